This is an optimization exercise on Yosys and OpenROAD, whose aim is small area, not a production implementation. Where RTL was checked, it was by simulation tests only, not by an equivalence proof against the original. The runs stand in the order in which they began. Some may have run side by side, so a run need not build on the results above it, and the first need not be the original design. Some runs may be left out. An edit can pass the tests and still lose a function that they never use. Function not checked in runs 1, 4 to 15, 17, 21, 31 and 34: the RTL went through the layout flow alone. No activity file was given, so power comes from the tool's default toggle rates.

**design/flow/design.v**
```verilog
module blinking #(   
)(
    input  logic clk,
    input  logic reset,
    input  logic [31:0] rate_ms,    
    output logic led
);
    localparam CLK_FREQ = 100_000_000;
    logic [31:0] counter;
    logic [31:0] toggle_count;
    always_comb begin
        if (rate_ms != 0)
            toggle_count = (CLK_FREQ / 1000) * rate_ms;
        else
            toggle_count = 32'd0;
    end
    always_ff @(posedge clk or posedge reset) begin
        if (reset) begin
            counter <= 0;
            led <= 0;
        end else begin
            if (counter >= toggle_count) begin
                counter <= 0;
                led <= ~led;
            end else begin
                counter <= counter + 1;
            end
        end
    end
endmodule
module blinking_led
   #(parameter W = 4)
   (
    input  logic clk,
    input  logic reset,
    input  logic cs,
    input  logic read,
    input  logic write,
    input  logic [4:0] addr,
    input  logic [31:0] wr_data,
    output logic [31:0] rd_data,
    output logic [W-1:0] led_out
   );
    logic [31:0] led_rate [3:0];   
   always_ff @(posedge clk or posedge reset) begin
      if (reset) begin
            led_rate[0] <= 32'd0;
            led_rate[1] <= 32'd0;
            led_rate[2] <= 32'd0;
            led_rate[3] <= 32'd0;
      end 
      else if (cs && write) begin
         case (addr)
            5'd0: led_rate[0] <= wr_data;
            5'd1: led_rate[1] <= wr_data;
            5'd2: led_rate[2] <= wr_data;
            5'd3: led_rate[3] <= wr_data;
            default: ;  
         endcase
      end
   end
   assign rd_data = 32'd0;
   blinking led0(.clk(clk), .reset(reset), .rate_ms(led_rate[0]), .led(led_out[0]));
   blinking led1(.clk(clk), .reset(reset), .rate_ms(led_rate[1]), .led(led_out[1]));
   blinking led2(.clk(clk), .reset(reset), .rate_ms(led_rate[2]), .led(led_out[2]));
   blinking led3(.clk(clk), .reset(reset), .rate_ms(led_rate[3]), .led(led_out[3]));
endmodule
```
**design/flow/run.sh**
```bash
#!/bin/bash
# synth_recipe.tcl (not shown) runs the flow's synth.tcl, then flattens the netlist and writes it again
# the make line also repeats each setting of config.mk as NAME=value (left out here)
make -C /OpenROAD-flow-scripts/flow DESIGN_CONFIG=/design/flow/config.mk WORK_HOME=/design/flow/orfs CLKGATE_MAP_FILE= SYNTH_SCRIPT=/design/flow/synth_recipe.tcl finish
```
**design/flow/config.mk**
```make
export PLATFORM = sky130hd
export DESIGN_NAME = blinking_led
export DESIGN_NICKNAME = blinking_led
export VERILOG_FILES = /design/flow/design.v
export SDC_FILE = /design/flow/constraint.sdc
export NUM_CORES = 4
export LEC_CHECK = 0
export CAP_MARGIN = 20
export CORE_MARGIN = 2
export CORE_UTILIZATION = 40
export SLEW_MARGIN = 20
```
**design/flow/constraint.sdc**
```tcl
create_clock -name core_clock -period 10.0 [get_ports {clk}]
set_input_delay 2.0000 -clock core_clock [delete_from_list [all_inputs] [get_ports {clk}]]
set_output_delay 2.0000 -clock core_clock [all_outputs]
set_load 0.01 [all_outputs]
```
==> results.sh, run 1 <==
export IMPL_status="no timing/DRC/antenna violations"
export IMPL_path_buf_inv=6
export IMPL_antenna_found_initial=1
export IMPL_synth_ff_latch_count=260
export IMPL_cp_slowest_stage_delay_ns=0.56
export IMPL_cts_setup_buffers=0
export IMPL_numCtsBuffers=35
export IMPL_yosysUniqueCellTypes=77
export IMPL_ys_async_sr_fraction=1.00
export IMPL_syn_area_per_cell_sq_um=9.33
export IMPL_worstSkewPairLatency_ns=0.56
export IMPL_grt_use_total=0.170
export IMPL_crit_cells=27
export IMPL_yosys_area_top_type="ha_1"
export IMPL_clockRootBuffer="clkbuf_16"
export IMPL_clk_pin_slew_ns=0.06
export IMPL_worstRegToRegCells=27
export IMPL_cts_sinks=260
export IMPL_critPathMostFrequentCell="inv_1"
export IMPL_die_w_microns=286
export IMPL_synth_flop_cell="dfrtp_1"
export IMPL_htreeDepth=2
export IMPL_seq_area_frac_synth=0.204
export IMPL_fin_nets=4339
export IMPL_io_buffers=44
export IMPL_setup_viol=0
export IMPL_critPathLaunchType="flip-flop"
export IMPL_cp_slowest_cell="fa_1"
export IMPL_drt_total_wl_mm=66.5
export IMPL_synthCells=3410
export IMPL_holdBufCountCts=0
export IMPL_cts_resized=0
export IMPL_fin_crit_ns=7.05
export IMPL_tritoncts="built"
export IMPL_netlist_top_cells_count="inv_1, ha_1, dfrtp_1, fa_1, nand2_1"
export IMPL_drv_slew=0
export IMPL_synthesis_area_sq_um=31800
export IMPL_rsz0062_at_grt="false"
export IMPL_grt_pass1_wl_mm=114
export IMPL_antenna_left=0
export IMPL_crit_required_ns=10.43
export IMPL_hold_path_cell_count=1
export IMPL_maxCapViolCount=0
export IMPL_synth_most_common_cell="inv_1"
export IMPL_die_y_microns=286
export IMPL_firstDrtPassIters=5
export IMPL_start_util=0.403
export IMPL_slew_headroom=0.451
export IMPL_rows=103
export IMPL_drive_above_1_share=0.0707
export IMPL_worstSetupPathType="reg -> reg"
export IMPL_drc_errors=0
export IMPL_tightest_slew_ns=0.823
export IMPL_dieArea_sq_um=81800
export IMPL_finalCritPeriodShare=0.705
export IMPL_hpwlAfterDp_mm=54.5
export IMPL_yosys_top_cells_area="ha_1, dfrtp_1, fa_1"
export IMPL_worst_clock_skew_ns=0.0207
export IMPL_syn2layout_area_growth_pct=8.75
export IMPL_vias_per_cell=4.72
export IMPL_core_sq_um=78900
export IMPL_hold_path_class="reg -> reg"
export IMPL_critPathArrivalTime_ns=7.47
export IMPL_fmax_mhz=142
export IMPL_grt_max_degree=97
export IMPL_pin_count=78
export IMPL_path_delay_family="adder cells"
export IMPL_num_vias=21400
export IMPL_synth_edff_count=0
export IMPL_drtIter0Drc=757
export IMPL_yosysTopAreaCellShare=0.229
export IMPL_crit_fanout=35
export IMPL_wl_per_cell_microns=14.7
export IMPL_endpoint_kind="flip-flop"
export IMPL_place_gp_congestion=0.872
export IMPL_grt_overflow=0
export IMPL_yosysWarnings=4
export IMPL_grt_pass1_vias=22100
export IMPL_tns_ns=0
export IMPL_hold_viol_final=0
export IMPL_cts_buffer_depth=3
[layer usage]
layer / up-vias / routed length (microns) / track usage
met5: - / 0 / 0
met3: 87 / 1530 / 0.0197
met4: 0 / 1750 / 0.0463
met2: 166 / 31200 / 0.286
li1: 11000 / - / -
met1: 10100 / 32000 / 0.232
[cells by family (layout without fill, tap and decap cells)]
family                     after synthesis  after routing  share of synthesized area
DFF                                    260            260                      0.204
and+or+nand+nor                        716            716                      0.113
other                                    1             33                   0.000118
muxes                                  114            114                     0.0403
AOI/OAI and AO/OA                      359            359                     0.0744
adders and majority gates              842            842                      0.392
buffers and inverters                  876            915                      0.108
xor gates and xnor gates               242            242                     0.0666
[final timing paths]
path                       slack [ns]             from               end
min in group asynchronous        1.94            reset   led2.counter[6]
hold reg to reg                  0.46         led1.led          led1.led
setup reg to reg                 2.95  led_rate[0][10]          led0.led
hold / removal                   0.46         led1.led          led1.led
max in group asynchronous        6.82            reset  led1.counter[27]
setup / recovery                 2.95  led_rate[0][10]          led0.led
[sequential cells by signal (all words and copies together), names as in the netlist]
register and cells:
led_rate 128, led0.counter 32, led1.counter 32, led2.counter 32
led3.counter 32, led0.led 1, led1.led 1, led2.led 1
led3.led 1
[area by class of cell]
type | instances | area [sq um]
diodes | 1 | 2.50
inverters | 796 | 3000
repair buffers | 57 | 538
flip-flops and latches | 260 | 6510
clock inverters | 18 | 274
fillers | 7739 | 44300
clock buffers | 44 | 971
multi-input cells | 2305 | 22000
well taps | 1050 | 1310
[worst reg2reg max path: cells and delay by family, from the launching register on]
kind | cells | cell delay, ns
compound gates | 8 | 1.30
fa+ha+maj | 7 | 2.93
buf+inv | 6 | 0.62
flops | 1 | 0.44
simple gates | 6 | 1.64
[per-stage QoR]
stage / hold slack [ns] / std cells / area (sq um) / setup WS [ns] / util
after global placement: 0.457 / 4468 / 33400 / 2.97 / 0.423
after floorplan: 0.443 / 3441 / 31900 / 0.845 / -
final: 0.463 / 4531 / 34600 / 2.95 / 0.439
after global routing: 0.477 / 4530 / 34600 / 2.49 / 0.439
after CTS: 0.469 / 4530 / 34600 / 2.89 / 0.439
after detailed placement: 0.460 / 4468 / 33400 / 2.94 / 0.423
[cells in the final DEF, fill, tap and decap left out, drive strengths merged, types with 14 or more instances in the layout]
cell type	netlist	final
a211oi	18	18
a21o	46	46
a21oi	95	95
and3	29	29
and4	16	16
clkbuf	35	44
clkdlybuf4s50	0	44
conb	1	32
dfrtp	260	260
fa	260	260
ha	582	582
inv	796	798
mux2	112	112
nand2	222	222
nand2b	14	14
nand3	60	60
nand4	53	53
nor2	186	186
nor2b	15	15
nor3	43	43
o211ai	17	17
o21ai	78	78
xnor2	135	135
xor2	107	107
Power of run 1 is left out: the tool's default activity adds up to more than one toggle a clock period on the data nets, which glitch-free logic cannot reach.
==> inputs of run 2 (changes only) <==
==> design/flow/design.v (replaced) <==
module blinking (
    input  logic        clk,
    input  logic        reset,
    input  logic        we,           
    input  logic [26:0] tnew,         
    output logic        led
);
    logic        valid;               
    logic [26:0] tq;
    logic [31:0] counter;
    logic        ge;
    assign ge = !valid || (counter[31:5] >= tq);
    always_ff @(posedge clk or posedge reset) begin
        if (reset) valid <= 1'b0;
        else if (we) valid <= 1'b1;
    end
    always_ff @(posedge clk) begin
        if (we) tq <= tnew;
    end
    always_ff @(posedge clk) begin
        if (ge) counter <= 32'd0;
        else    counter <= counter + 32'd1;
    end
    always_ff @(posedge clk or posedge reset) begin
        if (reset)   led <= 1'b0;
        else if (ge) led <= ~led;
    end
endmodule
module blinking_led
   #(parameter W = 4)
   (
    input  logic clk,
    input  logic reset,
    input  logic cs,
    input  logic read,
    input  logic write,
    input  logic [4:0] addr,
    input  logic [31:0] wr_data,
    output logic [31:0] rd_data,
    output logic [W-1:0] led_out
   );
   logic        we;
   logic [26:0] tnew;
   assign we   = cs && write && (addr[4:2] == 3'd0);
   assign tnew = wr_data[26:0] * 27'd3125;
   assign rd_data = 32'd0;
   genvar i;
   generate
      for (i = 0; i < W; i++) begin : g_led
         blinking led_i (.clk(clk), .reset(reset), .we(we && addr[1:0] == i),
                         .tnew(tnew), .led(led_out[i]));
      end
   endgenerate
endmodule
==> results.sh, run 2 <==
export IMPL_status="no timing/DRC/antenna violations"
export IMPL_cp_cell_sequence="clkdlybuf4s50_1, ha_1, ha_1, xor2_1, ha_1, a31oi_1, fa_1, fa_1, inv_1, ha_1, nand2_1, o21ai_0, a21oi_1, o22ai_1, nand3_1, a311o_1, xnor2_1"
export IMPL_hold_path_class="reg -> reg"
export IMPL_utilization=0.444
export IMPL_synthCells=1625
export IMPL_vdd_drop_max_mv=0.213
export IMPL_antenna_left=0
export IMPL_yosys_area_top_type="edfxtp_1"
export IMPL_cts_resized=0
export IMPL_synth_ff_latch_count=244
export IMPL_ys_async_sr_fraction=0.0328
export IMPL_clk_pin_slew_ns=0.06
export IMPL_wl_per_cell_microns=14.3
export IMPL_yosysUniqueCellTypes=62
export IMPL_finalCritPeriodShare=0.729
export IMPL_power_density_nw_per_um2=240
export IMPL_crit_fanout=7
export IMPL_diodes=0
export IMPL_setup_viol=0
export IMPL_tightest_slew_ns=1.03
export IMPL_tritoncts="built"
export IMPL_cts_sinks=244
export IMPL_synth_flop_cell="dfxtp_1"
export IMPL_synth_edff_count=108
export IMPL_seq_area_frac_synth=0.376
export IMPL_drive_above_1_share=0.0401
export IMPL_maxCapViolCount=0
export IMPL_worstSetupPathType="in -> reg"
export IMPL_start_util=0.403
export IMPL_place_gp_congestion=0.818
export IMPL_cts_buffer_depth=3
export IMPL_core_sq_um=39600
export IMPL_yosys_top_cells_area="edfxtp_1, ha_1, dfxtp_1"
export IMPL_grt_max_degree=34
export IMPL_numCtsBuffers=27
export IMPL_die_w_microns=204
export IMPL_drt_total_wl_mm=31.9
export IMPL_rows=73
export IMPL_cts_setup_buffers=0
export IMPL_grt_pass1_wl_mm=53.4
export IMPL_endpoint_kind="flip-flop"
export IMPL_dieArea_sq_um=41600
export IMPL_antenna_found_initial=0
export IMPL_grt_use_total=0.159
export IMPL_rsz0062_at_grt="false"
export IMPL_syn2layout_area_growth_pct=10.1
export IMPL_firstDrtPassIters=5
export IMPL_drtIter0Drc=529
export IMPL_critPathMostFrequentCell="ha_1"
export IMPL_hpwlAfterDp_mm=24.6
export IMPL_drv_slew=0
export IMPL_worstSkewPairLatency_ns=0.54
export IMPL_finalNonFillerCells=2222
export IMPL_holdBufCountCts=0
export IMPL_syn_area_per_cell_sq_um=9.84
export IMPL_yosysTopAreaCellShare=0.203
export IMPL_largest_register="g_led.led_i.counter"
export IMPL_cp_slowest_stage_delay_ns=0.81
export IMPL_clockRootBuffer="clkbuf_16"
export IMPL_htreeDepth=1
export IMPL_critPathArrivalTime_ns=7.47
export IMPL_cp_slowest_cell="xnor2_1"
export IMPL_io_buffers=39
export IMPL_die_y_microns=204
export IMPL_vias_per_cell=4.72
export IMPL_grt_pass1_vias=10600
export IMPL_pin_count=78
export IMPL_synth_most_common_cell="inv_1"
export IMPL_fmax_mhz=137
export IMPL_worst_clock_skew_ns=0.0158
export IMPL_dp_cells=2172
export IMPL_fin_crit_ns=7.29
export IMPL_reg_top3="g_led.led_i.counter (128), g_led.led_i.tq (108)"
export IMPL_critPathLaunchType="input port"
export IMPL_fin_nets=2002
export IMPL_grt_overflow=0
export IMPL_power_mw=4.23
export IMPL_largest_reg_flops=128
export IMPL_num_vias=10500
export IMPL_crit_required_ns=10.18
export IMPL_hold_viol_final=0
export IMPL_synthesis_area_sq_um=16000
export IMPL_leakagePower_nw=7.91
export IMPL_netlist_top_cells_count="inv_1, ha_1, nor2_1"
export IMPL_final_cell_mix="inv_1, ha_1, nor2_1"
export IMPL_yosysWarnings=1
export IMPL_tns_ns=0
export IMPL_drc_errors=0
export IMPL_slew_headroom=0.308
export IMPL_layout_commonest_cell="inv_1"
[run 2: per-stage QoR]
step	area [sq um]	hold WS [ns]	setup slack [ns]
after floorplan	16100	0.418	3.94
after global placement	16800	0.427	2.30
final	17600	0.451	2.71
after detailed placement	16800	0.440	2.22
after global routing	17600	0.484	2.51
after CTS	17600	0.452	2.77
[run 2: report_power, final]
part / switching, mW / internal (mW) / total, mW
registers: 0.0197 / 1.38 / 1.40
logic: 1.38 / 0.575 / 1.95
clock network: 0.388 / 0.497 / 0.885
[run 2: layout make-up]
class,instances,area [sq um]
inverter,284,1070
clock inverter,16,85.1
tap,525,657
fill,3848,22000
sequential,244,6010
timing repair buffer,42,413
clock buffer,34,702
multi-input combinational,1077,8680
[run 2: worst paths after layout]
path | start | to | slack [ns] | cells past startpoint
max | wr_data[1] | g_led[0].led_i.tq[25] | 2.71 | 17
min | g_led[1].led_i.counter[0] | g_led[1].led_i.counter[0] | 0.45 | 1
max reg2reg | g_led[0].led_i.tq[14] | g_led[0].led_i.led | 7.19 | 9
min reg2reg | g_led[1].led_i.counter[0] | g_led[1].led_i.counter[0] | 0.45 | 1
max in group asynchronous | reset | g_led[0].led_i.valid | 7.69 | 2
min in group asynchronous | reset | g_led[3].led_i.led | 1.86 | 2
[run 2: metal layers]
metal	vias to the layer above	track usage	routed length [microns]
li1	5421	-	-
met5	-	0	0
met3	35	0.0136	871
met2	130	0.272	14900
met1	4911	0.222	15600
met4	0	0.0287	453
[run 2: cell families (layout without fill, tap and decap cells)]
| family | Yosys count | count (layout) | synth area share |
|---|---|---|---|
| fa+ha+maj | 284 | 284 | 0.252 |
| buf+inv | 335 | 376 | 0.0895 |
| flops | 244 | 244 | 0.376 |
| compound gates | 141 | 141 | 0.0559 |
| other cells | 1 | 32 | 0.000234 |
| xor+xnor | 159 | 159 | 0.0871 |
| simple gates | 461 | 461 | 0.140 |
[run 2: worst max-delay path, delay by kind of cell]
kind            cells  cell delay, ns
buf+inv             2            0.74
fa+ha+maj           6            2.31
compound gates      5            1.16
xor+xnor            2            0.98
simple gates        2            0.26
==> inputs of run 3 (changes only) <==
--- a/design/flow/design.v
+++ b/design/flow/design.v
@@ -8,6 +8,21 @@
     logic        valid;               
-    logic [26:0] tq;
+    logic [26:0] tqn;                 
     logic [31:0] counter;
+    logic [31:0] cnext;
+    logic [27:0] cy;                  
+    logic [32:0] k;                   
     logic        ge;
-    assign ge = !valid || (counter[31:5] >= tq);
+    always_comb begin
+        cy[0] = 1'b1;
+        for (int i = 0; i < 27; i++)
+            cy[i+1] = (counter[i+5] & tqn[i]) | (counter[i+5] & cy[i]) | (tqn[i] & cy[i]);
+    end
+    assign ge = !valid || cy[27];
+    always_comb begin
+        k[0] = 1'b1;
+        for (int i = 0; i < 32; i++) begin
+            cnext[i] = (counter[i] ^ k[i]) & !ge;
+            k[i+1]   = k[i] & counter[i];
+        end
+    end
     always_ff @(posedge clk or posedge reset) begin
@@ -17,7 +32,6 @@
     always_ff @(posedge clk) begin
-        if (we) tq <= tnew;
+        if (we) tqn <= ~tnew;
     end
     always_ff @(posedge clk) begin
-        if (ge) counter <= 32'd0;
-        else    counter <= counter + 32'd1;
+        counter <= cnext;
     end
@@ -44,3 +58,17 @@
    assign we   = cs && write && (addr[4:2] == 3'd0);
-   assign tnew = wr_data[26:0] * 27'd3125;
+   function automatic logic [26:0] radd(input logic [26:0] a, input logic [26:0] b);
+      logic        c;
+      logic [26:0] s;
+      c = 1'b0;
+      for (int i = 0; i < 27; i++) begin
+         s[i] = a[i] ^ b[i] ^ c;
+         c    = (a[i] & b[i]) | (a[i] & c) | (b[i] & c);
+      end
+      radd = s;
+   endfunction
+   logic [26:0] x5, x3, x195;
+   assign x5   = radd(wr_data[26:0], {wr_data[24:0], 2'b0});
+   assign x3   = radd(wr_data[26:0], {wr_data[25:0], 1'b0});
+   assign x195 = radd(x3, {x3[20:0], 6'b0});
+   assign tnew = radd(x5, {x195[22:0], 4'b0});
    assign rd_data = 32'd0;
==> results.sh, run 3 <==
export IMPL_start_util=0.406
export IMPL_synth_edff_count=108
export IMPL_dp_slack_ns=-1.84
export IMPL_yosys_top_cells_area="edfxtp_1, dfxtp_1, ha_1"
export IMPL_synth_fa_ha_area_frac=0.260
export IMPL_tightest_slew_ns=0.601
export IMPL_drv_slew=0
export IMPL_hold_viol_final=0
export IMPL_io_buffers=39
export IMPL_violations="setup timing"
export IMPL_wl_per_cell_microns=14.7
export IMPL_clockPowerShare=0.327
export IMPL_vdd_drop_max_mv=0.202
export IMPL_layout_commonest_cell="dfxtp_1"
export IMPL_hpwlAfterDp_mm=16.5
export IMPL_setup_viol=12
export IMPL_vias_per_cell=4.93
export IMPL_drtIter0Drc=402
export IMPL_numCtsBuffers=27
export IMPL_grt_pass1_wl_mm=35.6
export IMPL_rsz0062_at_grt="true"
export IMPL_rows=64
export IMPL_antenna_found_initial=0
export IMPL_pin_count=78
export IMPL_worst_clock_skew_ns=0.0203
export IMPL_yosysUniqueCellTypes=61
export IMPL_crit_required_ns=10.24
export IMPL_switching_share=0.296
export IMPL_fin_crit_ns=10.68
export IMPL_endpoint_kind="flip-flop"
export IMPL_hold_worst_slack_ns=0.420
export IMPL_critPathArrivalTime_ns=10.92
export IMPL_slew_headroom=0.599
export IMPL_antenna_left=0
export IMPL_drive_above_1_share=0.180
export IMPL_final_cell_mix="dfxtp_1, ha_1, edfxtp_1"
export IMPL_drt_total_wl_mm=21.7
export IMPL_largest_reg_flops=128
export IMPL_fin_nets=1299
export IMPL_fin_ws_ns=-0.676
export IMPL_num_vias=7251
export IMPL_critPathMostFrequentCell="fa_2"
export IMPL_seq_area_frac_synth=0.482
export IMPL_yosys_area_share_simple=0.109
export IMPL_power_frac_comb=0.262
export IMPL_leakagePower_nw=6.18
export IMPL_muxShareOfSynthArea=0.000904
export IMPL_grt_use_total=0.134
export IMPL_clk_pin_slew_ns=0.06
export IMPL_netlist_top_cells_count="dfxtp_1, ha_1, edfxtp_1"
export IMPL_crit_fanout=4
export IMPL_cp_slowest_stage_delay_ns=0.42
export IMPL_status="finished with violations"
export IMPL_cts_buffer_depth=3
export IMPL_yosysWarnings=2
export IMPL_grt_max_degree=34
export IMPL_place_gp_congestion=0.795
export IMPL_grt_overflow=0
export IMPL_synth_top_family_by_area="adder cells"
export IMPL_cts_sinks=244
export IMPL_synthCells=968
export IMPL_tns_ns=-4.90
export IMPL_dieArea_sq_um=32600
export IMPL_multi_input_comb_area_sq_um=6160
export IMPL_hold_path_class="reg -> reg"
export IMPL_worstSetupPathType="in -> reg"
export IMPL_synth_flop_cell="dfxtp_1"
export IMPL_nFillCells=2689
export IMPL_synth_ff_latch_count=244
export IMPL_worstSkewPairLatency_ns=0.53
export IMPL_drc_errors=0
export IMPL_seqCellArea_sq_um=6010
export IMPL_core_sq_um=30700
export IMPL_syn2layout_area_growth_pct=16.6
export IMPL_tritoncts="built"
export IMPL_cp_slowest_cell="fa_1"
export IMPL_die_w_microns=180
export IMPL_synth_compound_area_frac=0.0899
export IMPL_reg_top3="g_led.led_i.counter (128), g_led.led_i.tqn (108)"
export IMPL_p_int_mw=2.17
export IMPL_synthXorXnorAreaFrac=0.0104
export IMPL_synth_most_common_cell="dfxtp_1"
export IMPL_yosysTopAreaCellShare=0.260
export IMPL_firstDrtPassIters=5
export IMPL_yosys_area_top_type="edfxtp_1"
export IMPL_ys_async_sr_fraction=0.0328
export IMPL_synthesis_area_sq_um=12500
export IMPL_p_switching_mw=0.913
export IMPL_pwr_share_seq=0.411
export IMPL_maxCapViolCount=0
export IMPL_critPathLaunchType="input port"
export IMPL_diodes=0
export IMPL_htreeDepth=1
export IMPL_grt_pass1_vias=7291
export IMPL_clockRootBuffer="clkbuf_16"
export IMPL_fmax_mhz=93.7
export IMPL_largest_register="g_led.led_i.counter"
export IMPL_die_y_microns=180
export IMPL_syn_area_per_cell_sq_um=12.9
export IMPL_power_density_nw_per_um2=212
export IMPL_finalCritPeriodShare=1.07
## run 3: changes by cell type after synthesis, moves of 38 or more
cell and delta:
inv_1 -218, nor2b_1 +56, and2_1 +38, nor2_1 -157, nand3_1 -50, xor2_1 -78, xnor2_1 -68, nand2_1 -63
ha_1 -96
## run 3: what timing repair did
action / in CTS / in global routing
hold buffers: 0 / 0
pin swaps: 4 / 0
setup buffers: 3 / 0
hold endpoints to repair: 0 / 0
gates resized for setup: 20 / 8
endpoints found under the setup margin: 20 / 16
## run 3: cells by family (layout without fill, tap and decap cells)
kind of cell,after synthesis,after routing
adders and majority gates,214,214
and+or+nand+nor,220,220
DFF,244,244
AOI/OAI and AO/OA,160,160
other,1,32
xor gates and xnor gates,14,14
muxes,1,1
buffers and inverters,114,190
## run 3: critical path, delay by kind of cell
| kind | cells | cell delay [ns] |
|---|---|---|
| xor+xnor | 4 | 0.60 |
| fa+ha+maj | 25 | 8.04 |
| buf+inv | 4 | 0.25 |
## run 3: power groups by stage
stage          logic (mW)  registers [mW]  clock network, mW
6_report            0.807            1.27               1.01
3_3_place_gp        0.803            1.29                  0
4_1_cts             0.832            1.27               1.04
3_5_place_dp        0.825            1.29                  0
2_1_floorplan       0.500            1.28                  0
5_1_grt             0.932            1.27               1.09
## run 3: layout make-up
class,instances,area share
repair buffers,74,0.0462
multi-input cells,641,0.424
clock inverters,7,0.00293
clock buffers,43,0.0624
inverters,66,0.0172
flip-flops and latches,244,0.413
well taps,396,0.0341
## run 3: routing by layer
| metal | wire length (microns) | vias up | GRT usage |
|---|---|---|---|
| met5 | 0 | - | 0 |
| met4 | 269 | 0 | 0.0290 |
| met3 | 880 | 20 | 0.0212 |
| met2 | 10000 | 137 | 0.222 |
| met1 | 10500 | 3526 | 0.187 |
| li1 | - | 3568 | - |
## run 3: worst paths after layout
path                                      startpoint                         end  slack [ns]  cells after the start
min in group asynchronous                      reset          g_led[1].led_i.led        1.83                      2
max                                       wr_data[0]      g_led[1].led_i.tqn[26]       -0.68                     33
max reg2reg                g_led[2].led_i.counter[0]  g_led[2].led_i.counter[31]        2.76                     34
min                        g_led[0].led_i.counter[0]   g_led[0].led_i.counter[0]        0.42                      1
max in group asynchronous                      reset        g_led[1].led_i.valid        7.76                      2
min reg2reg                g_led[0].led_i.counter[0]   g_led[0].led_i.counter[0]        0.42                      1
## run 3: stage by stage
stage / util / power (mW) / cell area (sq um) / instances
after floorplan: - / 1.78 / 12700 / 999
after global placement: 0.441 / 2.09 / 13500 / 1419
after detailed placement: 0.441 / 2.11 / 13500 / 1419
after CTS: 0.474 / 3.13 / 14500 / 1472
after global routing: 0.474 / 3.29 / 14500 / 1471
final: 0.474 / 3.08 / 14500 / 1471
==> inputs of run 4 (changes only) <==
--- a/design/flow/design.v
+++ b/design/flow/design.v
@@ -58,17 +58,444 @@
    assign we   = cs && write && (addr[4:2] == 3'd0);
-   function automatic logic [26:0] radd(input logic [26:0] a, input logic [26:0] b);
-      logic        c;
-      logic [26:0] s;
-      c = 1'b0;
-      for (int i = 0; i < 27; i++) begin
-         s[i] = a[i] ^ b[i] ^ c;
-         c    = (a[i] & b[i]) | (a[i] & c) | (b[i] & c);
-      end
-      radd = s;
-   endfunction
-   logic [26:0] x5, x3, x195;
-   assign x5   = radd(wr_data[26:0], {wr_data[24:0], 2'b0});
-   assign x3   = radd(wr_data[26:0], {wr_data[25:0], 1'b0});
-   assign x195 = radd(x3, {x3[20:0], 6'b0});
-   assign tnew = radd(x5, {x195[22:0], 4'b0});
+   logic [26:0] x, y;
+   assign x    = wr_data[26:0];
+   assign tnew = y;
+   logic s1;
+   logic c2;
+   logic s3;
+   logic c4;
+   logic s5;
+   logic c6;
+   logic s7;
+   logic c8;
+   logic s9;
+   logic c10;
+   logic s11;
+   logic c12;
+   logic s13;
+   logic c14;
+   logic s15;
+   logic c16;
+   logic s17;
+   logic c18;
+   logic s19;
+   logic c20;
+   logic s21;
+   logic c22;
+   logic s23;
+   logic c24;
+   logic s25;
+   logic c26;
+   logic s27;
+   logic c28;
+   logic s29;
+   logic c30;
+   logic s31;
+   logic c32;
+   logic s33;
+   logic c34;
+   logic s35;
+   logic c36;
+   logic s37;
+   logic c38;
+   logic s39;
+   logic c40;
+   logic s41;
+   logic c42;
+   logic s43;
+   logic c44;
+   logic s45;
+   logic c46;
+   logic s47;
+   logic c48;
+   logic s49;
+   logic c50;
+   logic s51;
+   logic c52;
+   logic s53;
+   logic c54;
+   logic s55;
+   logic c56;
+   logic s57;
+   logic c58;
+   logic s59;
+   logic c60;
+   logic s61;
+   logic c62;
+   logic s63;
+   logic c64;
+   logic s65;
+   logic c66;
+   logic s67;
+   logic c68;
+   logic s69;
+   logic c70;
+   logic s71;
+   logic c72;
+   logic s73;
+   logic c74;
+   logic s75;
+   logic c76;
+   logic s77;
+   logic c78;
+   logic s79;
+   logic c80;
+   logic s81;
+   logic c82;
+   logic s83;
+   logic c84;
+   logic s85;
+   logic c86;
+   logic s87;
+   logic c88;
+   logic s89;
+   logic c90;
+   logic s91;
+   logic c92;
+   logic s93;
+   logic c94;
+   logic s95;
+   logic c96;
+   logic s97;
+   logic c98;
+   logic s99;
+   logic c100;
+   logic s101;
+   logic c102;
+   logic s103;
+   logic c104;
+   logic s105;
+   logic c106;
+   logic s107;
+   logic c108;
+   logic s109;
+   logic c110;
+   logic s111;
+   logic c112;
+   logic s113;
+   logic c114;
+   logic s115;
+   logic c116;
+   logic s117;
+   logic c118;
+   logic s119;
+   logic c120;
+   logic s121;
+   logic c122;
+   logic s123;
+   logic c124;
+   logic s125;
+   logic c126;
+   logic s127;
+   logic c128;
+   logic s129;
+   logic c130;
+   logic s131;
+   logic c132;
+   logic s133;
+   logic c134;
+   logic s135;
+   logic c136;
+   logic s137;
+   logic c138;
+   logic s139;
+   logic c140;
+   logic s141;
+   logic c142;
+   logic s143;
+   logic c144;
+   logic s145;
+   logic c146;
+   logic s147;
+   logic c148;
+   logic s149;
+   logic c150;
+   logic s151;
+   logic c152;
+   logic s153;
+   logic c154;
+   logic s155;
+   logic c156;
+   logic s157;
+   logic c158;
+   logic s159;
+   logic c160;
+   logic s161;
+   logic c162;
+   logic s163;
+   logic c164;
+   logic s165;
+   logic c166;
+   logic s167;
+   logic c168;
+   logic s169;
+   logic c170;
+   logic s171;
+   logic c172;
+   logic s173;
+   logic c174;
+   logic s175;
+   logic c176;
+   logic s177;
+   logic c178;
+   logic s179;
+   logic c180;
+   logic s181;
+   logic c182;
+   logic s183;
+   logic c184;
+   logic s185;
+   logic c186;
+   logic s187;
+   logic c188;
+   logic s189;
+   logic c190;
+   logic s191;
+   logic c192;
+   logic s193;
+   logic c194;
+   logic s195;
+   logic c196;
+   logic s197;
+   logic c198;
+   logic s199;
+   logic c200;
+   logic s201;
+   logic c202;
+   logic s203;
+   logic c204;
+   logic s205;
+   logic c206;
+   assign s1 = x[10] ^ x[8];
+   assign c2 = x[10] & x[8];
+   assign s3 = x[11] ^ x[9] ^ x[7];
+   assign c4 = (x[11] & x[9]) | (x[11] & x[7]) | (x[9] & x[7]);
+   assign s5 = x[6] ^ x[1];
+   assign c6 = x[6] & x[1];
+   assign s7 = x[12] ^ x[10] ^ x[8];
+   assign c8 = (x[12] & x[10]) | (x[12] & x[8]) | (x[10] & x[8]);
+   assign s9 = x[7] ^ x[2] ^ x[1];
+   assign c10 = (x[7] & x[2]) | (x[7] & x[1]) | (x[2] & x[1]);
+   assign s11 = x[13] ^ x[11] ^ x[9];
+   assign c12 = (x[13] & x[11]) | (x[13] & x[9]) | (x[11] & x[9]);
+   assign s13 = x[8] ^ x[3] ^ x[2];
+   assign c14 = (x[8] & x[3]) | (x[8] & x[2]) | (x[3] & x[2]);
+   assign s15 = x[14] ^ x[12] ^ x[10];
+   assign c16 = (x[14] & x[12]) | (x[14] & x[10]) | (x[12] & x[10]);
+   assign s17 = x[9] ^ x[4] ^ x[3];
+   assign c18 = (x[9] & x[4]) | (x[9] & x[3]) | (x[4] & x[3]);
+   assign s19 = x[15] ^ x[13] ^ x[11];
+   assign c20 = (x[15] & x[13]) | (x[15] & x[11]) | (x[13] & x[11]);
+   assign s21 = x[10] ^ x[5] ^ x[4];
+   assign c22 = (x[10] & x[5]) | (x[10] & x[4]) | (x[5] & x[4]);
+   assign s23 = x[16] ^ x[14] ^ x[12];
+   assign c24 = (x[16] & x[14]) | (x[16] & x[12]) | (x[14] & x[12]);
+   assign s25 = x[11] ^ x[6] ^ x[5];
+   assign c26 = (x[11] & x[6]) | (x[11] & x[5]) | (x[6] & x[5]);
+   assign s27 = x[17] ^ x[15] ^ x[13];
+   assign c28 = (x[17] & x[15]) | (x[17] & x[13]) | (x[15] & x[13]);
+   assign s29 = x[12] ^ x[7] ^ x[6];
+   assign c30 = (x[12] & x[7]) | (x[12] & x[6]) | (x[7] & x[6]);
+   assign s31 = x[18] ^ x[16] ^ x[14];
+   assign c32 = (x[18] & x[16]) | (x[18] & x[14]) | (x[16] & x[14]);
+   assign s33 = x[13] ^ x[8] ^ x[7];
+   assign c34 = (x[13] & x[8]) | (x[13] & x[7]) | (x[8] & x[7]);
+   assign s35 = x[19] ^ x[17] ^ x[15];
+   assign c36 = (x[19] & x[17]) | (x[19] & x[15]) | (x[17] & x[15]);
+   assign s37 = x[14] ^ x[9] ^ x[8];
+   assign c38 = (x[14] & x[9]) | (x[14] & x[8]) | (x[9] & x[8]);
+   assign s39 = x[20] ^ x[18] ^ x[16];
+   assign c40 = (x[20] & x[18]) | (x[20] & x[16]) | (x[18] & x[16]);
+   assign s41 = x[15] ^ x[10] ^ x[9];
+   assign c42 = (x[15] & x[10]) | (x[15] & x[9]) | (x[10] & x[9]);
+   assign s43 = x[21] ^ x[19] ^ x[17];
+   assign c44 = (x[21] & x[19]) | (x[21] & x[17]) | (x[19] & x[17]);
+   assign s45 = x[16] ^ x[11] ^ x[10];
+   assign c46 = (x[16] & x[11]) | (x[16] & x[10]) | (x[11] & x[10]);
+   assign s47 = x[22] ^ x[20] ^ x[18];
+   assign c48 = (x[22] & x[20]) | (x[22] & x[18]) | (x[20] & x[18]);
+   assign s49 = x[17] ^ x[12] ^ x[11];
+   assign c50 = (x[17] & x[12]) | (x[17] & x[11]) | (x[12] & x[11]);
+   assign s51 = x[23] ^ x[21] ^ x[19];
+   assign c52 = (x[23] & x[21]) | (x[23] & x[19]) | (x[21] & x[19]);
+   assign s53 = x[18] ^ x[13] ^ x[12];
+   assign c54 = (x[18] & x[13]) | (x[18] & x[12]) | (x[13] & x[12]);
+   assign s55 = x[24] ^ x[22] ^ x[20];
+   assign c56 = (x[24] & x[22]) | (x[24] & x[20]) | (x[22] & x[20]);
+   assign s57 = x[19] ^ x[14] ^ x[13];
+   assign c58 = (x[19] & x[14]) | (x[19] & x[13]) | (x[14] & x[13]);
+   assign s59 = x[25] ^ x[23] ^ x[21];
+   assign c60 = (x[25] & x[23]) | (x[25] & x[21]) | (x[23] & x[21]);
+   assign s61 = x[20] ^ x[15] ^ x[14];
+   assign c62 = (x[20] & x[15]) | (x[20] & x[14]) | (x[15] & x[14]);
+   assign s63 = x[26] ^ x[24] ^ x[22];
+   assign c64 = (x[26] & x[24]) | (x[26] & x[22]) | (x[24] & x[22]);
+   assign s65 = x[21] ^ x[16] ^ x[15];
+   assign c66 = (x[21] & x[16]) | (x[21] & x[15]) | (x[16] & x[15]);
+   assign s67 = x[5] ^ x[3];
+   assign c68 = x[5] & x[3];
+   assign s69 = x[6] ^ x[4] ^ x[2];
+   assign c70 = (x[6] & x[4]) | (x[6] & x[2]) | (x[4] & x[2]);
+   assign s71 = x[7] ^ x[5] ^ x[3];
+   assign c72 = (x[7] & x[5]) | (x[7] & x[3]) | (x[5] & x[3]);
+   assign s73 = x[8] ^ x[6] ^ x[4];
+   assign c74 = (x[8] & x[6]) | (x[8] & x[4]) | (x[6] & x[4]);
+   assign s75 = x[9] ^ x[7] ^ x[5];
+   assign c76 = (x[9] & x[7]) | (x[9] & x[5]) | (x[7] & x[5]);
+   assign s77 = s1 ^ x[6] ^ x[5];
+   assign c78 = (s1 & x[6]) | (s1 & x[5]) | (x[6] & x[5]);
+   assign s79 = s3 ^ s5 ^ x[0];
+   assign c80 = (s3 & s5) | (s3 & x[0]) | (s5 & x[0]);
+   assign s81 = s7 ^ s9 ^ c4;
+   assign c82 = (s7 & s9) | (s7 & c4) | (s9 & c4);
+   assign s83 = s11 ^ s13 ^ c8;
+   assign c84 = (s11 & s13) | (s11 & c8) | (s13 & c8);
+   assign s85 = s15 ^ s17 ^ c12;
+   assign c86 = (s15 & s17) | (s15 & c12) | (s17 & c12);
+   assign s87 = s19 ^ s21 ^ c16;
+   assign c88 = (s19 & s21) | (s19 & c16) | (s21 & c16);
+   assign s89 = s23 ^ s25 ^ c20;
+   assign c90 = (s23 & s25) | (s23 & c20) | (s25 & c20);
+   assign s91 = s27 ^ s29 ^ c24;
+   assign c92 = (s27 & s29) | (s27 & c24) | (s29 & c24);
+   assign s93 = s31 ^ s33 ^ c28;
+   assign c94 = (s31 & s33) | (s31 & c28) | (s33 & c28);
+   assign s95 = s35 ^ s37 ^ c32;
+   assign c96 = (s35 & s37) | (s35 & c32) | (s37 & c32);
+   assign s97 = s39 ^ s41 ^ c36;
+   assign c98 = (s39 & s41) | (s39 & c36) | (s41 & c36);
+   assign s99 = s43 ^ s45 ^ c40;
+   assign c100 = (s43 & s45) | (s43 & c40) | (s45 & c40);
+   assign s101 = s47 ^ s49 ^ c44;
+   assign c102 = (s47 & s49) | (s47 & c44) | (s49 & c44);
+   assign s103 = s51 ^ s53 ^ c48;
+   assign c104 = (s51 & s53) | (s51 & c48) | (s53 & c48);
+   assign s105 = s55 ^ s57 ^ c52;
+   assign c106 = (s55 & s57) | (s55 & c52) | (s57 & c52);
+   assign s107 = s59 ^ s61 ^ c56;
+   assign c108 = (s59 & s61) | (s59 & c56) | (s61 & c56);
+   assign s109 = s63 ^ s65 ^ c60;
+   assign c110 = (s63 & s65) | (s63 & c60) | (s65 & c60);
+   assign s111 = x[4] ^ x[2];
+   assign c112 = x[4] & x[2];
+   assign s113 = s67 ^ x[1] ^ x[0];
+   assign c114 = (s67 & x[1]) | (s67 & x[0]) | (x[1] & x[0]);
+   assign s115 = s69 ^ x[1] ^ c68;
+   assign c116 = (s69 & x[1]) | (s69 & c68) | (x[1] & c68);
+   assign s117 = s71 ^ x[2] ^ c70;
+   assign c118 = (s71 & x[2]) | (s71 & c70) | (x[2] & c70);
+   assign s119 = s73 ^ x[3] ^ c72;
+   assign c120 = (s73 & x[3]) | (s73 & c72) | (x[3] & c72);
+   assign s121 = s75 ^ x[4] ^ c74;
+   assign c122 = (s75 & x[4]) | (s75 & c74) | (x[4] & c74);
+   assign s123 = s77 ^ x[0] ^ c76;
+   assign c124 = (s77 & x[0]) | (s77 & c76) | (x[0] & c76);
+   assign s125 = s79 ^ c2 ^ c78;
+   assign c126 = (s79 & c2) | (s79 & c78) | (c2 & c78);
+   assign s127 = s81 ^ c6 ^ c80;
+   assign c128 = (s81 & c6) | (s81 & c80) | (c6 & c80);
+   assign s129 = s83 ^ c10 ^ c82;
+   assign c130 = (s83 & c10) | (s83 & c82) | (c10 & c82);
+   assign s131 = s85 ^ c14 ^ c84;
+   assign c132 = (s85 & c14) | (s85 & c84) | (c14 & c84);
+   assign s133 = s87 ^ c18 ^ c86;
+   assign c134 = (s87 & c18) | (s87 & c86) | (c18 & c86);
+   assign s135 = s89 ^ c22 ^ c88;
+   assign c136 = (s89 & c22) | (s89 & c88) | (c22 & c88);
+   assign s137 = s91 ^ c26 ^ c90;
+   assign c138 = (s91 & c26) | (s91 & c90) | (c26 & c90);
+   assign s139 = s93 ^ c30 ^ c92;
+   assign c140 = (s93 & c30) | (s93 & c92) | (c30 & c92);
+   assign s141 = s95 ^ c34 ^ c94;
+   assign c142 = (s95 & c34) | (s95 & c94) | (c34 & c94);
+   assign s143 = s97 ^ c38 ^ c96;
+   assign c144 = (s97 & c38) | (s97 & c96) | (c38 & c96);
+   assign s145 = s99 ^ c42 ^ c98;
+   assign c146 = (s99 & c42) | (s99 & c98) | (c42 & c98);
+   assign s147 = s101 ^ c46 ^ c100;
+   assign c148 = (s101 & c46) | (s101 & c100) | (c46 & c100);
+   assign s149 = s103 ^ c50 ^ c102;
+   assign c150 = (s103 & c50) | (s103 & c102) | (c50 & c102);
+   assign s151 = s105 ^ c54 ^ c104;
+   assign c152 = (s105 & c54) | (s105 & c104) | (c54 & c104);
+   assign s153 = s107 ^ c58 ^ c106;
+   assign c154 = (s107 & c58) | (s107 & c106) | (c58 & c106);
+   assign s155 = s109 ^ c62 ^ c108;
+   assign c156 = (s109 & c62) | (s109 & c108) | (c62 & c108);
+   assign s157 = x[2] ^ x[0];
+   assign c158 = x[2] & x[0];
+   assign s159 = x[3] ^ x[1] ^ c158;
+   assign c160 = (x[3] & x[1]) | (x[3] & c158) | (x[1] & c158);
+   assign s161 = s111 ^ x[0] ^ c160;
+   assign c162 = (s111 & x[0]) | (s111 & c160) | (x[0] & c160);
+   assign s163 = s113 ^ c112 ^ c162;
+   assign c164 = (s113 & c112) | (s113 & c162) | (c112 & c162);
+   assign s165 = s115 ^ c114 ^ c164;
+   assign c166 = (s115 & c114) | (s115 & c164) | (c114 & c164);
+   assign s167 = s117 ^ c116 ^ c166;
+   assign c168 = (s117 & c116) | (s117 & c166) | (c116 & c166);
+   assign s169 = s119 ^ c118 ^ c168;
+   assign c170 = (s119 & c118) | (s119 & c168) | (c118 & c168);
+   assign s171 = s121 ^ c120 ^ c170;
+   assign c172 = (s121 & c120) | (s121 & c170) | (c120 & c170);
+   assign s173 = s123 ^ c122 ^ c172;
+   assign c174 = (s123 & c122) | (s123 & c172) | (c122 & c172);
+   assign s175 = s125 ^ c124 ^ c174;
+   assign c176 = (s125 & c124) | (s125 & c174) | (c124 & c174);
+   assign s177 = s127 ^ c126 ^ c176;
+   assign c178 = (s127 & c126) | (s127 & c176) | (c126 & c176);
+   assign s179 = s129 ^ c128 ^ c178;
+   assign c180 = (s129 & c128) | (s129 & c178) | (c128 & c178);
+   assign s181 = s131 ^ c130 ^ c180;
+   assign c182 = (s131 & c130) | (s131 & c180) | (c130 & c180);
+   assign s183 = s133 ^ c132 ^ c182;
+   assign c184 = (s133 & c132) | (s133 & c182) | (c132 & c182);
+   assign s185 = s135 ^ c134 ^ c184;
+   assign c186 = (s135 & c134) | (s135 & c184) | (c134 & c184);
+   assign s187 = s137 ^ c136 ^ c186;
+   assign c188 = (s137 & c136) | (s137 & c186) | (c136 & c186);
+   assign s189 = s139 ^ c138 ^ c188;
+   assign c190 = (s139 & c138) | (s139 & c188) | (c138 & c188);
+   assign s191 = s141 ^ c140 ^ c190;
+   assign c192 = (s141 & c140) | (s141 & c190) | (c140 & c190);
+   assign s193 = s143 ^ c142 ^ c192;
+   assign c194 = (s143 & c142) | (s143 & c192) | (c142 & c192);
+   assign s195 = s145 ^ c144 ^ c194;
+   assign c196 = (s145 & c144) | (s145 & c194) | (c144 & c194);
+   assign s197 = s147 ^ c146 ^ c196;
+   assign c198 = (s147 & c146) | (s147 & c196) | (c146 & c196);
+   assign s199 = s149 ^ c148 ^ c198;
+   assign c200 = (s149 & c148) | (s149 & c198) | (c148 & c198);
+   assign s201 = s151 ^ c150 ^ c200;
+   assign c202 = (s151 & c150) | (s151 & c200) | (c150 & c200);
+   assign s203 = s153 ^ c152 ^ c202;
+   assign c204 = (s153 & c152) | (s153 & c202) | (c152 & c202);
+   assign s205 = s155 ^ c154 ^ c204;
+   assign c206 = (s155 & c154) | (s155 & c204) | (c154 & c204);
+   assign y[0] = x[0];
+   assign y[1] = x[1];
+   assign y[2] = s157;
+   assign y[3] = s159;
+   assign y[4] = s161;
+   assign y[5] = s163;
+   assign y[6] = s165;
+   assign y[7] = s167;
+   assign y[8] = s169;
+   assign y[9] = s171;
+   assign y[10] = s173;
+   assign y[11] = s175;
+   assign y[12] = s177;
+   assign y[13] = s179;
+   assign y[14] = s181;
+   assign y[15] = s183;
+   assign y[16] = s185;
+   assign y[17] = s187;
+   assign y[18] = s189;
+   assign y[19] = s191;
+   assign y[20] = s193;
+   assign y[21] = s195;
+   assign y[22] = s197;
+   assign y[23] = s199;
+   assign y[24] = s201;
+   assign y[25] = s203;
+   assign y[26] = s205;
    assign rd_data = 32'd0;
==> results.sh, run 4 <==
export IMPL_maxCapViolCount=0
export IMPL_power_density_nw_per_um2=210
export IMPL_htreeDepth=1
export IMPL_fmax_mhz=99.6
export IMPL_antenna_left=0
export IMPL_netlist_top_cells_count="dfxtp_1, ha_1, inv_1"
export IMPL_finalCritPeriodShare=1.00
export IMPL_tightest_slew_ns=0.768
export IMPL_numCtsBuffers=27
export IMPL_drc_errors=0
export IMPL_hold_path_class="reg -> reg"
export IMPL_finalInstanceArea_sq_um=14700
export IMPL_pin_count=78
export IMPL_num_vias=7475
export IMPL_yosys_top_cells_area="edfxtp_1, dfxtp_1, fa_1"
export IMPL_cts_sinks=244
export IMPL_path_buf_inv=4
export IMPL_vias_per_cell=4.88
export IMPL_drtIter0Drc=412
export IMPL_drt_total_wl_mm=24.4
export IMPL_grt_max_degree=34
export IMPL_die_y_microns=184
export IMPL_rows=65
export IMPL_drv_slew=0
export IMPL_layout_commonest_cell="dfxtp_1"
export IMPL_syn_area_per_cell_sq_um=12.5
export IMPL_grt_pass1_vias=7692
export IMPL_reg_top3="g_led.led_i.counter (128), g_led.led_i.tqn (108)"
export IMPL_final_cell_mix="dfxtp_1, ha_1, inv_1"
export IMPL_diodes=0
export IMPL_worst_clock_skew_ns=0.0332
export IMPL_leakagePower_nw=6.71
export IMPL_yosys_area_top_type="edfxtp_1"
export IMPL_fin_crit_ns=10.04
export IMPL_wl_per_cell_microns=15.9
export IMPL_core_sq_um=31700
export IMPL_drive_above_1_share=0.117
export IMPL_clk_pin_slew_ns=0.06
export IMPL_regToRegStartpoint="g_led[2].led_i.counter[0]"
export IMPL_critPathMostFrequentCell="fa_2"
export IMPL_cp_slowest_cell="fa_2"
export IMPL_fin_nets=1368
export IMPL_crit_start="wr_data[2]"
export IMPL_yosysUniqueCellTypes=66
export IMPL_hpwlAfterDp_mm=18.0
export IMPL_worstSkewPairLatency_ns=0.55
export IMPL_status="finished with violations"
export IMPL_placed_cell_area_sq_um=13800
export IMPL_hp_start="g_led[2].led_i.counter[0]"
export IMPL_cp_slowest_stage_delay_ns=0.40
export IMPL_ys_async_sr_fraction=0.0328
export IMPL_critPathLaunchType="input port"
export IMPL_grt_overflow=0
export IMPL_clockRootBuffer="clkbuf_16"
export IMPL_die_w_microns=184
export IMPL_place_gp_congestion=0.813
export IMPL_violations="setup timing"
export IMPL_setup_viol=4
export IMPL_syn2layout_area_growth_pct=14.0
export IMPL_synthesis_area_sq_um=12900
export IMPL_endpoint_kind="flip-flop"
export IMPL_synth_most_common_cell="dfxtp_1"
export IMPL_synth_flop_cell="dfxtp_1"
export IMPL_crit_fanout=4
export IMPL_hold_viol_final=0
export IMPL_io_buffers=39
export IMPL_cts_buffer_depth=3
export IMPL_vdd_drop_max_mv=0.121
export IMPL_cts_setup_buffers=0
export IMPL_critPathArrivalTime_ns=10.32
export IMPL_grt_use_total=0.152
export IMPL_grt_pass1_wl_mm=40.0
export IMPL_power_mw=3.10
export IMPL_start_util=0.407
export IMPL_tritoncts="built"
export IMPL_synth_ff_latch_count=244
export IMPL_yosysWarnings=1
export IMPL_synth_edff_count=108
export IMPL_fin_ws_ns=-0.0449
export IMPL_rsz0062_at_grt="true"
export IMPL_antenna_found_initial=0
export IMPL_yosysTopAreaCellShare=0.251
export IMPL_firstDrtPassIters=5
export IMPL_slew_headroom=0.488
export IMPL_dieArea_sq_um=33700
export IMPL_holdBufCountCts=0
export IMPL_seq_area_frac_synth=0.465
export IMPL_crit_required_ns=10.27
export IMPL_largest_register="g_led.led_i.counter"
export IMPL_synthCells=1037
export IMPL_path_delay_family="adder cells"
export IMPL_worstSetupPathType="in -> reg"
export IMPL_largest_reg_flops=128
## run 4: cell count changes in the layout (fill, tap and decap cells not counted), sizes merged, moves of 10 or more
cell	before	now
buf	38	28
and3	1	31
o21ai	33	19
inv	67	126
fa	78	93
and2	70	100
nor2b	64	6
## run 4: worst paths after layout
path                                               to  slack, ns  cells after the start
min reg2reg                 g_led[2].led_i.counter[0]       0.42                      1
max in group asynchronous          g_led[0].led_i.led       7.83                      2
max reg2reg                g_led[2].led_i.counter[31]       3.21                     34
max                            g_led[1].led_i.tqn[26]      -0.04                     31
min                         g_led[2].led_i.counter[0]       0.42                      1
min in group asynchronous          g_led[2].led_i.led       1.79                      2
## run 4: cell type report
type,instances,area [sq um]
Clock inverter,9,72.6
Timing Repair Buffer,62,571
Inverter,123,462
Tap cell,402,503
Sequential cell,244,6010
Fill cell,2866,17000
Clock buffer,41,830
Multi-Input combinational cell,650,6290
## run 4: where the power goes
group / switching, mW / leakage, nW / internal (mW) / total [mW]
sequential: 0.0219 / 2.10 / 1.25 / 1.27
combinational: 0.591 / 4.16 / 0.265 / 0.856
clock: 0.399 / 0.447 / 0.577 / 0.975
total: 1.01 / 6.71 / 2.09 / 3.10
## run 4: logic make-up (layout without fill, tap and decap cells)
group	after synthesis	after routing	synth area share
AO/OA/AOI/OAI	155	155	0.0884
other	1	32	0.000290
XOR/XNOR	16	16	0.0108
multiplexers	1	1	0.000872
AND/OR/NAND/NOR	220	220	0.0964
adder cells (fa/ha/maj)	226	226	0.272
flip-flops	244	244	0.465
buffers and inverters	174	235	0.0665
## run 4: timing repair
item | CTS | global route
gates resized for setup | 32 | 7
endpoints found under the hold margin | 0 | 0
pin swaps | 4 | 4
endpoints found under the setup margin | 12 | 8
## run 4: worst register-to-register path, delay by kind of cell (launching register included)
family                     cells  cell delay, ns
AOI/OAI and AO/OA              2            0.18
adders and majority gates     30            6.00
DFF                            1            0.31
and+or+nand+nor                2            0.26
## run 4: metrics by stage
step	worst slack [ns]	hold slack, ns	util	TNS (ns)	cells
after global placement	-0.974	0.410	0.435	-10.71	1481
final	-0.0449	0.420	0.464	-0.176	1531
after CTS	-0.0302	0.421	0.463	-0.116	1531
after floorplan	-0.203	0.395	-	-0.952	1068
after detailed placement	-1.08	0.411	0.435	-11.82	1481
after global routing	-0.268	0.444	0.464	-1.07	1531
## run 4: routing by layer
| metal | track usage | up-vias | share of wire |
|---|---|---|---|
| met1 | 0.212 | 3581 | 0.48 |
| met4 | 0.0454 | 0 | 0.028 |
| li1 | - | 3701 | - |
| met3 | 0.0186 | 37 | 0.039 |
| met2 | 0.249 | 156 | 0.46 |
| met5 | 0 | - | 0 |
==> inputs of run 5 (changes only) <==
--- a/design/flow/design.v
+++ b/design/flow/design.v
@@ -267,2 +267,27 @@
    logic c206;
+   logic q207;
+   logic p208;
+   logic q209;
+   logic p210;
+   logic q211;
+   logic p212;
+   logic q213;
+   logic p214;
+   logic q215;
+   logic p216;
+   logic q217;
+   logic p218;
+   logic q219;
+   logic p220;
+   logic q221;
+   logic p222;
+   logic q223;
+   logic p224;
+   logic q225;
+   logic p226;
+   logic q227;
+   logic p228;
+   logic q229;
+   logic p230;
+   logic q231;
    assign s1 = x[10] ^ x[8];
@@ -445,4 +470,4 @@
    assign c178 = (s127 & c126) | (s127 & c176) | (c126 & c176);
-   assign s179 = s129 ^ c128 ^ c178;
-   assign c180 = (s129 & c128) | (s129 & c178) | (c128 & c178);
+   assign s179 = s129 ^ c128;
+   assign c180 = s129 & c128;
    assign s181 = s131 ^ c130 ^ c180;
@@ -473,2 +498,41 @@
    assign c206 = (s155 & c154) | (s155 & c204) | (c154 & c204);
+   assign y[13] = s179 ^ c178;
+   assign q207 = c178 & s179;
+   assign y[14] = s181 ^ q207;
+   assign p208 = s179 & s181;
+   assign q209 = c178 & p208;
+   assign y[15] = s183 ^ q209;
+   assign p210 = p208 & s183;
+   assign q211 = c178 & p210;
+   assign y[16] = s185 ^ q211;
+   assign p212 = p210 & s185;
+   assign q213 = c178 & p212;
+   assign y[17] = s187 ^ q213;
+   assign p214 = p212 & s187;
+   assign q215 = c178 & p214;
+   assign y[18] = s189 ^ q215;
+   assign p216 = p214 & s189;
+   assign q217 = c178 & p216;
+   assign y[19] = s191 ^ q217;
+   assign p218 = p216 & s191;
+   assign q219 = c178 & p218;
+   assign y[20] = s193 ^ q219;
+   assign p220 = p218 & s193;
+   assign q221 = c178 & p220;
+   assign y[21] = s195 ^ q221;
+   assign p222 = p220 & s195;
+   assign q223 = c178 & p222;
+   assign y[22] = s197 ^ q223;
+   assign p224 = p222 & s197;
+   assign q225 = c178 & p224;
+   assign y[23] = s199 ^ q225;
+   assign p226 = p224 & s199;
+   assign q227 = c178 & p226;
+   assign y[24] = s201 ^ q227;
+   assign p228 = p226 & s201;
+   assign q229 = c178 & p228;
+   assign y[25] = s203 ^ q229;
+   assign p230 = p228 & s203;
+   assign q231 = c178 & p230;
+   assign y[26] = s205 ^ q231;
    assign y[0] = x[0];
@@ -486,16 +550,2 @@
    assign y[12] = s177;
-   assign y[13] = s179;
-   assign y[14] = s181;
-   assign y[15] = s183;
-   assign y[16] = s185;
-   assign y[17] = s187;
-   assign y[18] = s189;
-   assign y[19] = s191;
-   assign y[20] = s193;
-   assign y[21] = s195;
-   assign y[22] = s197;
-   assign y[23] = s199;
-   assign y[24] = s201;
-   assign y[25] = s203;
-   assign y[26] = s205;
    assign rd_data = 32'd0;
==> results.sh, run 5 <==
export IMPL_largest_register="g_led.led_i.counter"
export IMPL_start_util=0.404
export IMPL_seq_area_frac_synth=0.459
export IMPL_critPathLaunchType="input port"
export IMPL_ff2ff_setup_slack_ns=3.19
export IMPL_diodes=0
export IMPL_pin_count=78
export IMPL_io_buffers=39
export IMPL_finalInstanceArea_sq_um=14800
export IMPL_multi_input_comb_area_sq_um=6370
export IMPL_finalCritPeriodShare=0.962
export IMPL_yosysTopAreaCellShare=0.248
export IMPL_power_density_nw_per_um2=223
export IMPL_drive_above_1_share=0.0812
export IMPL_hold_path_class="reg -> reg"
export IMPL_synth_most_common_cell="dfxtp_1"
export IMPL_min_to="g_led[3].led_i.counter[0]"
export IMPL_vdd_drop_max_mv=0.169
export IMPL_drc_errors=0
export IMPL_wl_per_cell_microns=15.6
export IMPL_cts_resized=0
export IMPL_worstSkewPairLatency_ns=0.52
export IMPL_syn_area_per_cell_sq_um=12.4
export IMPL_final_cell_mix="dfxtp_1, ha_1, inv_1"
export IMPL_antenna_found_initial=0
export IMPL_rows=66
export IMPL_netlist_top_cells_count="dfxtp_1, ha_1, inv_1"
export IMPL_tritoncts="built"
export IMPL_rsz0062_at_grt="false"
export IMPL_yosys_area_top_type="edfxtp_1"
export IMPL_grt_overflow=0
export IMPL_grt_pass1_vias=7600
export IMPL_synthesis_area_sq_um=13100
export IMPL_num_vias=7627
export IMPL_yosysUniqueCellTypes=67
export IMPL_ys_async_sr_fraction=0.0328
export IMPL_r2r_end="g_led[2].led_i.counter[31]"
export IMPL_synth_edff_count=108
export IMPL_cts_buffer_depth=3
export IMPL_fin_crit_ns=9.62
export IMPL_clockRootBuffer="clkbuf_16"
export IMPL_die_y_microns=185
export IMPL_largest_reg_flops=128
export IMPL_fmax_mhz=104
export IMPL_yosysWarnings=1
export IMPL_synthCells=1055
export IMPL_yosys_top_cells_area="edfxtp_1, dfxtp_1, fa_1"
export IMPL_layout_commonest_cell="dfxtp_1"
export IMPL_reg_top3="g_led.led_i.counter (128), g_led.led_i.tqn (108)"
export IMPL_seqCellArea_sq_um=6010
export IMPL_slew_headroom=0.253
export IMPL_crit_fanout=4
export IMPL_drv_slew=0
export IMPL_die_w_microns=185
export IMPL_hold_viol_final=0
export IMPL_critPathArrivalTime_ns=9.89
export IMPL_htreeDepth=1
export IMPL_endpoint_kind="flip-flop"
export IMPL_grt_use_total=0.149
export IMPL_synth_ff_latch_count=244
export IMPL_crit_required_ns=10.26
export IMPL_hpwlAfterDp_mm=18.1
export IMPL_worstSetupPathType="in -> reg"
export IMPL_clk_pin_slew_ns=0.06
export IMPL_synth_flop_cell="dfxtp_1"
export IMPL_place_gp_congestion=0.809
export IMPL_numCtsBuffers=26
export IMPL_power_mw=3.31
export IMPL_placed_cell_area_sq_um=13900
export IMPL_vias_per_cell=4.81
export IMPL_cts_setup_buffers=0
export IMPL_firstDrtPassIters=6
export IMPL_holdBufCountCts=0
export IMPL_drtIter0Drc=385
export IMPL_antenna_left=0
export IMPL_setup_viol=0
export IMPL_tightest_slew_ns=1.11
export IMPL_nFillCells=3008
export IMPL_leakagePower_nw=6.71
export IMPL_regToRegStartpoint="g_led[2].led_i.counter[0]"
export IMPL_worstRegToRegCells=34
export IMPL_syn2layout_area_growth_pct=13.3
export IMPL_maxCapViolCount=0
export IMPL_hp_start="g_led[3].led_i.counter[0]"
export IMPL_status="no timing/DRC/antenna violations"
export IMPL_grt_pass1_wl_mm=39.5
export IMPL_cts_sinks=244
export IMPL_worst_clock_skew_ns=0.00994
export IMPL_drt_total_wl_mm=24.7
export IMPL_core_sq_um=32400
export IMPL_hold_path_cell_count=1
export IMPL_grt_max_degree=34
export IMPL_dieArea_sq_um=34200
export IMPL_fin_nets=1386
## run 5: cells by family after synthesis
| kind of cell | count (synthesis) | share of synthesized area |
|---|---|---|
| compound gates | 155 | 0.0874 |
| xor+xnor | 29 | 0.0194 |
| fa+ha+maj | 227 | 0.269 |
| buf+inv | 166 | 0.0634 |
| flops | 244 | 0.459 |
| mux | 1 | 0.000861 |
| other cells | 1 | 0.000287 |
| simple gates | 232 | 0.100 |
## run 5: layout make-up
cell class | count | share of cell area
multi-input cells | 676 | 0.430
inverters | 115 | 0.0291
clock inverters | 12 | 0.00659
well taps | 442 | 0.0373
flip-flops and latches | 244 | 0.405
clock buffers | 36 | 0.0535
repair buffers | 62 | 0.0380
## run 5: critical path, cell delays in order
cell             delay (ns)
clkdlybuf4s50_1        0.49
fa_1                   0.57
inv_1                  0.06
fa_1                   0.46
fa_1                   0.49
inv_1                  0.04
ha_1                   0.17
inv_1                  0.07
fa_1                   0.17
inv_1                  0.05
fa_1                   0.45
fa_1                   0.46
fa_1                   0.46
fa_1                   0.46
fa_1                   0.47
fa_1                   0.46
fa_1                   0.46
fa_1                   0.46
fa_1                   0.43
inv_1                  0.09
fa_1                   0.20
fa_1                   0.41
nor3_1                 0.23
xnor2_1                0.27
## run 5: worst max-delay path by stage
stage,cells after the start,startpoint,end,slack [ns]
floorplan,23,wr_data[1],g_led[0].led_i.tqn[26],0.68
global placement,24,wr_data[2],g_led[0].led_i.tqn[25],-0.16
detailed placement,24,wr_data[2],g_led[3].led_i.tqn[26],-0.22
CTS,24,wr_data[2],g_led[0].led_i.tqn[25],0.33
global route,24,wr_data[2],g_led[0].led_i.tqn[26],0.0002
finish,24,wr_data[2],g_led[3].led_i.tqn[26],0.38
## run 5: layer usage
metal / GRT usage / up-vias / share of wire
met5: 0 / - / 0
met4: 0.0400 / 0 / 0.025
met3: 0.0234 / 38 / 0.048
met2: 0.250 / 167 / 0.47
met1: 0.200 / 3647 / 0.46
li1: - / 3775 / -
## run 5: stage by stage
step           worst slack [ns]  TNS [ns]  std cells  hold slack, ns  utilization
2_1_floorplan             0.681         0       1086           0.395            -
3_3_place_gp             -0.164     -1.38       1539           0.410        0.430
3_5_place_dp             -0.222     -2.12       1539           0.412        0.430
4_1_cts                   0.326         0       1587           0.425        0.458
5_1_grt                0.000236         0       1587           0.438        0.458
6_report                  0.377         0       1587           0.421        0.458
## run 5: power by group
| part | leakage, nW | internal, mW | switching [mW] |
|---|---|---|---|
| Clock | 0.430 | 0.581 | 0.393 |
| Sequential | 2.10 | 1.26 | 0.0218 |
| Combinational | 4.18 | 0.340 | 0.711 |
==> inputs of run 6 (changes only) <==
--- a/design/flow/config.mk
+++ b/design/flow/config.mk
@@ -10,2 +10,3 @@
 export CORE_UTILIZATION = 40
+export CTS_BUF_LIST = sky130_fd_sc_hd__clkbuf_4
 export SLEW_MARGIN = 20
==> results.sh, run 6 <==
export IMPL_vdd_drop_max_mv=0.104
export IMPL_endpoint="g_led[3].led_i.tqn[26]"
export IMPL_cts_resized=0
export IMPL_vias_per_cell=4.75
export IMPL_cts_buffer_depth=3
export IMPL_final_cell_mix="dfxtp_1, ha_1, inv_1"
export IMPL_io_buffers=39
export IMPL_clockRootBuffer="clkbuf_4"
export IMPL_syn_area_per_cell_sq_um=12.4
export IMPL_dieArea_sq_um=34200
export IMPL_cts_setup_buffers=0
export IMPL_fmax_mhz=105
export IMPL_synthesis_area_sq_um=13100
export IMPL_cp_slowest_stage_delay_ns=0.57
export IMPL_synthCells=1055
export IMPL_worstSkewPairLatency_ns=0.66
export IMPL_utilization=0.458
export IMPL_finalNonFillerCells=1661
export IMPL_fin_crit_ns=9.52
export IMPL_cp_slowest_cell="fa_1"
export IMPL_num_vias=7884
export IMPL_ff2ff_setup_slack_ns=3.20
export IMPL_fin_nets=1426
export IMPL_antenna_left=0
export IMPL_grt_pass1_wl_mm=40.5
export IMPL_synth_ff_latch_count=244
export IMPL_firstDrtPassIters=6
export IMPL_clk_pin_slew_ns=0.06
export IMPL_pin_count=78
export IMPL_antenna_found_initial=1
export IMPL_power_density_nw_per_um2=220
export IMPL_worstRegToRegCells=34
export IMPL_drc_errors=0
export IMPL_endpoint_kind="flip-flop"
export IMPL_hold_worst_slack_ns=0.420
export IMPL_cp_cell_sequence="clkdlybuf4s50_1, fa_1, inv_1, fa_1, fa_1, inv_1, ha_1, inv_1, fa_1, inv_1, fa_1, fa_1, fa_1, fa_1, fa_1, fa_1, fa_1, fa_1, fa_1, inv_1, fa_1, fa_1, nor3_1, xnor2_1"
export IMPL_drv_slew=0
export IMPL_path_delay_family="adder cells"
export IMPL_grt_pass1_vias=8021
export IMPL_synth_edff_count=108
export IMPL_place_gp_congestion=0.809
export IMPL_wl_per_cell_microns=15.2
export IMPL_setup_viol=0
export IMPL_holdBufCountCts=0
export IMPL_path_buf_inv=6
export IMPL_synth_flop_cell="dfxtp_1"
export IMPL_regToRegStartpoint="g_led[2].led_i.counter[0]"
export IMPL_tightest_slew_ns=0.995
export IMPL_critPathLaunchType="input port"
export IMPL_finalInstanceArea_sq_um=14800
export IMPL_reg_top3="g_led.led_i.counter (128), g_led.led_i.tqn (108)"
export IMPL_yosys_top_cells_area="edfxtp_1, dfxtp_1, fa_1"
export IMPL_maxCapViolCount=0
export IMPL_synth_most_common_cell="dfxtp_1"
export IMPL_critPathArrivalTime_ns=9.89
export IMPL_htreeDepth=3
export IMPL_die_w_microns=185
export IMPL_yosysTopAreaCellShare=0.248
export IMPL_crit_required_ns=10.37
export IMPL_dp_cells=1539
export IMPL_start_util=0.404
export IMPL_rsz0062_at_grt="false"
export IMPL_largest_register="g_led.led_i.counter"
export IMPL_finalCritPeriodShare=0.952
export IMPL_crit_start="wr_data[2]"
export IMPL_numCtsBuffers=66
export IMPL_yosys_area_top_type="edfxtp_1"
export IMPL_drt_total_wl_mm=25.3
export IMPL_leakagePower_nw=6.81
export IMPL_ys_async_sr_fraction=0.0328
export IMPL_yosysWarnings=1
export IMPL_yosysUniqueCellTypes=67
export IMPL_r2r_end="g_led[2].led_i.counter[31]"
export IMPL_drive_above_1_share=0.124
export IMPL_core_sq_um=32400
export IMPL_grt_overflow=0
export IMPL_status="no timing/DRC/antenna violations"
export IMPL_critPathMostFrequentCell="fa_1"
export IMPL_cts_sinks=244
export IMPL_tns_ns=0
export IMPL_netlist_top_cells_count="dfxtp_1, ha_1, inv_1"
export IMPL_tritoncts="built"
export IMPL_seq_area_frac_synth=0.459
export IMPL_crit_fanout=4
export IMPL_largest_reg_flops=128
export IMPL_slew_headroom=0.332
export IMPL_worst_clock_skew_ns=0.0366
export IMPL_hold_viol_final=0
export IMPL_rows=66
export IMPL_hold_path_class="reg -> reg"
export IMPL_grt_use_total=0.155
export IMPL_layout_commonest_cell="dfxtp_1"
export IMPL_placed_cell_area_sq_um=13900
export IMPL_syn2layout_area_growth_pct=13.3
export IMPL_die_y_microns=185
export IMPL_grt_max_degree=34
export IMPL_hpwlAfterDp_mm=18.1
export IMPL_worstSetupPathType="in -> reg"
export IMPL_crit_cells=24
export IMPL_drtIter0Drc=444
## run 6: cell counts after synthesis
No cell type changed its count.
## run 6: worst min path at each step
stage	start	endpoint	slack, ns	cells after the start
floorplan	g_led[1].led_i.counter[0]	g_led[1].led_i.counter[0]	0.40	1
global placement	g_led[0].led_i.counter[0]	g_led[0].led_i.counter[0]	0.41	1
detailed placement	g_led[2].led_i.counter[0]	g_led[2].led_i.counter[0]	0.41	1
CTS	g_led[2].led_i.counter[0]	g_led[2].led_i.counter[0]	0.42	1
global route	g_led[0].led_i.counter[0]	g_led[0].led_i.counter[0]	0.44	1
finish	g_led[3].led_i.counter[0]	g_led[3].led_i.counter[0]	0.42	1
## run 6: metrics by stage
stage / worst slack, ns / power, mW
floorplan: 0.681 / 1.88
global placement: -0.164 / 2.36
detailed placement: -0.222 / 2.38
CTS: 0.469 / 3.32
global route: 0.136 / 3.46
finish: 0.482 / 3.25
## run 6: layer usage
| metal | part of all wire | vias up | routed length, microns | global-route usage |
|---|---|---|---|---|
| li1 | - | 3890 | - | - |
| met1 | 0.45 | 3772 | 11500 | 0.198 |
| met2 | 0.47 | 177 | 12000 | 0.257 |
| met3 | 0.048 | 45 | 1210 | 0.0334 |
| met4 | 0.024 | 0 | 613 | 0.0587 |
| met5 | 0 | - | 0 | 0 |
## run 6: area by class of cell
type / instances / area (sq um)
fillers: 3054 / 17600
clock inverters: 27 / 184
multi-input cells: 676 / 6370
flip-flops and latches: 244 / 6010
inverters: 115 / 432
well taps: 442 / 553
diodes: 1 / 2.50
clock buffers: 94 / 706
repair buffers: 62 / 563
## run 6: worst register-to-register path, delay by kind of cell, from the launching register on
kind | cells | cell delay (ns)
adders and majority gates | 30 | 6.02
DFF | 1 | 0.31
AOI/OAI and AO/OA | 2 | 0.17
and+or+nand+nor | 2 | 0.26
## run 6: where the power goes
part	switching (mW)	internal [mW]
registers	0.0219	1.26
logic	0.702	0.339
clock network	0.416	0.514
total	1.14	2.11
## run 6: cells by family after synthesis
kind of cell,count (synthesis),synth area share
xor+xnor,29,0.0194
compound gates,155,0.0874
other cells,1,0.000287
mux,1,0.000861
simple gates,232,0.100
buf+inv,166,0.0634
flops,244,0.459
fa+ha+maj,227,0.269
==> inputs of run 7 (changes only) <==
--- a/design/flow/config.mk
+++ b/design/flow/config.mk
@@ -10,3 +10,4 @@
 export CORE_UTILIZATION = 40
-export CTS_BUF_LIST = sky130_fd_sc_hd__clkbuf_4
+export CTS_BUF_LIST = sky130_fd_sc_hd__clkbuf_2 sky130_fd_sc_hd__clkbuf_4 sky130_fd_sc_hd__clkbuf_8
+export CTS_CLUSTER_SIZE = 20
 export SLEW_MARGIN = 20
==> results.sh, run 7 <==
export IMPL_fin_nets=1402
export IMPL_critPathMostFrequentCell="fa_1"
export IMPL_largest_reg_flops=128
export IMPL_grt_use_met3=0.0281
export IMPL_worstSkewPairLatency_ns=0.53
export IMPL_placed_cell_area_sq_um=13900
export IMPL_dieArea_sq_um=34200
export IMPL_cts_resized=0
export IMPL_dp_cells=1539
export IMPL_critPathLaunchType="input port"
export IMPL_hold_path_cell_count=1
export IMPL_finalNonFillerCells=1616
export IMPL_wl_per_cell_microns=15.4
export IMPL_fmax_mhz=104
export IMPL_rows=66
export IMPL_leakagePower_nw=6.75
export IMPL_seq_area_frac_synth=0.459
export IMPL_syn_area_per_cell_sq_um=12.4
export IMPL_yosys_top_cells_area="edfxtp_1, dfxtp_1, fa_1"
export IMPL_synth_flop_cell="dfxtp_1"
export IMPL_synth_ff_latch_count=244
export IMPL_synthesis_area_sq_um=13100
export IMPL_reg_top3="g_led.led_i.counter (128), g_led.led_i.tqn (108)"
export IMPL_yosysUniqueCellTypes=67
export IMPL_worst_clock_skew_ns=0.0175
export IMPL_syn2layout_area_growth_pct=13.4
export IMPL_drive_above_1_share=0.104
export IMPL_clk_pin_slew_ns=0.06
export IMPL_drv_slew=0
export IMPL_path_delay_family="adder cells"
export IMPL_die_w_microns=185
export IMPL_drt_total_wl_mm=25.0
export IMPL_drtIter0Drc=436
export IMPL_cts_setup_buffers=0
export IMPL_synthCells=1055
export IMPL_tightest_slew_ns=1.09
export IMPL_netlist_top_cells_count="dfxtp_1, ha_1, inv_1"
export IMPL_setup_viol=0
export IMPL_diodes=0
export IMPL_hold_path_class="reg -> reg"
export IMPL_hp_start="g_led[3].led_i.counter[0]"
export IMPL_io_buffers=39
export IMPL_grt_pass1_wl_mm=40.0
export IMPL_min_to="g_led[3].led_i.counter[0]"
export IMPL_place_gp_congestion=0.809
export IMPL_nFillCells=3013
export IMPL_crit_fanout=4
export IMPL_fin_crit_ns=9.60
export IMPL_num_vias=7708
export IMPL_busiest_layer="met2"
export IMPL_core_sq_um=32400
export IMPL_grt_pass1_vias=7762
export IMPL_r2r_end="g_led[2].led_i.counter[31]"
export IMPL_cts_buffer_depth=3
export IMPL_maxCapViolCount=0
export IMPL_largest_register="g_led.led_i.counter"
export IMPL_cp_slowest_stage_delay_ns=0.57
export IMPL_multi_input_comb_area_sq_um=6370
export IMPL_seqCellArea_sq_um=6010
export IMPL_crit_required_ns=10.28
export IMPL_power_density_nw_per_um2=221
export IMPL_utilization=0.458
export IMPL_status="no timing/DRC/antenna violations"
export IMPL_layout_commonest_cell="dfxtp_1"
export IMPL_cp_slowest_cell="fa_1"
export IMPL_firstDrtPassIters=5
export IMPL_finalInstanceArea_sq_um=14800
export IMPL_grt_use_total=0.152
export IMPL_yosysWarnings=1
export IMPL_final_cell_mix="dfxtp_1, ha_1, inv_1"
export IMPL_yosysTopAreaCellShare=0.248
export IMPL_numCtsBuffers=42
export IMPL_synth_edff_count=108
export IMPL_critPathArrivalTime_ns=9.88
export IMPL_slew_headroom=0.269
export IMPL_worstSetupPathType="in -> reg"
export IMPL_antenna_found_initial=0
export IMPL_vdd_drop_max_mv=0.112
export IMPL_hpwlAfterDp_mm=18.1
export IMPL_cp_cell_sequence="clkdlybuf4s50_1, fa_1, inv_1, fa_1, fa_1, inv_1, ha_1, inv_1, fa_1, inv_1, fa_1, fa_1, fa_1, fa_1, fa_1, fa_1, fa_1, fa_1, fa_1, inv_1, fa_1, fa_1, nor3_1, xnor2_1"
export IMPL_hold_worst_slack_ns=0.420
export IMPL_antenna_left=0
export IMPL_finalCritPeriodShare=0.960
export IMPL_tritoncts="built"
export IMPL_vias_per_cell=4.77
export IMPL_ff2ff_setup_slack_ns=3.19
export IMPL_rsz0062_at_grt="false"
export IMPL_htreeDepth=2
export IMPL_clockRootBuffer="clkbuf_8"
export IMPL_met2_usage=0.251
export IMPL_cts_sinks=244
export IMPL_grt_overflow=0
export IMPL_path_buf_inv=6
export IMPL_start_util=0.404
export IMPL_ys_async_sr_fraction=0.0328
export IMPL_grt_max_degree=34
export IMPL_groute_layer_met1_usage=0.200
export IMPL_endpoint_kind="flip-flop"
export IMPL_worstRegToRegCells=34
export IMPL_die_y_microns=185
export IMPL_hold_viol_final=0
export IMPL_drc_errors=0
export IMPL_yosys_area_top_type="edfxtp_1"
export IMPL_holdBufCountCts=0
export IMPL_regToRegStartpoint="g_led[2].led_i.counter[0]"
export IMPL_pin_count=78
export IMPL_synth_most_common_cell="dfxtp_1"
[run 7: cell counts after synthesis]
Identical to the previous run, type by type.
[run 7: layout make-up]
type                       instances  share of cell area
multi-input combinational        676               0.430
sequential                       244               0.405
clock buffer                      61              0.0516
timing repair buffer              62              0.0380
tap                              442              0.0373
inverter                         115              0.0291
clock inverter                    16             0.00920
[run 7: routing by layer]
metal / part of all wire / up-vias / wire length, microns
met1: 0.45 / 3678 / 11300
met4: 0.030 / 0 / 758
met5: 0 / - / 0
li1: - / 3807 / -
met3: 0.050 / 49 / 1250
met2: 0.47 / 174 / 11600
[run 7: power by group]
group,internal [mW],leakage (nW),switching [mW]
sequential,1.26,2.10,0.0220
combinational,0.340,4.18,0.706
clock,0.546,0.470,0.400
[run 7: kinds of logic (layout without fill, tap and decap cells)]
kind of cell,Yosys count,after routing,synth area share
multiplexers,1,1,0.000861
flip-flops,244,244,0.459
adder cells (fa/ha/maj),227,227,0.269
other,1,32,0.000287
buffers and inverters,166,254,0.0634
XOR/XNOR,29,29,0.0194
AND/OR/NAND/NOR,232,232,0.100
AO/OA/AOI/OAI,155,155,0.0874
[run 7: per-stage QoR]
step	TNS (ns)	total power [mW]	worst slack (ns)
floorplan	0	1.88	0.681
global placement	-1.38	2.36	-0.164
detailed placement	-2.12	2.38	-0.222
CTS	0	3.34	0.352
global route	0	3.46	0.0242
finish	0	3.27	0.398
[run 7: worst max-delay path by stage]
| stage | startpoint | endpoint | slack [ns] | depth (start not counted) |
|---|---|---|---|---|
| detailed placement | wr_data[2] | g_led[3].led_i.tqn[26] | -0.22 | 24 |
| global route | wr_data[2] | g_led[1].led_i.tqn[26] | 0.02 | 24 |
| CTS | wr_data[2] | g_led[1].led_i.tqn[25] | 0.35 | 24 |
| floorplan | wr_data[1] | g_led[0].led_i.tqn[26] | 0.68 | 23 |
| global placement | wr_data[2] | g_led[0].led_i.tqn[25] | -0.16 | 24 |
| finish | wr_data[2] | g_led[0].led_i.tqn[26] | 0.40 | 24 |
==> inputs of run 8 (changes only) <==
--- a/design/flow/config.mk
+++ b/design/flow/config.mk
@@ -10,4 +10,5 @@
 export CORE_UTILIZATION = 40
-export CTS_BUF_LIST = sky130_fd_sc_hd__clkbuf_2 sky130_fd_sc_hd__clkbuf_4 sky130_fd_sc_hd__clkbuf_8
-export CTS_CLUSTER_SIZE = 20
+export CTS_BUF_LIST = sky130_fd_sc_hd__clkbuf_8
+export CTS_CLUSTER_DIAMETER = 80
+export CTS_CLUSTER_SIZE = 18
 export SLEW_MARGIN = 20
==> results.sh, run 8 <==
export IMPL_fin_nets=1378
export IMPL_holdBufCountCts=0
export IMPL_reg_top3="g_led.led_i.counter (128), g_led.led_i.tqn (108)"
export IMPL_regToRegStartpoint="g_led[2].led_i.counter[0]"
export IMPL_leakagePower_nw=6.50
export IMPL_crit_fanout=4
export IMPL_grt_pass1_wl_mm=39.2
export IMPL_grt_pass1_vias=7514
export IMPL_synth_most_common_cell="dfxtp_1"
export IMPL_cts_sinks=244
export IMPL_hold_path_class="reg -> reg"
export IMPL_syn_area_per_cell_sq_um=12.4
export IMPL_worst_clock_skew_ns=0.0400
export IMPL_yosysWarnings=1
export IMPL_netlist_top_cells_count="dfxtp_1, ha_1, inv_1"
export IMPL_cp_slowest_stage_delay_ns=0.57
export IMPL_core_sq_um=32400
export IMPL_grt_overflow=0
export IMPL_endpoint_kind="flip-flop"
export IMPL_tns_ns=0
export IMPL_critPathMostFrequentCell="fa_1"
export IMPL_yosys_top_cells_area="edfxtp_1, dfxtp_1, fa_1"
export IMPL_pin_count=78
export IMPL_cp_slowest_cell="fa_1"
export IMPL_r2r_end="g_led[2].led_i.counter[31]"
export IMPL_synthXorXnorAreaFrac=0.0194
export IMPL_clk_pin_slew_ns=0.11
export IMPL_maxCapViolCount=0
export IMPL_yosysUniqueCellTypes=67
export IMPL_cts_setup_buffers=0
export IMPL_numCtsBuffers=18
export IMPL_synthesis_area_sq_um=13100
export IMPL_rsz0062_at_grt="false"
export IMPL_slew_headroom=0.286
export IMPL_synth_flop_cell="dfxtp_1"
export IMPL_io_buffers=39
export IMPL_syn2layout_area_growth_pct=9.26
export IMPL_yosys_area_top_type="edfxtp_1"
export IMPL_vdd_drop_max_mv=0.106
export IMPL_crit_start="wr_data[2]"
export IMPL_critPathArrivalTime_ns=9.88
export IMPL_hold_path_cell_count=1
export IMPL_rows=66
export IMPL_drc_errors=0
export IMPL_drive_above_1_share=0.0638
export IMPL_worstSkewPairLatency_ns=0.54
export IMPL_muxShareOfSynthArea=0.000861
export IMPL_synth_fa_ha_area_frac=0.269
export IMPL_finalNonFillerCells=1571
export IMPL_largest_register="g_led.led_i.counter"
export IMPL_tightest_slew_ns=1.06
export IMPL_drtIter0Drc=388
export IMPL_fmax_mhz=104
export IMPL_setup_viol=0
export IMPL_min_to="g_led[3].led_i.counter[0]"
export IMPL_grt_max_degree=34
export IMPL_cp_cell_sequence="clkdlybuf4s50_1, fa_1, inv_1, fa_1, fa_1, inv_1, ha_1, inv_1, fa_1, inv_1, fa_1, fa_1, fa_1, fa_1, fa_1, fa_1, fa_1, fa_1, fa_1, inv_1, fa_1, fa_1, nor3_1, xnor2_1"
export IMPL_hold_viol_final=0
export IMPL_antenna_left=0
export IMPL_tritoncts="built"
export IMPL_synth_top_family_by_area="adder cells"
export IMPL_wl_per_cell_microns=15.6
export IMPL_vias_per_cell=4.79
export IMPL_yosys_area_share_simple=0.100
export IMPL_htreeDepth=1
export IMPL_die_w_microns=185
export IMPL_ff2ff_setup_slack_ns=3.17
export IMPL_die_y_microns=185
export IMPL_layout_commonest_cell="dfxtp_1"
export IMPL_ys_async_sr_fraction=0.0328
export IMPL_cts_buffer_depth=3
export IMPL_synth_ff_latch_count=244
export IMPL_cts_resized=0
export IMPL_final_cell_mix="dfxtp_1, ha_1, inv_1"
export IMPL_clockRootBuffer="clkbuf_8"
export IMPL_seq_area_frac_synth=0.459
export IMPL_drt_total_wl_mm=24.5
export IMPL_critPathLaunchType="input port"
export IMPL_grt_use_total=0.148
export IMPL_num_vias=7531
export IMPL_crit_required_ns=10.29
export IMPL_worstSetupPathType="in -> reg"
export IMPL_dieArea_sq_um=34200
export IMPL_hpwlAfterDp_mm=18.1
export IMPL_power_mw=2.87
export IMPL_worstRegToRegCells=34
export IMPL_synth_compound_area_frac=0.0874
export IMPL_finalInstanceArea_sq_um=14300
export IMPL_yosysTopAreaCellShare=0.248
export IMPL_dp_cells=1539
export IMPL_largest_reg_flops=128
export IMPL_utilization=0.441
export IMPL_placed_cell_area_sq_um=13900
export IMPL_power_density_nw_per_um2=201
export IMPL_fin_crit_ns=9.59
export IMPL_synthCells=1055
export IMPL_antenna_found_initial=0
export IMPL_synth_edff_count=108
export IMPL_firstDrtPassIters=5
export IMPL_drv_slew=0
export IMPL_start_util=0.404
export IMPL_diodes=0
export IMPL_finalCritPeriodShare=0.959
export IMPL_place_gp_congestion=0.809
export IMPL_hp_start="g_led[3].led_i.counter[0]"
export IMPL_status="no timing/DRC/antenna violations"
run 8: cell counts after synthesis:
No cell type changed its count.
run 8: cells by family after synthesis:
| family | count (synthesis) |
|---|---|
| XOR/XNOR | 29 |
| AND/OR/NAND/NOR | 232 |
| flip-flops | 244 |
| other | 1 |
| AO/OA/AOI/OAI | 155 |
| buffers and inverters | 166 |
| adder cells (fa/ha/maj) | 227 |
| multiplexers | 1 |
run 8: per-stage QoR:
step / worst slack, ns / hold WS, ns
after detailed placement: -0.222 / 0.412
final: 0.409 / 0.428
after CTS: 0.370 / 0.431
after floorplan: 0.681 / 0.395
after global routing: 0.0297 / 0.446
after global placement: -0.164 / 0.410
run 8: critical path, delay by kind of cell:
kind | cells | cell delay [ns]
fa+ha+maj | 16 | 6.58
xor+xnor | 1 | 0.27
simple gates | 1 | 0.23
buf+inv | 6 | 0.80
run 8: cell type report:
type / count / area (sq um)
well taps: 442 / 553
clock inverters: 12 / 88.8
fillers: 3066 / 18100
clock buffers: 20 / 275
multi-input cells: 676 / 6370
flip-flops and latches: 244 / 6010
inverters: 115 / 432
repair buffers: 62 / 563
run 8: worst max path at each step:
stage	slack, ns	end
floorplan	0.68	g_led[0].led_i.tqn[26]
global placement	-0.16	g_led[0].led_i.tqn[25]
detailed placement	-0.22	g_led[3].led_i.tqn[26]
CTS	0.37	g_led[0].led_i.tqn[25]
global route	0.03	g_led[1].led_i.tqn[26]
finish	0.41	g_led[1].led_i.tqn[26]
run 8: power breakdown:
part	internal [mW]	switching [mW]	leakage, nW	total (mW)
Combinational	0.339	0.704	4.18	1.04
Clock	0.216	0.326	0.217	0.542
Sequential	1.26	0.0218	2.10	1.28
Total	1.81	1.05	6.50	2.87
run 8: layer usage:
metal  wire length, microns  share of wire  track usage  vias up
met1                  11400           0.46        0.201     3633
met4                    552          0.022       0.0390        0
met3                   1070          0.044       0.0189       30
li1                       -              -            -     3732
met2                  11500           0.47        0.251      136
met5                      0              0            0        -
==> inputs of run 9 (changes only) <==
--- a/design/flow/config.mk
+++ b/design/flow/config.mk
@@ -10,5 +10,5 @@
 export CORE_UTILIZATION = 40
-export CTS_BUF_LIST = sky130_fd_sc_hd__clkbuf_8
-export CTS_CLUSTER_DIAMETER = 80
-export CTS_CLUSTER_SIZE = 18
+export CTS_BUF_LIST = sky130_fd_sc_hd__clkbuf_16
+export CTS_CLUSTER_DIAMETER = 100
+export CTS_CLUSTER_SIZE = 25
 export SLEW_MARGIN = 20
==> results.sh, run 9 <==
export IMPL_largest_register="g_led.led_i.counter"
export IMPL_firstDrtPassIters=4
export IMPL_maxCapViolCount=0
export IMPL_fin_nets=1373
export IMPL_dp_slack_ns=-0.222
export IMPL_yosys_top_cells_area="edfxtp_1, dfxtp_1, fa_1"
export IMPL_utilization=0.442
export IMPL_num_vias=7497
export IMPL_leakagePower_nw=6.49
export IMPL_hold_path_class="reg -> reg"
export IMPL_grt_pass1_wl_mm=39.0
export IMPL_grt_overflow=0
export IMPL_drv_slew=0
export IMPL_clockRootBuffer="clkbuf_16"
export IMPL_antenna_found_initial=0
export IMPL_vias_per_cell=4.80
export IMPL_layout_commonest_cell="dfxtp_1"
export IMPL_rows=66
export IMPL_diodes=0
export IMPL_setup_viol=0
export IMPL_dieArea_sq_um=34200
export IMPL_synthesis_area_sq_um=13100
export IMPL_seq_area_frac_synth=0.459
export IMPL_grt_use_total=0.147
export IMPL_vdd_drop_max_mv=0.106
export IMPL_htreeDepth=1
export IMPL_critPathArrivalTime_ns=9.90
export IMPL_die_w_microns=185
export IMPL_crit_fanout=4
export IMPL_synth_most_common_cell="dfxtp_1"
export IMPL_pin_count=78
export IMPL_seqCellArea_sq_um=6010
export IMPL_hpwlAfterDp_mm=18.1
export IMPL_syn2layout_area_growth_pct=9.39
export IMPL_tns_ns=0
export IMPL_synth_edff_count=108
export IMPL_yosysWarnings=1
export IMPL_power_mw=2.90
export IMPL_yosysTopAreaCellShare=0.248
export IMPL_grt_max_degree=34
export IMPL_grt_pass1_vias=7479
export IMPL_placed_cell_area_sq_um=13900
export IMPL_hold_viol_final=0
export IMPL_rsz0062_at_grt="false"
export IMPL_synthCells=1055
export IMPL_dp_cells=1539
export IMPL_tritoncts="built"
export IMPL_cts_sinks=244
export IMPL_worst_clock_skew_ns=0.0167
export IMPL_fin_ws_ns=0.351
export IMPL_wl_per_cell_microns=15.6
export IMPL_reg_top3="g_led.led_i.counter (128), g_led.led_i.tqn (108)"
export IMPL_synth_flop_cell="dfxtp_1"
export IMPL_numCtsBuffers=13
export IMPL_synth_ff_latch_count=244
export IMPL_drc_errors=0
export IMPL_antenna_left=0
export IMPL_worstSkewPairLatency_ns=0.49
export IMPL_multi_input_comb_area_sq_um=6380
export IMPL_nFillCells=3065
export IMPL_yosys_area_top_type="edfxtp_1"
export IMPL_start_util=0.404
export IMPL_endpoint_kind="flip-flop"
export IMPL_slew_headroom=0.247
export IMPL_final_cell_mix="dfxtp_1, ha_1, inv_1"
export IMPL_hold_worst_slack_ns=0.426
export IMPL_crit_required_ns=10.25
export IMPL_drtIter0Drc=392
export IMPL_finalNonFillerCells=1561
export IMPL_critPathLaunchType="input port"
export IMPL_status="no timing/DRC/antenna violations"
export IMPL_io_buffers=39
export IMPL_syn_area_per_cell_sq_um=12.4
export IMPL_power_density_nw_per_um2=202
export IMPL_ys_async_sr_fraction=0.0328
export IMPL_die_y_microns=185
export IMPL_finalCritPeriodShare=0.965
export IMPL_worstSetupPathType="in -> reg"
export IMPL_drive_above_1_share=0.0590
export IMPL_fin_crit_ns=9.65
export IMPL_core_sq_um=32400
export IMPL_finalInstanceArea_sq_um=14300
export IMPL_clk_pin_slew_ns=0.10
export IMPL_cts_setup_buffers=0
export IMPL_tightest_slew_ns=1.12
export IMPL_drt_total_wl_mm=24.3
export IMPL_place_gp_congestion=0.809
export IMPL_largest_reg_flops=128
export IMPL_netlist_top_cells_count="dfxtp_1, ha_1, inv_1"
export IMPL_fmax_mhz=104
export IMPL_yosysUniqueCellTypes=67
export IMPL_cts_buffer_depth=3
-- run 9: changes by cell type in the layout (fill, tap and decap cells not counted), sizes merged --
cell      change
clkbuf        -7
clkinvlp      +1
bufinv        -1
inv           -2
clkinv        -1
-- run 9: final timing paths --
check | startpoint | endpoint | slack, ns | cells after the start
max | wr_data[2] | g_led[3].led_i.tqn[25] | 0.35 | 24
min | g_led[3].led_i.counter[0] | g_led[3].led_i.counter[0] | 0.43 | 1
max reg2reg | g_led[2].led_i.counter[0] | g_led[2].led_i.counter[31] | 3.17 | 34
min reg2reg | g_led[3].led_i.counter[0] | g_led[3].led_i.counter[0] | 0.43 | 1
max in group asynchronous | reset | g_led[1].led_i.led | 7.78 | 2
min in group asynchronous | reset | g_led[2].led_i.led | 1.85 | 2
-- run 9: area by class of cell --
class                   count  area share
inverters                 115      0.0302
repair buffers             62      0.0394
well taps                 442      0.0387
clock buffers              13      0.0227
multi-input cells         676       0.446
flip-flops and latches    244       0.420
clock inverters             9     0.00297
-- run 9: cell families after synthesis --
logic type | share of synthesized area
mux | 0.000861
simple gates | 0.100
flops | 0.459
other cells | 0.000287
compound gates | 0.0874
buf+inv | 0.0634
fa+ha+maj | 0.269
xor+xnor | 0.0194
-- run 9: per-layer routing --
metal | global-route usage | up-vias | share of wire
met4 | 0.0444 | 0 | 0.028
met3 | 0.0193 | 31 | 0.043
li1 | - | 3731 | -
met2 | 0.248 | 137 | 0.47
met5 | 0 | - | 0
met1 | 0.198 | 3598 | 0.46
-- run 9: report_power, final --
| part | internal [mW] | switching (mW) | leakage, nW |
|---|---|---|---|
| clock | 0.242 | 0.314 | 0.202 |
| sequential | 1.26 | 0.0217 | 2.10 |
| combinational | 0.346 | 0.714 | 4.19 |
| total | 1.85 | 1.05 | 6.49 |
-- run 9: critical path, cell delays in order --
cell	delay (ns)
clkdlybuf4s50_1	0.49
fa_1	0.57
inv_1	0.06
fa_1	0.46
fa_1	0.49
inv_1	0.04
ha_1	0.17
inv_1	0.07
fa_1	0.17
inv_1	0.05
fa_1	0.45
fa_1	0.46
fa_1	0.46
fa_1	0.46
fa_1	0.47
fa_1	0.46
fa_1	0.46
fa_1	0.46
fa_1	0.43
inv_1	0.09
fa_1	0.20
fa_1	0.42
buf_4	0.15
xor2_1	0.35
-- run 9: what timing repair did --
action	in CTS	in global routing
hold buffers	0	0
endpoints found under the setup margin	0	4
resized for setup	0	2
==> inputs of run 10 (changes only) <==
--- a/design/flow/design.v
+++ b/design/flow/design.v
@@ -17,3 +17,3 @@
         for (int i = 0; i < 27; i++)
-            cy[i+1] = (counter[i+5] & tqn[i]) | (counter[i+5] & cy[i]) | (tqn[i] & cy[i]);
+            cy[i+1] = tqn[i] ? (counter[i+5] | cy[i]) : (counter[i+5] & cy[i]);
     end
==> design/flow/flow/run.sh (new file) <==
#!/bin/bash
# Own layout flow: the standard flow (standard synthesis unchanged), with
#  - the port buffers made of the smallest buffer cell (buf_1) instead of the flow's pick;
#  - no dummy loads in the clock tree.
set -euo pipefail
bash standard.sh \
  "BUFFER_PORTS_ARGS=-buffer_cell sky130_fd_sc_hd__buf_1" \
  finish > flow_make.log 2>&1
==> design/flow/standard.sh (new file) <==
#!/bin/bash
# synth_recipe.tcl (not shown) runs the flow's synth.tcl, then flattens the netlist and writes it again
# the make line also repeats each setting of config.mk as NAME=value (left out here)
make -C /OpenROAD-flow-scripts/flow DESIGN_CONFIG=/design/flow/config.mk WORK_HOME=/design/flow/orfs CLKGATE_MAP_FILE= SYNTH_SCRIPT=/design/flow/synth_recipe.tcl "${@:-finish}"
removed: design/flow/run.sh
==> results.sh, run 10 <==
export IMPL_start_util=0.407
export IMPL_power_density_nw_per_um2=204
export IMPL_tns_ns=0
export IMPL_drt_total_wl_mm=23.6
export IMPL_p_int_mw=1.80
export IMPL_antenna_left=0
export IMPL_grt_overflow=0
export IMPL_place_gp_congestion=0.810
export IMPL_multi_input_comb_area_sq_um=6210
export IMPL_maxCapViolCount=0
export IMPL_synth_ff_latch_count=244
export IMPL_hold_worst_slack_ns=0.426
export IMPL_cts_sinks=244
export IMPL_yosysTopAreaCellShare=0.253
export IMPL_synthesis_area_sq_um=12800
export IMPL_vias_per_cell=4.94
export IMPL_core_sq_um=31600
export IMPL_reg_top3="g_led.led_i.counter (128), g_led.led_i.tqn (108)"
export IMPL_largest_register="g_led.led_i.counter"
export IMPL_layout_commonest_cell="dfxtp_1"
export IMPL_numCtsBuffers=13
export IMPL_hold_viol_final=0
export IMPL_critPathLaunchType="input port"
export IMPL_grt_pass1_wl_mm=38.1
export IMPL_io_buffers=39
export IMPL_die_w_microns=183
export IMPL_drive_above_1_share=0.0431
export IMPL_antenna_found_initial=1
export IMPL_min_to="g_led[3].led_i.counter[0]"
export IMPL_grt_pass1_vias=7388
export IMPL_ff2ff_setup_slack_ns=3.30
export IMPL_yosysUniqueCellTypes=55
export IMPL_clockPowerShare=0.194
export IMPL_leakagePower_nw=6.18
export IMPL_cts_setup_buffers=0
export IMPL_syn_area_per_cell_sq_um=12.3
export IMPL_yosys_top_cells_area="edfxtp_1, dfxtp_1, fa_1"
export IMPL_die_y_microns=183
export IMPL_worstSetupPathType="in -> reg"
export IMPL_worstRegToRegCells=32
export IMPL_power_mw=2.82
export IMPL_rsz0062_at_grt="false"
export IMPL_r2r_end="g_led[2].led_i.counter[31]"
export IMPL_pwr_share_seq=0.452
export IMPL_largest_reg_flops=128
export IMPL_vdd_drop_max_mv=0.188
export IMPL_dieArea_sq_um=33600
export IMPL_htreeDepth=1
export IMPL_clk_pin_slew_ns=0.10
export IMPL_diodes=0
export IMPL_firstDrtPassIters=5
export IMPL_regToRegStartpoint="g_led[2].led_i.counter[0]"
export IMPL_power_frac_comb=0.354
export IMPL_switching_share=0.361
export IMPL_slew_headroom=0.316
export IMPL_drtIter0Drc=450
export IMPL_fmax_mhz=107
export IMPL_crit_fanout=5
export IMPL_rows=65
export IMPL_seq_area_frac_synth=0.468
export IMPL_synth_flop_cell="dfxtp_1"
export IMPL_dp_cells=1494
export IMPL_fin_nets=1368
export IMPL_synth_edff_count=108
export IMPL_utilization=0.438
export IMPL_hpwlAfterDp_mm=17.8
export IMPL_netlist_top_cells_count="dfxtp_1, ha_1, inv_1"
export IMPL_wl_per_cell_microns=15.6
export IMPL_endpoint_kind="flip-flop"
export IMPL_status="no timing/DRC/antenna violations"
export IMPL_seqCellArea_sq_um=6010
export IMPL_hp_start="g_led[3].led_i.counter[0]"
export IMPL_finalCritPeriodShare=0.931
export IMPL_drc_errors=0
export IMPL_setup_viol=0
export IMPL_yosys_area_top_type="edfxtp_1"
export IMPL_synth_most_common_cell="dfxtp_1"
export IMPL_critPathArrivalTime_ns=9.52
export IMPL_hold_path_cell_count=1
export IMPL_cts_buffer_depth=3
export IMPL_finalNonFillerCells=1515
export IMPL_grt_max_degree=34
export IMPL_fin_crit_ns=9.31
export IMPL_drv_slew=0
export IMPL_clockRootBuffer="clkbuf_16"
export IMPL_nFillCells=2901
export IMPL_p_switching_mw=1.02
export IMPL_syn2layout_area_growth_pct=7.69
export IMPL_synthCells=1048
export IMPL_tightest_slew_ns=1.02
export IMPL_grt_use_total=0.145
export IMPL_num_vias=7489
export IMPL_tritoncts="built"
export IMPL_crit_required_ns=10.21
export IMPL_pin_count=78
export IMPL_yosysWarnings=1
export IMPL_hold_path_class="reg -> reg"
export IMPL_final_cell_mix="dfxtp_1, ha_1, inv_1"
export IMPL_cts_resized=0
export IMPL_worst_clock_skew_ns=0.0124
export IMPL_worstSkewPairLatency_ns=0.47
export IMPL_holdBufCountCts=0
export IMPL_ys_async_sr_fraction=0.0328
run 10: metrics by stage:
stage / setup WS [ns] / instance area (sq um)
final: 0.694 / 13800
after global routing: 0.387 / 13800
after CTS: 0.627 / 13800
after detailed placement: 0.117 / 13500
after global placement: 0.203 / 13500
after floorplan: 0.681 / 13000
run 10: power groups by stage:
stage	logic (mW)	registers, mW	clock network (mW)
2_1_floorplan	0.590	1.29	0
3_3_place_gp	1.01	1.30	0
3_5_place_dp	1.04	1.30	0
4_1_cts	1.04	1.27	0.569
5_1_grt	1.11	1.28	0.601
6_report	0.997	1.27	0.547
run 10: cell type report:
cell class | instances | share of cell area
flip-flops and latches | 244 | 0.434
repair buffers | 61 | 0.0225
clock buffers | 13 | 0.0235
well taps | 402 | 0.0364
inverters | 116 | 0.0315
clock inverters | 8 | 0.00253
multi-input cells | 671 | 0.449
run 10: worst max-delay path by stage:
stage	startpoint	end	depth (start not counted)
global placement	wr_data[7]	g_led[1].led_i.tqn[26]	24
global route	wr_data[8]	g_led[3].led_i.tqn[26]	24
CTS	wr_data[7]	g_led[0].led_i.tqn[26]	24
finish	wr_data[7]	g_led[0].led_i.tqn[26]	24
detailed placement	wr_data[7]	g_led[0].led_i.tqn[26]	24
floorplan	wr_data[1]	g_led[0].led_i.tqn[26]	23
run 10: cell families after synthesis:
logic type      after synthesis  share of synthesized area
simple gates                231                     0.0964
compound gates              157                     0.0864
xor+xnor                     30                     0.0205
buf+inv                     164                     0.0600
flops                       244                      0.468
fa+ha+maj                   221                      0.269
other cells                   1                   0.000292
run 10: layer usage:
| layer | track usage | vias up | share of wire | wire length, microns |
|---|---|---|---|---|
| met1 | 0.206 | 3635 | 0.49 | 11500 |
| met5 | 0 | - | 0 | 0 |
| met3 | 0.0163 | 30 | 0.040 | 946 |
| li1 | - | 3666 | - | - |
| met2 | 0.233 | 158 | 0.45 | 10600 |
| met4 | 0.0448 | 0 | 0.026 | 604 |
run 10: worst max-delay path: stages:
cell     delay (ns)
buf_1          0.21
fa_1           0.54
inv_1          0.05
fa_1           0.41
fa_1           0.54
inv_1          0.04
ha_1           0.16
inv_1          0.07
fa_1           0.16
inv_1          0.05
fa_1           0.45
fa_1           0.48
fa_1           0.46
fa_1           0.46
fa_1           0.46
fa_1           0.47
fa_1           0.47
fa_1           0.47
fa_1           0.43
inv_1          0.09
fa_1           0.21
fa_1           0.43
nor3_1         0.23
xnor2_1        0.15
==> inputs of run 11 (changes only) <==
==> design/flow/run.sh (new file) <==
#!/bin/bash
# synth_recipe.tcl (not shown) runs the flow's synth.tcl, then flattens the netlist and writes it again
# the make line also repeats each setting of config.mk as NAME=value (left out here)
make -C /OpenROAD-flow-scripts/flow DESIGN_CONFIG=/design/flow/config.mk WORK_HOME=/design/flow/orfs CLKGATE_MAP_FILE= SYNTH_SCRIPT=/design/flow/synth_recipe.tcl finish
--- a/design/flow/config.mk
+++ b/design/flow/config.mk
@@ -9,6 +9,6 @@
 export CORE_MARGIN = 2
-export CORE_UTILIZATION = 40
+export CORE_UTILIZATION = 60
 export CTS_BUF_LIST = sky130_fd_sc_hd__clkbuf_16
 export CTS_CLUSTER_DIAMETER = 100
-export CTS_CLUSTER_SIZE = 25
+export CTS_CLUSTER_SIZE = 30
 export SLEW_MARGIN = 20
removed: design/flow/flow/run.sh
removed: design/flow/standard.sh
==> results.sh, run 11 <==
export IMPL_status="no timing/DRC/antenna violations"
export IMPL_hold_viol_final=0
export IMPL_grt_pass1_vias=7180
export IMPL_yosysUniqueCellTypes=55
export IMPL_synth_compound_area_frac=0.0864
export IMPL_netlist_top_cells_count="dfxtp_1, ha_1, inv_1"
export IMPL_dieArea_sq_um=22600
export IMPL_place_gp_congestion=0.833
export IMPL_worstSkewPairLatency_ns=0.48
export IMPL_hold_path_class="reg -> reg"
export IMPL_power_frac_comb=0.363
export IMPL_numCtsBuffers=12
export IMPL_syn2layout_area_growth_pct=8.60
export IMPL_synth_edff_count=108
export IMPL_p_int_mw=1.84
export IMPL_synthXorXnorAreaFrac=0.0205
export IMPL_maxCapViolCount=0
export IMPL_die_y_microns=150
export IMPL_clockRootBuffer="clkbuf_16"
export IMPL_ff2ff_setup_slack_ns=3.27
export IMPL_yosys_top_cells_area="edfxtp_1, dfxtp_1, fa_1"
export IMPL_pin_count=78
export IMPL_synth_most_common_cell="dfxtp_1"
export IMPL_hpwlAfterDp_mm=17.3
export IMPL_crit_fanout=4
export IMPL_layout_commonest_cell="dfxtp_1"
export IMPL_yosysTopAreaCellShare=0.253
export IMPL_synth_ff_latch_count=244
export IMPL_yosys_area_share_simple=0.0964
export IMPL_io_buffers=39
export IMPL_largest_reg_flops=128
export IMPL_drc_errors=0
export IMPL_yosysWarnings=1
export IMPL_drive_above_1_share=0.0467
export IMPL_synthCells=1048
export IMPL_holdBufCountCts=0
export IMPL_rsz0062_at_grt="false"
export IMPL_largest_register="g_led.led_i.counter"
export IMPL_grt_pass1_wl_mm=36.7
export IMPL_muxShareOfSynthArea=0
export IMPL_finalCritPeriodShare=0.959
export IMPL_endpoint_kind="flip-flop"
export IMPL_switching_share=0.359
export IMPL_finalInstanceArea_sq_um=13900
export IMPL_p_switching_mw=1.03
export IMPL_fin_nets=1368
export IMPL_yosys_area_top_type="edfxtp_1"
export IMPL_critPathLaunchType="input port"
export IMPL_pwr_share_seq=0.445
export IMPL_drv_slew=0
export IMPL_cts_buffer_depth=3
export IMPL_grt_overflow=0
export IMPL_power_density_nw_per_um2=205
export IMPL_synthesis_area_sq_um=12800
export IMPL_final_cell_mix="dfxtp_1, ha_1, inv_1"
export IMPL_leakagePower_nw=6.30
export IMPL_critPathArrivalTime_ns=9.79
export IMPL_drt_total_wl_mm=23.4
export IMPL_fmax_mhz=104
export IMPL_syn_area_per_cell_sq_um=12.3
export IMPL_htreeDepth=1
export IMPL_seq_area_frac_synth=0.468
export IMPL_cts_sinks=244
export IMPL_clockPowerShare=0.193
export IMPL_crit_required_ns=10.20
export IMPL_vdd_drop_max_mv=0.126
export IMPL_num_vias=7388
export IMPL_synth_flop_cell="dfxtp_1"
export IMPL_diodes=0
export IMPL_ys_async_sr_fraction=0.0328
export IMPL_antenna_found_initial=0
export IMPL_start_util=0.611
export IMPL_slew_headroom=0.403
export IMPL_rows=53
export IMPL_synth_fa_ha_area_frac=0.269
export IMPL_hold_worst_slack_ns=0.425
export IMPL_synth_top_family_by_area="adder cells"
export IMPL_reg_top3="g_led.led_i.counter (128), g_led.led_i.tqn (108)"
export IMPL_grt_max_degree=34
export IMPL_utilization=0.663
export IMPL_firstDrtPassIters=7
export IMPL_clk_pin_slew_ns=0.11
export IMPL_setup_viol=0
export IMPL_tns_ns=0
export IMPL_tightest_slew_ns=0.889
export IMPL_antenna_left=0
export IMPL_grt_use_total=0.213
export IMPL_fin_crit_ns=9.59
export IMPL_tritoncts="built"
export IMPL_vias_per_cell=5.32
export IMPL_placed_cell_area_sq_um=13600
export IMPL_cts_setup_buffers=0
export IMPL_core_sq_um=21000
export IMPL_worst_clock_skew_ns=0.0292
export IMPL_die_w_microns=150
export IMPL_drtIter0Drc=372
export IMPL_wl_per_cell_microns=16.9
export IMPL_worstSetupPathType="in -> reg"
run 11: power by group through the flow:
stage	clock (mW)	combinational [mW]	sequential [mW]
after floorplan	0	0.590	1.29
after global placement	0	1.02	1.29
after detailed placement	0	1.04	1.30
after CTS	0.571	1.05	1.27
after global routing	0.599	1.15	1.28
final	0.551	1.04	1.27
run 11: per-stage QoR:
stage / total power, mW / setup WS [ns] / cells
5_1_grt: 3.02 / 0.0429 / 1388
3_5_place_dp: 2.34 / -0.175 / 1368
3_3_place_gp: 2.31 / -0.0764 / 1368
6_report: 2.86 / 0.405 / 1388
4_1_cts: 2.89 / 0.324 / 1388
2_1_floorplan: 1.88 / 0.681 / 1079
run 11: what timing repair did:
item | CTS | global route
setup endpoints to repair | 0 | 4
resized for setup | 0 | 2
hold endpoints to repair | 0 | 0
run 11: cells by family after synthesis:
logic type                 count (synthesis)
and+or+nand+nor                          231
xor gates and xnor gates                  30
buffers and inverters                    164
AOI/OAI and AO/OA                        157
adders and majority gates                221
DFF                                      244
other                                      1
run 11: worst max-delay path, cell delays in order:
cell	delay, ns
clkdlybuf4s50_1	0.49
fa_1	0.56
inv_1	0.05
fa_1	0.46
fa_1	0.49
inv_1	0.04
ha_1	0.16
inv_1	0.07
fa_1	0.16
inv_1	0.05
fa_1	0.45
fa_1	0.47
fa_1	0.46
fa_1	0.47
fa_1	0.48
fa_1	0.46
fa_1	0.46
fa_1	0.47
fa_1	0.42
inv_1	0.09
fa_1	0.20
fa_1	0.43
nor3_2	0.23
xnor2_2	0.14
run 11: metal layers:
metal / vias up / share of wire / global-route usage
li1: 3658 / - / -
met1: 3539 / 0.48 / 0.306
met2: 152 / 0.45 / 0.343
met3: 39 / 0.033 / 0.0194
met4: 0 / 0.033 / 0.0741
met5: - / 0 / 0
run 11: cell type report:
| cell class | instances | area [sq um] |
|---|---|---|
| well taps | 275 | 344 |
| inverters | 116 | 435 |
| repair buffers | 62 | 563 |
| clock buffers | 13 | 325 |
| fillers | 1633 | 7070 |
| flip-flops and latches | 244 | 6010 |
| multi-input cells | 671 | 6230 |
| clock inverters | 7 | 47.5 |
run 11: worst paths after layout:
check,from,endpoint,cells after the start
hold reg to reg,g_led[1].led_i.counter[0],g_led[1].led_i.counter[0],1
hold / removal,g_led[1].led_i.counter[0],g_led[1].led_i.counter[0],1
min in group asynchronous,reset,g_led[0].led_i.valid,2
max in group asynchronous,reset,g_led[0].led_i.led,2
setup / recovery,wr_data[2],g_led[0].led_i.tqn[26],24
setup reg to reg,g_led[3].led_i.counter[0],g_led[3].led_i.counter[31],32
==> inputs of run 12 (changes only) <==
==> design/flow/flow/run.sh (new file) <==
#!/bin/bash
# Own layout flow: the standard flow with the standard synthesis unchanged, plus
#  - polopt.py: after synthesis, the full adders' polarities are chosen so that fewer
#    inverters sit between them (same logic function, same registers);
#  - the port buffers made of the smallest buffer cell (buf_1) instead of the flow's pick;
#  - the clock tree built from clkbuf_16 in clusters of up to 25 sinks, without dummy loads.
# Each tool's output goes to a log file of its own in this folder.
set -euo pipefail
R="$PWD/orfs/results/$FLOW_PLATFORM/blinking_led/base"
bash standard.sh "$R/1_2_yosys.v" > make_synth.log 2>&1
cp "$R/1_2_yosys.v" "$R/1_2_yosys_standard.v"
python3 flow/polopt.py "$R/1_2_yosys_standard.v" "$R/1_2_yosys.v" > polopt.log 2>&1
bash standard.sh \
  "BUFFER_PORTS_ARGS=-buffer_cell sky130_fd_sc_hd__buf_1" \
  "CTS_ARGS=-sink_clustering_enable -repair_clock_nets -sink_clustering_size 25 -sink_clustering_max_diameter 100 -buf_list sky130_fd_sc_hd__clkbuf_16 -dont_use_dummy_load" \
  finish > make_finish.log 2>&1
==> design/flow/flow/polopt.py (new file) <==
#!/usr/bin/env python3
"""Inverter clean-up for a Yosys netlist of sky130 cells.

A full adder is self-dual: fa(~a, ~b, ~c) = (~sum, ~cout). Synthesis leaves inverters between
full adders wherever it picked the other polarity. This script chooses, for each full adder,
whether it computes its signals true or inverted so that as few inverters as possible are needed,
then rebuilds the inverters: every net keeps its logic function at every non-full-adder pin.
Registers, ports and all other cells are left as they are.

usage: polopt.py IN.v OUT.v
"""
import re
import sys
import collections

src = open(sys.argv[1]).read()
m = re.search(r"^module\s.*?;\n", src, re.S | re.M)
head_end = m.end()
body_start = re.search(r"^\s*sky130_fd_sc_hd__", src[head_end:], re.M).start() + head_end
endm = src.rindex("endmodule")
decls = src[head_end:body_start]
inst_text = src[body_start:endm]

inst_re = re.compile(r"\s*(sky130_fd_sc_hd__\w+)\s+(\\\S+ |\S+)\s*\((.*?)\);\n", re.S)
pin_re = re.compile(r"\.(\w+)\(([^()]*)\)")
insts = []
pos = 0
while pos < len(inst_text):
    mm = inst_re.match(inst_text, pos)
    if not mm:
        rest = inst_text[pos:].strip()
        assert rest == "", "unparsed: " + inst_text[pos:pos + 200]
        break
    typ, name, body = mm.groups()
    pins = [(p, n.strip()) for p, n in pin_re.findall(body)]
    insts.append([typ, name, pins])
    pos = mm.end()

OUT_PINS = {"X", "Y", "Q", "Q_N", "SUM", "COUT", "HI", "LO"}
ports_out = set()
for line in decls.splitlines():
    mo = re.match(r"\s*output\s+(\[(\d+):(\d+)\]\s+)?(\S+);", line)
    if mo:
        if mo.group(1):
            hi, lo = int(mo.group(2)), int(mo.group(3))
            for i in range(min(hi, lo), max(hi, lo) + 1):
                ports_out.add(f"{mo.group(4)}[{i}]")
        else:
            ports_out.add(mo.group(4))

def is_inv(t):
    return re.match(r"sky130_fd_sc_hd__(inv|clkinv)_\d+$", t) is not None

def is_fa(t):
    return re.match(r"sky130_fd_sc_hd__fa_\d+$", t) is not None

# inverters that may be removed: output not a port
inv_of = {}  # out net -> in net
removable = set()
for i, (t, n, pins) in enumerate(insts):
    if is_inv(t):
        d = dict(pins)
        if d["Y"] not in ports_out:
            inv_of[d["Y"]] = d["A"]
            removable.add(i)

def lit(net):
    ph = 0
    while net in inv_of:
        net = inv_of[net]
        ph ^= 1
    return net, ph

driver = {}
for i, (t, n, pins) in enumerate(insts):
    if i in removable:
        continue
    for p, net in pins:
        if p in OUT_PINS:
            driver[net] = (i, p)

# consumers: (inst, pin index, base, phase)
cons = []
for i, (t, n, pins) in enumerate(insts):
    if i in removable:
        continue
    for k, (p, net) in enumerate(pins):
        if p in OUT_PINS or net == "" or net.startswith("1'b"):
            continue
        b, ph = lit(net)
        cons.append((i, k, b, ph))

fa_ids = [i for i, (t, n, p) in enumerate(insts) if is_fa(t)]
flip = collections.defaultdict(int)
by_base = collections.defaultdict(list)
for c in cons:
    by_base[c[2]].append(c)
fa_bases = collections.defaultdict(set)  # fa -> bases it touches
for c in cons:
    if is_fa(insts[c[0]][0]):
        fa_bases[c[0]].add(c[2])
for b, (i, p) in driver.items():
    if is_fa(insts[i][0]):
        fa_bases[i].add(b)

def provided(b):
    d = driver.get(b)
    if d and is_fa(insts[d[0]][0]):
        return flip[d[0]]
    return 0

def cost(b):
    pv = provided(b)
    for (i, k, bb, ph) in by_base[b]:
        req = ph ^ (flip[i] if is_fa(insts[i][0]) else 0)
        if req != pv:
            return 1
    return 0

def total():
    return sum(cost(b) for b in by_base)

before = total()
improved = True
while improved:
    improved = False
    for f in fa_ids:
        bs = fa_bases[f]
        c0 = sum(cost(b) for b in bs)
        flip[f] ^= 1
        c1 = sum(cost(b) for b in bs)
        if c1 < c0:
            improved = True
        else:
            flip[f] ^= 1
after = total()

# rebuild
new_inv = {}
extra_decl = []
def inv_net(b):
    if b not in new_inv:
        nm = f"_pol{len(new_inv)}_"
        new_inv[b] = nm
        extra_decl.append(f"  wire {nm};\n")
    return new_inv[b]

for (i, k, b, ph) in cons:
    req = ph ^ (flip[i] if is_fa(insts[i][0]) else 0)
    p, _ = insts[i][2][k]
    insts[i][2][k] = (p, b if req == provided(b) else inv_net(b))

def esc(net):
    return net + " " if net.startswith("\\") else net

out = [src[:head_end], decls] + extra_decl
for i, (t, n, pins) in enumerate(insts):
    if i in removable:
        continue
    out.append(f"  {t} {n}(\n" + ",\n".join(f"    .{p}({esc(net)})" for p, net in pins) + "\n  );\n")
for k, (b, nm) in enumerate(new_inv.items()):
    out.append(f"  sky130_fd_sc_hd__inv_1 _polinv{k}_ (\n    .A({esc(b)}),\n    .Y({nm})\n  );\n")
out.append(src[endm:])
open(sys.argv[2], "w").write("".join(out))
print(f"polopt: {len(removable)} inverters before, {len(new_inv)} after "
      f"(bases needing one: {before} -> {after}); {sum(flip[f] for f in fa_ids)} of {len(fa_ids)} full adders flipped")
==> design/flow/standard.sh (new file) <==
#!/bin/bash
# synth_recipe.tcl (not shown) runs the flow's synth.tcl, then flattens the netlist and writes it again
# the make line also repeats each setting of config.mk as NAME=value (left out here)
make -C /OpenROAD-flow-scripts/flow DESIGN_CONFIG=/design/flow/config.mk WORK_HOME=/design/flow/orfs CLKGATE_MAP_FILE= SYNTH_SCRIPT=/design/flow/synth_recipe.tcl "${@:-finish}"
--- a/design/flow/config.mk
+++ b/design/flow/config.mk
@@ -9,6 +9,3 @@
 export CORE_MARGIN = 2
-export CORE_UTILIZATION = 60
-export CTS_BUF_LIST = sky130_fd_sc_hd__clkbuf_16
-export CTS_CLUSTER_DIAMETER = 100
-export CTS_CLUSTER_SIZE = 30
+export CORE_UTILIZATION = 40
 export SLEW_MARGIN = 20
removed: design/flow/run.sh
==> results.sh, run 12 <==
export IMPL_io_buffers=39
export IMPL_rsz0062_at_grt="false"
export IMPL_numCtsBuffers=13
export IMPL_grt_max_degree=34
export IMPL_crit_start="wr_data[9]"
export IMPL_finalInstanceArea_sq_um=13600
export IMPL_drc_errors=0
export IMPL_power_mw=2.65
export IMPL_clk_pin_slew_ns=0.09
export IMPL_maxCapViolCount=0
export IMPL_vdd_drop_max_mv=0.155
export IMPL_final_cell_mix="dfxtp_1, ha_1, edfxtp_1"
export IMPL_grt_overflow=0
export IMPL_cts_setup_buffers=0
export IMPL_dp_slack_ns=-0.305
export IMPL_die_y_microns=181
export IMPL_hp_start="g_led[2].led_i.counter[0]"
export IMPL_finalNonFillerCells=1423
export IMPL_fin_nets=1290
export IMPL_critPathMostFrequentCell="fa_1"
export IMPL_drive_above_1_share=0.0633
export IMPL_cp_slowest_stage_delay_ns=0.55
export IMPL_antenna_found_initial=0
export IMPL_drt_total_wl_mm=21.6
export IMPL_path_delay_family="adder cells"
export IMPL_cp_slowest_cell="fa_1"
export IMPL_pwr_share_seq=0.479
export IMPL_antenna_left=0
export IMPL_syn_area_per_cell_sq_um=13.0
export IMPL_synthesis_area_sq_um=12500
export IMPL_cts_sinks=244
export IMPL_hold_viol_final=0
export IMPL_num_vias=7046
export IMPL_clockPowerShare=0.198
export IMPL_htreeDepth=1
export IMPL_start_util=0.408
export IMPL_diodes=0
export IMPL_dieArea_sq_um=32700
export IMPL_yosysWarnings=1
export IMPL_leakagePower_nw=5.75
export IMPL_pin_count=78
export IMPL_crit_required_ns=10.21
export IMPL_worstSkewPairLatency_ns=0.47
export IMPL_placed_cell_area_sq_um=13200
export IMPL_synthCells=960
export IMPL_syn2layout_area_growth_pct=8.59
export IMPL_critPathArrivalTime_ns=9.86
export IMPL_drtIter0Drc=355
export IMPL_power_density_nw_per_um2=195
export IMPL_largest_reg_flops=128
export IMPL_rows=64
export IMPL_dp_cells=1410
export IMPL_switching_share=0.319
export IMPL_critPathLaunchType="input port"
export IMPL_cp_cell_sequence="buf_1, buf_12, fa_1, fa_1, fa_1, ha_1, fa_1, fa_1, fa_1, fa_1, fa_1, fa_1, fa_1, fa_1, fa_1, fa_2, fa_1, fa_1, inv_1, nor3_2, xnor2_2"
export IMPL_endpoint_kind="flip-flop"
export IMPL_die_w_microns=181
export IMPL_grt_pass1_vias=7096
export IMPL_tns_ns=0
export IMPL_cts_buffer_depth=3
export IMPL_grt_use_total=0.136
export IMPL_hpwlAfterDp_mm=17.2
export IMPL_finalCritPeriodShare=0.965
export IMPL_reg_top3="g_led.led_i.counter (128), g_led.led_i.tqn (108)"
export IMPL_largest_register="g_led.led_i.counter"
export IMPL_vias_per_cell=4.95
export IMPL_place_gp_congestion=0.805
export IMPL_fmax_mhz=104
export IMPL_hold_path_class="reg -> reg"
export IMPL_slew_headroom=0.615
export IMPL_drv_slew=0
export IMPL_grt_pass1_wl_mm=36.2
export IMPL_worstSetupPathType="in -> reg"
export IMPL_worst_clock_skew_ns=0.0191
export IMPL_core_sq_um=30700
export IMPL_clockRootBuffer="clkbuf_16"
export IMPL_path_buf_inv=3
export IMPL_power_frac_comb=0.323
export IMPL_crit_fanout=5
export IMPL_cts_resized=0
export IMPL_firstDrtPassIters=5
export IMPL_tightest_slew_ns=0.576
export IMPL_p_switching_mw=0.846
export IMPL_fin_ws_ns=0.347
export IMPL_wl_per_cell_microns=15.2
export IMPL_layout_commonest_cell="dfxtp_1"
export IMPL_fin_crit_ns=9.65
export IMPL_tritoncts="built"
export IMPL_status="no timing/DRC/antenna violations"
export IMPL_p_int_mw=1.81
export IMPL_regToRegStartpoint="g_led[2].led_i.counter[0]"
export IMPL_holdBufCountCts=0
export IMPL_setup_viol=0
==> run 12: stage by stage <==
| step | hold WS, ns | util |
|---|---|---|
| 2_1_floorplan | 0.398 | - |
| 4_1_cts | 0.433 | 0.442 |
| 3_3_place_gp | 0.408 | 0.431 |
| 6_report | 0.423 | 0.443 |
| 5_1_grt | 0.453 | 0.443 |
| 3_5_place_dp | 0.417 | 0.431 |
==> run 12: area by class of cell <==
class                   instances  area [sq um]
repair buffers                 71           432
clock buffers                  13           325
multi-input cells             671          6220
flip-flops and latches        244          6010
fillers                      2819         17100
well taps                     396           495
inverters                      28           105
==> run 12: worst paths after layout <==
kind / end / slack [ns] / depth (start not counted)
setup reg to reg: g_led[2].led_i.counter[31] / 3.33 / 32
setup / recovery: g_led[0].led_i.tqn[26] / 0.35 / 21
hold / removal: g_led[2].led_i.counter[0] / 0.42 / 1
max in group asynchronous: g_led[1].led_i.valid / 8.08 / 2
min in group asynchronous: g_led[0].led_i.valid / 1.54 / 2
hold reg to reg: g_led[2].led_i.counter[0] / 0.42 / 1
==> run 12: metal layers <==
metal | up-vias | GRT usage | share of wire
met2 | 116 | 0.225 | 0.48
li1 | 3494 | - | -
met1 | 3414 | 0.189 | 0.47
met3 | 22 | 0.0216 | 0.037
met5 | - | 0 | 0
met4 | 0 | 0.0274 | 0.017
==> run 12: power by group through the flow <==
stage               Combinational, mW  Sequential, mW  Clock, mW
floorplan                       0.581            1.29          0
global placement                0.860            1.29          0
detailed placement              0.887            1.29          0
CTS                             0.888            1.27      0.548
global route                    0.984            1.27      0.579
finish                          0.858            1.27      0.526
==> inputs of run 13 (changes only) <==
--- a/design/flow/flow/run.sh
+++ b/design/flow/flow/run.sh
@@ -14,3 +14,3 @@
   "BUFFER_PORTS_ARGS=-buffer_cell sky130_fd_sc_hd__buf_1" \
-  "CTS_ARGS=-sink_clustering_enable -repair_clock_nets -sink_clustering_size 25 -sink_clustering_max_diameter 100 -buf_list sky130_fd_sc_hd__clkbuf_16 -dont_use_dummy_load" \
+  "CTS_ARGS=-sink_clustering_enable -repair_clock_nets -sink_clustering_size 30 -sink_clustering_max_diameter 80 -buf_list sky130_fd_sc_hd__clkbuf_16 -dont_use_dummy_load" \
   finish > make_finish.log 2>&1
--- a/design/flow/config.mk
+++ b/design/flow/config.mk
@@ -9,3 +9,3 @@
 export CORE_MARGIN = 2
-export CORE_UTILIZATION = 40
+export CORE_UTILIZATION = 60
 export SLEW_MARGIN = 20
==> results.sh, run 13 <==
export IMPL_status="no timing/DRC/antenna violations"
export IMPL_grt_max_degree=34
export IMPL_maxCapViolCount=0
export IMPL_vdd_drop_max_mv=0.232
export IMPL_grt_use_total=0.223
export IMPL_tightest_slew_ns=0.713
export IMPL_synthesis_area_sq_um=12500
export IMPL_critPathLaunchType="input port"
export IMPL_multi_input_comb_area_sq_um=6250
export IMPL_drtIter0Drc=380
export IMPL_critPathArrivalTime_ns=9.84
export IMPL_grt_overflow=0
export IMPL_setup_viol=0
export IMPL_power_density_nw_per_um2=204
export IMPL_reg_top3="g_led.led_i.counter (128), g_led.led_i.tqn (108)"
export IMPL_cts_buffer_depth=3
export IMPL_fin_ws_ns=0.315
export IMPL_hold_worst_slack_ns=0.418
export IMPL_grt_pass1_vias=7528
export IMPL_hpwlAfterDp_mm=18.5
export IMPL_holdBufCountCts=0
export IMPL_path_delay_family="adder cells"
export IMPL_drv_slew=0
export IMPL_worstSetupPathType="in -> reg"
export IMPL_cts_sinks=244
export IMPL_cts_setup_buffers=0
export IMPL_leakagePower_nw=5.74
export IMPL_tritoncts="built"
export IMPL_vias_per_cell=5.62
export IMPL_power_mw=2.73
export IMPL_hold_path_class="reg -> reg"
export IMPL_critPathMostFrequentCell="fa_1"
export IMPL_finalInstanceArea_sq_um=13400
export IMPL_fin_nets=1287
export IMPL_nFillCells=1561
export IMPL_syn2layout_area_growth_pct=7.04
export IMPL_worstSkewPairLatency_ns=0.48
export IMPL_crit_required_ns=10.16
export IMPL_firstDrtPassIters=5
export IMPL_num_vias=7267
export IMPL_numCtsBuffers=13
export IMPL_cp_cell_sequence="clkbuf_2, fa_1, fa_1, fa_1, ha_1, fa_1, fa_1, fa_1, fa_1, fa_2, fa_1, fa_1, fa_1, fa_1, fa_1, fa_1, fa_1, inv_1, xnor2_1, xnor2_1, xnor2_2"
export IMPL_largest_register="g_led.led_i.counter"
export IMPL_pin_count=78
export IMPL_crit_fanout=4
export IMPL_io_buffers=39
export IMPL_fin_crit_ns=9.69
export IMPL_layout_commonest_cell="dfxtp_1"
export IMPL_htreeDepth=1
export IMPL_finalCritPeriodShare=0.969
export IMPL_rows=52
export IMPL_dp_slack_ns=-0.479
export IMPL_grt_pass1_wl_mm=38.4
export IMPL_start_util=0.614
export IMPL_antenna_found_initial=0
export IMPL_core_sq_um=20400
export IMPL_syn_area_per_cell_sq_um=13.0
export IMPL_yosysWarnings=1
export IMPL_drive_above_1_share=0.0645
export IMPL_slew_headroom=0.524
export IMPL_endpoint_kind="flip-flop"
export IMPL_antenna_left=0
export IMPL_path_buf_inv=2
export IMPL_fmax_mhz=103
export IMPL_die_y_microns=148
export IMPL_drt_total_wl_mm=23.3
export IMPL_place_gp_congestion=0.908
export IMPL_synthCells=960
export IMPL_utilization=0.658
export IMPL_cp_slowest_stage_delay_ns=0.59
export IMPL_dieArea_sq_um=22000
export IMPL_rsz0062_at_grt="false"
export IMPL_worst_clock_skew_ns=0.0521
export IMPL_die_w_microns=148
export IMPL_largest_reg_flops=128
export IMPL_hold_viol_final=0
export IMPL_clockRootBuffer="clkbuf_16"
export IMPL_cp_slowest_cell="fa_1"
export IMPL_clk_pin_slew_ns=0.08
export IMPL_drc_errors=0
export IMPL_diodes=0
export IMPL_placed_cell_area_sq_um=13000
export IMPL_seqCellArea_sq_um=6010
export IMPL_wl_per_cell_microns=18.0
export IMPL_final_cell_mix="dfxtp_1, ha_1, edfxtp_1"
## run 13: cell count changes in the layout (fill, tap and decap cells not counted), moves of 2 or more
| cell | delta |
|---|---|
| a21oi_2 | -2 |
| a21oi_4 | +2 |
| buf_1 | -4 |
| buf_12 | -3 |
| clkbuf_2 | +4 |
## run 13: worst paths after layout
kind / startpoint / endpoint / slack, ns / cells past startpoint
max reg2reg: g_led[2].led_i.counter[0] / g_led[2].led_i.counter[31] / 3.22 / 32
min in group asynchronous: reset / g_led[1].led_i.led / 1.58 / 2
max: wr_data[9] / g_led[3].led_i.tqn[26] / 0.31 / 21
min reg2reg: g_led[2].led_i.counter[0] / g_led[2].led_i.counter[0] / 0.42 / 1
min: g_led[2].led_i.counter[0] / g_led[2].led_i.counter[0] / 0.42 / 1
max in group asynchronous: reset / g_led[3].led_i.valid / 7.92 / 2
## run 13: what timing repair did
action,CTS,global route
resized for setup,1,11
pin swaps,0,4
setup endpoints to repair,1,8
endpoints found under the hold margin,0,0
## run 13: layout make-up
type / instances / area share
Clock buffer: 13 / 0.0243
Multi-Input combinational cell: 671 / 0.466
Timing Repair Buffer: 68 / 0.0278
Tap cell: 270 / 0.0252
Sequential cell: 244 / 0.448
Inverter: 28 / 0.00785
## run 13: worst reg2reg max path: cells and delay by family, from the launching register on
family / cells / cell delay, ns
xor gates and xnor gates: 1 / 0.14
DFF: 1 / 0.32
and+or+nand+nor: 1 / 0.15
adders and majority gates: 30 / 6.10
## run 13: metrics by stage
step	cells	setup TNS, ns
after floorplan	991	0
after global placement	1281	-2.26
after detailed placement	1281	-3.49
after CTS	1294	0
after global routing	1294	0
final	1294	0
## run 13: where the power goes
part | switching [mW] | leakage, nW | internal (mW)
combinational | 0.588 | 3.48 | 0.336
sequential | 0.0164 | 2.10 | 1.26
clock | 0.296 | 0.160 | 0.235
## run 13: layer usage
layer | part of all wire | vias up | GRT usage
met5 | 0 | - | 0
met4 | 0.020 | 0 | 0.0443
met3 | 0.048 | 29 | 0.0393
met2 | 0.49 | 171 | 0.381
met1 | 0.44 | 3576 | 0.304
li1 | - | 3491 | -
==> inputs of run 14 (changes only) <==
--- a/design/flow/design.v
+++ b/design/flow/design.v
@@ -267,27 +267,2 @@
    logic c206;
-   logic q207;
-   logic p208;
-   logic q209;
-   logic p210;
-   logic q211;
-   logic p212;
-   logic q213;
-   logic p214;
-   logic q215;
-   logic p216;
-   logic q217;
-   logic p218;
-   logic q219;
-   logic p220;
-   logic q221;
-   logic p222;
-   logic q223;
-   logic p224;
-   logic q225;
-   logic p226;
-   logic q227;
-   logic p228;
-   logic q229;
-   logic p230;
-   logic q231;
    assign s1 = x[10] ^ x[8];
@@ -470,4 +445,4 @@
    assign c178 = (s127 & c126) | (s127 & c176) | (c126 & c176);
-   assign s179 = s129 ^ c128;
-   assign c180 = s129 & c128;
+   assign s179 = s129 ^ c128 ^ c178;
+   assign c180 = (s129 & c128) | (s129 & c178) | (c128 & c178);
    assign s181 = s131 ^ c130 ^ c180;
@@ -498,41 +473,2 @@
    assign c206 = (s155 & c154) | (s155 & c204) | (c154 & c204);
-   assign y[13] = s179 ^ c178;
-   assign q207 = c178 & s179;
-   assign y[14] = s181 ^ q207;
-   assign p208 = s179 & s181;
-   assign q209 = c178 & p208;
-   assign y[15] = s183 ^ q209;
-   assign p210 = p208 & s183;
-   assign q211 = c178 & p210;
-   assign y[16] = s185 ^ q211;
-   assign p212 = p210 & s185;
-   assign q213 = c178 & p212;
-   assign y[17] = s187 ^ q213;
-   assign p214 = p212 & s187;
-   assign q215 = c178 & p214;
-   assign y[18] = s189 ^ q215;
-   assign p216 = p214 & s189;
-   assign q217 = c178 & p216;
-   assign y[19] = s191 ^ q217;
-   assign p218 = p216 & s191;
-   assign q219 = c178 & p218;
-   assign y[20] = s193 ^ q219;
-   assign p220 = p218 & s193;
-   assign q221 = c178 & p220;
-   assign y[21] = s195 ^ q221;
-   assign p222 = p220 & s195;
-   assign q223 = c178 & p222;
-   assign y[22] = s197 ^ q223;
-   assign p224 = p222 & s197;
-   assign q225 = c178 & p224;
-   assign y[23] = s199 ^ q225;
-   assign p226 = p224 & s199;
-   assign q227 = c178 & p226;
-   assign y[24] = s201 ^ q227;
-   assign p228 = p226 & s201;
-   assign q229 = c178 & p228;
-   assign y[25] = s203 ^ q229;
-   assign p230 = p228 & s203;
-   assign q231 = c178 & p230;
-   assign y[26] = s205 ^ q231;
    assign y[0] = x[0];
@@ -550,2 +486,16 @@
    assign y[12] = s177;
+   assign y[13] = s179;
+   assign y[14] = s181;
+   assign y[15] = s183;
+   assign y[16] = s185;
+   assign y[17] = s187;
+   assign y[18] = s189;
+   assign y[19] = s191;
+   assign y[20] = s193;
+   assign y[21] = s195;
+   assign y[22] = s197;
+   assign y[23] = s199;
+   assign y[24] = s201;
+   assign y[25] = s203;
+   assign y[26] = s205;
    assign rd_data = 32'd0;
--- a/design/flow/flow/run.sh
+++ b/design/flow/flow/run.sh
@@ -14,3 +14,3 @@
   "BUFFER_PORTS_ARGS=-buffer_cell sky130_fd_sc_hd__buf_1" \
-  "CTS_ARGS=-sink_clustering_enable -repair_clock_nets -sink_clustering_size 30 -sink_clustering_max_diameter 80 -buf_list sky130_fd_sc_hd__clkbuf_16 -dont_use_dummy_load" \
+  "CTS_ARGS=-sink_clustering_enable -repair_clock_nets -sink_clustering_size 25 -sink_clustering_max_diameter 100 -buf_list sky130_fd_sc_hd__clkbuf_16 -dont_use_dummy_load" \
   finish > make_finish.log 2>&1
--- a/design/flow/config.mk
+++ b/design/flow/config.mk
@@ -9,3 +9,3 @@
 export CORE_MARGIN = 2
-export CORE_UTILIZATION = 60
+export CORE_UTILIZATION = 40
 export SLEW_MARGIN = 20
==> results.sh, run 14 <==
export IMPL_maxCapViolCount=0
export IMPL_num_vias=6601
export IMPL_final_cell_mix="dfxtp_1, ha_1, and2_1"
export IMPL_tns_ns=-0.465
export IMPL_grt_pass1_vias=6707
export IMPL_leakagePower_nw=5.67
export IMPL_largest_register="g_led.led_i.counter"
export IMPL_rsz0062_at_grt="true"
export IMPL_endpoint_kind="flip-flop"
export IMPL_syn_area_per_cell_sq_um=13.6
export IMPL_grt_pass1_wl_mm=35.4
export IMPL_fin_crit_ns=10.12
export IMPL_grt_use_total=0.142
export IMPL_fmax_mhz=98.8
export IMPL_hold_worst_slack_ns=0.427
export IMPL_worstSkewPairLatency_ns=0.48
export IMPL_die_w_microns=179
export IMPL_power_mw=2.55
export IMPL_hpwlAfterDp_mm=17.0
export IMPL_antenna_left=0
export IMPL_worst_clock_skew_ns=0.0255
export IMPL_fin_nets=1226
export IMPL_crit_required_ns=10.21
export IMPL_start_util=0.403
export IMPL_nFillCells=2799
export IMPL_hold_viol_final=0
export IMPL_vdd_drop_max_mv=0.0932
export IMPL_largest_reg_flops=128
export IMPL_grt_max_degree=34
export IMPL_dieArea_sq_um=32100
export IMPL_tritoncts="built"
export IMPL_antenna_found_initial=0
export IMPL_wl_per_cell_microns=15.9
export IMPL_synthesis_area_sq_um=12300
export IMPL_place_gp_congestion=0.848
export IMPL_violations="setup timing"
export IMPL_hold_path_class="reg -> reg"
export IMPL_core_sq_um=30400
export IMPL_drt_total_wl_mm=21.6
export IMPL_crit_start="wr_data[5]"
export IMPL_reg_top3="g_led.led_i.counter (128), g_led.led_i.tqn (108)"
export IMPL_pin_count=78
export IMPL_layout_commonest_cell="dfxtp_1"
export IMPL_fin_ws_ns=-0.118
export IMPL_dp_slack_ns=-0.889
export IMPL_cts_sinks=244
export IMPL_tightest_slew_ns=0.934
export IMPL_htreeDepth=1
export IMPL_synthCells=904
export IMPL_rows=64
export IMPL_syn2layout_area_growth_pct=8.50
export IMPL_cts_setup_buffers=0
export IMPL_setup_viol=4
export IMPL_drtIter0Drc=363
export IMPL_critPathLaunchType="input port"
export IMPL_clk_pin_slew_ns=0.09
export IMPL_status="finished with violations"
export IMPL_die_y_microns=179
export IMPL_cts_buffer_depth=3
export IMPL_yosysWarnings=1
export IMPL_regToRegStartpoint="g_led[2].led_i.counter[0]"
export IMPL_drc_errors=0
export IMPL_cp_slowest_cell="fa_1"
export IMPL_hp_start="g_led[0].led_i.counter[0]"
export IMPL_drive_above_1_share=0.0944
export IMPL_diodes=0
export IMPL_crit_fanout=4
export IMPL_vias_per_cell=4.85
export IMPL_grt_overflow=0
export IMPL_drv_slew=0
export IMPL_critPathMostFrequentCell="fa_2"
export IMPL_slew_headroom=0.376
export IMPL_io_buffers=39
export IMPL_worstSetupPathType="in -> reg"
export IMPL_critPathArrivalTime_ns=10.33
export IMPL_firstDrtPassIters=4
export IMPL_power_density_nw_per_um2=191
export IMPL_clockRootBuffer="clkbuf_16"
export IMPL_finalCritPeriodShare=1.01
export IMPL_numCtsBuffers=13
export IMPL_ff2ff_setup_slack_ns=3.26
export IMPL_cp_slowest_stage_delay_ns=0.57
[run 14: cell types whose count changed in the layout (fill, tap and decap cells not counted), sizes merged, moves of 11 or more]
cell	change
and2	+29
nor2	-25
nor2b	-32
o21ai	-17
o22ai	+15
o31ai	-11
[run 14: through the flow]
step           instances  area, sq um   util
2_1_floorplan        935        12400      -
3_3_place_gp        1346        12900  0.424
3_5_place_dp        1346        12900  0.424
4_1_cts             1359        13200  0.435
5_1_grt             1360        13300  0.437
6_report            1360        13300  0.437
[run 14: path summary, 6_finish.rpt]
path	to	cells after the start
max	g_led[0].led_i.tqn[26]	30
min	g_led[0].led_i.counter[0]	1
max reg2reg	g_led[2].led_i.counter[30]	31
min reg2reg	g_led[0].led_i.counter[0]	1
max in group asynchronous	g_led[1].led_i.valid	2
min in group asynchronous	g_led[1].led_i.led	2
[run 14: metal layers]
layer / vias to the layer above / GRT usage / routed length, microns
li1: 3293 / - / -
met1: 3158 / 0.206 / 10600
met2: 129 / 0.225 / 9700
met3: 21 / 0.0208 / 958
met4: 0 / 0.0306 / 400
met5: - / 0 / 0
[run 14: area by class of cell]
class,instances,area (sq um),share of cell area
inverters,38,143,0.0107
repair buffers,64,373,0.0280
clock buffers,13,325,0.0244
multi-input cells,605,5970,0.448
well taps,396,495,0.0372
flip-flops and latches,244,6010,0.451
[run 14: what timing repair did]
item	CTS	global route
setup endpoints to repair	4	8
pin swaps	2	2
resized for setup	9	16
hold buffers	0	0
[run 14: report_power, final]
group          internal (mW)  switching (mW)  total, mW
combinational          0.259           0.477      0.736
sequential              1.26          0.0238       1.28
clock                  0.235           0.297      0.531
[run 14: worst max-delay path, delay by kind of cell]
kind                       cells  cell delay, ns
adders and majority gates     23            7.65
xor gates and xnor gates       3            0.43
buffers and inverters          4            0.26
==> inputs of run 15 (changes only) <==
--- a/design/flow/config.mk
+++ b/design/flow/config.mk
@@ -10,2 +10,3 @@
 export CORE_UTILIZATION = 40
+export SETUP_SLACK_MARGIN = 0.3
 export SLEW_MARGIN = 20
==> results.sh, run 15 <==
export IMPL_numCtsBuffers=13
export IMPL_worstRegToRegCells=32
export IMPL_leakagePower_nw=5.66
export IMPL_dieArea_sq_um=32100
export IMPL_antenna_found_initial=0
export IMPL_diodes=0
export IMPL_utilization=0.437
export IMPL_grt_pass1_wl_mm=34.3
export IMPL_critPathMostFrequentCell="fa_2"
export IMPL_tightest_slew_ns=0.870
export IMPL_reg_top3="g_led.led_i.counter (128), g_led.led_i.tqn (108)"
export IMPL_finalCritPeriodShare=1.01
export IMPL_die_y_microns=179
export IMPL_power_mw=2.53
export IMPL_grt_use_total=0.137
export IMPL_final_cell_mix="dfxtp_1, ha_1, and2_1"
export IMPL_largest_reg_flops=128
export IMPL_syn_area_per_cell_sq_um=13.6
export IMPL_fmax_mhz=98.9
export IMPL_cts_setup_buffers=0
export IMPL_status="finished with violations"
export IMPL_grt_overflow=0
export IMPL_crit_required_ns=10.21
export IMPL_rows=64
export IMPL_htreeDepth=1
export IMPL_synthesis_area_sq_um=12300
export IMPL_drive_above_1_share=0.0923
export IMPL_tritoncts="built"
export IMPL_seqCellArea_sq_um=6010
export IMPL_yosysWarnings=1
export IMPL_synthCells=904
export IMPL_slew_headroom=0.419
export IMPL_die_w_microns=179
export IMPL_firstDrtPassIters=5
export IMPL_drtIter0Drc=374
export IMPL_vdd_drop_max_mv=0.0956
export IMPL_critPathLaunchType="input port"
export IMPL_grt_pass1_vias=6650
export IMPL_setup_viol=4
export IMPL_endpoint_kind="flip-flop"
export IMPL_maxCapViolCount=0
export IMPL_power_density_nw_per_um2=190
export IMPL_antenna_left=0
export IMPL_hold_path_cell_count=1
export IMPL_clk_pin_slew_ns=0.09
export IMPL_pin_count=78
export IMPL_crit_fanout=4
export IMPL_hold_viol_final=0
export IMPL_violations="setup timing"
export IMPL_critPathArrivalTime_ns=10.32
export IMPL_start_util=0.403
export IMPL_hpwlAfterDp_mm=16.8
export IMPL_fin_crit_ns=10.11
export IMPL_worst_clock_skew_ns=0.0104
export IMPL_layout_commonest_cell="dfxtp_1"
export IMPL_drc_errors=0
export IMPL_dp_slack_ns=-0.834
export IMPL_nFillCells=2809
export IMPL_drv_slew=0
export IMPL_vias_per_cell=4.85
export IMPL_tns_ns=-0.447
export IMPL_fin_nets=1226
export IMPL_clockRootBuffer="clkbuf_16"
export IMPL_holdBufCountCts=0
export IMPL_cp_slowest_stage_delay_ns=0.52
export IMPL_grt_max_degree=34
export IMPL_place_gp_congestion=0.857
export IMPL_drt_total_wl_mm=21.2
export IMPL_num_vias=6595
export IMPL_core_sq_um=30400
export IMPL_fin_ws_ns=-0.115
export IMPL_syn2layout_area_growth_pct=8.29
export IMPL_cts_sinks=244
export IMPL_largest_register="g_led.led_i.counter"
export IMPL_io_buffers=39
export IMPL_multi_input_comb_area_sq_um=5950
export IMPL_hold_worst_slack_ns=0.438
export IMPL_worstSkewPairLatency_ns=0.47
export IMPL_cp_slowest_cell="fa_1"
export IMPL_cts_buffer_depth=3
export IMPL_worstSetupPathType="in -> reg"
export IMPL_hold_path_class="reg -> reg"
export IMPL_wl_per_cell_microns=15.6
export IMPL_rsz0062_at_grt="true"
[run 15: final timing paths]
check / slack [ns] / start / to
worst min register to register: 0.44 / g_led[0].led_i.counter[0] / g_led[0].led_i.counter[0]
worst max-delay path: -0.11 / wr_data[2] / g_led[3].led_i.tqn[26]
max in group asynchronous: 7.99 / reset / g_led[3].led_i.valid
min in group asynchronous: 1.57 / reset / g_led[3].led_i.led
worst max register to register: 3.30 / g_led[2].led_i.counter[0] / g_led[2].led_i.counter[31]
worst min-delay path: 0.44 / g_led[0].led_i.counter[0] / g_led[0].led_i.counter[0]
[run 15: report_power, final]
| group | leakage (nW) | internal (mW) | total (mW) | switching, mW |
|---|---|---|---|---|
| Clock | 0.160 | 0.234 | 0.526 | 0.292 |
| Combinational | 3.39 | 0.254 | 0.719 | 0.465 |
| Sequential | 2.10 | 1.26 | 1.28 | 0.0241 |
| Total | 5.66 | 1.74 | 2.53 | 0.782 |
[run 15: metal layers]
layer  global-route usage  vias to the layer above  part of all wire
met1                0.194                     3155              0.48
met5                    0                        -                 0
li1                     -                     3290                 -
met4               0.0272                        0             0.011
met3               0.0269                       16             0.057
met2                0.221                      134              0.45
[run 15: what timing repair did]
| action | 4_1_cts | 5_1_grt |
|---|---|---|
| pin swaps | 4 | 2 |
| gates resized for setup | 11 | 6 |
| endpoints found under the setup margin | 8 | 8 |
[run 15: layout make-up]
class	count	area share
Inverter	38	0.0107
Clock buffer	13	0.0245
Multi-Input combinational cell	605	0.448
Timing Repair Buffer	64	0.0273
Sequential cell	244	0.452
Tap cell	396	0.0373
[run 15: critical path, delay by kind of cell]
family,cells,cell delay [ns]
fa+ha+maj,22,7.64
xor+xnor,3,0.46
buf+inv,4,0.25
[run 15: per-stage QoR]
stage / cell area, sq um / instances
2_1_floorplan: 12400 / 935
3_3_place_gp: 12900 / 1346
3_5_place_dp: 12900 / 1346
4_1_cts: 13200 / 1359
5_1_grt: 13300 / 1360
6_report: 13300 / 1360
==> inputs of run 16 (changes only) <==
--- a/design/flow/design.v
+++ b/design/flow/design.v
@@ -267,2 +267,15 @@
    logic c206;
+   logic q207;
+   logic p208;
+   logic q209;
+   logic p210;
+   logic q211;
+   logic p212;
+   logic q213;
+   logic p214;
+   logic q215;
+   logic p216;
+   logic q217;
+   logic p218;
+   logic q219;
    assign s1 = x[10] ^ x[8];
@@ -457,4 +470,4 @@
    assign c190 = (s139 & c138) | (s139 & c188) | (c138 & c188);
-   assign s191 = s141 ^ c140 ^ c190;
-   assign c192 = (s141 & c140) | (s141 & c190) | (c140 & c190);
+   assign s191 = s141 ^ c140;
+   assign c192 = s141 & c140;
    assign s193 = s143 ^ c142 ^ c192;
@@ -473,2 +486,23 @@
    assign c206 = (s155 & c154) | (s155 & c204) | (c154 & c204);
+   assign y[19] = s191 ^ c190;
+   assign q207 = c190 & s191;
+   assign y[20] = s193 ^ q207;
+   assign p208 = s191 & s193;
+   assign q209 = c190 & p208;
+   assign y[21] = s195 ^ q209;
+   assign p210 = p208 & s195;
+   assign q211 = c190 & p210;
+   assign y[22] = s197 ^ q211;
+   assign p212 = p210 & s197;
+   assign q213 = c190 & p212;
+   assign y[23] = s199 ^ q213;
+   assign p214 = p212 & s199;
+   assign q215 = c190 & p214;
+   assign y[24] = s201 ^ q215;
+   assign p216 = p214 & s201;
+   assign q217 = c190 & p216;
+   assign y[25] = s203 ^ q217;
+   assign p218 = p216 & s203;
+   assign q219 = c190 & p218;
+   assign y[26] = s205 ^ q219;
    assign y[0] = x[0];
@@ -492,10 +526,2 @@
    assign y[18] = s189;
-   assign y[19] = s191;
-   assign y[20] = s193;
-   assign y[21] = s195;
-   assign y[22] = s197;
-   assign y[23] = s199;
-   assign y[24] = s201;
-   assign y[25] = s203;
-   assign y[26] = s205;
    assign rd_data = 32'd0;
--- a/design/flow/config.mk
+++ b/design/flow/config.mk
@@ -10,3 +10,2 @@
 export CORE_UTILIZATION = 40
-export SETUP_SLACK_MARGIN = 0.3
 export SLEW_MARGIN = 20
==> results.sh, run 16 <==
export IMPL_status="no timing/DRC/antenna violations"
export IMPL_num_vias=7027
export IMPL_finalCritPeriodShare=0.965
export IMPL_crit_required_ns=10.20
export IMPL_nFillCells=2807
export IMPL_hpwlAfterDp_mm=17.7
export IMPL_critPathArrivalTime_ns=9.86
export IMPL_drv_slew=0
export IMPL_fin_ws_ns=0.348
export IMPL_hold_path_class="reg -> reg"
export IMPL_worstSkewPairLatency_ns=0.47
export IMPL_critPathLaunchType="input port"
export IMPL_grt_pass1_vias=6954
export IMPL_drc_errors=0
export IMPL_hold_viol_final=0
export IMPL_drt_total_wl_mm=23.0
export IMPL_grt_overflow=0
export IMPL_slew_headroom=0.379
export IMPL_fin_crit_ns=9.65
export IMPL_vias_per_cell=5.01
export IMPL_path_delay_family="adder cells"
export IMPL_reg_top3="g_led.led_i.counter (128), g_led.led_i.tqn (108)"
export IMPL_die_w_microns=181
export IMPL_worst_clock_skew_ns=0.0114
export IMPL_maxCapViolCount=0
export IMPL_diodes=0
export IMPL_path_buf_inv=4
export IMPL_antenna_found_initial=0
export IMPL_vdd_drop_max_mv=0.144
export IMPL_largest_register="g_led.led_i.counter"
export IMPL_firstDrtPassIters=7
export IMPL_worstRegToRegCells=32
export IMPL_cts_setup_buffers=0
export IMPL_cp_slowest_stage_delay_ns=0.48
export IMPL_wl_per_cell_microns=16.4
export IMPL_grt_use_total=0.144
export IMPL_start_util=0.407
export IMPL_ff2ff_setup_slack_ns=3.23
export IMPL_syn2layout_area_growth_pct=7.29
export IMPL_clockRootBuffer="clkbuf_16"
export IMPL_drive_above_1_share=0.0507
export IMPL_hold_path_cell_count=1
export IMPL_layout_commonest_cell="dfxtp_1"
export IMPL_grt_max_degree=33
export IMPL_numCtsBuffers=13
export IMPL_cts_sinks=244
export IMPL_cp_slowest_cell="fa_1"
export IMPL_largest_reg_flops=128
export IMPL_fmax_mhz=104
export IMPL_core_sq_um=30700
export IMPL_critPathMostFrequentCell="fa_1"
export IMPL_min_to="g_led[0].led_i.counter[0]"
export IMPL_tns_ns=0
export IMPL_tritoncts="built"
export IMPL_endpoint_kind="flip-flop"
export IMPL_crit_start="wr_data[0]"
export IMPL_synthesis_area_sq_um=12500
export IMPL_final_cell_mix="dfxtp_1, ha_1, edfxtp_1"
export IMPL_yosysWarnings=1
export IMPL_setup_viol=0
export IMPL_fin_nets=1269
export IMPL_tightest_slew_ns=0.929
export IMPL_holdBufCountCts=0
export IMPL_worstSetupPathType="in -> reg"
export IMPL_io_buffers=39
export IMPL_hp_start="g_led[0].led_i.counter[0]"
export IMPL_cts_buffer_depth=3
export IMPL_regToRegStartpoint="g_led[3].led_i.counter[0]"
export IMPL_place_gp_congestion=0.805
export IMPL_rsz0062_at_grt="false"
export IMPL_power_density_nw_per_um2=197
export IMPL_grt_pass1_wl_mm=37.3
export IMPL_syn_area_per_cell_sq_um=13.1
export IMPL_synthCells=949
export IMPL_clk_pin_slew_ns=0.09
export IMPL_dieArea_sq_um=32600
export IMPL_antenna_left=0
export IMPL_htreeDepth=1
export IMPL_r2r_end="g_led[3].led_i.counter[31]"
export IMPL_rows=64
export IMPL_drtIter0Drc=506
export IMPL_pin_count=78
export IMPL_die_y_microns=181
export IMPL_crit_fanout=4
export IMPL_leakagePower_nw=5.71
export IMPL_dp_slack_ns=-0.476
==> run 16: cell type report <==
| class | instances | area, sq um | area share |
|---|---|---|---|
| inverters | 33 | 124 | 0.00926 |
| multi-input cells | 655 | 6120 | 0.457 |
| clock buffers | 13 | 325 | 0.0243 |
| repair buffers | 61 | 312 | 0.0233 |
| well taps | 396 | 495 | 0.0370 |
| flip-flops and latches | 244 | 6010 | 0.449 |
==> run 16: what timing repair did <==
item	in CTS	in global routing
endpoints found under the setup margin	4	16
pin swaps	0	1
gates resized for setup	1	3
==> run 16: report_power, final <==
part / total [mW] / switching [mW] / internal, mW
Sequential: 1.27 / 0.0172 / 1.26
Combinational: 0.826 / 0.560 / 0.266
Clock: 0.533 / 0.298 / 0.235
Total: 2.63 / 0.876 / 1.76
==> run 16: worst reg2reg max path, delay by kind of cell, from the launching register on <==
kind,cells,cell delay (ns)
xor+xnor,1,0.13
flops,1,0.33
fa+ha+maj,30,6.07
simple gates,1,0.15
==> run 16: metal layers <==
metal	part of all wire	GRT usage
met1	0.50	0.216
met2	0.46	0.229
met3	0.034	0.0131
met4	0.014	0.0277
met5	0	0
==> run 16: how the worst max path moves through the flow <==
stage | to | slack [ns] | depth (start not counted)
6_report | g_led[1].led_i.tqn[26] | 0.35 | 27
5_1_grt | g_led[1].led_i.tqn[26] | 0.05 | 27
4_1_cts | g_led[3].led_i.tqn[26] | 0.11 | 27
3_5_place_dp | g_led[1].led_i.tqn[26] | -0.48 | 27
3_3_place_gp | g_led[3].led_i.tqn[26] | -0.29 | 27
2_1_floorplan | g_led[0].led_i.tqn[26] | 0.17 | 26
==> run 16: per-stage QoR <==
step | area (sq um) | hold slack, ns | utilization | cells | power, mW
CTS | 13400 | 0.428 | 0.436 | 1402 | 2.67
global placement | 13000 | 0.409 | 0.425 | 1389 | 2.10
detailed placement | 13000 | 0.410 | 0.425 | 1389 | 2.13
global route | 13400 | 0.444 | 0.436 | 1402 | 2.81
floorplan | 12600 | 0.398 | - | 980 | 1.81
finish | 13400 | 0.423 | 0.436 | 1402 | 2.63
==> inputs of run 17 (changes only) <==
--- a/design/flow/design.v
+++ b/design/flow/design.v
@@ -274,8 +274,2 @@
    logic q213;
-   logic p214;
-   logic q215;
-   logic p216;
-   logic q217;
-   logic p218;
-   logic q219;
    assign s1 = x[10] ^ x[8];
@@ -470,4 +464,4 @@
    assign c190 = (s139 & c138) | (s139 & c188) | (c138 & c188);
-   assign s191 = s141 ^ c140;
-   assign c192 = s141 & c140;
+   assign s191 = s141 ^ c140 ^ c190;
+   assign c192 = (s141 & c140) | (s141 & c190) | (c140 & c190);
    assign s193 = s143 ^ c142 ^ c192;
@@ -476,4 +470,4 @@
    assign c196 = (s145 & c144) | (s145 & c194) | (c144 & c194);
-   assign s197 = s147 ^ c146 ^ c196;
-   assign c198 = (s147 & c146) | (s147 & c196) | (c146 & c196);
+   assign s197 = s147 ^ c146;
+   assign c198 = s147 & c146;
    assign s199 = s149 ^ c148 ^ c198;
@@ -486,23 +480,14 @@
    assign c206 = (s155 & c154) | (s155 & c204) | (c154 & c204);
-   assign y[19] = s191 ^ c190;
-   assign q207 = c190 & s191;
-   assign y[20] = s193 ^ q207;
-   assign p208 = s191 & s193;
-   assign q209 = c190 & p208;
-   assign y[21] = s195 ^ q209;
-   assign p210 = p208 & s195;
-   assign q211 = c190 & p210;
-   assign y[22] = s197 ^ q211;
-   assign p212 = p210 & s197;
-   assign q213 = c190 & p212;
-   assign y[23] = s199 ^ q213;
-   assign p214 = p212 & s199;
-   assign q215 = c190 & p214;
-   assign y[24] = s201 ^ q215;
-   assign p216 = p214 & s201;
-   assign q217 = c190 & p216;
-   assign y[25] = s203 ^ q217;
-   assign p218 = p216 & s203;
-   assign q219 = c190 & p218;
-   assign y[26] = s205 ^ q219;
+   assign y[22] = s197 ^ c196;
+   assign q207 = c196 & s197;
+   assign y[23] = s199 ^ q207;
+   assign p208 = s197 & s199;
+   assign q209 = c196 & p208;
+   assign y[24] = s201 ^ q209;
+   assign p210 = p208 & s201;
+   assign q211 = c196 & p210;
+   assign y[25] = s203 ^ q211;
+   assign p212 = p210 & s203;
+   assign q213 = c196 & p212;
+   assign y[26] = s205 ^ q213;
    assign y[0] = x[0];
@@ -526,2 +511,5 @@
    assign y[18] = s189;
+   assign y[19] = s191;
+   assign y[20] = s193;
+   assign y[21] = s195;
    assign rd_data = 32'd0;
==> design/flow/flow/run.sh (replaced) <==
#!/bin/bash
# Own layout flow: the standard flow with the standard synthesis unchanged, plus
#  - polopt.py: after synthesis, the full adders' polarities are chosen so that fewer
#    inverters sit between them (same logic function, same registers);
#  - the port buffers made of the smallest buffer cell (buf_1) instead of the flow's pick;
#  - tiemerge.tcl: after global placement, one tie cell drives all the constant-0 output
#    ports instead of one tie cell per port;
#  - the clock tree built from clkbuf_16 in clusters of up to 25 sinks, without dummy loads.
# Each tool's output goes to a log file of its own in this folder.
set -euo pipefail
R="$PWD/orfs/results/$FLOW_PLATFORM/blinking_led/base"
ARGS=(
  "BUFFER_PORTS_ARGS=-buffer_cell sky130_fd_sc_hd__buf_1"
  "CTS_ARGS=-sink_clustering_enable -repair_clock_nets -sink_clustering_size 25 -sink_clustering_max_diameter 100 -buf_list sky130_fd_sc_hd__clkbuf_16 -dont_use_dummy_load"
)
bash standard.sh "$R/1_2_yosys.v" > make_synth.log 2>&1
cp "$R/1_2_yosys.v" "$R/1_2_yosys_standard.v"
python3 flow/polopt.py "$R/1_2_yosys_standard.v" "$R/1_2_yosys.v" > polopt.log 2>&1
bash standard.sh "${ARGS[@]}" "$R/3_3_place_gp.odb" > make_place.log 2>&1
TIE_DB="$R/3_3_place_gp.odb" openroad -no_init -exit flow/tiemerge.tcl > tiemerge.log 2>&1
bash standard.sh "${ARGS[@]}" finish > make_finish.log 2>&1
==> design/flow/flow/tiemerge.tcl (new file) <==
# Merge the tie cells that drive only output ports: one conb_1 per constant value drives all
# the ports that need that value (the flow's repair_tie_fanout gives each port its own).
set db_file $::env(TIE_DB)
read_db $db_file
set block [ord::get_db_block]
array set keep {}
set removed 0
foreach inst [$block getInsts] {
  if {[[$inst getMaster] getName] ne "sky130_fd_sc_hd__conb_1"} { continue }
  set used {}
  foreach it [$inst getITerms] {
    set n [$it getNet]
    if {$n ne "NULL" && [[$it getMTerm] getName] in {HI LO}} { lappend used [list [[$it getMTerm] getName] $n] }
  }
  if {[llength $used] != 1} { continue }
  lassign [lindex $used 0] pin net
  # only nets whose sole loads are ports
  if {[llength [$net getITerms]] != 1 || [llength [$net getBTerms]] == 0} { continue }
  if {![info exists keep($pin)]} { set keep($pin) $net; continue }
  foreach bt [$net getBTerms] { $bt connect $keep($pin) }
  odb::dbInst_destroy $inst
  odb::dbNet_destroy $net
  incr removed
}
puts "tiemerge: removed $removed tie cells"
write_db $db_file
==> results.sh, run 17 <==
export IMPL_crit_required_ns=10.18
export IMPL_wl_per_cell_microns=17.3
export IMPL_hold_path_cell_count=1
export IMPL_syn_area_per_cell_sq_um=12.9
export IMPL_fin_ws_ns=0.341
export IMPL_leakagePower_nw=5.64
export IMPL_rsz0062_at_grt="false"
export IMPL_worstSkewPairLatency_ns=0.48
export IMPL_crit_fanout=4
export IMPL_grt_pass1_vias=7191
export IMPL_status="no timing/DRC/antenna violations"
export IMPL_die_y_microns=181
export IMPL_slew_headroom=0.341
export IMPL_hold_viol_final=0
export IMPL_setup_viol=0
export IMPL_vdd_drop_max_mv=0.115
export IMPL_grt_overflow=0
export IMPL_dp_cells=1387
export IMPL_path_buf_inv=4
export IMPL_die_w_microns=181
export IMPL_antenna_left=0
export IMPL_worst_clock_skew_ns=0.0293
export IMPL_power_mw=2.72
export IMPL_fin_nets=1269
export IMPL_cts_buffer_depth=3
export IMPL_drt_total_wl_mm=24.2
export IMPL_num_vias=7291
export IMPL_cp_slowest_stage_delay_ns=0.53
export IMPL_dp_slack_ns=-0.419
export IMPL_start_util=0.409
export IMPL_hold_worst_slack_ns=0.421
export IMPL_vias_per_cell=5.20
export IMPL_antenna_found_initial=0
export IMPL_fin_crit_ns=9.66
export IMPL_path_delay_family="adder cells"
export IMPL_drive_above_1_share=0.0646
export IMPL_pin_count=78
export IMPL_synthCells=978
export IMPL_drtIter0Drc=490
export IMPL_hp_start="g_led[2].led_i.counter[0]"
export IMPL_numCtsBuffers=14
export IMPL_holdBufCountCts=0
export IMPL_drv_slew=0
export IMPL_worstRegToRegCells=32
export IMPL_firstDrtPassIters=7
export IMPL_cts_setup_buffers=0
export IMPL_cts_resized=0
export IMPL_layout_commonest_cell="dfxtp_1"
export IMPL_hpwlAfterDp_mm=18.0
export IMPL_cp_slowest_cell="fa_1"
export IMPL_grt_pass1_wl_mm=38.7
export IMPL_drc_errors=0
export IMPL_worstSetupPathType="in -> reg"
export IMPL_fmax_mhz=104
export IMPL_dieArea_sq_um=32900
export IMPL_critPathLaunchType="input port"
export IMPL_synthesis_area_sq_um=12600
export IMPL_clk_pin_slew_ns=0.06
export IMPL_clockRootBuffer="clkbuf_16"
export IMPL_rows=64
export IMPL_critPathArrivalTime_ns=9.84
export IMPL_tritoncts="built"
export IMPL_finalCritPeriodShare=0.966
export IMPL_final_cell_mix="dfxtp_1, ha_1, edfxtp_1"
export IMPL_cts_sinks=244
export IMPL_largest_reg_flops=128
export IMPL_regToRegStartpoint="g_led[3].led_i.counter[0]"
export IMPL_reg_top3="g_led.led_i.counter (128), g_led.led_i.tqn (108)"
export IMPL_finalNonFillerCells=1402
export IMPL_place_gp_congestion=0.824
export IMPL_critPathMostFrequentCell="fa_2"
export IMPL_io_buffers=39
export IMPL_htreeDepth=1
export IMPL_power_density_nw_per_um2=201
export IMPL_largest_register="g_led.led_i.counter"
export IMPL_yosysWarnings=1
export IMPL_syn2layout_area_growth_pct=7.06
export IMPL_endpoint_kind="flip-flop"
export IMPL_crit_start="wr_data[2]"
export IMPL_grt_use_total=0.150
export IMPL_hold_path_class="reg -> reg"
export IMPL_diodes=0
export IMPL_tightest_slew_ns=0.979
export IMPL_grt_max_degree=34
export IMPL_core_sq_um=30800
export IMPL_crit_cells=27
export IMPL_maxCapViolCount=0
## run 17: path summary, 6_finish.rpt
check / endpoint / slack, ns
worst max register to register: g_led[3].led_i.counter[31] / 3.36
worst max-delay path: g_led[1].led_i.tqn[26] / 0.34
max in group asynchronous: g_led[3].led_i.led / 7.95
worst min register to register: g_led[2].led_i.counter[0] / 0.42
worst min-delay path: g_led[2].led_i.counter[0] / 0.42
min in group asynchronous: g_led[1].led_i.valid / 1.58
## run 17: where the power goes
group,internal (mW),switching [mW]
Sequential,1.26,0.0198
Combinational,0.276,0.611
Clock,0.251,0.298
Total,1.79,0.928
## run 17: layout make-up
type,instances,area (sq um)
fillers,2773,17300
multi-input cells,641,6130
flip-flops and latches,244,6010
well taps,396,495
clock buffers,14,350
repair buffers,65,345
inverters,42,158
## run 17: metrics by stage
step / cell area, sq um / utilization / TNS, ns
after floorplan: 12700 / - / 0
after global placement: 13200 / 0.429 / -4.60
after detailed placement: 13100 / 0.425 / -5.63
after CTS: 13500 / 0.437 / 0
after global routing: 13500 / 0.438 / 0
final: 13500 / 0.438 / 0
## run 17: routing by layer
layer,wire [microns],share of wire,global-route usage,vias to the layer above
li1,-,-,-,3526
met1,11600,0.48,0.215,3571
met2,11100,0.46,0.245,164
met3,934,0.039,0.0134,30
met4,539,0.022,0.0403,0
met5,0,0,0,-
==> inputs of run 18 (changes only) <==
--- a/design/flow/design.v
+++ b/design/flow/design.v
@@ -274,2 +274,8 @@
    logic q213;
+   logic p214;
+   logic q215;
+   logic p216;
+   logic q217;
+   logic p218;
+   logic q219;
    assign s1 = x[10] ^ x[8];
@@ -464,4 +470,4 @@
    assign c190 = (s139 & c138) | (s139 & c188) | (c138 & c188);
-   assign s191 = s141 ^ c140 ^ c190;
-   assign c192 = (s141 & c140) | (s141 & c190) | (c140 & c190);
+   assign s191 = s141 ^ c140;
+   assign c192 = s141 & c140;
    assign s193 = s143 ^ c142 ^ c192;
@@ -470,4 +476,4 @@
    assign c196 = (s145 & c144) | (s145 & c194) | (c144 & c194);
-   assign s197 = s147 ^ c146;
-   assign c198 = s147 & c146;
+   assign s197 = s147 ^ c146 ^ c196;
+   assign c198 = (s147 & c146) | (s147 & c196) | (c146 & c196);
    assign s199 = s149 ^ c148 ^ c198;
@@ -480,14 +486,23 @@
    assign c206 = (s155 & c154) | (s155 & c204) | (c154 & c204);
-   assign y[22] = s197 ^ c196;
-   assign q207 = c196 & s197;
-   assign y[23] = s199 ^ q207;
-   assign p208 = s197 & s199;
-   assign q209 = c196 & p208;
-   assign y[24] = s201 ^ q209;
-   assign p210 = p208 & s201;
-   assign q211 = c196 & p210;
-   assign y[25] = s203 ^ q211;
-   assign p212 = p210 & s203;
-   assign q213 = c196 & p212;
-   assign y[26] = s205 ^ q213;
+   assign y[19] = s191 ^ c190;
+   assign q207 = c190 & s191;
+   assign y[20] = s193 ^ q207;
+   assign p208 = s191 & s193;
+   assign q209 = c190 & p208;
+   assign y[21] = s195 ^ q209;
+   assign p210 = p208 & s195;
+   assign q211 = c190 & p210;
+   assign y[22] = s197 ^ q211;
+   assign p212 = p210 & s197;
+   assign q213 = c190 & p212;
+   assign y[23] = s199 ^ q213;
+   assign p214 = p212 & s199;
+   assign q215 = c190 & p214;
+   assign y[24] = s201 ^ q215;
+   assign p216 = p214 & s201;
+   assign q217 = c190 & p216;
+   assign y[25] = s203 ^ q217;
+   assign p218 = p216 & s203;
+   assign q219 = c190 & p218;
+   assign y[26] = s205 ^ q219;
    assign y[0] = x[0];
@@ -511,5 +526,2 @@
    assign y[18] = s189;
-   assign y[19] = s191;
-   assign y[20] = s193;
-   assign y[21] = s195;
    assign rd_data = 32'd0;
==> results.sh, run 18 <==
export IMPL_diodes=0
export IMPL_final_cell_mix="dfxtp_1, ha_1, edfxtp_1"
export IMPL_pwr_share_seq=0.487
export IMPL_power_mw=2.62
export IMPL_switching_share=0.329
export IMPL_crit_fanout=4
export IMPL_wl_per_cell_microns=16.7
export IMPL_drive_above_1_share=0.0513
export IMPL_leakagePower_nw=5.61
export IMPL_nFillCells=2816
export IMPL_cp_slowest_stage_delay_ns=0.48
export IMPL_num_vias=6948
export IMPL_die_w_microns=181
export IMPL_place_gp_congestion=0.805
export IMPL_path_buf_inv=5
export IMPL_largest_register="g_led.led_i.counter"
export IMPL_start_util=0.407
export IMPL_drt_total_wl_mm=22.9
export IMPL_tritoncts="built"
export IMPL_cts_sinks=244
export IMPL_worstSkewPairLatency_ns=0.47
export IMPL_pin_count=78
export IMPL_maxCapViolCount=0
export IMPL_syn2layout_area_growth_pct=6.34
export IMPL_hp_start="g_led[0].led_i.counter[0]"
export IMPL_numCtsBuffers=13
export IMPL_cts_setup_buffers=0
export IMPL_antenna_found_initial=1
export IMPL_endpoint_kind="flip-flop"
export IMPL_core_sq_um=30700
export IMPL_hold_path_class="reg -> reg"
export IMPL_seqCellArea_sq_um=6010
export IMPL_synthesis_area_sq_um=12500
export IMPL_r2r_end="g_led[3].led_i.counter[31]"
export IMPL_crit_cells=27
export IMPL_ff2ff_setup_slack_ns=3.24
export IMPL_hold_viol_final=0
export IMPL_critPathLaunchType="input port"
export IMPL_slew_headroom=0.397
export IMPL_path_delay_family="adder cells"
export IMPL_power_density_nw_per_um2=197
export IMPL_die_y_microns=181
export IMPL_synthCells=949
export IMPL_critPathArrivalTime_ns=9.96
export IMPL_rows=64
export IMPL_finalInstanceArea_sq_um=13300
export IMPL_clockPowerShare=0.200
export IMPL_dieArea_sq_um=32600
export IMPL_drv_slew=0
export IMPL_layout_commonest_cell="dfxtp_1"
export IMPL_multi_input_comb_area_sq_um=6000
export IMPL_clockRootBuffer="clkbuf_16"
export IMPL_worst_clock_skew_ns=0.0179
export IMPL_yosysWarnings=1
export IMPL_grt_pass1_vias=7022
export IMPL_largest_reg_flops=128
export IMPL_clk_pin_slew_ns=0.09
export IMPL_status="no timing/DRC/antenna violations"
export IMPL_power_frac_comb=0.314
export IMPL_hpwlAfterDp_mm=17.9
export IMPL_vias_per_cell=5.07
export IMPL_vdd_drop_max_mv=0.128
export IMPL_grt_pass1_wl_mm=37.3
export IMPL_reg_top3="g_led.led_i.counter (128), g_led.led_i.tqn (108)"
export IMPL_crit_required_ns=10.26
export IMPL_io_buffers=39
export IMPL_antenna_left=0
export IMPL_critPathMostFrequentCell="fa_1"
export IMPL_crit_start="wr_data[0]"
export IMPL_regToRegStartpoint="g_led[3].led_i.counter[0]"
export IMPL_cp_slowest_cell="fa_1"
export IMPL_rsz0062_at_grt="false"
export IMPL_holdBufCountCts=0
export IMPL_tightest_slew_ns=0.903
export IMPL_fin_crit_ns=9.70
export IMPL_worstRegToRegCells=32
export IMPL_firstDrtPassIters=4
export IMPL_cts_buffer_depth=3
export IMPL_p_int_mw=1.75
export IMPL_setup_viol=0
export IMPL_drc_errors=0
export IMPL_placed_cell_area_sq_um=12900
export IMPL_drtIter0Drc=539
export IMPL_htreeDepth=1
export IMPL_grt_use_total=0.144
export IMPL_hold_worst_slack_ns=0.423
export IMPL_finalCritPeriodShare=0.970
export IMPL_endpoint="g_led[1].led_i.tqn[25]"
export IMPL_worstSetupPathType="in -> reg"
export IMPL_fin_nets=1238
export IMPL_grt_overflow=0
export IMPL_p_switching_mw=0.862
export IMPL_grt_max_degree=33
export IMPL_fmax_mhz=103
export IMPL_syn_area_per_cell_sq_um=13.1
[run 18: worst min-delay path by stage]
stage                                endpoint  slack [ns]  cells past startpoint
floorplan           g_led[1].led_i.counter[0]        0.40                      1
global placement    g_led[1].led_i.counter[0]        0.41                      1
detailed placement  g_led[0].led_i.counter[0]        0.41                      1
CTS                 g_led[0].led_i.counter[0]        0.43                      1
global route        g_led[1].led_i.counter[0]        0.44                      1
finish              g_led[0].led_i.counter[0]        0.42                      1
[run 18: power by group through the flow]
stage               Sequential (mW)  Combinational (mW)  Clock (mW)
finish                         1.27               0.821       0.523
global placement               1.30               0.807           0
detailed placement             1.30               0.835           0
CTS                            1.27               0.837       0.551
floorplan                      1.29               0.520           0
global route                   1.28               0.935       0.580
[run 18: what timing repair did]
action / 4_1_cts / 5_1_grt
endpoints found under the hold margin: 0 / 0
gates resized for setup: 0 / 3
endpoints found under the setup margin: 0 / 16
[run 18: cell type report]
cell class,instances,share of cell area
clock buffer,13,0.0245
inverter,33,0.00934
multi-input combinational,624,0.452
sequential,244,0.453
tap,396,0.0374
timing repair buffer,61,0.0235
[run 18: per-layer routing]
metal,global-route usage,wire (microns),up-vias
met2,0.239,10600,121
met3,0.0154,911,18
met1,0.207,11000,3409
met4,0.0274,371,0
met5,0,0,-
li1,-,-,3400
[run 18: per-stage QoR]
step,setup slack (ns),TNS [ns],cells,util
2_1_floorplan,0.173,0,980,-
3_3_place_gp,-0.289,-3.28,1389,0.425
3_5_place_dp,-0.475,-7.43,1358,0.421
4_1_cts,0.0174,0,1371,0.432
5_1_grt,0.00168,0,1371,0.432
6_report,0.295,0,1371,0.432
==> inputs of run 19 (changes only) <==
--- a/design/flow/flow/run.sh
+++ b/design/flow/flow/run.sh
@@ -13,3 +13,3 @@
   "BUFFER_PORTS_ARGS=-buffer_cell sky130_fd_sc_hd__buf_1"
-  "CTS_ARGS=-sink_clustering_enable -repair_clock_nets -sink_clustering_size 25 -sink_clustering_max_diameter 100 -buf_list sky130_fd_sc_hd__clkbuf_16 -dont_use_dummy_load"
+  "CTS_ARGS=-sink_clustering_enable -repair_clock_nets -sink_clustering_size 20 -sink_clustering_max_diameter 60 -buf_list sky130_fd_sc_hd__clkbuf_8 -dont_use_dummy_load"
 )
==> results.sh, run 19 <==
export IMPL_antenna_left=0
export IMPL_die_w_microns=181
export IMPL_dp_cells=1358
export IMPL_numCtsBuffers=21
export IMPL_drv_slew=0
export IMPL_pin_count=78
export IMPL_utilization=0.431
export IMPL_finalNonFillerCells=1379
export IMPL_hold_path_cell_count=1
export IMPL_dieArea_sq_um=32600
export IMPL_largest_reg_flops=128
export IMPL_vdd_drop_max_mv=0.123
export IMPL_status="no timing/DRC/antenna violations"
export IMPL_ff2ff_setup_slack_ns=3.25
export IMPL_num_vias=6974
export IMPL_critPathArrivalTime_ns=9.90
export IMPL_cts_buffer_depth=3
export IMPL_core_sq_um=30700
export IMPL_antenna_found_initial=1
export IMPL_leakagePower_nw=5.60
export IMPL_grt_overflow=0
export IMPL_syn2layout_area_growth_pct=6.05
export IMPL_io_buffers=39
export IMPL_hp_start="g_led[0].led_i.counter[0]"
export IMPL_regToRegStartpoint="g_led[3].led_i.counter[0]"
export IMPL_hold_viol_final=0
export IMPL_drtIter0Drc=452
export IMPL_worstSkewPairLatency_ns=0.55
export IMPL_fin_ws_ns=0.339
export IMPL_drt_total_wl_mm=23.1
export IMPL_crit_fanout=4
export IMPL_drc_errors=0
export IMPL_htreeDepth=1
export IMPL_grt_pass1_wl_mm=37.7
export IMPL_crit_required_ns=10.24
export IMPL_fin_nets=1246
export IMPL_layout_commonest_cell="dfxtp_1"
export IMPL_r2r_end="g_led[3].led_i.counter[31]"
export IMPL_worst_clock_skew_ns=0.0576
export IMPL_min_to="g_led[0].led_i.counter[0]"
export IMPL_drive_above_1_share=0.0590
export IMPL_critPathLaunchType="input port"
export IMPL_hold_path_class="reg -> reg"
export IMPL_rsz0062_at_grt="false"
export IMPL_wl_per_cell_microns=16.8
export IMPL_nFillCells=2830
export IMPL_worstSetupPathType="in -> reg"
export IMPL_firstDrtPassIters=4
export IMPL_clockRootBuffer="clkbuf_8"
export IMPL_cts_sinks=244
export IMPL_syn_area_per_cell_sq_um=13.1
export IMPL_endpoint_kind="flip-flop"
export IMPL_tritoncts="built"
export IMPL_largest_register="g_led.led_i.counter"
export IMPL_synthCells=949
export IMPL_setup_viol=0
export IMPL_dp_slack_ns=-0.475
export IMPL_final_cell_mix="dfxtp_1, ha_1, edfxtp_1"
export IMPL_tns_ns=0
export IMPL_power_mw=2.58
export IMPL_synthesis_area_sq_um=12500
export IMPL_maxCapViolCount=0
export IMPL_fmax_mhz=104
export IMPL_power_density_nw_per_um2=195
export IMPL_diodes=0
export IMPL_grt_pass1_vias=7109
export IMPL_fin_crit_ns=9.66
export IMPL_vias_per_cell=5.06
export IMPL_reg_top3="g_led.led_i.counter (128), g_led.led_i.tqn (108)"
export IMPL_yosysWarnings=1
export IMPL_start_util=0.407
export IMPL_finalCritPeriodShare=0.966
export IMPL_place_gp_congestion=0.805
export IMPL_tightest_slew_ns=0.928
export IMPL_hpwlAfterDp_mm=17.9
export IMPL_grt_max_degree=33
export IMPL_die_y_microns=181
export IMPL_worstRegToRegCells=32
export IMPL_clk_pin_slew_ns=0.07
export IMPL_grt_use_total=0.146
export IMPL_slew_headroom=0.380
export IMPL_rows=64
==> run 19: metal layers <==
layer  GRT usage  part of all wire  wire length [microns]
met4      0.0342             0.017                    399
met2       0.239              0.46                  10700
met1       0.208              0.48                  11100
met5           0                 0                      0
met3      0.0168             0.041                    944
==> run 19: worst max-delay path by stage <==
stage,from,to,slack (ns),cells after the start
6_report,wr_data[0],g_led[3].led_i.tqn[26],0.34,27
5_1_grt,wr_data[0],g_led[3].led_i.tqn[26],0.05,27
4_1_cts,wr_data[0],g_led[3].led_i.tqn[26],0.07,27
3_5_place_dp,wr_data[0],g_led[1].led_i.tqn[26],-0.48,27
3_3_place_gp,wr_data[0],g_led[3].led_i.tqn[26],-0.29,27
2_1_floorplan,wr_data[0],g_led[0].led_i.tqn[26],0.17,26
==> run 19: layout make-up <==
| class | instances | area [sq um] | area share |
|---|---|---|---|
| Inverter | 33 | 124 | 0.00937 |
| Tap cell | 396 | 495 | 0.0375 |
| Multi-Input combinational cell | 624 | 6000 | 0.454 |
| Sequential cell | 244 | 6010 | 0.454 |
| Timing Repair Buffer | 61 | 312 | 0.0236 |
| Clock buffer | 21 | 289 | 0.0219 |
==> run 19: power breakdown <==
group / switching, mW / leakage, nW / internal [mW]
logic: 0.548 / 3.35 / 0.265
clock network: 0.302 / 0.151 / 0.188
registers: 0.0173 / 2.10 / 1.26
==> run 19: critical path, cell delays in order <==
cell and delay [ns]:
buf_1 0.09, ha_1 0.21, fa_1 0.40, fa_1 0.43, fa_1 0.44, inv_1 0.10, fa_1 0.21, fa_1 0.19
inv_1 0.06, fa_1 0.44, fa_1 0.48, fa_2 0.43, fa_2 0.40, fa_1 0.46, fa_1 0.47, fa_1 0.46
fa_1 0.48, fa_1 0.47, fa_1 0.47, fa_1 0.46, inv_1 0.07, nor2_1 0.04, and3_1 0.21, nand3_1 0.11
or2_2 0.12, nor2_1 0.05, xnor2_2 0.16
==> run 19: through the flow <==
stage / cell area (sq um) / hold WS [ns]
6_report: 13200 / 0.419
4_1_cts: 13200 / 0.425
3_3_place_gp: 13000 / 0.409
5_1_grt: 13200 / 0.443
3_5_place_dp: 12900 / 0.414
2_1_floorplan: 12600 / 0.398
==> run 19: repair_timing <==
item / CTS / global route
endpoints found under the setup margin: 0 / 9
setup buffers: 0 / 0
hold buffers: 0 / 0
gates resized for setup: 0 / 3
==> inputs of run 20 (changes only) <==
--- a/design/flow/flow/run.sh
+++ b/design/flow/flow/run.sh
@@ -13,3 +13,3 @@
   "BUFFER_PORTS_ARGS=-buffer_cell sky130_fd_sc_hd__buf_1"
-  "CTS_ARGS=-sink_clustering_enable -repair_clock_nets -sink_clustering_size 20 -sink_clustering_max_diameter 60 -buf_list sky130_fd_sc_hd__clkbuf_8 -dont_use_dummy_load"
+  "CTS_ARGS=-sink_clustering_enable -repair_clock_nets -sink_clustering_size 25 -sink_clustering_max_diameter 100 -buf_list sky130_fd_sc_hd__clkbuf_16 -root_buf sky130_fd_sc_hd__clkbuf_4 -tree_buf sky130_fd_sc_hd__clkbuf_4 -dont_use_dummy_load"
 )
==> results.sh, run 20 <==
export IMPL_status="no timing/DRC/antenna violations"
export IMPL_die_w_microns=181
export IMPL_grt_pass1_wl_mm=37.2
export IMPL_slew_headroom=0.395
export IMPL_worstSkewPairLatency_ns=0.62
export IMPL_tns_ns=0
export IMPL_hold_viol_final=0
export IMPL_io_buffers=39
export IMPL_htreeDepth=1
export IMPL_fin_ws_ns=0.313
export IMPL_antenna_left=0
export IMPL_power_mw=2.57
export IMPL_core_sq_um=30700
export IMPL_rows=64
export IMPL_r2r_end="g_led[3].led_i.counter[31]"
export IMPL_die_y_microns=181
export IMPL_finalCritPeriodShare=0.969
export IMPL_vdd_drop_max_mv=0.123
export IMPL_final_cell_mix="dfxtp_1, ha_1, edfxtp_1"
export IMPL_pin_count=78
export IMPL_drtIter0Drc=470
export IMPL_syn_area_per_cell_sq_um=13.1
export IMPL_hold_path_class="reg -> reg"
export IMPL_leakagePower_nw=5.59
export IMPL_num_vias=6951
export IMPL_clk_pin_slew_ns=0.09
export IMPL_hpwlAfterDp_mm=17.9
export IMPL_nFillCells=2819
export IMPL_grt_use_total=0.144
export IMPL_grt_pass1_vias=7023
export IMPL_dp_slack_ns=-0.475
export IMPL_place_gp_congestion=0.805
export IMPL_crit_required_ns=10.34
export IMPL_synthCells=949
export IMPL_synthesis_area_sq_um=12500
export IMPL_endpoint_kind="flip-flop"
export IMPL_tritoncts="built"
export IMPL_drc_errors=0
export IMPL_fin_nets=1238
export IMPL_worstSetupPathType="in -> reg"
export IMPL_grt_overflow=0
export IMPL_reg_top3="g_led.led_i.counter (128), g_led.led_i.tqn (108)"
export IMPL_vias_per_cell=5.07
export IMPL_wl_per_cell_microns=16.7
export IMPL_regToRegStartpoint="g_led[3].led_i.counter[0]"
export IMPL_crit_fanout=4
export IMPL_fmax_mhz=103
export IMPL_crit_start="wr_data[0]"
export IMPL_power_density_nw_per_um2=194
export IMPL_setup_viol=0
export IMPL_grt_max_degree=33
export IMPL_fin_crit_ns=9.69
export IMPL_dieArea_sq_um=32600
export IMPL_firstDrtPassIters=5
export IMPL_syn2layout_area_growth_pct=5.90
export IMPL_clockRootBuffer="clkbuf_4"
export IMPL_drive_above_1_share=0.0492
export IMPL_rsz0062_at_grt="false"
export IMPL_critPathLaunchType="input port"
export IMPL_largest_reg_flops=128
export IMPL_maxCapViolCount=0
export IMPL_numCtsBuffers=13
export IMPL_tightest_slew_ns=0.906
export IMPL_layout_commonest_cell="dfxtp_1"
export IMPL_holdBufCountCts=0
export IMPL_antenna_found_initial=2
export IMPL_largest_register="g_led.led_i.counter"
export IMPL_drv_slew=0
export IMPL_endpoint="g_led[0].led_i.tqn[26]"
export IMPL_worstRegToRegCells=32
export IMPL_worst_clock_skew_ns=0.0289
export IMPL_drt_total_wl_mm=22.9
export IMPL_yosysWarnings=1
export IMPL_ff2ff_setup_slack_ns=3.24
export IMPL_critPathArrivalTime_ns=10.03
export IMPL_cts_sinks=244
export IMPL_cts_buffer_depth=3
export IMPL_start_util=0.407
-- run 20: critical path, cell delays in order --
cell and delay, ns:
buf_1 0.09, ha_1 0.21, fa_1 0.40, fa_1 0.43, fa_1 0.44, inv_1 0.10
fa_1 0.21, fa_1 0.19, inv_1 0.06, fa_1 0.44, fa_1 0.48, fa_1 0.48
fa_1 0.46, fa_1 0.46, fa_1 0.47, fa_1 0.46, fa_1 0.48, fa_1 0.47
fa_1 0.47, fa_1 0.46, inv_1 0.07, nor2_1 0.04, and3_1 0.21, nand3_1 0.11
or2_2 0.12, nor2_1 0.05, xnor2_2 0.16
-- run 20: worst min-delay path by stage --
stage / startpoint / endpoint / slack, ns / cells past startpoint
2_1_floorplan: g_led[1].led_i.counter[0] / g_led[1].led_i.counter[0] / 0.40 / 1
3_3_place_gp: g_led[1].led_i.counter[0] / g_led[1].led_i.counter[0] / 0.41 / 1
3_5_place_dp: g_led[0].led_i.counter[0] / g_led[0].led_i.counter[0] / 0.41 / 1
4_1_cts: g_led[0].led_i.counter[0] / g_led[0].led_i.counter[0] / 0.43 / 1
5_1_grt: g_led[1].led_i.counter[0] / g_led[1].led_i.counter[0] / 0.45 / 1
6_report: g_led[0].led_i.counter[0] / g_led[0].led_i.counter[0] / 0.42 / 1
-- run 20: cell type report --
cell class	count	area [sq um]	area share
clock buffer	13	273	0.0207
inverter	33	124	0.00938
antenna	1	2.50	0.000189
timing repair buffer	61	312	0.0236
sequential	244	6010	0.455
tap	396	495	0.0375
multi-input combinational	624	5990	0.454
-- run 20: routing by layer --
metal	wire, microns	share of wire	up-vias	global-route usage
li1	-	-	3399	-
met1	11100	0.48	3416	0.207
met2	10600	0.46	117	0.239
met3	783	0.034	19	0.0154
met4	362	0.016	0	0.0265
met5	0	0	-	0
-- run 20: repair_timing --
item | CTS | global route
gates resized for setup | 0 | 1
endpoints found under the hold margin | 0 | 0
endpoints found under the setup margin | 0 | 4
buffers inserted | 0 | 0
-- run 20: where the power goes --
group / switching, mW / leakage [nW] / internal [mW] / total, mW
Clock: 0.287 / 0.137 / 0.192 / 0.478
Sequential: 0.0173 / 2.10 / 1.26 / 1.27
Combinational: 0.551 / 3.35 / 0.263 / 0.815
Total: 0.855 / 5.59 / 1.71 / 2.57
-- run 20: metrics by stage --
step	std cells	utilization	instance area [sq um]	hold slack (ns)
6_report	1372	0.431	13200	0.423
5_1_grt	1372	0.431	13200	0.445
4_1_cts	1371	0.430	13200	0.428
3_5_place_dp	1358	0.421	12900	0.414
3_3_place_gp	1389	0.425	13000	0.409
2_1_floorplan	980	-	12600	0.398
==> inputs of run 21 (changes only) <==
--- a/design/flow/design.v
+++ b/design/flow/design.v
@@ -272,10 +272,2 @@
    logic q211;
-   logic p212;
-   logic q213;
-   logic p214;
-   logic q215;
-   logic p216;
-   logic q217;
-   logic p218;
-   logic q219;
    assign s1 = x[10] ^ x[8];
@@ -470,4 +462,4 @@
    assign c190 = (s139 & c138) | (s139 & c188) | (c138 & c188);
-   assign s191 = s141 ^ c140;
-   assign c192 = s141 & c140;
+   assign s191 = s141 ^ c140 ^ c190;
+   assign c192 = (s141 & c140) | (s141 & c190) | (c140 & c190);
    assign s193 = s143 ^ c142 ^ c192;
@@ -478,4 +470,4 @@
    assign c198 = (s147 & c146) | (s147 & c196) | (c146 & c196);
-   assign s199 = s149 ^ c148 ^ c198;
-   assign c200 = (s149 & c148) | (s149 & c198) | (c148 & c198);
+   assign s199 = s149 ^ c148;
+   assign c200 = s149 & c148;
    assign s201 = s151 ^ c150 ^ c200;
@@ -486,23 +478,11 @@
    assign c206 = (s155 & c154) | (s155 & c204) | (c154 & c204);
-   assign y[19] = s191 ^ c190;
-   assign q207 = c190 & s191;
-   assign y[20] = s193 ^ q207;
-   assign p208 = s191 & s193;
-   assign q209 = c190 & p208;
-   assign y[21] = s195 ^ q209;
-   assign p210 = p208 & s195;
-   assign q211 = c190 & p210;
-   assign y[22] = s197 ^ q211;
-   assign p212 = p210 & s197;
-   assign q213 = c190 & p212;
-   assign y[23] = s199 ^ q213;
-   assign p214 = p212 & s199;
-   assign q215 = c190 & p214;
-   assign y[24] = s201 ^ q215;
-   assign p216 = p214 & s201;
-   assign q217 = c190 & p216;
-   assign y[25] = s203 ^ q217;
-   assign p218 = p216 & s203;
-   assign q219 = c190 & p218;
-   assign y[26] = s205 ^ q219;
+   assign y[23] = s199 ^ c198;
+   assign q207 = c198 & s199;
+   assign y[24] = s201 ^ q207;
+   assign p208 = s199 & s201;
+   assign q209 = c198 & p208;
+   assign y[25] = s203 ^ q209;
+   assign p210 = p208 & s203;
+   assign q211 = c198 & p210;
+   assign y[26] = s205 ^ q211;
    assign y[0] = x[0];
@@ -526,2 +506,6 @@
    assign y[18] = s189;
+   assign y[19] = s191;
+   assign y[20] = s193;
+   assign y[21] = s195;
+   assign y[22] = s197;
    assign rd_data = 32'd0;
--- a/design/flow/flow/run.sh
+++ b/design/flow/flow/run.sh
@@ -13,3 +13,3 @@
   "BUFFER_PORTS_ARGS=-buffer_cell sky130_fd_sc_hd__buf_1"
-  "CTS_ARGS=-sink_clustering_enable -repair_clock_nets -sink_clustering_size 25 -sink_clustering_max_diameter 100 -buf_list sky130_fd_sc_hd__clkbuf_16 -root_buf sky130_fd_sc_hd__clkbuf_4 -tree_buf sky130_fd_sc_hd__clkbuf_4 -dont_use_dummy_load"
+  "CTS_ARGS=-sink_clustering_enable -repair_clock_nets -sink_clustering_size 25 -sink_clustering_max_diameter 100 -buf_list sky130_fd_sc_hd__clkbuf_16 -dont_use_dummy_load"
 )
==> results.sh, run 21 <==
export IMPL_routed_top_layer="met4"
export IMPL_vdd_drop_max_mv=0.120
export IMPL_diodes=0
export IMPL_die_y_microns=184
export IMPL_grt_overflow=0
export IMPL_slew_headroom=0.323
export IMPL_io_buffers=39
export IMPL_yosysWarnings=1
export IMPL_critPathArrivalTime_ns=9.96
export IMPL_hold_worst_slack_ns=0.425
export IMPL_htreeDepth=1
export IMPL_cp_slowest_stage_delay_ns=0.54
export IMPL_fin_nets=1279
export IMPL_numCtsBuffers=14
export IMPL_hold_viol_final=0
export IMPL_antenna_left=0
export IMPL_grt_max_degree=34
export IMPL_final_cell_mix="dfxtp_1, ha_1, edfxtp_1"
export IMPL_tightest_slew_ns=1.02
export IMPL_syn2layout_area_growth_pct=6.53
export IMPL_place_gp_congestion=0.801
export IMPL_drv_slew=0
export IMPL_grt_pass1_wl_mm=40.9
export IMPL_worstRegToRegCells=32
export IMPL_hp_start="g_led[0].led_i.counter[0]"
export IMPL_largest_register="g_led.led_i.counter"
export IMPL_worstSetupPathType="in -> reg"
export IMPL_core_sq_um=31700
export IMPL_start_util=0.409
export IMPL_largest_reg_flops=128
export IMPL_rows=65
export IMPL_cts_sinks=244
export IMPL_cts_buffer_depth=3
export IMPL_fin_crit_ns=9.75
export IMPL_pin_count=78
export IMPL_syn_area_per_cell_sq_um=13.1
export IMPL_drt_total_wl_mm=24.7
export IMPL_clk_pin_slew_ns=0.09
export IMPL_drc_errors=0
export IMPL_drtIter0Drc=472
export IMPL_num_vias=7282
export IMPL_dr_wl_met2_mm=11.9
export IMPL_critPathMostFrequentCell="fa_2"
export IMPL_hold_path_class="reg -> reg"
export IMPL_power_density_nw_per_um2=195
export IMPL_worst_clock_skew_ns=0.0344
export IMPL_holdBufCountCts=0
export IMPL_worstSkewPairLatency_ns=0.49
export IMPL_grt_use_total=0.156
export IMPL_status="no timing/DRC/antenna violations"
export IMPL_setup_viol=0
export IMPL_hpwlAfterDp_mm=18.8
export IMPL_die_w_microns=184
export IMPL_endpoint_kind="flip-flop"
export IMPL_regToRegStartpoint="g_led[3].led_i.counter[0]"
export IMPL_crit_required_ns=10.21
export IMPL_hold_path_cell_count=1
export IMPL_dieArea_sq_um=33900
export IMPL_drive_above_1_share=0.143
export IMPL_ff2ff_setup_slack_ns=3.30
export IMPL_synthCells=993
export IMPL_critPathLaunchType="input port"
export IMPL_r2r_end="g_led[3].led_i.counter[31]"
export IMPL_fmax_mhz=103
export IMPL_cp_slowest_cell="fa_1"
export IMPL_wl_per_cell_microns=17.4
export IMPL_finalCritPeriodShare=0.975
export IMPL_min_to="g_led[0].led_i.counter[0]"
export IMPL_reg_top3="g_led.led_i.counter (128), g_led.led_i.tqn (108)"
export IMPL_antenna_found_initial=0
export IMPL_synthesis_area_sq_um=13000
export IMPL_firstDrtPassIters=7
export IMPL_vias_per_cell=5.14
export IMPL_maxCapViolCount=0
export IMPL_met3_length_mm=1.02
export IMPL_rsz0062_at_grt="false"
export IMPL_nFillCells=2921
export IMPL_grt_pass1_vias=7634
export IMPL_tritoncts="built"
export IMPL_leakagePower_nw=5.89
export IMPL_crit_fanout=4
export IMPL_layout_commonest_cell="dfxtp_1"
export IMPL_clockRootBuffer="clkbuf_16"
export IMPL_finalNonFillerCells=1418
export IMPL_dp_cells=1404
export IMPL_wl_met1_mm=11.4
run 21: layer usage:
| metal | up-vias | GRT usage |
|---|---|---|
| met1 | 3553 | 0.213 |
| met4 | 0 | 0.0298 |
| li1 | 3563 | - |
| met3 | 23 | 0.0182 |
| met2 | 143 | 0.269 |
| met5 | - | 0 |
run 21: how the worst max path moves through the flow:
stage                           from                     end  cells after the start
after global placement    wr_data[2]  g_led[2].led_i.tqn[26]                     26
after CTS                 wr_data[2]  g_led[3].led_i.tqn[26]                     26
final                     wr_data[2]  g_led[3].led_i.tqn[26]                     26
after detailed placement  wr_data[2]  g_led[2].led_i.tqn[26]                     26
after global routing      wr_data[2]  g_led[3].led_i.tqn[26]                     26
after floorplan           wr_data[2]  g_led[0].led_i.tqn[26]                     25
run 21: stage by stage:
step / instance area [sq um] / setup slack [ns] / util / power (mW) / TNS [ns]
final: 13800 / 0.247 / 0.435 / 2.69 / 0
after global routing: 13800 / 0.0120 / 0.435 / 2.87 / 0
after CTS: 13800 / 0.0470 / 0.435 / 2.73 / 0
after detailed placement: 13400 / -0.527 / 0.424 / 2.16 / -6.78
after global placement: 13500 / -0.415 / 0.427 / 2.14 / -4.78
after floorplan: 13100 / 0.0171 / - / 1.79 / 0
run 21: repair_timing:
item	in CTS	in global routing
endpoints found under the setup margin	4	12
resized for setup	1	4
pin swaps	0	2
buffers inserted	0	0
run 21: cell type report:
type	count	area, sq um	share of cell area
Multi-Input combinational cell	658	6490	0.470
Sequential cell	244	6010	0.435
Tap cell	402	503	0.0364
Clock buffer	14	350	0.0254
Timing Repair Buffer	63	327	0.0236
Inverter	37	139	0.0101
run 21: worst max-delay path, delay by kind of cell:
kind                     cells  cell delay (ns)
adder cells (fa/ha/maj)     19             7.26
buffers and inverters        3             0.22
AND/OR/NAND/NOR              2             0.15
XOR/XNOR                     2             0.33
run 21: report_power, final:
group / switching (mW) / internal (mW) / leakage (nW)
sequential: 0.0307 / 1.25 / 2.10
combinational: 0.581 / 0.276 / 3.62
clock: 0.301 / 0.252 / 0.173
==> inputs of run 22 (changes only) <==
--- a/design/flow/design.v
+++ b/design/flow/design.v
@@ -272,2 +272,6 @@
    logic q211;
+   logic p212;
+   logic q213;
+   logic p214;
+   logic q215;
    assign s1 = x[10] ^ x[8];
@@ -466,8 +470,8 @@
    assign c194 = (s143 & c142) | (s143 & c192) | (c142 & c192);
-   assign s195 = s145 ^ c144 ^ c194;
-   assign c196 = (s145 & c144) | (s145 & c194) | (c144 & c194);
+   assign s195 = s145 ^ c144;
+   assign c196 = s145 & c144;
    assign s197 = s147 ^ c146 ^ c196;
    assign c198 = (s147 & c146) | (s147 & c196) | (c146 & c196);
-   assign s199 = s149 ^ c148;
-   assign c200 = s149 & c148;
+   assign s199 = s149 ^ c148 ^ c198;
+   assign c200 = (s149 & c148) | (s149 & c198) | (c148 & c198);
    assign s201 = s151 ^ c150 ^ c200;
@@ -478,11 +482,17 @@
    assign c206 = (s155 & c154) | (s155 & c204) | (c154 & c204);
-   assign y[23] = s199 ^ c198;
-   assign q207 = c198 & s199;
-   assign y[24] = s201 ^ q207;
-   assign p208 = s199 & s201;
-   assign q209 = c198 & p208;
-   assign y[25] = s203 ^ q209;
-   assign p210 = p208 & s203;
-   assign q211 = c198 & p210;
-   assign y[26] = s205 ^ q211;
+   assign y[21] = s195 ^ c194;
+   assign q207 = c194 & s195;
+   assign y[22] = s197 ^ q207;
+   assign p208 = s195 & s197;
+   assign q209 = c194 & p208;
+   assign y[23] = s199 ^ q209;
+   assign p210 = p208 & s199;
+   assign q211 = c194 & p210;
+   assign y[24] = s201 ^ q211;
+   assign p212 = p210 & s201;
+   assign q213 = c194 & p212;
+   assign y[25] = s203 ^ q213;
+   assign p214 = p212 & s203;
+   assign q215 = c194 & p214;
+   assign y[26] = s205 ^ q215;
    assign y[0] = x[0];
@@ -508,4 +518,2 @@
    assign y[20] = s193;
-   assign y[21] = s195;
-   assign y[22] = s197;
    assign rd_data = 32'd0;
==> results.sh, run 22 <==
export IMPL_cts_buffer_depth=3
export IMPL_crit_required_ns=10.20
export IMPL_holdBufCountCts=0
export IMPL_rows=64
export IMPL_final_cell_mix="dfxtp_1, ha_1, edfxtp_1"
export IMPL_r2r_end="g_led[2].led_i.counter[31]"
export IMPL_start_util=0.405
export IMPL_status="no timing/DRC/antenna violations"
export IMPL_pin_count=78
export IMPL_endpoint_kind="flip-flop"
export IMPL_hold_path_class="reg -> reg"
export IMPL_syn_area_per_cell_sq_um=13.2
export IMPL_vias_per_cell=5.11
export IMPL_setup_viol=0
export IMPL_worstSkewPairLatency_ns=0.48
export IMPL_power_density_nw_per_um2=205
export IMPL_grt_max_degree=34
export IMPL_worstSetupPathType="in -> reg"
export IMPL_yosysWarnings=1
export IMPL_clk_pin_slew_ns=0.10
export IMPL_rsz0062_at_grt="false"
export IMPL_p_int_mw=1.80
export IMPL_largest_register="g_led.led_i.counter"
export IMPL_clockPowerShare=0.197
export IMPL_synthCells=940
export IMPL_multi_input_comb_area_sq_um=5960
export IMPL_worstRegToRegCells=32
export IMPL_p_switching_mw=0.917
export IMPL_clockRootBuffer="clkbuf_16"
export IMPL_grt_overflow=0
export IMPL_core_sq_um=30600
export IMPL_firstDrtPassIters=5
export IMPL_drt_total_wl_mm=23.9
export IMPL_die_w_microns=180
export IMPL_fin_nets=1229
export IMPL_layout_commonest_cell="dfxtp_1"
export IMPL_leakagePower_nw=5.62
export IMPL_seqCellArea_sq_um=6010
export IMPL_synthesis_area_sq_um=12400
export IMPL_maxCapViolCount=0
export IMPL_power_mw=2.72
export IMPL_vdd_drop_max_mv=0.120
export IMPL_num_vias=6959
export IMPL_pwr_share_seq=0.478
export IMPL_antenna_found_initial=1
export IMPL_antenna_left=0
export IMPL_grt_use_total=0.152
export IMPL_cts_sinks=244
export IMPL_tightest_slew_ns=0.846
export IMPL_fmax_mhz=103
export IMPL_finalCritPeriodShare=0.968
export IMPL_drc_errors=0
export IMPL_wl_per_cell_microns=17.6
export IMPL_fin_crit_ns=9.68
export IMPL_drive_above_1_share=0.0580
export IMPL_critPathArrivalTime_ns=9.88
export IMPL_hpwlAfterDp_mm=17.8
export IMPL_dp_slack_ns=-0.417
export IMPL_finalNonFillerCells=1362
export IMPL_slew_headroom=0.421
export IMPL_die_y_microns=180
export IMPL_tritoncts="built"
export IMPL_switching_share=0.337
export IMPL_dp_cells=1348
export IMPL_largest_reg_flops=128
export IMPL_grt_pass1_vias=7197
export IMPL_worst_clock_skew_ns=0.0384
export IMPL_crit_fanout=4
export IMPL_io_buffers=39
export IMPL_ff2ff_setup_slack_ns=3.37
export IMPL_hold_path_cell_count=1
export IMPL_endpoint="g_led[2].led_i.tqn[26]"
export IMPL_fin_ws_ns=0.323
export IMPL_diodes=0
export IMPL_place_gp_congestion=0.824
export IMPL_nFillCells=2792
export IMPL_numCtsBuffers=13
export IMPL_crit_start="wr_data[2]"
export IMPL_reg_top3="g_led.led_i.counter (128), g_led.led_i.tqn (108)"
export IMPL_grt_pass1_wl_mm=39.0
export IMPL_hold_viol_final=0
export IMPL_syn2layout_area_growth_pct=6.87
export IMPL_htreeDepth=1
export IMPL_critPathLaunchType="input port"
export IMPL_dieArea_sq_um=32400
export IMPL_power_frac_comb=0.325
export IMPL_drv_slew=0
export IMPL_drtIter0Drc=485
export IMPL_regToRegStartpoint="g_led[2].led_i.counter[0]"
run 22: cell types whose count changed in the layout (fill, tap and decap cells not counted), sizes merged, moves of 6 or more:
cell,previous run,this run
and3,34,1
nor2b,3,35
and2,65,96
nor2,58,29
nand2,54,32
o22ai,21,36
o21ai,26,14
or2,14,4
o22a,7,0
a211oi,6,0
o2111ai,3,9
run 22: how the worst min path moves through the flow:
stage	endpoint	start	slack, ns
2_1_floorplan	g_led[1].led_i.counter[0]	g_led[1].led_i.counter[0]	0.40
3_3_place_gp	g_led[2].led_i.counter[0]	g_led[2].led_i.counter[0]	0.41
6_report	g_led[3].led_i.counter[0]	g_led[3].led_i.counter[0]	0.42
4_1_cts	g_led[1].led_i.counter[0]	g_led[1].led_i.counter[0]	0.43
5_1_grt	g_led[1].led_i.counter[0]	g_led[1].led_i.counter[0]	0.45
3_5_place_dp	g_led[1].led_i.counter[0]	g_led[1].led_i.counter[0]	0.41
run 22: critical path: stages:
cell and delay, ns:
buf_1 0.10, fa_1 0.54, inv_1 0.06, fa_1 0.52
fa_1 0.20, fa_1 0.18, inv_1 0.06, fa_1 0.45
fa_2 0.43, fa_1 0.47, fa_1 0.47, fa_2 0.41
fa_1 0.45, fa_1 0.47, fa_2 0.41, fa_2 0.40
fa_2 0.41, fa_2 0.40, fa_2 0.40, fa_1 0.44
inv_1 0.07, nor3b_1 0.05, nand2_1 0.09, nor3_1 0.06
xnor2_1 0.22, xnor2_2 0.11
run 22: layout make-up:
| type | instances | share of cell area |
|---|---|---|
| well taps | 396 | 0.0374 |
| repair buffers | 61 | 0.0241 |
| multi-input cells | 611 | 0.450 |
| flip-flops and latches | 244 | 0.453 |
| inverters | 37 | 0.0105 |
| clock buffers | 13 | 0.0246 |
run 22: through the flow:
step | cell area [sq um] | hold WS [ns] | setup TNS (ns) | utilization
2_1_floorplan | 12500 | 0.398 | 0 | -
3_3_place_gp | 13000 | 0.408 | -6.25 | 0.425
3_5_place_dp | 12900 | 0.412 | -7.41 | 0.421
4_1_cts | 13200 | 0.427 | 0 | 0.432
5_1_grt | 13200 | 0.455 | 0 | 0.433
6_report | 13200 | 0.422 | 0 | 0.433
run 22: timing repair:
item	4_1_cts	5_1_grt
buffers inserted	0	0
resized for setup	0	6
endpoints found under the setup margin	0	24
run 22: metal layers:
metal | up-vias | share of wire | global-route usage
li1 | 3349 | - | -
met5 | - | 0 | 0
met1 | 3433 | 0.47 | 0.218
met2 | 154 | 0.47 | 0.250
met4 | 0 | 0.015 | 0.0268
met3 | 23 | 0.045 | 0.0222
run 22: power by group through the flow:
stage / clock [mW] / sequential [mW] / combinational [mW]
after floorplan: 0 / 1.32 / 0.531
after global placement: 0 / 1.32 / 0.884
after detailed placement: 0 / 1.32 / 0.900
after CTS: 0.560 / 1.30 / 0.905
after global routing: 0.593 / 1.31 / 1.02
final: 0.536 / 1.30 / 0.885
==> inputs of run 23 (changes only) <==
--- a/design/flow/design.v
+++ b/design/flow/design.v
@@ -276,2 +276,6 @@
    logic q215;
+   logic p216;
+   logic q217;
+   logic p218;
+   logic q219;
    assign s1 = x[10] ^ x[8];
@@ -466,8 +470,8 @@
    assign c190 = (s139 & c138) | (s139 & c188) | (c138 & c188);
-   assign s191 = s141 ^ c140 ^ c190;
-   assign c192 = (s141 & c140) | (s141 & c190) | (c140 & c190);
+   assign s191 = s141 ^ c140;
+   assign c192 = s141 & c140;
    assign s193 = s143 ^ c142 ^ c192;
    assign c194 = (s143 & c142) | (s143 & c192) | (c142 & c192);
-   assign s195 = s145 ^ c144;
-   assign c196 = s145 & c144;
+   assign s195 = s145 ^ c144 ^ c194;
+   assign c196 = (s145 & c144) | (s145 & c194) | (c144 & c194);
    assign s197 = s147 ^ c146 ^ c196;
@@ -482,17 +486,23 @@
    assign c206 = (s155 & c154) | (s155 & c204) | (c154 & c204);
-   assign y[21] = s195 ^ c194;
-   assign q207 = c194 & s195;
-   assign y[22] = s197 ^ q207;
-   assign p208 = s195 & s197;
-   assign q209 = c194 & p208;
-   assign y[23] = s199 ^ q209;
-   assign p210 = p208 & s199;
-   assign q211 = c194 & p210;
-   assign y[24] = s201 ^ q211;
-   assign p212 = p210 & s201;
-   assign q213 = c194 & p212;
-   assign y[25] = s203 ^ q213;
-   assign p214 = p212 & s203;
-   assign q215 = c194 & p214;
-   assign y[26] = s205 ^ q215;
+   assign y[19] = s191 ^ c190;
+   assign q207 = c190 & s191;
+   assign y[20] = s193 ^ q207;
+   assign p208 = s191 & s193;
+   assign q209 = c190 & p208;
+   assign y[21] = s195 ^ q209;
+   assign p210 = p208 & s195;
+   assign q211 = c190 & p210;
+   assign y[22] = s197 ^ q211;
+   assign p212 = p210 & s197;
+   assign q213 = c190 & p212;
+   assign y[23] = s199 ^ q213;
+   assign p214 = p212 & s199;
+   assign q215 = c190 & p214;
+   assign y[24] = s201 ^ q215;
+   assign p216 = p214 & s201;
+   assign q217 = c190 & p216;
+   assign y[25] = s203 ^ q217;
+   assign p218 = p216 & s203;
+   assign q219 = c190 & p218;
+   assign y[26] = s205 ^ q219;
    assign y[0] = x[0];
@@ -516,4 +526,2 @@
    assign y[18] = s189;
-   assign y[19] = s191;
-   assign y[20] = s193;
    assign rd_data = 32'd0;
--- a/design/flow/flow/run.sh
+++ b/design/flow/flow/run.sh
@@ -13,3 +13,3 @@
   "BUFFER_PORTS_ARGS=-buffer_cell sky130_fd_sc_hd__buf_1"
-  "CTS_ARGS=-sink_clustering_enable -repair_clock_nets -sink_clustering_size 25 -sink_clustering_max_diameter 100 -buf_list sky130_fd_sc_hd__clkbuf_16 -dont_use_dummy_load"
+  "CTS_ARGS=-sink_clustering_enable -repair_clock_nets -sink_clustering_size 31 -sink_clustering_max_diameter 120 -buf_list sky130_fd_sc_hd__clkbuf_16 -root_buf sky130_fd_sc_hd__clkbuf_2 -tree_buf sky130_fd_sc_hd__clkbuf_2 -dont_use_dummy_load"
 )
==> results.sh, run 23 <==
export IMPL_holdBufCountCts=0
export IMPL_dieArea_sq_um=32600
export IMPL_yosysWarnings=1
export IMPL_rows=64
export IMPL_grt_overflow=0
export IMPL_critPathArrivalTime_ns=10.02
export IMPL_htreeDepth=1
export IMPL_setup_viol=0
export IMPL_clk_pin_slew_ns=0.11
export IMPL_worstSkewPairLatency_ns=0.69
export IMPL_hold_path_cell_count=1
export IMPL_reg_top3="g_led.led_i.counter (128), g_led.led_i.tqn (108)"
export IMPL_syn2layout_area_growth_pct=5.44
export IMPL_maxCapViolCount=0
export IMPL_endpoint_kind="flip-flop"
export IMPL_final_cell_mix="dfxtp_1, ha_1, edfxtp_1"
export IMPL_critPathLaunchType="input port"
export IMPL_slew_headroom=0.397
export IMPL_synthesis_area_sq_um=12500
export IMPL_vdd_drop_max_mv=0.125
export IMPL_cts_resized=0
export IMPL_power_density_nw_per_um2=191
export IMPL_grt_use_total=0.144
export IMPL_power_mw=2.52
export IMPL_cts_sinks=244
export IMPL_start_util=0.407
export IMPL_die_w_microns=181
export IMPL_cts_buffer_depth=3
export IMPL_syn_area_per_cell_sq_um=13.1
export IMPL_drv_slew=0
export IMPL_drtIter0Drc=490
export IMPL_worstRegToRegCells=32
export IMPL_fin_crit_ns=9.59
export IMPL_place_gp_congestion=0.805
export IMPL_num_vias=6949
export IMPL_tritoncts="built"
export IMPL_grt_pass1_vias=7030
export IMPL_antenna_found_initial=2
export IMPL_fin_nets=1236
export IMPL_drt_total_wl_mm=22.8
export IMPL_die_y_microns=181
export IMPL_hold_worst_slack_ns=0.426
export IMPL_worstSetupPathType="in -> reg"
export IMPL_placed_cell_area_sq_um=12900
export IMPL_hp_start="g_led[1].led_i.counter[0]"
export IMPL_finalNonFillerCells=1370
export IMPL_largest_reg_flops=128
export IMPL_hold_viol_final=0
export IMPL_hpwlAfterDp_mm=17.9
export IMPL_crit_start="wr_data[0]"
export IMPL_grt_max_degree=33
export IMPL_tightest_slew_ns=0.903
export IMPL_vias_per_cell=5.07
export IMPL_min_to="g_led[1].led_i.counter[0]"
export IMPL_crit_fanout=4
export IMPL_finalInstanceArea_sq_um=13100
export IMPL_antenna_left=0
export IMPL_finalCritPeriodShare=0.959
export IMPL_pin_count=78
export IMPL_worst_clock_skew_ns=0.0158
export IMPL_hold_path_class="reg -> reg"
export IMPL_tns_ns=0
export IMPL_cts_setup_buffers=0
export IMPL_dp_cells=1358
export IMPL_firstDrtPassIters=5
export IMPL_clockRootBuffer="clkbuf_2"
export IMPL_drc_errors=0
export IMPL_grt_pass1_wl_mm=37.4
export IMPL_core_sq_um=30700
export IMPL_fmax_mhz=104
export IMPL_numCtsBuffers=11
export IMPL_drive_above_1_share=0.0473
export IMPL_crit_required_ns=10.44
export IMPL_status="no timing/DRC/antenna violations"
export IMPL_rsz0062_at_grt="false"
export IMPL_layout_commonest_cell="dfxtp_1"
export IMPL_regToRegStartpoint="g_led[3].led_i.counter[0]"
export IMPL_io_buffers=39
export IMPL_wl_per_cell_microns=16.7
export IMPL_ff2ff_setup_slack_ns=3.22
export IMPL_synthCells=949
export IMPL_r2r_end="g_led[3].led_i.counter[31]"
export IMPL_leakagePower_nw=5.56
export IMPL_largest_register="g_led.led_i.counter"
[run 23: where the power goes]
group | leakage, nW | total, mW | switching (mW) | internal (mW)
logic | 3.35 | 0.810 | 0.547 | 0.263
clock network | 0.111 | 0.434 | 0.283 | 0.150
registers | 2.10 | 1.27 | 0.0172 | 1.26
total | 5.56 | 2.52 | 0.848 | 1.67
[run 23: worst max path at each step]
stage / endpoint / slack (ns) / cells after the start
6_report: g_led[3].led_i.tqn[26] / 0.41 / 27
5_1_grt: g_led[3].led_i.tqn[26] / 0.12 / 27
4_1_cts: g_led[3].led_i.tqn[26] / 0.27 / 27
3_5_place_dp: g_led[1].led_i.tqn[26] / -0.48 / 27
3_3_place_gp: g_led[3].led_i.tqn[26] / -0.29 / 27
2_1_floorplan: g_led[0].led_i.tqn[26] / 0.17 / 26
[run 23: final cells by class]
type,instances,area (sq um)
fillers,2832,17500
inverters,33,124
well taps,396,495
diodes,1,2.50
flip-flops and latches,244,6010
repair buffers,61,312
multi-input cells,624,5990
clock buffers,11,215
[run 23: worst max-delay path: stages]
cell,delay [ns]
buf_1,0.09
ha_1,0.21
fa_1,0.40
fa_1,0.43
fa_1,0.44
inv_1,0.10
fa_1,0.21
fa_1,0.19
inv_1,0.06
fa_1,0.44
fa_1,0.48
fa_1,0.48
fa_1,0.46
fa_1,0.46
fa_1,0.47
fa_1,0.46
fa_1,0.48
fa_1,0.47
fa_1,0.47
fa_1,0.46
inv_1,0.07
nor2_1,0.04
and3_1,0.21
nand3_1,0.11
or2_2,0.12
nor2_1,0.05
xnor2_2,0.16
[run 23: metrics by stage]
| step | utilization | worst slack (ns) |
|---|---|---|
| final | 0.429 | 0.414 |
| after global routing | 0.429 | 0.121 |
| after CTS | 0.428 | 0.270 |
| after detailed placement | 0.421 | -0.475 |
| after global placement | 0.425 | -0.289 |
| after floorplan | - | 0.173 |
[run 23: per-layer routing]
| layer | wire length, microns | global-route usage | part of all wire |
|---|---|---|---|
| met1 | 11100 | 0.209 | 0.49 |
| met2 | 10600 | 0.238 | 0.47 |
| met3 | 830 | 0.0139 | 0.036 |
| met4 | 284 | 0.0261 | 0.012 |
| met5 | 0 | 0 | 0 |
==> inputs of run 24 (changes only) <==
--- a/design/flow/design.v
+++ b/design/flow/design.v
@@ -276,6 +276,2 @@
    logic q215;
-   logic p216;
-   logic q217;
-   logic p218;
-   logic q219;
    assign s1 = x[10] ^ x[8];
@@ -470,8 +466,8 @@
    assign c190 = (s139 & c138) | (s139 & c188) | (c138 & c188);
-   assign s191 = s141 ^ c140;
-   assign c192 = s141 & c140;
+   assign s191 = s141 ^ c140 ^ c190;
+   assign c192 = (s141 & c140) | (s141 & c190) | (c140 & c190);
    assign s193 = s143 ^ c142 ^ c192;
    assign c194 = (s143 & c142) | (s143 & c192) | (c142 & c192);
-   assign s195 = s145 ^ c144 ^ c194;
-   assign c196 = (s145 & c144) | (s145 & c194) | (c144 & c194);
+   assign s195 = s145 ^ c144;
+   assign c196 = s145 & c144;
    assign s197 = s147 ^ c146 ^ c196;
@@ -486,23 +482,17 @@
    assign c206 = (s155 & c154) | (s155 & c204) | (c154 & c204);
-   assign y[19] = s191 ^ c190;
-   assign q207 = c190 & s191;
-   assign y[20] = s193 ^ q207;
-   assign p208 = s191 & s193;
-   assign q209 = c190 & p208;
-   assign y[21] = s195 ^ q209;
-   assign p210 = p208 & s195;
-   assign q211 = c190 & p210;
-   assign y[22] = s197 ^ q211;
-   assign p212 = p210 & s197;
-   assign q213 = c190 & p212;
-   assign y[23] = s199 ^ q213;
-   assign p214 = p212 & s199;
-   assign q215 = c190 & p214;
-   assign y[24] = s201 ^ q215;
-   assign p216 = p214 & s201;
-   assign q217 = c190 & p216;
-   assign y[25] = s203 ^ q217;
-   assign p218 = p216 & s203;
-   assign q219 = c190 & p218;
-   assign y[26] = s205 ^ q219;
+   assign y[21] = s195 ^ c194;
+   assign q207 = c194 & s195;
+   assign y[22] = s197 ^ q207;
+   assign p208 = s195 & s197;
+   assign q209 = c194 & p208;
+   assign y[23] = s199 ^ q209;
+   assign p210 = p208 & s199;
+   assign q211 = c194 & p210;
+   assign y[24] = s201 ^ q211;
+   assign p212 = p210 & s201;
+   assign q213 = c194 & p212;
+   assign y[25] = s203 ^ q213;
+   assign p214 = p212 & s203;
+   assign q215 = c194 & p214;
+   assign y[26] = s205 ^ q215;
    assign y[0] = x[0];
@@ -526,2 +516,4 @@
    assign y[18] = s189;
+   assign y[19] = s191;
+   assign y[20] = s193;
    assign rd_data = 32'd0;
--- a/design/flow/flow/run.sh
+++ b/design/flow/flow/run.sh
@@ -13,3 +13,3 @@
   "BUFFER_PORTS_ARGS=-buffer_cell sky130_fd_sc_hd__buf_1"
-  "CTS_ARGS=-sink_clustering_enable -repair_clock_nets -sink_clustering_size 31 -sink_clustering_max_diameter 120 -buf_list sky130_fd_sc_hd__clkbuf_16 -root_buf sky130_fd_sc_hd__clkbuf_2 -tree_buf sky130_fd_sc_hd__clkbuf_2 -dont_use_dummy_load"
+  "CTS_ARGS=-sink_clustering_enable -repair_clock_nets -sink_clustering_size 25 -sink_clustering_max_diameter 100 -buf_list sky130_fd_sc_hd__clkbuf_16 -root_buf sky130_fd_sc_hd__clkbuf_4 -tree_buf sky130_fd_sc_hd__clkbuf_4 -dont_use_dummy_load"
 )
==> results.sh, run 24 <==
export IMPL_tritoncts="built"
export IMPL_die_w_microns=180
export IMPL_final_cell_mix="dfxtp_1, ha_1, edfxtp_1"
export IMPL_regToRegStartpoint="g_led[2].led_i.counter[0]"
export IMPL_hold_path_cell_count=1
export IMPL_hpwlAfterDp_mm=17.8
export IMPL_clockPowerShare=0.183
export IMPL_hold_viol_final=0
export IMPL_fin_nets=1229
export IMPL_antenna_left=0
export IMPL_holdBufCountCts=0
export IMPL_hp_start="g_led[3].led_i.counter[0]"
export IMPL_num_vias=6978
export IMPL_grt_pass1_wl_mm=39.1
export IMPL_cts_sinks=244
export IMPL_core_sq_um=30600
export IMPL_wl_per_cell_microns=17.6
export IMPL_numCtsBuffers=13
export IMPL_finalCritPeriodShare=0.967
export IMPL_grt_max_degree=34
export IMPL_multi_input_comb_area_sq_um=5950
export IMPL_tightest_slew_ns=0.846
export IMPL_endpoint_kind="flip-flop"
export IMPL_power_mw=2.68
export IMPL_pin_count=78
export IMPL_drt_total_wl_mm=24.0
export IMPL_grt_use_met3=0.0222
export IMPL_p_int_mw=1.76
export IMPL_switching_share=0.344
export IMPL_rows=64
export IMPL_drtIter0Drc=512
export IMPL_worstSetupPathType="in -> reg"
export IMPL_setup_viol=0
export IMPL_crit_start="wr_data[2]"
export IMPL_met2_usage=0.250
export IMPL_cp_slowest_stage_delay_ns=0.54
export IMPL_critPathArrivalTime_ns=10.00
export IMPL_leakagePower_nw=5.60
export IMPL_drv_slew=0
export IMPL_maxCapViolCount=0
export IMPL_rsz0062_at_grt="false"
export IMPL_power_frac_comb=0.331
export IMPL_drc_errors=0
export IMPL_place_gp_congestion=0.824
export IMPL_slew_headroom=0.422
export IMPL_nFillCells=2801
export IMPL_clockRootBuffer="clkbuf_4"
export IMPL_r2r_end="g_led[2].led_i.counter[31]"
export IMPL_critPathLaunchType="input port"
export IMPL_grt_pass1_vias=7194
export IMPL_worstRegToRegCells=32
export IMPL_cts_buffer_depth=3
export IMPL_groute_layer_met1_usage=0.218
export IMPL_fmax_mhz=103
export IMPL_tns_ns=0
export IMPL_ff2ff_setup_slack_ns=3.37
export IMPL_firstDrtPassIters=6
export IMPL_reg_top3="g_led.led_i.counter (128), g_led.led_i.tqn (108)"
export IMPL_clk_pin_slew_ns=0.10
export IMPL_worstSkewPairLatency_ns=0.67
export IMPL_pwr_share_seq=0.486
export IMPL_htreeDepth=1
export IMPL_grt_use_total=0.153
export IMPL_p_switching_mw=0.920
export IMPL_critPathMostFrequentCell="fa_1"
export IMPL_crit_required_ns=10.33
export IMPL_grt_overflow=0
export IMPL_worst_clock_skew_ns=0.105
export IMPL_fin_crit_ns=9.67
export IMPL_dieArea_sq_um=32400
export IMPL_antenna_found_initial=2
export IMPL_syn2layout_area_growth_pct=6.39
export IMPL_crit_fanout=4
export IMPL_vdd_drop_max_mv=0.119
export IMPL_layout_commonest_cell="dfxtp_1"
export IMPL_synthCells=940
export IMPL_seqCellArea_sq_um=6010
export IMPL_cp_slowest_cell="fa_1"
export IMPL_busiest_layer="met2"
export IMPL_vias_per_cell=5.12
export IMPL_hold_worst_slack_ns=0.422
export IMPL_status="no timing/DRC/antenna violations"
export IMPL_hold_path_class="reg -> reg"
export IMPL_yosysWarnings=1
export IMPL_io_buffers=39
export IMPL_start_util=0.405
export IMPL_syn_area_per_cell_sq_um=13.2
export IMPL_power_density_nw_per_um2=203
export IMPL_synthesis_area_sq_um=12400
export IMPL_largest_register="g_led.led_i.counter"
export IMPL_largest_reg_flops=128
export IMPL_drive_above_1_share=0.0538
export IMPL_min_to="g_led[3].led_i.counter[0]"
export IMPL_die_y_microns=180
## run 24: cell count changes in the layout (fill, tap and decap cells not counted), sizes merged, moves of 5 or more
cell,change
nand2,-11
a211oi,-6
o21ai,-5
o22ai,+11
a21oi,+12
nor2,-9
a222oi,-5
a22oi,-7
o2111ai,+6
o31ai,-7
a31oi,+9
maj3,+6
## run 24: per-stage QoR
| stage | setup slack (ns) | area, sq um | utilization | instances |
|---|---|---|---|---|
| finish | 0.333 | 13200 | 0.431 | 1363 |
| global route | 0.0601 | 13200 | 0.431 | 1363 |
| CTS | 0.214 | 13200 | 0.430 | 1361 |
| detailed placement | -0.417 | 12900 | 0.421 | 1348 |
| global placement | -0.344 | 13000 | 0.425 | 1379 |
| floorplan | 0.0172 | 12500 | - | 971 |
## run 24: how the worst max path moves through the flow
stage | endpoint | slack, ns | cells after the start
2_1_floorplan | g_led[0].led_i.tqn[26] | 0.02 | 25
6_report | g_led[2].led_i.tqn[26] | 0.33 | 26
3_3_place_gp | g_led[1].led_i.tqn[26] | -0.34 | 26
3_5_place_dp | g_led[1].led_i.tqn[26] | -0.42 | 26
5_1_grt | g_led[2].led_i.tqn[26] | 0.06 | 29
4_1_cts | g_led[2].led_i.tqn[26] | 0.21 | 26
## run 24: layout make-up
type	count	share of cell area
flip-flops and latches	244	0.455
multi-input cells	611	0.451
well taps	396	0.0376
repair buffers	61	0.0242
clock buffers	13	0.0207
inverters	37	0.0105
diodes	1	0.000190
## run 24: power by group through the flow
stage                     registers, mW  logic [mW]  clock network (mW)
after detailed placement           1.32       0.900                   0
after CTS                          1.30       0.905               0.512
after floorplan                    1.32       0.531                   0
after global placement             1.32       0.884                   0
final                              1.30       0.886               0.490
after global routing               1.31        1.02               0.546
## run 24: critical path, delay by kind of cell
family	cells	cell delay [ns]
buffers and inverters	4	0.29
xor gates and xnor gates	2	0.33
adders and majority gates	17	7.18
and+or+nand+nor	3	0.20
## run 24: what timing repair did
item | 4_1_cts | 5_1_grt
buffers inserted | 0 | 0
endpoints found under the setup margin | 0 | 4
resized for setup | 0 | 2
## run 24: layer usage
| metal | vias to the layer above | part of all wire |
|---|---|---|
| met3 | 17 | 0.049 |
| li1 | 3355 | - |
| met5 | - | 0 |
| met2 | 170 | 0.47 |
| met1 | 3436 | 0.47 |
| met4 | 0 | 0.015 |
==> inputs of run 25 (changes only) <==
--- a/design/flow/config.mk
+++ b/design/flow/config.mk
@@ -9,3 +9,3 @@
 export CORE_MARGIN = 2
-export CORE_UTILIZATION = 40
+export CORE_UTILIZATION = 55
 export SLEW_MARGIN = 20
==> results.sh, run 25 <==
export IMPL_cts_resized=0
export IMPL_setup_viol=0
export IMPL_grt_use_total=0.217
export IMPL_worst_clock_skew_ns=0.0132
export IMPL_cp_slowest_stage_delay_ns=0.54
export IMPL_finalInstanceArea_sq_um=13000
export IMPL_drt_total_wl_mm=24.7
export IMPL_final_cell_mix="dfxtp_1, ha_1, edfxtp_1"
export IMPL_clk_pin_slew_ns=0.10
export IMPL_crit_required_ns=10.34
export IMPL_slew_headroom=0.345
export IMPL_worstSkewPairLatency_ns=0.62
export IMPL_tritoncts="built"
export IMPL_nFillCells=1731
export IMPL_leakagePower_nw=5.60
export IMPL_critPathArrivalTime_ns=10.06
export IMPL_grt_overflow=0
export IMPL_grt_max_degree=34
export IMPL_maxCapViolCount=0
export IMPL_wl_per_cell_microns=19.8
export IMPL_num_vias=7035
export IMPL_fmax_mhz=103
export IMPL_rsz0062_at_grt="false"
export IMPL_finalCritPeriodShare=0.971
export IMPL_firstDrtPassIters=5
export IMPL_worstSetupPathType="in -> reg"
export IMPL_vias_per_cell=5.63
export IMPL_p_switching_mw=0.971
export IMPL_pwr_share_seq=0.476
export IMPL_yosysWarnings=1
export IMPL_power_density_nw_per_um2=210
export IMPL_vdd_drop_max_mv=0.131
export IMPL_antenna_left=0
export IMPL_hold_path_class="reg -> reg"
export IMPL_core_sq_um=22000
export IMPL_hold_viol_final=0
export IMPL_numCtsBuffers=13
export IMPL_utilization=0.594
export IMPL_layout_commonest_cell="dfxtp_1"
export IMPL_cp_slowest_cell="fa_1"
export IMPL_p_int_mw=1.77
export IMPL_power_frac_comb=0.347
export IMPL_cts_sinks=244
export IMPL_synthesis_area_sq_um=12400
export IMPL_cts_setup_buffers=0
export IMPL_status="no timing/DRC/antenna violations"
export IMPL_fin_crit_ns=9.71
export IMPL_reg_top3="g_led.led_i.counter (128), g_led.led_i.tqn (108)"
export IMPL_htreeDepth=1
export IMPL_syn_area_per_cell_sq_um=13.2
export IMPL_start_util=0.565
export IMPL_switching_share=0.355
export IMPL_tightest_slew_ns=0.977
export IMPL_cts_buffer_depth=3
export IMPL_antenna_found_initial=3
export IMPL_largest_reg_flops=128
export IMPL_hpwlAfterDp_mm=18.9
export IMPL_die_w_microns=154
export IMPL_crit_fanout=4
export IMPL_fin_nets=1230
export IMPL_drtIter0Drc=404
export IMPL_holdBufCountCts=0
export IMPL_largest_register="g_led.led_i.counter"
export IMPL_grt_pass1_wl_mm=39.6
export IMPL_synthCells=940
export IMPL_die_y_microns=154
export IMPL_dieArea_sq_um=23800
export IMPL_pin_count=78
export IMPL_grt_pass1_vias=7579
export IMPL_drive_above_1_share=0.0569
export IMPL_drc_errors=0
export IMPL_critPathLaunchType="input port"
export IMPL_syn2layout_area_growth_pct=5.25
export IMPL_clockRootBuffer="clkbuf_4"
export IMPL_endpoint_kind="flip-flop"
export IMPL_rows=54
export IMPL_place_gp_congestion=0.903
export IMPL_placed_cell_area_sq_um=12700
export IMPL_clockPowerShare=0.177
export IMPL_critPathMostFrequentCell="fa_1"
export IMPL_drv_slew=0
export IMPL_io_buffers=39
## run 25: cell count changes in the layout (fill, tap and decap cells not counted), sizes merged
cell   before  now
diode       1    2
buf        61   62
## run 25: path summary, 6_finish.rpt
check	start	endpoint	slack, ns	depth (start not counted)
max in group asynchronous	reset	g_led[3].led_i.valid	8.31	2
hold reg to reg	g_led[1].led_i.counter[0]	g_led[1].led_i.counter[0]	0.43	1
min in group asynchronous	reset	g_led[1].led_i.led	1.35	2
hold / removal	g_led[1].led_i.counter[0]	g_led[1].led_i.counter[0]	0.43	1
setup reg to reg	g_led[2].led_i.counter[0]	g_led[2].led_i.counter[31]	3.23	32
setup / recovery	wr_data[2]	g_led[0].led_i.tqn[26]	0.29	26
## run 25: stage by stage
stage                     std cells  hold WS (ns)  total power, mW  worst slack [ns]  TNS [ns]
after floorplan                 971         0.398             1.85            0.0172         0
after global placement         1265         0.407             2.24            -0.546     -8.08
after detailed placement       1234         0.417             2.28            -0.659    -11.79
after CTS                      1247         0.436             2.76           0.00779         0
after global routing           1249         0.456             2.91            0.0154         0
final                          1249         0.433             2.74             0.287         0
## run 25: final cells by class
cell class	count	area, sq um	area share
Sequential cell	244	6010	0.460
Multi-Input combinational cell	611	5960	0.456
Tap cell	280	350	0.0269
Timing Repair Buffer	62	319	0.0245
Clock buffer	13	273	0.0209
Inverter	37	139	0.0106
Antenna cell	2	5.00	0.000384
## run 25: power by group through the flow
stage	Clock (mW)	Sequential [mW]	Combinational [mW]
floorplan	0	1.32	0.531
global placement	0	1.32	0.921
detailed placement	0	1.33	0.957
CTS	0.500	1.30	0.958
global route	0.533	1.31	1.07
finish	0.485	1.30	0.951
## run 25: critical path, delay by kind of cell
family | cells | cell delay, ns
adders and majority gates | 17 | 7.15
and+or+nand+nor | 3 | 0.19
buffers and inverters | 4 | 0.30
xor gates and xnor gates | 2 | 0.39
## run 25: metal layers
layer / vias to the layer above / wire, microns / track usage
li1: 3373 / - / -
met1: 3507 / 11100 / 0.291
met2: 126 / 12200 / 0.383
met3: 29 / 840 / 0.0248
met4: 0 / 493 / 0.0472
met5: - / 0 / 0
==> inputs of run 26 (changes only) <==
==> design/flow/flow/run.sh (replaced) <==
#!/bin/bash
# Own layout flow: the standard flow with the standard synthesis unchanged, plus
#  - polopt.py: after synthesis, the full adders' polarities are chosen so that fewer
#    inverters sit between them (same logic function, same registers);
#  - cntopt.py: the counters' half adder + clear gate per bit rebuilt as xnor/xor + nor2 with
#    the carry chain in alternating polarity (same logic function, same registers);
#  - the port buffers made of the smallest buffer cell (buf_1) instead of the flow's pick;
#  - tiemerge.tcl: after global placement, one tie cell drives all the constant-0 output
#    ports instead of one tie cell per port;
#  - the clock tree built from clkbuf_16 in clusters of up to 25 sinks, with clkbuf_2 above
#    them, without dummy loads.
# Each tool's output goes to a log file of its own in this folder.
set -euo pipefail
R="$PWD/orfs/results/$FLOW_PLATFORM/blinking_led/base"
ARGS=(
  "BUFFER_PORTS_ARGS=-buffer_cell sky130_fd_sc_hd__buf_1"
  "CTS_ARGS=-sink_clustering_enable -repair_clock_nets -sink_clustering_size 25 -sink_clustering_max_diameter 100 -buf_list sky130_fd_sc_hd__clkbuf_16 -root_buf sky130_fd_sc_hd__clkbuf_2 -tree_buf sky130_fd_sc_hd__clkbuf_2 -dont_use_dummy_load"
)
bash standard.sh "$R/1_2_yosys.v" > make_synth.log 2>&1
cp "$R/1_2_yosys.v" "$R/1_2_yosys_standard.v"
python3 flow/polopt.py "$R/1_2_yosys_standard.v" "$R/1_2_yosys_polopt.v" > polopt.log 2>&1
python3 flow/cntopt.py "$R/1_2_yosys_polopt.v" "$R/1_2_yosys.v" > cntopt.log 2>&1
bash standard.sh "${ARGS[@]}" "$R/3_3_place_gp.odb" > make_place.log 2>&1
TIE_DB="$R/3_3_place_gp.odb" openroad -no_init -exit flow/tiemerge.tcl > tiemerge.log 2>&1
bash standard.sh "${ARGS[@]}" finish > make_finish.log 2>&1
==> design/flow/flow/cntopt.py (new file) <==
#!/usr/bin/env python3
"""Counter clean-up for a Yosys netlist of sky130 cells.

Synthesis builds each counter bit with a clear as a half adder (q ^ k, q & k) whose sum goes
through an and2 (or nor2b) with the clear into the flip-flop. This script rebuilds those bits
with the carry chain in alternating polarity:
    carry true  k : next = nor2(clr, xnor2(q, k)),  carry out kn = nand2(q, k)
    carry low  kn : next = nor2(clr, xor2(q, kn)),  carry out k  = nor2b(kn, q)
which computes the same functions with less area. Flip-flops, ports and all other cells are
left as they are.

usage: cntopt.py IN.v OUT.v
"""
import re
import sys
import collections

src = open(sys.argv[1]).read()
m = re.search(r"^module\s.*?;\n", src, re.S | re.M)
head_end = m.end()
body_start = re.search(r"^\s*sky130_fd_sc_hd__", src[head_end:], re.M).start() + head_end
endm = src.rindex("endmodule")
decls = src[head_end:body_start]
inst_text = src[body_start:endm]

inst_re = re.compile(r"\s*(sky130_fd_sc_hd__\w+)\s+(\\\S+ |\S+)\s*\((.*?)\);\n", re.S)
pin_re = re.compile(r"\.(\w+)\(([^()]*)\)")
insts = []
pos = 0
while pos < len(inst_text):
    mm = inst_re.match(inst_text, pos)
    if not mm:
        assert inst_text[pos:].strip() == "", "unparsed: " + inst_text[pos:pos + 200]
        break
    typ, name, body = mm.groups()
    insts.append([typ, name, [(p, n.strip()) for p, n in pin_re.findall(body)]])
    pos = mm.end()

OUT_PINS = {"X", "Y", "Q", "Q_N", "SUM", "COUT", "HI", "LO"}
driver = {}
loads = collections.defaultdict(list)
for i, (t, n, pins) in enumerate(insts):
    for p, net in pins:
        if p in OUT_PINS:
            driver[net] = (i, p)
        elif net:
            loads[net].append((i, p))

def typ(i):
    return insts[i][0].replace("sky130_fd_sc_hd__", "")

def pin(i, p):
    return dict(insts[i][2])[p]

new_cells = []
new_nets = []
removed = set()
cnt = [0]

def net():
    cnt[0] += 1
    nm = f"_cnt{cnt[0]}_"
    new_nets.append(nm)
    return nm

def cell(t, pins):
    cnt[0] += 1
    new_cells.append((f"sky130_fd_sc_hd__{t}", f"_cntc{cnt[0]}_", pins))

# the clear in true polarity, one net per clear-low net (an inverter where none exists)
clr_true = {}
def clear_of(gn):
    if gn in clr_true:
        return clr_true[gn]
    d = driver.get(gn)
    if d and re.match(r"(inv|clkinv)_\d+$", typ(d[0])):
        clr_true[gn] = pin(d[0], "A")
    else:
        c = net()
        cell("inv_1", [("A", gn), ("Y", c)])
        clr_true[gn] = c
    return clr_true[gn]

# candidate bits: ha -> (q, k, clear net (true) getter, gate index, flop D net)
cand = {}
for i, (t, n, pins) in enumerate(insts):
    if not re.match(r"ha_\d+$", typ(i)):
        continue
    s = pin(i, "SUM")
    if len(loads[s]) != 1:
        continue
    g, gp = loads[s][0]
    gt = typ(g)
    d_net = pin(g, "X") if gt.startswith("and2_") else pin(g, "Y") if gt.startswith("nor2b_") else None
    if d_net is None or len(loads[d_net]) != 1:
        continue
    f, fp = loads[d_net][0]
    if not re.match(r"dfxtp_\d+$", typ(f)) or fp != "D":
        continue
    q = pin(f, "Q")
    a, b = pin(i, "A"), pin(i, "B")
    if q == a:
        k = b
    elif q == b:
        k = a
    else:
        continue
    if gt.startswith("and2_"):
        other = pin(g, "B") if gp == "A" else pin(g, "A")
        clr = ("low", other)
    else:
        if gp != "B_N":
            continue
        clr = ("true", pin(g, "A"))
    cand[i] = dict(q=q, k=k, clr=clr, gate=g, d=d_net, cout=pin(i, "COUT"))

# chains: a candidate whose k is the COUT of another candidate follows it
cout_of = {c["cout"]: i for i, c in cand.items()}
starts = [i for i, c in cand.items() if c["k"] not in cout_of]
rewired = collections.defaultdict(dict)  # consumer inst -> {pin: new net}
done = 0
for st in starts:
    i = st
    k_net, k_low = cand[i]["k"], False
    while True:
        c = cand[i]
        clr = c["clr"][1] if c["clr"][0] == "true" else clear_of(c["clr"][1])
        x = net()
        cell("xor2_1" if k_low else "xnor2_1", [("A", c["q"]), ("B", k_net), ("X" if k_low else "Y", x)])
        cell("nor2_1", [("A", clr), ("B", x), ("Y", c["d"])])
        removed.add(i)
        removed.add(c["gate"])
        done += 1
        cout = c["cout"]
        users = [(u, p) for (u, p) in loads[cout]]
        nxt = [u for (u, p) in users if u in cand and cand[u]["k"] == cout]
        others = [(u, p) for (u, p) in users if not (u in cand and cand[u]["k"] == cout)]
        if not users:
            break
        nk = net()
        if k_low:
            cell("nor2b_1", [("A", k_net), ("B_N", c["q"]), ("Y", nk)])   # k = ~kn & q
        else:
            cell("nand2_1", [("A", c["q"]), ("B", k_net), ("Y", nk)])     # kn = ~(q & k)
        new_low = not k_low
        if others:
            if new_low:
                t = net()
                cell("inv_1", [("A", nk), ("Y", t)])
            else:
                t = nk
            for (u, p) in others:
                rewired[u][p] = t
        if not nxt:
            break
        i = nxt[0]
        k_net, k_low = nk, new_low

def esc(nm):
    return nm + " " if nm.startswith("\\") else nm

out = [src[:head_end], decls] + [f"  wire {nm};\n" for nm in new_nets]
for i, (t, n, pins) in enumerate(insts):
    if i in removed:
        continue
    pins = [(p, rewired[i].get(p, nt)) for p, nt in pins]
    out.append(f"  {t} {n}(\n" + ",\n".join(f"    .{p}({esc(nt)})" for p, nt in pins) + "\n  );\n")
for t, n, pins in new_cells:
    out.append(f"  {t} {n} (\n" + ",\n".join(f"    .{p}({esc(nt)})" for p, nt in pins) + "\n  );\n")
out.append(src[endm:])
open(sys.argv[2], "w").write("".join(out))
print(f"cntopt: rebuilt {done} counter bits in {len(starts)} chains")
--- a/design/flow/flow/polopt.py
+++ b/design/flow/flow/polopt.py
@@ -14,2 +14,4 @@
 import collections
+import math
+import random
 
@@ -123,2 +125,12 @@
 before = total()
+
+def delta_flip(f):
+    bs = fa_bases[f]
+    c0 = sum(cost(b) for b in bs)
+    flip[f] ^= 1
+    c1 = sum(cost(b) for b in bs)
+    flip[f] ^= 1
+    return c1 - c0
+
+# greedy descent, then simulated annealing from the best point found (fixed seed: repeatable)
 improved = True
@@ -127,10 +139,20 @@
     for f in fa_ids:
-        bs = fa_bases[f]
-        c0 = sum(cost(b) for b in bs)
+        if delta_flip(f) < 0:
+            flip[f] ^= 1
+            improved = True
+rng = random.Random(1)
+cur = total()
+best, best_flip = cur, dict(flip)
+steps = 200000
+for step in range(steps):
+    temp = 2.0 * (1 - step / steps) + 0.01
+    f = rng.choice(fa_ids)
+    d = delta_flip(f)
+    if d <= 0 or rng.random() < math.exp(-d / temp):
         flip[f] ^= 1
-        c1 = sum(cost(b) for b in bs)
-        if c1 < c0:
-            improved = True
-        else:
-            flip[f] ^= 1
+        cur += d
+        if cur < best:
+            best, best_flip = cur, dict(flip)
+flip.clear()
+flip.update(best_flip)
 after = total()
--- a/design/flow/config.mk
+++ b/design/flow/config.mk
@@ -7,5 +7,5 @@
 export LEC_CHECK = 0
-export CAP_MARGIN = 20
+export CAP_MARGIN = 5
 export CORE_MARGIN = 2
-export CORE_UTILIZATION = 55
-export SLEW_MARGIN = 20
+export CORE_UTILIZATION = 40
+export SLEW_MARGIN = 5
==> results.sh, run 26 <==
export IMPL_maxCapViolCount=0
export IMPL_dieArea_sq_um=32100
export IMPL_layout_commonest_cell="nor2_1"
export IMPL_holdBufCountCts=0
export IMPL_power_mw=2.58
export IMPL_fin_ws_ns=0.396
export IMPL_firstDrtPassIters=5
export IMPL_start_util=0.403
export IMPL_worstSetupPathType="in -> reg"
export IMPL_fmax_mhz=104
export IMPL_grt_max_degree=34
export IMPL_drc_errors=0
export IMPL_clockRootBuffer="clkbuf_2"
export IMPL_power_density_nw_per_um2=198
export IMPL_place_gp_congestion=0.870
export IMPL_crit_required_ns=10.44
export IMPL_largest_reg_flops=128
export IMPL_utilization=0.429
export IMPL_regToRegStartpoint="g_led[1].led_i.counter[0]"
export IMPL_hold_path_class="reg -> reg"
export IMPL_antenna_found_initial=4
export IMPL_numCtsBuffers=13
export IMPL_largest_register="g_led.led_i.counter"
export IMPL_pin_count=78
export IMPL_placed_cell_area_sq_um=12800
export IMPL_finalInstanceArea_sq_um=13000
export IMPL_status="no timing/DRC/antenna violations"
export IMPL_grt_use_total=0.156
export IMPL_clk_pin_slew_ns=0.10
export IMPL_yosysWarnings=1
export IMPL_worstSkewPairLatency_ns=0.73
export IMPL_reg_top3="g_led.led_i.counter (128), g_led.led_i.tqn (108)"
export IMPL_drive_above_1_share=0.0568
export IMPL_drv_slew=0
export IMPL_setup_viol=0
export IMPL_rows=64
export IMPL_syn2layout_area_growth_pct=6.28
export IMPL_worst_clock_skew_ns=0.0213
export IMPL_rsz0062_at_grt="false"
export IMPL_dp_slack_ns=-0.463
export IMPL_min_to="g_led[2].led_i.counter[0]"
export IMPL_synthesis_area_sq_um=12300
export IMPL_tightest_slew_ns=0.696
export IMPL_crit_fanout=4
export IMPL_finalCritPeriodShare=0.960
export IMPL_critPathArrivalTime_ns=10.05
export IMPL_fin_nets=1234
export IMPL_core_sq_um=30400
export IMPL_synthCells=1068
export IMPL_vdd_drop_max_mv=0.0973
export IMPL_cts_buffer_depth=3
export IMPL_hp_start="g_led[2].led_i.counter[0]"
export IMPL_fin_crit_ns=9.60
export IMPL_final_cell_mix="nor2_1, dfxtp_1, edfxtp_1"
export IMPL_slew_headroom=0.536
export IMPL_antenna_left=0
export IMPL_tritoncts="built"
export IMPL_grt_pass1_wl_mm=38.6
export IMPL_hpwlAfterDp_mm=18.4
export IMPL_ff2ff_setup_slack_ns=4.72
export IMPL_worstRegToRegCells=32
export IMPL_cts_sinks=244
export IMPL_drtIter0Drc=502
export IMPL_io_buffers=39
export IMPL_hold_viol_final=0
export IMPL_critPathLaunchType="input port"
export IMPL_num_vias=7466
export IMPL_cts_resized=0
export IMPL_die_y_microns=179
export IMPL_endpoint_kind="flip-flop"
export IMPL_vias_per_cell=5.01
export IMPL_leakagePower_nw=4.51
export IMPL_wl_per_cell_microns=16.1
export IMPL_htreeDepth=1
export IMPL_drt_total_wl_mm=24.0
export IMPL_cts_setup_buffers=0
export IMPL_hold_worst_slack_ns=0.463
export IMPL_r2r_end="g_led[1].led_i.counter[31]"
export IMPL_hold_path_cell_count=1
export IMPL_grt_overflow=0
export IMPL_syn_area_per_cell_sq_um=11.5
export IMPL_grt_pass1_vias=7439
export IMPL_die_w_microns=179
run 26: layout make-up:
| cell class | instances | area [sq um] |
|---|---|---|
| Clock buffer | 13 | 265 |
| Sequential cell | 244 | 6010 |
| Inverter | 45 | 169 |
| Multi-Input combinational cell | 731 | 5820 |
| Timing Repair Buffer | 58 | 289 |
| Fill cell | 2882 | 17400 |
| Antenna cell | 3 | 7.51 |
| Tap cell | 396 | 495 |
run 26: worst max path at each step:
stage / from / end / cells after the start
after floorplan: wr_data[0] / g_led[0].led_i.tqn[26] / 25
after global placement: wr_data[0] / g_led[1].led_i.tqn[26] / 26
after detailed placement: wr_data[0] / g_led[1].led_i.tqn[26] / 26
after CTS: wr_data[0] / g_led[3].led_i.tqn[26] / 26
after global routing: wr_data[0] / g_led[2].led_i.tqn[25] / 26
final: wr_data[0] / g_led[3].led_i.tqn[26] / 26
run 26: routing by layer:
metal  share of wire  vias up  GRT usage
li1                -     3618          -
met1            0.47     3666      0.219
met2            0.46      154      0.258
met3           0.041       28     0.0180
met4           0.024        0     0.0380
met5               0        -          0
run 26: metrics by stage:
stage	TNS, ns	instances
detailed placement	-6.64	1474
CTS	0	1487
floorplan	0	1099
global placement	-4.95	1505
finish	0	1490
global route	0	1489
run 26: worst max-delay path, cell delays in order:
cell     delay (ns)
buf_1          0.09
ha_1           0.21
fa_2           0.34
fa_2           0.38
fa_2           0.35
fa_2           0.35
fa_2           0.41
fa_2           0.40
fa_2           0.42
fa_2           0.41
fa_2           0.42
fa_2           0.41
fa_2           0.41
fa_2           0.40
fa_2           0.41
fa_2           0.40
fa_2           0.41
fa_2           0.40
fa_2           0.41
fa_2           0.39
inv_1          0.06
nor3b_1        0.05
nand2_1        0.08
nor3_1         0.06
xnor2_1        0.23
xnor2_2        0.15
run 26: power breakdown:
group / internal (mW) / switching, mW
clock network: 0.184 / 0.293
logic: 0.273 / 0.556
registers: 1.26 / 0.0205
==> inputs of run 27 (changes only) <==
--- a/design/flow/config.mk
+++ b/design/flow/config.mk
@@ -7,5 +7,5 @@
 export LEC_CHECK = 0
-export CAP_MARGIN = 5
+export CAP_MARGIN = 20
 export CORE_MARGIN = 2
 export CORE_UTILIZATION = 40
-export SLEW_MARGIN = 5
+export SLEW_MARGIN = 20
==> results.sh, run 27 <==
export IMPL_largest_register="g_led.led_i.counter"
export IMPL_vias_per_cell=5.01
export IMPL_hold_path_cell_count=1
export IMPL_dp_cells=1474
export IMPL_pin_count=78
export IMPL_worst_clock_skew_ns=0.0213
export IMPL_hold_path_class="reg -> reg"
export IMPL_antenna_found_initial=4
export IMPL_fin_ws_ns=0.396
export IMPL_final_cell_mix="nor2_1, dfxtp_1, edfxtp_1"
export IMPL_hold_worst_slack_ns=0.463
export IMPL_syn_area_per_cell_sq_um=11.5
export IMPL_rsz0062_at_grt="false"
export IMPL_path_delay_family="adder cells"
export IMPL_dieArea_sq_um=32100
export IMPL_worstSetupPathType="in -> reg"
export IMPL_io_buffers=39
export IMPL_cts_buffer_depth=3
export IMPL_critPathLaunchType="input port"
export IMPL_cp_slowest_stage_delay_ns=0.42
export IMPL_num_vias=7466
export IMPL_drc_errors=0
export IMPL_nFillCells=2882
export IMPL_start_util=0.403
export IMPL_layout_commonest_cell="nor2_1"
export IMPL_drive_above_1_share=0.0568
export IMPL_htreeDepth=1
export IMPL_holdBufCountCts=0
export IMPL_ff2ff_setup_slack_ns=4.72
export IMPL_yosysWarnings=1
export IMPL_die_y_microns=179
export IMPL_antenna_left=0
export IMPL_hold_viol_final=0
export IMPL_fin_nets=1234
export IMPL_power_mw=2.58
export IMPL_cts_sinks=244
export IMPL_power_density_nw_per_um2=198
export IMPL_worstRegToRegCells=32
export IMPL_multi_input_comb_area_sq_um=5820
export IMPL_drt_total_wl_mm=24.0
export IMPL_grt_pass1_vias=7439
export IMPL_placed_cell_area_sq_um=12800
export IMPL_fin_crit_ns=9.60
export IMPL_r2r_end="g_led[1].led_i.counter[31]"
export IMPL_path_buf_inv=2
export IMPL_syn2layout_area_growth_pct=6.28
export IMPL_grt_pass1_wl_mm=38.6
export IMPL_endpoint_kind="flip-flop"
export IMPL_synthCells=1068
export IMPL_utilization=0.429
export IMPL_hp_start="g_led[2].led_i.counter[0]"
export IMPL_crit_fanout=4
export IMPL_numCtsBuffers=13
export IMPL_clockRootBuffer="clkbuf_2"
export IMPL_rows=64
export IMPL_regToRegStartpoint="g_led[1].led_i.counter[0]"
export IMPL_grt_overflow=0
export IMPL_wl_per_cell_microns=16.1
export IMPL_status="no timing/DRC/antenna violations"
export IMPL_seqCellArea_sq_um=6010
export IMPL_finalNonFillerCells=1490
export IMPL_worstSkewPairLatency_ns=0.73
export IMPL_drv_slew=0
export IMPL_vdd_drop_max_mv=0.0973
export IMPL_grt_use_total=0.156
export IMPL_die_w_microns=179
export IMPL_crit_required_ns=10.44
export IMPL_critPathMostFrequentCell="fa_2"
export IMPL_clk_pin_slew_ns=0.10
export IMPL_finalCritPeriodShare=0.960
export IMPL_leakagePower_nw=4.51
export IMPL_slew_headroom=0.536
export IMPL_firstDrtPassIters=5
export IMPL_finalInstanceArea_sq_um=13000
export IMPL_setup_viol=0
export IMPL_hpwlAfterDp_mm=18.4
export IMPL_tritoncts="built"
export IMPL_core_sq_um=30400
export IMPL_min_to="g_led[2].led_i.counter[0]"
export IMPL_dp_slack_ns=-0.463
export IMPL_maxCapViolCount=0
export IMPL_tns_ns=0
export IMPL_largest_reg_flops=128
export IMPL_fmax_mhz=104
export IMPL_tightest_slew_ns=0.696
export IMPL_grt_max_degree=34
export IMPL_place_gp_congestion=0.870
export IMPL_drtIter0Drc=502
export IMPL_cp_slowest_cell="fa_2"
export IMPL_reg_top3="g_led.led_i.counter (128), g_led.led_i.tqn (108)"
export IMPL_synthesis_area_sq_um=12300
export IMPL_critPathArrivalTime_ns=10.05
[run 27: what timing repair did]
action / in CTS / in global routing
setup buffers: 0 / 0
endpoints found under the setup margin: 0 / 4
resized for setup: 0 / 1
[run 27: area by class of cell]
| cell class | count | share of cell area |
|---|---|---|
| sequential | 244 | 0.460 |
| multi-input combinational | 731 | 0.446 |
| tap | 396 | 0.0380 |
| timing repair buffer | 58 | 0.0222 |
| clock buffer | 13 | 0.0203 |
| inverter | 45 | 0.0129 |
| antenna | 3 | 0.000575 |
[run 27: worst reg2reg max path: cells and delay by family, from the launching register on]
family                    cells  cell delay, ns
DFF                           1            0.38
and+or+nand+nor              31            4.64
xor gates and xnor gates      1            0.14
[run 27: worst max-delay path by stage]
| stage | from | endpoint | cells past startpoint |
|---|---|---|---|
| 2_1_floorplan | wr_data[0] | g_led[0].led_i.tqn[26] | 25 |
| 3_3_place_gp | wr_data[0] | g_led[1].led_i.tqn[26] | 26 |
| 3_5_place_dp | wr_data[0] | g_led[1].led_i.tqn[26] | 26 |
| 4_1_cts | wr_data[0] | g_led[3].led_i.tqn[26] | 26 |
| 5_1_grt | wr_data[0] | g_led[2].led_i.tqn[25] | 26 |
| 6_report | wr_data[0] | g_led[3].led_i.tqn[26] | 26 |
[run 27: power breakdown]
part / internal [mW] / switching [mW] / total, mW / leakage, nW
combinational: 0.273 / 0.556 / 0.829 / 2.28
sequential: 1.26 / 0.0205 / 1.28 / 2.10
clock: 0.184 / 0.293 / 0.477 / 0.136
total: 1.71 / 0.870 / 2.58 / 4.51
[run 27: routing by layer]
layer / GRT usage / up-vias / share of wire
li1: - / 3618 / -
met1: 0.219 / 3666 / 0.47
met2: 0.258 / 154 / 0.46
met3: 0.0180 / 28 / 0.041
met4: 0.0380 / 0 / 0.024
met5: 0 / - / 0
==> inputs of run 28 (changes only) <==
--- a/design/flow/flow/run.sh
+++ b/design/flow/flow/run.sh
@@ -16,3 +16,3 @@
   "BUFFER_PORTS_ARGS=-buffer_cell sky130_fd_sc_hd__buf_1"
-  "CTS_ARGS=-sink_clustering_enable -repair_clock_nets -sink_clustering_size 25 -sink_clustering_max_diameter 100 -buf_list sky130_fd_sc_hd__clkbuf_16 -root_buf sky130_fd_sc_hd__clkbuf_2 -tree_buf sky130_fd_sc_hd__clkbuf_2 -dont_use_dummy_load"
+  "CTS_ARGS=-sink_clustering_enable -repair_clock_nets -sink_clustering_size 31 -sink_clustering_max_diameter 120 -buf_list sky130_fd_sc_hd__clkbuf_16 -root_buf sky130_fd_sc_hd__clkbuf_2 -tree_buf sky130_fd_sc_hd__clkbuf_2 -dont_use_dummy_load"
 )
==> results.sh, run 28 <==
export IMPL_status="no timing/DRC/antenna violations"
export IMPL_power_frac_comb=0.325
export IMPL_drv_slew=0
export IMPL_power_density_nw_per_um2=196
export IMPL_largest_reg_flops=128
export IMPL_wl_per_cell_microns=16.2
export IMPL_tritoncts="built"
export IMPL_grt_max_degree=34
export IMPL_synthCells=1068
export IMPL_fmax_mhz=104
export IMPL_grt_overflow=0
export IMPL_grt_use_total=0.156
export IMPL_drive_above_1_share=0.0551
export IMPL_die_y_microns=179
export IMPL_hold_worst_slack_ns=0.466
export IMPL_utilization=0.427
export IMPL_syn2layout_area_growth_pct=5.85
export IMPL_placed_cell_area_sq_um=12800
export IMPL_power_mw=2.54
export IMPL_synthesis_area_sq_um=12300
export IMPL_p_switching_mw=0.861
export IMPL_maxCapViolCount=0
export IMPL_fin_nets=1232
export IMPL_rsz0062_at_grt="false"
export IMPL_fin_crit_ns=9.62
export IMPL_layout_commonest_cell="nor2_1"
export IMPL_reg_top3="g_led.led_i.counter (128), g_led.led_i.tqn (108)"
export IMPL_slew_headroom=0.526
export IMPL_vdd_drop_max_mv=0.0970
export IMPL_switching_share=0.339
export IMPL_core_sq_um=30400
export IMPL_drc_errors=0
export IMPL_io_buffers=39
export IMPL_die_w_microns=179
export IMPL_critPathLaunchType="input port"
export IMPL_hpwlAfterDp_mm=18.4
export IMPL_cts_sinks=244
export IMPL_pwr_share_seq=0.503
export IMPL_pin_count=78
export IMPL_place_gp_congestion=0.870
export IMPL_final_cell_mix="nor2_1, dfxtp_1, edfxtp_1"
export IMPL_cts_buffer_depth=3
export IMPL_crit_required_ns=10.46
export IMPL_drtIter0Drc=453
export IMPL_endpoint_kind="flip-flop"
export IMPL_finalCritPeriodShare=0.962
export IMPL_ff2ff_setup_slack_ns=4.71
export IMPL_critPathArrivalTime_ns=10.08
export IMPL_drt_total_wl_mm=24.0
export IMPL_grt_pass1_wl_mm=38.6
export IMPL_rows=64
export IMPL_numCtsBuffers=11
export IMPL_dieArea_sq_um=32100
export IMPL_worstSetupPathType="in -> reg"
export IMPL_hold_viol_final=0
export IMPL_tightest_slew_ns=0.711
export IMPL_start_util=0.403
export IMPL_largest_register="g_led.led_i.counter"
export IMPL_antenna_found_initial=4
export IMPL_tns_ns=0
export IMPL_crit_fanout=4
export IMPL_clockRootBuffer="clkbuf_2"
export IMPL_vias_per_cell=5.03
export IMPL_num_vias=7474
export IMPL_grt_pass1_vias=7463
export IMPL_syn_area_per_cell_sq_um=11.5
export IMPL_worst_clock_skew_ns=0.0163
export IMPL_antenna_left=0
export IMPL_firstDrtPassIters=7
export IMPL_hold_path_class="reg -> reg"
export IMPL_finalInstanceArea_sq_um=13000
export IMPL_cts_setup_buffers=0
export IMPL_setup_viol=0
export IMPL_leakagePower_nw=4.48
export IMPL_clk_pin_slew_ns=0.12
export IMPL_yosysWarnings=1
export IMPL_htreeDepth=1
export IMPL_clockPowerShare=0.172
export IMPL_p_int_mw=1.68
export IMPL_worstSkewPairLatency_ns=0.69
==> run 28: power by group through the flow <==
stage                     sequential, mW  clock, mW  combinational [mW]
final                               1.28      0.438               0.826
after global routing                1.28      0.484               0.958
after CTS                           1.28      0.457               0.850
after detailed placement            1.30          0               0.847
after global placement              1.30          0               0.826
after floorplan                     1.30          0               0.527
==> run 28: area by class of cell <==
type | instances | area, sq um
diodes | 2 | 5.00
clock buffers | 11 | 215
fillers | 2887 | 17400
inverters | 45 | 169
multi-input cells | 731 | 5820
flip-flops and latches | 244 | 6010
well taps | 396 | 495
repair buffers | 58 | 289
==> run 28: repair_timing <==
| item | in CTS | in global routing |
|---|---|---|
| hold buffers | 0 | 0 |
| endpoints found under the setup margin | 0 | 4 |
| hold endpoints to repair | 0 | 0 |
| gates resized for setup | 0 | 1 |
==> run 28: worst paths after layout <==
kind | from | cells past startpoint | to
worst max-delay path | wr_data[0] | 26 | g_led[3].led_i.tqn[25]
worst min-delay path | g_led[2].led_i.counter[0] | 1 | g_led[2].led_i.counter[0]
worst max register to register | g_led[1].led_i.counter[0] | 32 | g_led[1].led_i.counter[31]
worst min register to register | g_led[2].led_i.counter[0] | 1 | g_led[2].led_i.counter[0]
max in group asynchronous | reset | 2 | g_led[1].led_i.valid
min in group asynchronous | reset | 2 | g_led[3].led_i.led
==> run 28: metrics by stage <==
step	cells	worst slack [ns]
4_1_cts	1485	0.238
6_report	1487	0.382
2_1_floorplan	1099	0.00675
3_5_place_dp	1474	-0.463
3_3_place_gp	1505	-0.377
5_1_grt	1487	0.0842
==> run 28: worst max-delay path, stage by stage <==
cell     delay (ns)
buf_1          0.09
ha_1           0.21
fa_2           0.34
fa_2           0.38
fa_2           0.35
fa_2           0.35
fa_2           0.41
fa_2           0.40
fa_2           0.42
fa_2           0.41
fa_2           0.42
fa_2           0.41
fa_2           0.41
fa_2           0.40
fa_2           0.41
fa_2           0.40
fa_2           0.41
fa_2           0.40
fa_2           0.41
fa_2           0.39
inv_1          0.06
nor3b_1        0.05
nand2_1        0.08
buf_4          0.12
nor2_1         0.04
xor2_1         0.32
==> run 28: per-layer routing <==
metal | part of all wire | vias to the layer above | track usage
met5 | 0 | - | 0
met4 | 0.025 | 0 | 0.0427
met3 | 0.042 | 26 | 0.0176
met2 | 0.46 | 177 | 0.256
met1 | 0.47 | 3669 | 0.219
li1 | - | 3602 | -
==> inputs of run 29 (changes only) <==
--- a/design/flow/flow/run.sh
+++ b/design/flow/flow/run.sh
@@ -16,3 +16,3 @@
   "BUFFER_PORTS_ARGS=-buffer_cell sky130_fd_sc_hd__buf_1"
-  "CTS_ARGS=-sink_clustering_enable -repair_clock_nets -sink_clustering_size 31 -sink_clustering_max_diameter 120 -buf_list sky130_fd_sc_hd__clkbuf_16 -root_buf sky130_fd_sc_hd__clkbuf_2 -tree_buf sky130_fd_sc_hd__clkbuf_2 -dont_use_dummy_load"
+  "CTS_ARGS=-sink_clustering_enable -repair_clock_nets -sink_clustering_size 28 -sink_clustering_max_diameter 110 -buf_list sky130_fd_sc_hd__clkbuf_16 -root_buf sky130_fd_sc_hd__clkbuf_2 -tree_buf sky130_fd_sc_hd__clkbuf_2 -dont_use_dummy_load"
 )
==> results.sh, run 29 <==
export IMPL_status="no timing/DRC/antenna violations"
export IMPL_multi_input_comb_area_sq_um=5820
export IMPL_largest_register="g_led.led_i.counter"
export IMPL_grt_overflow=0
export IMPL_antenna_found_initial=4
export IMPL_rows=64
export IMPL_vdd_drop_max_mv=0.109
export IMPL_cts_sinks=244
export IMPL_fin_ws_ns=0.355
export IMPL_synthesis_area_sq_um=12300
export IMPL_firstDrtPassIters=5
export IMPL_ff2ff_setup_slack_ns=4.69
export IMPL_r2r_end="g_led[2].led_i.counter[31]"
export IMPL_layout_commonest_cell="nor2_1"
export IMPL_crit_fanout=4
export IMPL_hold_viol_final=0
export IMPL_hold_path_class="reg -> reg"
export IMPL_fmax_mhz=104
export IMPL_busiest_layer="met2"
export IMPL_drc_errors=0
export IMPL_worstRegToRegCells=32
export IMPL_worstSetupPathType="in -> reg"
export IMPL_fin_nets=1233
export IMPL_final_cell_mix="nor2_1, dfxtp_1, edfxtp_1"
export IMPL_synthCells=1068
export IMPL_antenna_left=0
export IMPL_hold_worst_slack_ns=0.464
export IMPL_rsz0062_at_grt="false"
export IMPL_largest_reg_flops=128
export IMPL_wl_per_cell_microns=16.2
export IMPL_grt_use_total=0.156
export IMPL_drtIter0Drc=470
export IMPL_groute_layer_met1_usage=0.220
export IMPL_cts_buffer_depth=3
export IMPL_fin_crit_ns=9.64
export IMPL_reg_top3="g_led.led_i.counter (128), g_led.led_i.tqn (108)"
export IMPL_seqCellArea_sq_um=6010
export IMPL_finalCritPeriodShare=0.964
export IMPL_slew_headroom=0.531
export IMPL_hpwlAfterDp_mm=18.4
export IMPL_critPathLaunchType="input port"
export IMPL_vias_per_cell=4.99
export IMPL_worstSkewPairLatency_ns=0.75
export IMPL_worst_clock_skew_ns=0.0969
export IMPL_crit_required_ns=10.44
export IMPL_grt_pass1_wl_mm=38.8
export IMPL_leakagePower_nw=4.50
export IMPL_dieArea_sq_um=32100
export IMPL_setup_viol=0
export IMPL_numCtsBuffers=12
export IMPL_grt_use_met3=0.0153
export IMPL_regToRegStartpoint="g_led[2].led_i.counter[0]"
export IMPL_place_gp_congestion=0.870
export IMPL_htreeDepth=1
export IMPL_min_to="g_led[2].led_i.counter[0]"
export IMPL_tritoncts="built"
export IMPL_clk_pin_slew_ns=0.11
export IMPL_utilization=0.428
export IMPL_crit_start="wr_data[0]"
export IMPL_met2_usage=0.259
export IMPL_critPathArrivalTime_ns=10.08
export IMPL_nFillCells=2894
export IMPL_tightest_slew_ns=0.703
export IMPL_pin_count=78
export IMPL_num_vias=7437
export IMPL_start_util=0.403
export IMPL_hp_start="g_led[2].led_i.counter[0]"
export IMPL_core_sq_um=30400
export IMPL_die_w_microns=179
export IMPL_drive_above_1_share=0.0560
export IMPL_syn2layout_area_growth_pct=6.07
export IMPL_drv_slew=0
export IMPL_yosysWarnings=1
export IMPL_drt_total_wl_mm=24.1
export IMPL_io_buffers=39
export IMPL_power_density_nw_per_um2=197
export IMPL_holdBufCountCts=0
export IMPL_hold_path_cell_count=1
export IMPL_die_y_microns=179
export IMPL_grt_pass1_vias=7444
export IMPL_clockRootBuffer="clkbuf_2"
export IMPL_grt_max_degree=34
export IMPL_dp_slack_ns=-0.463
export IMPL_endpoint_kind="flip-flop"
export IMPL_maxCapViolCount=0
export IMPL_syn_area_per_cell_sq_um=11.5
## run 29: changes by cell type in the layout (fill, tap and decap cells not counted)
cell       previous run  this run
diode_2               2         3
clkbuf_16             8         9
## run 29: worst max path at each step
stage	slack [ns]	cells past startpoint	endpoint
after global routing	0.05	26	g_led[2].led_i.tqn[25]
after CTS	0.20	26	g_led[1].led_i.tqn[26]
final	0.36	26	g_led[2].led_i.tqn[25]
after floorplan	0.007	25	g_led[0].led_i.tqn[26]
after global placement	-0.38	26	g_led[1].led_i.tqn[26]
after detailed placement	-0.46	26	g_led[1].led_i.tqn[26]
## run 29: area by class of cell
type	count	share of cell area
tap	396	0.0380
clock buffer	12	0.0184
multi-input combinational	731	0.447
inverter	45	0.0130
antenna	3	0.000576
sequential	244	0.461
timing repair buffer	58	0.0222
## run 29: routing by layer
metal / part of all wire / up-vias
met5: 0 / -
li1: - / 3607
met2: 0.46 / 155
met4: 0.018 / 0
met3: 0.036 / 25
met1: 0.48 / 3650
## run 29: power breakdown
| group | switching (mW) | internal, mW | total, mW |
|---|---|---|---|
| registers | 0.0204 | 1.26 | 1.28 |
| logic | 0.557 | 0.273 | 0.829 |
| clock network | 0.291 | 0.167 | 0.458 |
| total | 0.868 | 1.70 | 2.57 |
## run 29: worst max-delay path, cell delays in order
cell and delay (ns):
buf_1 0.09, ha_1 0.21, fa_2 0.34, fa_2 0.38, fa_2 0.35, fa_2 0.35, fa_2 0.41, fa_2 0.40
fa_2 0.41, fa_2 0.41, fa_2 0.42, fa_2 0.41, fa_2 0.41, fa_2 0.40, fa_2 0.41, fa_2 0.40
fa_2 0.41, fa_2 0.40, fa_2 0.41, fa_2 0.39, inv_1 0.06, nor3b_1 0.05, nand2_1 0.08, buf_4 0.12
nor2_1 0.04, xor2_1 0.32
## run 29: repair_timing
| action | in CTS | in global routing |
|---|---|---|
| setup buffers | 0 | 0 |
| setup endpoints to repair | 0 | 4 |
| gates resized for setup | 0 | 1 |
## run 29: stage by stage
stage                     instances  cell area, sq um  total power, mW  setup TNS [ns]
final                          1489             13000             2.57               0
after CTS                      1486             13000             2.60               0
after global placement         1505             12900             2.13           -4.95
after global routing           1488             13000             2.75               0
after detailed placement       1474             12800             2.15           -6.64
after floorplan                1099             12400             1.82               0
==> inputs of run 30 (changes only) <==
--- a/design/flow/design.v
+++ b/design/flow/design.v
@@ -276,2 +276,6 @@
    logic q215;
+   logic p216;
+   logic q217;
+   logic p218;
+   logic q219;
    assign s1 = x[10] ^ x[8];
@@ -466,8 +470,8 @@
    assign c190 = (s139 & c138) | (s139 & c188) | (c138 & c188);
-   assign s191 = s141 ^ c140 ^ c190;
-   assign c192 = (s141 & c140) | (s141 & c190) | (c140 & c190);
+   assign s191 = s141 ^ c140;
+   assign c192 = s141 & c140;
    assign s193 = s143 ^ c142 ^ c192;
    assign c194 = (s143 & c142) | (s143 & c192) | (c142 & c192);
-   assign s195 = s145 ^ c144;
-   assign c196 = s145 & c144;
+   assign s195 = s145 ^ c144 ^ c194;
+   assign c196 = (s145 & c144) | (s145 & c194) | (c144 & c194);
    assign s197 = s147 ^ c146 ^ c196;
@@ -482,17 +486,23 @@
    assign c206 = (s155 & c154) | (s155 & c204) | (c154 & c204);
-   assign y[21] = s195 ^ c194;
-   assign q207 = c194 & s195;
-   assign y[22] = s197 ^ q207;
-   assign p208 = s195 & s197;
-   assign q209 = c194 & p208;
-   assign y[23] = s199 ^ q209;
-   assign p210 = p208 & s199;
-   assign q211 = c194 & p210;
-   assign y[24] = s201 ^ q211;
-   assign p212 = p210 & s201;
-   assign q213 = c194 & p212;
-   assign y[25] = s203 ^ q213;
-   assign p214 = p212 & s203;
-   assign q215 = c194 & p214;
-   assign y[26] = s205 ^ q215;
+   assign y[19] = s191 ^ c190;
+   assign q207 = c190 & s191;
+   assign y[20] = s193 ^ q207;
+   assign p208 = s191 & s193;
+   assign q209 = c190 & p208;
+   assign y[21] = s195 ^ q209;
+   assign p210 = p208 & s195;
+   assign q211 = c190 & p210;
+   assign y[22] = s197 ^ q211;
+   assign p212 = p210 & s197;
+   assign q213 = c190 & p212;
+   assign y[23] = s199 ^ q213;
+   assign p214 = p212 & s199;
+   assign q215 = c190 & p214;
+   assign y[24] = s201 ^ q215;
+   assign p216 = p214 & s201;
+   assign q217 = c190 & p216;
+   assign y[25] = s203 ^ q217;
+   assign p218 = p216 & s203;
+   assign q219 = c190 & p218;
+   assign y[26] = s205 ^ q219;
    assign y[0] = x[0];
@@ -516,4 +526,2 @@
    assign y[18] = s189;
-   assign y[19] = s191;
-   assign y[20] = s193;
    assign rd_data = 32'd0;
==> results.sh, run 30 <==
export IMPL_rows=64
export IMPL_drtIter0Drc=481
export IMPL_setup_viol=0
export IMPL_routed_top_layer="met4"
export IMPL_clockRootBuffer="clkbuf_2"
export IMPL_reg_top3="g_led.led_i.counter (128), g_led.led_i.tqn (108)"
export IMPL_hold_path_class="reg -> reg"
export IMPL_io_buffers=39
export IMPL_grt_pass1_wl_mm=38.6
export IMPL_yosysWarnings=1
export IMPL_r2r_end="g_led[3].led_i.counter[31]"
export IMPL_crit_required_ns=10.41
export IMPL_utilization=0.428
export IMPL_placed_cell_area_sq_um=12800
export IMPL_clockPowerShare=0.180
export IMPL_drive_above_1_share=0.0464
export IMPL_synthesis_area_sq_um=12400
export IMPL_fin_crit_ns=9.59
export IMPL_crit_fanout=4
export IMPL_maxCapViolCount=0
export IMPL_critPathLaunchType="input port"
export IMPL_clk_pin_slew_ns=0.11
export IMPL_critPathArrivalTime_ns=10.00
export IMPL_largest_register="g_led.led_i.counter"
export IMPL_worstSkewPairLatency_ns=0.76
export IMPL_start_util=0.405
export IMPL_antenna_found_initial=1
export IMPL_cts_buffer_depth=3
export IMPL_power_frac_comb=0.314
export IMPL_firstDrtPassIters=5
export IMPL_numCtsBuffers=12
export IMPL_power_density_nw_per_um2=193
export IMPL_vdd_drop_max_mv=0.144
export IMPL_pin_count=78
export IMPL_worstSetupPathType="in -> reg"
export IMPL_fin_nets=1243
export IMPL_drc_errors=0
export IMPL_worstRegToRegCells=32
export IMPL_grt_pass1_vias=7359
export IMPL_dr_wl_met2_mm=11.2
export IMPL_dp_slack_ns=-0.467
export IMPL_p_switching_mw=0.821
export IMPL_crit_start="wr_data[0]"
export IMPL_drv_slew=0
export IMPL_met3_length_microns=689
export IMPL_dieArea_sq_um=32300
export IMPL_core_sq_um=30500
export IMPL_finalNonFillerCells=1497
export IMPL_slew_headroom=0.549
export IMPL_place_gp_congestion=0.793
export IMPL_antenna_left=0
export IMPL_syn_area_per_cell_sq_um=11.5
export IMPL_wl_met1_mm=10.9
export IMPL_pwr_share_seq=0.505
export IMPL_tritoncts="built"
export IMPL_endpoint_kind="flip-flop"
export IMPL_wl_per_cell_microns=15.6
export IMPL_regToRegStartpoint="g_led[3].led_i.counter[0]"
export IMPL_drt_total_wl_mm=23.3
export IMPL_rsz0062_at_grt="false"
export IMPL_fmax_mhz=104
export IMPL_status="no timing/DRC/antenna violations"
export IMPL_fin_ws_ns=0.405
export IMPL_htreeDepth=1
export IMPL_finalCritPeriodShare=0.959
export IMPL_die_y_microns=180
export IMPL_syn2layout_area_growth_pct=5.69
export IMPL_final_cell_mix="nor2_1, dfxtp_1, edfxtp_1"
export IMPL_die_w_microns=180
export IMPL_p_int_mw=1.70
export IMPL_vias_per_cell=4.94
export IMPL_ff2ff_setup_slack_ns=4.60
export IMPL_grt_use_total=0.146
export IMPL_synthCells=1077
export IMPL_grt_max_degree=33
export IMPL_tightest_slew_ns=0.677
export IMPL_largest_reg_flops=128
export IMPL_dp_cells=1484
export IMPL_layout_commonest_cell="nor2_1"
export IMPL_leakagePower_nw=4.36
export IMPL_endpoint="g_led[0].led_i.tqn[26]"
export IMPL_worst_clock_skew_ns=0.111
export IMPL_num_vias=7393
export IMPL_switching_share=0.325
export IMPL_hold_viol_final=0
export IMPL_cts_sinks=244
export IMPL_hpwlAfterDp_mm=18.0
export IMPL_grt_overflow=0
export IMPL_finalInstanceArea_sq_um=13100
==> run 30: through the flow <==
step	setup TNS, ns	power, mW	hold slack, ns
after floorplan	0	1.83	0.426
after global placement	-5.86	2.08	0.435
after detailed placement	-7.12	2.11	0.445
after CTS	0	2.57	0.471
after global routing	0	2.69	0.476
final	0	2.52	0.465
==> run 30: how the worst min path moves through the flow <==
stage / from / endpoint / slack (ns) / cells past startpoint
6_report: g_led[2].led_i.counter[0] / g_led[2].led_i.counter[0] / 0.47 / 1
5_1_grt: g_led[2].led_i.counter[0] / g_led[2].led_i.counter[0] / 0.48 / 1
4_1_cts: g_led[2].led_i.counter[0] / g_led[2].led_i.counter[0] / 0.47 / 1
3_5_place_dp: g_led[0].led_i.counter[0] / g_led[0].led_i.counter[0] / 0.45 / 1
3_3_place_gp: g_led[0].led_i.counter[0] / g_led[0].led_i.counter[0] / 0.43 / 1
2_1_floorplan: g_led[0].led_i.counter[0] / g_led[0].led_i.counter[0] / 0.43 / 1
==> run 30: layout make-up <==
| class | instances | area (sq um) |
|---|---|---|
| clock buffer | 12 | 240 |
| tap | 396 | 495 |
| fill | 2838 | 17500 |
| multi-input combinational | 744 | 5860 |
| inverter | 41 | 154 |
| antenna | 1 | 2.50 |
| timing repair buffer | 59 | 297 |
| sequential | 244 | 6010 |
==> run 30: timing repair <==
action	in CTS	in global routing
endpoints found under the hold margin	0	0
hold buffers	0	0
endpoints found under the setup margin	0	2
gates resized for setup	0	1
setup buffers	0	0
==> run 30: power by group through the flow <==
stage / logic, mW / clock network (mW) / registers [mW]
floorplan: 0.537 / 0 / 1.29
global placement: 0.784 / 0 / 1.30
detailed placement: 0.815 / 0 / 1.30
CTS: 0.817 / 0.477 / 1.28
global route: 0.910 / 0.505 / 1.28
finish: 0.794 / 0.455 / 1.28
==> run 30: metal layers <==
layer | track usage | vias up
li1 | - | 3656
met1 | 0.205 | 3574
met2 | 0.248 | 137
met3 | 0.0154 | 26
met4 | 0.0319 | 0
met5 | 0 | -
==> run 30: critical path, cell delays in order <==
cell and delay [ns]:
buf_1 0.09, ha_1 0.20, fa_1 0.39, fa_2 0.38
fa_2 0.40, fa_2 0.40, fa_1 0.45, fa_1 0.46
fa_1 0.49, fa_1 0.47, fa_1 0.46, fa_1 0.46
fa_1 0.47, fa_1 0.46, fa_2 0.41, fa_2 0.41
fa_2 0.40, fa_1 0.44, inv_1 0.06, nor2_1 0.04
and3_1 0.20, nand3_1 0.10, or2_2 0.12, nor2_1 0.05
xnor2_2 0.17
==> inputs of run 31 (changes only) <==
--- a/design/flow/design.v
+++ b/design/flow/design.v
@@ -280,2 +280,6 @@
    logic q219;
+   logic p220;
+   logic q221;
+   logic p222;
+   logic q223;
    assign s1 = x[10] ^ x[8];
@@ -466,8 +470,8 @@
    assign c186 = (s135 & c134) | (s135 & c184) | (c134 & c184);
-   assign s187 = s137 ^ c136 ^ c186;
-   assign c188 = (s137 & c136) | (s137 & c186) | (c136 & c186);
+   assign s187 = s137 ^ c136;
+   assign c188 = s137 & c136;
    assign s189 = s139 ^ c138 ^ c188;
    assign c190 = (s139 & c138) | (s139 & c188) | (c138 & c188);
-   assign s191 = s141 ^ c140;
-   assign c192 = s141 & c140;
+   assign s191 = s141 ^ c140 ^ c190;
+   assign c192 = (s141 & c140) | (s141 & c190) | (c140 & c190);
    assign s193 = s143 ^ c142 ^ c192;
@@ -486,23 +490,29 @@
    assign c206 = (s155 & c154) | (s155 & c204) | (c154 & c204);
-   assign y[19] = s191 ^ c190;
-   assign q207 = c190 & s191;
-   assign y[20] = s193 ^ q207;
-   assign p208 = s191 & s193;
-   assign q209 = c190 & p208;
-   assign y[21] = s195 ^ q209;
-   assign p210 = p208 & s195;
-   assign q211 = c190 & p210;
-   assign y[22] = s197 ^ q211;
-   assign p212 = p210 & s197;
-   assign q213 = c190 & p212;
-   assign y[23] = s199 ^ q213;
-   assign p214 = p212 & s199;
-   assign q215 = c190 & p214;
-   assign y[24] = s201 ^ q215;
-   assign p216 = p214 & s201;
-   assign q217 = c190 & p216;
-   assign y[25] = s203 ^ q217;
-   assign p218 = p216 & s203;
-   assign q219 = c190 & p218;
-   assign y[26] = s205 ^ q219;
+   assign y[17] = s187 ^ c186;
+   assign q207 = c186 & s187;
+   assign y[18] = s189 ^ q207;
+   assign p208 = s187 & s189;
+   assign q209 = c186 & p208;
+   assign y[19] = s191 ^ q209;
+   assign p210 = p208 & s191;
+   assign q211 = c186 & p210;
+   assign y[20] = s193 ^ q211;
+   assign p212 = p210 & s193;
+   assign q213 = c186 & p212;
+   assign y[21] = s195 ^ q213;
+   assign p214 = p212 & s195;
+   assign q215 = c186 & p214;
+   assign y[22] = s197 ^ q215;
+   assign p216 = p214 & s197;
+   assign q217 = c186 & p216;
+   assign y[23] = s199 ^ q217;
+   assign p218 = p216 & s199;
+   assign q219 = c186 & p218;
+   assign y[24] = s201 ^ q219;
+   assign p220 = p218 & s201;
+   assign q221 = c186 & p220;
+   assign y[25] = s203 ^ q221;
+   assign p222 = p220 & s203;
+   assign q223 = c186 & p222;
+   assign y[26] = s205 ^ q223;
    assign y[0] = x[0];
@@ -524,4 +534,2 @@
    assign y[16] = s185;
-   assign y[17] = s187;
-   assign y[18] = s189;
    assign rd_data = 32'd0;
==> results.sh, run 31 <==
export IMPL_status="no timing/DRC/antenna violations"
export IMPL_antenna_found_initial=1
export IMPL_critPathArrivalTime_ns=9.54
export IMPL_largest_reg_flops=128
export IMPL_critPathLaunchType="input port"
export IMPL_hp_start="g_led[0].led_i.counter[0]"
export IMPL_cts_setup_buffers=0
export IMPL_num_vias=7323
export IMPL_finalInstanceArea_sq_um=13000
export IMPL_final_cell_mix="nor2_1, dfxtp_1, edfxtp_1"
export IMPL_grt_pass1_wl_mm=38.3
export IMPL_drtIter0Drc=349
export IMPL_pin_count=78
export IMPL_hold_path_cell_count=1
export IMPL_clockRootBuffer="clkbuf_2"
export IMPL_utilization=0.427
export IMPL_worstRegToRegCells=32
export IMPL_cts_resized=0
export IMPL_power_mw=2.51
export IMPL_start_util=0.406
export IMPL_crit_start="wr_data[0]"
export IMPL_syn2layout_area_growth_pct=5.31
export IMPL_fin_crit_ns=9.08
export IMPL_drv_slew=0
export IMPL_fmax_mhz=110
export IMPL_cts_sinks=244
export IMPL_fin_nets=1245
export IMPL_finalCritPeriodShare=0.908
export IMPL_dieArea_sq_um=32400
export IMPL_grt_max_degree=33
export IMPL_grt_overflow=0
export IMPL_crit_required_ns=10.46
export IMPL_worst_clock_skew_ns=0.0900
export IMPL_crit_fanout=4
export IMPL_cts_buffer_depth=3
export IMPL_synthCells=1085
export IMPL_r2r_end="g_led[2].led_i.counter[31]"
export IMPL_drc_errors=0
export IMPL_htreeDepth=1
export IMPL_grt_use_total=0.144
export IMPL_endpoint_kind="flip-flop"
export IMPL_slew_headroom=0.519
export IMPL_synthesis_area_sq_um=12400
export IMPL_place_gp_congestion=0.767
export IMPL_worstSetupPathType="in -> reg"
export IMPL_drt_total_wl_mm=22.5
export IMPL_power_density_nw_per_um2=193
export IMPL_rsz0062_at_grt="false"
export IMPL_die_w_microns=180
export IMPL_regToRegStartpoint="g_led[2].led_i.counter[0]"
export IMPL_drive_above_1_share=0.0345
export IMPL_vias_per_cell=4.89
export IMPL_layout_commonest_cell="nor2_1"
export IMPL_holdBufCountCts=0
export IMPL_ff2ff_setup_slack_ns=4.63
export IMPL_numCtsBuffers=12
export IMPL_tightest_slew_ns=0.721
export IMPL_die_y_microns=180
export IMPL_maxCapViolCount=0
export IMPL_leakagePower_nw=4.32
export IMPL_placed_cell_area_sq_um=12800
export IMPL_hpwlAfterDp_mm=17.4
export IMPL_wl_per_cell_microns=15.0
export IMPL_largest_register="g_led.led_i.counter"
export IMPL_reg_top3="g_led.led_i.counter (128), g_led.led_i.tqn (108)"
export IMPL_io_buffers=39
export IMPL_firstDrtPassIters=6
export IMPL_hold_viol_final=0
export IMPL_syn_area_per_cell_sq_um=11.4
export IMPL_rows=64
export IMPL_clk_pin_slew_ns=0.11
export IMPL_core_sq_um=30500
export IMPL_worstSkewPairLatency_ns=0.76
export IMPL_grt_pass1_vias=7427
export IMPL_yosysWarnings=1
export IMPL_nFillCells=2840
export IMPL_tns_ns=0
export IMPL_hold_path_class="reg -> reg"
export IMPL_tritoncts="built"
export IMPL_setup_viol=0
export IMPL_antenna_left=0
export IMPL_vdd_drop_max_mv=0.142
export IMPL_min_to="g_led[0].led_i.counter[0]"
==> run 31: area by class of cell <==
cell class                      instances  area, sq um  area share
Antenna cell                            1         2.50    0.000192
Clock buffer                           12          240      0.0184
Inverter                               41          154      0.0118
Multi-Input combinational cell        752         5890       0.452
Sequential cell                       244         6010       0.461
Tap cell                              396          495      0.0380
Timing Repair Buffer                   53          251      0.0193
==> run 31: how the worst max path moves through the flow <==
| stage | end | slack, ns | cells after the start |
|---|---|---|---|
| 2_1_floorplan | g_led[0].led_i.tqn[26] | 0.61 | 22 |
| 3_3_place_gp | g_led[3].led_i.tqn[26] | 0.27 | 23 |
| 3_5_place_dp | g_led[3].led_i.tqn[25] | 0.18 | 22 |
| 4_1_cts | g_led[3].led_i.tqn[25] | 0.92 | 22 |
| 5_1_grt | g_led[3].led_i.tqn[25] | 0.53 | 22 |
| 6_report | g_led[3].led_i.tqn[25] | 0.92 | 22 |
==> run 31: worst max-delay path: stages <==
cell     delay, ns
buf_1         0.09
ha_1          0.20
fa_1          0.38
fa_1          0.43
fa_1          0.47
fa_1          0.46
fa_1          0.46
fa_1          0.46
fa_1          0.46
fa_1          0.46
fa_1          0.46
fa_1          0.46
fa_1          0.46
fa_1          0.46
fa_1          0.46
fa_1          0.48
inv_1         0.07
nor2_1        0.05
and3_1        0.22
nand4_1       0.15
nor3_1        0.11
xor2_1        0.30
==> run 31: routing by layer <==
metal  vias up  GRT usage  share of wire
met2       108      0.245           0.48
met5         -          0              0
met1      3532      0.200           0.48
met3        20     0.0158          0.026
li1       3663          -              -
met4         0     0.0309          0.017
==> run 31: report_power, final <==
group	internal, mW	switching (mW)	leakage, nW	total, mW
Combinational	0.264	0.510	2.10	0.774
Sequential	1.26	0.0197	2.10	1.28
Clock	0.167	0.294	0.123	0.461
Total	1.69	0.824	4.32	2.51
==> run 31: per-stage QoR <==
stage / instances / hold slack [ns] / setup slack (ns)
floorplan: 1116 / 0.426 / 0.610
global placement: 1517 / 0.434 / 0.272
detailed placement: 1486 / 0.448 / 0.177
CTS: 1498 / 0.468 / 0.921
global route: 1499 / 0.477 / 0.534
finish: 1499 / 0.465 / 0.921
==> inputs of run 32 (changes only) <==
--- a/design/flow/design.v
+++ b/design/flow/design.v
@@ -276,10 +276,2 @@
    logic q215;
-   logic p216;
-   logic q217;
-   logic p218;
-   logic q219;
-   logic p220;
-   logic q221;
-   logic p222;
-   logic q223;
    assign s1 = x[10] ^ x[8];
@@ -470,4 +462,4 @@
    assign c186 = (s135 & c134) | (s135 & c184) | (c134 & c184);
-   assign s187 = s137 ^ c136;
-   assign c188 = s137 & c136;
+   assign s187 = s137 ^ c136 ^ c186;
+   assign c188 = (s137 & c136) | (s137 & c186) | (c136 & c186);
    assign s189 = s139 ^ c138 ^ c188;
@@ -478,4 +470,4 @@
    assign c194 = (s143 & c142) | (s143 & c192) | (c142 & c192);
-   assign s195 = s145 ^ c144 ^ c194;
-   assign c196 = (s145 & c144) | (s145 & c194) | (c144 & c194);
+   assign s195 = s145 ^ c144;
+   assign c196 = s145 & c144;
    assign s197 = s147 ^ c146 ^ c196;
@@ -490,29 +482,17 @@
    assign c206 = (s155 & c154) | (s155 & c204) | (c154 & c204);
-   assign y[17] = s187 ^ c186;
-   assign q207 = c186 & s187;
-   assign y[18] = s189 ^ q207;
-   assign p208 = s187 & s189;
-   assign q209 = c186 & p208;
-   assign y[19] = s191 ^ q209;
-   assign p210 = p208 & s191;
-   assign q211 = c186 & p210;
-   assign y[20] = s193 ^ q211;
-   assign p212 = p210 & s193;
-   assign q213 = c186 & p212;
-   assign y[21] = s195 ^ q213;
-   assign p214 = p212 & s195;
-   assign q215 = c186 & p214;
-   assign y[22] = s197 ^ q215;
-   assign p216 = p214 & s197;
-   assign q217 = c186 & p216;
-   assign y[23] = s199 ^ q217;
-   assign p218 = p216 & s199;
-   assign q219 = c186 & p218;
-   assign y[24] = s201 ^ q219;
-   assign p220 = p218 & s201;
-   assign q221 = c186 & p220;
-   assign y[25] = s203 ^ q221;
-   assign p222 = p220 & s203;
-   assign q223 = c186 & p222;
-   assign y[26] = s205 ^ q223;
+   assign y[21] = s195 ^ c194;
+   assign q207 = c194 & s195;
+   assign y[22] = s197 ^ q207;
+   assign p208 = s195 & s197;
+   assign q209 = c194 & p208;
+   assign y[23] = s199 ^ q209;
+   assign p210 = p208 & s199;
+   assign q211 = c194 & p210;
+   assign y[24] = s201 ^ q211;
+   assign p212 = p210 & s201;
+   assign q213 = c194 & p212;
+   assign y[25] = s203 ^ q213;
+   assign p214 = p212 & s203;
+   assign q215 = c194 & p214;
+   assign y[26] = s205 ^ q215;
    assign y[0] = x[0];
@@ -534,2 +514,6 @@
    assign y[16] = s185;
+   assign y[17] = s187;
+   assign y[18] = s189;
+   assign y[19] = s191;
+   assign y[20] = s193;
    assign rd_data = 32'd0;
--- a/design/flow/flow/run.sh
+++ b/design/flow/flow/run.sh
@@ -9,3 +9,3 @@
 #    ports instead of one tie cell per port;
-#  - the clock tree built from clkbuf_16 in clusters of up to 25 sinks, with clkbuf_2 above
+#  - the clock tree built from clkbuf_16 in clusters of up to 28 sinks, with clkbuf_2 above
 #    them, without dummy loads.
==> results.sh, run 32 <==
export IMPL_status="no timing/DRC/antenna violations"
export IMPL_dp_cells=1474
export IMPL_reg_top3="g_led.led_i.counter (128), g_led.led_i.tqn (108)"
export IMPL_p_switching_mw=0.868
export IMPL_hp_start="g_led[2].led_i.counter[0]"
export IMPL_layout_commonest_cell="nor2_1"
export IMPL_wl_per_cell_microns=16.2
export IMPL_grt_overflow=0
export IMPL_endpoint_kind="flip-flop"
export IMPL_start_util=0.403
export IMPL_hold_worst_slack_ns=0.464
export IMPL_pin_count=78
export IMPL_crit_required_ns=10.44
export IMPL_finalNonFillerCells=1489
export IMPL_nFillCells=2894
export IMPL_grt_pass1_vias=7444
export IMPL_largest_reg_flops=128
export IMPL_drt_total_wl_mm=24.1
export IMPL_synthesis_area_sq_um=12300
export IMPL_grt_pass1_wl_mm=38.8
export IMPL_grt_use_total=0.156
export IMPL_antenna_left=0
export IMPL_p_int_mw=1.70
export IMPL_leakagePower_nw=4.50
export IMPL_yosysWarnings=1
export IMPL_vias_per_cell=4.99
export IMPL_worst_clock_skew_ns=0.0969
export IMPL_cp_slowest_cell="fa_2"
export IMPL_core_sq_um=30400
export IMPL_crit_fanout=4
export IMPL_htreeDepth=1
export IMPL_maxCapViolCount=0
export IMPL_clockPowerShare=0.178
export IMPL_power_density_nw_per_um2=197
export IMPL_seqCellArea_sq_um=6010
export IMPL_switching_share=0.338
export IMPL_crit_start="wr_data[0]"
export IMPL_fmax_mhz=104
export IMPL_die_w_microns=179
export IMPL_critPathArrivalTime_ns=10.08
export IMPL_cp_slowest_stage_delay_ns=0.42
export IMPL_tritoncts="built"
export IMPL_clockRootBuffer="clkbuf_2"
export IMPL_setup_viol=0
export IMPL_fin_crit_ns=9.64
export IMPL_rows=64
export IMPL_finalCritPeriodShare=0.964
export IMPL_multi_input_comb_area_sq_um=5820
export IMPL_tightest_slew_ns=0.703
export IMPL_pwr_share_seq=0.498
export IMPL_slew_headroom=0.531
export IMPL_critPathMostFrequentCell="fa_2"
export IMPL_holdBufCountCts=0
export IMPL_num_vias=7437
export IMPL_drv_slew=0
export IMPL_rsz0062_at_grt="false"
export IMPL_firstDrtPassIters=5
export IMPL_largest_register="g_led.led_i.counter"
export IMPL_fin_nets=1233
export IMPL_place_gp_congestion=0.870
export IMPL_worstSkewPairLatency_ns=0.75
export IMPL_power_frac_comb=0.323
export IMPL_antenna_found_initial=4
export IMPL_final_cell_mix="nor2_1, dfxtp_1, edfxtp_1"
export IMPL_critPathLaunchType="input port"
export IMPL_dieArea_sq_um=32100
export IMPL_worstSetupPathType="in -> reg"
export IMPL_syn2layout_area_growth_pct=6.07
export IMPL_numCtsBuffers=12
export IMPL_die_y_microns=179
export IMPL_cts_sinks=244
export IMPL_drc_errors=0
export IMPL_cts_buffer_depth=3
export IMPL_vdd_drop_max_mv=0.109
export IMPL_hold_path_class="reg -> reg"
export IMPL_drive_above_1_share=0.0560
export IMPL_synthCells=1068
export IMPL_power_mw=2.57
export IMPL_hpwlAfterDp_mm=18.4
export IMPL_regToRegStartpoint="g_led[2].led_i.counter[0]"
export IMPL_cts_setup_buffers=0
export IMPL_drtIter0Drc=470
export IMPL_hold_viol_final=0
export IMPL_clk_pin_slew_ns=0.11
export IMPL_io_buffers=39
export IMPL_syn_area_per_cell_sq_um=11.5
export IMPL_grt_max_degree=34
==> run 32: metal layers <==
metal	global-route usage	part of all wire	up-vias
met5	0	0	-
met3	0.0153	0.036	25
li1	-	-	3607
met1	0.220	0.48	3650
met4	0.0383	0.018	0
met2	0.259	0.46	155
==> run 32: worst max-delay path, delay by kind of cell <==
family / cells / cell delay (ns)
adder cells (fa/ha/maj): 19 / 7.32
XOR/XNOR: 1 / 0.32
buffers and inverters: 3 / 0.27
AND/OR/NAND/NOR: 3 / 0.17
==> run 32: power by group through the flow <==
stage	clock, mW	combinational [mW]	sequential [mW]
after global placement	0	0.826	1.30
after floorplan	0	0.527	1.30
final	0.458	0.829	1.28
after CTS	0.473	0.851	1.28
after detailed placement	0	0.847	1.30
after global routing	0.506	0.959	1.28
==> run 32: final cells by class <==
| cell class | instances | area share |
|---|---|---|
| Antenna cell | 3 | 0.000576 |
| Inverter | 45 | 0.0130 |
| Sequential cell | 244 | 0.461 |
| Tap cell | 396 | 0.0380 |
| Timing Repair Buffer | 58 | 0.0222 |
| Multi-Input combinational cell | 731 | 0.447 |
| Clock buffer | 12 | 0.0184 |
==> run 32: what timing repair did <==
item / 4_1_cts / 5_1_grt
gates resized for setup: 0 / 1
endpoints found under the hold margin: 0 / 0
setup endpoints to repair: 0 / 4
==> run 32: metrics by stage <==
step / worst slack, ns / utilization / TNS [ns] / cell area, sq um
2_1_floorplan: 0.00675 / - / 0 / 12400
3_3_place_gp: -0.377 / 0.423 / -4.95 / 12900
3_5_place_dp: -0.463 / 0.420 / -6.64 / 12800
4_1_cts: 0.205 / 0.427 / 0 / 13000
5_1_grt: 0.0455 / 0.428 / 0 / 13000
6_report: 0.355 / 0.428 / 0 / 13000
==> run 32: worst paths after layout <==
kind	to	slack [ns]	depth (start not counted)
min	g_led[2].led_i.counter[0]	0.46	1
max	g_led[2].led_i.tqn[25]	0.36	26
min reg2reg	g_led[2].led_i.counter[0]	0.46	1
max reg2reg	g_led[2].led_i.counter[31]	4.69	32
max in group asynchronous	g_led[2].led_i.valid	8.18	2
min in group asynchronous	g_led[1].led_i.valid	1.31	2
==> inputs of run 33 (changes only) <==
--- a/design/flow/flow/cntopt.py
+++ b/design/flow/flow/cntopt.py
@@ -72,2 +72,9 @@
 def clear_of(gn):
+    # look through buffers (the flow removes synthesis buffers and rebuffers anyway)
+    while True:
+        d = driver.get(gn)
+        if d and re.match(r"(buf|clkbuf)_\d+$", typ(d[0])):
+            gn = pin(d[0], "A")
+        else:
+            break
     if gn in clr_true:
@@ -158,2 +165,29 @@
 
+# remove combinational cells left without loads (the buffers that fed the old clear gates)
+ports_out = set()
+for line in decls.splitlines():
+    mo = re.match(r"\s*output\s+(\[(\d+):(\d+)\]\s+)?(\S+);", line)
+    if mo:
+        if mo.group(1):
+            hi, lo = int(mo.group(2)), int(mo.group(3))
+            ports_out.update(f"{mo.group(4)}[{b}]" for b in range(min(hi, lo), max(hi, lo) + 1))
+        else:
+            ports_out.add(mo.group(4))
+final = [(t, n, [(p, rewired[i].get(p, nt)) for p, nt in pins])
+         for i, (t, n, pins) in enumerate(insts) if i not in removed] + new_cells
+swept = 0
+while True:
+    used = collections.Counter(nt for t, n, pins in final for p, nt in pins if p not in OUT_PINS)
+    keep = []
+    for t, n, pins in final:
+        outs = [nt for p, nt in pins if p in OUT_PINS]
+        comb = not re.search(r"__(df|edf|sdf|dl|conb)", t)
+        if comb and outs and all(used[o] == 0 and o not in ports_out for o in outs):
+            swept += 1
+            continue
+        keep.append((t, n, pins))
+    if len(keep) == len(final):
+        break
+    final = keep
+
 def esc(nm):
@@ -162,11 +196,6 @@
 out = [src[:head_end], decls] + [f"  wire {nm};\n" for nm in new_nets]
-for i, (t, n, pins) in enumerate(insts):
-    if i in removed:
-        continue
-    pins = [(p, rewired[i].get(p, nt)) for p, nt in pins]
+for t, n, pins in final:
     out.append(f"  {t} {n}(\n" + ",\n".join(f"    .{p}({esc(nt)})" for p, nt in pins) + "\n  );\n")
-for t, n, pins in new_cells:
-    out.append(f"  {t} {n} (\n" + ",\n".join(f"    .{p}({esc(nt)})" for p, nt in pins) + "\n  );\n")
 out.append(src[endm:])
 open(sys.argv[2], "w").write("".join(out))
-print(f"cntopt: rebuilt {done} counter bits in {len(starts)} chains")
+print(f"cntopt: rebuilt {done} counter bits in {len(starts)} chains; removed {swept} cells left without loads")
==> results.sh, run 33 <==
export IMPL_vias_per_cell=4.96
export IMPL_hold_path_cell_count=1
export IMPL_tns_ns=0
export IMPL_dieArea_sq_um=32000
export IMPL_endpoint_kind="flip-flop"
export IMPL_final_cell_mix="nor2_1, dfxtp_1, edfxtp_1"
export IMPL_crit_required_ns=10.50
export IMPL_drive_above_1_share=0.0546
export IMPL_crit_fanout=4
export IMPL_cts_sinks=244
export IMPL_die_y_microns=179
export IMPL_worstRegToRegCells=32
export IMPL_cts_setup_buffers=0
export IMPL_power_mw=2.61
export IMPL_fin_nets=1223
export IMPL_io_buffers=39
export IMPL_worst_clock_skew_ns=0.0983
export IMPL_rows=63
export IMPL_min_to="g_led[1].led_i.counter[0]"
export IMPL_critPathLaunchType="input port"
export IMPL_num_vias=7289
export IMPL_syn2layout_area_growth_pct=6.08
export IMPL_pin_count=78
export IMPL_fin_crit_ns=9.69
export IMPL_vdd_drop_max_mv=0.119
export IMPL_setup_viol=0
export IMPL_grt_max_degree=34
export IMPL_hp_start="g_led[1].led_i.counter[0]"
export IMPL_die_w_microns=179
export IMPL_htreeDepth=1
export IMPL_worstSkewPairLatency_ns=0.80
export IMPL_critPathArrivalTime_ns=10.18
export IMPL_firstDrtPassIters=5
export IMPL_path_buf_inv=2
export IMPL_holdBufCountCts=0
export IMPL_hpwlAfterDp_mm=18.2
export IMPL_syn_area_per_cell_sq_um=11.6
export IMPL_path_delay_family="adder cells"
export IMPL_regToRegStartpoint="g_led[3].led_i.counter[0]"
export IMPL_synthCells=1053
export IMPL_tritoncts="built"
export IMPL_wl_per_cell_microns=16.6
export IMPL_hold_viol_final=0
export IMPL_layout_commonest_cell="nor2_1"
export IMPL_status="no timing/DRC/antenna violations"
export IMPL_clockRootBuffer="clkbuf_2"
export IMPL_finalInstanceArea_sq_um=13000
export IMPL_rsz0062_at_grt="false"
export IMPL_largest_reg_flops=128
export IMPL_hold_path_class="reg -> reg"
export IMPL_finalNonFillerCells=1471
export IMPL_grt_overflow=0
export IMPL_grt_pass1_wl_mm=39.2
export IMPL_yosysWarnings=1
export IMPL_start_util=0.409
export IMPL_drv_slew=0
export IMPL_largest_register="g_led.led_i.counter"
export IMPL_leakagePower_nw=4.43
export IMPL_placed_cell_area_sq_um=12700
export IMPL_worstSetupPathType="in -> reg"
export IMPL_maxCapViolCount=0
export IMPL_finalCritPeriodShare=0.969
export IMPL_utilization=0.434
export IMPL_dp_slack_ns=-0.453
export IMPL_core_sq_um=29900
export IMPL_drtIter0Drc=443
export IMPL_dp_cells=1458
export IMPL_antenna_found_initial=2
export IMPL_cts_buffer_depth=3
export IMPL_cp_slowest_stage_delay_ns=0.41
export IMPL_tightest_slew_ns=1.00
export IMPL_cp_slowest_cell="fa_2"
export IMPL_cts_resized=0
export IMPL_numCtsBuffers=12
export IMPL_drt_total_wl_mm=24.4
export IMPL_fin_ws_ns=0.313
export IMPL_ff2ff_setup_slack_ns=4.69
export IMPL_power_density_nw_per_um2=201
export IMPL_drc_errors=0
export IMPL_synthesis_area_sq_um=12200
export IMPL_place_gp_congestion=0.836
export IMPL_grt_pass1_vias=7278
export IMPL_critPathMostFrequentCell="fa_2"
export IMPL_grt_use_total=0.160
export IMPL_hold_worst_slack_ns=0.466
export IMPL_antenna_left=0
export IMPL_fmax_mhz=103
export IMPL_r2r_end="g_led[3].led_i.counter[31]"
export IMPL_clk_pin_slew_ns=0.10
export IMPL_reg_top3="g_led.led_i.counter (128), g_led.led_i.tqn (108)"
export IMPL_slew_headroom=0.331
==> run 33: final cells by class <==
type,instances,area (sq um)
Fill cell,2735,16900
Multi-Input combinational cell,731,5810
Tap cell,390,488
Sequential cell,244,6010
Inverter,36,135
Timing Repair Buffer,57,282
Clock buffer,12,240
Antenna cell,1,2.50
==> run 33: worst max path at each step <==
stage / slack [ns] / start / cells past startpoint / end
3_5_place_dp: -0.45 / wr_data[2] / 26 / g_led[2].led_i.tqn[26]
3_3_place_gp: -0.32 / wr_data[2] / 26 / g_led[2].led_i.tqn[26]
5_1_grt: 0.01 / wr_data[2] / 26 / g_led[3].led_i.tqn[26]
2_1_floorplan: 0.007 / wr_data[0] / 25 / g_led[0].led_i.tqn[26]
4_1_cts: 0.32 / wr_data[2] / 26 / g_led[3].led_i.tqn[26]
6_report: 0.31 / wr_data[2] / 26 / g_led[3].led_i.tqn[26]
==> run 33: layer usage <==
| layer | wire [microns] | global-route usage | part of all wire |
|---|---|---|---|
| met1 | 11800 | 0.224 | 0.48 |
| met2 | 11300 | 0.264 | 0.46 |
| met3 | 903 | 0.0208 | 0.037 |
| met4 | 424 | 0.0373 | 0.017 |
| met5 | 0 | 0 | 0 |
==> run 33: worst reg2reg max path, delay by kind of cell (launching register included) <==
kind / cells / cell delay [ns]
and+or+nand+nor: 31 / 4.74
DFF: 1 / 0.39
xor gates and xnor gates: 1 / 0.15
==> run 33: power breakdown <==
part / switching, mW / internal [mW] / total [mW]
Clock: 0.301 / 0.167 / 0.468
Sequential: 0.0204 / 1.26 / 1.28
Combinational: 0.592 / 0.268 / 0.861
Total: 0.914 / 1.69 / 2.61
==> inputs of run 34 (changes only) <==
==> design/flow/design.v (replaced) <==
module blinking (
    input  logic        clk,
    input  logic        reset,
    input  logic        we,           
    input  logic [26:0] tnew,         
    output logic        led
);
    logic        valid;               
    logic [26:0] tqn;                 
    logic [31:0] counter;
    logic [31:0] cnext;
    logic [27:0] cy;                  
    logic [32:0] k;                   
    logic        ge;
    always_comb begin
        cy[0] = 1'b1;
        for (int i = 0; i < 27; i++)
            cy[i+1] = tqn[i] ? (counter[i+5] | cy[i]) : (counter[i+5] & cy[i]);
    end
    assign ge = !valid || cy[27];
    always_comb begin
        k[0] = 1'b1;
        for (int i = 0; i < 32; i++) begin
            cnext[i] = (counter[i] ^ k[i]) & !ge;
            k[i+1]   = k[i] & counter[i];
        end
    end
    always_ff @(posedge clk or posedge reset) begin
        if (reset) valid <= 1'b0;
        else if (we) valid <= 1'b1;
    end
    always_ff @(posedge clk) begin
        if (we) tqn <= ~tnew;
    end
    always_ff @(posedge clk) begin
        counter <= cnext;
    end
    always_ff @(posedge clk or posedge reset) begin
        if (reset)   led <= 1'b0;
        else if (ge) led <= ~led;
    end
endmodule
module blinking_led
   #(parameter W = 4)
   (
    input  logic clk,
    input  logic reset,
    input  logic cs,
    input  logic read,
    input  logic write,
    input  logic [4:0] addr,
    input  logic [31:0] wr_data,
    output logic [31:0] rd_data,
    output logic [W-1:0] led_out
   );
   logic        we;
   logic [26:0] tnew;
   assign we   = cs && write && (addr[4:2] == 3'd0);
   logic [26:0] x, y;
   assign x    = wr_data[26:0];
   assign tnew = y;
   logic s1;
   logic c2;
   logic s3;
   logic c4;
   logic s5;
   logic c6;
   logic s7;
   logic c8;
   logic s9;
   logic c10;
   logic s11;
   logic c12;
   logic s13;
   logic c14;
   logic s15;
   logic c16;
   logic s17;
   logic c18;
   logic s19;
   logic c20;
   logic s21;
   logic c22;
   logic s23;
   logic c24;
   logic s25;
   logic c26;
   logic s27;
   logic c28;
   logic s29;
   logic c30;
   logic s31;
   logic c32;
   logic s33;
   logic c34;
   logic s35;
   logic c36;
   logic s37;
   logic c38;
   logic s39;
   logic c40;
   logic s41;
   logic c42;
   logic s43;
   logic c44;
   logic s45;
   logic c46;
   logic s47;
   logic c48;
   logic s49;
   logic c50;
   logic s51;
   logic c52;
   logic s53;
   logic c54;
   logic s55;
   logic c56;
   logic s57;
   logic c58;
   logic s59;
   logic c60;
   logic s61;
   logic c62;
   logic s63;
   logic c64;
   logic s65;
   logic c66;
   logic s67;
   logic c68;
   logic s69;
   logic c70;
   logic s71;
   logic c72;
   logic s73;
   logic c74;
   logic s75;
   logic c76;
   logic s77;
   logic c78;
   logic s79;
   logic c80;
   logic s81;
   logic c82;
   logic s83;
   logic c84;
   logic s85;
   logic c86;
   logic s87;
   logic c88;
   logic s89;
   logic c90;
   logic s91;
   logic c92;
   logic s93;
   logic c94;
   logic s95;
   logic c96;
   logic s97;
   logic c98;
   logic s99;
   logic c100;
   logic s101;
   logic c102;
   logic s103;
   logic c104;
   logic s105;
   logic c106;
   logic s107;
   logic c108;
   logic s109;
   logic c110;
   logic s111;
   logic c112;
   logic s113;
   logic c114;
   logic s115;
   logic c116;
   logic s117;
   logic c118;
   logic s119;
   logic c120;
   logic s121;
   logic c122;
   logic s123;
   logic c124;
   logic s125;
   logic c126;
   logic s127;
   logic c128;
   logic s129;
   logic c130;
   logic s131;
   logic c132;
   logic s133;
   logic c134;
   logic s135;
   logic c136;
   logic s137;
   logic c138;
   logic s139;
   logic c140;
   logic s141;
   logic c142;
   logic s143;
   logic c144;
   logic s145;
   logic c146;
   logic s147;
   logic c148;
   logic s149;
   logic c150;
   logic s151;
   logic c152;
   logic s153;
   logic c154;
   logic s155;
   logic c156;
   logic s157;
   logic c158;
   logic s159;
   logic c160;
   logic s161;
   logic c162;
   logic s163;
   logic c164;
   logic s165;
   logic c166;
   logic s167;
   logic c168;
   logic s169;
   logic c170;
   logic s171;
   logic c172;
   logic s173;
   logic c174;
   logic q175;
   logic p176;
   logic q177;
   logic p178;
   logic q179;
   logic p180;
   logic q181;
   logic p182;
   logic q183;
   assign s1 = x[1] ^ x[0];
   assign c2 = x[1] & x[0];
   assign s3 = x[2] ^ x[1] ^ c2;
   assign c4 = (x[2] & x[1]) | (x[2] & c2) | (x[1] & c2);
   assign s5 = x[3] ^ x[2] ^ c4;
   assign c6 = (x[3] & x[2]) | (x[3] & c4) | (x[2] & c4);
   assign s7 = x[4] ^ x[3] ^ c6;
   assign c8 = (x[4] & x[3]) | (x[4] & c6) | (x[3] & c6);
   assign s9 = x[5] ^ x[4] ^ c8;
   assign c10 = (x[5] & x[4]) | (x[5] & c8) | (x[4] & c8);
   assign s11 = x[6] ^ x[5] ^ c10;
   assign c12 = (x[6] & x[5]) | (x[6] & c10) | (x[5] & c10);
   assign s13 = x[7] ^ x[6] ^ c12;
   assign c14 = (x[7] & x[6]) | (x[7] & c12) | (x[6] & c12);
   assign s15 = x[8] ^ x[7] ^ c14;
   assign c16 = (x[8] & x[7]) | (x[8] & c14) | (x[7] & c14);
   assign s17 = x[9] ^ x[8] ^ c16;
   assign c18 = (x[9] & x[8]) | (x[9] & c16) | (x[8] & c16);
   assign s19 = x[10] ^ x[9] ^ c18;
   assign c20 = (x[10] & x[9]) | (x[10] & c18) | (x[9] & c18);
   assign s21 = x[11] ^ x[10] ^ c20;
   assign c22 = (x[11] & x[10]) | (x[11] & c20) | (x[10] & c20);
   assign s23 = x[12] ^ x[11] ^ c22;
   assign c24 = (x[12] & x[11]) | (x[12] & c22) | (x[11] & c22);
   assign s25 = x[13] ^ x[12] ^ c24;
   assign c26 = (x[13] & x[12]) | (x[13] & c24) | (x[12] & c24);
   assign s27 = x[14] ^ x[13] ^ c26;
   assign c28 = (x[14] & x[13]) | (x[14] & c26) | (x[13] & c26);
   assign s29 = x[15] ^ x[14] ^ c28;
   assign c30 = (x[15] & x[14]) | (x[15] & c28) | (x[14] & c28);
   assign s31 = x[16] ^ x[15] ^ c30;
   assign c32 = (x[16] & x[15]) | (x[16] & c30) | (x[15] & c30);
   assign s33 = x[17] ^ x[16] ^ c32;
   assign c34 = (x[17] & x[16]) | (x[17] & c32) | (x[16] & c32);
   assign s35 = x[18] ^ x[17] ^ c34;
   assign c36 = (x[18] & x[17]) | (x[18] & c34) | (x[17] & c34);
   assign s37 = x[19] ^ x[18] ^ c36;
   assign c38 = (x[19] & x[18]) | (x[19] & c36) | (x[18] & c36);
   assign s39 = x[20] ^ x[19] ^ c38;
   assign c40 = (x[20] & x[19]) | (x[20] & c38) | (x[19] & c38);
   assign s41 = x[21] ^ x[20] ^ c40;
   assign c42 = (x[21] & x[20]) | (x[21] & c40) | (x[20] & c40);
   assign s43 = x[22] ^ x[21] ^ c42;
   assign c44 = (x[22] & x[21]) | (x[22] & c42) | (x[21] & c42);
   assign s45 = x[10] ^ x[8];
   assign c46 = x[10] & x[8];
   assign s47 = x[11] ^ x[9] ^ s13;
   assign c48 = (x[11] & x[9]) | (x[11] & s13) | (x[9] & s13);
   assign s49 = x[12] ^ x[10] ^ s15;
   assign c50 = (x[12] & x[10]) | (x[12] & s15) | (x[10] & s15);
   assign s51 = x[13] ^ x[11] ^ s17;
   assign c52 = (x[13] & x[11]) | (x[13] & s17) | (x[11] & s17);
   assign s53 = x[14] ^ x[12] ^ s19;
   assign c54 = (x[14] & x[12]) | (x[14] & s19) | (x[12] & s19);
   assign s55 = x[15] ^ x[13] ^ s21;
   assign c56 = (x[15] & x[13]) | (x[15] & s21) | (x[13] & s21);
   assign s57 = x[16] ^ x[14] ^ s23;
   assign c58 = (x[16] & x[14]) | (x[16] & s23) | (x[14] & s23);
   assign s59 = x[17] ^ x[15] ^ s25;
   assign c60 = (x[17] & x[15]) | (x[17] & s25) | (x[15] & s25);
   assign s61 = x[18] ^ x[16] ^ s27;
   assign c62 = (x[18] & x[16]) | (x[18] & s27) | (x[16] & s27);
   assign s63 = x[19] ^ x[17] ^ s29;
   assign c64 = (x[19] & x[17]) | (x[19] & s29) | (x[17] & s29);
   assign s65 = x[20] ^ x[18] ^ s31;
   assign c66 = (x[20] & x[18]) | (x[20] & s31) | (x[18] & s31);
   assign s67 = x[21] ^ x[19] ^ s33;
   assign c68 = (x[21] & x[19]) | (x[21] & s33) | (x[19] & s33);
   assign s69 = x[22] ^ x[20] ^ s35;
   assign c70 = (x[22] & x[20]) | (x[22] & s35) | (x[20] & s35);
   assign s71 = x[23] ^ x[21] ^ s37;
   assign c72 = (x[23] & x[21]) | (x[23] & s37) | (x[21] & s37);
   assign s73 = x[24] ^ x[22] ^ s39;
   assign c74 = (x[24] & x[22]) | (x[24] & s39) | (x[22] & s39);
   assign s75 = x[25] ^ x[23] ^ s41;
   assign c76 = (x[25] & x[23]) | (x[25] & s41) | (x[23] & s41);
   assign s77 = x[26] ^ x[24] ^ s43;
   assign c78 = (x[26] & x[24]) | (x[26] & s43) | (x[24] & s43);
   assign s79 = x[4] ^ x[2];
   assign c80 = x[4] & x[2];
   assign s81 = x[5] ^ x[3] ^ s1;
   assign c82 = (x[5] & x[3]) | (x[5] & s1) | (x[3] & s1);
   assign s83 = x[6] ^ x[4] ^ s3;
   assign c84 = (x[6] & x[4]) | (x[6] & s3) | (x[4] & s3);
   assign s85 = x[7] ^ x[5] ^ s5;
   assign c86 = (x[7] & x[5]) | (x[7] & s5) | (x[5] & s5);
   assign s87 = x[8] ^ x[6] ^ s7;
   assign c88 = (x[8] & x[6]) | (x[8] & s7) | (x[6] & s7);
   assign s89 = x[9] ^ x[7] ^ s9;
   assign c90 = (x[9] & x[7]) | (x[9] & s9) | (x[7] & s9);
   assign s91 = s45 ^ s11 ^ x[0];
   assign c92 = (s45 & s11) | (s45 & x[0]) | (s11 & x[0]);
   assign s93 = s47 ^ s1 ^ c46;
   assign c94 = (s47 & s1) | (s47 & c46) | (s1 & c46);
   assign s95 = s49 ^ s3 ^ c48;
   assign c96 = (s49 & s3) | (s49 & c48) | (s3 & c48);
   assign s97 = s51 ^ s5 ^ c50;
   assign c98 = (s51 & s5) | (s51 & c50) | (s5 & c50);
   assign s99 = s53 ^ s7 ^ c52;
   assign c100 = (s53 & s7) | (s53 & c52) | (s7 & c52);
   assign s101 = s55 ^ s9 ^ c54;
   assign c102 = (s55 & s9) | (s55 & c54) | (s9 & c54);
   assign s103 = s57 ^ s11 ^ c56;
   assign c104 = (s57 & s11) | (s57 & c56) | (s11 & c56);
   assign s105 = s59 ^ s13 ^ c58;
   assign c106 = (s59 & s13) | (s59 & c58) | (s13 & c58);
   assign s107 = s61 ^ s15 ^ c60;
   assign c108 = (s61 & s15) | (s61 & c60) | (s15 & c60);
   assign s109 = s63 ^ s17 ^ c62;
   assign c110 = (s63 & s17) | (s63 & c62) | (s17 & c62);
   assign s111 = s65 ^ s19 ^ c64;
   assign c112 = (s65 & s19) | (s65 & c64) | (s19 & c64);
   assign s113 = s67 ^ s21 ^ c66;
   assign c114 = (s67 & s21) | (s67 & c66) | (s21 & c66);
   assign s115 = s69 ^ s23 ^ c68;
   assign c116 = (s69 & s23) | (s69 & c68) | (s23 & c68);
   assign s117 = s71 ^ s25 ^ c70;
   assign c118 = (s71 & s25) | (s71 & c70) | (s25 & c70);
   assign s119 = s73 ^ s27 ^ c72;
   assign c120 = (s73 & s27) | (s73 & c72) | (s27 & c72);
   assign s121 = s75 ^ s29 ^ c74;
   assign c122 = (s75 & s29) | (s75 & c74) | (s29 & c74);
   assign s123 = s77 ^ s31 ^ c76;
   assign c124 = (s77 & s31) | (s77 & c76) | (s31 & c76);
   assign s125 = x[2] ^ x[0];
   assign c126 = x[2] & x[0];
   assign s127 = x[3] ^ x[1] ^ c126;
   assign c128 = (x[3] & x[1]) | (x[3] & c126) | (x[1] & c126);
   assign s129 = s79 ^ x[0] ^ c128;
   assign c130 = (s79 & x[0]) | (s79 & c128) | (x[0] & c128);
   assign s131 = s81 ^ c80 ^ c130;
   assign c132 = (s81 & c80) | (s81 & c130) | (c80 & c130);
   assign s133 = s83 ^ c82 ^ c132;
   assign c134 = (s83 & c82) | (s83 & c132) | (c82 & c132);
   assign s135 = s85 ^ c84 ^ c134;
   assign c136 = (s85 & c84) | (s85 & c134) | (c84 & c134);
   assign s137 = s87 ^ c86 ^ c136;
   assign c138 = (s87 & c86) | (s87 & c136) | (c86 & c136);
   assign s139 = s89 ^ c88 ^ c138;
   assign c140 = (s89 & c88) | (s89 & c138) | (c88 & c138);
   assign s141 = s91 ^ c90 ^ c140;
   assign c142 = (s91 & c90) | (s91 & c140) | (c90 & c140);
   assign s143 = s93 ^ c92 ^ c142;
   assign c144 = (s93 & c92) | (s93 & c142) | (c92 & c142);
   assign s145 = s95 ^ c94 ^ c144;
   assign c146 = (s95 & c94) | (s95 & c144) | (c94 & c144);
   assign s147 = s97 ^ c96 ^ c146;
   assign c148 = (s97 & c96) | (s97 & c146) | (c96 & c146);
   assign s149 = s99 ^ c98 ^ c148;
   assign c150 = (s99 & c98) | (s99 & c148) | (c98 & c148);
   assign s151 = s101 ^ c100 ^ c150;
   assign c152 = (s101 & c100) | (s101 & c150) | (c100 & c150);
   assign s153 = s103 ^ c102 ^ c152;
   assign c154 = (s103 & c102) | (s103 & c152) | (c102 & c152);
   assign s155 = s105 ^ c104 ^ c154;
   assign c156 = (s105 & c104) | (s105 & c154) | (c104 & c154);
   assign s157 = s107 ^ c106 ^ c156;
   assign c158 = (s107 & c106) | (s107 & c156) | (c106 & c156);
   assign s159 = s109 ^ c108 ^ c158;
   assign c160 = (s109 & c108) | (s109 & c158) | (c108 & c158);
   assign s161 = s111 ^ c110 ^ c160;
   assign c162 = (s111 & c110) | (s111 & c160) | (c110 & c160);
   assign s163 = s113 ^ c112;
   assign c164 = s113 & c112;
   assign s165 = s115 ^ c114 ^ c164;
   assign c166 = (s115 & c114) | (s115 & c164) | (c114 & c164);
   assign s167 = s117 ^ c116 ^ c166;
   assign c168 = (s117 & c116) | (s117 & c166) | (c116 & c166);
   assign s169 = s119 ^ c118 ^ c168;
   assign c170 = (s119 & c118) | (s119 & c168) | (c118 & c168);
   assign s171 = s121 ^ c120 ^ c170;
   assign c172 = (s121 & c120) | (s121 & c170) | (c120 & c170);
   assign s173 = s123 ^ c122 ^ c172;
   assign c174 = (s123 & c122) | (s123 & c172) | (c122 & c172);
   assign y[21] = s163 ^ c162;
   assign q175 = c162 & s163;
   assign y[22] = s165 ^ q175;
   assign p176 = s163 & s165;
   assign q177 = c162 & p176;
   assign y[23] = s167 ^ q177;
   assign p178 = p176 & s167;
   assign q179 = c162 & p178;
   assign y[24] = s169 ^ q179;
   assign p180 = p178 & s169;
   assign q181 = c162 & p180;
   assign y[25] = s171 ^ q181;
   assign p182 = p180 & s171;
   assign q183 = c162 & p182;
   assign y[26] = s173 ^ q183;
   assign y[0] = x[0];
   assign y[1] = x[1];
   assign y[2] = s125;
   assign y[3] = s127;
   assign y[4] = s129;
   assign y[5] = s131;
   assign y[6] = s133;
   assign y[7] = s135;
   assign y[8] = s137;
   assign y[9] = s139;
   assign y[10] = s141;
   assign y[11] = s143;
   assign y[12] = s145;
   assign y[13] = s147;
   assign y[14] = s149;
   assign y[15] = s151;
   assign y[16] = s153;
   assign y[17] = s155;
   assign y[18] = s157;
   assign y[19] = s159;
   assign y[20] = s161;
   assign rd_data = 32'd0;
   genvar i;
   generate
      for (i = 0; i < W; i++) begin : g_led
         blinking led_i (.clk(clk), .reset(reset), .we(we && addr[1:0] == i),
                         .tnew(tnew), .led(led_out[i]));
      end
   endgenerate
endmodule
--- a/design/flow/flow/cntopt.py
+++ b/design/flow/flow/cntopt.py
@@ -4,3 +4,3 @@
 Synthesis builds each counter bit with a clear as a half adder (q ^ k, q & k) whose sum goes
-through an and2 (or nor2b) with the clear into the flip-flop. This script rebuilds those bits
+through an and2 (or a nor2b, or an inverter and a nor2) with the clear into the flip-flop. This script rebuilds those bits
 with the carry chain in alternating polarity:
@@ -100,3 +100,12 @@
     gt = typ(g)
-    d_net = pin(g, "X") if gt.startswith("and2_") else pin(g, "Y") if gt.startswith("nor2b_") else None
+    extra = None
+    if re.match(r"(inv|clkinv)_\d+$", gt):
+        # sum -> inverter -> nor2 with the clear
+        sn = pin(g, "Y")
+        if len(loads[sn]) != 1 or not typ(loads[sn][0][0]).startswith("nor2_"):
+            continue
+        extra = g
+        g, gp = loads[sn][0]
+        gt = typ(g)
+    d_net = pin(g, "X") if gt.startswith("and2_") else pin(g, "Y") if gt.startswith(("nor2b_", "nor2_")) else None
     if d_net is None or len(loads[d_net]) != 1:
@@ -117,3 +126,9 @@
         clr = ("low", other)
+    elif gt.startswith("nor2_"):
+        if extra is None:
+            continue
+        clr = ("true", pin(g, "B") if gp == "A" else pin(g, "A"))
     else:
+        if extra is not None:
+            continue
         if gp != "B_N":
@@ -121,3 +136,3 @@
         clr = ("true", pin(g, "A"))
-    cand[i] = dict(q=q, k=k, clr=clr, gate=g, d=d_net, cout=pin(i, "COUT"))
+    cand[i] = dict(q=q, k=k, clr=clr, gate=g, extra=extra, d=d_net, cout=pin(i, "COUT"))
 
@@ -139,2 +154,4 @@
         removed.add(c["gate"])
+        if c["extra"] is not None:
+            removed.add(c["extra"])
         done += 1
==> results.sh, run 34 <==
export IMPL_tritoncts="built"
export IMPL_critPathLaunchType="input port"
export IMPL_synthesis_area_sq_um=12200
export IMPL_hold_viol_final=0
export IMPL_slew_headroom=0.398
export IMPL_r2r_end="g_led[2].led_i.counter[31]"
export IMPL_firstDrtPassIters=5
export IMPL_critPathArrivalTime_ns=11.50
export IMPL_largest_register="g_led.led_i.counter"
export IMPL_nFillCells=2816
export IMPL_final_cell_mix="nor2_1, dfxtp_1, edfxtp_1"
export IMPL_fin_ws_ns=-1.08
export IMPL_seqCellArea_sq_um=6010
export IMPL_power_mw=2.69
export IMPL_synthCells=1070
export IMPL_place_gp_congestion=0.808
export IMPL_pwr_share_seq=0.476
export IMPL_worstSetupPathType="in -> reg"
export IMPL_hold_path_cell_count=1
export IMPL_pin_count=78
export IMPL_yosysWarnings=1
export IMPL_clk_pin_slew_ns=0.10
export IMPL_layout_commonest_cell="nor2_1"
export IMPL_grt_overflow=0
export IMPL_drt_total_wl_mm=21.8
export IMPL_tns_ns=-8.27
export IMPL_tightest_slew_ns=0.902
export IMPL_maxCapViolCount=0
export IMPL_drive_above_1_share=0.116
export IMPL_syn2layout_area_growth_pct=9.04
export IMPL_fmax_mhz=90.2
export IMPL_start_util=0.408
export IMPL_grt_pass1_wl_mm=36.9
export IMPL_p_switching_mw=0.864
export IMPL_worstRegToRegCells=32
export IMPL_cts_buffer_depth=3
export IMPL_hp_start="g_led[2].led_i.counter[0]"
export IMPL_setup_viol=12
export IMPL_clockPowerShare=0.171
export IMPL_regToRegStartpoint="g_led[2].led_i.counter[0]"
export IMPL_min_to="g_led[2].led_i.counter[0]"
export IMPL_drc_errors=0
export IMPL_fin_nets=1242
export IMPL_power_density_nw_per_um2=202
export IMPL_drtIter0Drc=402
export IMPL_hpwlAfterDp_mm=16.6
export IMPL_antenna_found_initial=1
export IMPL_finalCritPeriodShare=1.11
export IMPL_io_buffers=39
export IMPL_violations="setup timing"
export IMPL_largest_reg_flops=128
export IMPL_status="finished with violations"
export IMPL_leakagePower_nw=4.48
export IMPL_num_vias=7439
export IMPL_drv_slew=0
export IMPL_switching_share=0.322
export IMPL_hold_path_class="reg -> reg"
export IMPL_core_sq_um=29800
export IMPL_power_frac_comb=0.353
export IMPL_crit_fanout=4
export IMPL_worstSkewPairLatency_ns=0.75
export IMPL_die_w_microns=178
export IMPL_cp_slowest_cell="fa_1"
export IMPL_ff2ff_setup_slack_ns=4.60
export IMPL_numCtsBuffers=12
export IMPL_cp_slowest_stage_delay_ns=0.56
export IMPL_vias_per_cell=4.95
export IMPL_rows=63
export IMPL_p_int_mw=1.82
export IMPL_reg_top3="g_led.led_i.counter (128), g_led.led_i.tqn (108)"
export IMPL_endpoint_kind="flip-flop"
export IMPL_htreeDepth=1
export IMPL_rsz0062_at_grt="true"
export IMPL_crit_required_ns=10.42
export IMPL_die_y_microns=178
export IMPL_fin_crit_ns=11.08
export IMPL_grt_use_total=0.143
export IMPL_multi_input_comb_area_sq_um=5940
export IMPL_dieArea_sq_um=31800
export IMPL_wl_per_cell_microns=14.5
export IMPL_syn_area_per_cell_sq_um=11.4
export IMPL_antenna_left=0
export IMPL_grt_max_degree=33
export IMPL_clockRootBuffer="clkbuf_2"
export IMPL_vdd_drop_max_mv=0.172
export IMPL_worst_clock_skew_ns=0.0882
export IMPL_cts_sinks=244
export IMPL_grt_pass1_vias=7595
export IMPL_holdBufCountCts=0
export IMPL_hold_worst_slack_ns=0.464
export IMPL_critPathMostFrequentCell="fa_2"
export IMPL_dp_slack_ns=-1.95
==> run 34: power by group through the flow <==
| stage | Sequential, mW | Clock (mW) | Combinational (mW) |
|---|---|---|---|
| after floorplan | 1.30 | 0 | 0.572 |
| after global placement | 1.30 | 0 | 0.848 |
| after detailed placement | 1.30 | 0 | 0.878 |
| after CTS | 1.28 | 0.484 | 0.934 |
| after global routing | 1.28 | 0.518 | 1.09 |
| final | 1.28 | 0.460 | 0.948 |
==> run 34: stage by stage <==
stage	cell area (sq um)	cells	util
finish	13300	1504	0.445
CTS	13200	1502	0.444
global placement	13000	1521	0.437
detailed placement	12900	1490	0.433
global route	13300	1504	0.445
floorplan	12400	1101	-
==> run 34: layer usage <==
layer	track usage	vias to the layer above	part of all wire
met5	0	-	0
met4	0.0305	0	0.014
met3	0.0139	17	0.025
met2	0.249	96	0.49
met1	0.195	3616	0.47
li1	-	3710	-
==> run 34: timing repair <==
action / CTS / global route
pin swaps: 15 / 7
gates resized for setup: 15 / 8
endpoints found under the setup margin: 20 / 24
hold endpoints to repair: 0 / 0
buffers inserted: 1 / 2
==> run 34: layout make-up <==
cell class | count | area share
Antenna cell | 1 | 0.000189
Clock buffer | 12 | 0.0181
Inverter | 34 | 0.00962
Multi-Input combinational cell | 746 | 0.448
Sequential cell | 244 | 0.453
Tap cell | 390 | 0.0368
Timing Repair Buffer | 77 | 0.0349
==> run 34: critical path, delay by kind of cell <==
| family | cells | cell delay, ns |
|---|---|---|
| XOR/XNOR | 5 | 0.71 |
| AO/OA/AOI/OAI | 1 | 0.20 |
| adder cells (fa/ha/maj) | 23 | 8.35 |
| buffers and inverters | 3 | 0.25 |
==> run 34: how the worst max path moves through the flow <==
stage / from / to / slack [ns] / cells past startpoint
4_1_cts: wr_data[1] / g_led[0].led_i.tqn[26] / -1.07 / 32
2_1_floorplan: wr_data[0] / g_led[0].led_i.tqn[26] / -1.46 / 31
6_report: wr_data[1] / g_led[0].led_i.tqn[26] / -1.08 / 32
3_3_place_gp: wr_data[0] / g_led[0].led_i.tqn[26] / -1.88 / 32
5_1_grt: wr_data[1] / g_led[0].led_i.tqn[26] / -1.40 / 32
3_5_place_dp: wr_data[0] / g_led[0].led_i.tqn[26] / -1.95 / 32
==> inputs of run 35 (changes only) <==
==> design/flow/design.v: back to that of run 22 <==
--- a/design/flow/flow/run.sh
+++ b/design/flow/flow/run.sh
@@ -9,3 +9,3 @@
 #    ports instead of one tie cell per port;
-#  - the clock tree built from clkbuf_16 in clusters of up to 28 sinks, with clkbuf_2 above
+#  - the clock tree built from clkbuf_16 in clusters of up to 30 sinks, with clkbuf_2 above
 #    them, without dummy loads.
@@ -16,3 +16,3 @@
   "BUFFER_PORTS_ARGS=-buffer_cell sky130_fd_sc_hd__buf_1"
-  "CTS_ARGS=-sink_clustering_enable -repair_clock_nets -sink_clustering_size 28 -sink_clustering_max_diameter 110 -buf_list sky130_fd_sc_hd__clkbuf_16 -root_buf sky130_fd_sc_hd__clkbuf_2 -tree_buf sky130_fd_sc_hd__clkbuf_2 -dont_use_dummy_load"
+  "CTS_ARGS=-sink_clustering_enable -repair_clock_nets -sink_clustering_size 30 -sink_clustering_max_diameter 110 -buf_list sky130_fd_sc_hd__clkbuf_16 -root_buf sky130_fd_sc_hd__clkbuf_2 -tree_buf sky130_fd_sc_hd__clkbuf_2 -dont_use_dummy_load"
 )
--- a/design/flow/flow/cntopt.py
+++ b/design/flow/flow/cntopt.py
@@ -4,3 +4,3 @@
 Synthesis builds each counter bit with a clear as a half adder (q ^ k, q & k) whose sum goes
-through an and2 (or a nor2b, or an inverter and a nor2) with the clear into the flip-flop. This script rebuilds those bits
+through an and2 (or nor2b) with the clear into the flip-flop. This script rebuilds those bits
 with the carry chain in alternating polarity:
@@ -100,12 +100,3 @@
     gt = typ(g)
-    extra = None
-    if re.match(r"(inv|clkinv)_\d+$", gt):
-        # sum -> inverter -> nor2 with the clear
-        sn = pin(g, "Y")
-        if len(loads[sn]) != 1 or not typ(loads[sn][0][0]).startswith("nor2_"):
-            continue
-        extra = g
-        g, gp = loads[sn][0]
-        gt = typ(g)
-    d_net = pin(g, "X") if gt.startswith("and2_") else pin(g, "Y") if gt.startswith(("nor2b_", "nor2_")) else None
+    d_net = pin(g, "X") if gt.startswith("and2_") else pin(g, "Y") if gt.startswith("nor2b_") else None
     if d_net is None or len(loads[d_net]) != 1:
@@ -126,9 +117,3 @@
         clr = ("low", other)
-    elif gt.startswith("nor2_"):
-        if extra is None:
-            continue
-        clr = ("true", pin(g, "B") if gp == "A" else pin(g, "A"))
     else:
-        if extra is not None:
-            continue
         if gp != "B_N":
@@ -136,3 +121,3 @@
         clr = ("true", pin(g, "A"))
-    cand[i] = dict(q=q, k=k, clr=clr, gate=g, extra=extra, d=d_net, cout=pin(i, "COUT"))
+    cand[i] = dict(q=q, k=k, clr=clr, gate=g, d=d_net, cout=pin(i, "COUT"))
 
@@ -154,4 +139,2 @@
         removed.add(c["gate"])
-        if c["extra"] is not None:
-            removed.add(c["extra"])
         done += 1
==> results.sh, run 35 <==
export IMPL_drtIter0Drc=447
export IMPL_maxCapViolCount=0
export IMPL_r2r_end="g_led[3].led_i.counter[31]"
export IMPL_synthesis_area_sq_um=12200
export IMPL_tritoncts="built"
export IMPL_start_util=0.409
export IMPL_ff2ff_setup_slack_ns=4.70
export IMPL_fmax_mhz=103
export IMPL_pin_count=78
export IMPL_vias_per_cell=4.96
export IMPL_io_buffers=39
export IMPL_drc_errors=0
export IMPL_yosysWarnings=1
export IMPL_place_gp_congestion=0.836
export IMPL_cp_slowest_stage_delay_ns=0.41
export IMPL_finalNonFillerCells=1471
export IMPL_status="no timing/DRC/antenna violations"
export IMPL_path_delay_family="adder cells"
export IMPL_leakagePower_nw=4.44
export IMPL_cp_slowest_cell="fa_2"
export IMPL_drt_total_wl_mm=24.5
export IMPL_syn2layout_area_growth_pct=6.14
export IMPL_worst_clock_skew_ns=0.114
export IMPL_critPathArrivalTime_ns=10.09
export IMPL_numCtsBuffers=12
export IMPL_fin_crit_ns=9.67
export IMPL_slew_headroom=0.329
export IMPL_rsz0062_at_grt="false"
export IMPL_finalInstanceArea_sq_um=13000
export IMPL_hpwlAfterDp_mm=18.2
export IMPL_setup_viol=0
export IMPL_fin_nets=1223
export IMPL_grt_overflow=0
export IMPL_worstRegToRegCells=32
export IMPL_layout_commonest_cell="nor2_1"
export IMPL_critPathLaunchType="input port"
export IMPL_firstDrtPassIters=5
export IMPL_holdBufCountCts=0
export IMPL_vdd_drop_max_mv=0.123
export IMPL_tightest_slew_ns=1.01
export IMPL_rows=63
export IMPL_syn_area_per_cell_sq_um=11.6
export IMPL_hp_start="g_led[1].led_i.counter[0]"
export IMPL_critPathMostFrequentCell="fa_2"
export IMPL_cts_sinks=244
export IMPL_power_mw=2.61
export IMPL_crit_required_ns=10.42
export IMPL_utilization=0.434
export IMPL_clockRootBuffer="clkbuf_2"
export IMPL_worstSetupPathType="in -> reg"
export IMPL_wl_per_cell_microns=16.6
export IMPL_antenna_found_initial=2
export IMPL_drv_slew=0
export IMPL_finalCritPeriodShare=0.967
export IMPL_synthCells=1053
export IMPL_dp_cells=1458
export IMPL_grt_max_degree=34
export IMPL_antenna_left=0
export IMPL_cts_buffer_depth=3
export IMPL_reg_top3="g_led.led_i.counter (128), g_led.led_i.tqn (108)"
export IMPL_die_w_microns=179
export IMPL_grt_use_total=0.159
export IMPL_final_cell_mix="nor2_1, dfxtp_1, edfxtp_1"
export IMPL_min_to="g_led[1].led_i.counter[0]"
export IMPL_path_buf_inv=2
export IMPL_hold_viol_final=0
export IMPL_grt_pass1_vias=7261
export IMPL_die_y_microns=179
export IMPL_endpoint_kind="flip-flop"
export IMPL_hold_path_class="reg -> reg"
export IMPL_core_sq_um=29900
export IMPL_grt_pass1_wl_mm=39.2
export IMPL_placed_cell_area_sq_um=12700
export IMPL_regToRegStartpoint="g_led[3].led_i.counter[0]"
export IMPL_num_vias=7298
export IMPL_hold_worst_slack_ns=0.465
export IMPL_dieArea_sq_um=32000
export IMPL_power_density_nw_per_um2=201
export IMPL_largest_register="g_led.led_i.counter"
export IMPL_largest_reg_flops=128
export IMPL_crit_fanout=4
export IMPL_hold_path_cell_count=1
export IMPL_worstSkewPairLatency_ns=0.78
export IMPL_clk_pin_slew_ns=0.11
export IMPL_htreeDepth=1
export IMPL_drive_above_1_share=0.0556
## run 35: how the worst max path moves through the flow
stage,from,to,slack [ns],depth (start not counted)
2_1_floorplan,wr_data[0],g_led[0].led_i.tqn[26],0.007,25
3_3_place_gp,wr_data[2],g_led[2].led_i.tqn[26],-0.32,26
3_5_place_dp,wr_data[2],g_led[2].led_i.tqn[26],-0.45,26
4_1_cts,wr_data[2],g_led[3].led_i.tqn[26],0.28,26
5_1_grt,wr_data[2],g_led[3].led_i.tqn[26],0.08,26
6_report,wr_data[2],g_led[3].led_i.tqn[26],0.33,26
## run 35: through the flow
stage,setup TNS (ns),setup slack [ns]
2_1_floorplan,0,0.00675
3_3_place_gp,-4.86,-0.318
3_5_place_dp,-7.47,-0.453
4_1_cts,0,0.284
5_1_grt,0,0.0836
6_report,0,0.331
## run 35: repair_timing
action,CTS,global route
endpoints found under the setup margin,0,3
gates resized for setup,0,1
buffers inserted,0,0
## run 35: final cells by class
type / instances / area (sq um)
Multi-Input combinational cell: 731 / 5820
Timing Repair Buffer: 57 / 282
Tap cell: 390 / 488
Clock buffer: 12 / 240
Fill cell: 2735 / 16900
Sequential cell: 244 / 6010
Inverter: 36 / 135
Antenna cell: 1 / 2.50
## run 35: metal layers
| metal | part of all wire | global-route usage |
|---|---|---|
| met5 | 0 | 0 |
| met4 | 0.019 | 0.0362 |
| met3 | 0.041 | 0.0244 |
| met2 | 0.46 | 0.261 |
| met1 | 0.48 | 0.222 |
## run 35: power by group
part	switching (mW)	total (mW)	internal, mW	leakage (nW)
Combinational	0.592	0.866	0.274	2.22
Sequential	0.0203	1.28	1.26	2.10
Clock	0.298	0.465	0.167	0.123
Total	0.910	2.61	1.70	4.44
==> inputs of run 36 (changes only) <==
--- a/design/flow/flow/run.sh
+++ b/design/flow/flow/run.sh
@@ -9,3 +9,3 @@
 #    ports instead of one tie cell per port;
-#  - the clock tree built from clkbuf_16 in clusters of up to 30 sinks, with clkbuf_2 above
+#  - the clock tree built from clkbuf_16 in clusters of up to 28 sinks, with clkbuf_2 above
 #    them, without dummy loads.
@@ -15,4 +15,4 @@
 ARGS=(
-  "BUFFER_PORTS_ARGS=-buffer_cell sky130_fd_sc_hd__buf_1"
-  "CTS_ARGS=-sink_clustering_enable -repair_clock_nets -sink_clustering_size 30 -sink_clustering_max_diameter 110 -buf_list sky130_fd_sc_hd__clkbuf_16 -root_buf sky130_fd_sc_hd__clkbuf_2 -tree_buf sky130_fd_sc_hd__clkbuf_2 -dont_use_dummy_load"
+  "BUFFER_PORTS_ARGS=-buffer_cell sky130_fd_sc_hd__buf_2"
+  "CTS_ARGS=-sink_clustering_enable -repair_clock_nets -sink_clustering_size 28 -sink_clustering_max_diameter 110 -buf_list sky130_fd_sc_hd__clkbuf_16 -root_buf sky130_fd_sc_hd__clkbuf_2 -tree_buf sky130_fd_sc_hd__clkbuf_2 -dont_use_dummy_load"
 )
==> results.sh, run 36 <==
export IMPL_holdBufCountCts=0
export IMPL_crit_fanout=4
export IMPL_cts_setup_buffers=0
export IMPL_worst_clock_skew_ns=0.107
export IMPL_drive_above_1_share=0.0891
export IMPL_worstSkewPairLatency_ns=0.76
export IMPL_endpoint="g_led[2].led_i.tqn[26]"
export IMPL_drc_errors=0
export IMPL_pin_count=78
export IMPL_grt_max_degree=34
export IMPL_power_density_nw_per_um2=199
export IMPL_crit_start="wr_data[0]"
export IMPL_vias_per_cell=5.00
export IMPL_cts_sinks=244
export IMPL_worstRegToRegCells=32
export IMPL_nFillCells=2787
export IMPL_utilization=0.435
export IMPL_hold_viol_final=0
export IMPL_drt_total_wl_mm=24.3
export IMPL_drv_slew=0
export IMPL_num_vias=7352
export IMPL_rsz0062_at_grt="false"
export IMPL_clockRootBuffer="clkbuf_2"
export IMPL_cts_buffer_depth=3
export IMPL_numCtsBuffers=12
export IMPL_r2r_end="g_led[0].led_i.counter[31]"
export IMPL_firstDrtPassIters=7
export IMPL_cts_resized=0
export IMPL_setup_viol=0
export IMPL_ff2ff_setup_slack_ns=4.65
export IMPL_final_cell_mix="nor2_1, dfxtp_1, edfxtp_1"
export IMPL_grt_pass1_vias=7407
export IMPL_synthesis_area_sq_um=12200
export IMPL_grt_pass1_wl_mm=39.5
export IMPL_largest_register="g_led.led_i.counter"
export IMPL_yosysWarnings=1
export IMPL_tightest_slew_ns=0.989
export IMPL_tritoncts="built"
export IMPL_reg_top3="g_led.led_i.counter (128), g_led.led_i.tqn (108)"
export IMPL_critPathArrivalTime_ns=10.15
export IMPL_endpoint_kind="flip-flop"
export IMPL_rows=63
export IMPL_syn_area_per_cell_sq_um=11.6
export IMPL_synthCells=1053
export IMPL_place_gp_congestion=0.822
export IMPL_crit_required_ns=10.55
export IMPL_slew_headroom=0.340
export IMPL_grt_overflow=0
export IMPL_hpwlAfterDp_mm=18.1
export IMPL_critPathMostFrequentCell="fa_2"
export IMPL_die_y_microns=179
export IMPL_start_util=0.409
export IMPL_io_buffers=39
export IMPL_maxCapViolCount=0
export IMPL_die_w_microns=179
export IMPL_drtIter0Drc=403
export IMPL_vdd_drop_max_mv=0.110
export IMPL_syn2layout_area_growth_pct=6.38
export IMPL_dieArea_sq_um=32000
export IMPL_largest_reg_flops=128
export IMPL_fin_crit_ns=9.60
export IMPL_leakagePower_nw=4.53
export IMPL_cp_slowest_stage_delay_ns=0.42
export IMPL_antenna_found_initial=4
export IMPL_hold_path_class="reg -> reg"
export IMPL_wl_per_cell_microns=16.5
export IMPL_htreeDepth=1
export IMPL_fin_nets=1221
export IMPL_clk_pin_slew_ns=0.10
export IMPL_finalCritPeriodShare=0.960
export IMPL_status="no timing/DRC/antenna violations"
export IMPL_cp_slowest_cell="fa_2"
export IMPL_hold_path_cell_count=1
export IMPL_core_sq_um=29900
export IMPL_critPathLaunchType="input port"
export IMPL_regToRegStartpoint="g_led[0].led_i.counter[0]"
export IMPL_fmax_mhz=104
export IMPL_layout_commonest_cell="nor2_1"
export IMPL_antenna_left=0
export IMPL_worstSetupPathType="in -> reg"
export IMPL_grt_use_total=0.160
export IMPL_power_mw=2.59
## run 36: critical path, delay by kind of cell
kind / cells / cell delay, ns
and+or+nand+nor: 3 / 0.19
xor gates and xnor gates: 2 / 0.45
adders and majority gates: 19 / 7.32
buffers and inverters: 2 / 0.17
## run 36: final cells by class
type	count	area, sq um	area share
well taps	390	488	0.0375
repair buffers	55	315	0.0243
diodes	2	5.00	0.000385
inverters	36	135	0.0104
multi-input cells	731	5810	0.447
clock buffers	12	240	0.0185
flip-flops and latches	244	6010	0.462
## run 36: worst min path at each step
stage | start | endpoint | slack (ns)
after detailed placement | g_led[1].led_i.counter[0] | g_led[1].led_i.counter[0] | 0.44
final | g_led[1].led_i.counter[0] | g_led[1].led_i.counter[0] | 0.46
after CTS | g_led[1].led_i.counter[0] | g_led[1].led_i.counter[0] | 0.46
after floorplan | g_led[1].led_i.counter[0] | g_led[1].led_i.counter[0] | 0.43
after global placement | g_led[1].led_i.counter[0] | g_led[1].led_i.counter[0] | 0.44
after global routing | g_led[1].led_i.counter[0] | g_led[1].led_i.counter[0] | 0.49
## run 36: metal layers
metal	GRT usage	up-vias	share of wire	routed length, microns
met2	0.257	156	0.45	11000
met1	0.232	3587	0.49	11800
met3	0.0191	26	0.040	979
li1	-	3583	-	-
met5	0	-	0	0
met4	0.0407	0	0.019	464
## run 36: stage by stage
step	hold WS, ns	setup TNS [ns]	cell area, sq um	cells	worst slack, ns
finish	0.464	0	13000	1470	0.399
global route	0.492	0	13000	1469	0.177
CTS	0.464	0	13000	1468	0.414
detailed placement	0.443	-7.14	12800	1456	-0.404
global placement	0.435	-5.52	12900	1487	-0.336
floorplan	0.426	0	12400	1084	0.00675
## run 36: power breakdown
group | internal (mW) | switching (mW)
logic | 0.269 | 0.585
registers | 1.26 | 0.0208
clock network | 0.167 | 0.292
total | 1.69 | 0.898

[port drivers added, routing unchanged]
The results above use ideal ports. As a check the final layouts listed here were re-extracted and re-timed, cells and wires unchanged. Step 1, drivers: a clkbuf_16 drives clk and a buf_2 each remaining input, both assumed. Step 2 times the ports against the registers' clock, not the clock port: input delays grow and output delays shrink by t, the midpoint of the rising clock arrivals with the driver on. a / b / c = ideal ports / drivers / drivers and shift; a / b = the first two.
| run | t (ns) | setup WS [ns] | hold slack, ns |
|---|---|---|---|
| run 1 | 0.617 | 2.954 / 2.954 / 2.954 | 0.463 / 0.463 / 0.463 |
| run 2 | 0.573 | 2.714 / 2.733 / 2.159 | 0.451 / 0.451 / 0.451 |
| run 3 | 0.568 | -0.676 / -0.679 / -1.246 | 0.420 / 0.420 / 0.420 |
| run 4 | 0.576 | -0.045 / -0.057 / -0.633 | 0.420 / 0.420 / 0.420 |
| run 5 | 0.563 | 0.377 / 0.403 / -0.160 | 0.421 / 0.421 / 0.421 |
| run 6 | 0.678 | 0.482 / 0.501 / -0.177 | 0.420 / 0.420 / 0.420 |
| run 7 | 0.568 | 0.398 / 0.420 / -0.148 | 0.420 / 0.420 / 0.420 |
| run 8 | 0.563 | 0.409 / 0.428 / -0.135 | 0.428 / 0.428 / 0.428 |
| run 9 | 0.528 | 0.351 / 0.377 / -0.150 | 0.426 / 0.426 / 0.426 |
| run 10 | 0.514 | 0.694 / 0.716 / 0.201 | 0.426 / 0.426 / 0.426 |
| run 11 | 0.511 | 0.405 / 0.426 / -0.085 | 0.425 / 0.425 / 0.425 |
| run 12 | 0.510 | 0.347 / 0.374 / -0.135 | 0.423 / 0.423 / 0.423 |
| run 13 | 0.505 | 0.315 / 0.336 / -0.169 | 0.418 / 0.418 / 0.418 |
| run 14 | 0.516 | -0.118 / -0.106 / -0.622 | 0.427 / 0.427 / 0.427 |
| run 15 | 0.516 | -0.115 / -0.109 / -0.625 | 0.438 / 0.438 / 0.438 |
| run 16 | 0.514 | 0.348 / 0.371 / -0.143 | 0.423 / 0.423 / 0.423 |
| run 17 | 0.505 | 0.341 / 0.361 / -0.144 | 0.421 / 0.421 / 0.421 |
| run 18 | 0.508 | 0.295 / 0.323 / -0.185 | 0.423 / 0.423 / 0.423 |
| run 19 | 0.560 | 0.339 / 0.359 / -0.201 | 0.419 / 0.419 / 0.419 |
| run 20 | 0.646 | 0.313 / 0.334 / -0.312 | 0.423 / 0.423 / 0.423 |
| run 21 | 0.518 | 0.247 / 0.276 / -0.242 | 0.425 / 0.425 / 0.425 |
| run 22 | 0.512 | 0.323 / 0.349 / -0.163 | 0.422 / 0.422 / 0.422 |
| run 23 | 0.730 | 0.414 / 0.437 / -0.293 | 0.426 / 0.426 / 0.426 |
| run 24 | 0.669 | 0.333 / 0.359 / -0.310 | 0.422 / 0.422 / 0.422 |
| run 25 | 0.658 | 0.287 / 0.307 / -0.351 | 0.433 / 0.433 / 0.433 |
| run 26 | 0.755 | 0.396 / 0.416 / -0.339 | 0.463 / 0.463 / 0.463 |
| run 27 | 0.755 | 0.396 / 0.416 / -0.339 | 0.463 / 0.463 / 0.463 |
| run 28 | 0.725 | 0.382 / 0.405 / -0.320 | 0.466 / 0.466 / 0.466 |
| run 29 | 0.744 | 0.355 / 0.374 / -0.369 | 0.464 / 0.464 / 0.464 |
| run 30 | 0.748 | 0.405 / 0.425 / -0.323 | 0.465 / 0.465 / 0.465 |
| run 31 | 0.752 | 0.921 / 0.939 / 0.187 | 0.465 / 0.465 / 0.465 |
| run 32 | 0.744 | 0.355 / 0.374 / -0.369 | 0.464 / 0.464 / 0.464 |
| run 33 | 0.798 | 0.313 / 0.339 / -0.460 | 0.466 / 0.466 / 0.466 |
| run 34 | 0.747 | -1.082 / -1.083 / -1.830 | 0.464 / 0.464 / 0.464 |
| run 35 | 0.771 | 0.331 / 0.357 / -0.414 | 0.465 / 0.465 / 0.465 |
| run 36 | 0.757 | 0.399 / 0.426 / -0.331 | 0.464 / 0.464 / 0.464 |
With both steps, setup timing fails in 27 of these runs, where it was met with ideal ports. For run 33, which loses most, drivers alone change the setup slack by +0.026 ns; drivers and shift together by -0.773 ns.
